Source: an optimization exercise on an open RTL-to-GDS flow (aim: small area and a short achievable clock period). Production flows keep margins and buffers that such runs may drop. At most, simulation tests tie the RTL to the original design; equivalence was not proved. Order is by start time. A run may have started before the one above it ended, and the first run may already hold edits. Not every run is shown, and edits may drop behaviour that the tests do not exercise. Only the layout flow was run in runs 6, 11, 12, 28 and 29; the RTL was not checked for function there. The clock cells of runs 5 to 43 come from the design's own scripts or RTL, not from TritonCTS. No driver is modelled on the clock port, so clock power and skew are understated where the tree is cut down; a real chip needs a root buffer or a tree.

==> flow/design.v <==
module XORmessage(a,m,b);
input [127:0] a;
input [127:0] m;
output[127:0] b;
assign b = a ^ m;
endmodule
module GS(a3,a2,a1,a0,sbox_type,
          b3,b2,b1,b0);
input  a3,a2,a1,a0,sbox_type;
output b3,b2,b1,b0;
nand (a0_a2,a0,a2);
xnor (t1,a1,a0_a2);
nand (t1_a3,t1,a3);
xnor (t0,a0,t1_a3);
nor  (t0_t1,t0,t1);
xnor (t2,a2,t0_t1);
xnor (t3,a3,t2);
xnor (s1,t1,t3);
nand (t0_s1,t0,s1);
xnor (s2,t2,t0_s1);
buf  (b3,t0);
buf  (b1,s1);
buf  (b2,s2);
xor  (b0,t3,sbox_type);
endmodule
module SubCells(a0,a1,a2,a3,sbox_type,
                b0,b1,b2,b3);
input [31:0] a0,a1,a2,a3;
input        sbox_type;
output[31:0] b0,b1,b2,b3;
GS u31(a3[31],a2[31],a1[31],a0[31],sbox_type,b3[31],b2[31],b1[31],b0[31]);
GS u30(a3[30],a2[30],a1[30],a0[30],sbox_type,b3[30],b2[30],b1[30],b0[30]);
GS u29(a3[29],a2[29],a1[29],a0[29],sbox_type,b3[29],b2[29],b1[29],b0[29]);
GS u28(a3[28],a2[28],a1[28],a0[28],sbox_type,b3[28],b2[28],b1[28],b0[28]);
GS u27(a3[27],a2[27],a1[27],a0[27],sbox_type,b3[27],b2[27],b1[27],b0[27]);
GS u26(a3[26],a2[26],a1[26],a0[26],sbox_type,b3[26],b2[26],b1[26],b0[26]);
GS u25(a3[25],a2[25],a1[25],a0[25],sbox_type,b3[25],b2[25],b1[25],b0[25]);
GS u24(a3[24],a2[24],a1[24],a0[24],sbox_type,b3[24],b2[24],b1[24],b0[24]);
GS u23(a3[23],a2[23],a1[23],a0[23],sbox_type,b3[23],b2[23],b1[23],b0[23]);
GS u22(a3[22],a2[22],a1[22],a0[22],sbox_type,b3[22],b2[22],b1[22],b0[22]);
GS u21(a3[21],a2[21],a1[21],a0[21],sbox_type,b3[21],b2[21],b1[21],b0[21]);
GS u20(a3[20],a2[20],a1[20],a0[20],sbox_type,b3[20],b2[20],b1[20],b0[20]);
GS u19(a3[19],a2[19],a1[19],a0[19],sbox_type,b3[19],b2[19],b1[19],b0[19]);
GS u18(a3[18],a2[18],a1[18],a0[18],sbox_type,b3[18],b2[18],b1[18],b0[18]);
GS u17(a3[17],a2[17],a1[17],a0[17],sbox_type,b3[17],b2[17],b1[17],b0[17]);
GS u16(a3[16],a2[16],a1[16],a0[16],sbox_type,b3[16],b2[16],b1[16],b0[16]);
GS u15(a3[15],a2[15],a1[15],a0[15],sbox_type,b3[15],b2[15],b1[15],b0[15]);
GS u14(a3[14],a2[14],a1[14],a0[14],sbox_type,b3[14],b2[14],b1[14],b0[14]);
GS u13(a3[13],a2[13],a1[13],a0[13],sbox_type,b3[13],b2[13],b1[13],b0[13]);
GS u12(a3[12],a2[12],a1[12],a0[12],sbox_type,b3[12],b2[12],b1[12],b0[12]);
GS u11(a3[11],a2[11],a1[11],a0[11],sbox_type,b3[11],b2[11],b1[11],b0[11]);
GS u10(a3[10],a2[10],a1[10],a0[10],sbox_type,b3[10],b2[10],b1[10],b0[10]);
GS u09(a3[ 9],a2[ 9],a1[ 9],a0[ 9],sbox_type,b3[ 9],b2[ 9],b1[ 9],b0[ 9]);
GS u08(a3[ 8],a2[ 8],a1[ 8],a0[ 8],sbox_type,b3[ 8],b2[ 8],b1[ 8],b0[ 8]);
GS u07(a3[ 7],a2[ 7],a1[ 7],a0[ 7],sbox_type,b3[ 7],b2[ 7],b1[ 7],b0[ 7]);
GS u06(a3[ 6],a2[ 6],a1[ 6],a0[ 6],sbox_type,b3[ 6],b2[ 6],b1[ 6],b0[ 6]);
GS u05(a3[ 5],a2[ 5],a1[ 5],a0[ 5],sbox_type,b3[ 5],b2[ 5],b1[ 5],b0[ 5]);
GS u04(a3[ 4],a2[ 4],a1[ 4],a0[ 4],sbox_type,b3[ 4],b2[ 4],b1[ 4],b0[ 4]);
GS u03(a3[ 3],a2[ 3],a1[ 3],a0[ 3],sbox_type,b3[ 3],b2[ 3],b1[ 3],b0[ 3]);
GS u02(a3[ 2],a2[ 2],a1[ 2],a0[ 2],sbox_type,b3[ 2],b2[ 2],b1[ 2],b0[ 2]);
GS u01(a3[ 1],a2[ 1],a1[ 1],a0[ 1],sbox_type,b3[ 1],b2[ 1],b1[ 1],b0[ 1]);
GS u00(a3[ 0],a2[ 0],a1[ 0],a0[ 0],sbox_type,b3[ 0],b2[ 0],b1[ 0],b0[ 0]);
endmodule
module PermBits(a0,a1,a2,a3,
                b0,b1,b2,b3);
input [31:0] a0,a1,a2,a3;
output[31:0] b0,b1,b2,b3;
assign b0[0] = a0[0];
assign b0[24] = a0[1];
assign b0[16] = a0[2];
assign b0[8] = a0[3];
assign b0[1] = a0[4];
assign b0[25] = a0[5];
assign b0[17] = a0[6];
assign b0[9] = a0[7];
assign b0[2] = a0[8];
assign b0[26] = a0[9];
assign b0[18] = a0[10];
assign b0[10] = a0[11];
assign b0[3] = a0[12];
assign b0[27] = a0[13];
assign b0[19] = a0[14];
assign b0[11] = a0[15];
assign b0[4] = a0[16];
assign b0[28] = a0[17];
assign b0[20] = a0[18];
assign b0[12] = a0[19];
assign b0[5] = a0[20];
assign b0[29] = a0[21];
assign b0[21] = a0[22];
assign b0[13] = a0[23];
assign b0[6] = a0[24];
assign b0[30] = a0[25];
assign b0[22] = a0[26];
assign b0[14] = a0[27];
assign b0[7] = a0[28];
assign b0[31] = a0[29];
assign b0[23] = a0[30];
assign b0[15] = a0[31];
assign b1[8] = a1[0];
assign b1[0] = a1[1];
assign b1[24] = a1[2];
assign b1[16] = a1[3];
assign b1[9] = a1[4];
assign b1[1] = a1[5];
assign b1[25] = a1[6];
assign b1[17] = a1[7];
assign b1[10] = a1[8];
assign b1[2] = a1[9];
assign b1[26] = a1[10];
assign b1[18] = a1[11];
assign b1[11] = a1[12];
assign b1[3] = a1[13];
assign b1[27] = a1[14];
assign b1[19] = a1[15];
assign b1[12] = a1[16];
assign b1[4] = a1[17];
assign b1[28] = a1[18];
assign b1[20] = a1[19];
assign b1[13] = a1[20];
assign b1[5] = a1[21];
assign b1[29] = a1[22];
assign b1[21] = a1[23];
assign b1[14] = a1[24];
assign b1[6] = a1[25];
assign b1[30] = a1[26];
assign b1[22] = a1[27];
assign b1[15] = a1[28];
assign b1[7] = a1[29];
assign b1[31] = a1[30];
assign b1[23] = a1[31];
assign b2[16] = a2[0];
assign b2[8] = a2[1];
assign b2[0] = a2[2];
assign b2[24] = a2[3];
assign b2[17] = a2[4];
assign b2[9] = a2[5];
assign b2[1] = a2[6];
assign b2[25] = a2[7];
assign b2[18] = a2[8];
assign b2[10] = a2[9];
assign b2[2] = a2[10];
assign b2[26] = a2[11];
assign b2[19] = a2[12];
assign b2[11] = a2[13];
assign b2[3] = a2[14];
assign b2[27] = a2[15];
assign b2[20] = a2[16];
assign b2[12] = a2[17];
assign b2[4] = a2[18];
assign b2[28] = a2[19];
assign b2[21] = a2[20];
assign b2[13] = a2[21];
assign b2[5] = a2[22];
assign b2[29] = a2[23];
assign b2[22] = a2[24];
assign b2[14] = a2[25];
assign b2[6] = a2[26];
assign b2[30] = a2[27];
assign b2[23] = a2[28];
assign b2[15] = a2[29];
assign b2[7] = a2[30];
assign b2[31] = a2[31];
assign b3[24] = a3[0];
assign b3[16] = a3[1];
assign b3[8] = a3[2];
assign b3[0] = a3[3];
assign b3[25] = a3[4];
assign b3[17] = a3[5];
assign b3[9] = a3[6];
assign b3[1] = a3[7];
assign b3[26] = a3[8];
assign b3[18] = a3[9];
assign b3[10] = a3[10];
assign b3[2] = a3[11];
assign b3[27] = a3[12];
assign b3[19] = a3[13];
assign b3[11] = a3[14];
assign b3[3] = a3[15];
assign b3[28] = a3[16];
assign b3[20] = a3[17];
assign b3[12] = a3[18];
assign b3[4] = a3[19];
assign b3[29] = a3[20];
assign b3[21] = a3[21];
assign b3[13] = a3[22];
assign b3[5] = a3[23];
assign b3[30] = a3[24];
assign b3[22] = a3[25];
assign b3[14] = a3[26];
assign b3[6] = a3[27];
assign b3[31] = a3[28];
assign b3[23] = a3[29];
assign b3[15] = a3[30];
assign b3[7] = a3[31];
endmodule
module AddRoundKey(a0,a1,a2,a3,
                   key0,
                   key2,
                   rc,
                   b0,b1,b2,b3);
input [31:0] a0,a1,a2,a3;
input [31:0] key0;
input [31:0] key2;
input [5:0]  rc;
output[31:0] b0,b1,b2,b3;
assign b0 = a0;
assign b1 = a1 ^ key0;
assign b2 = a2 ^ key2;
assign b3[31]   = a3[31] ^ 1'b1;
assign b3[30:6] = a3[30:6];
assign b3[5:0]  = a3[5:0] ^ rc;
endmodule
module RoundFunction(a,
                     key0,
                     key2,
                     rc,
                     sbox_type,
                     b);
input [127:0] a;
input [31:0] key0;
input [31:0] key2;
input [5:0]  rc;
input        sbox_type;
output[127:0] b;
wire [31:0] a0,a1,a2,a3;
wire [31:0] s0,s1,s2,s3;
wire [31:0] p0,p1,p2,p3;
wire [31:0] b0,b1,b2,b3;
assign a0 = {a[124],a[120],a[116],a[112],a[108],a[104],a[100],a[96],a[92],a[88],a[84],a[80],a[76],a[72],a[68],a[64],a[60],a[56],a[52],a[48],a[44],a[40],a[36],a[32],a[28],a[24],a[20],a[16],a[12],a[8],a[4],a[0] };
assign a1 = {a[125],a[121],a[117],a[113],a[109],a[105],a[101],a[97],a[93],a[89],a[85],a[81],a[77],a[73],a[69],a[65],a[61],a[57],a[53],a[49],a[45],a[41],a[37],a[33],a[29],a[25],a[21],a[17],a[13],a[9],a[5],a[1] };
assign a2 = {a[126],a[122],a[118],a[114],a[110],a[106],a[102],a[98],a[94],a[90],a[86],a[82],a[78],a[74],a[70],a[66],a[62],a[58],a[54],a[50],a[46],a[42],a[38],a[34],a[30],a[26],a[22],a[18],a[14],a[10],a[6],a[2]};
assign a3 = {a[127],a[123],a[119],a[115],a[111],a[107],a[103],a[99],a[95],a[91],a[87],a[83],a[79],a[75],a[71],a[67],a[63],a[59],a[55],a[51],a[47],a[43],a[39],a[35],a[31],a[27],a[23],a[19],a[15],a[11],a[7],a[3]};
SubCells sc0(a0,a1,a2,a3,
             sbox_type,
             s0,s1,s2,s3);
PermBits pm0(s0,s1,s2,s3,
             p0,p1,p2,p3);
AddRoundKey ak0(p0,p1,p2,p3,
                key0,
                key2,
                rc,
                b0,b1,b2,b3);
assign b={b3[31],b2[31],b1[31],b0[31],
          b3[30],b2[30],b1[30],b0[30],
          b3[29],b2[29],b1[29],b0[29], 
          b3[28],b2[28],b1[28],b0[28], 
          b3[27],b2[27],b1[27],b0[27], 
          b3[26],b2[26],b1[26],b0[26], 
          b3[25],b2[25],b1[25],b0[25],
          b3[24],b2[24],b1[24],b0[24],
          b3[23],b2[23],b1[23],b0[23],
          b3[22],b2[22],b1[22],b0[22],
          b3[21],b2[21],b1[21],b0[21],
          b3[20],b2[20],b1[20],b0[20],
          b3[19],b2[19],b1[19],b0[19], 
          b3[18],b2[18],b1[18],b0[18], 
          b3[17],b2[17],b1[17],b0[17], 
          b3[16],b2[16],b1[16],b0[16], 
          b3[15],b2[15],b1[15],b0[15],
          b3[14],b2[14],b1[14],b0[14],
          b3[13],b2[13],b1[13],b0[13],
          b3[12],b2[12],b1[12],b0[12],
          b3[11],b2[11],b1[11],b0[11],
          b3[10],b2[10],b1[10],b0[10],
          b3[9] ,b2[9] ,b1[9] ,b0[9] ,
          b3[8] ,b2[8] ,b1[8] ,b0[8] ,
          b3[7] ,b2[7] ,b1[7] ,b0[7] ,
          b3[6] ,b2[6] ,b1[6] ,b0[6] ,
          b3[5] ,b2[5] ,b1[5] ,b0[5] ,
          b3[4] ,b2[4] ,b1[4] ,b0[4] ,
          b3[3] ,b2[3] ,b1[3] ,b0[3] ,
          b3[2] ,b2[2] ,b1[2] ,b0[2] ,
          b3[1] ,b2[1] ,b1[1] ,b0[1] ,
          b3[0] ,b2[0] ,b1[0] ,b0[0] };
endmodule
module LFSR(clk,rst,LFSR_out);
input        clk,rst;
output [5:0] LFSR_out;
reg  [5:0] LFSR_out_r;
wire [5:0] LFSR_out_w;
assign LFSR_out_w[5] = LFSR_out_r[4];
assign LFSR_out_w[4] = LFSR_out_r[3];
assign LFSR_out_w[3] = LFSR_out_r[2];
assign LFSR_out_w[2] = LFSR_out_r[1];
assign LFSR_out_w[1] = LFSR_out_r[0];
assign LFSR_out_w[0] = LFSR_out_r[5] ^ LFSR_out_r[4] ^ 1'b1;
always @(posedge clk) begin
    if(rst) begin
        LFSR_out_r[5] <= 0;
        LFSR_out_r[4] <= 0;
        LFSR_out_r[3] <= 0;
        LFSR_out_r[2] <= 0;
        LFSR_out_r[1] <= 0;
        LFSR_out_r[0] <= 0;
    end
    else begin
        LFSR_out_r[5] <= LFSR_out_w[5];
        LFSR_out_r[4] <= LFSR_out_w[4];
        LFSR_out_r[3] <= LFSR_out_w[3];
        LFSR_out_r[2] <= LFSR_out_w[2];
        LFSR_out_r[1] <= LFSR_out_w[1];
        LFSR_out_r[0] <= LFSR_out_w[0];
    end
end
assign LFSR_out = LFSR_out_w;
endmodule
module KeyUpdate(a,
                 b);
input [127:0] a;
output[127:0] b;
wire [31:0] a0,a1,a2,a3;
wire [31:0] b0,b1,b2,b3;
assign a0 = a[31:0];
assign a1 = a[63:32];
assign a2 = a[95:64];
assign a3 = a[127:96];
assign b3[0] = a0[12];
assign b3[1] = a0[13];
assign b3[2] = a0[14];
assign b3[3] = a0[15];
assign b3[4] = a0[0];
assign b3[5] = a0[1];
assign b3[6] = a0[2];
assign b3[7] = a0[3];
assign b3[8] = a0[4];
assign b3[9] = a0[5];
assign b3[10] = a0[6];
assign b3[11] = a0[7];
assign b3[12] = a0[8];
assign b3[13] = a0[9];
assign b3[14] = a0[10];
assign b3[15] = a0[11];
assign b3[16] = a0[18];
assign b3[17] = a0[19];
assign b3[18] = a0[20];
assign b3[19] = a0[21];
assign b3[20] = a0[22];
assign b3[21] = a0[23];
assign b3[22] = a0[24];
assign b3[23] = a0[25];
assign b3[24] = a0[26];
assign b3[25] = a0[27];
assign b3[26] = a0[28];
assign b3[27] = a0[29];
assign b3[28] = a0[30];
assign b3[29] = a0[31];
assign b3[30] = a0[16];
assign b3[31] = a0[17];
assign b0 = a1;
assign b1 = a2;
assign b2 = a3;
assign b = {b3,b2,b1,b0};
endmodule
module PelicanMAC(clk,rst,
             load_iv,
             load_k,
             load_m,
             din,
             dout,
             done);
input             clk,rst;
input             load_iv;
output reg        load_k;
output reg        load_m;
input     [127:0] din;
output reg[127:0] dout;
output reg        done;
reg [127:0] s;
reg [127:0] k_enc;
reg         sbox_type;
reg  [127:0] xmi;
wire [127:0] xmo;
reg  [127:0] rfi;
wire [127:0] rfo;
reg         rst_lfsr;
wire [5:0]  LFSR_out;
wire [127:0] kuo;
reg [2:0] state;
reg [5:0] cntr,cntr_limit;
reg       cntr_up;
reg [2:0] blok;
reg       blok_up;
always @(posedge clk) begin 
    if(rst) begin
        state <= 3'd4;  
    end
    else begin
        case(state)
        3'd0: state <= (cntr_up) ? 1 : 0;                          
        3'd1: state <= (cntr_up) ? ((blok>3) ? 5 : 3) : 1;  
        3'd2: state <= (cntr_up) ? 3 : 2;                          
        3'd3: state <= (blok_up) ? 0 : 2;                          
        3'd4: state <= 3'd0;                                       
        default: state <= state;                                   
        endcase
    end
end
always @(*) begin
    case(state)
    3'd1   : cntr_limit=39;  
    3'd2   : cntr_limit=25;  
    default: cntr_limit=1;   
    endcase
end
always @(*) begin
    cntr_up = (cntr==cntr_limit);
end
always @(posedge clk) begin
    case(state)
    3'd0,3'd1,3'd2: cntr <= (~cntr_up) ? cntr+1 : 0;
    default       : cntr <= 0; 
    endcase
end
always @(*) begin
    blok_up = (blok==3);
end
always @(posedge clk) begin
    blok <= (rst) ? 0 : blok + (state==3'd3);
end
always @(*) begin 
    load_m = (cntr_up && ~(blok>3) && (state==3'd1 || state==3'd2));
end
always @(*) begin 
    case(state)
    3'd0   : load_k = 1;
    default: load_k = 0;
    endcase
end
always@(*) begin
    done = (state==3'd5);
end
always @(*) begin
    dout <= s;
end
always @(posedge clk) begin
    if(load_iv) begin
        s <= din;
    end
    else begin
        case(state)
        3'd3     : s <= xmo;
        3'd1,3'd2: s <= rfo;
        default  : s <= s;
        endcase
    end
end
always @(posedge clk) begin 
    case(state)
    3'd0   : k_enc <= din;
    default: k_enc <= kuo;
    endcase
end
always @(*) begin
    xmi = s;
    rfi = s;
end
always @(*) begin
    case(state)
    3'd1   : sbox_type = 0;
    default: sbox_type = 1;
    endcase
end
always @(*) begin
    case(state)
    3'd0,3'd3: rst_lfsr = 1;
    default  : rst_lfsr = 0;
    endcase  
end
XORmessage xm0(xmi,
               din,
               xmo);
RoundFunction rf0(rfi,
                  (k_enc[31:0]  & {32{~sbox_type}}),
                  (k_enc[95:64] & {32{~sbox_type}}),
                  LFSR_out,
                  sbox_type,
                  rfo);
LFSR lf0(clk,rst_lfsr,
         LFSR_out);
KeyUpdate ku0(k_enc,
              kuo);
endmodule
==> flow/run.sh <==
#!/bin/bash
# synth_recipe.tcl (not shown) runs the flow's synth.tcl, then flattens the netlist and writes it again
# the make line also repeats each setting of config.mk as NAME=value (left out here)
make -C /OpenROAD-flow-scripts/flow DESIGN_CONFIG=/design/flow/config.mk WORK_HOME=/design/flow/orfs CLKGATE_MAP_FILE= SYNTH_SCRIPT=/design/flow/synth_recipe.tcl finish
==> flow/config.mk <==
export PLATFORM = sky130hd
export DESIGN_NAME = PelicanMAC
export DESIGN_NICKNAME = PelicanMAC
export VERILOG_FILES = /design/flow/design.v
export SDC_FILE = /design/flow/constraint.sdc
export NUM_CORES = 4
export LEC_CHECK = 0
export CAP_MARGIN = 20
export CORE_MARGIN = 2
export CORE_UTILIZATION = 40
export SLEW_MARGIN = 20
==> flow/constraint.sdc <==
create_clock -name core_clock -period 3.5 [get_ports {clk}]
set_input_delay 0.7000 -clock core_clock [delete_from_list [all_inputs] [get_ports {clk}]]
set_output_delay 0.7000 -clock core_clock [all_outputs]
set_load 0.01 [all_outputs]
==> impl_results.md, run 1 <==
* Number of max-cap violations at 0
* Count of flip-flops with a built-in enable after synthesis at 128
* Detailed-placement wirelength estimate at 44900 µm
* Count of boundary I/O pins at 262
* GRT Util Overall at 26.6%
* Clock Sinks at 274
* Element type at the critical path end: primary output
* CTS H-Tree Depth at 1
* Avg Cell Area, Syn at 9.01 µm²
* Slowest-stage cell, CP: sky130_fd_sc_hd__or3b_1
* Insertion delay to the later sink of the worst-skew pair at 0.59 ns
* Global-route wire length before repair at 96100 µm
* Endpoint required time on the critical path at 2.80 ns
* Post-DRT Antenna Nets at 0
* Combined area of all synthesized cells at 18500 µm²
* Wire per inst at 24.0 µm
* Global placer's final weighted congestion at 0.833
* Port Buffer Count at 261
* Die Footprint at 47900 µm²
* Count of unresolved DRC violations after routing at 0
* TritonCTS clock tree: built
* Cell-by-cell trace of the critical path: or3b_1 -> mux2i_1 -> or2_2 -> nor3_1 -> dlymetal6s2s_1
* Final number of hold-violating endpoints at 0
* Number of gates given a new drive strength after cts at 3
* Number of instances in the synthesized netlist at 2050
* Crit Path Class: reg -> out
* Maximum frequency from static timing analysis at 329 MHz
* Pin count of the biggest net entering global routing at 206
* Effective utilization at floorplan at 40.6%
* Floorplan core area at 45500 µm²
* Worst-case headroom to the max-slew limit at 26.2%
* Root cell of the clock tree: sky130_fd_sc_hd__clkbuf_16
* Startpoint class of the critical path: flop
* Final-stage net count at 2237
* Yosys synthesis warning count at 12
* Unrepaired setup endpoints after global routing: false
* Area added between synthesis and finish at 17.4%
* Final core utilization at 47.7%
* Vert. Die Dim at 219 µm
* 1st-pass router iterations at 5
* Via count of the first global-routing pass at 14800
* Finish-stage setup viols at 0
* Arrival time of the worst setup path at 2.34 ns
* Flop and latch count out of synthesis at 274
* Width of the die at 219 µm
* Drt total wl at 65600 µm
* CTS buffer count at 31
* Number of buffers inserted by hold repair at cts at 0
* Setup TNS at 0 ns
* Clock period minus worst slack at 3.04 ns
* Critical path peak fanout at 12
* Average via count per standard cell at 5.82
* Detailed router's first-iteration violation count at 1909
* Synth unique cells at 54
* Post-CTS setup buffer count at 0
* Sequential-to-total area share from yosys stat at 36.6%
* Fraction of layout instances using a drive strength above 1 at 11.2%
* Worst hold path type: reg -> reg
* Leading register cell type out of synthesis: sky130_fd_sc_hd__dfxtp_1
* FFs w/ async S/R, synth at 0%
* Maximum clock insertion buffer count at 3
* Outcome: timing/DRC/antenna clean
* Total overflow reported by the global router at 0
* Layout fillers at 4341
* Clock Pin Slew Worst Setup and Hold Paths at 0.06 ns
* Worst-case clock skew at 0.0153 ns
* Initial antenna violation count at 10
* Slew of the pin with the lowest slew margin at 1.11 ns
* Peak per-stage delay on the critical path at 0.44 ns
* Final period utilization at 86.7%
* Core Rows at 78
* Via count at 15900
* Max-slew violations at 0
## layer usage
layer  vias to the layer above  wire (µm)  GRT usage, %
li1                       7449          -             -
met1                      7684      28100          36.1
met2                       621      29500          41.7
met3                       137       5160          4.84
met4                        12       2760          11.0
met5                         -         88             0
## sequential cells by signal, indices dropped and copies added, names as in the netlist
name	count
k_enc	128
s	128
cntr	6
lf0.LFSR_out_r	6
blok	3
state	3
## path summary, 6_finish.rpt
kind	from	to	slack (ns)	cells past startpoint
worst min register to register	k_enc[56]	k_enc[24]	0.45	1
worst max register to register	state[0]	s[43]	1.12	5
worst min-delay path	k_enc[56]	k_enc[24]	0.45	1
worst max-delay path	state[0]	load_m	0.46	5
## worst max-delay path, delay by kind of cell, from the launching register on
kind	cells	cell delay (ns)
and+or+nand+nor	3	0.94
DFF	1	0.43
buffers and inverters	1	0.21
muxes	1	0.16
## area by class of cell
cell class / count / area, µm² / share of cell area, %
Multi-Input combinational cell: 1488 / 10100 / 46.4
Sequential cell: 274 / 6770 / 31.2
Timing Repair Buffer: 281 / 2890 / 13.3
Clock buffer: 51 / 1040 / 4.81
Tap cell: 600 / 751 / 3.46
Inverter: 27 / 101 / 0.467
Clock inverter: 6 / 58.8 / 0.271
Antenna cell: 4 / 10.0 / 0.0461
## cell families after synthesis
logic type,after synthesis,share of synthesized area (%)
and+or+nand+nor,860,26.0
DFF,274,36.6
muxes,184,11.0
xor gates and xnor gates,110,5.26
buffers and inverters,288,9.10
adders and majority gates,3,0.203
AOI/OAI and AO/OA,331,11.8
## synthesized netlist by cell type, types with 4 or more instances
cell type / instances / area share (%)
sky130_fd_sc_hd__nor2b_1: 142 / 4.8
sky130_fd_sc_hd__mux2_2: 150 / 9.1
sky130_fd_sc_hd__o2111ai_1: 62 / 2.9
sky130_fd_sc_hd__and4b_1: 6 / 0.33
sky130_fd_sc_hd__xor2_1: 7 / 0.33
sky130_fd_sc_hd__buf_6: 7 / 0.43
sky130_fd_sc_hd__a21oi_1: 18 / 0.49
sky130_fd_sc_hd__buf_4: 134 / 5.4
sky130_fd_sc_hd__nand3_1: 35 / 0.95
sky130_fd_sc_hd__nand3b_1: 5 / 0.20
sky130_fd_sc_hd__or4_1: 62 / 2.5
sky130_fd_sc_hd__a221oi_1: 22 / 1.0
sky130_fd_sc_hd__nand2b_1: 4 / 0.14
sky130_fd_sc_hd__inv_1: 26 / 0.53
sky130_fd_sc_hd__mux2i_1: 34 / 1.8
sky130_fd_sc_hd__o211ai_1: 8 / 0.33
sky130_fd_sc_hd__clkbuf_1: 84 / 1.7
sky130_fd_sc_hd__o21a_1: 32 / 1.3
sky130_fd_sc_hd__nor2_1: 78 / 1.6
sky130_fd_sc_hd__nor3b_1: 133 / 5.4
sky130_fd_sc_hd__a211oi_1: 28 / 1.1
sky130_fd_sc_hd__buf_2: 32 / 0.87
sky130_fd_sc_hd__dfxtp_1: 146 / 16
sky130_fd_sc_hd__nand2_1: 222 / 4.5
sky130_fd_sc_hd__xnor2_1: 102 / 4.8
sky130_fd_sc_hd__and2_1: 33 / 1.1
sky130_fd_sc_hd__edfxtp_1: 128 / 21
sky130_fd_sc_hd__nand4_1: 64 / 2.2
sky130_fd_sc_hd__nor3_1: 61 / 1.7
sky130_fd_sc_hd__o21ai_0: 150 / 4.1
## per-stage QoR
stage | instance area (µm²) | instances | hold WS (ns) | worst slack [ns]
detailed placement | 20600 | 2670 | 0.442 | 0.477
global placement | 20600 | 2670 | 0.438 | 0.483
finish | 21700 | 2731 | 0.455 | 0.465
global route | 21700 | 2728 | 0.466 | 0.352
CTS | 21700 | 2727 | 0.457 | 0.0425
floorplan | 18500 | 2050 | 0.434 | 0.298
## placed cells by master (no fill, tap or decap), types with 34 or more instances in the layout
master	Yosys	final
sky130_fd_sc_hd__clkdlybuf4s50_1	0	259
sky130_fd_sc_hd__dfxtp_1	146	144
sky130_fd_sc_hd__edfxtp_1	128	128
sky130_fd_sc_hd__mux2_2	150	150
sky130_fd_sc_hd__mux2i_1	34	34
sky130_fd_sc_hd__nand2_1	222	222
sky130_fd_sc_hd__nand3_1	35	35
sky130_fd_sc_hd__nand4_1	64	64
sky130_fd_sc_hd__nor2_1	78	78
sky130_fd_sc_hd__nor2b_1	142	142
sky130_fd_sc_hd__nor3_1	61	60
sky130_fd_sc_hd__nor3b_1	133	133
sky130_fd_sc_hd__o2111ai_1	62	62
sky130_fd_sc_hd__o21ai_0	150	149
sky130_fd_sc_hd__or4_1	62	62
sky130_fd_sc_hd__xnor2_1	102	102
Power of run 1 is not shown: the default activity estimate is doubtful for this run.
==> run 2: changes to the inputs <==
==> flow/design.v (replaced) <==
module GS(a3,a2,a1,a0,
          b3,b2,b1,b0);
input  a3,a2,a1,a0;
output b3,b2,b1,b0;
wire t0,t1,t2,t3,s1,s2;
assign t1 = a1 ^ ~(a0 & a2) ^ 1'b1;
assign t0 = a0 ^ ~(t1 & a3) ^ 1'b1;
assign t2 = a2 ^ ~(t0 | t1) ^ 1'b1;
assign t3 = ~(a3 ^ t2);
assign s1 = ~(t1 ^ t3);
assign s2 = t2 ^ ~(t0 & s1) ^ 1'b1;
assign b3 = t0;
assign b1 = s1;
assign b2 = s2;
assign b0 = t3;
endmodule
module SubCells(a0,a1,a2,a3,
                b0,b1,b2,b3);
input [31:0] a0,a1,a2,a3;
output[31:0] b0,b1,b2,b3;
genvar i;
generate
for (i = 0; i < 32; i = i + 1) begin : sb
    GS u(a3[i],a2[i],a1[i],a0[i],b3[i],b2[i],b1[i],b0[i]);
end
endgenerate
endmodule
module PermBits(a0,a1,a2,a3,
                b0,b1,b2,b3);
input [31:0] a0,a1,a2,a3;
output[31:0] b0,b1,b2,b3;
assign b0[0] = a0[0];
assign b0[24] = a0[1];
assign b0[16] = a0[2];
assign b0[8] = a0[3];
assign b0[1] = a0[4];
assign b0[25] = a0[5];
assign b0[17] = a0[6];
assign b0[9] = a0[7];
assign b0[2] = a0[8];
assign b0[26] = a0[9];
assign b0[18] = a0[10];
assign b0[10] = a0[11];
assign b0[3] = a0[12];
assign b0[27] = a0[13];
assign b0[19] = a0[14];
assign b0[11] = a0[15];
assign b0[4] = a0[16];
assign b0[28] = a0[17];
assign b0[20] = a0[18];
assign b0[12] = a0[19];
assign b0[5] = a0[20];
assign b0[29] = a0[21];
assign b0[21] = a0[22];
assign b0[13] = a0[23];
assign b0[6] = a0[24];
assign b0[30] = a0[25];
assign b0[22] = a0[26];
assign b0[14] = a0[27];
assign b0[7] = a0[28];
assign b0[31] = a0[29];
assign b0[23] = a0[30];
assign b0[15] = a0[31];
assign b1[8] = a1[0];
assign b1[0] = a1[1];
assign b1[24] = a1[2];
assign b1[16] = a1[3];
assign b1[9] = a1[4];
assign b1[1] = a1[5];
assign b1[25] = a1[6];
assign b1[17] = a1[7];
assign b1[10] = a1[8];
assign b1[2] = a1[9];
assign b1[26] = a1[10];
assign b1[18] = a1[11];
assign b1[11] = a1[12];
assign b1[3] = a1[13];
assign b1[27] = a1[14];
assign b1[19] = a1[15];
assign b1[12] = a1[16];
assign b1[4] = a1[17];
assign b1[28] = a1[18];
assign b1[20] = a1[19];
assign b1[13] = a1[20];
assign b1[5] = a1[21];
assign b1[29] = a1[22];
assign b1[21] = a1[23];
assign b1[14] = a1[24];
assign b1[6] = a1[25];
assign b1[30] = a1[26];
assign b1[22] = a1[27];
assign b1[15] = a1[28];
assign b1[7] = a1[29];
assign b1[31] = a1[30];
assign b1[23] = a1[31];
assign b2[16] = a2[0];
assign b2[8] = a2[1];
assign b2[0] = a2[2];
assign b2[24] = a2[3];
assign b2[17] = a2[4];
assign b2[9] = a2[5];
assign b2[1] = a2[6];
assign b2[25] = a2[7];
assign b2[18] = a2[8];
assign b2[10] = a2[9];
assign b2[2] = a2[10];
assign b2[26] = a2[11];
assign b2[19] = a2[12];
assign b2[11] = a2[13];
assign b2[3] = a2[14];
assign b2[27] = a2[15];
assign b2[20] = a2[16];
assign b2[12] = a2[17];
assign b2[4] = a2[18];
assign b2[28] = a2[19];
assign b2[21] = a2[20];
assign b2[13] = a2[21];
assign b2[5] = a2[22];
assign b2[29] = a2[23];
assign b2[22] = a2[24];
assign b2[14] = a2[25];
assign b2[6] = a2[26];
assign b2[30] = a2[27];
assign b2[23] = a2[28];
assign b2[15] = a2[29];
assign b2[7] = a2[30];
assign b2[31] = a2[31];
assign b3[24] = a3[0];
assign b3[16] = a3[1];
assign b3[8] = a3[2];
assign b3[0] = a3[3];
assign b3[25] = a3[4];
assign b3[17] = a3[5];
assign b3[9] = a3[6];
assign b3[1] = a3[7];
assign b3[26] = a3[8];
assign b3[18] = a3[9];
assign b3[10] = a3[10];
assign b3[2] = a3[11];
assign b3[27] = a3[12];
assign b3[19] = a3[13];
assign b3[11] = a3[14];
assign b3[3] = a3[15];
assign b3[28] = a3[16];
assign b3[20] = a3[17];
assign b3[12] = a3[18];
assign b3[4] = a3[19];
assign b3[29] = a3[20];
assign b3[21] = a3[21];
assign b3[13] = a3[22];
assign b3[5] = a3[23];
assign b3[30] = a3[24];
assign b3[22] = a3[25];
assign b3[14] = a3[26];
assign b3[6] = a3[27];
assign b3[31] = a3[28];
assign b3[23] = a3[29];
assign b3[15] = a3[30];
assign b3[7] = a3[31];
endmodule
module RoundFunction(a,
                     b);
input [127:0] a;
output[127:0] b;
wire [31:0] a0,a1,a2,a3;
wire [31:0] s0,s1,s2,s3;
wire [31:0] p0,p1,p2,p3;
genvar i;
generate
for (i = 0; i < 32; i = i + 1) begin : sl
    assign a0[i] = a[4*i];
    assign a1[i] = a[4*i+1];
    assign a2[i] = a[4*i+2];
    assign a3[i] = a[4*i+3];
    assign b[4*i]   = p0[i];
    assign b[4*i+1] = p1[i];
    assign b[4*i+2] = p2[i];
    assign b[4*i+3] = p3[i];
end
endgenerate
SubCells sc0(a0,a1,a2,a3,
             s0,s1,s2,s3);
PermBits pm0(s0,s1,s2,s3,
             p0,p1,p2,p3);
endmodule
module KeyUpdate(a,
                 b);
input [127:0] a;
output[127:0] b;
wire [31:0] a0,a1,a2,a3;
wire [31:0] b0,b1,b2,b3;
assign a0 = a[31:0];
assign a1 = a[63:32];
assign a2 = a[95:64];
assign a3 = a[127:96];
assign b3[0] = a0[12];
assign b3[1] = a0[13];
assign b3[2] = a0[14];
assign b3[3] = a0[15];
assign b3[4] = a0[0];
assign b3[5] = a0[1];
assign b3[6] = a0[2];
assign b3[7] = a0[3];
assign b3[8] = a0[4];
assign b3[9] = a0[5];
assign b3[10] = a0[6];
assign b3[11] = a0[7];
assign b3[12] = a0[8];
assign b3[13] = a0[9];
assign b3[14] = a0[10];
assign b3[15] = a0[11];
assign b3[16] = a0[18];
assign b3[17] = a0[19];
assign b3[18] = a0[20];
assign b3[19] = a0[21];
assign b3[20] = a0[22];
assign b3[21] = a0[23];
assign b3[22] = a0[24];
assign b3[23] = a0[25];
assign b3[24] = a0[26];
assign b3[25] = a0[27];
assign b3[26] = a0[28];
assign b3[27] = a0[29];
assign b3[28] = a0[30];
assign b3[29] = a0[31];
assign b3[30] = a0[16];
assign b3[31] = a0[17];
assign b0 = a1;
assign b1 = a2;
assign b2 = a3;
assign b = {b3,b2,b1,b0};
endmodule
module PelicanMAC(clk,rst,
             load_iv,
             load_k,
             load_m,
             din,
             dout,
             done);
input             clk,rst;
input             load_iv;
output            load_k;
output            load_m;
input     [127:0] din;
output    [127:0] dout;
output            done;
reg st_i, st_k, st_e, st_p, st_x, st_d;    
reg st_r, st_h;                            
reg kc;                                    
reg [1:0] blok;                            
reg second;                                
reg last;                                  
reg lm;                                    
reg [5:0] q;                               
wire last_n = (st_e & (q == 6'd45)) | (st_p & (q == 6'd33));
wire b3     = (blok == 2'd3);
wire n_i = rst;
wire n_k = ~rst & (st_i | (st_k & ~kc) | (st_x & b3));
wire n_e = ~rst & ((st_k & kc) | (st_e & ~last));
wire n_x = ~rst & ((st_e & last & ~second) | (st_p & last));
wire n_p = ~rst & ((st_x & ~b3) | (st_p & ~last));
wire n_d = ~rst & (st_d | (st_e & last & second));
always @(posedge clk) begin
    st_i   <= n_i;
    st_k   <= n_k;
    st_e   <= n_e;
    st_p   <= n_p;
    st_x   <= n_x;
    st_d   <= n_d;
    st_r   <= n_e | n_p;
    st_h   <= n_i | n_k | n_x | n_d;
    kc     <= ~rst & st_k & ~kc;
    blok   <= rst ? 2'd0 : blok + {1'b0, st_x};
    second <= ~rst & (second | (st_x & b3));
    last   <= ~rst & last_n;
    lm     <= ~rst & ((st_e & (q == 6'd45) & ~second) | (st_p & (q == 6'd33)));
    q      <= (st_k | st_x) ? 6'd1 : {q[4:0], ~(q[5] ^ q[4])};
end
assign load_k = st_k;
assign load_m = lm;
assign done   = st_d;
reg  [127:0] s;
reg  [127:0] k;
wire [127:0] sp;
wire [127:0] kuo;
wire rl = st_r & ~load_iv;       
wire hl = st_h & ~load_iv;       
wire xl = st_x | load_iv;        
wire el = st_e & ~load_iv;       
wire pl = st_p & ~load_iv;       
RoundFunction rf0(s, sp);
KeyUpdate ku0(k, kuo);
reg [127:0] t;
integer m;
always @(*) begin
    t = 128'd0;
    for (m = 0; m < 32; m = m + 1) begin
        t[4*m]   = pl;
        t[4*m+1] = k[m]    & el;
        t[4*m+2] = k[64+m] & el;
    end
    for (m = 0; m < 6; m = m + 1)
        t[4*m+3] = q[m] & rl;
    t[127] = rl;
end
always @(posedge clk) begin
    s <= ((sp & {128{rl}}) | (s & {128{hl}})) ^ (din & {128{xl}}) ^ t;
    k <= st_k ? din : kuo;
end
assign dout = s;
endmodule
--- a/flow/config.mk
+++ b/flow/config.mk
@@ -8,4 +8,5 @@
 export CAP_MARGIN = 20
 export CORE_MARGIN = 2
 export CORE_UTILIZATION = 40
+export SETUP_SLACK_MARGIN = 2.0
 export SLEW_MARGIN = 20
==> run 2 against run 1 <==
Die area decreased by 6.5%. First-iteration DRC count decreased by 12%. Non-clock buffer count is 243 higher. Highest routed layer is now met4. Register-to-register slack gained 0.65 ns. Count of clock-buffer cells in the layout is 6 lower. Fmax increased by 65%. Clock skew is 0.0041 ns higher. Area after synthesis decreased by 6.6%. Final cell count is 1.7% higher.
==> impl_results.md, run 2 <==
* Outcome: timing/DRC/antenna clean (unchanged)
* Synth unique cells at 48 (was 54)
* Most common library cell in the layout ignoring fill and taps: sky130_fd_sc_hd__nand2_1 (was sky130_fd_sc_hd__clkdlybuf4s50_1)
* Detailed router's first-iteration violation count at 1674 (was 1909)
* Count of flip-flops with a built-in enable after synthesis at 0 (was 128)
* Tightest hold margin at 0.451 ns (was 0.455 ns)
* Startpoint class of the critical path: flop (unchanged)
* Width of the die at 212 µm (was 219 µm)
* Combined area of all synthesized cells at 17200 µm² (was 18500 µm²)
* Total overflow reported by the global router at 0 (unchanged)
* Via count of the first global-routing pass at 15100 (was 14800)
* Drt total wl at 74100 µm (was 65600 µm)
* Effective utilization at floorplan at 40.3% (was 40.6%)
* GRT Util Overall at 31.0% (was 26.6%)
* Layout fillers at 3591 (was 4341)
* Worst-case headroom to the max-slew limit at 67.2% (was 26.2%)
* Post-DRT Antenna Nets at 0 (unchanged)
* Leading cell types in the layout, fill and taps excluded: sky130_fd_sc_hd__nand2_1, sky130_fd_sc_hd__buf_4, sky130_fd_sc_hd__buf_6 (was sky130_fd_sc_hd__clkdlybuf4s50_1, sky130_fd_sc_hd__nand2_1, sky130_fd_sc_hd__mux2_2)
* Final number of hold-violating endpoints at 0 (unchanged)
* Avg Cell Area, Syn at 8.81 µm² (was 9.01 µm²)
* FF-to-FF setup slack at 1.77 ns (was 1.12 ns)
* Library cell with the highest instance count after synthesis: sky130_fd_sc_hd__dfxtp_1 (was sky130_fd_sc_hd__nand2_1)
* Clock Pin Slew Worst Setup and Hold Paths at 0.06 ns (about the same)
* Initial antenna violation count at 0 (was 10)
* Die Footprint at 44800 µm² (was 47900 µm²)
* Pin count of the biggest net entering global routing at 72 (was 206)
* Core Rows at 76 (was 78)
* Final period utilization at 52.5% (was 86.7%)
* Number of instances in the synthesized netlist at 1957 (was 2050)
* CTS buffer count at 31 (unchanged)
* Area taken by flip-flops and latches at 6020 µm² (was 6770 µm²)
* Finish-stage setup viols at 0 (unchanged)
* Global-route wire length before repair at 101000 µm (was 96100 µm)
* Critical path peak fanout at 2 (was 12)
* Clock Sinks at 276 (was 274)
* Yosys synthesis warning count at 1 (was 12)
* Dominant cell type by count on the critical path: sky130_fd_sc_hd__buf_6
* Port Buffer Count at 261 (unchanged)
* Post-synth top area cell: sky130_fd_sc_hd__dfxtp_1 (was sky130_fd_sc_hd__edfxtp_1)
* Count of unresolved DRC violations after routing at 0 (unchanged)
* Area of combinational cells with multiple inputs at 11500 µm² (was 10100 µm²)
* Fraction of layout instances using a drive strength above 1 at 45.3% (was 11.2%)
* Slew of the pin with the lowest slew margin at 0.492 ns (was 1.11 ns)
* Pre-CTS setup slack at 1.01 ns (was 0.477 ns)
* Worst hold path type: reg -> reg (unchanged)
* Final-stage net count at 2340 (was 2237)
* Cell-by-cell trace of the critical path: buf_6 -> buf_6 (was or3b_1 -> mux2i_1 -> or2_2 -> nor3_1 -> dlymetal6s2s_1)
* Buf/Inv on CP at 2 (was 1)
* Clock period minus worst slack at 1.84 ns (was 3.04 ns)
* Crit path setup slack, layout at 1.66 ns (was 0.465 ns)
* CP delay by family, top: flip-flops (was simple AND/OR/NAND/NOR gates)
* 1st-pass router iterations at 5 (unchanged)
* Floorplan core area at 42800 µm² (was 45500 µm²)
* Unrepaired setup endpoints after global routing: true (was false)
* Antenna cell count at 0 (was 4)
* Synth top area cells: sky130_fd_sc_hd__dfxtp_1, sky130_fd_sc_hd__mux2_2, sky130_fd_sc_hd__xnor2_1, sky130_fd_sc_hd__buf_4, sky130_fd_sc_hd__nand2_1 (was sky130_fd_sc_hd__edfxtp_1, sky130_fd_sc_hd__dfxtp_1, sky130_fd_sc_hd__mux2_2, sky130_fd_sc_hd__buf_4, sky130_fd_sc_hd__nor3b_1)
* Maximum clock insertion buffer count at 3 (unchanged)
* Maximum frequency from static timing analysis at 544 MHz (was 329 MHz)
* Slowest-stage cell, CP: sky130_fd_sc_hd__dfxtp_1 (was sky130_fd_sc_hd__or3b_1)
* Flop and latch count out of synthesis at 276 (was 274)
* Peak per-stage delay on the critical path at 0.31 ns (was 0.44 ns)
* Endpoint required time on the critical path at 2.80 ns (about the same)
* Worst-case clock skew at 0.0194 ns (was 0.0153 ns)
* Count of boundary I/O pins at 262 (unchanged)
* Element type at the critical path end: primary output (unchanged)
* CTS H-Tree Depth at 1 (unchanged)
* Setup TNS at 0 ns (unchanged)
* TritonCTS clock tree: built (unchanged)
* Max-slew violations at 0 (unchanged)
* Fraction of post-synthesis cell area in the top cell type by area at 32.0% (was 20.8%)
* Arrival time of the worst setup path at 1.14 ns (was 2.34 ns)
* Average via count per standard cell at 5.96 (was 5.82)
* Wire per inst at 26.7 µm (was 24.0 µm)
* Number of max-cap violations at 0 (unchanged)
* Insertion delay to the later sink of the worst-skew pair at 0.59 ns (about the same)
* Number of buffers inserted by hold repair at cts at 0 (unchanged)
* Final core utilization at 58.6% (was 47.7%)
* Largest registers in the final layout: k (128), s (128), q (6) (was k_enc (128), s (128))
* Vert. Die Dim at 212 µm (was 219 µm)
* Leading register cell type out of synthesis: sky130_fd_sc_hd__dfxtp_1 (unchanged)
* Sequential-to-total area share from yosys stat at 32.0% (was 36.6%)
* Commonest cells in the synthesized netlist: sky130_fd_sc_hd__dfxtp_1, sky130_fd_sc_hd__nand2_1, sky130_fd_sc_hd__xnor2_1 (was sky130_fd_sc_hd__nand2_1, sky130_fd_sc_hd__mux2_2, sky130_fd_sc_hd__o21ai_0)
* Via count at 16500 (was 15900)
* FFs w/ async S/R, synth at 0% (unchanged)
* Detailed-placement wirelength estimate at 46700 µm (was 44900 µm)
* Root cell of the clock tree: sky130_fd_sc_hd__clkbuf_16 (unchanged)
* Crit Path Class: reg -> out (unchanged)
* Global placer's final weighted congestion at 0.900 (was 0.833)
* Area added between synthesis and finish at 45.4% (was 17.4%)
## run 2: kinds of logic after synthesis
group	share of synthesized area [%]
buffers and inverters	10.6
AND/OR/NAND/NOR	18.2
flip-flops	32.0
adder cells (fa/ha/maj)	0.145
AO/OA/AOI/OAI	20.0
XOR/XNOR	10.5
multiplexers	8.49
## run 2: timing repair
action	CTS	global route
setup buffers	176	40
cloned	22	8
resized for setup	1092	127
hold endpoints to repair	0	0
setup endpoints to repair	276	318
pin swaps	73	75
## run 2: cell type report
class | count | share of cell area (%)
timing repair buffer | 524 | 23.1
clock buffer | 45 | 3.70
tap | 546 | 2.72
sequential | 276 | 24.0
inverter | 3 | 0.0449
multi-input combinational | 1371 | 45.9
clock inverter | 12 | 0.554
## run 2: worst reg2reg max path, stage by stage (launching register included)
cell and delay, ns:
sky130_fd_sc_hd__dfxtp_2 0.32, sky130_fd_sc_hd__buf_8 0.12, sky130_fd_sc_hd__nor2b_4 0.14, sky130_fd_sc_hd__buf_6 0.15, sky130_fd_sc_hd__buf_6 0.13, sky130_fd_sc_hd__buf_16 0.14
sky130_fd_sc_hd__buf_8 0.13, sky130_fd_sc_hd__buf_6 0.11, sky130_fd_sc_hd__a22oi_2 0.17, sky130_fd_sc_hd__xor2_1 0.23
## run 2: layer usage
metal,track usage [%],share of wire (%),vias to the layer above
met1,40.6,40,8106
met5,0,0,-
met2,49.2,45,943
met3,7.64,10,168
met4,11.5,4.2,0
li1,-,-,7323
## run 2: through the flow
step	instances	cell area [µm²]
finish	2777	25100
global route	2777	25100
CTS	2729	24000
detailed placement	2474	19600
global placement	2474	19600
floorplan	1957	18200
## run 2: final timing paths
check	to	startpoint	cells past startpoint
max	dout[106]	s[106]	2
min	k[26]	k[58]	1
max reg2reg	s[20]	st_r	9
min reg2reg	k[26]	k[58]	1
Power of run 2 is not shown: the default activity estimate is doubtful for this run.
==> run 3: changes to the inputs <==
--- a/flow/config.mk
+++ b/flow/config.mk
@@ -8,5 +8,4 @@
 export CAP_MARGIN = 20
 export CORE_MARGIN = 2
 export CORE_UTILIZATION = 40
-export SETUP_SLACK_MARGIN = 2.0
 export SLEW_MARGIN = 20
==> run 3 against run 2 <==
Register-to-register slack got worse by 0.77 ns. Sequential cell count unchanged. Final area fell by 20%. Sequential share of layout area is 3.5 points higher. Clock skew is 0.0018 ns higher. Worst hold slack got worse by 0.0012 ns. Area after synthesis unchanged. Non-clock buffer count down 233. Global-route usage down 4.3 points. First-iteration DRC count fell by 5.3%. Count of clock-buffer cells in the layout up 6. Critical endpoint is now dout[110]. Largest cell class unchanged. Highest routed layer unchanged.
==> impl_results.md, run 3 <==
* Setup TNS at 0 ns (unchanged)
* Finish-stage setup viols at 0 (unchanged)
* Count of flip-flops with a built-in enable after synthesis at 0 (unchanged)
* Number of stages on the worst setup path at 1 (was 2)
* Max-slew violations at 0 (unchanged)
* Unrepaired setup endpoints after global routing: false (was true)
* Library cell with the highest instance count after synthesis: sky130_fd_sc_hd__dfxtp_1 (unchanged)
* Post-CTS setup buffer count at 0 (was 176)
* Clock period minus worst slack at 2.58 ns (was 1.84 ns)
* Root cell of the clock tree: sky130_fd_sc_hd__clkbuf_16 (unchanged)
* Leading register cell type out of synthesis: sky130_fd_sc_hd__dfxtp_1 (unchanged)
* Combined area of all synthesized cells at 17200 µm² (unchanged)
* Initial antenna violation count at 0 (unchanged)
* GRT Util Overall at 26.7% (was 31.0%)
* XOR/XNOR share of the synthesized area at 10.5% (unchanged)
* Count of boundary I/O pins at 262 (unchanged)
* Maximum clock insertion buffer count at 3 (unchanged)
* Via count of the first global-routing pass at 13300 (was 15100)
* Antenna cell count at 0 (unchanged)
* Fraction of post-synthesis cell area in the top cell type by area at 32.0% (unchanged)
* Peak per-stage delay on the critical path at 0.68 ns (was 0.31 ns)
* Slowest-stage cell, CP: sky130_fd_sc_hd__clkdlybuf4s50_1 (was sky130_fd_sc_hd__dfxtp_1)
* Clock Pin Slew Worst Setup and Hold Paths at 0.06 ns (about the same)
* Leading cell types in the layout, fill and taps excluded: sky130_fd_sc_hd__dfxtp_1, sky130_fd_sc_hd__clkdlybuf4s50_1, sky130_fd_sc_hd__nand2_1 (was sky130_fd_sc_hd__nand2_1, sky130_fd_sc_hd__buf_4, sky130_fd_sc_hd__buf_6)
* Largest registers in the final layout: k (128), s (128), q (6) (unchanged)
* Synth Area in Simple Gates at 18.2% (unchanged)
* CTS H-Tree Depth at 2 (was 1)
* CTS buffer count at 35 (was 31)
* 1st-pass router iterations at 6 (was 5)
* TritonCTS clock tree: built (unchanged)
* Element type at the critical path end: primary output (unchanged)
* Synth top area cells: sky130_fd_sc_hd__dfxtp_1, sky130_fd_sc_hd__mux2_2, sky130_fd_sc_hd__xnor2_1, sky130_fd_sc_hd__buf_4, sky130_fd_sc_hd__nand2_1 (unchanged)
* Total overflow reported by the global router at 0 (unchanged)
* Final period utilization at 73.7% (was 52.5%)
* Core Rows at 76 (unchanged)
* Detailed-placement wirelength estimate at 47300 µm (was 46700 µm)
* CP delay by family, top: buffers and inverters (was flip-flops)
* Share of synthesized cell area in full adder, half adder and majority cells at 0.145% (unchanged)
* Area added between synthesis and finish at 16.7% (was 45.4%)
* Number of max-cap violations at 0 (unchanged)
* Mux cell area share after synthesis at 8.49% (unchanged)
* Worst-case clock skew at 0.0211 ns (was 0.0194 ns)
* Crit Path Class: reg -> out (unchanged)
* Number of cell instances on the worst register-to-register path at 3 (was 9)
* Worst-case headroom to the max-slew limit at 38.9% (was 67.2%)
* Floorplan core area at 42800 µm² (unchanged)
* Commonest cells in the synthesized netlist: sky130_fd_sc_hd__dfxtp_1, sky130_fd_sc_hd__nand2_1, sky130_fd_sc_hd__xnor2_1 (unchanged)
* Number of buffers inserted by hold repair at cts at 0 (unchanged)
* Sequential-to-total area share from yosys stat at 32.0% (unchanged)
* Die Footprint at 44800 µm² (unchanged)
* Synth Area in Compound Gates at 20.0% (unchanged)
* Synth unique cells at 48 (unchanged)
* Main combinational cell family by area after synthesis: compound AO/OA/AOI/OAI gates (unchanged)
* Width of the die at 212 µm (unchanged)
* Layout fillers at 4087 (was 3591)
* Post-DRT Antenna Nets at 0 (unchanged)
* Arrival time of the worst setup path at 1.88 ns (was 1.14 ns)
* Vert. Die Dim at 212 µm (unchanged)
* Clock Sinks at 276 (unchanged)
* Outcome: timing/DRC/antenna clean (unchanged)
* Insertion delay to the later sink of the worst-skew pair at 0.53 ns (was 0.59 ns)
* Pin count of the biggest net entering global routing at 134 (was 72)
* Effective utilization at floorplan at 40.3% (unchanged)
* Startpoint class of the critical path: flop (unchanged)
* Area taken by flip-flops and latches at 5530 µm² (was 6020 µm²)
* Most common library cell in the layout ignoring fill and taps: sky130_fd_sc_hd__dfxtp_1 (was sky130_fd_sc_hd__nand2_1)
* Via count at 14600 (was 16500)
* Final number of hold-violating endpoints at 0 (unchanged)
* Post-synth top area cell: sky130_fd_sc_hd__dfxtp_1 (unchanged)
* Avg Cell Area, Syn at 8.81 µm² (unchanged)
* FFs w/ async S/R, synth at 0% (unchanged)
* Critical path peak fanout at 10 (was 2)
* Global placer's final weighted congestion at 0.897 (was 0.900)
* Cell-by-cell trace of the critical path: clkdlybuf4s50_1 (was buf_6 -> buf_6)
* Final-stage net count at 2106 (was 2340)
* Buf/Inv on CP at 1 (was 2)
* Yosys synthesis warning count at 1 (unchanged)
* Number of instances in the synthesized netlist at 1957 (unchanged)
* Global-route wire length before repair at 88000 µm (was 101000 µm)
* Area of combinational cells with multiple inputs at 9920 µm² (was 11500 µm²)
* Slew of the pin with the lowest slew margin at 0.915 ns (was 0.492 ns)
* Wire per inst at 24.1 µm (was 26.7 µm)
* Port Buffer Count at 261 (unchanged)
* Number of gates given a new drive strength after cts at 0 (was 1092)
* Detailed router's first-iteration violation count at 1585 (was 1674)
* Fraction of layout instances using a drive strength above 1 at 15.8% (was 45.3%)
* Flop and latch count out of synthesis at 276 (unchanged)
* Drt total wl at 61400 µm (was 74100 µm)
* Worst hold path depth at 1 (unchanged)
* Endpoint required time on the critical path at 2.80 ns (about the same)
* Worst hold path type: reg -> reg (unchanged)
* Count of unresolved DRC violations after routing at 0 (unchanged)
* Average via count per standard cell at 5.75 (was 5.96)
* Maximum frequency from static timing analysis at 388 MHz (was 544 MHz)
[run 3: cell counts after synthesis]
No cell type changed its count.
[run 3: path summary, 6_finish.rpt]
kind                            slack, ns   start         to
worst max register to register       1.00    st_e      s[97]
worst min register to register       0.45  k[111]      k[79]
worst min-delay path                 0.45  k[111]      k[79]
worst max-delay path                 0.92  s[110]  dout[110]
[run 3: per-layer routing]
| layer | wire length [µm] | track usage, % | up-vias |
|---|---|---|---|
| met2 | 26800 | 40.4 | 619 |
| met1 | 27100 | 37.9 | 7081 |
| met5 | 0 | 0 | - |
| met4 | 1450 | 6.70 | 0 |
| met3 | 5990 | 6.54 | 76 |
| li1 | - | - | 6829 |
[run 3: through the flow]
stage	instance area (µm²)	setup WS, ns	hold slack, ns	std cells	utilization, %
after floorplan	17200	1.74	0.425	1957	-
after global placement	19000	0.902	0.437	2482	44.5
after detailed placement	19000	0.913	0.442	2482	44.5
after CTS	20100	0.935	0.452	2542	47.0
after global routing	20100	0.897	0.465	2542	47.0
final	20100	0.919	0.450	2542	47.0
[run 3: final cells by class]
| type | count | share of cell area, % |
|---|---|---|
| Sequential cell | 276 | 27.5 |
| Multi-Input combinational cell | 1366 | 49.3 |
| Clock inverter | 9 | 0.298 |
| Tap cell | 546 | 3.39 |
| Clock buffer | 51 | 5.10 |
| Inverter | 3 | 0.0559 |
| Timing Repair Buffer | 291 | 14.4 |
[run 3: cells by family (layout without fill, tap and decap cells)]
kind of cell,Yosys count,count (layout)
AND/OR/NAND/NOR,577,577
adder cells (fa/ha/maj),2,2
AO/OA/AOI/OAI,450,450
buffers and inverters,315,354
flip-flops,276,276
multiplexers,130,130
XOR/XNOR,207,207
Power of run 3 is not shown: the default activity estimate is doubtful for this run.
==> run 4: changes to the inputs <==
==> flow/flow/run.sh (new file) <==
#!/bin/bash
# Standard ORFS layout, with plain buf_1 cells as the port buffers (the
# resizer still upsizes them where timing or slew needs it).
set -euo pipefail
export BUFFER_PORTS_ARGS="-buffer_cell sky130_fd_sc_hd__buf_1"
bash standard.sh > standard.log 2>&1
==> flow/standard.sh (new file) <==
#!/bin/bash
# synth_recipe.tcl (not shown) runs the flow's synth.tcl, then flattens the netlist and writes it again
# the make line also repeats each setting of config.mk as NAME=value (left out here)
make -C /OpenROAD-flow-scripts/flow DESIGN_CONFIG=/design/flow/config.mk WORK_HOME=/design/flow/orfs CLKGATE_MAP_FILE= SYNTH_SCRIPT=/design/flow/synth_recipe.tcl "${@:-finish}"
--- a/flow/config.mk
+++ b/flow/config.mk
@@ -8,4 +8,7 @@
 export CAP_MARGIN = 20
 export CORE_MARGIN = 2
 export CORE_UTILIZATION = 40
+export CTS_BUF_LIST = sky130_fd_sc_hd__clkbuf_8
+export CTS_CLUSTER_SIZE = 20
+export SETUP_SLACK_MARGIN = 1.5
 export SLEW_MARGIN = 20
removed: flow/run.sh
==> run 4 against run 3 <==
Clock skew barely moved. Final cell count grew 1.2%. Final area down 5.9%. Synthesized cell count unchanged. Non-clock buffer count is 3 higher. Worst hold slack lost 0.099 ns. Register-to-register slack better by 0.57 ns. Wire length down 0.38%. Die area unchanged. Highest routed layer unchanged.
==> impl_results.md, run 4 <==
* Startpoint class of the critical path: flop (unchanged)
* Cell area after layout at 19000 µm² (was 20100 µm²)
* CTS H-Tree Depth at 2 (unchanged)
* GRT Util Overall at 26.6% (was 26.7%)
* Outcome: timing/DRC/antenna clean (unchanged)
* 1st-pass router iterations at 6 (unchanged)
* Reg-to-reg startpoint: st_e (unchanged)
* Endpoint required time on the critical path at 2.80 ns (about the same)
* Combined area of all synthesized cells at 17200 µm² (unchanged)
* Worst hold path type: in -> reg (was reg -> reg)
* Clock Sinks at 276 (unchanged)
* Maximum frequency from static timing analysis at 507 MHz (was 388 MHz)
* Via count at 14800 (was 14600)
* Arrival time of the worst setup path at 1.27 ns (was 1.88 ns)
* Clock period minus worst slack at 1.97 ns (was 2.58 ns)
* Largest registers in the final layout: k (128), s (128), q (6) (unchanged)
* Effective utilization at floorplan at 40.3% (unchanged)
* Total overflow reported by the global router at 0 (unchanged)
* Number of stages on the worst setup path at 1 (unchanged)
* Layout fillers at 4190 (was 4087)
* Yosys synthesis warning count at 1 (unchanged)
* Unrepaired setup endpoints after global routing: false (unchanged)
* Synth top area cells: sky130_fd_sc_hd__dfxtp_1, sky130_fd_sc_hd__mux2_2, sky130_fd_sc_hd__xnor2_1, sky130_fd_sc_hd__buf_4, sky130_fd_sc_hd__nand2_1 (unchanged)
* Timing endpoint of the critical path: dout[112] (was dout[110])
* Detailed router's first-iteration violation count at 1383 (was 1585)
* Library cell with the highest instance count after synthesis: sky130_fd_sc_hd__dfxtp_1 (unchanged)
* CP delay by family, top: flip-flops (was buffers and inverters)
* Initial antenna violation count at 0 (unchanged)
* Vert. Die Dim at 212 µm (unchanged)
* Final number of hold-violating endpoints at 0 (unchanged)
* TritonCTS clock tree: built (unchanged)
* Count of boundary I/O pins at 262 (unchanged)
* Commonest cells in the synthesized netlist: sky130_fd_sc_hd__dfxtp_1, sky130_fd_sc_hd__nand2_1, sky130_fd_sc_hd__xnor2_1 (unchanged)
* Via count of the first global-routing pass at 13500 (was 13300)
* Area of placed instances at 17400 µm² (was 19000 µm²)
* Width of the die at 212 µm (unchanged)
* CTS buffer count at 50 (was 35)
* Sequential-to-total area share from yosys stat at 32.0% (unchanged)
* Count of unresolved DRC violations after routing at 0 (unchanged)
* Post-synth top area cell: sky130_fd_sc_hd__dfxtp_1 (unchanged)
* Crit Path Class: reg -> out (unchanged)
* Max-slew violations at 0 (unchanged)
* Number of instances in the synthesized netlist at 1957 (unchanged)
* Slew of the pin with the lowest slew margin at 0.676 ns (was 0.915 ns)
* Worst-case clock skew at 0.0211 ns (about the same)
* Global placer's final weighted congestion at 0.899 (was 0.897)
* Leading register cell type out of synthesis: sky130_fd_sc_hd__dfxtp_1 (unchanged)
* Final core utilization at 44.3% (was 47.0%)
* Most common library cell in the layout ignoring fill and taps: sky130_fd_sc_hd__buf_1 (was sky130_fd_sc_hd__dfxtp_1)
* Floorplan core area at 42800 µm² (unchanged)
* Global-route wire length before repair at 88000 µm (about the same)
* Buf/Inv on CP at 1 (unchanged)
* Avg Cell Area, Syn at 8.81 µm² (unchanged)
* FF-to-FF setup slack at 1.57 ns (was 1.00 ns)
* Worst flop-to-flop path endpoint: s[105] (was s[97])
* Finish-stage setup viols at 0 (unchanged)
* Worst-case headroom to the max-slew limit at 54.4% (was 38.9%)
* Core Rows at 76 (unchanged)
* Clock Pin Slew Worst Setup and Hold Paths at 0.06 ns (about the same)
* Antenna cell count at 0 (unchanged)
* Element type at the critical path end: primary output (unchanged)
* Number of cell instances on the worst register-to-register path at 6 (was 3)
* Root cell of the clock tree: sky130_fd_sc_hd__clkbuf_8 (was sky130_fd_sc_hd__clkbuf_16)
* Fraction of layout instances using a drive strength above 1 at 26.2% (was 15.8%)
* Synth unique cells at 48 (unchanged)
* Pin count of the biggest net entering global routing at 103 (was 134)
* Detailed-placement wirelength estimate at 46800 µm (was 47300 µm)
* Number of max-cap violations at 0 (unchanged)
* Area added between synthesis and finish at 9.87% (was 16.7%)
* Worst setup startpoint: s[112] (was s[110])
* Critical path peak fanout at 10 (unchanged)
* Maximum clock insertion buffer count at 3 (unchanged)
* Die Footprint at 44800 µm² (unchanged)
* Tightest hold margin at 0.351 ns (was 0.450 ns)
* FFs w/ async S/R, synth at 0% (unchanged)
* Post-DRT Antenna Nets at 0 (unchanged)
* Cell-by-cell trace of the critical path: buf_2 (was clkdlybuf4s50_1)
* Average via count per standard cell at 5.74 (was 5.75)
* Final period utilization at 56.4% (was 73.7%)
* Peak per-stage delay on the critical path at 0.45 ns (was 0.68 ns)
* Insertion delay to the later sink of the worst-skew pair at 0.63 ns (was 0.53 ns)
* Port Buffer Count at 261 (unchanged)
* Count of flip-flops with a built-in enable after synthesis at 0 (unchanged)
* Drt total wl at 61200 µm (was 61400 µm)
* Flop and latch count out of synthesis at 276 (unchanged)
* Setup TNS at 0 ns (unchanged)
* Slowest-stage cell, CP: sky130_fd_sc_hd__dfxtp_2 (was sky130_fd_sc_hd__clkdlybuf4s50_1)
* Leading cell types in the layout, fill and taps excluded: sky130_fd_sc_hd__buf_1, sky130_fd_sc_hd__nand2_1, sky130_fd_sc_hd__dfxtp_1 (was sky130_fd_sc_hd__dfxtp_1, sky130_fd_sc_hd__clkdlybuf4s50_1, sky130_fd_sc_hd__nand2_1)
* Final-stage net count at 2126 (was 2106)
* Wire per inst at 23.8 µm (was 24.1 µm)
* Fraction of post-synthesis cell area in the top cell type by area at 32.0% (unchanged)
run 4: cell counts after synthesis:
No cell type changed its count.
run 4: metrics by stage:
step	setup slack (ns)	cells
final	1.53	2572
after global routing	1.50	2572
after CTS	1.50	2566
after detailed placement	0.895	2475
after global placement	0.865	2475
after floorplan	1.74	1957
run 4: worst min-delay path by stage:
stage,startpoint,to,slack [ns],cells past startpoint
floorplan,st_i,st_h,0.43,2
global placement,k[101],k[69],0.44,1
global route,din[31],k[31],0.35,2
detailed placement,k[100],k[68],0.44,1
CTS,din[63],s[63],0.30,3
finish,din[63],s[63],0.35,3
run 4: per-layer routing:
layer | wire, µm | track usage [%] | part of all wire [%] | up-vias
li1 | - | - | - | 6888
met4 | 1370 | 7.14 | 2.2 | 0
met2 | 27400 | 41.6 | 45 | 650
met1 | 26900 | 37.3 | 44 | 7156
met3 | 5470 | 5.28 | 8.9 | 77
met5 | 0 | 0 | 0 | -
run 4: cell type report:
type | count | area [µm²] | area share, %
tap | 546 | 683 | 3.60
inverter | 3 | 11.3 | 0.0594
timing repair buffer | 294 | 1460 | 7.71
multi-input combinational | 1368 | 9960 | 52.6
sequential | 276 | 5820 | 30.7
clock inverter | 18 | 87.6 | 0.462
clock buffer | 67 | 922 | 4.87
run 4: cells by family after synthesis:
logic type                 count (synthesis)  synth area share (%)
xor gates and xnor gates                 207                  10.5
muxes                                    130                  8.49
and+or+nand+nor                          577                  18.2
AOI/OAI and AO/OA                        450                  20.0
adders and majority gates                  2                 0.145
DFF                                      276                  32.0
buffers and inverters                    315                  10.6
run 4: timing repair:
item / 4_1_cts / 5_1_grt
setup endpoints to repair: 227 / 64
hold buffers: 0 / 0
buffers inserted: 5 / 5
cloned: 1 / 1
resized for setup: 203 / 43
hold endpoints to repair: 0 / 0
Power of run 4 is not shown: the default activity estimate is doubtful for this run.
==> run 5: changes to the inputs <==
==> flow/flow/run.sh (replaced) <==
#!/bin/bash
# ORFS layout through standard.sh, with
#  - plain buf_1 cells as port buffers (the resizer upsizes where needed),
#  - a hand-built two-level clock tree (flow/cts_hook.tcl) in place of
#    TritonCTS, for a low clock insertion delay.
set -euo pipefail
here=$(cd "$(dirname "$0")" && pwd)
export BUFFER_PORTS_ARGS="-buffer_cell sky130_fd_sc_hd__buf_1"
export PRE_CTS_TCL="$here/cts_hook.tcl"
export MCTS_RLEV=2 MCTS_LLEV=2
export MCTS_ROOT=sky130_fd_sc_hd__clkbuf_16 MCTS_LEAF=sky130_fd_sc_hd__clkbuf_16
bash standard.sh > standard.log 2>&1
==> flow/flow/cts_hook.tcl (new file) <==
# PRE_CTS hook: build a shallow, balanced clock tree by hand (see mancts.tcl)
# in place of TritonCTS; the rest of ORFS's CTS step (legalisation, timing
# repair) runs as usual.
source [file join [file dirname [info script]] mancts.tcl]
man_cts $::env(MCTS_RLEV) $::env(MCTS_LLEV) $::env(MCTS_ROOT) $::env(MCTS_LEAF)
set_propagated_clock [all_clocks]
rename clock_tree_synthesis ""
proc clock_tree_synthesis {args} {
  puts "clock_tree_synthesis skipped: clock tree built by cts_hook.tcl"
}
==> flow/flow/mancts.tcl (new file) <==
# Manual clock tree: the flip-flops are split by balanced recursive bisection
# of their placed positions into 2^(rlev+llev) groups; each group gets a leaf
# buffer at its centre, and each 2^llev neighbouring leaves a root buffer
# driven by the clock port (2^rlev roots). With llev 0 the roots drive the
# flip-flops directly.
proc man_cts {rlev llev rootcell leafcell} {
  set block [ord::get_db_block]
  set db [ord::get_db]
  set clknet [$block findNet clk]
  set sinks {}
  foreach it [$clknet getITerms] {
    lappend sinks $it
  }
  # positions
  set pts {}
  foreach it $sinks {
    set inst [$it getInst]
    set bb [$inst getBBox]
    lappend pts [list [expr {([$bb xMin]+[$bb xMax])/2}] [expr {([$bb yMin]+[$bb yMax])/2}]]
  }
  # balanced recursive bisection: split along the wider spread
  proc bisect {items levels} {
    if {$levels == 0} { return [list $items] }
    set xs {}; set ys {}
    foreach it $items { lappend xs [lindex $it 0]; lappend ys [lindex $it 1] }
    set xs [lsort -integer $xs]; set ys [lsort -integer $ys]
    set ax [expr {([lindex $xs end] - [lindex $xs 0]) >= ([lindex $ys end] - [lindex $ys 0]) ? 0 : 1}]
    set s [lsort -integer -index $ax $items]
    set h [expr {[llength $s] / 2}]
    return [concat [bisect [lrange $s 0 [expr {$h-1}]] [expr {$levels-1}]] [bisect [lrange $s $h end] [expr {$levels-1}]]]
  }
  proc centre {items} {
    set sx 0; set sy 0
    foreach it $items { incr sx [lindex $it 0]; incr sy [lindex $it 1] }
    set n [llength $items]
    return [list [expr {$sx / $n}] [expr {$sy / $n}]]
  }
  set items {}
  set i 0
  foreach p $pts { lappend items [list [lindex $p 0] [lindex $p 1] $i]; incr i }
  set groups [bisect $items [expr {$rlev + $llev}]]
  set lasg [lrepeat [llength $pts] 0]
  set lcs {}
  set g 0
  foreach grp $groups {
    lappend lcs [centre $grp]
    foreach it $grp { lset lasg [lindex $it 2] $g }
    incr g
  }
  set nleaf [expr {$llev > 0 ? [llength $groups] : 0}]
  set nroot [expr {1 << $rlev}]
  set per [expr {1 << $llev}]
  set rcs {}; set rasg {}
  for {set r 0} {$r < $nroot} {incr r} {
    set sub {}
    for {set l [expr {$r*$per}]} {$l < ($r+1)*$per} {incr l} { lappend sub [lindex $lcs $l]; lappend rasg $r }
    lappend rcs [centre $sub]
  }
  set rootm [$db findMaster $rootcell]
  set leafm [$db findMaster $leafcell]
  # root buffers
  set rnets {}
  for {set r 0} {$r < $nroot} {incr r} {
    set inst [odb::dbInst_create $block $rootm "mcts_root_$r"]
    $inst setLocation [lindex $rcs $r 0] [lindex $rcs $r 1]
    $inst setPlacementStatus PLACED
    set net [odb::dbNet_create $block "mcts_rnet_$r"]
    $net setSigType CLOCK
    [$inst findITerm A] connect $clknet
    [$inst findITerm X] connect $net
    lappend rnets $net
  }
  set dnets $rnets
  if {$nleaf > 0} {
    set dnets {}
    for {set l 0} {$l < $nleaf} {incr l} {
      set inst [odb::dbInst_create $block $leafm "mcts_leaf_$l"]
      $inst setLocation [lindex $lcs $l 0] [lindex $lcs $l 1]
      $inst setPlacementStatus PLACED
      set net [odb::dbNet_create $block "mcts_lnet_$l"]
      $net setSigType CLOCK
      [$inst findITerm A] connect [lindex $rnets [lindex $rasg $l]]
      [$inst findITerm X] connect $net
      lappend dnets $net
    }
  }
  set i 0
  foreach it $sinks {
    $it disconnect
    $it connect [lindex $dnets [lindex $lasg $i]]
    incr i
  }
}
--- a/flow/config.mk
+++ b/flow/config.mk
@@ -8,7 +8,5 @@
 export CAP_MARGIN = 20
 export CORE_MARGIN = 2
 export CORE_UTILIZATION = 40
-export CTS_BUF_LIST = sky130_fd_sc_hd__clkbuf_8
-export CTS_CLUSTER_SIZE = 20
-export SETUP_SLACK_MARGIN = 1.5
+export SETUP_SLACK_MARGIN = 1.8
 export SLEW_MARGIN = 20
==> run 5 against run 4 <==
Via count rose by 1.2%. Critical path depth rose by 4. Final cell count fell by 1.6%. Worst hold slack improved by 0.097 ns. Sequential cell count did not move. Register-to-register slack improved by 0.25 ns. Die area did not move. Wire length rose by 7.0%. Utilization fell by 0.19 points. Setup slack improved by 0.26 ns. Fmax rose by 15%. Critical endpoint is now s[121]. Highest routed layer unchanged.
==> impl_results.md, run 5 <==
* Leading cell types in the layout, fill and taps excluded: sky130_fd_sc_hd__buf_1, sky130_fd_sc_hd__nand2_1, sky130_fd_sc_hd__dfxtp_1 (unchanged)
* Timing endpoint of the critical path: s[121] (was dout[112])
* Sequential-to-total area share from yosys stat at 32.0% (unchanged)
* Buf/Inv on CP at 2 (was 1)
* Most common library cell in the layout ignoring fill and taps: sky130_fd_sc_hd__buf_1 (unchanged)
* Peak per-stage delay on the critical path at 0.51 ns (was 0.45 ns)
* Insertion delay to the later sink of the worst-skew pair at 0.33 ns (was 0.63 ns)
* Maximum frequency from static timing analysis at 584 MHz (was 507 MHz)
* Initial antenna violation count at 2 (was 0)
* Library cell with the highest instance count after synthesis: sky130_fd_sc_hd__dfxtp_1 (unchanged)
* Pin count of the biggest net entering global routing at 80 (was 103)
* Clock period minus worst slack at 1.71 ns (was 1.97 ns)
* Detailed-placement wirelength estimate at 47900 µm (was 46800 µm)
* Worst flop-to-flop path endpoint: s[33] (was s[105])
* Global-route wire length before repair at 91100 µm (was 88000 µm)
* Via count of the first global-routing pass at 13300 (was 13500)
* Critical path peak fanout at 22 (was 10)
* Leading register cell type out of synthesis: sky130_fd_sc_hd__dfxtp_1 (unchanged)
* Number of buffers inserted by hold repair at cts at 0 (unchanged)
* Largest registers in the final layout: k (128), s (128), q (6) (unchanged)
* Yosys synthesis warning count at 1 (unchanged)
* Setup TNS at 0 ns (unchanged)
* Number of stages on the worst setup path at 5 (was 1)
* Unrepaired setup endpoints after global routing: true (was false)
* Number of instances in the synthesized netlist at 1957 (unchanged)
* Area added between synthesis and finish at 9.39% (was 9.87%)
* Share of synthesized cell area in full adder, half adder and majority cells at 0.145% (unchanged)
* Count of unresolved DRC violations after routing at 0 (unchanged)
* FF-to-FF setup slack at 1.82 ns (was 1.57 ns)
* Wire per inst at 25.9 µm (was 23.8 µm)
* Startpoint class of the critical path: input pin (was flop)
* Final period utilization at 48.9% (was 56.4%)
* Fraction of post-synthesis cell area in the top cell type by area at 32.0% (unchanged)
* Flop and latch count out of synthesis at 276 (unchanged)
* 1st-pass router iterations at 6 (unchanged)
* Average via count per standard cell at 5.91 (was 5.74)
* Global placer's final weighted congestion at 0.910 (was 0.899)
* Combined area of all synthesized cells at 17200 µm² (unchanged)
* Via count at 15000 (was 14800)
* Synth top area cells: sky130_fd_sc_hd__dfxtp_1, sky130_fd_sc_hd__mux2_2, sky130_fd_sc_hd__xnor2_1, sky130_fd_sc_hd__buf_4, sky130_fd_sc_hd__nand2_1 (unchanged)
* Element type at the critical path end: flop (was primary output)
* Die Footprint at 44800 µm² (unchanged)
* Core Rows at 76 (unchanged)
* Reg-to-reg startpoint: st_e (unchanged)
* Vert. Die Dim at 212 µm (unchanged)
* Post-synth top area cell: sky130_fd_sc_hd__dfxtp_1 (unchanged)
* CP delay by family, top: compound AO/OA/AOI/OAI gates (was flip-flops)
* Slowest-stage cell, CP: sky130_fd_sc_hd__a32oi_1 (was sky130_fd_sc_hd__dfxtp_2)
* Width of the die at 212 µm (unchanged)
* Clock Pin Slew Worst Setup and Hold Paths at 0.09 ns (was 0.06 ns)
* Floorplan core area at 42800 µm² (unchanged)
* Post-DRT Antenna Nets at 0 (unchanged)
* Count of flip-flops with a built-in enable after synthesis at 0 (unchanged)
* Final number of hold-violating endpoints at 0 (unchanged)
* FFs w/ async S/R, synth at 0% (unchanged)
* Commonest cells in the synthesized netlist: sky130_fd_sc_hd__dfxtp_1, sky130_fd_sc_hd__nand2_1, sky130_fd_sc_hd__xnor2_1 (unchanged)
* GRT Util Overall at 27.5% (was 26.6%)
* XOR/XNOR share of the synthesized area at 10.5% (unchanged)
* Number of cell instances on the worst register-to-register path at 5 (was 6)
* Final-stage net count at 2118 (was 2126)
* Synth Area in Simple Gates at 18.2% (unchanged)
* Endpoint required time on the critical path at 3.69 ns (was 2.80 ns)
* Effective utilization at floorplan at 40.3% (unchanged)
* Detailed router's first-iteration violation count at 1577 (was 1383)
* Outcome: timing/DRC/antenna clean (unchanged)
* Arrival time of the worst setup path at 1.91 ns (was 1.27 ns)
* Synth Area in Compound Gates at 20.0% (unchanged)
* Worst setup startpoint: load_iv (was s[112])
* Crit Path Class: in -> reg (was reg -> out)
* Avg Cell Area, Syn at 8.81 µm² (unchanged)
* Mux cell area share after synthesis at 8.49% (unchanged)
* Max-slew violations at 0 (unchanged)
* Port Buffer Count at 261 (unchanged)
* Drt total wl at 65400 µm (was 61200 µm)
* Worst-case clock skew at 0.0260 ns (was 0.0211 ns)
* Slew of the pin with the lowest slew margin at 0.680 ns (was 0.676 ns)
* Worst-case headroom to the max-slew limit at 54.6% (was 54.4%)
* Cell-by-cell trace of the critical path: clkbuf_16 -> buf_4 -> a21o_1 -> a32oi_1 -> xor2_1 (was buf_2)
* Main combinational cell family by area after synthesis: compound AO/OA/AOI/OAI gates (unchanged)
* Count of boundary I/O pins at 262 (unchanged)
* Total overflow reported by the global router at 0 (unchanged)
* Synth unique cells at 48 (unchanged)
* Worst hold path type: reg -> reg (was in -> reg)
* Finish-stage setup viols at 0 (unchanged)
* Fraction of layout instances using a drive strength above 1 at 24.1% (was 26.2%)
* Layout fillers at 4238 (was 4190)
* Number of max-cap violations at 0 (unchanged)
-- run 5: cell counts after synthesis --
No cell type changed its count.
-- run 5: worst register-to-register path: cells and delay by family (launching register included) --
| kind | cells | cell delay (ns) |
|---|---|---|
| flops | 1 | 0.47 |
| simple gates | 2 | 0.39 |
| compound gates | 1 | 0.28 |
| buf+inv | 1 | 0.27 |
| xor+xnor | 1 | 0.19 |
-- run 5: repair_timing --
action                                  in CTS  in global routing
resized for setup                          200                 60
pin swaps                                    1                  5
buffers inserted                            14                  5
cloned                                       5                  4
endpoints found under the setup margin     319                 83
-- run 5: layout make-up --
type,instances,area [µm²],share of cell area [%]
Inverter,3,11.3,0.0597
Antenna cell,2,5.00,0.0265
Buffer,20,500,2.65
Tap cell,546,683,3.62
Timing Repair Buffer,317,1750,9.28
Multi-Input combinational cell,1367,10100,53.5
Sequential cell,276,5820,30.9
-- run 5: worst min path at each step --
stage                       from     to  slack (ns)  cells after the start
final                     k[104]  k[72]        0.45                      1
after global routing       k[97]  k[65]        0.47                      1
after CTS                 k[120]  k[88]        0.45                      1
after detailed placement  k[127]  k[95]        0.44                      1
after global placement     k[37]   k[5]        0.44                      1
after floorplan             st_i   st_h        0.43                      2
-- run 5: kinds of logic (layout without fill, tap and decap cells) --
group	count (synthesis)	in the layout
simple gates	577	578
compound gates	450	450
buf+inv	315	340
flops	276	276
xor+xnor	207	207
mux	130	130
fa+ha+maj	2	2
other cells	0	2
-- run 5: layer usage --
layer | track usage, % | vias up | routed length [µm]
met3 | 5.83 | 79 | 6580
met2 | 41.9 | 726 | 28600
met4 | 6.61 | 0 | 1800
met5 | 0 | - | 0
met1 | 39.5 | 7303 | 28500
li1 | - | 6847 | -
-- run 5: stage by stage --
stage / std cells / area, µm² / hold slack (ns) / setup WS [ns] / utilization [%]
2_1_floorplan: 1957 / 17300 / 0.425 / 1.77 / -
5_1_grt: 2530 / 18900 / 0.471 / 1.78 / 44.1
6_report: 2531 / 18900 / 0.448 / 1.79 / 44.1
4_1_cts: 2520 / 18600 / 0.450 / 1.79 / 43.4
3_3_place_gp: 2481 / 17400 / 0.437 / 0.878 / 40.7
3_5_place_dp: 2481 / 17400 / 0.442 / 0.844 / 40.7
Power of run 5 is not shown: the default activity estimate is doubtful for this run.
==> run 6: changes to the inputs <==
--- a/flow/design.v
+++ b/flow/design.v
@@ -1,3 +1,15 @@
+module XORmessage(f,s,d,k,r,h,x,e,
+                  y);
+input  f,s,d,k,r,h,x,e;
+output y;
+assign y = ((f & r) | (s & h)) ^ ((d & x) | (k & e));
+endmodule
+module XORmessage0(f,s,d,r,h,x,
+                   y);
+input  f,s,d,r,h,x;
+output y;
+assign y = ((f & r) | (s & h)) ^ (d & x);
+endmodule
 module GS(a3,a2,a1,a0,
           b3,b2,b1,b0);
 input  a3,a2,a1,a0;
@@ -158,6 +170,12 @@
 assign b3[15] = a3[30];
 assign b3[7] = a3[31];
 endmodule
+module AddRoundKey(d,u,l,nl,
+                   y);
+input  d,u,l,nl;
+output y;
+assign y = (d & l) | (u & nl);
+endmodule
 module RoundFunction(a,
                      b);
 input [127:0] a;
@@ -245,7 +263,7 @@
 output    [127:0] dout;
 output            done;
 reg st_i, st_k, st_e, st_p, st_x, st_d;    
-reg st_r, st_h;                            
+reg st_r, st_h, st_nk;                     
 reg kc;                                    
 reg [1:0] blok;                            
 reg second;                                
@@ -269,6 +287,7 @@
     st_d   <= n_d;
     st_r   <= n_e | n_p;
     st_h   <= n_i | n_k | n_x | n_d;
+    st_nk  <= ~n_k;
     kc     <= ~rst & st_k & ~kc;
     blok   <= rst ? 2'd0 : blok + {1'b0, st_x};
     second <= ~rst & (second | (st_x & b3));
@@ -290,22 +309,36 @@
 wire pl = st_p & ~load_iv;       
 RoundFunction rf0(s, sp);
 KeyUpdate ku0(k, kuo);
-reg [127:0] t;
+reg [127:0] kt, ke;
 integer m;
 always @(*) begin
-    t = 128'd0;
+    kt = 128'd0;
+    ke = 128'd0;
     for (m = 0; m < 32; m = m + 1) begin
-        t[4*m]   = pl;
-        t[4*m+1] = k[m]    & el;
-        t[4*m+2] = k[64+m] & el;
+        kt[4*m]   = 1'b1;     ke[4*m]   = pl;
+        kt[4*m+1] = k[m];     ke[4*m+1] = el;
+        kt[4*m+2] = k[64+m];  ke[4*m+2] = el;
+    end
+    for (m = 0; m < 6; m = m + 1) begin
+        kt[4*m+3] = q[m];     ke[4*m+3] = rl;
     end
-    for (m = 0; m < 6; m = m + 1)
-        t[4*m+3] = q[m] & rl;
-    t[127] = rl;
+    kt[127] = 1'b1;           ke[127] = rl;
 end
+wire [127:0] sn, kn;
+genvar j;
+generate
+for (j = 0; j < 128; j = j + 1) begin : sb
+    if ((j % 4 == 3) && (j / 4 >= 6) && (j != 127)) begin : nc
+        XORmessage0 mx(sp[j], s[j], din[j], rl, hl, xl, sn[j]);
+    end else begin : wc
+        XORmessage  mx(sp[j], s[j], din[j], kt[j], rl, hl, xl, ke[j], sn[j]);
+    end
+    AddRoundKey km(din[j], kuo[j], st_k, st_nk, kn[j]);
+end
+endgenerate
 always @(posedge clk) begin
-    s <= ((sp & {128{rl}}) | (s & {128{hl}})) ^ (din & {128{xl}}) ^ t;
-    k <= st_k ? din : kuo;
+    s <= sn;
+    k <= kn;
 end
 assign dout = s;
 endmodule
--- a/flow/config.mk
+++ b/flow/config.mk
@@ -10,3 +10,5 @@
 export CORE_UTILIZATION = 40
 export SETUP_SLACK_MARGIN = 1.8
 export SLEW_MARGIN = 20
+export SYNTH_HIERARCHICAL = 1
+export SYNTH_MINIMUM_KEEP_SIZE = 0
==> run 6 against run 5 <==
Final cell count shrank 15%. Area after synthesis decreased by 6.1%. Utilization shrank 1.3 points. Register-to-register slack better by 0.09 ns. Sequential share of layout area grew 3.0 points. Die area decreased by 6.0%.
==> impl_results.md, run 6 <==
* Count of flip-flops with a built-in enable after synthesis at 0 (unchanged)
* Element type at the critical path end: primary output (was flop)
* Initial antenna violation count at 6 (was 2)
* Cell-by-cell trace of the critical path: buf_1 (was clkbuf_16 -> buf_4 -> a21o_1 -> a32oi_1 -> xor2_1)
* GRT Util Overall at 23.4% (was 27.5%)
* Combined area of all synthesized cells at 16200 µm² (was 17200 µm²)
* Crit Path Class: reg -> out (was in -> reg)
* Worst-case headroom to the max-slew limit at 55.3% (was 54.6%)
* Outcome: timing/DRC/antenna clean (unchanged)
* Final period utilization at 48.3% (was 48.9%)
* Startpoint of the tightest hold check path: k[115] (was k[104])
* Width of the die at 205 µm (was 212 µm)
* FF-to-FF setup slack at 1.91 ns (was 1.82 ns)
* Clock period minus worst slack at 1.69 ns (was 1.71 ns)
* Slew of the pin with the lowest slew margin at 0.670 ns (was 0.680 ns)
* Global placer's final weighted congestion at 0.818 (was 0.910)
* Via count at 12000 (was 15000)
* Vert. Die Dim at 205 µm (was 212 µm)
* Via count of the first global-routing pass at 11100 (was 13300)
* Number of cell instances on the worst register-to-register path at 4 (was 5)
* Avg Cell Area, Syn at 10.3 µm² (was 8.81 µm²)
* Total overflow reported by the global router at 0 (unchanged)
* Commonest cells in the synthesized netlist: sky130_fd_sc_hd__buf_4, sky130_fd_sc_hd__dfxtp_1, sky130_fd_sc_hd__a22oi_2 (was sky130_fd_sc_hd__dfxtp_1, sky130_fd_sc_hd__nand2_1, sky130_fd_sc_hd__xnor2_1)
* Die Footprint at 42100 µm² (was 44800 µm²)
* Number of buffers inserted by hold repair at cts at 0 (unchanged)
* Effective utilization at floorplan at 40.7% (was 40.3%)
* Insertion delay to the later sink of the worst-skew pair at 0.31 ns (was 0.33 ns)
* Cell area after layout at 17000 µm² (was 18900 µm²)
* Clock Pin Slew Worst Setup and Hold Paths at 0.08 ns (was 0.09 ns)
* Largest registers in the final layout: k (128), s (128), q (6) (unchanged)
* Library cell with the highest instance count after synthesis: sky130_fd_sc_hd__buf_4 (was sky130_fd_sc_hd__dfxtp_1)
* Final-stage net count at 1763 (was 2118)
* Leading cell types in the layout, fill and taps excluded: sky130_fd_sc_hd__buf_1, sky130_fd_sc_hd__a22oi_2, sky130_fd_sc_hd__dfxtp_1 (was sky130_fd_sc_hd__buf_1, sky130_fd_sc_hd__nand2_1, sky130_fd_sc_hd__dfxtp_1)
* Detailed-placement wirelength estimate at 37200 µm (was 47900 µm)
* Synth top area cells: sky130_fd_sc_hd__dfxtp_1, sky130_fd_sc_hd__a22oi_2, sky130_fd_sc_hd__buf_4, sky130_fd_sc_hd__a22o_1, sky130_fd_sc_hd__xor2_1 (was sky130_fd_sc_hd__dfxtp_1, sky130_fd_sc_hd__mux2_2, sky130_fd_sc_hd__xnor2_1, sky130_fd_sc_hd__buf_4, sky130_fd_sc_hd__nand2_1)
* Number of instances in the synthesized netlist at 1573 (was 1957)
* Post-DRT Antenna Nets at 0 (unchanged)
* Sequential-to-total area share from yosys stat at 34.3% (was 32.0%)
* Worst flop-to-flop path endpoint: s[54] (was s[33])
* Fraction of layout instances using a drive strength above 1 at 27.3% (was 24.1%)
* Core Rows at 73 (was 76)
* Worst-case clock skew at 0.0126 ns (was 0.0260 ns)
* Slowest-stage cell, CP: sky130_fd_sc_hd__dfxtp_2 (was sky130_fd_sc_hd__a32oi_1)
* Pre-CTS setup slack at 1.08 ns (was 0.844 ns)
* Main combinational cell family by area after synthesis: compound AO/OA/AOI/OAI gates (unchanged)
* Critical path peak fanout at 9 (was 22)
* Drt total wl at 51700 µm (was 65400 µm)
* Final number of hold-violating endpoints at 0 (unchanged)
* Fraction of post-synthesis cell area in the top cell type by area at 34.3% (was 32.0%)
* Share of synthesized cell area in full adder, half adder and majority cells at 0.155% (was 0.145%)
* Port Buffer Count at 261 (unchanged)
* XOR/XNOR share of the synthesized area at 12.2% (was 10.5%)
* Floorplan core area at 39800 µm² (was 42800 µm²)
* Synth Area in Simple Gates at 6.40% (was 18.2%)
* Area taken by flip-flops and latches at 5780 µm² (was 5820 µm²)
* Count of boundary I/O pins at 262 (unchanged)
* Yosys synthesis warning count at 7 (was 1)
* Pin count of the biggest net entering global routing at 75 (was 80)
* Synth Area in Compound Gates at 29.6% (was 20.0%)
* Peak per-stage delay on the critical path at 0.48 ns (was 0.51 ns)
* Unrepaired setup endpoints after global routing: true (unchanged)
* Finish-stage setup viols at 0 (unchanged)
* Worst hold path type: reg -> reg (unchanged)
* Maximum frequency from static timing analysis at 592 MHz (was 584 MHz)
* Number of max-cap violations at 0 (unchanged)
* Arrival time of the worst setup path at 0.99 ns (was 1.91 ns)
* Area of placed instances at 16100 µm² (was 17400 µm²)
* Buf/Inv on CP at 1 (was 2)
* Area added between synthesis and finish at 5.27% (was 9.39%)
* Reg-to-reg startpoint: st_x (was st_e)
* Most common library cell in the layout ignoring fill and taps: sky130_fd_sc_hd__buf_1 (unchanged)
* Post-synth top area cell: sky130_fd_sc_hd__dfxtp_1 (unchanged)
* Crit path setup slack, layout at 1.81 ns (was 1.79 ns)
* Leading register cell type out of synthesis: sky130_fd_sc_hd__dfxtp_1 (unchanged)
* Final core utilization at 42.8% (was 44.1%)
* Layout fillers at 3964 (was 4238)
* Worst hold path endpoint: k[83] (was k[72])
* 1st-pass router iterations at 5 (was 6)
* CP delay by family, top: flip-flops (was compound AO/OA/AOI/OAI gates)
* Area of combinational cells with multiple inputs at 8630 µm² (was 10100 µm²)
* Wire per inst at 24.0 µm (was 25.9 µm)
* Worst hold path depth at 1 (unchanged)
* Max-slew violations at 0 (unchanged)
* Average via count per standard cell at 5.55 (was 5.91)
* Setup TNS at 0 ns (unchanged)
* Startpoint class of the critical path: flop (was input pin)
* Synth unique cells at 30 (was 48)
* Endpoint required time on the critical path at 2.80 ns (was 3.69 ns)
* Global-route wire length before repair at 73900 µm (was 91100 µm)
* Count of unresolved DRC violations after routing at 0 (unchanged)
* Mux cell area share after synthesis at 3.96% (was 8.49%)
* Flop and latch count out of synthesis at 277 (was 276)
* Detailed router's first-iteration violation count at 823 (was 1577)
* FFs w/ async S/R, synth at 0% (unchanged)
## run 6: changes by cell type in the layout (fill, tap and decap cells not counted), sizes merged, moves of 36 or more
| cell | change |
|---|---|
| xor2 | +60 |
| mux2i | +64 |
| nand2b | -67 |
| nand2 | -113 |
| xnor2 | -42 |
| a211o | -39 |
| a32oi | -58 |
| nor2 | -36 |
| a22o | +127 |
| nand3 | -45 |
| and2 | -51 |
| a22oi | +162 |
| mux2 | -130 |
| o21ai | -81 |
## run 6: metal layers
metal	GRT usage [%]	wire length, µm	vias up
met2	38.8	24100	313
met4	4.75	1060	4
li1	-	-	5586
met5	0	27	-
met1	31.9	23100	6007
met3	4.34	3410	59
## run 6: cell type report
class	count	share of cell area, %
multi-input combinational	1038	50.6
sequential	277	33.9
timing repair buffer	292	8.63
tap	525	3.85
buffer	20	2.94
antenna	4	0.0587
inverter	1	0.0220
## run 6: how the worst max path moves through the flow
stage | start | to | slack (ns) | cells after the start
final | s[68] | dout[68] | 1.81 | 1
after global routing | load_iv | s[105] | 1.76 | 5
after CTS | st_k | load_k | 1.60 | 1
after detailed placement | load_iv | s[1] | 1.08 | 5
after global placement | load_iv | s[8] | 1.11 | 5
after floorplan | load_iv | s[0] | -0.37 | 3
## run 6: modules after synthesis (local to each module, per instance), excerpt
| module | flip-flops and latches | cells inside |
|---|---|---|
| PelicanMAC | 277 | 325 |
| KeyUpdate | 0 | 128 |
| PermBits | 0 | 128 |
| GS | 0 | 15 |
| XORmessage | 0 | 3 |
| XORmessage0 | 0 | 3 |
| AddRoundKey | 0 | 1 |
## run 6: metrics by stage
step	hold WS, ns	instances
floorplan	0.441	1605
global placement	0.422	2121
detailed placement	0.424	2121
CTS	0.442	2150
global route	0.455	2156
finish	0.438	2157
## run 6: cells by family after synthesis
logic type | Yosys count
muxes | 64
xor gates and xnor gates | 225
buffers and inverters | 290
and+or+nand+nor | 218
adders and majority gates | 2
AOI/OAI and AO/OA | 496
DFF | 277
other | 1
## run 6: timing repair
item | 4_1_cts | 5_1_grt
resized for setup | 141 | 40
endpoints found under the setup margin | 295 | 96
pin swaps | 2 | 1
buffers inserted | 9 | 3
Power of run 6 is not shown: the default activity estimate is doubtful for this run.
==> run 7: changes to the inputs <==
--- a/flow/design.v
+++ b/flow/design.v
@@ -10,6 +10,12 @@
 output y;
 assign y = ((f & r) | (s & h)) ^ (d & x);
 endmodule
+module XORmessage1(f,s,d,r,h,x,e,
+                   y);
+input  f,s,d,r,h,x,e;
+output y;
+assign y = ((f & r) | (s & h)) ^ ((d & x) | e);
+endmodule
 module GS(a3,a2,a1,a0,
           b3,b2,b1,b0);
 input  a3,a2,a1,a0;
@@ -315,20 +321,22 @@
     kt = 128'd0;
     ke = 128'd0;
     for (m = 0; m < 32; m = m + 1) begin
-        kt[4*m]   = 1'b1;     ke[4*m]   = pl;
         kt[4*m+1] = k[m];     ke[4*m+1] = el;
         kt[4*m+2] = k[64+m];  ke[4*m+2] = el;
     end
     for (m = 0; m < 6; m = m + 1) begin
         kt[4*m+3] = q[m];     ke[4*m+3] = rl;
     end
-    kt[127] = 1'b1;           ke[127] = rl;
 end
 wire [127:0] sn, kn;
 genvar j;
 generate
 for (j = 0; j < 128; j = j + 1) begin : sb
-    if ((j % 4 == 3) && (j / 4 >= 6) && (j != 127)) begin : nc
+    if (j % 4 == 0) begin : c1
+        XORmessage1 mx(sp[j], s[j], din[j], rl, hl, xl, pl, sn[j]);
+    end else if (j == 127) begin : c2
+        XORmessage1 mx(sp[j], s[j], din[j], rl, hl, xl, rl, sn[j]);
+    end else if ((j % 4 == 3) && (j / 4 >= 6)) begin : nc
         XORmessage0 mx(sp[j], s[j], din[j], rl, hl, xl, sn[j]);
     end else begin : wc
         XORmessage  mx(sp[j], s[j], din[j], kt[j], rl, hl, xl, ke[j], sn[j]);
==> flow/flow/run.sh (replaced) <==
#!/bin/bash
# ORFS layout through standard.sh, with
#  - the standard flow's synthesis script, but ABC mapping for area (flow/synth.tcl),
#  - plain buf_1 cells as port buffers (the resizer upsizes where needed),
#  - a hand-built two-level clock tree (flow/cts_hook.tcl) in place of
#    TritonCTS, for a low clock insertion delay.
set -euo pipefail
here=$(cd "$(dirname "$0")" && pwd)
export BUFFER_PORTS_ARGS="-buffer_cell sky130_fd_sc_hd__buf_1"
export PRE_CTS_TCL="$here/cts_hook.tcl"
export MCTS_RLEV=2 MCTS_LLEV=2
export MCTS_ROOT=sky130_fd_sc_hd__clkbuf_16 MCTS_LEAF=sky130_fd_sc_hd__clkbuf_16
bash standard.sh SYNTH_SCRIPT="$here/synth.tcl" > standard.log 2>&1
==> flow/flow/abc_area.script (new file) <==
strash
dch
map -a
==> flow/flow/synth.tcl (new file) <==
# The standard synthesis script (synth_recipe.tcl), except that ABC maps
# with flow/abc_area.script: area-oriented mapping without ABC's own
# buffering and sizing, which the placer's timing repair does instead.
# Registers, flattening and renaming are exactly as in synth_recipe.tcl.
set ::abc_area_script [file join [file dirname [info script]] abc_area.script]
proc synth {args} { yosys synth -nofsm -noshare {*}$args }
proc abc {args} {
  set i [lsearch -exact $args -script]
  if {$i >= 0} { lset args [expr {$i + 1}] $::abc_area_script }
  yosys abc {*}$args
}
source $::env(SCRIPTS_DIR)/synth.tcl
# left out here: clear keep_hierarchy, flatten, clean up, hide names made inside functions, write 1_2_yosys.v
--- a/flow/config.mk
+++ b/flow/config.mk
@@ -8,7 +8,7 @@
 export CAP_MARGIN = 20
 export CORE_MARGIN = 2
 export CORE_UTILIZATION = 40
-export SETUP_SLACK_MARGIN = 1.8
+export SETUP_SLACK_MARGIN = 2.0
 export SLEW_MARGIN = 20
 export SYNTH_HIERARCHICAL = 1
 export SYNTH_MINIMUM_KEEP_SIZE = 0
==> run 7 against run 6 <==
Global-route usage up 5.7 points. Sequential share of layout area down 5.9 points. Via count up 9.7%. Synthesized cell count down 5.5%. Area after synthesis down 12%. First-iteration DRC count up 39%. Worst hold slack better by 0.0045 ns. Sequential cell count unchanged. Die area down 11%. Fmax down 32%. Final cell count up 9.6%. Still clean. Critical path type is now reg -> reg. Utilization up 18 points.
==> impl_results.md, run 7 <==
* Synth top area cells: sky130_fd_sc_hd__dfxtp_1, sky130_fd_sc_hd__xor2_1, sky130_fd_sc_hd__buf_4, sky130_fd_sc_hd__a22oi_1, sky130_fd_sc_hd__a22o_2 (was sky130_fd_sc_hd__dfxtp_1, sky130_fd_sc_hd__a22oi_2, sky130_fd_sc_hd__buf_4, sky130_fd_sc_hd__a22o_1, sky130_fd_sc_hd__xor2_1)
* Worst hold path endpoint: k[93] (was k[83])
* Outcome: timing/DRC/antenna clean (unchanged)
* Via count of the first global-routing pass at 12400 (was 11100)
* CP delay by family, top: XOR/XNOR gates (was flip-flops)
* Wire per inst at 25.6 µm (was 24.0 µm)
* Largest registers in the final layout: k (128), s (128), q (6) (unchanged)
* Max-slew violations at 0 (unchanged)
* Worst hold path type: reg -> reg (unchanged)
* Post-synth top area cell: sky130_fd_sc_hd__dfxtp_1 (unchanged)
* Number of instances in the synthesized netlist at 1487 (was 1573)
* Area of placed instances at 14200 µm² (was 16100 µm²)
* Avg Cell Area, Syn at 9.61 µm² (was 10.3 µm²)
* Worst-case headroom to the max-slew limit at 53.9% (was 55.3%)
* Reg-to-reg startpoint: s[68] (was st_x)
* Detailed router's first-iteration violation count at 1141 (was 823)
* Pin count of the biggest net entering global routing at 85 (was 75)
* Count of boundary I/O pins at 262 (unchanged)
* Yosys synthesis warning count at 7 (unchanged)
* Vert. Die Dim at 193 µm (was 205 µm)
* Final number of hold-violating endpoints at 0 (unchanged)
* Final period utilization at 71.3% (was 48.3%)
* GRT Util Overall at 29.2% (was 23.4%)
* Global-route wire length before repair at 80500 µm (was 73900 µm)
* Unrepaired setup endpoints after global routing: true (unchanged)
* Fraction of layout instances using a drive strength above 1 at 59.1% (was 27.3%)
* Worst hold path depth at 1 (unchanged)
* Detailed-placement wirelength estimate at 34800 µm (was 37200 µm)
* Port Buffer Count at 261 (unchanged)
* Worst flop-to-flop path endpoint: s[50] (was s[54])
* Final core utilization at 60.6% (was 42.8%)
* FFs w/ async S/R, synth at 0% (unchanged)
* Number of max-cap violations at 0 (unchanged)
* Crit Path Class: reg -> reg (was reg -> out)
* Cell area after layout at 21400 µm² (was 17000 µm²)
* Core Rows at 69 (was 73)
* Count of unresolved DRC violations after routing at 0 (unchanged)
* Fraction of post-synthesis cell area in the top cell type by area at 38.8% (was 34.3%)
* Width of the die at 193 µm (was 205 µm)
* Cell-by-cell trace of the critical path: nand2_4 -> xnor2_4 -> nand2_2 -> xor2_2 -> nand2_1 -> xor2_2 -> xnor2_2 -> xor2_1 -> nand2_1 -> xnor2_2 -> a22oi_2 -> xor2_1 (was buf_1)
* Startpoint class of the critical path: flop (unchanged)
* Floorplan core area at 35400 µm² (was 39800 µm²)
* Initial antenna violation count at 4 (was 6)
* Global placer's final weighted congestion at 0.888 (was 0.818)
* Clock Pin Slew Worst Setup and Hold Paths at 0.08 ns (about the same)
* 1st-pass router iterations at 5 (unchanged)
* Peak per-stage delay on the critical path at 0.41 ns (was 0.48 ns)
* Effective utilization at floorplan at 40.4% (was 40.7%)
* Flop and latch count out of synthesis at 277 (unchanged)
* Slowest-stage cell, CP: sky130_fd_sc_hd__dfxtp_4 (was sky130_fd_sc_hd__dfxtp_2)
* Arrival time of the worst setup path at 2.72 ns (was 0.99 ns)
* Slew of the pin with the lowest slew margin at 0.691 ns (was 0.670 ns)
* Via count at 13100 (was 12000)
* Library cell with the highest instance count after synthesis: sky130_fd_sc_hd__dfxtp_1 (was sky130_fd_sc_hd__buf_4)
* Total overflow reported by the global router at 0 (unchanged)
* Post-DRT Antenna Nets at 0 (unchanged)
* Leading cell types in the layout, fill and taps excluded: sky130_fd_sc_hd__buf_4, sky130_fd_sc_hd__buf_6, sky130_fd_sc_hd__xor2_1 (was sky130_fd_sc_hd__buf_1, sky130_fd_sc_hd__a22oi_2, sky130_fd_sc_hd__dfxtp_1)
* Finish-stage setup viols at 0 (unchanged)
* Layout fillers at 2735 (was 3964)
* Maximum frequency from static timing analysis at 401 MHz (was 592 MHz)
* Drt total wl at 60600 µm (was 51700 µm)
* FF-to-FF setup slack at 1.01 ns (was 1.91 ns)
* Commonest cells in the synthesized netlist: sky130_fd_sc_hd__dfxtp_1, sky130_fd_sc_hd__buf_4, sky130_fd_sc_hd__xor2_1 (was sky130_fd_sc_hd__buf_4, sky130_fd_sc_hd__dfxtp_1, sky130_fd_sc_hd__a22oi_2)
* Worst-case clock skew at 0.0122 ns (was 0.0126 ns)
* Die Footprint at 37300 µm² (was 42100 µm²)
* Clock period minus worst slack at 2.49 ns (was 1.69 ns)
* Area added between synthesis and finish at 50.0% (was 5.27%)
* Final-stage net count at 2036 (was 1763)
* Synth unique cells at 18 (was 30)
* Average via count per standard cell at 5.56 (was 5.55)
* Element type at the critical path end: flop (was primary output)
* Combined area of all synthesized cells at 14300 µm² (was 16200 µm²)
* Most common library cell in the layout ignoring fill and taps: sky130_fd_sc_hd__buf_4 (was sky130_fd_sc_hd__buf_1)
* Buf/Inv on CP at 0 (was 1)
* Insertion delay to the later sink of the worst-skew pair at 0.31 ns (about the same)
* Startpoint of the tightest hold check path: k[125] (was k[115])
* Setup TNS at 0 ns (unchanged)
* Count of flip-flops with a built-in enable after synthesis at 0 (unchanged)
* Critical path peak fanout at 2 (was 9)
* Sequential-to-total area share from yosys stat at 38.8% (was 34.3%)
* Leading register cell type out of synthesis: sky130_fd_sc_hd__dfxtp_1 (unchanged)
* Endpoint required time on the critical path at 3.73 ns (was 2.80 ns)
* Number of cell instances on the worst register-to-register path at 12 (was 4)
==> run 7: routing by layer <==
| layer | GRT usage [%] | wire, µm | up-vias |
|---|---|---|---|
| met1 | 38.4 | 23600 | 6505 |
| met5 | 0 | 37 | - |
| met3 | 5.56 | 5730 | 177 |
| met2 | 48.5 | 28400 | 765 |
| li1 | - | - | 5678 |
| met4 | 8.89 | 2850 | 6 |
==> run 7: per-stage QoR <==
stage          cells  worst slack, ns  hold WS, ns
3_5_place_dp    1975            0.565        0.429
4_1_cts         2232             1.10        0.443
3_3_place_gp    1975            0.601        0.429
2_1_floorplan   1487            0.761        0.416
6_report        2363             1.01        0.442
5_1_grt         2362            0.919        0.451
==> run 7: repair_timing <==
item / in CTS / in global routing
hold buffers: 0 / 0
cloned: 8 / 2
pin swaps: 259 / 289
setup buffers: 229 / 128
setup endpoints to repair: 342 / 258
resized for setup: 753 / 253
==> run 7: worst max path at each step <==
stage	start	endpoint	slack [ns]	cells after the start
after global routing	s[68]	s[50]	0.92	12
after CTS	s[44]	s[106]	1.10	12
final	s[68]	s[50]	1.01	12
after global placement	s[44]	s[106]	0.60	12
after detailed placement	s[44]	s[106]	0.56	12
after floorplan	load_iv	s[0]	0.76	3
==> run 7: final cells by class <==
type                    instances  area (µm²)  area share, %
plain buffers                  20         500           2.33
flip-flops and latches        277        6000           28.0
diodes                          1        2.50         0.0117
repair buffers                650        5450           25.4
multi-input cells             875        8530           39.8
inverters                      79         377           1.76
well taps                     461         577           2.69
==> run 7: Yosys stat by module, one instance, submodules excluded, excerpt <==
module	area, µm²	times used	flip-flops and latches
PelicanMAC	5820	1	277
KeyUpdate	961	1	0
PermBits	961	1	0
GS	75.1	32	0
XORmessage	23.8	70	0
XORmessage1	21.3	33	0
XORmessage0	20.0	25	0
AddRoundKey	10.0	128	0
==> run 7: cell families after synthesis <==
kind of cell,count (synthesis),share of synthesized area [%]
XOR/XNOR,320,19.6
buffers and inverters,335,15.5
flip-flops,277,38.8
AO/OA/AOI/OAI,368,20.9
AND/OR/NAND/NOR,185,5.00
adder cells (fa/ha/maj),2,0.175
Power of run 7 is not shown: the default activity estimate is doubtful for this run.
==> run 8: changes to the inputs <==
--- a/flow/config.mk
+++ b/flow/config.mk
@@ -8,7 +8,7 @@
 export CAP_MARGIN = 20
 export CORE_MARGIN = 2
 export CORE_UTILIZATION = 40
-export SETUP_SLACK_MARGIN = 2.0
+export SETUP_SLACK_MARGIN = 1.8
 export SLEW_MARGIN = 20
 export SYNTH_HIERARCHICAL = 1
 export SYNTH_MINIMUM_KEEP_SIZE = 0
==> run 8 against run 7 <==
Still clean on timing, DRC and antenna. Synthesized cell count did not move. Register-to-register slack about the same. Fmax is 0.20% higher. Critical path depth stayed put. Die area unchanged. Sequential share of layout area increased by 1.4 points. Clock skew is essentially flat. Highest routed layer unchanged.
==> impl_results.md, run 8 <==
* GRT Util Overall at 28.1% (was 29.2%)
* Floorplan core area at 35400 µm² (unchanged)
* Number of instances in the synthesized netlist at 1487 (unchanged)
* Final-stage net count at 1985 (was 2036)
* Vert. Die Dim at 193 µm (unchanged)
* Post-synth top area cell: sky130_fd_sc_hd__dfxtp_1 (unchanged)
* Global placer's final weighted congestion at 0.851 (was 0.888)
* Via count of the first global-routing pass at 12200 (was 12400)
* Cell-by-cell trace of the critical path: nand2_4 -> xnor2_4 -> nand2_2 -> xor2_2 -> nand2_2 -> xor2_2 -> xnor2_2 -> xor2_1 -> nand2_2 -> xnor2_4 -> a22oi_1 -> xor2_1 (was nand2_4 -> xnor2_4 -> nand2_2 -> xor2_2 -> nand2_1 -> xor2_2 -> xnor2_2 -> xor2_1 -> nand2_1 -> xnor2_2 -> a22oi_2 -> xor2_1)
* Area added between synthesis and finish at 38.2% (was 50.0%)
* Largest registers in the final layout: k (128), s (128), q (6) (unchanged)
* 1st-pass router iterations at 5 (unchanged)
* Wire per inst at 24.7 µm (was 25.6 µm)
* Flop and latch count out of synthesis at 277 (unchanged)
* Initial antenna violation count at 10 (was 4)
* Maximum frequency from static timing analysis at 402 MHz (was 401 MHz)
* Width of the die at 193 µm (unchanged)
* FF-to-FF setup slack at 1.01 ns (about the same)
* Startpoint class of the critical path: flop (unchanged)
* Setup TNS at 0 ns (unchanged)
* Synth unique cells at 18 (unchanged)
* Effective utilization at floorplan at 40.4% (unchanged)
* Fraction of layout instances using a drive strength above 1 at 51.6% (was 59.1%)
* Most common library cell in the layout ignoring fill and taps: sky130_fd_sc_hd__buf_4 (unchanged)
* Arrival time of the worst setup path at 2.72 ns (about the same)
* Crit Path Class: reg -> reg (unchanged)
* Worst-case headroom to the max-slew limit at 45.1% (was 53.9%)
* Post-DRT Antenna Nets at 0 (unchanged)
* Library cell with the highest instance count after synthesis: sky130_fd_sc_hd__dfxtp_1 (unchanged)
* Critical path peak fanout at 2 (unchanged)
* Startpoint of the tightest hold check path: k[37] (was k[125])
* Finish-stage setup viols at 0 (unchanged)
* Core Rows at 69 (unchanged)
* Count of unresolved DRC violations after routing at 0 (unchanged)
* Grt peak-use layer: met2 (unchanged)
* Leading register cell type out of synthesis: sky130_fd_sc_hd__dfxtp_1 (unchanged)
* Reg-to-reg startpoint: s[44] (was s[68])
* Detailed-placement wirelength estimate at 34800 µm (about the same)
* Port Buffer Count at 261 (unchanged)
* Fraction of post-synthesis cell area in the top cell type by area at 38.8% (unchanged)
* Sequential-to-total area share from yosys stat at 38.8% (unchanged)
* Total overflow reported by the global router at 0 (unchanged)
* Insertion delay to the later sink of the worst-skew pair at 0.31 ns (about the same)
* Combined area of all synthesized cells at 14300 µm² (unchanged)
* Clock period minus worst slack at 2.49 ns (about the same)
* Drt total wl at 57200 µm (was 60600 µm)
* Worst hold path endpoint: k[5] (was k[93])
* Met1 Resource Use GR at 36.6% (was 38.4%)
* Die Footprint at 37300 µm² (unchanged)
* Leading cell types in the layout, fill and taps excluded: sky130_fd_sc_hd__buf_4, sky130_fd_sc_hd__buf_1, sky130_fd_sc_hd__dfxtp_1 (was sky130_fd_sc_hd__buf_4, sky130_fd_sc_hd__buf_6, sky130_fd_sc_hd__xor2_1)
* Final period utilization at 71.1% (was 71.3%)
* Pin count of the biggest net entering global routing at 71 (was 85)
* Synth top area cells: sky130_fd_sc_hd__dfxtp_1, sky130_fd_sc_hd__xor2_1, sky130_fd_sc_hd__buf_4, sky130_fd_sc_hd__a22oi_1, sky130_fd_sc_hd__a22o_2 (unchanged)
* Number of max-cap violations at 0 (unchanged)
* Detailed router's first-iteration violation count at 950 (was 1141)
* GR Util met3 at 6.39% (was 5.56%)
* Commonest cells in the synthesized netlist: sky130_fd_sc_hd__dfxtp_1, sky130_fd_sc_hd__buf_4, sky130_fd_sc_hd__xor2_1 (unchanged)
* Worst flop-to-flop path endpoint: s[106] (was s[50])
* GR Layer Usage met2 at 46.3% (was 48.5%)
* Avg Cell Area, Syn at 9.61 µm² (unchanged)
* FFs w/ async S/R, synth at 0% (unchanged)
* Peak per-stage delay on the critical path at 0.39 ns (was 0.41 ns)
* Yosys synthesis warning count at 7 (unchanged)
* Slowest-stage cell, CP: sky130_fd_sc_hd__dfxtp_4 (unchanged)
* Worst-case clock skew at 0.0119 ns (was 0.0122 ns)
* Worst hold path depth at 1 (unchanged)
* Final number of hold-violating endpoints at 0 (unchanged)
* Slew of the pin with the lowest slew margin at 0.824 ns (was 0.691 ns)
* Via count at 12500 (was 13100)
* Element type at the critical path end: flop (unchanged)
* Endpoint required time on the critical path at 3.73 ns (about the same)
* Dominant cell type by count on the critical path: sky130_fd_sc_hd__nand2_2
* Worst hold path type: reg -> reg (unchanged)
* Count of flip-flops with a built-in enable after synthesis at 0 (unchanged)
* Average via count per standard cell at 5.38 (was 5.56)
* Number of cell instances on the worst register-to-register path at 12 (unchanged)
* Global-route wire length before repair at 77800 µm (was 80500 µm)
* Outcome: timing/DRC/antenna clean (unchanged)
* Unrepaired setup endpoints after global routing: true (unchanged)
* Max-slew violations at 0 (unchanged)
* Count of boundary I/O pins at 262 (unchanged)
* Clock Pin Slew Worst Setup and Hold Paths at 0.08 ns (about the same)
## run 8: cell counts after synthesis
Identical to the previous run, type by type.
## run 8: kinds of logic after synthesis
| logic type | after synthesis | synth area share (%) |
|---|---|---|
| buffers and inverters | 335 | 15.5 |
| DFF | 277 | 38.8 |
| and+or+nand+nor | 185 | 5.00 |
| AOI/OAI and AO/OA | 368 | 20.9 |
| adders and majority gates | 2 | 0.175 |
| xor gates and xnor gates | 320 | 19.6 |
## run 8: worst max-delay path: cells and delay by family (launching register included)
kind,cells,cell delay [ns]
AOI/OAI and AO/OA,1,0.21
DFF,1,0.39
xor gates and xnor gates,7,1.41
and+or+nand+nor,4,0.39
## run 8: worst max path at each step
stage            start     end  slack, ns  depth (start not counted)
2_1_floorplan  load_iv    s[0]       0.76                          3
3_3_place_gp     s[44]  s[106]       0.55                         12
3_5_place_dp     s[30]  s[102]       0.51                         12
4_1_cts          s[44]  s[106]       1.11                         12
5_1_grt          s[44]  s[106]       0.97                         12
6_report         s[44]  s[106]       1.01                         12
## run 8: what timing repair did
| item | in CTS | in global routing |
|---|---|---|
| resized for setup | 350 | 271 |
| hold buffers | 0 | 0 |
| buffers inserted | 244 | 70 |
| cloned | 3 | 3 |
| endpoints found under the setup margin | 155 | 178 |
| pin swaps | 215 | 256 |
## run 8: per-stage QoR
stage	cell area, µm²	std cells	utilization, %	hold slack (ns)	worst slack (ns)
after floorplan	14300	1487	-	0.416	0.761
after global placement	14200	1971	40.1	0.428	0.554
after detailed placement	14200	1971	40.1	0.429	0.508
after CTS	18000	2238	50.9	0.446	1.11
after global routing	19700	2311	55.8	0.462	0.971
final	19800	2317	55.8	0.441	1.01
## run 8: cell type report
cell class	count	area, µm²
Fill cell	2992	15600
Timing Repair Buffer	597	3950
Antenna cell	6	15.0
Multi-Input combinational cell	877	8570
Buffer	20	500
Inverter	79	338
Tap cell	461	577
Sequential cell	277	5810
## run 8: per-layer routing
metal	wire length [µm]	vias up	share of wire, %
met5	87	-	0.15
met4	2460	12	4.3
met3	5160	137	9.0
met2	26700	569	47
met1	22800	6169	40
li1	-	5577	-
## run 8: modules after synthesis, one instance, submodules excluded, a selection
module,flip-flops and latches,area [µm²],times used,cells
AddRoundKey,0,10.0,128,1
GS,0,75.1,32,12
KeyUpdate,0,961,1,128
PelicanMAC,277,5820,1,335
PermBits,0,961,1,128
XORmessage,0,23.8,70,3
XORmessage0,0,20.0,25,3
XORmessage1,0,21.3,33,3
Power of run 8 is not shown: the default activity estimate is doubtful for this run.
==> run 9: changes to the inputs <==
==> flow/flow/synth.tcl (replaced) <==
# The standard synthesis script (synth_recipe.tcl), except that ABC maps
# the S-box module GS first with ORFS's speed script, then everything else
# with flow/abc_area.script: area-oriented mapping without ABC's own buffering
# and sizing, which the placer's timing repair does instead. Registers,
# flattening and renaming are exactly as in synth_recipe.tcl.
set ::abc_area_script [file join [file dirname [info script]] abc_area.script]
proc synth {args} { yosys synth -nofsm -noshare {*}$args }
proc abc {args} {
  set i [lsearch -exact $args -script]
  if {$i >= 0} {
    yosys abc {*}$args GS
    lset args [expr {$i + 1}] $::abc_area_script
  }
  yosys abc {*}$args
}
source $::env(SCRIPTS_DIR)/synth.tcl
# left out here: clear keep_hierarchy, flatten, clean up, hide names made inside functions, write 1_2_yosys.v
--- a/flow/config.mk
+++ b/flow/config.mk
@@ -8,7 +8,7 @@
 export CAP_MARGIN = 20
 export CORE_MARGIN = 2
 export CORE_UTILIZATION = 40
-export SETUP_SLACK_MARGIN = 1.8
+export SETUP_SLACK_MARGIN = 2.0
 export SLEW_MARGIN = 20
 export SYNTH_HIERARCHICAL = 1
 export SYNTH_MINIMUM_KEEP_SIZE = 0
==> run 9 against run 8 <==
Still clean on timing, DRC and antenna. Clock skew increased by 0.0044 ns. Worst hold slack better by 0.0022 ns. Final area grew 0.46%. Critical path type is now in -> reg.
==> impl_results.md, run 9 <==
* Outcome: timing/DRC/antenna clean (unchanged)
* Area taken by flip-flops and latches at 6020 µm² (was 5810 µm²)
* Port Buffer Count at 261 (unchanged)
* FF-to-FF setup slack at 1.93 ns (was 1.01 ns)
* Number of cell instances on the worst register-to-register path at 5 (was 12)
* Total instance count after detailed placement at 2076 (was 1971)
* Max-slew violations at 0 (unchanged)
* Synth top area cells: sky130_fd_sc_hd__dfxtp_1, sky130_fd_sc_hd__buf_4, sky130_fd_sc_hd__a22oi_1, sky130_fd_sc_hd__a22o_2, sky130_fd_sc_hd__xor2_1 (was sky130_fd_sc_hd__dfxtp_1, sky130_fd_sc_hd__xor2_1, sky130_fd_sc_hd__buf_4, sky130_fd_sc_hd__a22oi_1, sky130_fd_sc_hd__a22o_2)
* Startpoint of the tightest hold check path: kc (was k[37])
* Endpoint required time on the critical path at 3.74 ns (was 3.73 ns)
* Wire per inst at 27.7 µm (was 24.7 µm)
* Yosys synthesis warning count at 7 (unchanged)
* Arrival time of the worst setup path at 1.90 ns (was 2.72 ns)
* Global placer's final weighted congestion at 0.833 (was 0.851)
* Leading cell types in the layout, fill and taps excluded: sky130_fd_sc_hd__dfxtp_1, sky130_fd_sc_hd__buf_4, sky130_fd_sc_hd__buf_1 (was sky130_fd_sc_hd__buf_4, sky130_fd_sc_hd__buf_1, sky130_fd_sc_hd__dfxtp_1)
* Number of instances in the synthesized netlist at 1583 (was 1487)
* Sequential-to-total area share from yosys stat at 36.7% (was 38.8%)
* Number of max-cap violations at 0 (unchanged)
* Unrepaired setup endpoints after global routing: true (unchanged)
* Area added between synthesis and finish at 31.5% (was 38.2%)
* Slew of the pin with the lowest slew margin at 0.533 ns (was 0.824 ns)
* Number of buffers inserted by hold repair at cts at 0 (unchanged)
* Worst hold path type: reg -> reg (unchanged)
* Final-stage net count at 1922 (was 1985)
* Worst flop-to-flop path endpoint: s[106] (unchanged)
* Clock period minus worst slack at 1.66 ns (was 2.49 ns)
* Synth unique cells at 23 (was 18)
* Vert. Die Dim at 198 µm (was 193 µm)
* Final non-filler cell total at 2304 (was 2317)
* Initial antenna violation count at 8 (was 10)
* Global-route wire length before repair at 82600 µm (was 77800 µm)
* Fraction of post-synthesis cell area in the top cell type by area at 36.7% (was 38.8%)
* Flop and latch count out of synthesis at 277 (unchanged)
* Count of boundary I/O pins at 262 (unchanged)
* FFs w/ async S/R, synth at 0% (unchanged)
* Post-DRT Antenna Nets at 0 (unchanged)
* Cell area after layout at 19900 µm² (was 19800 µm²)
* Final number of hold-violating endpoints at 0 (unchanged)
* Via count of the first global-routing pass at 12300 (was 12200)
* Worst-case headroom to the max-slew limit at 64.3% (was 45.1%)
* Largest registers in the final layout: k (128), s (128), q (6) (unchanged)
* Detailed-placement wirelength estimate at 34400 µm (was 34800 µm)
* Critical path peak fanout at 8 (was 2)
* Clock Pin Slew Worst Setup and Hold Paths at 0.08 ns (about the same)
* Crit Path Class: in -> reg (was reg -> reg)
* Area of combinational cells with multiple inputs at 8130 µm² (was 8570 µm²)
* Pre-CTS setup slack at 1.11 ns (was 0.508 ns)
* Floorplan core area at 37400 µm² (was 35400 µm²)
* Layout fillers at 3353 (was 2992)
* Worst hold path endpoint: kc (was k[5])
* Library cell with the highest instance count after synthesis: sky130_fd_sc_hd__buf_4 (was sky130_fd_sc_hd__dfxtp_1)
* Post-synth top area cell: sky130_fd_sc_hd__dfxtp_1 (unchanged)
* Worst-case clock skew at 0.0163 ns (was 0.0119 ns)
* Element type at the critical path end: flop (unchanged)
* Reg-to-reg startpoint: s[47] (was s[44])
* Commonest cells in the synthesized netlist: sky130_fd_sc_hd__buf_4, sky130_fd_sc_hd__dfxtp_1, sky130_fd_sc_hd__a22oi_1 (was sky130_fd_sc_hd__dfxtp_1, sky130_fd_sc_hd__buf_4, sky130_fd_sc_hd__xor2_1)
* Leading register cell type out of synthesis: sky130_fd_sc_hd__dfxtp_1 (unchanged)
* Fraction of layout instances using a drive strength above 1 at 43.1% (was 51.6%)
* Via count at 13500 (was 12500)
* Pin count of the biggest net entering global routing at 72 (was 71)
* GRT Util Overall at 28.8% (was 28.1%)
* Insertion delay to the later sink of the worst-skew pair at 0.32 ns (was 0.31 ns)
* Setup TNS at 0 ns (unchanged)
* Drt total wl at 63800 µm (was 57200 µm)
* Worst hold path depth at 1 (unchanged)
* Crit path setup slack, layout at 1.84 ns (was 1.01 ns)
* Startpoint class of the critical path: input pin (was flop)
* Width of the die at 198 µm (was 193 µm)
* Combined area of all synthesized cells at 15100 µm² (was 14300 µm²)
* Die Footprint at 39300 µm² (was 37300 µm²)
* Maximum frequency from static timing analysis at 601 MHz (was 402 MHz)
* Final period utilization at 47.6% (was 71.1%)
* 1st-pass router iterations at 6 (was 5)
* Avg Cell Area, Syn at 9.54 µm² (was 9.61 µm²)
* Detailed router's first-iteration violation count at 1266 (was 950)
* Total overflow reported by the global router at 0 (unchanged)
* Count of flip-flops with a built-in enable after synthesis at 0 (unchanged)
* Core Rows at 71 (was 69)
* Area of placed instances at 14700 µm² (was 14200 µm²)
* Finish-stage setup viols at 0 (unchanged)
* Count of unresolved DRC violations after routing at 0 (unchanged)
* Effective utilization at floorplan at 40.4% (about the same)
* Average via count per standard cell at 5.87 (was 5.38)
==> run 9: cell families (layout without fill, tap and decap cells) <==
kind of cell	after synthesis	after routing	synth area share [%]
flip-flops	277	277	36.7
multiplexers	64	64	4.24
other	0	6	0
AO/OA/AOI/OAI	496	496	24.6
adder cells (fa/ha/maj)	2	2	0.166
XOR/XNOR	224	224	13.0
buffers and inverters	303	507	14.7
AND/OR/NAND/NOR	217	217	6.59
==> run 9: critical path, cell delays in order <==
cell and delay [ns]:
sky130_fd_sc_hd__buf_12 0.10, sky130_fd_sc_hd__or2_4 0.24, sky130_fd_sc_hd__buf_12 0.16, sky130_fd_sc_hd__buf_12 0.13, sky130_fd_sc_hd__buf_16 0.15, sky130_fd_sc_hd__a22oi_2 0.24, sky130_fd_sc_hd__xor2_1 0.16
==> run 9: per-module statistics from Yosys, one instance, submodules excluded, a selection <==
module	cells inside	area, µm²	times used	flops+latches
XORmessage	3	23.8	70	0
AddRoundKey	1	10.0	128	0
KeyUpdate	128	961	1	0
XORmessage1	3	21.3	33	0
PermBits	128	961	1	0
PelicanMAC	335	5820	1	277
GS	15	100	32	0
XORmessage0	3	20.0	25	0
==> run 9: how the worst max path moves through the flow <==
stage	cells past startpoint	endpoint	from	slack, ns
after global routing	7	s[46]	load_iv	1.82
final	7	s[46]	load_iv	1.84
after floorplan	3	s[0]	load_iv	0.76
after global placement	5	s[5]	load_iv	1.17
after CTS	7	s[98]	load_iv	1.86
after detailed placement	5	s[46]	load_iv	1.11
==> run 9: metrics by stage <==
step	hold WS [ns]	utilization, %
global route	0.453	53.1
global placement	0.428	39.4
finish	0.443	53.1
floorplan	0.416	-
detailed placement	0.430	39.4
CTS	0.446	48.6
==> run 9: area by class of cell <==
class                   instances  area share, %
plain buffers                  20           2.52
flip-flops and latches        277           30.3
inverters                      15          0.290
well taps                     511           3.22
repair buffers                472           22.6
diodes                          6         0.0756
multi-input cells            1003           41.0
==> run 9: metal layers <==
layer	vias up	share of wire [%]	routed length [µm]	track usage [%]
met3	199	9.6	6130	6.95
met1	6673	39	25100	36.3
met2	730	45	28700	46.0
met4	6	6.1	3890	13.9
li1	5924	-	-	-
met5	-	0.066	42	0
==> run 9: what timing repair did <==
action,CTS,global route
setup buffers,144,21
pin swaps,6,18
endpoints found under the setup margin,274,227
gates cloned,17,20
resized for setup,532,203
Power of run 9 is not shown: the default activity estimate is doubtful for this run.
==> run 10: changes to the inputs <==
--- a/flow/config.mk
+++ b/flow/config.mk
@@ -8,7 +8,7 @@
 export CAP_MARGIN = 20
 export CORE_MARGIN = 2
 export CORE_UTILIZATION = 40
-export SETUP_SLACK_MARGIN = 2.0
+export SETUP_SLACK_MARGIN = 1.8
 export SLEW_MARGIN = 20
 export SYNTH_HIERARCHICAL = 1
 export SYNTH_MINIMUM_KEEP_SIZE = 0
==> run 10 against run 9 <==
Still clean on timing, DRC and antenna. Final area down 21%. Fmax down 0.89%. Register-to-register slack worse by 0.08 ns. Critical path type is now reg -> out.
==> impl_results.md, run 10 <==
* Peak per-stage delay on the critical path at 0.48 ns (was 0.24 ns)
* Number of instances in the synthesized netlist at 1583 (unchanged)
* Clock period minus worst slack at 1.68 ns (was 1.66 ns)
* Element type at the critical path end: primary output (was flop)
* Setup TNS at 0 ns (unchanged)
* Area added between synthesis and finish at 3.81% (was 31.5%)
* Combined area of all synthesized cells at 15100 µm² (unchanged)
* Total instance count after detailed placement at 2082 (was 2076)
* Layout fillers at 3714 (was 3353)
* Slowest-stage cell, CP: sky130_fd_sc_hd__dfxtp_2 (was sky130_fd_sc_hd__or2_4)
* Pre-CTS setup slack at 0.946 ns (was 1.11 ns)
* Insertion delay to the later sink of the worst-skew pair at 0.31 ns (was 0.32 ns)
* Endpoint required time on the critical path at 2.80 ns (was 3.74 ns)
* Final core utilization at 41.9% (was 53.1%)
* Final-stage net count at 1738 (was 1922)
* Worst-case headroom to the max-slew limit at 45.3% (was 64.3%)
* Max-slew violations at 0 (unchanged)
* Worst hold path type: reg -> reg (unchanged)
* Synth top area cells: sky130_fd_sc_hd__dfxtp_1, sky130_fd_sc_hd__buf_4, sky130_fd_sc_hd__a22oi_1, sky130_fd_sc_hd__a22o_2, sky130_fd_sc_hd__xor2_1 (unchanged)
* Synth Area in Simple Gates at 6.59% (unchanged)
* Post-synth top area cell: sky130_fd_sc_hd__dfxtp_1 (unchanged)
* Maximum frequency from static timing analysis at 595 MHz (was 601 MHz)
* Flop and latch count out of synthesis at 277 (unchanged)
* Effective utilization at floorplan at 40.4% (unchanged)
* Crit path setup slack, layout at 1.82 ns (was 1.84 ns)
* CP delay by family, top: flip-flops (was buffers and inverters)
* GR Util met3 at 3.92% (was 6.95%)
* Finish-stage setup viols at 0 (unchanged)
* Main combinational cell family by area after synthesis: compound AO/OA/AOI/OAI gates (unchanged)
* Share of synthesized cell area in full adder, half adder and majority cells at 0.166% (unchanged)
* Number of buffers inserted by hold repair at cts at 0 (unchanged)
* Detailed-placement wirelength estimate at 35400 µm (was 34400 µm)
* Synth unique cells at 23 (unchanged)
* Final number of hold-violating endpoints at 0 (unchanged)
* Library cell with the highest instance count after synthesis: sky130_fd_sc_hd__buf_4 (unchanged)
* Via count of the first global-routing pass at 10900 (was 12300)
* Core Rows at 71 (unchanged)
* Yosys synthesis warning count at 7 (unchanged)
* Mux cell area share after synthesis at 4.24% (unchanged)
* Clock Pin Slew Worst Setup and Hold Paths at 0.08 ns (about the same)
* Unrepaired setup endpoints after global routing: true (unchanged)
* Count of flip-flops with a built-in enable after synthesis at 0 (unchanged)
* Area of combinational cells with multiple inputs at 7380 µm² (was 8130 µm²)
* Sequential-to-total area share from yosys stat at 36.7% (unchanged)
* Avg Cell Area, Syn at 9.54 µm² (unchanged)
* Arrival time of the worst setup path at 0.98 ns (was 1.90 ns)
* Wire per inst at 23.4 µm (was 27.7 µm)
* GR Layer Usage met2 at 39.0% (was 46.0%)
* Fraction of layout instances using a drive strength above 1 at 20.4% (was 43.1%)
* Total overflow reported by the global router at 0 (unchanged)
* FFs w/ async S/R, synth at 0% (unchanged)
* Die Footprint at 39300 µm² (unchanged)
* Final period utilization at 48.0% (was 47.6%)
* Most common library cell in the layout ignoring fill and taps: sky130_fd_sc_hd__buf_1
* Area taken by flip-flops and latches at 5750 µm² (was 6020 µm²)
* Detailed router's first-iteration violation count at 787 (was 1266)
* Largest registers in the final layout: k (128), s (128), q (6) (unchanged)
* Outcome: timing/DRC/antenna clean (unchanged)
* Global placer's final weighted congestion at 0.812 (was 0.833)
* Drt total wl at 49700 µm (was 63800 µm)
* Count of boundary I/O pins at 262 (unchanged)
* XOR/XNOR share of the synthesized area at 13.0% (unchanged)
* Grt peak-use layer: met2 (unchanged)
* Initial antenna violation count at 8 (unchanged)
* Average via count per standard cell at 5.60 (was 5.87)
* Critical path peak fanout at 9 (was 8)
* Vert. Die Dim at 198 µm (unchanged)
* Number of max-cap violations at 0 (unchanged)
* Met1 Resource Use GR at 33.5% (was 36.3%)
* Leading register cell type out of synthesis: sky130_fd_sc_hd__dfxtp_1 (unchanged)
* GRT Util Overall at 24.2% (was 28.8%)
* Startpoint class of the critical path: flop (was input pin)
* Port Buffer Count at 261 (unchanged)
* Commonest cells in the synthesized netlist: sky130_fd_sc_hd__buf_4, sky130_fd_sc_hd__dfxtp_1, sky130_fd_sc_hd__a22oi_1 (unchanged)
* Worst-case clock skew at 0.0138 ns (was 0.0163 ns)
* Crit Path Class: reg -> out (was in -> reg)
* Pin count of the biggest net entering global routing at 69 (was 72)
* Cell-by-cell trace of the critical path: buf_1 (was buf_12 -> or2_4 -> buf_12 -> buf_12 -> buf_16 -> a22oi_2 -> xor2_1)
* Leading cell types in the layout, fill and taps excluded: sky130_fd_sc_hd__buf_1, sky130_fd_sc_hd__a22oi_1, sky130_fd_sc_hd__dfxtp_1 (was sky130_fd_sc_hd__dfxtp_1, sky130_fd_sc_hd__buf_4, sky130_fd_sc_hd__buf_1)
* Width of the die at 198 µm (unchanged)
* Synth Area in Compound Gates at 24.6% (unchanged)
* 1st-pass router iterations at 6 (unchanged)
* Count of unresolved DRC violations after routing at 0 (unchanged)
* Post-DRT Antenna Nets at 0 (unchanged)
* Final non-filler cell total at 2121 (was 2304)
* Buf/Inv on CP at 1 (was 4)
* Slew of the pin with the lowest slew margin at 0.820 ns (was 0.533 ns)
* Global-route wire length before repair at 72000 µm (was 82600 µm)
* Fraction of post-synthesis cell area in the top cell type by area at 36.7% (unchanged)
* Via count at 11900 (was 13500)
* Floorplan core area at 37400 µm² (unchanged)
==> run 10: cell count changes in the layout (fill, tap and decap cells not counted), moves of 13 or more <==
cell | before | now
sky130_fd_sc_hd__buf_6 | 115 | 3
sky130_fd_sc_hd__dfxtp_4 | 125 | 18
sky130_fd_sc_hd__a21oi_2 | 16 | 0
sky130_fd_sc_hd__buf_16 | 22 | 0
sky130_fd_sc_hd__a21oi_1 | 71 | 101
sky130_fd_sc_hd__dfxtp_2 | 7 | 112
sky130_fd_sc_hd__buf_1 | 130 | 249
sky130_fd_sc_hd__a22oi_1 | 96 | 197
sky130_fd_sc_hd__buf_12 | 22 | 9
sky130_fd_sc_hd__a22oi_2 | 104 | 3
sky130_fd_sc_hd__clkbuf_16 | 37 | 20
sky130_fd_sc_hd__buf_4 | 145 | 14
sky130_fd_sc_hd__a21oi_4 | 14 | 0
==> run 10: path summary, 6_finish.rpt <==
path / start / slack [ns] / depth (start not counted) / endpoint
max: s[19] / 1.82 / 1 / dout[19]
min: k[113] / 0.45 / 1 / k[81]
max reg2reg: st_nk / 1.85 / 2 / k[1]
min reg2reg: k[113] / 0.45 / 1 / k[81]
==> run 10: final cells by class <==
| type | instances | share of cell area, % |
|---|---|---|
| Sequential cell | 277 | 36.7 |
| Multi-Input combinational cell | 1004 | 47.1 |
| Antenna cell | 7 | 0.112 |
| Buffer | 20 | 3.19 |
| Timing Repair Buffer | 287 | 8.45 |
| Tap cell | 511 | 4.08 |
| Inverter | 15 | 0.359 |
==> run 10: repair_timing <==
action,in CTS,in global routing
cloned,1,0
setup buffers,11,0
pin swaps,3,1
endpoints found under the hold margin,0,0
resized for setup,126,37
endpoints found under the setup margin,237,64
==> run 10: modules after synthesis (local to each module, per instance), a selection <==
module,cells,cell area [µm²],times used,flops+latches
PermBits,128,961,1,0
AddRoundKey,1,10.0,128,0
PelicanMAC,335,5820,1,277
XORmessage1,3,21.3,33,0
XORmessage0,3,20.0,25,0
XORmessage,3,23.8,70,0
KeyUpdate,128,961,1,0
GS,15,100,32,0
==> run 10: through the flow <==
step                cell area, µm²  hold WS (ns)
floorplan                    15100         0.416
global placement             14800         0.428
detailed placement           14800         0.429
CTS                          15600         0.447
global route                 15700         0.458
finish                       15700         0.445
==> run 10: layer usage <==
layer	share of wire [%]	wire length (µm)
met1	44	22000
met2	46	22900
met3	6.9	3430
met4	2.7	1330
met5	0.089	44
==> run 10: cell families (layout without fill, tap and decap cells) <==
logic type	after synthesis	count (layout)
compound gates	496	496
xor+xnor	224	224
fa+ha+maj	2	2
buf+inv	303	322
flops	277	277
mux	64	64
other cells	0	7
simple gates	217	218
Power of run 10 is not shown: the default activity estimate is doubtful for this run.
==> run 11: changes to the inputs <==
--- a/flow/design.v
+++ b/flow/design.v
@@ -269,7 +269,6 @@
 output    [127:0] dout;
 output            done;
 reg st_i, st_k, st_e, st_p, st_x, st_d;    
-reg st_r, st_h, st_nk;                     
 reg kc;                                    
 reg [1:0] blok;                            
 reg second;                                
@@ -291,9 +290,6 @@
     st_p   <= n_p;
     st_x   <= n_x;
     st_d   <= n_d;
-    st_r   <= n_e | n_p;
-    st_h   <= n_i | n_k | n_x | n_d;
-    st_nk  <= ~n_k;
     kc     <= ~rst & st_k & ~kc;
     blok   <= rst ? 2'd0 : blok + {1'b0, st_x};
     second <= ~rst & (second | (st_x & b3));
@@ -304,15 +300,35 @@
 assign load_k = st_k;
 assign load_m = lm;
 assign done   = st_d;
+reg [3:0] gk, gnk, ge, gr, gh, gx;
+reg [3:0] gk_n, ge_n, gr_n;
+integer g;
+always @(*) begin
+    for (g = 0; g < 4; g = g + 1) begin
+        gk_n[g] = ~rst & (st_i | (gk[g] & ~kc) | (st_x & b3));
+        ge_n[g] = ~rst & ((st_k & kc) | (ge[g] & ~last));
+        gr_n[g] = ~rst & ((st_k & kc) | (st_x & ~b3) | (gr[g] & ~last));
+    end
+end
+always @(posedge clk) begin
+    for (g = 0; g < 4; g = g + 1) begin
+        gk[g]  <= gk_n[g];
+        gnk[g] <= ~gk_n[g];
+        ge[g]  <= ge_n[g];
+        gr[g]  <= gr_n[g];
+        gh[g]  <= ~gr_n[g];
+        gx[g]  <= ~rst & last & gr[g] & ~(st_e & second);
+    end
+end
 reg  [127:0] s;
 reg  [127:0] k;
 wire [127:0] sp;
 wire [127:0] kuo;
-wire rl = st_r & ~load_iv;       
-wire hl = st_h & ~load_iv;       
-wire xl = st_x | load_iv;        
-wire el = st_e & ~load_iv;       
-wire pl = st_p & ~load_iv;       
+wire [3:0] rl = gr & ~{4{load_iv}};    
+wire [3:0] hl = gh & ~{4{load_iv}};    
+wire [3:0] xl = gx |  {4{load_iv}};    
+wire [3:0] el = ge & ~{4{load_iv}};    
+wire       pl = st_p & ~load_iv;       
 RoundFunction rf0(s, sp);
 KeyUpdate ku0(k, kuo);
 reg [127:0] kt, ke;
@@ -321,11 +337,11 @@
     kt = 128'd0;
     ke = 128'd0;
     for (m = 0; m < 32; m = m + 1) begin
-        kt[4*m+1] = k[m];     ke[4*m+1] = el;
-        kt[4*m+2] = k[64+m];  ke[4*m+2] = el;
+        kt[4*m+1] = k[m];     ke[4*m+1] = el[m/8];
+        kt[4*m+2] = k[64+m];  ke[4*m+2] = el[m/8];
     end
     for (m = 0; m < 6; m = m + 1) begin
-        kt[4*m+3] = q[m];     ke[4*m+3] = rl;
+        kt[4*m+3] = q[m];     ke[4*m+3] = rl[0];
     end
 end
 wire [127:0] sn, kn;
@@ -333,15 +349,15 @@
 generate
 for (j = 0; j < 128; j = j + 1) begin : sb
     if (j % 4 == 0) begin : c1
-        XORmessage1 mx(sp[j], s[j], din[j], rl, hl, xl, pl, sn[j]);
+        XORmessage1 mx(sp[j], s[j], din[j], rl[j/32], hl[j/32], xl[j/32], pl, sn[j]);
     end else if (j == 127) begin : c2
-        XORmessage1 mx(sp[j], s[j], din[j], rl, hl, xl, rl, sn[j]);
+        XORmessage1 mx(sp[j], s[j], din[j], rl[3], hl[3], xl[3], rl[3], sn[j]);
     end else if ((j % 4 == 3) && (j / 4 >= 6)) begin : nc
-        XORmessage0 mx(sp[j], s[j], din[j], rl, hl, xl, sn[j]);
+        XORmessage0 mx(sp[j], s[j], din[j], rl[j/32], hl[j/32], xl[j/32], sn[j]);
     end else begin : wc
-        XORmessage  mx(sp[j], s[j], din[j], kt[j], rl, hl, xl, ke[j], sn[j]);
+        XORmessage  mx(sp[j], s[j], din[j], kt[j], rl[j/32], hl[j/32], xl[j/32], ke[j], sn[j]);
     end
-    AddRoundKey km(din[j], kuo[j], st_k, st_nk, kn[j]);
+    AddRoundKey km(din[j], kuo[j], gk[j/32], gnk[j/32], kn[j]);
 end
 endgenerate
 always @(posedge clk) begin
--- a/flow/config.mk
+++ b/flow/config.mk
@@ -8,7 +8,7 @@
 export CAP_MARGIN = 20
 export CORE_MARGIN = 2
 export CORE_UTILIZATION = 40
-export SETUP_SLACK_MARGIN = 1.8
+export SETUP_SLACK_MARGIN = 2.0
 export SLEW_MARGIN = 20
 export SYNTH_HIERARCHICAL = 1
 export SYNTH_MINIMUM_KEEP_SIZE = 0
==> run 11 against run 10 <==
Still clean on timing, DRC and antenna. Setup slack better by 0.12 ns. Critical path depth stayed put. Final cell count is 12% higher. Utilization is 7.9 points higher. Clock skew is 0.0055 ns higher. Worst hold slack worse by 0.018 ns. Sequential share of layout area is 3.2 points lower. Synthesized cell count is 5.1% higher. Final area is 23% higher. Register-to-register slack better by 0.11 ns. Die area is 4.3% higher. Sequential cell count is 21 higher. Critical path type unchanged.
==> impl_results.md, run 11 <==
* Average via count per standard cell at 5.86 (was 5.60)
* Global placer's final weighted congestion at 0.900 (was 0.812)
* Clock Pin Slew Worst Setup and Hold Paths at 0.08 ns (about the same)
* Outcome: timing/DRC/antenna clean (unchanged)
* Effective utilization at floorplan at 40.7% (was 40.4%)
* Area added between synthesis and finish at 22.3% (was 3.81%)
* Leading cell types in the layout, fill and taps excluded: sky130_fd_sc_hd__buf_4, sky130_fd_sc_hd__a22oi_1, sky130_fd_sc_hd__dfxtp_1 (was sky130_fd_sc_hd__buf_1, sky130_fd_sc_hd__a22oi_1, sky130_fd_sc_hd__dfxtp_1)
* Worst hold path type: reg -> reg (unchanged)
* Endpoint required time on the critical path at 2.80 ns (about the same)
* Final number of hold-violating endpoints at 0 (unchanged)
* Startpoint class of the critical path: flop (unchanged)
* FFs w/ async S/R, synth at 0% (unchanged)
* Number of cell instances on the worst register-to-register path at 5 (was 2)
* Slew of the pin with the lowest slew margin at 0.656 ns (was 0.820 ns)
* Post-DRT Antenna Nets at 0 (unchanged)
* Area of combinational cells with multiple inputs at 7880 µm² (was 7380 µm²)
* Commonest cells in the synthesized netlist: sky130_fd_sc_hd__dfxtp_1, sky130_fd_sc_hd__buf_4, sky130_fd_sc_hd__a22oi_1 (was sky130_fd_sc_hd__buf_4, sky130_fd_sc_hd__dfxtp_1, sky130_fd_sc_hd__a22oi_1)
* Combined area of all synthesized cells at 15800 µm² (was 15100 µm²)
* Drt total wl at 65200 µm (was 49700 µm)
* Post-synth top area cell: sky130_fd_sc_hd__dfxtp_1 (unchanged)
* Unrepaired setup endpoints after global routing: true (unchanged)
* Crit Path Class: reg -> out (unchanged)
* Wire per inst at 27.4 µm (was 23.4 µm)
* Cell-by-cell trace of the critical path: buf_6 (was buf_1)
* Peak per-stage delay on the critical path at 0.42 ns (was 0.48 ns)
* Worst-case headroom to the max-slew limit at 56.3% (was 45.3%)
* Final-stage net count at 1995 (was 1738)
* Number of max-cap violations at 0 (unchanged)
* Element type at the critical path end: primary output (unchanged)
* Maximum frequency from static timing analysis at 640 MHz (was 595 MHz)
* Setup TNS at 0 ns (unchanged)
* Cell area after layout at 19300 µm² (was 15700 µm²)
* Fraction of layout instances using a drive strength above 1 at 36.5% (was 20.4%)
* GRT Util Overall at 29.9% (was 24.2%)
* Startpoint of the tightest hold check path: kc (was k[113])
* Worst flop-to-flop path endpoint: s[34] (was k[1])
* 1st-pass router iterations at 6 (unchanged)
* Finish-stage setup viols at 0 (unchanged)
* Clock period minus worst slack at 1.56 ns (was 1.68 ns)
* Port Buffer Count at 261 (unchanged)
* Via count at 13900 (was 11900)
* Worst-case clock skew at 0.0193 ns (was 0.0138 ns)
* Worst hold path depth at 1 (unchanged)
* Count of flip-flops with a built-in enable after synthesis at 0 (unchanged)
* Leading register cell type out of synthesis: sky130_fd_sc_hd__dfxtp_1 (unchanged)
* Count of unresolved DRC violations after routing at 0 (unchanged)
* Core Rows at 72 (was 71)
* Number of instances in the synthesized netlist at 1663 (was 1583)
* FF-to-FF setup slack at 1.96 ns (was 1.85 ns)
* Yosys synthesis warning count at 7 (unchanged)
* Detailed router's first-iteration violation count at 1834 (was 787)
* Initial antenna violation count at 1 (was 8)
* Insertion delay to the later sink of the worst-skew pair at 0.32 ns (was 0.31 ns)
* Largest registers in the final layout: k (128), s (128), q (6) (unchanged)
* Floorplan core area at 38700 µm² (was 37400 µm²)
* Total overflow reported by the global router at 0 (unchanged)
* Slowest-stage cell, CP: sky130_fd_sc_hd__dfxtp_4 (was sky130_fd_sc_hd__dfxtp_2)
* Final period utilization at 44.7% (was 48.0%)
* Arrival time of the worst setup path at 0.86 ns (was 0.98 ns)
* Detailed-placement wirelength estimate at 41400 µm (was 35400 µm)
* Width of the die at 203 µm (was 198 µm)
* Area taken by flip-flops and latches at 6460 µm² (was 5750 µm²)
* Via count of the first global-routing pass at 13100 (was 10900)
* Flop and latch count out of synthesis at 298 (was 277)
* Count of boundary I/O pins at 262 (unchanged)
* Library cell with the highest instance count after synthesis: sky130_fd_sc_hd__dfxtp_1 (was sky130_fd_sc_hd__buf_4)
* Die Footprint at 41000 µm² (was 39300 µm²)
* Buf/Inv on CP at 1 (unchanged)
* Critical path peak fanout at 2 (was 9)
* Fraction of post-synthesis cell area in the top cell type by area at 37.8% (was 36.7%)
* Sequential-to-total area share from yosys stat at 37.8% (was 36.7%)
* Reg-to-reg startpoint: s[7] (was st_nk)
* Vert. Die Dim at 203 µm (was 198 µm)
* Layout fillers at 3644 (was 3714)
* Max-slew violations at 0 (unchanged)
* Avg Cell Area, Syn at 9.48 µm² (was 9.54 µm²)
* Synth top area cells: sky130_fd_sc_hd__dfxtp_1, sky130_fd_sc_hd__buf_4, sky130_fd_sc_hd__a22oi_1, sky130_fd_sc_hd__a22o_2, sky130_fd_sc_hd__xor2_1 (unchanged)
* CP delay by family, top: flip-flops (unchanged)
* Most common library cell in the layout ignoring fill and taps: sky130_fd_sc_hd__buf_4 (was sky130_fd_sc_hd__buf_1)
* Pin count of the biggest net entering global routing at 34 (was 69)
* Area of placed instances at 15600 µm² (was 14800 µm²)
* Synth unique cells at 22 (was 23)
* Global-route wire length before repair at 91200 µm (was 72000 µm)
* Worst hold path endpoint: kc (was k[81])
run 11: area by class of cell:
cell class                      count  share of cell area, %
Inverter                           35                  0.682
Sequential cell                   298                   33.5
Timing Repair Buffer              460                   19.0
Multi-Input combinational cell   1047                   40.9
Buffer                             20                   2.60
Tap cell                          518                   3.36
Antenna cell                        1                 0.0130
run 11: cells by family after synthesis:
logic type	count (synthesis)	synth area share, %
AO/OA/AOI/OAI	511	24.0
XOR/XNOR	224	12.4
adder cells (fa/ha/maj)	2	0.159
buffers and inverters	323	14.5
flip-flops	298	37.8
multiplexers	64	4.06
AND/OR/NAND/NOR	241	6.91
run 11: worst max path at each step:
stage / startpoint / endpoint / slack, ns / depth (start not counted)
floorplan: load_iv / s[0] / 1.89 / 3
global placement: load_iv / s[46] / 0.96 / 5
detailed placement: load_iv / s[94] / 0.90 / 5
CTS: s[31] / s[36] / 1.96 / 5
global route: s[7] / dout[7] / 1.95 / 1
finish: s[7] / dout[7] / 1.94 / 1
run 11: through the flow:
stage | worst slack [ns] | instances | hold WS [ns] | utilization (%)
CTS | 1.96 | 2371 | 0.426 | 48.9
floorplan | 1.89 | 1663 | 0.403 | -
detailed placement | 0.898 | 2180 | 0.416 | 40.3
global placement | 0.962 | 2180 | 0.412 | 40.3
finish | 1.94 | 2379 | 0.427 | 49.8
global route | 1.95 | 2378 | 0.449 | 49.8
run 11: repair_timing:
item                                    in CTS  in global routing
endpoints found under the setup margin     297                217
resized for setup                          563                 57
buffers inserted                           167                  5
pin swaps                                    9                 17
gates cloned                                 4                  2
hold buffers                                 0                  0
run 11: metal layers:
layer | global-route usage [%] | routed length, µm | share of wire, %
met1 | 40.5 | 26800 | 41
met2 | 46.9 | 28700 | 44
met3 | 5.60 | 6310 | 9.7
met4 | 12.3 | 3380 | 5.2
met5 | 0 | 0 | 0
run 11: modules after synthesis, one instance, submodules excluded, a selection:
module       cell area, µm²  flops+latches
XORmessage             23.8              0
GS                      100              0
PermBits                961              0
XORmessage0            20.0              0
PelicanMAC             6490            298
AddRoundKey            10.0              0
XORmessage1            21.3              0
KeyUpdate               961              0
Power of run 11 is not shown: the default activity estimate is doubtful for this run.
==> run 12: changes to the inputs <==
--- a/flow/config.mk
+++ b/flow/config.mk
@@ -8,7 +8,7 @@
 export CAP_MARGIN = 20
 export CORE_MARGIN = 2
 export CORE_UTILIZATION = 40
-export SETUP_SLACK_MARGIN = 2.0
+export SETUP_SLACK_MARGIN = 1.8
 export SLEW_MARGIN = 20
 export SYNTH_HIERARCHICAL = 1
 export SYNTH_MINIMUM_KEEP_SIZE = 0
==> run 12 against run 11 <==
Global-route usage decreased by 2.7 points. Area after synthesis unchanged. Still clean. Wire length decreased by 10%. Via count decreased by 7.4%. Die area unchanged. Worst hold slack about the same. Highest routed layer unchanged. Critical endpoint is now k[75].
==> impl_results.md, run 12 <==
* Outcome: timing/DRC/antenna clean (unchanged)
* Floorplan core area at 38700 µm² (unchanged)
* Final-stage net count at 1829 (was 1995)
* Wire per inst at 26.4 µm (was 27.4 µm)
* Slew of the pin with the lowest slew margin at 1.07 ns (was 0.656 ns)
* 1st-pass router iterations at 6 (unchanged)
* Grt peak-use layer: met2 (unchanged)
* GR Util met3 at 4.51% (was 5.60%)
* Drt total wl at 58500 µm (was 65200 µm)
* Startpoint class of the critical path: flop (unchanged)
* Average via count per standard cell at 5.84 (was 5.86)
* Crit path setup slack, layout at 1.80 ns (was 1.94 ns)
* Synth top area cells: sky130_fd_sc_hd__dfxtp_1, sky130_fd_sc_hd__buf_4, sky130_fd_sc_hd__a22oi_1, sky130_fd_sc_hd__a22o_2, sky130_fd_sc_hd__xor2_1 (unchanged)
* Pre-CTS setup slack at 0.984 ns (was 0.898 ns)
* Vert. Die Dim at 203 µm (unchanged)
* Flop and latch count out of synthesis at 298 (unchanged)
* Pin count of the biggest net entering global routing at 34 (unchanged)
* Global-route wire length before repair at 83300 µm (was 91200 µm)
* Maximum frequency from static timing analysis at 589 MHz (was 640 MHz)
* Insertion delay to the later sink of the worst-skew pair at 0.32 ns (about the same)
* GR Layer Usage met2 at 42.7% (was 46.9%)
* Fraction of layout instances using a drive strength above 1 at 21.2% (was 36.5%)
* Fraction of post-synthesis cell area in the top cell type by area at 37.8% (unchanged)
* Sequential-to-total area share from yosys stat at 37.8% (unchanged)
* GRT Util Overall at 27.3% (was 29.9%)
* Worst hold path type: reg -> reg (unchanged)
* Setup TNS at 0 ns (unchanged)
* Endpoint required time on the critical path at 3.75 ns (was 2.80 ns)
* Crit Path Class: reg -> reg (was reg -> out)
* Area added between synthesis and finish at 4.43% (was 22.3%)
* Most common library cell in the layout ignoring fill and taps: sky130_fd_sc_hd__buf_1 (was sky130_fd_sc_hd__buf_4)
* Via count of the first global-routing pass at 11800 (was 13100)
* Effective utilization at floorplan at 40.7% (unchanged)
* Count of unresolved DRC violations after routing at 0 (unchanged)
* Commonest cells in the synthesized netlist: sky130_fd_sc_hd__dfxtp_1, sky130_fd_sc_hd__buf_4, sky130_fd_sc_hd__a22oi_1 (unchanged)
* FFs w/ async S/R, synth at 0% (unchanged)
* Critical path peak fanout at 20 (was 2)
* Worst-case headroom to the max-slew limit at 28.4% (was 56.3%)
* Layout fillers at 3874 (was 3644)
* Initial antenna violation count at 0 (was 1)
* Global placer's final weighted congestion at 0.900 (about the same)
* Worst-case clock skew at 0.0226 ns (was 0.0193 ns)
* Arrival time of the worst setup path at 1.95 ns (was 0.86 ns)
* Width of the die at 203 µm (unchanged)
* Avg Cell Area, Syn at 9.48 µm² (unchanged)
* Via count at 12900 (was 13900)
* Leading cell types in the layout, fill and taps excluded: sky130_fd_sc_hd__buf_1, sky130_fd_sc_hd__a22oi_1, sky130_fd_sc_hd__dfxtp_1 (was sky130_fd_sc_hd__buf_4, sky130_fd_sc_hd__a22oi_1, sky130_fd_sc_hd__dfxtp_1)
* Clock period minus worst slack at 1.70 ns (was 1.56 ns)
* Combined area of all synthesized cells at 15800 µm² (unchanged)
* Max-slew violations at 0 (unchanged)
* Final number of hold-violating endpoints at 0 (unchanged)
* Leading register cell type out of synthesis: sky130_fd_sc_hd__dfxtp_1 (unchanged)
* Count of boundary I/O pins at 262 (unchanged)
* Library cell with the highest instance count after synthesis: sky130_fd_sc_hd__dfxtp_1 (unchanged)
* Met1 Resource Use GR at 38.4% (was 40.5%)
* Number of instances in the synthesized netlist at 1663 (unchanged)
* Element type at the critical path end: flop (was primary output)
* Post-DRT Antenna Nets at 0 (unchanged)
* Port Buffer Count at 261 (unchanged)
* Detailed router's first-iteration violation count at 1332 (was 1834)
* Core Rows at 72 (unchanged)
* Antenna cell count at 0 (was 1)
* Number of max-cap violations at 0 (unchanged)
* Post-synth top area cell: sky130_fd_sc_hd__dfxtp_1 (unchanged)
* Finish-stage setup viols at 0 (unchanged)
* Total overflow reported by the global router at 0 (unchanged)
* Detailed-placement wirelength estimate at 41700 µm (was 41400 µm)
* Clock Pin Slew Worst Setup and Hold Paths at 0.08 ns (about the same)
* Unrepaired setup endpoints after global routing: true (unchanged)
* Final period utilization at 48.5% (was 44.7%)
* Yosys synthesis warning count at 7 (unchanged)
* Synth unique cells at 22 (unchanged)
* Count of flip-flops with a built-in enable after synthesis at 0 (unchanged)
* Largest registers in the final layout: k (128), s (128), q (6) (unchanged)
* Die Footprint at 41000 µm² (unchanged)
-- run 12: path summary, 6_finish.rpt --
kind / start / end / slack, ns / cells after the start
max: gk[2] / k[75] / 1.80 / 2
min: kc / kc / 0.43 / 1
max reg2reg: gk[2] / k[75] / 1.80 / 2
min reg2reg: kc / kc / 0.43 / 1
-- run 12: cells by family after synthesis --
family	count (synthesis)	synth area share, %
xor gates and xnor gates	224	12.4
muxes	64	4.06
DFF	298	37.8
buffers and inverters	323	14.5
and+or+nand+nor	241	6.91
adders and majority gates	2	0.159
AOI/OAI and AO/OA	511	24.0
-- run 12: worst max-delay path, cell delays in order (launching register included) --
cell and delay [ns]:
sky130_fd_sc_hd__dfxtp_1 1.03, sky130_fd_sc_hd__buf_4 0.40, sky130_fd_sc_hd__a22o_2 0.20
-- run 12: cell type report --
cell class / count / area [µm²] / area share [%]
plain buffers: 20 / 500 / 3.04
repair buffers: 296 / 1390 / 8.43
well taps: 518 / 648 / 3.94
inverters: 35 / 131 / 0.798
flip-flops and latches: 298 / 6160 / 37.4
multi-input cells: 1045 / 7630 / 46.4
-- run 12: routing by layer --
layer	up-vias	wire length, µm
met5	-	0
met2	656	26000
li1	5809	-
met3	105	4970
met4	0	2150
met1	6342	25400
-- run 12: timing repair --
item                       in CTS  in global routing
gates cloned                    3                  0
pin swaps                      10                  0
hold buffers                    0                  0
buffers inserted               10                  0
setup endpoints to repair     244                 60
resized for setup             151                 41
-- run 12: Yosys stat by module, one instance, submodules excluded, excerpt --
module | flops+latches | copies in the design | area, µm²
PermBits | 0 | 1 | 961
XORmessage1 | 0 | 33 | 21.3
XORmessage0 | 0 | 25 | 20.0
KeyUpdate | 0 | 1 | 961
PelicanMAC | 298 | 1 | 6490
XORmessage | 0 | 70 | 23.8
AddRoundKey | 0 | 128 | 10.0
GS | 0 | 32 | 100
-- run 12: metrics by stage --
stage	instances	util, %	area, µm²	hold slack (ns)
after floorplan	1663	-	15800	0.403
after global placement	2179	40.1	15500	0.411
after detailed placement	2179	40.1	15500	0.417
after CTS	2212	42.3	16400	0.427
after global routing	2212	42.5	16500	0.456
final	2212	42.5	16500	0.428
Power of run 12 is not shown: the default activity estimate is doubtful for this run.
==> run 13: changes to the inputs <==
==> flow/design.v: back to that of run 7 <==
==> flow/flow/abc_gs.script (new file) <==
&get -n
&st
&dch
&nf
&put
==> flow/flow/synth.tcl (replaced) <==
# The standard synthesis script (synth_recipe.tcl), except that ABC maps
# the S-box module GS first with flow/abc_gs.script (ABC's delay-oriented
# mapper without buffering and sizing), the key-input module AddRoundKey with
# ORFS's speed script, then everything else with flow/abc_area.script: area-oriented mapping without ABC's own buffering
# and sizing, which the placer's timing repair does instead. Registers,
# flattening and renaming are exactly as in synth_recipe.tcl.
set ::abc_area_script [file join [file dirname [info script]] abc_area.script]
set ::abc_gs_script [file join [file dirname [info script]] abc_gs.script]
proc synth {args} { yosys synth -nofsm -noshare {*}$args }
proc abc {args} {
  set i [lsearch -exact $args -script]
  if {$i >= 0} {
    set a2 $args
    lset a2 [expr {$i + 1}] $::abc_gs_script
    yosys abc {*}$a2 GS
    yosys abc {*}$args AddRoundKey
    lset args [expr {$i + 1}] $::abc_area_script
  }
  yosys abc {*}$args
}
source $::env(SCRIPTS_DIR)/synth.tcl
# left out here: clear keep_hierarchy, flatten, clean up, hide names made inside functions, write 1_2_yosys.v
==> run 13 against run 12 <==
Global-route usage hardly changed. Die area is 7.4% lower. Register-to-register slack worse by 0.21 ns. Largest cell class unchanged.
==> impl_results.md, run 13 <==
* Final-stage net count at 1914 (was 1829)
* Library cell with the highest instance count after synthesis: sky130_fd_sc_hd__dfxtp_1 (unchanged)
* Detailed router's first-iteration violation count at 928 (was 1332)
* Unrepaired setup endpoints after global routing: true (unchanged)
* Yosys synthesis warning count at 7 (unchanged)
* Detailed-placement wirelength estimate at 34900 µm (was 41700 µm)
* Floorplan core area at 35700 µm² (was 38700 µm²)
* Core Rows at 69 (was 72)
* Final number of hold-violating endpoints at 0 (unchanged)
* Element type at the critical path end: flop (unchanged)
* Flop and latch count out of synthesis at 277 (was 298)
* Total overflow reported by the global router at 0 (unchanged)
* Leading register cell type out of synthesis: sky130_fd_sc_hd__dfxtp_1 (unchanged)
* Count of unresolved DRC violations after routing at 0 (unchanged)
* Leading cell types in the layout, fill and taps excluded: sky130_fd_sc_hd__buf_1, sky130_fd_sc_hd__buf_4, sky130_fd_sc_hd__a22oi_1 (was sky130_fd_sc_hd__buf_1, sky130_fd_sc_hd__a22oi_1, sky130_fd_sc_hd__dfxtp_1)
* Fraction of post-synthesis cell area in the top cell type by area at 38.0% (was 37.8%)
* Number of stages on the worst setup path at 7 (was 2)
* Die Footprint at 38000 µm² (was 41000 µm²)
* Via count of the first global-routing pass at 11800 (about the same)
* Peak per-stage delay on the critical path at 0.47 ns (was 1.03 ns)
* Timing endpoint of the critical path: s[106] (was k[75])
* Largest registers in the final layout: k (128), s (128), q (6) (unchanged)
* Worst flop-to-flop path endpoint: s[106] (was k[75])
* Startpoint of the tightest hold check path: k[101] (was kc)
* Sequential-to-total area share from yosys stat at 38.0% (was 37.8%)
* Finish-stage setup viols at 0 (unchanged)
* Final core utilization at 53.2% (was 42.5%)
* Post-synth top area cell: sky130_fd_sc_hd__dfxtp_1 (unchanged)
* FF-to-FF setup slack at 1.59 ns (was 1.80 ns)
* Via count at 12800 (was 12900)
* Startpoint class of the critical path: flop (unchanged)
* Wire per inst at 25.3 µm (was 26.4 µm)
* Buf/Inv on CP at 1 (unchanged)
* 1st-pass router iterations at 5 (was 6)
* Number of cell instances on the worst register-to-register path at 7 (was 2)
* Initial antenna violation count at 4 (was 0)
* Number of max-cap violations at 0 (unchanged)
* Max-slew violations at 0 (unchanged)
* Area added between synthesis and finish at 30.4% (was 4.43%)
* Vert. Die Dim at 195 µm (was 203 µm)
* Avg Cell Area, Syn at 9.80 µm² (was 9.48 µm²)
* Combined area of all synthesized cells at 14600 µm² (was 15800 µm²)
* Worst-case headroom to the max-slew limit at 52.6% (was 28.4%)
* Global placer's final weighted congestion at 0.854 (was 0.900)
* Count of flip-flops with a built-in enable after synthesis at 0 (unchanged)
* Arrival time of the worst setup path at 2.10 ns (was 1.95 ns)
* Outcome: timing/DRC/antenna clean (unchanged)
* Pin count of the biggest net entering global routing at 75 (was 34)
* Synth unique cells at 21 (was 22)
* Worst setup startpoint: s[46] (was gk[2])
* Synth top area cells: sky130_fd_sc_hd__dfxtp_1, sky130_fd_sc_hd__buf_4, sky130_fd_sc_hd__a22oi_1, sky130_fd_sc_hd__xor2_1, sky130_fd_sc_hd__a22o_1 (was sky130_fd_sc_hd__dfxtp_1, sky130_fd_sc_hd__buf_4, sky130_fd_sc_hd__a22oi_1, sky130_fd_sc_hd__a22o_2, sky130_fd_sc_hd__xor2_1)
* FFs w/ async S/R, synth at 0% (unchanged)
* Slowest-stage cell, CP: sky130_fd_sc_hd__xnor3_2 (was sky130_fd_sc_hd__dfxtp_1)
* Global-route wire length before repair at 78100 µm (was 83300 µm)
* Post-DRT Antenna Nets at 0 (unchanged)
* Width of the die at 195 µm (was 203 µm)
* Worst hold path type: reg -> reg (unchanged)
* Fraction of layout instances using a drive strength above 1 at 38.1% (was 21.2%)
* Cell-by-cell trace of the critical path: inv_2 -> xnor3_2 -> xor2_4 -> a21oi_2 -> a31oi_4 -> a22oi_2 -> xor2_1 (was buf_4 -> a22o_2)
* CP delay by family, top: XOR/XNOR gates (was flip-flops)
* Number of instances in the synthesized netlist at 1487 (was 1663)
* Clock period minus worst slack at 1.91 ns (was 1.70 ns)
* Worst-case clock skew at 0.0130 ns (was 0.0226 ns)
* Endpoint required time on the critical path at 3.69 ns (was 3.75 ns)
* Insertion delay to the later sink of the worst-skew pair at 0.32 ns (about the same)
* Final period utilization at 54.6% (was 48.5%)
* Drt total wl at 56700 µm (was 58500 µm)
* Layout fillers at 3164 (was 3874)
* Critical path peak fanout at 3 (was 20)
* GRT Util Overall at 27.3% (about the same)
* Port Buffer Count at 261 (unchanged)
* Count of boundary I/O pins at 262 (unchanged)
* Crit Path Class: reg -> reg (unchanged)
* Setup TNS at 0 ns (unchanged)
* Clock Pin Slew Worst Setup and Hold Paths at 0.08 ns (about the same)
* Reg-to-reg startpoint: s[46] (was gk[2])
* Commonest cells in the synthesized netlist: sky130_fd_sc_hd__dfxtp_1, sky130_fd_sc_hd__buf_4, sky130_fd_sc_hd__a22oi_1 (unchanged)
* Slew of the pin with the lowest slew margin at 0.710 ns (was 1.07 ns)
* Effective utilization at floorplan at 40.8% (was 40.7%)
* Maximum frequency from static timing analysis at 523 MHz (was 589 MHz)
* Average via count per standard cell at 5.70 (was 5.84)
run 13: cell count changes in the layout (fill, tap and decap cells not counted), sizes merged, moves of 31 or more:
cell    before  now
buf        288  497
mux2i       64    0
a21oi      113   69
nand2       99   58
a21o         0   32
nand3b      32    0
o211ai      32    0
o21ai       32    0
xnor2       96   64
xnor3        0   32
xor2       128  160
nand3       33   64
run 13: worst min path at each step:
| stage | end | slack (ns) | depth (start not counted) |
|---|---|---|---|
| 2_1_floorplan | q[2] | 0.42 | 2 |
| 3_3_place_gp | k[68] | 0.42 | 1 |
| 3_5_place_dp | k[13] | 0.42 | 1 |
| 4_1_cts | k[69] | 0.44 | 1 |
| 5_1_grt | k[13] | 0.45 | 1 |
| 6_report | k[69] | 0.44 | 1 |
run 13: metal layers:
layer / wire (µm) / track usage, % / vias to the layer above
li1: - / - / 5711
met1: 23800 / 36.7 / 6393
met2: 26500 / 44.8 / 567
met3: 4270 / 4.72 / 102
met4: 2050 / 8.20 / 6
met5: 43 / 0 / -
run 13: worst reg2reg max path, cell delays in order (launching register included):
cell and delay (ns):
sky130_fd_sc_hd__dfxtp_4 0.37, sky130_fd_sc_hd__inv_2 0.08, sky130_fd_sc_hd__xnor3_2 0.47, sky130_fd_sc_hd__xor2_4 0.23, sky130_fd_sc_hd__a21oi_2 0.10, sky130_fd_sc_hd__a31oi_4 0.26
sky130_fd_sc_hd__a22oi_2 0.13, sky130_fd_sc_hd__xor2_1 0.16
run 13: area by class of cell:
| cell class | count | area [µm²] | area share [%] |
|---|---|---|---|
| timing repair buffer | 526 | 3360 | 17.7 |
| antenna | 1 | 2.50 | 0.0132 |
| sequential | 277 | 5920 | 31.1 |
| tap | 461 | 577 | 3.03 |
| multi-input combinational | 909 | 8430 | 44.4 |
| buffer | 20 | 500 | 2.63 |
| inverter | 47 | 216 | 1.14 |
run 13: logic make-up (layout without fill, tap and decap cells):
kind of cell,count (synthesis),count (layout),share of synthesized area (%)
AO/OA/AOI/OAI,464,464,23.5
XOR/XNOR,256,256,18.4
adder cells (fa/ha/maj),2,2,0.172
buffers and inverters,303,593,14.4
flip-flops,277,277,38.0
other,0,1,0
AND/OR/NAND/NOR,185,187,5.45
run 13: metrics by stage:
| step | hold WS [ns] | instance area [µm²] | worst slack (ns) | cells |
|---|---|---|---|---|
| 6_report | 0.441 | 19000 | 1.59 | 2241 |
| 5_1_grt | 0.450 | 19000 | 1.54 | 2241 |
| 3_3_place_gp | 0.421 | 14500 | 0.969 | 1967 |
| 3_5_place_dp | 0.424 | 14500 | 0.943 | 1967 |
| 2_1_floorplan | 0.416 | 14600 | 0.761 | 1487 |
| 4_1_cts | 0.439 | 17600 | 1.57 | 2145 |
run 13: what timing repair did:
action                                  in CTS  in global routing
endpoints found under the setup margin     157                104
pin swaps                                  155                128
hold buffers                                 0                  0
gates cloned                                 5                  1
gates resized for setup                    378                205
hold endpoints to repair                     0                  0
buffers inserted                           153                 94
run 13: per-module statistics from Yosys (local to each module, per instance), a selection:
module / cell area, µm² / cells inside / flip-flops and latches / times used
XORmessage: 23.8 / 3 / 0 / 70
XORmessage0: 20.0 / 3 / 0 / 25
GS: 88.8 / 12 / 0 / 32
KeyUpdate: 961 / 128 / 0 / 1
AddRoundKey: 8.76 / 1 / 0 / 128
PermBits: 961 / 128 / 0 / 1
PelicanMAC: 5820 / 335 / 277 / 1
XORmessage1: 21.3 / 3 / 0 / 33
Power of run 13 is not shown: the default activity estimate is doubtful for this run.
==> run 14: changes to the inputs <==
==> flow/flow/synth.tcl (replaced) <==
# The standard synthesis script (synth_recipe.tcl), except that ABC maps
# the S-box module GS and the key-input module AddRoundKey first with ORFS's
# speed script, then everything else
# with flow/abc_area.script: area-oriented mapping without ABC's own buffering
# and sizing, which the placer's timing repair does instead. Registers,
# flattening and renaming are exactly as in synth_recipe.tcl.
set ::abc_area_script [file join [file dirname [info script]] abc_area.script]
proc synth {args} { yosys synth -nofsm -noshare {*}$args }
proc abc {args} {
  set i [lsearch -exact $args -script]
  if {$i >= 0} {
    yosys abc {*}$args GS
    yosys abc {*}$args AddRoundKey
    lset args [expr {$i + 1}] $::abc_area_script
  }
  yosys abc {*}$args
}
source $::env(SCRIPTS_DIR)/synth.tcl
# left out here: clear keep_hierarchy, flatten, clean up, hide names made inside functions, write 1_2_yosys.v
--- a/flow/config.mk
+++ b/flow/config.mk
@@ -7,7 +7,7 @@
 export LEC_CHECK = 0
 export CAP_MARGIN = 20
 export CORE_MARGIN = 2
-export CORE_UTILIZATION = 40
+export CORE_UTILIZATION = 60
 export SETUP_SLACK_MARGIN = 1.8
 export SLEW_MARGIN = 20
 export SYNTH_HIERARCHICAL = 1
removed: flow/flow/abc_gs.script
==> run 14 against run 13 <==
Setup slack better by 0.16 ns. Critical path type is now reg -> out. Wire length is 18% lower. Critical path depth is 6 lower. Sequential share of layout area is 6.3 points higher. Fmax is 8.9% higher. Area after synthesis is 2.5% higher. Global-route usage is 6.3 points higher. Synthesized cell count is 6.5% higher. Register-to-register slack better by 0.29 ns. Still clean. First-iteration DRC count is 40% higher. Die area is 31% lower.
==> impl_results.md, run 14 <==
* Detailed-placement wirelength estimate at 29800 µm (was 34900 µm)
* Commonest cells in the synthesized netlist: sky130_fd_sc_hd__buf_4, sky130_fd_sc_hd__dfxtp_1, sky130_fd_sc_hd__a22oi_1 (was sky130_fd_sc_hd__dfxtp_1, sky130_fd_sc_hd__buf_4, sky130_fd_sc_hd__a22oi_1)
* Final period utilization at 50.1% (was 54.6%)
* Post-DRT Antenna Nets at 0 (unchanged)
* Final non-filler cell total at 1926 (was 2241)
* Max-slew violations at 0 (unchanged)
* Cell-by-cell trace of the critical path: buf_1 (was inv_2 -> xnor3_2 -> xor2_4 -> a21oi_2 -> a31oi_4 -> a22oi_2 -> xor2_1)
* Most common library cell in the layout ignoring fill and taps: sky130_fd_sc_hd__buf_1
* Fraction of post-synthesis cell area in the top cell type by area at 37.1% (was 38.0%)
* Count of unresolved DRC violations after routing at 0 (unchanged)
* Leading cell types in the layout, fill and taps excluded: sky130_fd_sc_hd__buf_1, sky130_fd_sc_hd__a22oi_1, sky130_fd_sc_hd__dfxtp_1 (was sky130_fd_sc_hd__buf_1, sky130_fd_sc_hd__buf_4, sky130_fd_sc_hd__a22oi_1)
* Final core utilization at 62.9% (was 53.2%)
* Vert. Die Dim at 162 µm (was 195 µm)
* Global-route wire length before repair at 67700 µm (was 78100 µm)
* Library cell with the highest instance count after synthesis: sky130_fd_sc_hd__buf_4 (was sky130_fd_sc_hd__dfxtp_1)
* Unrepaired setup endpoints after global routing: true (unchanged)
* Maximum frequency from static timing analysis at 570 MHz (was 523 MHz)
* Core Rows at 57 (was 69)
* Count of boundary I/O pins at 262 (unchanged)
* Effective utilization at floorplan at 61.2% (was 40.8%)
* Floorplan core area at 24400 µm² (was 35700 µm²)
* Fraction of layout instances using a drive strength above 1 at 11.7% (was 38.1%)
* Worst-case headroom to the max-slew limit at 52.7% (was 52.6%)
* Element type at the critical path end: primary output (was flop)
* Global placer's final weighted congestion at 0.840 (was 0.854)
* Combined area of all synthesized cells at 14900 µm² (was 14600 µm²)
* Number of instances in the synthesized netlist at 1583 (was 1487)
* Largest registers in the final layout: k (128), s (128), q (6) (unchanged)
* Area added between synthesis and finish at 2.71% (was 30.4%)
* Port Buffer Count at 261 (unchanged)
* FFs w/ async S/R, synth at 0% (unchanged)
* Arrival time of the worst setup path at 1.05 ns (was 2.10 ns)
* Synth unique cells at 23 (was 21)
* Clock Pin Slew Worst Setup and Hold Paths at 0.08 ns (about the same)
* Detailed router's first-iteration violation count at 1297 (was 928)
* Worst hold path type: reg -> reg (unchanged)
* Startpoint class of the critical path: flop (unchanged)
* Total overflow reported by the global router at 0 (unchanged)
* Average via count per standard cell at 6.21 (was 5.70)
* Critical path peak fanout at 11 (was 3)
* GRT Util Overall at 33.6% (was 27.3%)
* Avg Cell Area, Syn at 9.43 µm² (was 9.80 µm²)
* Yosys synthesis warning count at 7 (unchanged)
* Endpoint required time on the critical path at 2.80 ns (was 3.69 ns)
* Setup TNS at 0 ns (unchanged)
* 1st-pass router iterations at 5 (unchanged)
* Number of max-cap violations at 0 (unchanged)
* Total instance count after detailed placement at 1893 (was 1967)
* Drt total wl at 46300 µm (was 56700 µm)
* Buf/Inv on CP at 1 (unchanged)
* Outcome: timing/DRC/antenna clean (unchanged)
* Clock period minus worst slack at 1.75 ns (was 1.91 ns)
* Finish-stage setup viols at 0 (unchanged)
* Slew of the pin with the lowest slew margin at 0.709 ns (was 0.710 ns)
* Via count of the first global-routing pass at 10800 (was 11800)
* Slowest-stage cell, CP: sky130_fd_sc_hd__dfxtp_4 (was sky130_fd_sc_hd__xnor3_2)
* Width of the die at 162 µm (was 195 µm)
* Via count at 12000 (was 12800)
* Synth top area cells: sky130_fd_sc_hd__dfxtp_1, sky130_fd_sc_hd__buf_4, sky130_fd_sc_hd__a22oi_1, sky130_fd_sc_hd__a22o_1, sky130_fd_sc_hd__xor2_1 (was sky130_fd_sc_hd__dfxtp_1, sky130_fd_sc_hd__buf_4, sky130_fd_sc_hd__a22oi_1, sky130_fd_sc_hd__xor2_1, sky130_fd_sc_hd__a22o_1)
* Pin count of the biggest net entering global routing at 69 (was 75)
* Wire per inst at 24.1 µm (was 25.3 µm)
* Final-stage net count at 1737 (was 1914)
* Count of flip-flops with a built-in enable after synthesis at 0 (unchanged)
* Final number of hold-violating endpoints at 0 (unchanged)
* CP delay by family, top: flip-flops (was XOR/XNOR gates)
* Sequential-to-total area share from yosys stat at 37.1% (was 38.0%)
* Leading register cell type out of synthesis: sky130_fd_sc_hd__dfxtp_1 (unchanged)
* Initial antenna violation count at 0 (was 4)
* Worst-case clock skew at 0.0173 ns (was 0.0130 ns)
* Flop and latch count out of synthesis at 277 (unchanged)
* Die Footprint at 26200 µm² (was 38000 µm²)
* Peak per-stage delay on the critical path at 0.56 ns (was 0.47 ns)
* Number of buffers inserted by hold repair at cts at 0 (unchanged)
* Insertion delay to the later sink of the worst-skew pair at 0.31 ns (was 0.32 ns)
* Post-synth top area cell: sky130_fd_sc_hd__dfxtp_1 (unchanged)
* Antenna cell count at 0 (was 1)
* Crit Path Class: reg -> out (was reg -> reg)
run 14: cell families (layout without fill, tap and decap cells):
group | count (synthesis) | count (layout) | share of synthesized area, %
AO/OA/AOI/OAI | 496 | 496 | 23.8
XOR/XNOR | 224 | 224 | 13.1
adder cells (fa/ha/maj) | 2 | 2 | 0.168
buffers and inverters | 303 | 321 | 14.9
flip-flops | 277 | 277 | 37.1
multiplexers | 64 | 64 | 4.29
AND/OR/NAND/NOR | 217 | 218 | 6.66
run 14: worst register-to-register path, stage by stage, from the launching register on:
cell and delay, ns:
sky130_fd_sc_hd__dfxtp_4 0.80, sky130_fd_sc_hd__buf_4 0.52, sky130_fd_sc_hd__a22o_1 0.23
run 14: path summary, 6_finish.rpt:
kind                            startpoint  slack, ns  depth (start not counted)  endpoint
worst min register to register      k[113]       0.44                          1     k[81]
worst max register to register       st_nk       1.88                          2     k[92]
worst max-delay path                  st_k       1.75                          1    load_k
worst min-delay path                k[113]       0.44                          1     k[81]
run 14: what timing repair did:
action / 4_1_cts / 5_1_grt
pin swaps: 3 / 0
resized for setup: 90 / 61
cloned: 5 / 0
endpoints found under the setup margin: 247 / 106
buffers inserted: 6 / 2
run 14: per-stage QoR:
step           hold slack (ns)  setup slack (ns)  area (µm²)
2_1_floorplan            0.416             0.761       15000
3_3_place_gp             0.423              1.21       14400
3_5_place_dp             0.424              1.18       14400
4_1_cts                  0.438              1.66       15200
5_1_grt                  0.460              1.73       15300
6_report                 0.437              1.75       15300
run 14: modules after synthesis, one instance, submodules excluded, excerpt:
module | cells inside | area (µm²) | copies in the design
XORmessage0 | 3 | 20.0 | 25
GS | 15 | 100 | 32
PelicanMAC | 335 | 5820 | 1
XORmessage1 | 3 | 21.3 | 33
AddRoundKey | 1 | 8.76 | 128
KeyUpdate | 128 | 961 | 1
run 14: cell type report:
class	count	area [µm²]
fillers	2145	9050
plain buffers	20	500
repair buffers	286	1420
well taps	324	405
multi-input cells	1004	7220
inverters	15	60.1
flip-flops and latches	277	5740
run 14: metal layers:
metal / GRT usage, % / part of all wire [%] / up-vias
met4: 9.09 / 3.0 / 0
met2: 52.8 / 45 / 525
met5: 0 / 0 / -
li1: - / - / 5539
met3: 4.93 / 8.5 / 62
met1: 48.2 / 44 / 5834
Power of run 14 is not shown: the default activity estimate is doubtful for this run.
==> run 15: changes to the inputs <==
--- a/flow/config.mk
+++ b/flow/config.mk
@@ -7,8 +7,8 @@
 export LEC_CHECK = 0
 export CAP_MARGIN = 20
 export CORE_MARGIN = 2
-export CORE_UTILIZATION = 60
-export SETUP_SLACK_MARGIN = 1.8
+export CORE_UTILIZATION = 40
+export SETUP_SLACK_MARGIN = 1.9
 export SLEW_MARGIN = 20
 export SYNTH_HIERARCHICAL = 1
 export SYNTH_MINIMUM_KEEP_SIZE = 0
==> run 15 against run 14 <==
Sequential share of layout area down 1.9 points. Setup slack gained 0.13 ns. Wire length up 16%. Fmax rose by 8.1%. Area after synthesis stayed put. Critical path depth grew 6. Register-to-register slack better by 0.04 ns. Clock skew about the same. Via count increased by 3.3%. Final cell count grew 11%. Final area rose by 11%. Sequential cell count stayed put. Critical path type is now in -> reg. Largest cell class unchanged.
==> impl_results.md, run 15 <==
* Outcome: timing/DRC/antenna clean (unchanged)
* Detailed-placement wirelength estimate at 34800 µm (was 29800 µm)
* Avg Cell Area, Syn at 9.43 µm² (unchanged)
* Core Rows at 70 (was 57)
* Crit Path Class: in -> reg (was reg -> out)
* Endpoint required time on the critical path at 3.74 ns (was 2.80 ns)
* Finish-stage setup viols at 0 (unchanged)
* Startpoint of the tightest hold check path: k[61] (was k[113])
* Insertion delay to the later sink of the worst-skew pair at 0.31 ns (about the same)
* Critical path peak fanout at 8 (was 11)
* Maximum frequency from static timing analysis at 616 MHz (was 570 MHz)
* Commonest cells in the synthesized netlist: sky130_fd_sc_hd__buf_4, sky130_fd_sc_hd__dfxtp_1, sky130_fd_sc_hd__a22oi_1 (unchanged)
* Count of flip-flops with a built-in enable after synthesis at 0 (unchanged)
* Combined area of all synthesized cells at 14900 µm² (unchanged)
* Worst flop-to-flop path endpoint: s[105] (was k[92])
* Area added between synthesis and finish at 13.6% (was 2.71%)
* Leading register cell type out of synthesis: sky130_fd_sc_hd__dfxtp_1 (unchanged)
* Area taken by flip-flops and latches at 6030 µm² (was 5740 µm²)
* Final-stage net count at 1810 (was 1737)
* Port Buffer Count at 261 (unchanged)
* Number of instances in the synthesized netlist at 1583 (unchanged)
* Library cell with the highest instance count after synthesis: sky130_fd_sc_hd__buf_4 (unchanged)
* Top layer reached by signal wires: met4 (unchanged)
* Flop and latch count out of synthesis at 277 (unchanged)
* Worst-case headroom to the max-slew limit at 64.5% (was 52.7%)
* FF-to-FF setup slack at 1.92 ns (was 1.88 ns)
* Initial antenna violation count at 2 (was 0)
* Clock Pin Slew Worst Setup and Hold Paths at 0.08 ns (about the same)
* Clock period minus worst slack at 1.62 ns (was 1.75 ns)
* Final number of hold-violating endpoints at 0 (unchanged)
* Floorplan core area at 36700 µm² (was 24400 µm²)
* Amount of wire on met3 after detailed routing at 3940 µm (was 3950 µm)
* Metal2 WL at 24500 µm (was 20800 µm)
* Count of boundary I/O pins at 262 (unchanged)
* Leading cell types in the layout, fill and taps excluded: sky130_fd_sc_hd__a22oi_1, sky130_fd_sc_hd__buf_1, sky130_fd_sc_hd__dfxtp_1 (was sky130_fd_sc_hd__buf_1, sky130_fd_sc_hd__a22oi_1, sky130_fd_sc_hd__dfxtp_1)
* Number of max-cap violations at 0 (unchanged)
* Fraction of post-synthesis cell area in the top cell type by area at 37.1% (unchanged)
* Via count of the first global-routing pass at 11300 (was 10800)
* Yosys synthesis warning count at 7 (unchanged)
* Worst hold path depth at 1 (unchanged)
* M1 wire length at 23400 µm (was 20200 µm)
* Total overflow reported by the global router at 0 (unchanged)
* Worst hold path type: reg -> reg (unchanged)
* Drt total wl at 53800 µm (was 46300 µm)
* Global placer's final weighted congestion at 0.825 (was 0.840)
* Synth top area cells: sky130_fd_sc_hd__dfxtp_1, sky130_fd_sc_hd__buf_4, sky130_fd_sc_hd__a22oi_1, sky130_fd_sc_hd__a22o_1, sky130_fd_sc_hd__xor2_1 (unchanged)
* Wire per inst at 25.1 µm (was 24.1 µm)
* Worst hold path endpoint: k[29] (was k[81])
* Width of the die at 197 µm (was 162 µm)
* Post-synth top area cell: sky130_fd_sc_hd__dfxtp_1 (unchanged)
* Largest registers in the final layout: k (128), s (128), q (6) (unchanged)
* Element type at the critical path end: flop (was primary output)
* Slew of the pin with the lowest slew margin at 0.530 ns (was 0.709 ns)
* Sequential-to-total area share from yosys stat at 37.1% (unchanged)
* Area of combinational cells with multiple inputs at 7450 µm² (was 7220 µm²)
* Setup TNS at 0 ns (unchanged)
* Layout fillers at 3553 (was 2145)
* Final period utilization at 46.4% (was 50.1%)
* Pin count of the biggest net entering global routing at 88 (was 69)
* Reg-to-reg startpoint: st_e (was st_nk)
* Worst-case clock skew at 0.0170 ns (was 0.0173 ns)
* Max-slew violations at 0 (unchanged)
* Unrepaired setup endpoints after global routing: true (unchanged)
* 1st-pass router iterations at 5 (unchanged)
* Vert. Die Dim at 197 µm (was 162 µm)
* Startpoint class of the critical path: input pin (was flop)
* Global-route wire length before repair at 75800 µm (was 67700 µm)
* Via count at 12400 (was 12000)
* Number of buffers inserted by hold repair at cts at 0 (unchanged)
* FFs w/ async S/R, synth at 0% (unchanged)
* Effective utilization at floorplan at 40.7% (was 61.2%)
* Post-DRT Antenna Nets at 0 (unchanged)
* Average via count per standard cell at 5.76 (was 6.21)
* Arrival time of the worst setup path at 1.87 ns (was 1.05 ns)
* GRT Util Overall at 25.9% (was 33.6%)
* Detailed router's first-iteration violation count at 998 (was 1297)
* Fraction of layout instances using a drive strength above 1 at 24.7% (was 11.7%)
* Synth unique cells at 23 (unchanged)
* Die Footprint at 38900 µm² (was 26200 µm²)
* Count of unresolved DRC violations after routing at 0 (unchanged)
* Number of cell instances on the worst register-to-register path at 5 (was 2)
run 15: cell types whose count changed in the layout (fill, tap and decap cells not counted), moves of 5 or more:
cell                       change
sky130_fd_sc_hd__dfxtp_2     -114
sky130_fd_sc_hd__a22oi_2      +44
sky130_fd_sc_hd__buf_2        +59
sky130_fd_sc_hd__buf_12        +8
sky130_fd_sc_hd__a22oi_1      -44
sky130_fd_sc_hd__dfxtp_4     +115
sky130_fd_sc_hd__clkbuf_2     +34
sky130_fd_sc_hd__buf_4        +65
sky130_fd_sc_hd__buf_1       -102
sky130_fd_sc_hd__a21oi_2       +5
sky130_fd_sc_hd__a21oi_1       -5
run 15: per-stage QoR:
stage	instance area (µm²)	instances	util, %	hold WS [ns]	setup slack (ns)
after floorplan	15000	1583	-	0.416	0.761
after global placement	14600	2040	39.9	0.422	1.17
after detailed placement	14600	2040	39.9	0.423	1.13
after CTS	16300	2094	44.4	0.443	1.86
after global routing	17000	2144	46.2	0.458	1.83
final	17000	2145	46.2	0.439	1.88
run 15: cell type report:
class,instances,area share [%]
Multi-Input combinational cell,1004,43.9
Timing Repair Buffer,359,13.8
Sequential cell,277,35.5
Antenna cell,2,0.0295
Tap cell,468,3.45
Buffer,20,2.95
Inverter,15,0.339
run 15: logic make-up after synthesis:
family	after synthesis	synth area share, %
AOI/OAI and AO/OA	496	23.8
xor gates and xnor gates	224	13.1
adders and majority gates	2	0.168
buffers and inverters	303	14.9
DFF	277	37.1
muxes	64	4.29
and+or+nand+nor	217	6.66
run 15: worst max-delay path: stages:
cell and delay (ns):
sky130_fd_sc_hd__buf_12 0.10, sky130_fd_sc_hd__or2_4 0.23, sky130_fd_sc_hd__buf_8 0.15, sky130_fd_sc_hd__buf_12 0.15, sky130_fd_sc_hd__buf_16 0.16, sky130_fd_sc_hd__a22oi_2 0.20, sky130_fd_sc_hd__xor2_1 0.16
run 15: modules after synthesis, one instance, submodules excluded, a selection:
module,times used,area (µm²),flip-flops and latches
KeyUpdate,1,961,0
AddRoundKey,128,8.76,0
PelicanMAC,1,5820,277
GS,32,100,0
PermBits,1,961,0
XORmessage1,33,21.3,0
XORmessage,70,23.8,0
XORmessage0,25,20.0,0
run 15: worst max-delay path by stage:
stage             from     end  slack [ns]  depth (start not counted)
2_1_floorplan  load_iv    s[0]        0.76                          3
3_3_place_gp   load_iv  s[119]        1.17                          5
3_5_place_dp   load_iv   s[58]        1.13                          5
4_1_cts        load_iv   s[54]        1.86                          7
5_1_grt        load_iv   s[21]        1.83                          7
6_report       load_iv  s[121]        1.88                          7
run 15: layer usage:
layer / up-vias / global-route usage, %
met5: - / 0
met4: 0 / 7.99
li1: 5701 / -
met1: 6063 / 36.1
met3: 85 / 4.06
met2: 503 / 41.1
run 15: timing repair:
action / CTS / global route
cloned: 7 / 3
gates resized for setup: 349 / 90
pin swaps: 10 / 21
endpoints found under the setup margin: 257 / 205
buffers inserted: 27 / 46
Power of run 15 is not shown: the default activity estimate is doubtful for this run.
==> run 16: changes to the inputs <==
--- a/flow/config.mk
+++ b/flow/config.mk
@@ -8,7 +8,7 @@
 export CAP_MARGIN = 20
 export CORE_MARGIN = 2
 export CORE_UTILIZATION = 40
-export SETUP_SLACK_MARGIN = 1.9
+export SETUP_SLACK_MARGIN = 1.8
 export SLEW_MARGIN = 20
 export SYNTH_HIERARCHICAL = 1
 export SYNTH_MINIMUM_KEEP_SIZE = 0
==> run 16 against run 15 <==
Global-route usage down 1.1 points. Final cell count decreased by 3.3%. Clock skew is 0.0036 ns higher. Critical path type is now reg -> out. Largest cell class unchanged. Die area unchanged. Fmax shrank 3.1%.
==> impl_results.md, run 16 <==
* Count of flip-flops with a built-in enable after synthesis at 0 (unchanged)
* Synth top area cells: sky130_fd_sc_hd__dfxtp_1, sky130_fd_sc_hd__buf_4, sky130_fd_sc_hd__a22oi_1, sky130_fd_sc_hd__a22o_1, sky130_fd_sc_hd__xor2_1 (unchanged)
* Critical path peak fanout at 7 (was 8)
* Amount of wire on met3 after detailed routing at 3470 µm (was 3940 µm)
* Fraction of layout instances using a drive strength above 1 at 12.5% (was 24.7%)
* Number of max-cap violations at 0 (unchanged)
* Worst-case headroom to the max-slew limit at 50.7% (was 64.5%)
* Setup TNS at 0 ns (unchanged)
* Finish-stage setup viols at 0 (unchanged)
* Startpoint class of the critical path: flop (was input pin)
* Layout fillers at 3660 (was 3553)
* CP delay by family, top: flip-flops (was buffers and inverters)
* Largest registers in the final layout: k (128), s (128), q (6) (unchanged)
* Wire per inst at 24.4 µm (was 25.1 µm)
* FFs w/ async S/R, synth at 0% (unchanged)
* Unrepaired setup endpoints after global routing: true (unchanged)
* Flop and latch count out of synthesis at 277 (unchanged)
* Post-synth top area cell: sky130_fd_sc_hd__dfxtp_1 (unchanged)
* Drt total wl at 50600 µm (was 53800 µm)
* Number of cell instances on the worst register-to-register path at 3 (was 5)
* Max-slew violations at 0 (unchanged)
* Leading register cell type out of synthesis: sky130_fd_sc_hd__dfxtp_1 (unchanged)
* Synth unique cells at 23 (unchanged)
* Startpoint of the tightest hold check path: k[47] (was k[61])
* Final period utilization at 47.8% (was 46.4%)
* Library cell with the highest instance count after synthesis: sky130_fd_sc_hd__buf_4 (unchanged)
* M1 wire length at 22600 µm (was 23400 µm)
* Buf/Inv on CP at 1 (was 4)
* Worst hold path endpoint: k[15] (was k[29])
* Detailed-placement wirelength estimate at 34600 µm (was 34800 µm)
* Initial antenna violation count at 2 (unchanged)
* Detailed router's first-iteration violation count at 968 (was 998)
* Area added between synthesis and finish at 3.66% (was 13.6%)
* Port Buffer Count at 261 (unchanged)
* Final-stage net count at 1738 (was 1810)
* Commonest cells in the synthesized netlist: sky130_fd_sc_hd__buf_4, sky130_fd_sc_hd__dfxtp_1, sky130_fd_sc_hd__a22oi_1 (unchanged)
* Count of boundary I/O pins at 262 (unchanged)
* Width of the die at 197 µm (unchanged)
* Leading cell types in the layout, fill and taps excluded: sky130_fd_sc_hd__buf_1, sky130_fd_sc_hd__a22oi_1, sky130_fd_sc_hd__dfxtp_1 (was sky130_fd_sc_hd__a22oi_1, sky130_fd_sc_hd__buf_1, sky130_fd_sc_hd__dfxtp_1)
* Number of instances in the synthesized netlist at 1583 (unchanged)
* Worst hold path depth at 1 (unchanged)
* Clock Pin Slew Worst Setup and Hold Paths at 0.08 ns (about the same)
* Worst flop-to-flop path endpoint: k[108] (was s[105])
* Final number of hold-violating endpoints at 0 (unchanged)
* Worst hold path type: reg -> reg (unchanged)
* Element type at the critical path end: primary output (was flop)
* Maximum frequency from static timing analysis at 597 MHz (was 616 MHz)
* Post-DRT Antenna Nets at 0 (unchanged)
* FF-to-FF setup slack at 1.88 ns (was 1.92 ns)
* GRT Util Overall at 24.8% (was 25.9%)
* Arrival time of the worst setup path at 0.97 ns (was 1.87 ns)
* Pin count of the biggest net entering global routing at 78 (was 88)
* Combined area of all synthesized cells at 14900 µm² (unchanged)
* Endpoint required time on the critical path at 2.80 ns (was 3.74 ns)
* Insertion delay to the later sink of the worst-skew pair at 0.31 ns (about the same)
* Clock period minus worst slack at 1.67 ns (was 1.62 ns)
* Fraction of post-synthesis cell area in the top cell type by area at 37.1% (unchanged)
* Number of buffers inserted by hold repair at cts at 0 (unchanged)
* Crit Path Class: reg -> out (was in -> reg)
* Peak per-stage delay on the critical path at 0.43 ns (was 0.23 ns)
* Worst-case clock skew at 0.0206 ns (was 0.0170 ns)
* Sequential-to-total area share from yosys stat at 37.1% (unchanged)
* Global-route wire length before repair at 72900 µm (was 75800 µm)
* Die Footprint at 38900 µm² (unchanged)
* Count of unresolved DRC violations after routing at 0 (unchanged)
* Core Rows at 70 (unchanged)
* Total overflow reported by the global router at 0 (unchanged)
* 1st-pass router iterations at 5 (unchanged)
* Avg Cell Area, Syn at 9.43 µm² (unchanged)
* Cell area after layout at 15500 µm² (was 17000 µm²)
* Via count at 11900 (was 12400)
* Average via count per standard cell at 5.76 (about the same)
* Via count of the first global-routing pass at 11000 (was 11300)
* Metal2 WL at 23200 µm (was 24500 µm)
* Outcome: timing/DRC/antenna clean (unchanged)
* Top layer reached by signal wires: met4 (unchanged)
* Vert. Die Dim at 197 µm (unchanged)
* Slowest-stage cell, CP: sky130_fd_sc_hd__dfxtp_2 (was sky130_fd_sc_hd__or2_4)
* Number of stages on the worst setup path at 1 (was 7)
* Reg-to-reg startpoint: st_k (was st_e)
* Most common library cell in the layout ignoring fill and taps: sky130_fd_sc_hd__buf_1
* Global placer's final weighted congestion at 0.818 (was 0.825)
* Cell-by-cell trace of the critical path: buf_1 (was buf_12 -> or2_4 -> buf_8 -> buf_12 -> buf_16 -> a22oi_2 -> xor2_1)
* Effective utilization at floorplan at 40.7% (unchanged)
* Area of placed instances at 14500 µm² (was 14600 µm²)
* Yosys synthesis warning count at 7 (unchanged)
* Slew of the pin with the lowest slew margin at 0.739 ns (was 0.530 ns)
* Floorplan core area at 36700 µm² (unchanged)
-- run 16: final cells by class --
class / count / area (µm²) / share of cell area (%)
diodes: 3 / 7.51 / 0.0485
plain buffers: 20 / 500 / 3.23
inverters: 15 / 56.3 / 0.364
multi-input cells: 1004 / 7210 / 46.5
flip-flops and latches: 277 / 5750 / 37.2
well taps: 468 / 586 / 3.78
repair buffers: 287 / 1370 / 8.87
-- run 16: per-stage QoR --
step	std cells	util, %	hold slack (ns)	worst slack (ns)
after floorplan	1583	-	0.416	0.761
after global placement	2039	39.6	0.422	1.21
after detailed placement	2039	39.6	0.424	1.13
after CTS	2069	41.9	0.440	1.70
after global routing	2073	42.2	0.451	1.80
final	2074	42.2	0.439	1.83
-- run 16: repair_timing --
action	4_1_cts	5_1_grt
endpoints found under the setup margin	284	75
pin swaps	2	1
buffers inserted	7	2
cloned	3	0
resized for setup	121	46
-- run 16: per-module statistics from Yosys, one instance, submodules excluded, excerpt --
module | cells inside | cell area [µm²]
GS | 15 | 100
XORmessage | 3 | 23.8
KeyUpdate | 128 | 961
PelicanMAC | 335 | 5820
XORmessage0 | 3 | 20.0
XORmessage1 | 3 | 21.3
PermBits | 128 | 961
AddRoundKey | 1 | 8.76
-- run 16: worst max path at each step --
stage,from,end,slack (ns)
after CTS,st_k,load_k,1.70
after global placement,load_iv,s[117],1.21
final,s[98],dout[98],1.83
after global routing,s[83],dout[83],1.80
after detailed placement,load_iv,s[117],1.13
after floorplan,load_iv,s[0],0.76
-- run 16: metal layers --
layer  vias up  global-route usage (%)
li1       5541                       -
met1      5902                    34.7
met2       437                    40.1
met3        59                    3.91
met4         0                    5.93
met5         -                       0
-- run 16: logic make-up after synthesis --
logic type	Yosys count	synth area share (%)
simple gates	217	6.66
buf+inv	303	14.9
fa+ha+maj	2	0.168
compound gates	496	23.8
flops	277	37.1
xor+xnor	224	13.1
mux	64	4.29
Power of run 16 is not shown: the default activity estimate is doubtful for this run.
==> run 17: changes to the inputs <==
--- a/flow/flow/run.sh
+++ b/flow/flow/run.sh
@@ -9,5 +9,5 @@
 export BUFFER_PORTS_ARGS="-buffer_cell sky130_fd_sc_hd__buf_1"
 export PRE_CTS_TCL="$here/cts_hook.tcl"
 export MCTS_RLEV=2 MCTS_LLEV=2
-export MCTS_ROOT=sky130_fd_sc_hd__clkbuf_16 MCTS_LEAF=sky130_fd_sc_hd__clkbuf_16
+export MCTS_ROOT=sky130_fd_sc_hd__clkbuf_16 MCTS_LEAF=sky130_fd_sc_hd__clkbuf_8
 bash standard.sh SYNTH_SCRIPT="$here/synth.tcl" > standard.log 2>&1
==> run 17 against run 16 <==
Via count shrank 0.15%. Die area is the same. Register-to-register slack gained 0.02 ns. Final area shrank 0.90%. Worst hold slack gained 0.0039 ns. Critical path type is now in -> reg. Highest routed layer unchanged.
==> impl_results.md, run 17 <==
* Finish-stage setup viols at 0 (unchanged)
* Average via count per standard cell at 5.75 (was 5.76)
* Setup TNS at 0 ns (unchanged)
* Count of boundary I/O pins at 262 (unchanged)
* Fraction of layout instances using a drive strength above 1 at 12.9% (was 12.5%)
* Initial antenna violation count at 1 (was 2)
* Count of unresolved DRC violations after routing at 0 (unchanged)
* Global placer's final weighted congestion at 0.818 (unchanged)
* Worst hold path type: reg -> reg (unchanged)
* Maximum frequency from static timing analysis at 584 MHz (was 597 MHz)
* Drt total wl at 50300 µm (was 50600 µm)
* Final core utilization at 41.8% (was 42.2%)
* Vert. Die Dim at 197 µm (unchanged)
* Flop and latch count out of synthesis at 277 (unchanged)
* Startpoint class of the critical path: input pin (was flop)
* Detailed router's first-iteration violation count at 972 (was 968)
* Via count at 11900 (about the same)
* Sequential-to-total area share from yosys stat at 37.1% (unchanged)
* Combined area of all synthesized cells at 14900 µm² (unchanged)
* Unrepaired setup endpoints after global routing: true (unchanged)
* Most common library cell in the layout ignoring fill and taps: sky130_fd_sc_hd__buf_1 (unchanged)
* Total overflow reported by the global router at 0 (unchanged)
* 1st-pass router iterations at 5 (unchanged)
* Slowest-stage cell, CP: sky130_fd_sc_hd__clkbuf_16 (was sky130_fd_sc_hd__dfxtp_2)
* Fraction of post-synthesis cell area in the top cell type by area at 37.1% (unchanged)
* Pin count of the biggest net entering global routing at 78 (unchanged)
* Critical path peak fanout at 64 (was 7)
* Wire per inst at 24.3 µm (was 24.4 µm)
* Final period utilization at 48.9% (was 47.8%)
* Final number of hold-violating endpoints at 0 (unchanged)
* Via count of the first global-routing pass at 10900 (was 11000)
* Final-stage net count at 1738 (unchanged)
* Core Rows at 70 (unchanged)
* Cell-by-cell trace of the critical path: buf_2 -> nor2_4 -> clkbuf_16 -> a22oi_1 -> xor2_1 (was buf_1)
* Element type at the critical path end: flop (was primary output)
* Yosys synthesis warning count at 7 (unchanged)
* Leading register cell type out of synthesis: sky130_fd_sc_hd__dfxtp_1 (unchanged)
* Clock Pin Slew Worst Setup and Hold Paths at 0.12 ns (was 0.08 ns)
* Crit path setup slack, layout at 1.79 ns (was 1.83 ns)
* Pre-CTS setup slack at 1.13 ns (unchanged)
* Detailed-placement wirelength estimate at 34600 µm (unchanged)
* Insertion delay to the later sink of the worst-skew pair at 0.32 ns (was 0.31 ns)
* Crit Path Class: in -> reg (was reg -> out)
* Library cell with the highest instance count after synthesis: sky130_fd_sc_hd__buf_4 (unchanged)
* Global-route wire length before repair at 72300 µm (was 72900 µm)
* Synth unique cells at 23 (unchanged)
* FFs w/ async S/R, synth at 0% (unchanged)
* Number of instances in the synthesized netlist at 1583 (unchanged)
* Clock period minus worst slack at 1.71 ns (was 1.67 ns)
* Area taken by flip-flops and latches at 5810 µm² (was 5750 µm²)
* Worst-case headroom to the max-slew limit at 50.5% (was 50.7%)
* Tightest hold margin at 0.442 ns (was 0.439 ns)
* Die Footprint at 38900 µm² (unchanged)
* Synth top area cells: sky130_fd_sc_hd__dfxtp_1, sky130_fd_sc_hd__buf_4, sky130_fd_sc_hd__a22oi_1, sky130_fd_sc_hd__a22o_1, sky130_fd_sc_hd__xor2_1 (unchanged)
* Outcome: timing/DRC/antenna clean (unchanged)
* Count of flip-flops with a built-in enable after synthesis at 0 (unchanged)
* Area of combinational cells with multiple inputs at 7210 µm² (about the same)
* Area added between synthesis and finish at 2.72% (was 3.66%)
* Max-slew violations at 0 (unchanged)
* Effective utilization at floorplan at 40.7% (unchanged)
* Slew of the pin with the lowest slew margin at 0.742 ns (was 0.739 ns)
* Commonest cells in the synthesized netlist: sky130_fd_sc_hd__buf_4, sky130_fd_sc_hd__dfxtp_1, sky130_fd_sc_hd__a22oi_1 (unchanged)
* Avg Cell Area, Syn at 9.43 µm² (unchanged)
* Width of the die at 197 µm (unchanged)
* Worst-case clock skew at 0.0184 ns (was 0.0206 ns)
* Largest registers in the final layout: k (128), s (128), q (6) (unchanged)
* Endpoint required time on the critical path at 3.69 ns (was 2.80 ns)
* Peak per-stage delay on the critical path at 0.39 ns (was 0.43 ns)
* Post-DRT Antenna Nets at 0 (unchanged)
* Leading cell types in the layout, fill and taps excluded: sky130_fd_sc_hd__buf_1, sky130_fd_sc_hd__a22oi_1, sky130_fd_sc_hd__dfxtp_1 (unchanged)
* Floorplan core area at 36700 µm² (unchanged)
* Layout fillers at 3668 (was 3660)
* GRT Util Overall at 24.6% (was 24.8%)
* Arrival time of the worst setup path at 1.91 ns (was 0.97 ns)
* Number of max-cap violations at 0 (unchanged)
* Post-synth top area cell: sky130_fd_sc_hd__dfxtp_1 (unchanged)
* Port Buffer Count at 261 (unchanged)
==> run 17: cell counts after synthesis <==
Identical to the previous run, type by type.
==> run 17: layout make-up <==
type | instances | share of cell area, %
Inverter | 15 | 0.367
Antenna cell | 1 | 0.0163
Timing Repair Buffer | 287 | 8.87
Tap cell | 468 | 3.82
Multi-Input combinational cell | 1004 | 47.0
Sequential cell | 277 | 37.8
Buffer | 20 | 2.09
==> run 17: worst paths after layout <==
| path | from | endpoint | slack, ns | cells past startpoint |
|---|---|---|---|---|
| max | load_iv | s[23] | 1.79 | 5 |
| min | k[115] | k[83] | 0.44 | 1 |
| max reg2reg | st_k | k[108] | 1.90 | 3 |
| min reg2reg | k[115] | k[83] | 0.44 | 1 |
==> run 17: layer usage <==
layer	part of all wire [%]	vias to the layer above	track usage [%]	wire length, µm
met4	1.6	0	4.04	826
met1	45	5905	34.8	22700
met3	6.5	45	3.12	3280
li1	-	5528	-	-
met2	47	443	40.4	23500
met5	0	-	0	0
==> run 17: Yosys stat by module, one instance, submodules excluded, a selection <==
| module | flip-flops and latches | cell area [µm²] | copies in the design | cells inside |
|---|---|---|---|---|
| PermBits | 0 | 961 | 1 | 128 |
| PelicanMAC | 277 | 5820 | 1 | 335 |
| XORmessage | 0 | 23.8 | 70 | 3 |
| AddRoundKey | 0 | 8.76 | 128 | 1 |
| KeyUpdate | 0 | 961 | 1 | 128 |
| XORmessage1 | 0 | 21.3 | 33 | 3 |
| XORmessage0 | 0 | 20.0 | 25 | 3 |
==> run 17: logic make-up after synthesis <==
group                    after synthesis  share of synthesized area [%]
buffers and inverters                303                           14.9
adder cells (fa/ha/maj)                2                          0.168
AO/OA/AOI/OAI                        496                           23.8
flip-flops                           277                           37.1
XOR/XNOR                             224                           13.1
AND/OR/NAND/NOR                      217                           6.66
multiplexers                          64                           4.29
==> run 17: metrics by stage <==
step	area, µm²	std cells
final	15300	2072
after floorplan	15000	1583
after global placement	14500	2039
after global routing	15300	2072
after detailed placement	14500	2039
after CTS	15200	2066
==> run 17: critical path: cells and delay by family <==
family                    cells  cell delay, ns
and+or+nand+nor               1            0.27
buffers and inverters         2            0.58
AOI/OAI and AO/OA             1            0.14
xor gates and xnor gates      1            0.16
==> run 17: timing repair <==
item,in CTS,in global routing
cloned,2,1
buffers inserted,5,4
hold buffers,0,0
endpoints found under the setup margin,294,95
pin swaps,1,0
resized for setup,142,51
Power of run 17 is not shown: the default activity estimate is doubtful for this run.
==> run 18: changes to the inputs <==
==> flow/flow/run.sh (replaced) <==
#!/bin/bash
# ORFS layout through standard.sh, with
#  - the standard flow's synthesis script, but ABC mapping for area (flow/synth.tcl),
#  - plain buf_1 cells as port buffers (the resizer upsizes where needed),
#  - a hand-built two-level clock tree of inverters (two inversions keep
#    the clock's polarity; flow/cts_hook.tcl) in place of
#    TritonCTS, for a low clock insertion delay.
set -euo pipefail
here=$(cd "$(dirname "$0")" && pwd)
export BUFFER_PORTS_ARGS="-buffer_cell sky130_fd_sc_hd__buf_1"
export PRE_CTS_TCL="$here/cts_hook.tcl"
export MCTS_RLEV=2 MCTS_LLEV=2
export MCTS_ROOT=sky130_fd_sc_hd__clkinv_16 MCTS_LEAF=sky130_fd_sc_hd__clkinv_8
bash standard.sh SYNTH_SCRIPT="$here/synth.tcl" > standard.log 2>&1
--- a/flow/flow/cts_hook.tcl
+++ b/flow/flow/cts_hook.tcl
@@ -8,3 +8,9 @@
 proc clock_tree_synthesis {args} {
   puts "clock_tree_synthesis skipped: clock tree built by cts_hook.tcl"
 }
+# ORFS's CTS step next clones clock inverters next to each register load;
+# the hand-built tree is already final.
+rename repair_clock_inverters ""
+proc repair_clock_inverters {args} {
+  puts "repair_clock_inverters skipped: clock tree built by cts_hook.tcl"
+}
--- a/flow/flow/mancts.tcl
+++ b/flow/flow/mancts.tcl
@@ -2,7 +2,8 @@
 # of their placed positions into 2^(rlev+llev) groups; each group gets a leaf
 # buffer at its centre, and each 2^llev neighbouring leaves a root buffer
 # driven by the clock port (2^rlev roots). With llev 0 the roots drive the
-# flip-flops directly.
+# flip-flops directly. The cells may be buffers or, with two levels,
+# inverters (output pin Y), whose two inversions keep the polarity.
 proc man_cts {rlev llev rootcell leafcell} {
   set block [ord::get_db_block]
   set db [ord::get_db]
@@ -67,7 +68,7 @@
     set net [odb::dbNet_create $block "mcts_rnet_$r"]
     $net setSigType CLOCK
     [$inst findITerm A] connect $clknet
-    [$inst findITerm X] connect $net
+    [$inst findITerm [expr {[$inst findITerm X] ne "NULL" ? "X" : "Y"}]] connect $net
     lappend rnets $net
   }
   set dnets $rnets
@@ -80,7 +81,7 @@
       set net [odb::dbNet_create $block "mcts_lnet_$l"]
       $net setSigType CLOCK
       [$inst findITerm A] connect [lindex $rnets [lindex $rasg $l]]
-      [$inst findITerm X] connect $net
+      [$inst findITerm [expr {[$inst findITerm X] ne "NULL" ? "X" : "Y"}]] connect $net
       lappend dnets $net
     }
   }
==> run 18 against run 17 <==
Still clean. Fmax increased by 1.1%. Final area increased by 1.0%. Die area unchanged. Area after synthesis unchanged. Largest cell class unchanged.
==> impl_results.md, run 18 <==
* Max-slew violations at 0 (unchanged)
* Via count at 12000 (was 11900)
* Fraction of layout instances using a drive strength above 1 at 6.52% (was 12.9%)
* Post-synth top area cell: sky130_fd_sc_hd__dfxtp_1 (unchanged)
* Final period utilization at 48.4% (was 48.9%)
* Total overflow reported by the global router at 0 (unchanged)
* Via count of the first global-routing pass at 11000 (was 10900)
* Leading cell types in the layout, fill and taps excluded: sky130_fd_sc_hd__buf_1, sky130_fd_sc_hd__dfxtp_1, sky130_fd_sc_hd__a22oi_1 (was sky130_fd_sc_hd__buf_1, sky130_fd_sc_hd__a22oi_1, sky130_fd_sc_hd__dfxtp_1)
* GRT Util Overall at 25.1% (was 24.6%)
* Synth unique cells at 23 (unchanged)
* Die Footprint at 38900 µm² (unchanged)
* Core Rows at 70 (unchanged)
* CP delay by family, top: buffers and inverters (unchanged)
* Slowest-stage cell, CP: sky130_fd_sc_hd__buf_4 (was sky130_fd_sc_hd__clkbuf_16)
* Commonest cells in the synthesized netlist: sky130_fd_sc_hd__buf_4, sky130_fd_sc_hd__dfxtp_1, sky130_fd_sc_hd__a22oi_1 (unchanged)
* Setup TNS at 0 ns (unchanged)
* Leading register cell type out of synthesis: sky130_fd_sc_hd__dfxtp_1 (unchanged)
* Combined area of all synthesized cells at 14900 µm² (unchanged)
* Count of flip-flops with a built-in enable after synthesis at 0 (unchanged)
* Endpoint required time on the critical path at 3.55 ns (was 3.69 ns)
* Sequential-to-total area share from yosys stat at 37.1% (unchanged)
* Finish-stage setup viols at 0 (unchanged)
* Element type at the critical path end: flop (unchanged)
* Worst-case headroom to the max-slew limit at 50.0% (was 50.5%)
* Worst-case clock skew at 0.0162 ns (was 0.0184 ns)
* Floorplan core area at 36700 µm² (unchanged)
* GR Layer Usage met2 at 40.1% (was 40.4%)
* Post-DRT Antenna Nets at 0 (unchanged)
* Insertion delay to the later sink of the worst-skew pair at 0.17 ns (was 0.32 ns)
* Outcome: timing/DRC/antenna clean (unchanged)
* Startpoint class of the critical path: input pin (unchanged)
* Clock Pin Slew Worst Setup and Hold Paths at 0.07 ns (was 0.12 ns)
* Pin count of the biggest net entering global routing at 90 (was 78)
* Area added between synthesis and finish at 3.80% (was 2.72%)
* Critical path peak fanout at 29 (was 64)
* Drt total wl at 52700 µm (was 50300 µm)
* Largest registers in the final layout: k (128), s (128), q (6) (unchanged)
* Width of the die at 197 µm (unchanged)
* Avg Cell Area, Syn at 9.43 µm² (unchanged)
* Library cell with the highest instance count after synthesis: sky130_fd_sc_hd__buf_4 (unchanged)
* Number of max-cap violations at 0 (unchanged)
* Flop and latch count out of synthesis at 277 (unchanged)
* Unrepaired setup endpoints after global routing: true (unchanged)
* Global placer's final weighted congestion at 0.818 (unchanged)
* Average via count per standard cell at 5.79 (was 5.75)
* Effective utilization at floorplan at 40.7% (unchanged)
* Final-stage net count at 1746 (was 1738)
* Peak per-stage delay on the critical path at 0.37 ns (was 0.39 ns)
* Most common library cell in the layout ignoring fill and taps: sky130_fd_sc_hd__buf_1 (unchanged)
* Crit Path Class: in -> reg (unchanged)
* 1st-pass router iterations at 5 (unchanged)
* Count of unresolved DRC violations after routing at 0 (unchanged)
* Detailed router's first-iteration violation count at 1041 (was 972)
* Number of buffers inserted by hold repair at cts at 0 (unchanged)
* Port Buffer Count at 261 (unchanged)
* Buf/Inv on CP at 2 (unchanged)
* Vert. Die Dim at 197 µm (unchanged)
* Synth top area cells: sky130_fd_sc_hd__dfxtp_1, sky130_fd_sc_hd__buf_4, sky130_fd_sc_hd__a22oi_1, sky130_fd_sc_hd__a22o_1, sky130_fd_sc_hd__xor2_1 (unchanged)
* Yosys synthesis warning count at 7 (unchanged)
* Global-route wire length before repair at 73400 µm (was 72300 µm)
* FFs w/ async S/R, synth at 0% (unchanged)
* Wire per inst at 25.3 µm (was 24.3 µm)
* Cell-by-cell trace of the critical path: buf_6 -> nor2_4 -> buf_4 -> a22oi_1 -> xor2_1 (was buf_2 -> nor2_4 -> clkbuf_16 -> a22oi_1 -> xor2_1)
* Initial antenna violation count at 2 (was 1)
* Worst hold path type: reg -> reg (unchanged)
* Count of boundary I/O pins at 262 (unchanged)
* Slew of the pin with the lowest slew margin at 0.750 ns (was 0.742 ns)
* Arrival time of the worst setup path at 1.74 ns (was 1.91 ns)
* Grt peak-use layer: met2 (unchanged)
* Clock period minus worst slack at 1.69 ns (was 1.71 ns)
* Met1 Resource Use GR at 34.4% (was 34.8%)
* Maximum frequency from static timing analysis at 590 MHz (was 584 MHz)
* Final number of hold-violating endpoints at 0 (unchanged)
* GR Util met3 at 4.59% (was 3.12%)
* Number of instances in the synthesized netlist at 1583 (unchanged)
* Fraction of post-synthesis cell area in the top cell type by area at 37.1% (unchanged)
* Detailed-placement wirelength estimate at 34600 µm (unchanged)
==> run 18: cell counts after synthesis <==
Identical to the previous run, type by type.
==> run 18: per-stage QoR <==
step                      worst slack, ns  std cells  utilization [%]  hold WS [ns]  area [µm²]
final                                1.81       2082             42.2         0.437       15500
after global routing                 1.75       2081             42.2         0.450       15500
after CTS                            1.75       2071             41.5         0.438       15200
after detailed placement             1.13       2039             39.6         0.424       14500
after global placement               1.21       2039             39.6         0.422       14500
after floorplan                     0.761       1583                -         0.416       15000
==> run 18: path summary, 6_finish.rpt <==
kind / start / endpoint / slack (ns) / depth (start not counted)
max: load_iv / s[33] / 1.81 / 5
min: k[61] / k[29] / 0.44 / 1
max reg2reg: s[74] / s[113] / 1.86 / 4
min reg2reg: k[61] / k[29] / 0.44 / 1
==> run 18: layout make-up <==
class,instances,area (µm²)
fill,3638,21200
multi-input combinational,1005,7310
sequential,277,5580
timing repair buffer,294,1580
tap,468,586
inverter,35,437
antenna,3,7.51
==> run 18: per-module statistics from Yosys (local to each module, per instance), a selection <==
module	cells	copies in the design	flops+latches
AddRoundKey	1	128	0
GS	15	32	0
KeyUpdate	128	1	0
PelicanMAC	335	1	277
PermBits	128	1	0
XORmessage	3	70	0
XORmessage0	3	25	0
XORmessage1	3	33	0
==> run 18: repair_timing <==
item / 4_1_cts / 5_1_grt
pin swaps: 2 / 2
resized for setup: 26 / 37
setup endpoints to repair: 183 / 185
setup buffers: 6 / 2
gates cloned: 6 / 6
==> run 18: cells by family after synthesis <==
logic type | share of synthesized area, %
buf+inv | 14.9
flops | 37.1
xor+xnor | 13.1
simple gates | 6.66
fa+ha+maj | 0.168
mux | 4.29
compound gates | 23.8
==> run 18: layer usage <==
| metal | up-vias | share of wire, % |
|---|---|---|
| met1 | 5920 | 44 |
| met3 | 71 | 7.7 |
| li1 | 5554 | - |
| met4 | 0 | 2.9 |
| met2 | 500 | 45 |
| met5 | - | 0 |
Power of run 18 is not shown: the default activity estimate is doubtful for this run.
==> run 19: changes to the inputs <==
--- a/flow/flow/run.sh
+++ b/flow/flow/run.sh
@@ -10,5 +10,5 @@
 export BUFFER_PORTS_ARGS="-buffer_cell sky130_fd_sc_hd__buf_1"
 export PRE_CTS_TCL="$here/cts_hook.tcl"
 export MCTS_RLEV=2 MCTS_LLEV=2
-export MCTS_ROOT=sky130_fd_sc_hd__clkinv_16 MCTS_LEAF=sky130_fd_sc_hd__clkinv_8
+export MCTS_ROOT=sky130_fd_sc_hd__inv_8 MCTS_LEAF=sky130_fd_sc_hd__inv_8
 bash standard.sh SYNTH_SCRIPT="$here/synth.tcl" > standard.log 2>&1
==> run 19 against run 18 <==
Worst hold slack improved by 0.0062 ns. Global-route usage grew 0.33 points. Still clean on timing, DRC and antenna. Sequential share of layout area is essentially flat. Final cell count about the same. Final area barely moved. Synthesized cell count is the same. Via count is 0.22% higher. Wire length grew 1.2%. First-iteration DRC count is 9.7% lower. Critical path depth unchanged. Sequential cell count did not move.
==> impl_results.md, run 19 <==
* Startpoint class of the critical path: input pin (unchanged)
* Final period utilization at 48.1% (was 48.4%)
* FFs w/ async S/R, synth at 0% (unchanged)
* Maximum frequency from static timing analysis at 594 MHz (was 590 MHz)
* Via count at 12100 (was 12000)
* Sequential-to-total area share from yosys stat at 37.1% (unchanged)
* Clock Pin Slew Worst Setup and Hold Paths at 0.09 ns (was 0.07 ns)
* Synth top area cells: sky130_fd_sc_hd__dfxtp_1, sky130_fd_sc_hd__buf_4, sky130_fd_sc_hd__a22oi_1, sky130_fd_sc_hd__a22o_1, sky130_fd_sc_hd__xor2_1 (unchanged)
* Total overflow reported by the global router at 0 (unchanged)
* Amount of wire on met3 after detailed routing at 4190 µm (was 4040 µm)
* Port Buffer Count at 261 (unchanged)
* Detailed-placement wirelength estimate at 34600 µm (unchanged)
* M1 wire length at 23500 µm (was 23200 µm)
* Largest registers in the final layout: k (128), s (128), q (6) (unchanged)
* Width of the die at 197 µm (unchanged)
* Unrepaired setup endpoints after global routing: true (unchanged)
* Outcome: timing/DRC/antenna clean (unchanged)
* Core Rows at 70 (unchanged)
* Most common library cell in the layout ignoring fill and taps: sky130_fd_sc_hd__buf_1 (unchanged)
* Count of flip-flops with a built-in enable after synthesis at 0 (unchanged)
* Post-synth top area cell: sky130_fd_sc_hd__dfxtp_1 (unchanged)
* Area of placed instances at 14500 µm² (unchanged)
* Floorplan core area at 36700 µm² (unchanged)
* Critical path peak fanout at 28 (was 29)
* Worst hold path type: reg -> reg (unchanged)
* Insertion delay to the later sink of the worst-skew pair at 0.16 ns (was 0.17 ns)
* Clock period minus worst slack at 1.68 ns (was 1.69 ns)
* Endpoint required time on the critical path at 3.58 ns (was 3.55 ns)
* Arrival time of the worst setup path at 1.76 ns (was 1.74 ns)
* Number of instances in the synthesized netlist at 1583 (unchanged)
* Avg Cell Area, Syn at 9.43 µm² (unchanged)
* Worst-case clock skew at 0.0145 ns (was 0.0162 ns)
* Global-route wire length before repair at 74700 µm (was 73400 µm)
* Total instance count after detailed placement at 2039 (unchanged)
* Pin count of the biggest net entering global routing at 65 (was 90)
* Max-slew violations at 0 (unchanged)
* Leading cell types in the layout, fill and taps excluded: sky130_fd_sc_hd__buf_1, sky130_fd_sc_hd__dfxtp_1, sky130_fd_sc_hd__a22oi_1 (unchanged)
* Final non-filler cell total at 2083 (was 2082)
* Worst-case headroom to the max-slew limit at 50.2% (was 50.0%)
* Average via count per standard cell at 5.80 (was 5.79)
* Flop and latch count out of synthesis at 277 (unchanged)
* Post-DRT Antenna Nets at 0 (unchanged)
* Top layer reached by signal wires: met4 (unchanged)
* Area added between synthesis and finish at 3.69% (was 3.80%)
* Cell area after layout at 15500 µm² (about the same)
* Count of unresolved DRC violations after routing at 0 (unchanged)
* Count of boundary I/O pins at 262 (unchanged)
* Cell-by-cell trace of the critical path: buf_6 -> or2_4 -> buf_12 -> a22oi_2 -> xor2_1 (was buf_6 -> nor2_4 -> buf_4 -> a22oi_1 -> xor2_1)
* Crit Path Class: in -> reg (unchanged)
* Setup TNS at 0 ns (unchanged)
* Wire per inst at 25.6 µm (was 25.3 µm)
* Final number of hold-violating endpoints at 0 (unchanged)
* Via count of the first global-routing pass at 11100 (was 11000)
* Vert. Die Dim at 197 µm (unchanged)
* Final core utilization at 42.2% (about the same)
* GRT Util Overall at 25.4% (was 25.1%)
* Slew of the pin with the lowest slew margin at 0.747 ns (was 0.750 ns)
* Number of max-cap violations at 0 (unchanged)
* Die Footprint at 38900 µm² (unchanged)
* Effective utilization at floorplan at 40.7% (unchanged)
* Peak per-stage delay on the critical path at 0.33 ns (was 0.37 ns)
* Slowest-stage cell, CP: sky130_fd_sc_hd__or2_4 (was sky130_fd_sc_hd__buf_4)
* Yosys synthesis warning count at 7 (unchanged)
* Final-stage net count at 1748 (was 1746)
* Element type at the critical path end: flop (unchanged)
* Metal2 WL at 24600 µm (was 23900 µm)
* Initial antenna violation count at 0 (was 2)
* Commonest cells in the synthesized netlist: sky130_fd_sc_hd__buf_4, sky130_fd_sc_hd__dfxtp_1, sky130_fd_sc_hd__a22oi_1 (unchanged)
* Fraction of layout instances using a drive strength above 1 at 7.63% (was 6.52%)
* Combined area of all synthesized cells at 14900 µm² (unchanged)
* Fraction of post-synthesis cell area in the top cell type by area at 37.1% (unchanged)
* Global placer's final weighted congestion at 0.818 (unchanged)
* Finish-stage setup viols at 0 (unchanged)
* Library cell with the highest instance count after synthesis: sky130_fd_sc_hd__buf_4 (unchanged)
* 1st-pass router iterations at 5 (unchanged)
* Drt total wl at 53400 µm (was 52700 µm)
* Leading register cell type out of synthesis: sky130_fd_sc_hd__dfxtp_1 (unchanged)
* Detailed router's first-iteration violation count at 940 (was 1041)
* Synth unique cells at 23 (unchanged)
-- run 19: changes by cell type in the layout (fill, tap and decap cells not counted) --
| cell | change |
|---|---|
| sky130_fd_sc_hd__clkinv_16 | -4 |
| sky130_fd_sc_hd__diode_2 | -1 |
| sky130_fd_sc_hd__buf_12 | +2 |
| sky130_fd_sc_hd__a21oi_1 | -1 |
| sky130_fd_sc_hd__buf_16 | +1 |
| sky130_fd_sc_hd__buf_6 | -3 |
| sky130_fd_sc_hd__a21oi_2 | +1 |
| sky130_fd_sc_hd__clkinv_8 | -16 |
| sky130_fd_sc_hd__a22oi_2 | +15 |
| sky130_fd_sc_hd__buf_8 | +2 |
| sky130_fd_sc_hd__inv_8 | +20 |
| sky130_fd_sc_hd__a22oi_1 | -15 |
-- run 19: final timing paths --
path / cells past startpoint / slack (ns) / endpoint / startpoint
setup reg to reg: 4 / 1.84 / s[113] / s[72]
hold / removal: 1 / 0.44 / k[89] / k[121]
setup / recovery: 5 / 1.82 / s[65] / load_iv
hold reg to reg: 1 / 0.44 / k[89] / k[121]
-- run 19: area by class of cell --
class / instances / area [µm²]
well taps: 468 / 586
diodes: 2 / 5.00
fillers: 3659 / 21200
inverters: 35 / 282
multi-input cells: 1005 / 7390
flip-flops and latches: 277 / 5580
repair buffers: 296 / 1650
-- run 19: cells by family after synthesis --
group                    count (synthesis)  synth area share, %
AO/OA/AOI/OAI                          496                 23.8
XOR/XNOR                               224                 13.1
adder cells (fa/ha/maj)                  2                0.168
buffers and inverters                  303                 14.9
flip-flops                             277                 37.1
multiplexers                            64                 4.29
AND/OR/NAND/NOR                        217                 6.66
-- run 19: through the flow --
stage	setup WS (ns)	hold WS, ns
CTS	1.74	0.441
floorplan	0.761	0.416
finish	1.82	0.443
detailed placement	1.13	0.424
global placement	1.21	0.422
global route	1.80	0.453
-- run 19: repair_timing --
action | in CTS | in global routing
pin swaps | 2 | 4
hold buffers | 0 | 0
setup endpoints to repair | 183 | 119
resized for setup | 26 | 56
setup buffers | 8 | 1
gates cloned | 7 | 6
-- run 19: Yosys stat by module (local to each module, per instance), a selection --
module | cells | flops+latches | cell area [µm²]
AddRoundKey | 1 | 0 | 8.76
GS | 15 | 0 | 100
KeyUpdate | 128 | 0 | 961
PelicanMAC | 335 | 277 | 5820
PermBits | 128 | 0 | 961
XORmessage | 3 | 0 | 23.8
XORmessage0 | 3 | 0 | 20.0
XORmessage1 | 3 | 0 | 21.3
-- run 19: per-layer routing --
layer | track usage, % | up-vias
li1 | - | 5569
met1 | 35.8 | 5929
met2 | 41.9 | 516
met3 | 3.45 | 57
met4 | 4.46 | 0
met5 | 0 | -
-- run 19: worst max-delay path: cells and delay by family --
family | cells | cell delay, ns
and+or+nand+nor | 1 | 0.33
AOI/OAI and AO/OA | 1 | 0.19
xor gates and xnor gates | 1 | 0.19
buffers and inverters | 2 | 0.34
Power of run 19 is not shown: the default activity estimate is doubtful for this run.
==> run 20: changes to the inputs <==
==> flow/flow/run.sh (replaced) <==
#!/bin/bash
# ORFS layout through standard.sh, with
#  - the standard flow's synthesis script, but ABC mapping for area (flow/synth.tcl),
#  - plain buf_1 cells as port buffers (the resizer upsizes where needed),
#  - a hand-built two-level clock tree (flow/cts_hook.tcl) in place of
#    TritonCTS, for a low clock insertion delay.
set -euo pipefail
here=$(cd "$(dirname "$0")" && pwd)
export BUFFER_PORTS_ARGS="-buffer_cell sky130_fd_sc_hd__buf_1"
export PRE_CTS_TCL="$here/cts_hook.tcl"
export MCTS_RLEV=2 MCTS_LLEV=2
export MCTS_ROOT=sky130_fd_sc_hd__clkbuf_16 MCTS_LEAF=sky130_fd_sc_hd__clkbuf_16
bash standard.sh SYNTH_SCRIPT="$here/synth.tcl" > standard.log 2>&1
--- a/flow/flow/cts_hook.tcl
+++ b/flow/flow/cts_hook.tcl
@@ -8,9 +8,3 @@
 proc clock_tree_synthesis {args} {
   puts "clock_tree_synthesis skipped: clock tree built by cts_hook.tcl"
 }
-# ORFS's CTS step next clones clock inverters next to each register load;
-# the hand-built tree is already final.
-rename repair_clock_inverters ""
-proc repair_clock_inverters {args} {
-  puts "repair_clock_inverters skipped: clock tree built by cts_hook.tcl"
-}
--- a/flow/flow/mancts.tcl
+++ b/flow/flow/mancts.tcl
@@ -2,8 +2,7 @@
 # of their placed positions into 2^(rlev+llev) groups; each group gets a leaf
 # buffer at its centre, and each 2^llev neighbouring leaves a root buffer
 # driven by the clock port (2^rlev roots). With llev 0 the roots drive the
-# flip-flops directly. The cells may be buffers or, with two levels,
-# inverters (output pin Y), whose two inversions keep the polarity.
+# flip-flops directly.
 proc man_cts {rlev llev rootcell leafcell} {
   set block [ord::get_db_block]
   set db [ord::get_db]
@@ -68,7 +67,7 @@
     set net [odb::dbNet_create $block "mcts_rnet_$r"]
     $net setSigType CLOCK
     [$inst findITerm A] connect $clknet
-    [$inst findITerm [expr {[$inst findITerm X] ne "NULL" ? "X" : "Y"}]] connect $net
+    [$inst findITerm X] connect $net
     lappend rnets $net
   }
   set dnets $rnets
@@ -81,7 +80,7 @@
       set net [odb::dbNet_create $block "mcts_lnet_$l"]
       $net setSigType CLOCK
       [$inst findITerm A] connect [lindex $rnets [lindex $rasg $l]]
-      [$inst findITerm [expr {[$inst findITerm X] ne "NULL" ? "X" : "Y"}]] connect $net
+      [$inst findITerm X] connect $net
       lappend dnets $net
     }
   }
--- a/flow/config.mk
+++ b/flow/config.mk
@@ -7,7 +7,7 @@
 export LEC_CHECK = 0
 export CAP_MARGIN = 20
 export CORE_MARGIN = 2
-export CORE_UTILIZATION = 40
+export CORE_UTILIZATION = 50
 export SETUP_SLACK_MARGIN = 1.8
 export SLEW_MARGIN = 20
 export SYNTH_HIERARCHICAL = 1
==> run 20 against run 19 <==
Sequential share of layout area is 1.4 points higher. Critical path depth down 4. Worst hold slack got worse by 0.0033 ns.
==> impl_results.md, run 20 <==
* GRT Util Overall at 28.3% (was 25.4%)
* Max-slew violations at 0 (unchanged)
* FFs w/ async S/R, synth at 0% (unchanged)
* Insertion delay to the later sink of the worst-skew pair at 0.31 ns (was 0.16 ns)
* Die Footprint at 31300 µm² (was 38900 µm²)
* Library cell with the highest instance count after synthesis: sky130_fd_sc_hd__buf_4 (unchanged)
* Element type at the critical path end: primary output (was flop)
* Synth unique cells at 23 (unchanged)
* Critical path peak fanout at 9 (was 28)
* Leading register cell type out of synthesis: sky130_fd_sc_hd__dfxtp_1 (unchanged)
* Top layer reached by signal wires: met4 (unchanged)
* Metal2 WL at 21000 µm (was 24600 µm)
* Cell-by-cell trace of the critical path: buf_1 (was buf_6 -> or2_4 -> buf_12 -> a22oi_2 -> xor2_1)
* Avg Cell Area, Syn at 9.43 µm² (unchanged)
* 1st-pass router iterations at 5 (unchanged)
* Antenna cell count at 0 (was 2)
* Peak per-stage delay on the critical path at 0.49 ns (was 0.33 ns)
* Layout fillers at 2828 (was 3659)
* Count of flip-flops with a built-in enable after synthesis at 0 (unchanged)
* Slew of the pin with the lowest slew margin at 0.517 ns (was 0.747 ns)
* Final-stage net count at 1735 (was 1748)
* Flop and latch count out of synthesis at 277 (unchanged)
* CP delay by family, top: flip-flops (was buffers and inverters)
* Worst-case headroom to the max-slew limit at 65.5% (was 50.2%)
* Number of max-cap violations at 0 (unchanged)
* Arrival time of the worst setup path at 0.98 ns (was 1.76 ns)
* Final number of hold-violating endpoints at 0 (unchanged)
* Count of unresolved DRC violations after routing at 0 (unchanged)
* Largest registers in the final layout: k (128), s (128), q (6) (unchanged)
* Clock Pin Slew Worst Setup and Hold Paths at 0.08 ns (was 0.09 ns)
* Most common library cell in the layout ignoring fill and taps: sky130_fd_sc_hd__buf_1 (unchanged)
* Sequential-to-total area share from yosys stat at 37.1% (unchanged)
* Buf/Inv on CP at 1 (was 2)
* Maximum frequency from static timing analysis at 594 MHz (about the same)
* Unrepaired setup endpoints after global routing: true (unchanged)
* Area of combinational cells with multiple inputs at 7220 µm² (was 7390 µm²)
* Post-synth top area cell: sky130_fd_sc_hd__dfxtp_1 (unchanged)
* Fraction of layout instances using a drive strength above 1 at 11.9% (was 7.63%)
* Clock period minus worst slack at 1.68 ns (about the same)
* Leading cell types in the layout, fill and taps excluded: sky130_fd_sc_hd__buf_1, sky130_fd_sc_hd__a22oi_1, sky130_fd_sc_hd__dfxtp_1 (was sky130_fd_sc_hd__buf_1, sky130_fd_sc_hd__dfxtp_1, sky130_fd_sc_hd__a22oi_1)
* Width of the die at 177 µm (was 197 µm)
* Worst-case clock skew at 0.00919 ns (was 0.0145 ns)
* Via count of the first global-routing pass at 10600 (was 11100)
* Vert. Die Dim at 177 µm (was 197 µm)
* Drt total wl at 46500 µm (was 53400 µm)
* Finish-stage setup viols at 0 (unchanged)
* Synth top area cells: sky130_fd_sc_hd__dfxtp_1, sky130_fd_sc_hd__buf_4, sky130_fd_sc_hd__a22oi_1, sky130_fd_sc_hd__a22o_1, sky130_fd_sc_hd__xor2_1 (unchanged)
* Area taken by flip-flops and latches at 5750 µm² (was 5580 µm²)
* Worst hold path type: reg -> reg (unchanged)
* Post-DRT Antenna Nets at 0 (unchanged)
* Core Rows at 63 (was 70)
* Setup TNS at 0 ns (unchanged)
* Final period utilization at 48.1% (about the same)
* Global placer's final weighted congestion at 0.827 (was 0.818)
* Detailed-placement wirelength estimate at 31500 µm (was 34600 µm)
* Global-route wire length before repair at 67500 µm (was 74700 µm)
* Endpoint required time on the critical path at 2.80 ns (was 3.58 ns)
* Number of instances in the synthesized netlist at 1583 (unchanged)
* Outcome: timing/DRC/antenna clean (unchanged)
* Combined area of all synthesized cells at 14900 µm² (unchanged)
* Slowest-stage cell, CP: sky130_fd_sc_hd__dfxtp_2 (was sky130_fd_sc_hd__or2_4)
* Amount of wire on met3 after detailed routing at 3330 µm (was 4190 µm)
* Commonest cells in the synthesized netlist: sky130_fd_sc_hd__buf_4, sky130_fd_sc_hd__dfxtp_1, sky130_fd_sc_hd__a22oi_1 (unchanged)
* Tightest hold margin at 0.439 ns (was 0.443 ns)
* Count of boundary I/O pins at 262 (unchanged)
* Wire per inst at 23.4 µm (was 25.6 µm)
* Average via count per standard cell at 5.91 (was 5.80)
* Port Buffer Count at 261 (unchanged)
* Detailed router's first-iteration violation count at 996 (was 940)
* Startpoint class of the critical path: flop (was input pin)
* Initial antenna violation count at 0 (unchanged)
* Total overflow reported by the global router at 0 (unchanged)
* Area added between synthesis and finish at 2.94% (was 3.69%)
* Floorplan core area at 29600 µm² (was 36700 µm²)
* Pin count of the biggest net entering global routing at 104 (was 65)
* Fraction of post-synthesis cell area in the top cell type by area at 37.1% (unchanged)
* Yosys synthesis warning count at 7 (unchanged)
* Number of buffers inserted by hold repair at cts at 0 (unchanged)
* M1 wire length at 20700 µm (was 23500 µm)
* Crit Path Class: reg -> out (was in -> reg)
* Via count at 11800 (was 12100)
* Effective utilization at floorplan at 50.5% (was 40.7%)
[run 20: cell count changes in the layout (fill, tap and decap cells not counted), sizes merged]
cell	delta
buf	-12
clkbuf	+20
clkinv	-1
clkinvlp	+1
diode	-2
inv	-20
nor2	+1
or2	-2
[run 20: final cells by class]
| type | count | share of cell area, % |
|---|---|---|
| buffer | 20 | 3.26 |
| inverter | 15 | 0.391 |
| multi-input combinational | 1004 | 46.9 |
| tap | 390 | 3.17 |
| sequential | 277 | 37.4 |
| timing repair buffer | 284 | 8.87 |
[run 20: logic make-up after synthesis]
| family | synth area share [%] |
|---|---|
| mux | 4.29 |
| buf+inv | 14.9 |
| fa+ha+maj | 0.168 |
| compound gates | 23.8 |
| simple gates | 6.66 |
| flops | 37.1 |
| xor+xnor | 13.1 |
[run 20: per-module statistics from Yosys, one instance, submodules excluded, excerpt]
module	copies in the design	flip-flops and latches	area, µm²
PelicanMAC	1	277	5820
XORmessage	70	0	23.8
XORmessage0	25	0	20.0
XORmessage1	33	0	21.3
AddRoundKey	128	0	8.76
GS	32	0	100
PermBits	1	0	961
KeyUpdate	1	0	961
[run 20: layer usage]
layer,GRT usage (%),vias up
met5,0,-
met4,8.37,0
met3,3.84,69
met2,44.5,453
met1,40.5,5696
li1,-,5541
[run 20: path summary, 6_finish.rpt]
check / start / to / slack, ns / cells after the start
hold reg to reg: k[121] / k[89] / 0.44 / 1
setup / recovery: s[31] / dout[31] / 1.82 / 1
setup reg to reg: st_k / q[0] / 1.92 / 5
hold / removal: k[121] / k[89] / 0.44 / 1
[run 20: per-stage QoR]
step | area (µm²) | cells | util, % | setup WS (ns)
after floorplan | 15000 | 1583 | - | 0.761
after detailed placement | 14500 | 1957 | 48.9 | 1.20
final | 15400 | 1990 | 52.0 | 1.82
after global placement | 14500 | 1957 | 48.9 | 1.25
after CTS | 15300 | 1988 | 51.6 | 1.80
after global routing | 15400 | 1990 | 52.0 | 1.77
[run 20: repair_timing]
action                                  CTS  global route
pin swaps                                 2             0
endpoints found under the setup margin  219           136
cloned                                    2             0
endpoints found under the hold margin     0             0
resized for setup                       104            55
setup buffers                             9             2
Power of run 20 is not shown: the default activity estimate is doubtful for this run.
==> run 21: changes to the inputs <==
--- a/flow/config.mk
+++ b/flow/config.mk
@@ -7,8 +7,8 @@
 export LEC_CHECK = 0
 export CAP_MARGIN = 20
 export CORE_MARGIN = 2
-export CORE_UTILIZATION = 50
-export SETUP_SLACK_MARGIN = 1.8
+export CORE_UTILIZATION = 40
+export SETUP_SLACK_MARGIN = 1.85
 export SLEW_MARGIN = 20
 export SYNTH_HIERARCHICAL = 1
 export SYNTH_MINIMUM_KEEP_SIZE = 0
==> run 21 against run 20 <==
Sequential share of layout area down 0.58 points. Worst hold slack worse by 0.0055 ns. Still clean. Die area up 24%. Via count up 2.0%. Clock skew up 0.0065 ns. Fmax up 3.2%. Critical path type unchanged. Utilization down 8.4 points. Wire length up 12%.
==> impl_results.md, run 21 <==
* Outcome: timing/DRC/antenna clean (unchanged)
* Library cell with the highest instance count after synthesis: sky130_fd_sc_hd__buf_4 (unchanged)
* Final-stage net count at 1747 (was 1735)
* FFs w/ async S/R, synth at 0% (unchanged)
* Width of the die at 197 µm (was 177 µm)
* Synth top area cells: sky130_fd_sc_hd__dfxtp_1, sky130_fd_sc_hd__buf_4, sky130_fd_sc_hd__a22oi_1, sky130_fd_sc_hd__a22o_1, sky130_fd_sc_hd__xor2_1 (unchanged)
* Largest registers in the final layout: k (128), s (128), q (6) (unchanged)
* Max-slew violations at 0 (unchanged)
* Drt total wl at 51900 µm (was 46500 µm)
* Effective utilization at floorplan at 40.7% (was 50.5%)
* Detailed-placement wirelength estimate at 34300 µm (was 31500 µm)
* Setup TNS at 0 ns (unchanged)
* Number of max-cap violations at 0 (unchanged)
* Layout fillers at 3590 (was 2828)
* Vert. Die Dim at 197 µm (was 177 µm)
* Insertion delay to the later sink of the worst-skew pair at 0.31 ns (about the same)
* CP delay by family, top: flip-flops (unchanged)
* Critical path peak fanout at 7 (was 9)
* Fraction of post-synthesis cell area in the top cell type by area at 37.1% (unchanged)
* Pre-CTS setup slack at 1.13 ns (was 1.20 ns)
* Number of instances in the synthesized netlist at 1583 (unchanged)
* Post-DRT Antenna Nets at 0 (unchanged)
* Wire per inst at 24.9 µm (was 23.4 µm)
* Worst-case headroom to the max-slew limit at 48.6% (was 65.5%)
* Crit Path Class: reg -> out (unchanged)
* Peak per-stage delay on the critical path at 0.42 ns (was 0.49 ns)
* Crit path setup slack, layout at 1.87 ns (was 1.82 ns)
* Maximum frequency from static timing analysis at 613 MHz (was 594 MHz)
* Arrival time of the worst setup path at 0.93 ns (was 0.98 ns)
* Slew of the pin with the lowest slew margin at 0.771 ns (was 0.517 ns)
* Most common library cell in the layout ignoring fill and taps: sky130_fd_sc_hd__buf_1 (unchanged)
* Sequential-to-total area share from yosys stat at 37.1% (unchanged)
* Post-synth top area cell: sky130_fd_sc_hd__dfxtp_1 (unchanged)
* GRT Util Overall at 25.3% (was 28.3%)
* Endpoint required time on the critical path at 2.80 ns (about the same)
* Slowest-stage cell, CP: sky130_fd_sc_hd__dfxtp_2 (unchanged)
* Die Footprint at 38900 µm² (was 31300 µm²)
* Avg Cell Area, Syn at 9.43 µm² (unchanged)
* Worst hold path type: reg -> reg (unchanged)
* Buf/Inv on CP at 1 (unchanged)
* Leading cell types in the layout, fill and taps excluded: sky130_fd_sc_hd__buf_1, sky130_fd_sc_hd__a22oi_1, sky130_fd_sc_hd__dfxtp_1 (unchanged)
* Element type at the critical path end: primary output (unchanged)
* Detailed router's first-iteration violation count at 932 (was 996)
* Via count at 12000 (was 11800)
* Area of combinational cells with multiple inputs at 7370 µm² (was 7220 µm²)
* Global-route wire length before repair at 74200 µm (was 67500 µm)
* Initial antenna violation count at 4 (was 0)
* Finish-stage setup viols at 0 (unchanged)
* Total overflow reported by the global router at 0 (unchanged)
* Pin count of the biggest net entering global routing at 70 (was 104)
* Startpoint class of the critical path: flop (unchanged)
* Average via count per standard cell at 5.76 (was 5.91)
* Yosys synthesis warning count at 7 (unchanged)
* Commonest cells in the synthesized netlist: sky130_fd_sc_hd__buf_4, sky130_fd_sc_hd__dfxtp_1, sky130_fd_sc_hd__a22oi_1 (unchanged)
* Clock Pin Slew Worst Setup and Hold Paths at 0.08 ns (about the same)
* Count of unresolved DRC violations after routing at 0 (unchanged)
* Via count of the first global-routing pass at 11100 (was 10600)
* Worst-case clock skew at 0.0157 ns (was 0.00919 ns)
* Number of buffers inserted by hold repair at cts at 0 (unchanged)
* Area taken by flip-flops and latches at 5890 µm² (was 5750 µm²)
* Leading register cell type out of synthesis: sky130_fd_sc_hd__dfxtp_1 (unchanged)
* Tightest hold margin at 0.434 ns (was 0.439 ns)
* Fraction of layout instances using a drive strength above 1 at 16.4% (was 11.9%)
* Area added between synthesis and finish at 7.23% (was 2.94%)
* Cell-by-cell trace of the critical path: buf_1 (unchanged)
* Port Buffer Count at 261 (unchanged)
* Synth unique cells at 23 (unchanged)
* Global placer's final weighted congestion at 0.814 (was 0.827)
* 1st-pass router iterations at 5 (unchanged)
* Floorplan core area at 36700 µm² (was 29600 µm²)
* Clock period minus worst slack at 1.63 ns (was 1.68 ns)
* Combined area of all synthesized cells at 14900 µm² (unchanged)
* Unrepaired setup endpoints after global routing: false (was true)
* Final number of hold-violating endpoints at 0 (unchanged)
* Count of boundary I/O pins at 262 (unchanged)
* Flop and latch count out of synthesis at 277 (unchanged)
* Final period utilization at 46.6% (was 48.1%)
* Core Rows at 70 (was 63)
* Count of flip-flops with a built-in enable after synthesis at 0 (unchanged)
-- run 21: metrics by stage --
stage | std cells | util [%] | cell area, µm²
after floorplan | 1583 | - | 15000
after CTS | 2074 | 42.9 | 15700
final | 2083 | 43.6 | 16000
after global routing | 2082 | 43.6 | 16000
after detailed placement | 2035 | 39.6 | 14500
after global placement | 2035 | 39.6 | 14500
-- run 21: cell families (layout without fill, tap and decap cells) --
kind of cell             after synthesis  in the layout  synth area share [%]
AO/OA/AOI/OAI                        496            496                  23.8
XOR/XNOR                             224            224                  13.1
multiplexers                          64             64                  4.29
flip-flops                           277            277                  37.1
adder cells (fa/ha/maj)                2              2                 0.168
other                                  0              3                     0
AND/OR/NAND/NOR                      217            218                  6.66
buffers and inverters                303            331                  14.9
-- run 21: final cells by class --
| type | count | area share, % |
|---|---|---|
| diodes | 3 | 0.0469 |
| plain buffers | 20 | 3.12 |
| inverters | 15 | 0.352 |
| multi-input cells | 1004 | 46.0 |
| flip-flops and latches | 277 | 36.8 |
| well taps | 468 | 3.66 |
| repair buffers | 296 | 9.98 |
-- run 21: path summary, 6_finish.rpt --
path                from  endpoint  slack, ns  cells past startpoint
setup / recovery   s[94]  dout[94]       1.87                      1
hold / removal    k[117]     k[85]       0.43                      1
setup reg to reg   st_nk      k[9]       1.93                      2
hold reg to reg   k[117]     k[85]       0.43                      1
-- run 21: routing by layer --
layer | up-vias | wire length [µm] | GRT usage (%) | part of all wire (%)
met2 | 460 | 23900 | 41.3 | 46
met4 | 2 | 1300 | 5.93 | 2.5
met5 | - | 16 | 0 | 0.031
met1 | 5896 | 22800 | 34.9 | 44
met3 | 62 | 3910 | 4.34 | 7.5
li1 | 5570 | - | - | -
-- run 21: per-module statistics from Yosys (local to each module, per instance), a selection --
module | times used | flops+latches
PelicanMAC | 1 | 277
KeyUpdate | 1 | 0
GS | 32 | 0
XORmessage | 70 | 0
XORmessage0 | 25 | 0
AddRoundKey | 128 | 0
-- run 21: repair_timing --
item	4_1_cts	5_1_grt
setup buffers	14	4
setup endpoints to repair	296	109
hold endpoints to repair	0	0
pin swaps	7	1
gates resized for setup	203	76
cloned	5	2
Power of run 21 is not shown: the default activity estimate is doubtful for this run.
==> run 22: changes to the inputs <==
--- a/flow/config.mk
+++ b/flow/config.mk
@@ -8,7 +8,7 @@
 export CAP_MARGIN = 20
 export CORE_MARGIN = 2
 export CORE_UTILIZATION = 40
-export SETUP_SLACK_MARGIN = 1.85
+export SETUP_SLACK_MARGIN = 1.75
 export SLEW_MARGIN = 20
 export SYNTH_HIERARCHICAL = 1
 export SYNTH_MINIMUM_KEEP_SIZE = 0
==> run 22 against run 21 <==
Still clean. Global-route usage down 1.1 points. Die area unchanged. Wire length down 2.7%. Final area down 4.4%. Utilization down 1.9 points. Via count down 0.98%. Area after synthesis unchanged. Synthesized cell count unchanged. Worst hold slack better by 0.0065 ns. Largest cell class unchanged. Highest routed layer is now met4.
==> impl_results.md, run 22 <==
* Number of max-cap violations at 0 (unchanged)
* Synth top area cells: sky130_fd_sc_hd__dfxtp_1, sky130_fd_sc_hd__buf_4, sky130_fd_sc_hd__a22oi_1, sky130_fd_sc_hd__a22o_1, sky130_fd_sc_hd__xor2_1 (unchanged)
* Startpoint class of the critical path: flop (unchanged)
* Cell-by-cell trace of the critical path: buf_1 (unchanged)
* Outcome: timing/DRC/antenna clean (unchanged)
* Slowest-stage cell, CP: sky130_fd_sc_hd__dfxtp_4 (was sky130_fd_sc_hd__dfxtp_2)
* Pin count of the biggest net entering global routing at 90 (was 70)
* Endpoint required time on the critical path at 2.80 ns (about the same)
* Final number of hold-violating endpoints at 0 (unchanged)
* Worst hold path type: reg -> reg (unchanged)
* Critical path peak fanout at 15 (was 7)
* FFs w/ async S/R, synth at 0% (unchanged)
* Clock period minus worst slack at 1.80 ns (was 1.63 ns)
* Leading register cell type out of synthesis: sky130_fd_sc_hd__dfxtp_1 (unchanged)
* Worst hold path endpoint: k[29] (was k[85])
* Most common library cell in the layout ignoring fill and taps: sky130_fd_sc_hd__buf_1 (unchanged)
* Vert. Die Dim at 197 µm (unchanged)
* Pre-CTS setup slack at 1.13 ns (about the same)
* Post-DRT Antenna Nets at 0 (unchanged)
* Reg-to-reg startpoint: st_h (was st_nk)
* Width of the die at 197 µm (unchanged)
* Flop and latch count out of synthesis at 277 (unchanged)
* Library cell with the highest instance count after synthesis: sky130_fd_sc_hd__buf_4 (unchanged)
* Tightest hold margin at 0.440 ns (was 0.434 ns)
* Floorplan core area at 36700 µm² (unchanged)
* Initial antenna violation count at 1 (was 4)
* Port Buffer Count at 261 (unchanged)
* Detailed-placement wirelength estimate at 34600 µm (was 34300 µm)
* Finish-stage setup viols at 0 (unchanged)
* Number of buffers inserted by hold repair at cts at 0 (unchanged)
* Global-route wire length before repair at 71400 µm (was 74200 µm)
* GRT Util Overall at 24.2% (was 25.3%)
* Total overflow reported by the global router at 0 (unchanged)
* Sequential-to-total area share from yosys stat at 37.1% (unchanged)
* Count of unresolved DRC violations after routing at 0 (unchanged)
* Crit Path Class: reg -> out (unchanged)
* Final period utilization at 51.3% (was 46.6%)
* Count of boundary I/O pins at 262 (unchanged)
* CP delay by family, top: flip-flops (unchanged)
* Max-slew violations at 0 (unchanged)
* Leading cell types in the layout, fill and taps excluded: sky130_fd_sc_hd__buf_1, sky130_fd_sc_hd__a22oi_1, sky130_fd_sc_hd__dfxtp_1 (unchanged)
* Via count at 11900 (was 12000)
* FF-to-FF setup slack at 1.93 ns (about the same)
* Worst hold path depth at 1 (unchanged)
* Commonest cells in the synthesized netlist: sky130_fd_sc_hd__buf_4, sky130_fd_sc_hd__dfxtp_1, sky130_fd_sc_hd__a22oi_1 (unchanged)
* Combined area of all synthesized cells at 14900 µm² (unchanged)
* Core Rows at 70 (unchanged)
* Post-synth top area cell: sky130_fd_sc_hd__dfxtp_1 (unchanged)
* Number of cell instances on the worst register-to-register path at 5 (was 2)
* Final-stage net count at 1734 (was 1747)
* Synth unique cells at 23 (unchanged)
* Peak per-stage delay on the critical path at 0.58 ns (was 0.42 ns)
* Area added between synthesis and finish at 2.54% (was 7.23%)
* Worst flop-to-flop path endpoint: s[95] (was k[9])
* Element type at the critical path end: primary output (unchanged)
* Fraction of post-synthesis cell area in the top cell type by area at 37.1% (unchanged)
* Average via count per standard cell at 5.74 (was 5.76)
* Global placer's final weighted congestion at 0.818 (was 0.814)
* Detailed router's first-iteration violation count at 1012 (was 932)
* Die Footprint at 38900 µm² (unchanged)
* Arrival time of the worst setup path at 1.10 ns (was 0.93 ns)
* Worst-case headroom to the max-slew limit at 48.5% (was 48.6%)
* Largest registers in the final layout: k (128), s (128), q (6) (unchanged)
* 1st-pass router iterations at 5 (unchanged)
* Clock Pin Slew Worst Setup and Hold Paths at 0.08 ns (about the same)
* Setup TNS at 0 ns (unchanged)
* Fraction of layout instances using a drive strength above 1 at 9.88% (was 16.4%)
* Wire per inst at 24.4 µm (was 24.9 µm)
* Count of flip-flops with a built-in enable after synthesis at 0 (unchanged)
* Drt total wl at 50600 µm (was 51900 µm)
* Via count of the first global-routing pass at 10900 (was 11100)
* Worst-case clock skew at 0.0212 ns (was 0.0157 ns)
* Unrepaired setup endpoints after global routing: true (was false)
* Buf/Inv on CP at 1 (unchanged)
* Crit path setup slack, layout at 1.70 ns (was 1.87 ns)
* Slew of the pin with the lowest slew margin at 0.772 ns (was 0.771 ns)
* Maximum frequency from static timing analysis at 557 MHz (was 613 MHz)
* Insertion delay to the later sink of the worst-skew pair at 0.31 ns (about the same)
* Startpoint of the tightest hold check path: k[61] (was k[117])
* Effective utilization at floorplan at 40.7% (unchanged)
* Avg Cell Area, Syn at 9.43 µm² (unchanged)
* Yosys synthesis warning count at 7 (unchanged)
* Number of instances in the synthesized netlist at 1583 (unchanged)
run 22: cell counts after synthesis:
No cell type changed its count.
run 22: kinds of logic (layout without fill, tap and decap cells):
logic type	Yosys count	in the layout	share of synthesized area [%]
and+or+nand+nor	217	218	6.66
muxes	64	64	4.29
buffers and inverters	303	318	14.9
xor gates and xnor gates	224	224	13.1
AOI/OAI and AO/OA	496	496	23.8
DFF	277	277	37.1
other	0	1	0
adders and majority gates	2	2	0.168
run 22: repair_timing:
item                                   CTS  global route
pin swaps                                1             0
gates cloned                             2             1
gates resized for setup                 52            58
setup buffers                            3             2
setup endpoints to repair              188           102
endpoints found under the hold margin    0             0
run 22: per-stage QoR:
stage,utilization (%),instance area (µm²),instances
6_report,41.7,15300,2068
5_1_grt,41.7,15300,2068
4_1_cts,41.4,15200,2064
3_5_place_dp,39.6,14500,2039
3_3_place_gp,39.6,14500,2039
2_1_floorplan,-,15000,1583
run 22: final cells by class:
type                       count  area (µm²)
antenna                        1        2.50
buffer                        20         500
fill                        3666       21400
inverter                      15        56.3
multi-input combinational   1004        7210
sequential                   277        5680
tap                          468         586
timing repair buffer         283        1280
run 22: Yosys stat by module (local to each module, per instance), a selection:
module       cell area (µm²)  cells inside
PelicanMAC              5820           335
KeyUpdate                961           128
PermBits                 961           128
GS                       100            15
XORmessage              23.8             3
XORmessage1             21.3             3
XORmessage0             20.0             3
AddRoundKey             8.76             1
run 22: worst max-delay path by stage:
stage          depth (start not counted)  endpoint  slack [ns]  startpoint
4_1_cts                                1    load_k        1.58        st_k
3_5_place_dp                           5    s[117]        1.13     load_iv
6_report                               1    load_k        1.70        st_k
2_1_floorplan                          3      s[0]        0.76     load_iv
5_1_grt                                1    load_k        1.69        st_k
3_3_place_gp                           5    s[117]        1.21     load_iv
run 22: per-layer routing:
metal  part of all wire, %  track usage [%]  wire length, µm  up-vias
met2                    46             39.6            23300      456
met4                   2.4             4.93             1210        0
met5                     0                0                0        -
met1                    44             33.9            22300     5825
li1                      -                -                -     5534
met3                   7.4             3.52             3750       57
Power of run 22 is not shown: the default activity estimate is doubtful for this run.
==> run 23: changes to the inputs <==
--- a/flow/config.mk
+++ b/flow/config.mk
@@ -8,7 +8,7 @@
 export CAP_MARGIN = 20
 export CORE_MARGIN = 2
 export CORE_UTILIZATION = 40
-export SETUP_SLACK_MARGIN = 1.75
+export SETUP_SLACK_MARGIN = 1.82
 export SLEW_MARGIN = 20
 export SYNTH_HIERARCHICAL = 1
 export SYNTH_MINIMUM_KEEP_SIZE = 0
==> run 23 against run 22 <==
Sequential cell count unchanged. Die area unchanged. Final cell count increased by 0.58%. Utilization increased by 1.5 points.
==> impl_results.md, run 23 <==
* Number of buffers inserted by hold repair at cts at 0 (unchanged)
* Crit Path Class: reg -> out (unchanged)
* Average via count per standard cell at 5.74 (about the same)
* Drt total wl at 51400 µm (was 50600 µm)
* Post-synth top area cell: sky130_fd_sc_hd__dfxtp_1 (unchanged)
* Yosys synthesis warning count at 7 (unchanged)
* Via count at 11900 (about the same)
* Insertion delay to the later sink of the worst-skew pair at 0.31 ns (about the same)
* Number of max-cap violations at 0 (unchanged)
* Detailed-placement wirelength estimate at 34300 µm (was 34600 µm)
* Area added between synthesis and finish at 6.13% (was 2.54%)
* Buf/Inv on CP at 1 (unchanged)
* Count of flip-flops with a built-in enable after synthesis at 0 (unchanged)
* Wire per inst at 24.7 µm (was 24.4 µm)
* Number of instances in the synthesized netlist at 1583 (unchanged)
* Sequential-to-total area share from yosys stat at 37.1% (unchanged)
* Fraction of post-synthesis cell area in the top cell type by area at 37.1% (unchanged)
* Finish-stage setup viols at 0 (unchanged)
* Leading cell types in the layout, fill and taps excluded: sky130_fd_sc_hd__buf_1, sky130_fd_sc_hd__a22oi_1, sky130_fd_sc_hd__dfxtp_1 (unchanged)
* Final period utilization at 47.3% (was 51.3%)
* Outcome: timing/DRC/antenna clean (unchanged)
* Worst hold path type: reg -> reg (unchanged)
* Floorplan core area at 36700 µm² (unchanged)
* Cell-by-cell trace of the critical path: buf_2 (was buf_1)
* Unrepaired setup endpoints after global routing: false (was true)
* 1st-pass router iterations at 5 (unchanged)
* Initial antenna violation count at 4 (was 1)
* Pin count of the biggest net entering global routing at 70 (was 90)
* Peak per-stage delay on the critical path at 0.45 ns (was 0.58 ns)
* GRT Util Overall at 25.2% (was 24.2%)
* Clock Pin Slew Worst Setup and Hold Paths at 0.08 ns (about the same)
* Via count of the first global-routing pass at 11000 (was 10900)
* Leading register cell type out of synthesis: sky130_fd_sc_hd__dfxtp_1 (unchanged)
* Width of the die at 197 µm (unchanged)
* Endpoint required time on the critical path at 2.80 ns (about the same)
* Most common library cell in the layout ignoring fill and taps: sky130_fd_sc_hd__buf_1 (unchanged)
* Final-stage net count at 1743 (was 1734)
* Count of boundary I/O pins at 262 (unchanged)
* Layout fillers at 3612 (was 3666)
* Clock period minus worst slack at 1.65 ns (was 1.80 ns)
* Global-route wire length before repair at 74200 µm (was 71400 µm)
* Worst-case clock skew at 0.0166 ns (was 0.0212 ns)
* Detailed router's first-iteration violation count at 978 (was 1012)
* Fraction of layout instances using a drive strength above 1 at 15.1% (was 9.88%)
* Setup TNS at 0 ns (unchanged)
* Die Footprint at 38900 µm² (unchanged)
* Combined area of all synthesized cells at 14900 µm² (unchanged)
* Vert. Die Dim at 197 µm (unchanged)
* CP delay by family, top: flip-flops (unchanged)
* Post-DRT Antenna Nets at 0 (unchanged)
* Slowest-stage cell, CP: sky130_fd_sc_hd__dfxtp_2 (was sky130_fd_sc_hd__dfxtp_4)
* Max-slew violations at 0 (unchanged)
* Global placer's final weighted congestion at 0.814 (was 0.818)
* Total overflow reported by the global router at 0 (unchanged)
* Effective utilization at floorplan at 40.7% (unchanged)
* Arrival time of the worst setup path at 0.95 ns (was 1.10 ns)
* Critical path peak fanout at 9 (was 15)
* Core Rows at 70 (unchanged)
* Maximum frequency from static timing analysis at 605 MHz (was 557 MHz)
* Commonest cells in the synthesized netlist: sky130_fd_sc_hd__buf_4, sky130_fd_sc_hd__dfxtp_1, sky130_fd_sc_hd__a22oi_1 (unchanged)
* Flop and latch count out of synthesis at 277 (unchanged)
* Startpoint class of the critical path: flop (unchanged)
* Final number of hold-violating endpoints at 0 (unchanged)
* Synth unique cells at 23 (unchanged)
* Library cell with the highest instance count after synthesis: sky130_fd_sc_hd__buf_4 (unchanged)
* Port Buffer Count at 261 (unchanged)
* Largest registers in the final layout: k (128), s (128), q (6) (unchanged)
* Avg Cell Area, Syn at 9.43 µm² (unchanged)
* Worst-case headroom to the max-slew limit at 48.0% (was 48.5%)
* FFs w/ async S/R, synth at 0% (unchanged)
* Element type at the critical path end: primary output (unchanged)
* Synth top area cells: sky130_fd_sc_hd__dfxtp_1, sky130_fd_sc_hd__buf_4, sky130_fd_sc_hd__a22oi_1, sky130_fd_sc_hd__a22o_1, sky130_fd_sc_hd__xor2_1 (unchanged)
* Slew of the pin with the lowest slew margin at 0.780 ns (was 0.772 ns)
* Count of unresolved DRC violations after routing at 0 (unchanged)
[run 23: cell count changes in the layout (fill, tap and decap cells not counted), sizes merged]
| cell | previous run | this run |
|---|---|---|
| diode | 1 | 4 |
| clkbuf | 24 | 33 |
| bufbuf | 0 | 3 |
| buf | 279 | 276 |
[run 23: final timing paths]
| kind | slack [ns] | from | to | cells past startpoint |
|---|---|---|---|---|
| max reg2reg | 1.88 | st_x | s[16] | 4 |
| max | 1.85 | s[5] | dout[5] | 1 |
| min | 0.43 | k[117] | k[85] | 1 |
| min reg2reg | 0.43 | k[117] | k[85] | 1 |
[run 23: kinds of logic after synthesis]
logic type / count (synthesis) / synth area share [%]
AO/OA/AOI/OAI: 496 / 23.8
XOR/XNOR: 224 / 13.1
adder cells (fa/ha/maj): 2 / 0.168
buffers and inverters: 303 / 14.9
flip-flops: 277 / 37.1
multiplexers: 64 / 4.29
AND/OR/NAND/NOR: 217 / 6.66
[run 23: area by class of cell]
class | count | area [µm²] | area share (%)
antenna | 4 | 10.0 | 0.0631
buffer | 20 | 500 | 3.16
inverter | 15 | 56.3 | 0.355
multi-input combinational | 1004 | 7350 | 46.4
sequential | 277 | 5790 | 36.5
tap | 468 | 586 | 3.69
timing repair buffer | 292 | 1560 | 9.84
[run 23: layer usage]
layer	vias up	share of wire [%]	track usage [%]
li1	5561	-	-
met1	5891	45	35.3
met2	440	46	41.2
met5	-	0.031	0
met3	50	6.9	4.11
met4	2	1.7	4.20
[run 23: Yosys stat by module (local to each module, per instance), excerpt]
module | cell area (µm²) | copies in the design
PelicanMAC | 5820 | 1
KeyUpdate | 961 | 1
PermBits | 961 | 1
GS | 100 | 32
XORmessage | 23.8 | 70
XORmessage1 | 21.3 | 33
XORmessage0 | 20.0 | 25
AddRoundKey | 8.76 | 128
[run 23: timing repair]
action,CTS,global route
setup buffers,11,3
cloned,5,2
pin swaps,3,3
endpoints found under the setup margin,286,88
resized for setup,171,45
[run 23: per-stage QoR]
stage          cell area (µm²)  cells  hold WS (ns)  setup slack, ns  util, %
2_1_floorplan            15000   1583         0.416            0.761        -
3_3_place_gp             14500   2035         0.422             1.18     39.6
3_5_place_dp             14500   2035         0.424             1.13     39.6
4_1_cts                  15700   2071         0.438             1.72     42.7
5_1_grt                  15800   2079         0.451             1.82     43.2
6_report                 15900   2080         0.434             1.85     43.2
Power of run 23 is not shown: the default activity estimate is doubtful for this run.
==> run 24: changes to the inputs <==
--- a/flow/config.mk
+++ b/flow/config.mk
@@ -7,8 +7,8 @@
 export LEC_CHECK = 0
 export CAP_MARGIN = 20
 export CORE_MARGIN = 2
-export CORE_UTILIZATION = 40
-export SETUP_SLACK_MARGIN = 1.82
+export CORE_UTILIZATION = 45
+export SETUP_SLACK_MARGIN = 1.8
 export SLEW_MARGIN = 20
 export SYNTH_HIERARCHICAL = 1
 export SYNTH_MINIMUM_KEEP_SIZE = 0
==> run 24 against run 23 <==
Die area decreased by 11%. First-iteration DRC count increased by 12%. Synthesized cell count unchanged. Worst hold slack improved by 0.0057 ns. Critical path depth increased by 5. Clock skew decreased by 0.0063 ns. Final cell count decreased by 1.7%. Area after synthesis unchanged. Critical endpoint is now s[61]. Highest routed layer is now met4.
==> impl_results.md, run 24 <==
* Clock period minus worst slack at 1.71 ns (was 1.65 ns)
* Count of flip-flops with a built-in enable after synthesis at 0 (unchanged)
* Effective utilization at floorplan at 45.8% (was 40.7%)
* Via count of the first global-routing pass at 10700 (was 11000)
* Total overflow reported by the global router at 0 (unchanged)
* Global-route wire length before repair at 69200 µm (was 74200 µm)
* Max-slew violations at 0 (unchanged)
* Global placer's final weighted congestion at 0.831 (was 0.814)
* Vert. Die Dim at 186 µm (was 197 µm)
* Detailed-placement wirelength estimate at 32300 µm (was 34300 µm)
* Area added between synthesis and finish at 3.89% (was 6.13%)
* Port Buffer Count at 261 (unchanged)
* Buf/Inv on CP at 3 (was 1)
* Startpoint class of the critical path: input pin (was flop)
* Most common library cell in the layout ignoring fill and taps: sky130_fd_sc_hd__buf_1 (unchanged)
* Avg Cell Area, Syn at 9.43 µm² (unchanged)
* Average via count per standard cell at 5.85 (was 5.74)
* Cell-by-cell trace of the critical path: buf_4 -> or2_4 -> buf_12 -> buf_12 -> a22oi_1 -> xor2_1 (was buf_2)
* Post-synth top area cell: sky130_fd_sc_hd__dfxtp_1 (unchanged)
* Slew of the pin with the lowest slew margin at 0.660 ns (was 0.780 ns)
* Core Rows at 66 (was 70)
* Total instance count after detailed placement at 2009 (was 2035)
* Width of the die at 186 µm (was 197 µm)
* Synth Area in Compound Gates at 23.8% (unchanged)
* Finish-stage setup viols at 0 (unchanged)
* Count of boundary I/O pins at 262 (unchanged)
* Synth unique cells at 23 (unchanged)
* Leading cell types in the layout, fill and taps excluded: sky130_fd_sc_hd__buf_1, sky130_fd_sc_hd__a22oi_1, sky130_fd_sc_hd__dfxtp_1 (unchanged)
* Clock Pin Slew Worst Setup and Hold Paths at 0.08 ns (about the same)
* Slowest-stage cell, CP: sky130_fd_sc_hd__or2_4 (was sky130_fd_sc_hd__dfxtp_2)
* 1st-pass router iterations at 6 (was 5)
* Main combinational cell family by area after synthesis: compound AO/OA/AOI/OAI gates (unchanged)
* Tightest hold margin at 0.439 ns (was 0.434 ns)
* Wire per inst at 23.6 µm (was 24.7 µm)
* Insertion delay to the later sink of the worst-skew pair at 0.31 ns (about the same)
* Synth top area cells: sky130_fd_sc_hd__dfxtp_1, sky130_fd_sc_hd__buf_4, sky130_fd_sc_hd__a22oi_1, sky130_fd_sc_hd__a22o_1, sky130_fd_sc_hd__xor2_1 (unchanged)
* Library cell with the highest instance count after synthesis: sky130_fd_sc_hd__buf_4 (unchanged)
* Share of synthesized cell area in full adder, half adder and majority cells at 0.168% (unchanged)
* Element type at the critical path end: flop (was primary output)
* Via count at 12000 (was 11900)
* Layout fillers at 3211 (was 3612)
* Detailed router's first-iteration violation count at 1095 (was 978)
* Final non-filler cell total at 2045 (was 2080)
* Drt total wl at 48400 µm (was 51400 µm)
* Combined area of all synthesized cells at 14900 µm² (unchanged)
* CP delay by family, top: buffers and inverters (was flip-flops)
* Maximum frequency from static timing analysis at 584 MHz (was 605 MHz)
* Worst-case headroom to the max-slew limit at 56.0% (was 48.0%)
* Peak per-stage delay on the critical path at 0.33 ns (was 0.45 ns)
* Leading register cell type out of synthesis: sky130_fd_sc_hd__dfxtp_1 (unchanged)
* Final period utilization at 48.9% (was 47.3%)
* Arrival time of the worst setup path at 1.95 ns (was 0.95 ns)
* Synth Area in Simple Gates at 6.66% (unchanged)
* Fraction of post-synthesis cell area in the top cell type by area at 37.1% (unchanged)
* Endpoint required time on the critical path at 3.74 ns (was 2.80 ns)
* Worst-case clock skew at 0.0103 ns (was 0.0166 ns)
* Sequential-to-total area share from yosys stat at 37.1% (unchanged)
* Setup TNS at 0 ns (unchanged)
* Dominant cell type by count on the critical path: sky130_fd_sc_hd__buf_12
* Yosys synthesis warning count at 7 (unchanged)
* Final core utilization at 47.6% (was 43.2%)
* Fraction of layout instances using a drive strength above 1 at 12.4% (was 15.1%)
* Number of buffers inserted by hold repair at cts at 0 (unchanged)
* FFs w/ async S/R, synth at 0% (unchanged)
* Flop and latch count out of synthesis at 277 (unchanged)
* Die Footprint at 34700 µm² (was 38900 µm²)
* Mux cell area share after synthesis at 4.29% (unchanged)
* Final number of hold-violating endpoints at 0 (unchanged)
* GRT Util Overall at 26.6% (was 25.2%)
* XOR/XNOR share of the synthesized area at 13.1% (unchanged)
* Pin count of the biggest net entering global routing at 129 (was 70)
* Antenna cell count at 0 (was 4)
* Final-stage net count at 1738 (was 1743)
* Largest registers in the final layout: k (128), s (128), q (6) (unchanged)
* Commonest cells in the synthesized netlist: sky130_fd_sc_hd__buf_4, sky130_fd_sc_hd__dfxtp_1, sky130_fd_sc_hd__a22oi_1 (unchanged)
* Critical path peak fanout at 36 (was 9)
* Unrepaired setup endpoints after global routing: true (was false)
* Initial antenna violation count at 0 (was 4)
* Floorplan core area at 32600 µm² (was 36700 µm²)
* Count of unresolved DRC violations after routing at 0 (unchanged)
* Number of max-cap violations at 0 (unchanged)
* Worst hold path type: reg -> reg (unchanged)
* Outcome: timing/DRC/antenna clean (unchanged)
* Crit Path Class: in -> reg (was reg -> out)
* Number of instances in the synthesized netlist at 1583 (unchanged)
* Post-DRT Antenna Nets at 0 (unchanged)
-- run 24: cell counts after synthesis --
Identical to the previous run, type by type.
-- run 24: layout make-up --
cell class | count | area [µm²] | area share, %
Sequential cell | 277 | 5740 | 37.0
Multi-Input combinational cell | 1005 | 7230 | 46.6
Inverter | 15 | 56.3 | 0.363
Timing Repair Buffer | 286 | 1440 | 9.26
Tap cell | 442 | 553 | 3.56
Buffer | 20 | 500 | 3.23
-- run 24: per-stage QoR --
step / instance area [µm²] / worst slack, ns
finish: 15500 / 1.79
global route: 15500 / 1.76
CTS: 15400 / 1.80
detailed placement: 14500 / 0.973
global placement: 14500 / 1.03
floorplan: 15000 / 0.761
-- run 24: final timing paths --
| kind | slack (ns) | from | cells after the start | to |
|---|---|---|---|---|
| max | 1.79 | load_iv | 6 | s[61] |
| min | 0.44 | k[121] | 1 | k[89] |
| max reg2reg | 1.94 | st_r | 4 | s[126] |
| min reg2reg | 0.44 | k[121] | 1 | k[89] |
-- run 24: repair_timing --
action,in CTS,in global routing
buffers inserted,11,0
setup endpoints to repair,222,66
pin swaps,3,0
resized for setup,107,52
cloned,5,0
-- run 24: per-module statistics from Yosys (local to each module, per instance), excerpt --
| module | flip-flops and latches | area, µm² |
|---|---|---|
| AddRoundKey | 0 | 8.76 |
| GS | 0 | 100 |
| PelicanMAC | 277 | 5820 |
| PermBits | 0 | 961 |
| XORmessage | 0 | 23.8 |
| XORmessage0 | 0 | 20.0 |
-- run 24: logic make-up after synthesis --
family	after synthesis
AO/OA/AOI/OAI	496
AND/OR/NAND/NOR	217
buffers and inverters	303
XOR/XNOR	224
multiplexers	64
flip-flops	277
adder cells (fa/ha/maj)	2
-- run 24: layer usage --
| metal | part of all wire (%) | vias up | wire length, µm | global-route usage [%] |
|---|---|---|---|---|
| met5 | 0 | - | 0 | 0 |
| li1 | - | 5547 | - | - |
| met4 | 2.7 | 0 | 1320 | 6.36 |
| met1 | 43 | 5820 | 20900 | 37.4 |
| met2 | 46 | 523 | 22100 | 43.1 |
| met3 | 8.2 | 70 | 3970 | 3.86 |
Power of run 24 is not shown: the default activity estimate is doubtful for this run.
==> run 25: changes to the inputs <==
--- a/flow/config.mk
+++ b/flow/config.mk
@@ -7,7 +7,7 @@
 export LEC_CHECK = 0
 export CAP_MARGIN = 20
 export CORE_MARGIN = 2
-export CORE_UTILIZATION = 45
+export CORE_UTILIZATION = 35
 export SETUP_SLACK_MARGIN = 1.8
 export SLEW_MARGIN = 20
 export SYNTH_HIERARCHICAL = 1
==> run 25 against run 24 <==
Fmax is 2.9% lower. Die area is 28% higher. Sequential share of layout area is 0.18 points lower. Global-route usage is 4.4 points lower. Clock skew is 0.0084 ns higher. Via count is 0.25% lower. Final cell count is 5.1% higher. Area after synthesis stayed put. Setup slack worse by 0.051 ns. Register-to-register slack worse by 0.03 ns. Sequential cell count stayed put. Wire length is 6.6% higher.
==> impl_results.md, run 25 <==
* Via count at 11900 (was 12000)
* Critical path peak fanout at 94 (was 36)
* M1 wire length at 23100 µm (was 20900 µm)
* Post-synth top area cell: sky130_fd_sc_hd__dfxtp_1 (unchanged)
* Slowest-stage cell, CP: sky130_fd_sc_hd__clkbuf_16 (was sky130_fd_sc_hd__or2_4)
* Endpoint required time on the critical path at 3.69 ns (was 3.74 ns)
* CP delay by family, top: buffers and inverters (unchanged)
* Final period utilization at 50.4% (was 48.9%)
* Buf/Inv on CP at 2 (was 3)
* Port Buffer Count at 261 (unchanged)
* Number of max-cap violations at 0 (unchanged)
* Global-route wire length before repair at 74600 µm (was 69200 µm)
* Finish-stage setup viols at 0 (unchanged)
* Clock period minus worst slack at 1.76 ns (was 1.71 ns)
* Worst hold path depth at 1 (unchanged)
* Synth top area cells: sky130_fd_sc_hd__dfxtp_1, sky130_fd_sc_hd__buf_4, sky130_fd_sc_hd__a22oi_1, sky130_fd_sc_hd__a22o_1, sky130_fd_sc_hd__xor2_1 (unchanged)
* Arrival time of the worst setup path at 1.96 ns (was 1.95 ns)
* Cell-by-cell trace of the critical path: buf_2 -> nor2_4 -> clkbuf_16 -> a22oi_1 -> xor2_1 (was buf_4 -> or2_4 -> buf_12 -> buf_12 -> a22oi_1 -> xor2_1)
* Synth unique cells at 23 (unchanged)
* Count of boundary I/O pins at 262 (unchanged)
* Area of placed instances at 14700 µm² (was 14500 µm²)
* Worst hold path type: reg -> reg (unchanged)
* Detailed-placement wirelength estimate at 37200 µm (was 32300 µm)
* Die Footprint at 44300 µm² (was 34700 µm²)
* Total overflow reported by the global router at 0 (unchanged)
* Tightest hold margin at 0.443 ns (was 0.439 ns)
* Slew of the pin with the lowest slew margin at 0.702 ns (was 0.660 ns)
* Final-stage net count at 1744 (was 1738)
* Final number of hold-violating endpoints at 0 (unchanged)
* Avg Cell Area, Syn at 9.43 µm² (unchanged)
* FFs w/ async S/R, synth at 0% (unchanged)
* Fraction of layout instances using a drive strength above 1 at 13.5% (was 12.4%)
* Outcome: timing/DRC/antenna clean (unchanged)
* Max-slew violations at 0 (unchanged)
* Largest registers in the final layout: k (128), s (128), q (6) (unchanged)
* Global placer's final weighted congestion at 0.819 (was 0.831)
* Number of instances in the synthesized netlist at 1583 (unchanged)
* 1st-pass router iterations at 5 (was 6)
* Via count of the first global-routing pass at 11200 (was 10700)
* Top layer reached by signal wires: met5 (was met4)
* Metal2 WL at 23500 µm (was 22100 µm)
* Final non-filler cell total at 2150 (was 2045)
* Area added between synthesis and finish at 4.62% (was 3.89%)
* Leading register cell type out of synthesis: sky130_fd_sc_hd__dfxtp_1 (unchanged)
* Sequential-to-total area share from yosys stat at 37.1% (unchanged)
* Width of the die at 211 µm (was 186 µm)
* Crit Path Class: in -> reg (unchanged)
* Clock Pin Slew Worst Setup and Hold Paths at 0.08 ns (about the same)
* Library cell with the highest instance count after synthesis: sky130_fd_sc_hd__buf_4 (unchanged)
* Initial antenna violation count at 3 (was 0)
* Core Rows at 75 (was 66)
* Combined area of all synthesized cells at 14900 µm² (unchanged)
* Unrepaired setup endpoints after global routing: true (unchanged)
* Vert. Die Dim at 211 µm (was 186 µm)
* Insertion delay to the later sink of the worst-skew pair at 0.32 ns (was 0.31 ns)
* Commonest cells in the synthesized netlist: sky130_fd_sc_hd__buf_4, sky130_fd_sc_hd__dfxtp_1, sky130_fd_sc_hd__a22oi_1 (unchanged)
* Count of unresolved DRC violations after routing at 0 (unchanged)
* Startpoint class of the critical path: input pin (unchanged)
* Worst-case clock skew at 0.0187 ns (was 0.0103 ns)
* Fraction of post-synthesis cell area in the top cell type by area at 37.1% (unchanged)
* Effective utilization at floorplan at 35.5% (was 45.8%)
* Pin count of the biggest net entering global routing at 95 (was 129)
* Total instance count after detailed placement at 2113 (was 2009)
* Flop and latch count out of synthesis at 277 (unchanged)
* Amount of wire on met3 after detailed routing at 3510 µm (was 3970 µm)
* Floorplan core area at 42000 µm² (was 32600 µm²)
* Peak per-stage delay on the critical path at 0.39 ns (was 0.33 ns)
* Yosys synthesis warning count at 7 (unchanged)
* Element type at the critical path end: flop (unchanged)
* Leading cell types in the layout, fill and taps excluded: sky130_fd_sc_hd__buf_1, sky130_fd_sc_hd__a22oi_1, sky130_fd_sc_hd__dfxtp_1 (unchanged)
* Number of cell instances on the worst register-to-register path at 5 (was 4)
* Setup TNS at 0 ns (unchanged)
* Average via count per standard cell at 5.55 (was 5.85)
* Most common library cell in the layout ignoring fill and taps: sky130_fd_sc_hd__buf_1 (unchanged)
* Cell area after layout at 15600 µm² (was 15500 µm²)
* GRT Util Overall at 22.2% (was 26.6%)
* Detailed router's first-iteration violation count at 908 (was 1095)
* Drt total wl at 51500 µm (was 48400 µm)
* Post-DRT Antenna Nets at 0 (unchanged)
* Maximum frequency from static timing analysis at 567 MHz (was 584 MHz)
* Number of stages on the worst setup path at 5 (was 6)
* Wire per inst at 24.0 µm (was 23.6 µm)
* Count of flip-flops with a built-in enable after synthesis at 0 (unchanged)
* Worst-case headroom to the max-slew limit at 53.2% (was 56.0%)
## run 25: worst reg2reg max path, cell delays in order (launching register included)
cell and delay (ns):
sky130_fd_sc_hd__dfxtp_1 0.40, sky130_fd_sc_hd__clkinv_1 0.15, sky130_fd_sc_hd__nor2_4 0.29, sky130_fd_sc_hd__buf_4 0.32
sky130_fd_sc_hd__a22oi_1 0.14, sky130_fd_sc_hd__xor2_1 0.18
## run 25: stage by stage
step                util, %  setup WS (ns)
floorplan                 -          0.761
CTS                    36.8           1.68
global placement       34.9           1.14
finish                 37.2           1.74
global route           37.2           1.71
detailed placement     34.9           1.09
## run 25: layer usage
metal	track usage [%]	vias up
li1	-	5561
met1	30.8	5860
met2	35.7	433
met3	3.37	74
met4	6.31	2
met5	0	-
## run 25: path summary, 6_finish.rpt
| check | slack, ns | end | start |
|---|---|---|---|
| hold / removal | 0.44 | k[16] | k[48] |
| setup / recovery | 1.74 | s[89] | load_iv |
| hold reg to reg | 0.44 | k[16] | k[48] |
| setup reg to reg | 1.91 | s[10] | st_e |
## run 25: layout make-up
| type | instances | area (µm²) |
|---|---|---|
| fill | 4295 | 26400 |
| multi-input combinational | 1004 | 7230 |
| sequential | 277 | 5760 |
| timing repair buffer | 293 | 1400 |
| tap | 539 | 674 |
| buffer | 20 | 500 |
| inverter | 15 | 56.3 |
| antenna | 2 | 5.00 |
## run 25: kinds of logic (layout without fill, tap and decap cells)
kind of cell	after synthesis	in the layout	share of synthesized area, %
AO/OA/AOI/OAI	496	496	23.8
buffers and inverters	303	328	14.9
flip-flops	277	277	37.1
XOR/XNOR	224	224	13.1
AND/OR/NAND/NOR	217	218	6.66
multiplexers	64	64	4.29
adder cells (fa/ha/maj)	2	2	0.168
other	0	2	0
## run 25: Yosys stat by module, one instance, submodules excluded, excerpt
module | times used | flops+latches | area [µm²]
XORmessage1 | 33 | 0 | 21.3
PelicanMAC | 1 | 277 | 5820
AddRoundKey | 128 | 0 | 8.76
XORmessage0 | 25 | 0 | 20.0
KeyUpdate | 1 | 0 | 961
PermBits | 1 | 0 | 961
GS | 32 | 0 | 100
XORmessage | 70 | 0 | 23.8
## run 25: timing repair
item                                    4_1_cts  5_1_grt
setup buffers                                 9        5
pin swaps                                     2        0
hold buffers                                  0        0
endpoints found under the setup margin      287      149
cloned                                        1        0
resized for setup                           134       47
Power of run 25 is not shown: the default activity estimate is doubtful for this run.
==> run 26: changes to the inputs <==
--- a/flow/config.mk
+++ b/flow/config.mk
@@ -7,7 +7,8 @@
 export LEC_CHECK = 0
 export CAP_MARGIN = 20
 export CORE_MARGIN = 2
-export CORE_UTILIZATION = 35
+export CORE_UTILIZATION = 40
+export PLACE_DENSITY = 0.5
 export SETUP_SLACK_MARGIN = 1.8
 export SLEW_MARGIN = 20
 export SYNTH_HIERARCHICAL = 1
==> run 26 against run 25 <==
Still clean. Register-to-register slack about the same. Worst hold slack got worse by 0.00098 ns. Sequential share of layout area fell by 0.70 points. Clock skew shrank 0.0067 ns. Critical endpoint is now s[105]. Highest routed layer is now met4.
==> impl_results.md, run 26 <==
* Outcome: timing/DRC/antenna clean (unchanged)
* Width of the die at 197 µm (was 211 µm)
* Reg-to-reg startpoint: st_e (unchanged)
* Final core utilization at 43.4% (was 37.2%)
* Average via count per standard cell at 5.64 (was 5.55)
* Clock period minus worst slack at 1.76 ns (about the same)
* Setup TNS at 0 ns (unchanged)
* Final number of hold-violating endpoints at 0 (unchanged)
* Fraction of post-synthesis cell area in the top cell type by area at 37.1% (unchanged)
* Total overflow reported by the global router at 0 (unchanged)
* Avg Cell Area, Syn at 9.43 µm² (unchanged)
* Initial antenna violation count at 1 (was 3)
* Mux cell area share after synthesis at 4.29% (unchanged)
* Count of unresolved DRC violations after routing at 0 (unchanged)
* Flop and latch count out of synthesis at 277 (unchanged)
* Clock Pin Slew Worst Setup and Hold Paths at 0.08 ns (about the same)
* Endpoint required time on the critical path at 3.71 ns (was 3.69 ns)
* Synth top area cells: sky130_fd_sc_hd__dfxtp_1, sky130_fd_sc_hd__buf_4, sky130_fd_sc_hd__a22oi_1, sky130_fd_sc_hd__a22o_1, sky130_fd_sc_hd__xor2_1 (unchanged)
* Leading cell types in the layout, fill and taps excluded: sky130_fd_sc_hd__buf_1, sky130_fd_sc_hd__a22oi_1, sky130_fd_sc_hd__dfxtp_1 (unchanged)
* Main combinational cell family by area after synthesis: compound AO/OA/AOI/OAI gates (unchanged)
* Combined area of all synthesized cells at 14900 µm² (unchanged)
* Leading register cell type out of synthesis: sky130_fd_sc_hd__dfxtp_1 (unchanged)
* Vert. Die Dim at 197 µm (was 211 µm)
* Slew of the pin with the lowest slew margin at 0.663 ns (was 0.702 ns)
* Startpoint of the tightest hold check path: k[96] (was k[48])
* Sequential-to-total area share from yosys stat at 37.1% (unchanged)
* Die Footprint at 38900 µm² (was 44300 µm²)
* Detailed-placement wirelength estimate at 34500 µm (was 37200 µm)
* Finish-stage setup viols at 0 (unchanged)
* Wire per inst at 24.7 µm (was 24.0 µm)
* Arrival time of the worst setup path at 1.97 ns (was 1.96 ns)
* Worst hold path type: reg -> reg (unchanged)
* Unrepaired setup endpoints after global routing: true (unchanged)
* Number of max-cap violations at 0 (unchanged)
* Core Rows at 70 (was 75)
* Commonest cells in the synthesized netlist: sky130_fd_sc_hd__buf_4, sky130_fd_sc_hd__dfxtp_1, sky130_fd_sc_hd__a22oi_1 (unchanged)
* Yosys synthesis warning count at 7 (unchanged)
* GRT Util Overall at 25.3% (was 22.2%)
* FF-to-FF setup slack at 1.90 ns (was 1.91 ns)
* Synth Area in Compound Gates at 23.8% (unchanged)
* Largest registers in the final layout: k (128), s (128), q (6) (unchanged)
* FFs w/ async S/R, synth at 0% (unchanged)
* Synth Area in Simple Gates at 6.66% (unchanged)
* XOR/XNOR share of the synthesized area at 13.1% (unchanged)
* Number of instances in the synthesized netlist at 1583 (unchanged)
* Crit Path Class: in -> reg (unchanged)
* 1st-pass router iterations at 5 (unchanged)
* Synth unique cells at 23 (unchanged)
* Area added between synthesis and finish at 6.67% (was 4.62%)
* Via count of the first global-routing pass at 10700 (was 11200)
* Cell area after layout at 15900 µm² (was 15600 µm²)
* Effective utilization at floorplan at 40.7% (was 35.5%)
* Worst-case clock skew at 0.0120 ns (was 0.0187 ns)
* Final period utilization at 50.2% (was 50.4%)
* Max-slew violations at 0 (unchanged)
* Number of cell instances on the worst register-to-register path at 5 (unchanged)
* Share of synthesized cell area in full adder, half adder and majority cells at 0.168% (unchanged)
* Worst flop-to-flop path endpoint: s[13] (was s[10])
* Port Buffer Count at 261 (unchanged)
* Critical path peak fanout at 24 (was 94)
* Floorplan core area at 36700 µm² (was 42000 µm²)
* Fraction of layout instances using a drive strength above 1 at 16.2% (was 13.5%)
* Library cell with the highest instance count after synthesis: sky130_fd_sc_hd__buf_4 (unchanged)
* Worst hold path depth at 1 (unchanged)
* Final-stage net count at 1749 (was 1744)
* Via count at 11800 (was 11900)
* Global-route wire length before repair at 73700 µm (was 74600 µm)
* Detailed router's first-iteration violation count at 916 (was 908)
* Drt total wl at 51500 µm (about the same)
* Worst-case headroom to the max-slew limit at 55.8% (was 53.2%)
* Post-DRT Antenna Nets at 0 (unchanged)
* Global placer's final weighted congestion at 0.801 (was 0.819)
* Worst hold path endpoint: k[64] (was k[16])
* Post-synth top area cell: sky130_fd_sc_hd__dfxtp_1 (unchanged)
* Element type at the critical path end: flop (unchanged)
* Count of boundary I/O pins at 262 (unchanged)
* Count of flip-flops with a built-in enable after synthesis at 0 (unchanged)
* Most common library cell in the layout ignoring fill and taps: sky130_fd_sc_hd__buf_1 (unchanged)
* Startpoint class of the critical path: input pin (unchanged)
* Area of placed instances at 14600 µm² (was 14700 µm²)
* Insertion delay to the later sink of the worst-skew pair at 0.31 ns (was 0.32 ns)
* Maximum frequency from static timing analysis at 570 MHz (was 567 MHz)
* Pin count of the biggest net entering global routing at 65 (was 95)
-- run 26: per-module statistics from Yosys (local to each module, per instance), a selection --
module | flip-flops and latches | cells inside | times used
XORmessage0 | 0 | 3 | 25
AddRoundKey | 0 | 1 | 128
PelicanMAC | 277 | 335 | 1
PermBits | 0 | 128 | 1
XORmessage | 0 | 3 | 70
XORmessage1 | 0 | 3 | 33
KeyUpdate | 0 | 128 | 1
GS | 0 | 15 | 32
-- run 26: area by class of cell --
| class | instances | area, µm² |
|---|---|---|
| antenna | 1 | 2.50 |
| buffer | 20 | 500 |
| inverter | 15 | 56.3 |
| timing repair buffer | 297 | 1560 |
| sequential | 277 | 5760 |
| tap | 468 | 586 |
| fill | 3656 | 20800 |
| multi-input combinational | 1005 | 7470 |
-- run 26: per-layer routing --
metal | track usage, % | up-vias | part of all wire [%] | routed length (µm)
met2 | 40.2 | 352 | 46 | 23600
met5 | 0 | - | 0 | 0
li1 | - | 5569 | - | -
met4 | 5.54 | 0 | 2.4 | 1210
met1 | 37.1 | 5780 | 47 | 24100
met3 | 2.54 | 53 | 5.1 | 2610
-- run 26: worst max-delay path by stage --
stage,endpoint,slack (ns),cells after the start,start
global placement,s[54],1.10,5,load_iv
global route,s[105],1.76,6,load_iv
finish,s[105],1.74,6,load_iv
floorplan,s[0],0.76,3,load_iv
detailed placement,s[22],1.08,5,load_iv
CTS,s[17],1.79,6,load_iv
-- run 26: cell families (layout without fill, tap and decap cells) --
logic type                 Yosys count  count (layout)
xor gates and xnor gates           224             224
muxes                               64              64
AOI/OAI and AO/OA                  496             496
other                                0               1
adders and majority gates            2               2
DFF                                277             277
buffers and inverters              303             332
and+or+nand+nor                    217             219
-- run 26: worst max-delay path, cell delays in order --
cell and delay (ns):
sky130_fd_sc_hd__buf_4 0.17, sky130_fd_sc_hd__or2_4 0.32, sky130_fd_sc_hd__buf_4 0.17, sky130_fd_sc_hd__buf_16 0.17, sky130_fd_sc_hd__a22oi_2 0.19, sky130_fd_sc_hd__xor2_1 0.21
-- run 26: repair_timing --
| item | CTS | global route |
|---|---|---|
| buffers inserted | 13 | 4 |
| gates resized for setup | 120 | 97 |
| setup endpoints to repair | 235 | 101 |
| gates cloned | 7 | 0 |
| hold buffers | 0 | 0 |
| pin swaps | 3 | 2 |
-- run 26: stage by stage --
stage          setup slack [ns]  cells  hold slack, ns
5_1_grt                    1.76   2083           0.452
3_3_place_gp               1.10   2038           0.422
2_1_floorplan             0.761   1583           0.416
3_5_place_dp               1.08   2038           0.423
6_report                   1.74   2083           0.442
4_1_cts                    1.79   2078           0.441
Power of run 26 is not shown: the default activity estimate is doubtful for this run.
==> run 27: changes to the inputs <==
--- a/flow/config.mk
+++ b/flow/config.mk
@@ -8,7 +8,7 @@
 export CAP_MARGIN = 20
 export CORE_MARGIN = 2
 export CORE_UTILIZATION = 40
-export PLACE_DENSITY = 0.5
+export PLACE_DENSITY = 0.7
 export SETUP_SLACK_MARGIN = 1.8
 export SLEW_MARGIN = 20
 export SYNTH_HIERARCHICAL = 1
==> run 27 against run 26 <==
Still clean on timing, DRC and antenna. Register-to-register slack worse by 0.06 ns. Final cell count down 0.29%. Synthesized cell count did not move. Final area shrank 1.8%. Setup slack improved by 0.065 ns. Fmax rose by 3.9%. Wire length increased by 1.4%. Die area unchanged. Sequential cell count did not move.
==> impl_results.md, run 27 <==
* Outcome: timing/DRC/antenna clean (unchanged)
* Detailed-placement wirelength estimate at 34600 µm (was 34500 µm)
* Startpoint of the tightest hold check path: k[108] (was k[96])
* Area added between synthesis and finish at 4.75% (was 6.67%)
* Fraction of layout instances using a drive strength above 1 at 12.9% (was 16.2%)
* Maximum frequency from static timing analysis at 592 MHz (was 570 MHz)
* Library cell with the highest instance count after synthesis: sky130_fd_sc_hd__buf_4 (unchanged)
* Via count of the first global-routing pass at 11200 (was 10700)
* Commonest cells in the synthesized netlist: sky130_fd_sc_hd__buf_4, sky130_fd_sc_hd__dfxtp_1, sky130_fd_sc_hd__a22oi_1 (unchanged)
* Worst hold path endpoint: k[76] (was k[64])
* Critical path peak fanout at 16 (was 24)
* Count of flip-flops with a built-in enable after synthesis at 0 (unchanged)
* Die Footprint at 38900 µm² (unchanged)
* Leading cell types in the layout, fill and taps excluded: sky130_fd_sc_hd__buf_1, sky130_fd_sc_hd__a22oi_1, sky130_fd_sc_hd__dfxtp_1 (unchanged)
* Drt total wl at 52200 µm (was 51500 µm)
* Final number of hold-violating endpoints at 0 (unchanged)
* Number of max-cap violations at 0 (unchanged)
* Element type at the critical path end: flop (unchanged)
* Core Rows at 70 (unchanged)
* Worst-case clock skew at 0.0168 ns (was 0.0120 ns)
* Worst hold path depth at 1 (unchanged)
* Leading register cell type out of synthesis: sky130_fd_sc_hd__dfxtp_1 (unchanged)
* Global-route wire length before repair at 73400 µm (was 73700 µm)
* Met1 Resource Use GR at 33.5% (was 37.1%)
* Endpoint required time on the critical path at 3.72 ns (was 3.71 ns)
* Area of combinational cells with multiple inputs at 7250 µm² (was 7470 µm²)
* Fraction of post-synthesis cell area in the top cell type by area at 37.1% (unchanged)
* Total instance count after detailed placement at 2035 (was 2038)
* Buf/Inv on CP at 3 (unchanged)
* Combined area of all synthesized cells at 14900 µm² (unchanged)
* Count of boundary I/O pins at 262 (unchanged)
* GRT Util Overall at 25.1% (was 25.3%)
* Slowest-stage cell, CP: sky130_fd_sc_hd__or2_4 (unchanged)
* Synth top area cells: sky130_fd_sc_hd__dfxtp_1, sky130_fd_sc_hd__buf_4, sky130_fd_sc_hd__a22oi_1, sky130_fd_sc_hd__a22o_1, sky130_fd_sc_hd__xor2_1 (unchanged)
* Worst hold path type: reg -> reg (unchanged)
* Layout fillers at 3605 (was 3656)
* Post-DRT Antenna Nets at 0 (unchanged)
* GR Layer Usage met2 at 40.2% (about the same)
* Number of cell instances on the worst register-to-register path at 2 (was 5)
* Largest registers in the final layout: k (128), s (128), q (6) (unchanged)
* Max-slew violations at 0 (unchanged)
* Final-stage net count at 1739 (was 1749)
* Grt peak-use layer: met2 (unchanged)
* GR Util met3 at 5.98% (was 2.54%)
* FFs w/ async S/R, synth at 0% (unchanged)
* Pin count of the biggest net entering global routing at 68 (was 65)
* Port Buffer Count at 261 (unchanged)
* Avg Cell Area, Syn at 9.43 µm² (unchanged)
* Reg-to-reg startpoint: st_nk (was st_e)
* Finish-stage setup viols at 0 (unchanged)
* Yosys synthesis warning count at 7 (unchanged)
* Insertion delay to the later sink of the worst-skew pair at 0.31 ns (about the same)
* Setup TNS at 0 ns (unchanged)
* Vert. Die Dim at 197 µm (unchanged)
* Initial antenna violation count at 6 (was 1)
* Count of unresolved DRC violations after routing at 0 (unchanged)
* Floorplan core area at 36700 µm² (unchanged)
* Total overflow reported by the global router at 0 (unchanged)
* Clock Pin Slew Worst Setup and Hold Paths at 0.07 ns (was 0.08 ns)
* Worst flop-to-flop path endpoint: k[108] (was s[13])
* Most common library cell in the layout ignoring fill and taps: sky130_fd_sc_hd__buf_1 (unchanged)
* Worst setup startpoint: load_iv (unchanged)
* 1st-pass router iterations at 6 (was 5)
* Flop and latch count out of synthesis at 277 (unchanged)
* Startpoint class of the critical path: input pin (unchanged)
* Post-synth top area cell: sky130_fd_sc_hd__dfxtp_1 (unchanged)
* Crit Path Class: in -> reg (unchanged)
* Via count at 12100 (was 11800)
* CP delay by family, top: buffers and inverters (unchanged)
* Final period utilization at 48.3% (was 50.2%)
* Sequential-to-total area share from yosys stat at 37.1% (unchanged)
* Area taken by flip-flops and latches at 5750 µm² (was 5760 µm²)
* Slew of the pin with the lowest slew margin at 0.857 ns (was 0.663 ns)
* Average via count per standard cell at 5.84 (was 5.64)
* Number of instances in the synthesized netlist at 1583 (unchanged)
* Worst-case headroom to the max-slew limit at 42.9% (was 55.8%)
* Detailed router's first-iteration violation count at 1208 (was 916)
* Cell-by-cell trace of the critical path: buf_6 -> or2_4 -> buf_12 -> clkbuf_16 -> a22oi_1 -> xor2_1 (was buf_4 -> or2_4 -> buf_4 -> buf_16 -> a22oi_2 -> xor2_1)
* Clock period minus worst slack at 1.69 ns (was 1.76 ns)
* Peak per-stage delay on the critical path at 0.31 ns (was 0.32 ns)
* Effective utilization at floorplan at 40.7% (unchanged)
* Final non-filler cell total at 2077 (was 2083)
* Cell area after layout at 15600 µm² (was 15900 µm²)
* Global placer's final weighted congestion at 0.815 (was 0.801)
* FF-to-FF setup slack at 1.84 ns (was 1.90 ns)
* Synth unique cells at 23 (unchanged)
* Wire per inst at 25.1 µm (was 24.7 µm)
* Arrival time of the worst setup path at 1.91 ns (was 1.97 ns)
* Area of placed instances at 14500 µm² (was 14600 µm²)
* Unrepaired setup endpoints after global routing: true (unchanged)
* Width of the die at 197 µm (unchanged)
[run 27: layer usage]
| layer | routed length, µm | up-vias | part of all wire, % |
|---|---|---|---|
| met5 | 28 | - | 0.054 |
| met1 | 21900 | 5935 | 42 |
| met4 | 1620 | 4 | 3.1 |
| met3 | 4810 | 84 | 9.2 |
| li1 | - | 5557 | - |
| met2 | 23800 | 540 | 46 |
[run 27: cell type report]
cell class                 count  area share, %
sequential                   277           36.7
timing repair buffer         287           9.53
antenna                        5         0.0800
tap                          468           3.74
buffer                        20           3.20
multi-input combinational   1005           46.4
inverter                      15          0.360
[run 27: kinds of logic (layout without fill, tap and decap cells)]
| kind of cell | count (synthesis) | in the layout | synth area share (%) |
|---|---|---|---|
| fa+ha+maj | 2 | 2 | 0.168 |
| mux | 64 | 64 | 4.29 |
| buf+inv | 303 | 322 | 14.9 |
| other cells | 0 | 5 | 0 |
| flops | 277 | 277 | 37.1 |
| xor+xnor | 224 | 224 | 13.1 |
| simple gates | 217 | 219 | 6.66 |
| compound gates | 496 | 496 | 23.8 |
[run 27: worst register-to-register path: cells and delay by family, from the launching register on]
family | cells | cell delay (ns)
flops | 1 | 0.90
compound gates | 1 | 0.29
buf+inv | 1 | 0.38
[run 27: repair_timing]
item / 4_1_cts / 5_1_grt
cloned: 6 / 2
hold buffers: 0 / 0
pin swaps: 3 / 3
setup endpoints to repair: 233 / 132
resized for setup: 123 / 51
buffers inserted: 9 / 0
[run 27: metrics by stage]
stage	hold WS, ns	util (%)	worst slack (ns)
after floorplan	0.416	-	0.761
after global placement	0.422	39.6	0.984
after detailed placement	0.426	39.6	0.941
after CTS	0.437	42.2	1.79
after global routing	0.455	42.6	1.80
final	0.438	42.6	1.81
[run 27: per-module statistics from Yosys, one instance, submodules excluded, a selection]
module       cells  area (µm²)  copies in the design
AddRoundKey      1        8.76                   128
PermBits       128         961                     1
XORmessage0      3        20.0                    25
KeyUpdate      128         961                     1
PelicanMAC     335        5820                     1
XORmessage1      3        21.3                    33
[run 27: worst max path at each step]
| stage | end | slack [ns] | cells after the start |
|---|---|---|---|
| 5_1_grt | s[76] | 1.80 | 5 |
| 3_3_place_gp | s[11] | 0.98 | 5 |
| 6_report | s[65] | 1.81 | 6 |
| 2_1_floorplan | s[0] | 0.76 | 3 |
| 4_1_cts | s[105] | 1.79 | 6 |
| 3_5_place_dp | s[15] | 0.94 | 5 |
Power of run 27 is not shown: the default activity estimate is doubtful for this run.
==> run 28: changes to the inputs <==
--- a/flow/design.v
+++ b/flow/design.v
@@ -20,17 +20,12 @@
           b3,b2,b1,b0);
 input  a3,a2,a1,a0;
 output b3,b2,b1,b0;
-wire t0,t1,t2,t3,s1,s2;
-assign t1 = a1 ^ ~(a0 & a2) ^ 1'b1;
-assign t0 = a0 ^ ~(t1 & a3) ^ 1'b1;
-assign t2 = a2 ^ ~(t0 | t1) ^ 1'b1;
-assign t3 = ~(a3 ^ t2);
-assign s1 = ~(t1 ^ t3);
-assign s2 = t2 ^ ~(t0 & s1) ^ 1'b1;
-assign b3 = t0;
-assign b1 = s1;
-assign b2 = s2;
-assign b0 = t3;
+wire x23 = a2 ^ a3;
+wire x12 = a1 ^ a2;
+assign b0 = ~(a0 | a1) ^ x23;
+assign b1 = (a0 & ~x12) ^ x23;
+assign b2 = a3 ? (a0 ^ (a2 & ~a1)) : x12;
+assign b3 = a0 ^ (a3 & (a1 ^ (a0 & a2)));
 endmodule
 module SubCells(a0,a1,a2,a3,
                 b0,b1,b2,b3);
--- a/flow/config.mk
+++ b/flow/config.mk
@@ -8,7 +8,6 @@
 export CAP_MARGIN = 20
 export CORE_MARGIN = 2
 export CORE_UTILIZATION = 40
-export PLACE_DENSITY = 0.7
 export SETUP_SLACK_MARGIN = 1.8
 export SLEW_MARGIN = 20
 export SYNTH_HIERARCHICAL = 1
==> run 28 against run 27 <==
Still clean. Register-to-register slack is essentially flat. Global-route usage shrank 0.85 points. Area after synthesis is the same. Clock skew shrank 0.0040 ns. Final area grew 0.67%. Utilization grew 0.29 points. Critical path type is now reg -> out. Largest cell class unchanged.
==> impl_results.md, run 28 <==
* Outcome: timing/DRC/antenna clean (unchanged)
* Mux cell area share after synthesis at 4.29% (unchanged)
* Final period utilization at 47.8% (was 48.3%)
* Fraction of layout instances using a drive strength above 1 at 13.9% (was 12.9%)
* Worst-case headroom to the max-slew limit at 54.4% (was 42.9%)
* Width of the die at 197 µm (unchanged)
* Area added between synthesis and finish at 5.45% (was 4.75%)
* Total instance count after detailed placement at 1977 (was 2035)
* Cell-by-cell trace of the critical path: buf_2 (was buf_6 -> or2_4 -> buf_12 -> clkbuf_16 -> a22oi_1 -> xor2_1)
* Critical path peak fanout at 5 (was 16)
* Worst setup startpoint: s[5] (was load_iv)
* Clock period minus worst slack at 1.67 ns (was 1.69 ns)
* Most common library cell in the layout ignoring fill and taps: sky130_fd_sc_hd__buf_1 (unchanged)
* Sequential-to-total area share from yosys stat at 37.1% (unchanged)
* Core Rows at 70 (unchanged)
* Synth top area cells: sky130_fd_sc_hd__dfxtp_1, sky130_fd_sc_hd__buf_4, sky130_fd_sc_hd__a22oi_1, sky130_fd_sc_hd__xor2_1, sky130_fd_sc_hd__a22o_1 (was sky130_fd_sc_hd__dfxtp_1, sky130_fd_sc_hd__buf_4, sky130_fd_sc_hd__a22oi_1, sky130_fd_sc_hd__a22o_1, sky130_fd_sc_hd__xor2_1)
* Leading register cell type out of synthesis: sky130_fd_sc_hd__dfxtp_1 (unchanged)
* Final core utilization at 42.9% (was 42.6%)
* Element type at the critical path end: primary output (was flop)
* Library cell with the highest instance count after synthesis: sky130_fd_sc_hd__dfxtp_1 (was sky130_fd_sc_hd__buf_4)
* Wire per inst at 24.5 µm (was 25.1 µm)
* Drt total wl at 49500 µm (was 52200 µm)
* Worst hold path type: reg -> reg (unchanged)
* Area of combinational cells with multiple inputs at 7360 µm² (was 7250 µm²)
* Final-stage net count at 1712 (was 1739)
* Die Footprint at 38900 µm² (unchanged)
* Final number of hold-violating endpoints at 0 (unchanged)
* Buf/Inv on CP at 1 (was 3)
* Initial antenna violation count at 3 (was 6)
* 1st-pass router iterations at 6 (unchanged)
* Count of boundary I/O pins at 262 (unchanged)
* Maximum frequency from static timing analysis at 597 MHz (was 592 MHz)
* Global placer's final weighted congestion at 0.827 (was 0.815)
* Post-DRT Antenna Nets at 0 (unchanged)
* Layout fillers at 3602 (was 3605)
* Clock Pin Slew Worst Setup and Hold Paths at 0.08 ns (was 0.07 ns)
* Count of flip-flops with a built-in enable after synthesis at 0 (unchanged)
* Port Buffer Count at 261 (unchanged)
* Largest registers in the final layout: k (128), s (128), q (6) (unchanged)
* Final non-filler cell total at 2018 (was 2077)
* Startpoint class of the critical path: flop (was input pin)
* Combined area of all synthesized cells at 14900 µm² (unchanged)
* Detailed-placement wirelength estimate at 35400 µm (was 34600 µm)
* Max-slew violations at 0 (unchanged)
* Slowest-stage cell, CP: sky130_fd_sc_hd__dfxtp_1 (was sky130_fd_sc_hd__or2_4)
* Main combinational cell family by area after synthesis: compound AO/OA/AOI/OAI gates (unchanged)
* Yosys synthesis warning count at 7 (unchanged)
* Detailed router's first-iteration violation count at 926 (was 1208)
* Worst-case clock skew at 0.0128 ns (was 0.0168 ns)
* Peak per-stage delay on the critical path at 0.46 ns (was 0.31 ns)
* Share of synthesized cell area in full adder, half adder and majority cells at 2.85% (was 0.168%)
* Pin count of the biggest net entering global routing at 70 (was 68)
* Number of instances in the synthesized netlist at 1487 (was 1583)
* Crit Path Class: reg -> out (was in -> reg)
* Reg-to-reg startpoint: s[45] (was st_nk)
* Flop and latch count out of synthesis at 277 (unchanged)
* Fraction of post-synthesis cell area in the top cell type by area at 37.1% (unchanged)
* Slew of the pin with the lowest slew margin at 0.684 ns (was 0.857 ns)
* Number of max-cap violations at 0 (unchanged)
* Count of unresolved DRC violations after routing at 0 (unchanged)
* CP delay by family, top: flip-flops (was buffers and inverters)
* Leading cell types in the layout, fill and taps excluded: sky130_fd_sc_hd__buf_1, sky130_fd_sc_hd__a22oi_1, sky130_fd_sc_hd__dfxtp_1 (unchanged)
* Insertion delay to the later sink of the worst-skew pair at 0.31 ns (about the same)
* XOR/XNOR share of the synthesized area at 16.6% (was 13.1%)
* Via count of the first global-routing pass at 10700 (was 11200)
* Floorplan core area at 36700 µm² (unchanged)
* Avg Cell Area, Syn at 10.0 µm² (was 9.43 µm²)
* Total overflow reported by the global router at 0 (unchanged)
* Synth Area in Simple Gates at 3.18% (was 6.66%)
* Area taken by flip-flops and latches at 5680 µm² (was 5750 µm²)
* Setup TNS at 0 ns (unchanged)
* Startpoint of the tightest hold check path: k[37] (was k[108])
* FFs w/ async S/R, synth at 0% (unchanged)
* Arrival time of the worst setup path at 0.97 ns (was 1.91 ns)
* GRT Util Overall at 24.3% (was 25.1%)
* Vert. Die Dim at 197 µm (unchanged)
* Finish-stage setup viols at 0 (unchanged)
* Average via count per standard cell at 5.57 (was 5.84)
* Post-synth top area cell: sky130_fd_sc_hd__dfxtp_1 (unchanged)
* Synth Area in Compound Gates at 21.9% (was 23.8%)
* Global-route wire length before repair at 70800 µm (was 73400 µm)
* Effective utilization at floorplan at 40.7% (unchanged)
* Unrepaired setup endpoints after global routing: true (unchanged)
* Commonest cells in the synthesized netlist: sky130_fd_sc_hd__dfxtp_1, sky130_fd_sc_hd__buf_4, sky130_fd_sc_hd__a22oi_1 (was sky130_fd_sc_hd__buf_4, sky130_fd_sc_hd__dfxtp_1, sky130_fd_sc_hd__a22oi_1)
* Synth unique cells at 23 (unchanged)
* Via count at 11200 (was 12100)
* Endpoint required time on the critical path at 2.80 ns (was 3.72 ns)
==> run 28: cell families after synthesis <==
| logic type | count (synthesis) |
|---|---|
| AOI/OAI and AO/OA | 432 |
| xor gates and xnor gates | 256 |
| adders and majority gates | 34 |
| buffers and inverters | 303 |
| DFF | 277 |
| muxes | 64 |
| and+or+nand+nor | 121 |
==> run 28: routing by layer <==
metal  vias up  wire length (µm)  global-route usage, %
met5         -                 0                      0
met4         0              1560                   7.02
met3        58              3440                   4.05
met2       374             22400                   38.7
met1      5557             22100                   33.7
li1       5250                 -                      -
==> run 28: per-stage QoR <==
stage                     hold slack (ns)  cell area, µm²  worst slack, ns
after floorplan                     0.416           15000            0.761
after detailed placement            0.425           14800             1.08
after CTS                           0.438           15600             1.80
after global placement              0.422           14800             1.11
final                               0.435           15800             1.83
after global routing                0.444           15700             1.77
==> run 28: timing repair <==
action	in CTS	in global routing
endpoints found under the setup margin	265	61
cloned	2	0
pin swaps	3	1
resized for setup	85	42
setup buffers	13	1
hold buffers	0	0
==> run 28: path summary, 6_finish.rpt <==
path / slack, ns / cells after the start / endpoint
max: 1.83 / 1 / dout[5]
min reg2reg: 0.44 / 1 / k[5]
min: 0.44 / 1 / k[5]
max reg2reg: 1.83 / 6 / s[106]
==> run 28: Yosys stat by module, one instance, submodules excluded, excerpt <==
module / cells inside / times used
XORmessage: 3 / 70
XORmessage1: 3 / 33
PelicanMAC: 335 / 1
XORmessage0: 3 / 25
PermBits: 128 / 1
AddRoundKey: 1 / 128
GS: 12 / 32
KeyUpdate: 128 / 1
==> run 28: final cells by class <==
class | count | area share [%]
diodes | 5 | 0.0794
plain buffers | 20 | 3.18
inverters | 47 | 1.12
repair buffers | 293 | 9.08
well taps | 468 | 3.72
multi-input cells | 908 | 46.8
flip-flops and latches | 277 | 36.1
Power of run 28 is not shown: the default activity estimate is doubtful for this run.
==> run 29: changes to the inputs <==
==> flow/design.v: back to that of run 11 <==
==> run 29 against run 28 <==
Global-route usage increased by 2.9 points. Fmax is 0.85% lower. Still clean. Wire length grew 18%. Final area increased by 3.9%. Synthesized cell count is 12% higher. Critical path type unchanged. Critical endpoint is now dout[96].
==> impl_results.md, run 29 <==
* Detailed-placement wirelength estimate at 41200 µm (was 35400 µm)
* Max-slew violations at 0 (unchanged)
* Count of unresolved DRC violations after routing at 0 (unchanged)
* Port Buffer Count at 261 (unchanged)
* Total overflow reported by the global router at 0 (unchanged)
* Number of cell instances on the worst register-to-register path at 2 (was 6)
* Final-stage net count at 1835 (was 1712)
* Final period utilization at 48.3% (was 47.8%)
* Peak per-stage delay on the critical path at 0.46 ns (about the same)
* Insertion delay to the later sink of the worst-skew pair at 0.32 ns (was 0.31 ns)
* Unrepaired setup endpoints after global routing: false (was true)
* Number of instances in the synthesized netlist at 1663 (was 1487)
* Most common library cell in the layout ignoring fill and taps: sky130_fd_sc_hd__buf_1 (unchanged)
* Average via count per standard cell at 5.81 (was 5.57)
* Synth top area cells: sky130_fd_sc_hd__dfxtp_1, sky130_fd_sc_hd__buf_4, sky130_fd_sc_hd__a22oi_1, sky130_fd_sc_hd__a22o_1, sky130_fd_sc_hd__xor2_1 (was sky130_fd_sc_hd__dfxtp_1, sky130_fd_sc_hd__buf_4, sky130_fd_sc_hd__a22oi_1, sky130_fd_sc_hd__xor2_1, sky130_fd_sc_hd__a22o_1)
* Worst hold path depth at 1 (unchanged)
* Width of the die at 202 µm (was 197 µm)
* Largest registers in the final layout: k (128), s (128), q (6) (unchanged)
* 1st-pass router iterations at 6 (unchanged)
* Die Footprint at 40600 µm² (was 38900 µm²)
* CP delay by family, top: flip-flops (unchanged)
* Element type at the critical path end: primary output (unchanged)
* Number of max-cap violations at 0 (unchanged)
* Via count at 12900 (was 11200)
* Number of stages on the worst setup path at 1 (unchanged)
* Worst hold path type: reg -> reg (unchanged)
* Pin count of the biggest net entering global routing at 39 (was 70)
* Endpoint required time on the critical path at 2.80 ns (about the same)
* GRT Util Overall at 27.2% (was 24.3%)
* Yosys synthesis warning count at 7 (unchanged)
* Clock Pin Slew Worst Setup and Hold Paths at 0.09 ns (was 0.08 ns)
* Outcome: timing/DRC/antenna clean (unchanged)
* Leading register cell type out of synthesis: sky130_fd_sc_hd__dfxtp_1 (unchanged)
* Commonest cells in the synthesized netlist: sky130_fd_sc_hd__dfxtp_1, sky130_fd_sc_hd__buf_4, sky130_fd_sc_hd__a22oi_1 (unchanged)
* Effective utilization at floorplan at 40.5% (was 40.7%)
* Sequential-to-total area share from yosys stat at 38.2% (was 37.1%)
* Combined area of all synthesized cells at 15600 µm² (was 14900 µm²)
* Maximum frequency from static timing analysis at 592 MHz (was 597 MHz)
* Via count of the first global-routing pass at 11900 (was 10700)
* Wire per inst at 26.3 µm (was 24.5 µm)
* Initial antenna violation count at 1 (was 3)
* Leading cell types in the layout, fill and taps excluded: sky130_fd_sc_hd__buf_1, sky130_fd_sc_hd__a22oi_1, sky130_fd_sc_hd__dfxtp_1 (unchanged)
* Global-route wire length before repair at 83100 µm (was 70800 µm)
* Layout fillers at 3921 (was 3602)
* Final core utilization at 42.4% (was 42.9%)
* Area added between synthesis and finish at 4.86% (was 5.45%)
* Count of boundary I/O pins at 262 (unchanged)
* Final number of hold-violating endpoints at 0 (unchanged)
* Buf/Inv on CP at 1 (unchanged)
* Finish-stage setup viols at 0 (unchanged)
* Count of flip-flops with a built-in enable after synthesis at 0 (unchanged)
* Library cell with the highest instance count after synthesis: sky130_fd_sc_hd__dfxtp_1 (unchanged)
* Worst-case headroom to the max-slew limit at 47.5% (was 54.4%)
* Slew of the pin with the lowest slew margin at 0.786 ns (was 0.684 ns)
* Clock period minus worst slack at 1.69 ns (was 1.67 ns)
* Drt total wl at 58400 µm (was 49500 µm)
* Post-DRT Antenna Nets at 0 (unchanged)
* Worst-case clock skew at 0.0171 ns (was 0.0128 ns)
* Setup TNS at 0 ns (unchanged)
* Avg Cell Area, Syn at 9.38 µm² (was 10.0 µm²)
* Synth unique cells at 22 (was 23)
* Core Rows at 72 (was 70)
* Detailed router's first-iteration violation count at 1219 (was 926)
* Fraction of layout instances using a drive strength above 1 at 13.8% (was 13.9%)
* Cell-by-cell trace of the critical path: buf_2 (unchanged)
* Floorplan core area at 38600 µm² (was 36700 µm²)
* FFs w/ async S/R, synth at 0% (unchanged)
* Slowest-stage cell, CP: sky130_fd_sc_hd__dfxtp_2 (was sky130_fd_sc_hd__dfxtp_1)
* Fraction of post-synthesis cell area in the top cell type by area at 38.2% (was 37.1%)
* Startpoint class of the critical path: flop (unchanged)
* Global placer's final weighted congestion at 0.872 (was 0.827)
* Flop and latch count out of synthesis at 298 (was 277)
* Crit Path Class: reg -> out (unchanged)
* Arrival time of the worst setup path at 0.99 ns (was 0.97 ns)
* Vert. Die Dim at 202 µm (was 197 µm)
* Post-synth top area cell: sky130_fd_sc_hd__dfxtp_1 (unchanged)
* Critical path peak fanout at 9 (was 5)
-- run 29: layer usage --
metal	global-route usage (%)	up-vias	wire, µm
met5	0	-	12
met4	7.67	2	1900
met3	5.04	97	5410
met2	44.2	683	26600
met1	36.9	6311	24600
li1	-	5810	-
-- run 29: area by class of cell --
type                            count  area [µm²]  area share, %
Multi-Input combinational cell   1044        7450           45.5
Sequential cell                   298        6160           37.7
Timing Repair Buffer              303        1470           8.97
Tap cell                          518         648           3.96
Buffer                             20         500           3.06
Inverter                           35         131          0.803
Antenna cell                        1        2.50         0.0153
-- run 29: final timing paths --
kind | slack (ns) | from | endpoint
setup reg to reg | 1.92 | gnk[3] | k[127]
hold / removal | 0.42 | kc | kc
setup / recovery | 1.81 | s[96] | dout[96]
hold reg to reg | 0.42 | kc | kc
-- run 29: Yosys stat by module (local to each module, per instance), a selection --
module,area [µm²],copies in the design,flip-flops and latches
GS,100,32,0
XORmessage1,21.3,33,0
XORmessage0,20.0,25,0
AddRoundKey,8.76,128,0
PermBits,961,1,0
XORmessage,23.8,70,0
KeyUpdate,961,1,0
PelicanMAC,6490,1,298
-- run 29: cell families after synthesis --
kind of cell | share of synthesized area (%)
DFF | 38.2
and+or+nand+nor | 6.98
adders and majority gates | 0.160
xor gates and xnor gates | 12.6
AOI/OAI and AO/OA | 23.2
muxes | 4.11
buffers and inverters | 14.7
-- run 29: stage by stage --
| stage | hold slack [ns] | std cells | setup slack (ns) | area [µm²] |
|---|---|---|---|---|
| floorplan | 0.403 | 1663 | 1.87 | 15700 |
| global placement | 0.411 | 2181 | 0.997 | 15400 |
| detailed placement | 0.416 | 2181 | 0.900 | 15400 |
| CTS | 0.427 | 2218 | 1.80 | 16300 |
| global route | 0.454 | 2218 | 1.80 | 16400 |
| finish | 0.424 | 2219 | 1.81 | 16400 |
-- run 29: timing repair --
action	in CTS	in global routing
pin swaps	9	0
cloned	2	0
buffers inserted	15	0
resized for setup	134	43
setup endpoints to repair	236	74
hold buffers	0	0
Power of run 29 is not shown: the default activity estimate is doubtful for this run.
==> run 30: changes to the inputs <==
==> flow/design.v: back to that of run 7 <==
==> flow/flow/run.sh (replaced) <==
#!/bin/bash
# ORFS layout through standard.sh, with
#  - the standard flow's synthesis script, but ABC mapping for area (flow/synth.tcl),
#  - plain buf_1 cells as port buffers (the resizer upsizes where needed),
#  - a hand-built two-level clock tree of inverters (two inversions keep
#    the clock's polarity; flow/cts_hook.tcl) in place of
#    TritonCTS, for a low clock insertion delay.
set -euo pipefail
here=$(cd "$(dirname "$0")" && pwd)
export BUFFER_PORTS_ARGS="-buffer_cell sky130_fd_sc_hd__buf_1"
export PRE_CTS_TCL="$here/cts_hook.tcl"
export MCTS_RLEV=2 MCTS_LLEV=2
export MCTS_ROOT=sky130_fd_sc_hd__inv_2 MCTS_LEAF=sky130_fd_sc_hd__inv_8
bash standard.sh SYNTH_SCRIPT="$here/synth.tcl" > standard.log 2>&1
--- a/flow/flow/cts_hook.tcl
+++ b/flow/flow/cts_hook.tcl
@@ -8,3 +8,9 @@
 proc clock_tree_synthesis {args} {
   puts "clock_tree_synthesis skipped: clock tree built by cts_hook.tcl"
 }
+# ORFS's CTS step next clones clock inverters next to each register load;
+# the hand-built tree is already final.
+rename repair_clock_inverters ""
+proc repair_clock_inverters {args} {
+  puts "repair_clock_inverters skipped: clock tree built by cts_hook.tcl"
+}
--- a/flow/flow/mancts.tcl
+++ b/flow/flow/mancts.tcl
@@ -2,7 +2,8 @@
 # of their placed positions into 2^(rlev+llev) groups; each group gets a leaf
 # buffer at its centre, and each 2^llev neighbouring leaves a root buffer
 # driven by the clock port (2^rlev roots). With llev 0 the roots drive the
-# flip-flops directly.
+# flip-flops directly. The cells may be buffers or, with two levels,
+# inverters (output pin Y), whose two inversions keep the polarity.
 proc man_cts {rlev llev rootcell leafcell} {
   set block [ord::get_db_block]
   set db [ord::get_db]
@@ -67,7 +68,7 @@
     set net [odb::dbNet_create $block "mcts_rnet_$r"]
     $net setSigType CLOCK
     [$inst findITerm A] connect $clknet
-    [$inst findITerm X] connect $net
+    [$inst findITerm [expr {[$inst findITerm X] ne "NULL" ? "X" : "Y"}]] connect $net
     lappend rnets $net
   }
   set dnets $rnets
@@ -80,7 +81,7 @@
       set net [odb::dbNet_create $block "mcts_lnet_$l"]
       $net setSigType CLOCK
       [$inst findITerm A] connect [lindex $rnets [lindex $rasg $l]]
-      [$inst findITerm X] connect $net
+      [$inst findITerm [expr {[$inst findITerm X] ne "NULL" ? "X" : "Y"}]] connect $net
       lappend dnets $net
     }
   }
==> run 30 against run 29 <==
Highest routed layer is now met4. Fmax is 1.9% lower. Final area down 6.8%. Area after synthesis decreased by 4.3%. Worst hold slack improved by 0.019 ns. Clock skew rose by 0.0086 ns. Via count decreased by 8.0%. Wire length down 13%. Register-to-register slack is essentially flat. Critical endpoint is now s[11]. Critical path type is now in -> reg. First-iteration DRC count decreased by 22%. Still clean on timing, DRC and antenna.
==> impl_results.md, run 30 <==
* Outcome: timing/DRC/antenna clean (unchanged)
* Final number of hold-violating endpoints at 0 (unchanged)
* Critical path peak fanout at 32 (was 9)
* Global placer's final weighted congestion at 0.818 (was 0.872)
* Most common library cell in the layout ignoring fill and taps: sky130_fd_sc_hd__buf_1 (unchanged)
* Worst-case clock skew at 0.0256 ns (was 0.0171 ns)
* GRT Util Overall at 24.7% (was 27.2%)
* Post-DRT Antenna Nets at 0 (unchanged)
* Number of instances in the synthesized netlist at 1583 (was 1663)
* Port Buffer Count at 261 (unchanged)
* Detailed router's first-iteration violation count at 954 (was 1219)
* Number of buffers inserted by hold repair at cts at 0 (unchanged)
* Synth top area cells: sky130_fd_sc_hd__dfxtp_1, sky130_fd_sc_hd__buf_4, sky130_fd_sc_hd__a22oi_1, sky130_fd_sc_hd__a22o_1, sky130_fd_sc_hd__xor2_1 (unchanged)
* Element type at the critical path end: flop (was primary output)
* Fraction of layout instances using a drive strength above 1 at 13.2% (was 13.8%)
* Maximum frequency from static timing analysis at 581 MHz (was 592 MHz)
* Floorplan core area at 36700 µm² (was 38600 µm²)
* Drt total wl at 51100 µm (was 58400 µm)
* Arrival time of the worst setup path at 1.92 ns (was 0.99 ns)
* GR Util met3 at 3.79% (was 5.04%)
* Unrepaired setup endpoints after global routing: true (was false)
* Average via count per standard cell at 5.72 (was 5.81)
* Largest registers in the final layout: k (128), s (128), q (6) (unchanged)
* Core Rows at 70 (was 72)
* Pin count of the biggest net entering global routing at 78 (was 39)
* Max-slew violations at 0 (unchanged)
* Reg-to-reg startpoint: st_h (was gnk[3])
* Worst-case headroom to the max-slew limit at 50.3% (was 47.5%)
* Count of flip-flops with a built-in enable after synthesis at 0 (unchanged)
* Insertion delay to the later sink of the worst-skew pair at 0.33 ns (was 0.32 ns)
* Met1 Resource Use GR at 34.5% (was 36.9%)
* Detailed-placement wirelength estimate at 34600 µm (was 41200 µm)
* Via count of the first global-routing pass at 10900 (was 11900)
* Worst setup startpoint: load_iv (was s[96])
* Final period utilization at 49.2% (was 48.3%)
* Global-route wire length before repair at 72500 µm (was 83100 µm)
* Slew of the pin with the lowest slew margin at 0.745 ns (was 0.786 ns)
* Clock Pin Slew Worst Setup and Hold Paths at 0.11 ns (was 0.09 ns)
* Library cell with the highest instance count after synthesis: sky130_fd_sc_hd__buf_4 (was sky130_fd_sc_hd__dfxtp_1)
* Area added between synthesis and finish at 2.07% (was 4.86%)
* FFs w/ async S/R, synth at 0% (unchanged)
* Initial antenna violation count at 3 (was 1)
* Wire per inst at 24.6 µm (was 26.3 µm)
* Commonest cells in the synthesized netlist: sky130_fd_sc_hd__buf_4, sky130_fd_sc_hd__dfxtp_1, sky130_fd_sc_hd__a22oi_1 (was sky130_fd_sc_hd__dfxtp_1, sky130_fd_sc_hd__buf_4, sky130_fd_sc_hd__a22oi_1)
* Fraction of post-synthesis cell area in the top cell type by area at 37.1% (was 38.2%)
* Count of unresolved DRC violations after routing at 0 (unchanged)
* Leading register cell type out of synthesis: sky130_fd_sc_hd__dfxtp_1 (unchanged)
* Die Footprint at 38900 µm² (was 40600 µm²)
* Endpoint required time on the critical path at 3.70 ns (was 2.80 ns)
* Combined area of all synthesized cells at 14900 µm² (was 15600 µm²)
* Total overflow reported by the global router at 0 (unchanged)
* Effective utilization at floorplan at 40.7% (was 40.5%)
* Synth unique cells at 23 (was 22)
* Count of boundary I/O pins at 262 (unchanged)
* Finish-stage setup viols at 0 (unchanged)
* Sequential-to-total area share from yosys stat at 37.1% (was 38.2%)
* Vert. Die Dim at 197 µm (was 202 µm)
* Crit Path Class: in -> reg (was reg -> out)
* Flop and latch count out of synthesis at 277 (was 298)
* Width of the die at 197 µm (was 202 µm)
* Worst hold path type: reg -> reg (unchanged)
* Grt peak-use layer: met2 (unchanged)
* Startpoint of the tightest hold check path: k[61] (was kc)
* GR Layer Usage met2 at 39.2% (was 44.2%)
* Avg Cell Area, Syn at 9.43 µm² (was 9.38 µm²)
* Clock period minus worst slack at 1.72 ns (was 1.69 ns)
* Via count at 11900 (was 12900)
* Number of max-cap violations at 0 (unchanged)
* Post-synth top area cell: sky130_fd_sc_hd__dfxtp_1 (unchanged)
* Final-stage net count at 1740 (was 1835)
* Yosys synthesis warning count at 7 (unchanged)
* Setup TNS at 0 ns (unchanged)
* 1st-pass router iterations at 5 (was 6)
* Leading cell types in the layout, fill and taps excluded: sky130_fd_sc_hd__buf_1, sky130_fd_sc_hd__a22oi_1, sky130_fd_sc_hd__dfxtp_1 (unchanged)
* Startpoint class of the critical path: input pin (was flop)
[run 30: cell count changes after synthesis, moves of 3 or more]
cell / before / now
sky130_fd_sc_hd__a21oi_1: 113 / 101
sky130_fd_sc_hd__a31oi_1: 5 / 1
sky130_fd_sc_hd__clkinv_1: 35 / 15
sky130_fd_sc_hd__dfxtp_1: 298 / 277
sky130_fd_sc_hd__nand2_1: 99 / 90
sky130_fd_sc_hd__nor2_1: 65 / 54
sky130_fd_sc_hd__or2_2: 5 / 2
[run 30: worst paths after layout]
kind	endpoint	slack [ns]	cells after the start
worst max register to register	s[11]	1.93	5
worst min register to register	k[29]	0.44	1
worst max-delay path	s[11]	1.78	5
worst min-delay path	k[29]	0.44	1
[run 30: cells by family (layout without fill, tap and decap cells)]
group           Yosys count  in the layout  share of synthesized area [%]
simple gates            217            218                           6.66
fa+ha+maj                 2              2                          0.168
compound gates          496            496                           23.8
flops                   277            277                           37.1
mux                      64             64                           4.29
xor+xnor                224            224                           13.1
buf+inv                 303            324                           14.9
other cells               0              3                              0
[run 30: metal layers]
metal	routed length, µm	part of all wire (%)
met1	22900	45
met2	23200	45
met3	3420	6.7
met4	1560	3.1
met5	0	0
[run 30: layout make-up]
| type | instances | area, µm² |
|---|---|---|
| Antenna cell | 3 | 7.51 |
| Timing Repair Buffer | 289 | 1370 |
| Multi-Input combinational cell | 1004 | 7210 |
| Sequential cell | 277 | 5820 |
| Fill cell | 3700 | 21500 |
| Inverter | 35 | 251 |
| Tap cell | 468 | 586 |
[run 30: critical path, stage by stage]
cell and delay, ns:
sky130_fd_sc_hd__buf_2 0.18, sky130_fd_sc_hd__nor2_4 0.31, sky130_fd_sc_hd__buf_6 0.39, sky130_fd_sc_hd__a22oi_1 0.14, sky130_fd_sc_hd__xor2_1 0.17
[run 30: per-stage QoR]
step           cells  util [%]  setup slack, ns  instance area, µm²  hold WS (ns)
2_1_floorplan   1583         -            0.761               15000         0.416
3_3_place_gp    2039      39.6             1.21               14500         0.422
3_5_place_dp    2039      39.6             1.13               14500         0.424
4_1_cts         2069      41.1             1.80               15100         0.444
5_1_grt         2076      41.5             1.77               15200         0.458
6_report        2076      41.5             1.78               15200         0.443
[run 30: Yosys stat by module, one instance, submodules excluded, excerpt]
module / cell area (µm²) / times used / cells / flip-flops and latches
XORmessage0: 20.0 / 25 / 3 / 0
XORmessage1: 21.3 / 33 / 3 / 0
AddRoundKey: 8.76 / 128 / 1 / 0
GS: 100 / 32 / 15 / 0
XORmessage: 23.8 / 70 / 3 / 0
KeyUpdate: 961 / 1 / 128 / 0
PermBits: 961 / 1 / 128 / 0
[run 30: timing repair]
| item | in CTS | in global routing |
|---|---|---|
| endpoints found under the setup margin | 300 | 91 |
| gates resized for setup | 154 | 51 |
| buffers inserted | 8 | 2 |
| endpoints found under the hold margin | 0 | 0 |
| cloned | 2 | 2 |
| pin swaps | 1 | 2 |
Power of run 30 is not shown: the default activity estimate is doubtful for this run.
==> run 31: changes to the inputs <==
--- a/flow/flow/run.sh
+++ b/flow/flow/run.sh
@@ -10,5 +10,5 @@
 export BUFFER_PORTS_ARGS="-buffer_cell sky130_fd_sc_hd__buf_1"
 export PRE_CTS_TCL="$here/cts_hook.tcl"
 export MCTS_RLEV=2 MCTS_LLEV=2
-export MCTS_ROOT=sky130_fd_sc_hd__inv_2 MCTS_LEAF=sky130_fd_sc_hd__inv_8
+export MCTS_ROOT=sky130_fd_sc_hd__inv_4 MCTS_LEAF=sky130_fd_sc_hd__inv_8
 bash standard.sh SYNTH_SCRIPT="$here/synth.tcl" > standard.log 2>&1
--- a/flow/config.mk
+++ b/flow/config.mk
@@ -8,7 +8,7 @@
 export CAP_MARGIN = 20
 export CORE_MARGIN = 2
 export CORE_UTILIZATION = 40
-export SETUP_SLACK_MARGIN = 1.8
+export SETUP_SLACK_MARGIN = 1.85
 export SLEW_MARGIN = 20
 export SYNTH_HIERARCHICAL = 1
 export SYNTH_MINIMUM_KEEP_SIZE = 0
==> run 31 against run 30 <==
Still clean on timing, DRC and antenna. Setup slack got worse by 0.040 ns. Via count rose by 6.5%. Final cell count rose by 2.3%. Sequential share of layout area fell by 4.3 points. Utilization rose by 4.4 points. Register-to-register slack got worse by 0.06 ns. Worst hold slack got worse by 0.011 ns. Wire length rose by 12%. Synthesized cell count did not move. Clock skew rose by 0.00078 ns. Critical path depth rose by 3. Sequential cell count did not move.
==> impl_results.md, run 31 <==
* Fraction of layout instances using a drive strength above 1 at 20.5% (was 13.2%)
* Library cell with the highest instance count after synthesis: sky130_fd_sc_hd__buf_4 (unchanged)
* Final-stage net count at 1788 (was 1740)
* Worst-case clock skew at 0.0264 ns (was 0.0256 ns)
* Avg Cell Area, Syn at 9.43 µm² (unchanged)
* Synth Area in Compound Gates at 23.8% (unchanged)
* Dominant cell type by count on the critical path: sky130_fd_sc_hd__buf_12
* Worst hold path type: reg -> reg (unchanged)
* Worst-case headroom to the max-slew limit at 47.1% (was 50.3%)
* Largest registers in the final layout: k (128), s (128), q (6) (unchanged)
* Via count at 12600 (was 11900)
* Main combinational cell family by area after synthesis: compound AO/OA/AOI/OAI gates (unchanged)
* Area of combinational cells with multiple inputs at 7750 µm² (was 7210 µm²)
* Arrival time of the worst setup path at 1.85 ns (was 1.92 ns)
* M1 wire length at 24300 µm (was 22900 µm)
* Pre-CTS setup slack at 1.13 ns (about the same)
* Clock period minus worst slack at 1.76 ns (was 1.72 ns)
* Detailed-placement wirelength estimate at 34300 µm (was 34600 µm)
* Die Footprint at 38900 µm² (unchanged)
* Amount of wire on met3 after detailed routing at 5120 µm (was 3420 µm)
* 1st-pass router iterations at 5 (unchanged)
* Number of buffers inserted by hold repair at cts at 0 (unchanged)
* Wire per inst at 27.1 µm (was 24.6 µm)
* Crit Path Class: in -> reg (unchanged)
* Clock Pin Slew Worst Setup and Hold Paths at 0.10 ns (was 0.11 ns)
* Effective utilization at floorplan at 40.7% (unchanged)
* Drt total wl at 57400 µm (was 51100 µm)
* Startpoint class of the critical path: input pin (unchanged)
* Setup TNS at 0 ns (unchanged)
* Endpoint required time on the critical path at 3.59 ns (was 3.70 ns)
* Floorplan core area at 36700 µm² (unchanged)
* Number of instances in the synthesized netlist at 1583 (unchanged)
* FFs w/ async S/R, synth at 0% (unchanged)
* Crit path setup slack, layout at 1.74 ns (was 1.78 ns)
* Pin count of the biggest net entering global routing at 70 (was 78)
* Leading cell types in the layout, fill and taps excluded: sky130_fd_sc_hd__buf_1, sky130_fd_sc_hd__dfxtp_1, sky130_fd_sc_hd__xor2_1, sky130_fd_sc_hd__a22o_1, sky130_fd_sc_hd__dfxtp_2 (was sky130_fd_sc_hd__buf_1, sky130_fd_sc_hd__a22oi_1, sky130_fd_sc_hd__dfxtp_1)
* Initial antenna violation count at 3 (unchanged)
* Detailed router's first-iteration violation count at 1249 (was 954)
* Final period utilization at 50.3% (was 49.2%)
* Most common library cell in the layout ignoring fill and taps: sky130_fd_sc_hd__buf_1 (unchanged)
* Finish-stage setup viols at 0 (unchanged)
* Share of synthesized cell area in full adder, half adder and majority cells at 0.168% (unchanged)
* Core Rows at 70 (unchanged)
* Mux cell area share after synthesis at 4.29% (unchanged)
* Synth Area in Simple Gates at 6.66% (unchanged)
* Final number of hold-violating endpoints at 0 (unchanged)
* Element type at the critical path end: flop (unchanged)
* Slew of the pin with the lowest slew margin at 0.794 ns (was 0.745 ns)
* Global-route wire length before repair at 77700 µm (was 72500 µm)
* Port Buffer Count at 261 (unchanged)
* Number of max-cap violations at 0 (unchanged)
* Combined area of all synthesized cells at 14900 µm² (unchanged)
* Fraction of post-synthesis cell area in the top cell type by area at 37.1% (unchanged)
* Vert. Die Dim at 197 µm (unchanged)
* Post-synth top area cell: sky130_fd_sc_hd__dfxtp_1 (unchanged)
* Leading register cell type out of synthesis: sky130_fd_sc_hd__dfxtp_1 (unchanged)
* Peak per-stage delay on the critical path at 0.18 ns (was 0.39 ns)
* Layout fillers at 3529 (was 3700)
* Cell area after layout at 16900 µm² (was 15200 µm²)
* Synth top area cells: sky130_fd_sc_hd__dfxtp_1, sky130_fd_sc_hd__buf_4, sky130_fd_sc_hd__a22oi_1, sky130_fd_sc_hd__a22o_1, sky130_fd_sc_hd__xor2_1 (unchanged)
* Metal2 WL at 26500 µm (was 23200 µm)
* Total overflow reported by the global router at 0 (unchanged)
* Post-DRT Antenna Nets at 0 (unchanged)
* Sequential-to-total area share from yosys stat at 37.1% (unchanged)
* Commonest cells in the synthesized netlist: sky130_fd_sc_hd__buf_4, sky130_fd_sc_hd__dfxtp_1, sky130_fd_sc_hd__a22oi_1 (unchanged)
* Max-slew violations at 0 (unchanged)
* Area of placed instances at 14500 µm² (about the same)
* Average via count per standard cell at 5.96 (was 5.72)
* Count of flip-flops with a built-in enable after synthesis at 0 (unchanged)
* Top layer reached by signal wires: met5 (was met4)
* Yosys synthesis warning count at 7 (unchanged)
* Area taken by flip-flops and latches at 5710 µm² (was 5820 µm²)
* Slowest-stage cell, CP: sky130_fd_sc_hd__xor2_1 (was sky130_fd_sc_hd__buf_6)
* Area added between synthesis and finish at 13.0% (was 2.07%)
* Unrepaired setup endpoints after global routing: true (unchanged)
* Synth unique cells at 23 (unchanged)
* Cell-by-cell trace of the critical path: buf_12 -> buf_4 -> nor2_4 -> buf_12 -> buf_12 -> clkbuf_16 -> a22oi_1 -> xor2_1 (was buf_2 -> nor2_4 -> buf_6 -> a22oi_1 -> xor2_1)
* Count of boundary I/O pins at 262 (unchanged)
* Outcome: timing/DRC/antenna clean (unchanged)
* Flop and latch count out of synthesis at 277 (unchanged)
* Global placer's final weighted congestion at 0.814 (was 0.818)
* Via count of the first global-routing pass at 11200 (was 10900)
* Count of unresolved DRC violations after routing at 0 (unchanged)
* Insertion delay to the later sink of the worst-skew pair at 0.23 ns (was 0.33 ns)
* GRT Util Overall at 26.7% (was 24.7%)
* Width of the die at 197 µm (unchanged)
* Maximum frequency from static timing analysis at 568 MHz (was 581 MHz)
* Critical path peak fanout at 7 (was 32)
* XOR/XNOR share of the synthesized area at 13.1% (unchanged)
## run 31: cell counts after synthesis
No cell type changed its count.
## run 31: per-stage QoR
step / hold slack, ns / std cells / utilization, %
final: 0.433 / 2123 / 46.0
after global routing: 0.453 / 2123 / 46.0
after CTS: 0.441 / 2096 / 43.5
after detailed placement: 0.424 / 2035 / 39.6
after global placement: 0.422 / 2035 / 39.6
after floorplan: 0.416 / 1583 / -
## run 31: repair_timing
| item | 4_1_cts | 5_1_grt |
|---|---|---|
| endpoints found under the setup margin | 239 | 181 |
| pin swaps | 15 | 15 |
| gates cloned | 16 | 21 |
| endpoints found under the hold margin | 0 | 0 |
| setup buffers | 25 | 4 |
| gates resized for setup | 159 | 127 |
## run 31: Yosys stat by module, one instance, submodules excluded, excerpt
module	copies in the design	area (µm²)	cells
XORmessage	70	23.8	3
PelicanMAC	1	5820	335
PermBits	1	961	128
XORmessage0	25	20.0	3
AddRoundKey	128	8.76	1
GS	32	100	15
## run 31: layout make-up
cell class | instances | area share, %
multi-input combinational | 1004 | 45.9
sequential | 277 | 33.9
timing repair buffer | 337 | 15.1
tap | 468 | 3.47
inverter | 35 | 1.55
antenna | 2 | 0.0297
## run 31: critical path: cells and delay by family
kind / cells / cell delay (ns)
compound gates: 1 / 0.11
xor+xnor: 1 / 0.18
buf+inv: 5 / 0.70
simple gates: 1 / 0.15
## run 31: kinds of logic (layout without fill, tap and decap cells)
group | Yosys count | after routing
AND/OR/NAND/NOR | 217 | 218
buffers and inverters | 303 | 372
flip-flops | 277 | 277
other | 0 | 2
AO/OA/AOI/OAI | 496 | 496
XOR/XNOR | 224 | 224
adder cells (fa/ha/maj) | 2 | 2
multiplexers | 64 | 64
## run 31: final timing paths
check | start | end | slack, ns | depth (start not counted)
setup reg to reg | st_x | s[42] | 1.87 | 6
hold reg to reg | k[117] | k[85] | 0.43 | 1
setup / recovery | load_iv | s[98] | 1.74 | 8
hold / removal | k[117] | k[85] | 0.43 | 1
## run 31: routing by layer
layer	vias up	GRT usage, %
met5	-	0
met4	2	4.43
met3	84	4.49
met2	596	43.9
met1	6284	37.2
li1	5677	-
Power of run 31 is not shown: the default activity estimate is doubtful for this run.
==> run 32: changes to the inputs <==
--- a/flow/flow/run.sh
+++ b/flow/flow/run.sh
@@ -9,6 +9,6 @@
 here=$(cd "$(dirname "$0")" && pwd)
 export BUFFER_PORTS_ARGS="-buffer_cell sky130_fd_sc_hd__buf_1"
 export PRE_CTS_TCL="$here/cts_hook.tcl"
-export MCTS_RLEV=2 MCTS_LLEV=2
-export MCTS_ROOT=sky130_fd_sc_hd__inv_4 MCTS_LEAF=sky130_fd_sc_hd__inv_8
+export MCTS_RLEV=2 MCTS_LLEV=3
+export MCTS_ROOT=sky130_fd_sc_hd__inv_4 MCTS_LEAF=sky130_fd_sc_hd__inv_4
 bash standard.sh SYNTH_SCRIPT="$here/synth.tcl" > standard.log 2>&1
--- a/flow/config.mk
+++ b/flow/config.mk
@@ -8,7 +8,7 @@
 export CAP_MARGIN = 20
 export CORE_MARGIN = 2
 export CORE_UTILIZATION = 40
-export SETUP_SLACK_MARGIN = 1.85
+export SETUP_SLACK_MARGIN = 1.8
 export SLEW_MARGIN = 20
 export SYNTH_HIERARCHICAL = 1
 export SYNTH_MINIMUM_KEEP_SIZE = 0
==> run 32 against run 31 <==
Largest cell class unchanged. Critical path depth shrank 2. First-iteration DRC count is 22% lower. Worst hold slack gained 0.00091 ns. Final area fell by 9.6%. Via count is 5.6% lower. Fmax up 2.9%. Utilization shrank 4.4 points. Critical path type unchanged.
==> impl_results.md, run 32 <==
* Vert. Die Dim at 197 µm (unchanged)
* Detailed router's first-iteration violation count at 977 (was 1249)
* Number of instances in the synthesized netlist at 1583 (unchanged)
* Insertion delay to the later sink of the worst-skew pair at 0.24 ns (was 0.23 ns)
* Grt peak-use layer: met2 (unchanged)
* Outcome: timing/DRC/antenna clean (unchanged)
* Slew of the pin with the lowest slew margin at 0.753 ns (was 0.794 ns)
* Final period utilization at 48.9% (was 50.3%)
* Wire per inst at 24.7 µm (was 27.1 µm)
* Drt total wl at 51600 µm (was 57400 µm)
* Core Rows at 70 (unchanged)
* Dominant cell type by count on the critical path: sky130_fd_sc_hd__buf_4 (was sky130_fd_sc_hd__buf_12)
* Clock Pin Slew Worst Setup and Hold Paths at 0.09 ns (was 0.10 ns)
* Number of buffers inserted by hold repair at cts at 0 (unchanged)
* Area of placed instances at 14500 µm² (about the same)
* Synth top area cells: sky130_fd_sc_hd__dfxtp_1, sky130_fd_sc_hd__buf_4, sky130_fd_sc_hd__a22oi_1, sky130_fd_sc_hd__a22o_1, sky130_fd_sc_hd__xor2_1 (unchanged)
* Finish-stage setup viols at 0 (unchanged)
* Initial antenna violation count at 2 (was 3)
* Maximum frequency from static timing analysis at 584 MHz (was 568 MHz)
* Count of boundary I/O pins at 262 (unchanged)
* Die Footprint at 38900 µm² (unchanged)
* Floorplan core area at 36700 µm² (unchanged)
* Port Buffer Count at 261 (unchanged)
* Largest registers in the final layout: k (128), s (128), q (6) (unchanged)
* Startpoint class of the critical path: input pin (unchanged)
* Commonest cells in the synthesized netlist: sky130_fd_sc_hd__buf_4, sky130_fd_sc_hd__dfxtp_1, sky130_fd_sc_hd__a22oi_1 (unchanged)
* Unrepaired setup endpoints after global routing: true (unchanged)
* Post-DRT Antenna Nets at 0 (unchanged)
* Synth unique cells at 23 (unchanged)
* Final number of hold-violating endpoints at 0 (unchanged)
* Slowest-stage cell, CP: sky130_fd_sc_hd__buf_6 (was sky130_fd_sc_hd__xor2_1)
* Cell-by-cell trace of the critical path: buf_4 -> nor2_4 -> buf_4 -> buf_6 -> a22oi_1 -> xor2_1 (was buf_12 -> buf_4 -> nor2_4 -> buf_12 -> buf_12 -> clkbuf_16 -> a22oi_1 -> xor2_1)
* Count of unresolved DRC violations after routing at 0 (unchanged)
* Via count at 11900 (was 12600)
* Worst hold path type: reg -> reg (unchanged)
* FFs w/ async S/R, synth at 0% (unchanged)
* Sequential-to-total area share from yosys stat at 37.1% (unchanged)
* Most common library cell in the layout ignoring fill and taps: sky130_fd_sc_hd__buf_1 (unchanged)
* Count of flip-flops with a built-in enable after synthesis at 0 (unchanged)
* Worst-case headroom to the max-slew limit at 49.8% (was 47.1%)
* Leading register cell type out of synthesis: sky130_fd_sc_hd__dfxtp_1 (unchanged)
* Effective utilization at floorplan at 40.7% (unchanged)
* Pin count of the biggest net entering global routing at 78 (was 70)
* Area added between synthesis and finish at 2.10% (was 13.0%)
* Met1 Resource Use GR at 35.2% (was 37.2%)
* Worst-case clock skew at 0.0294 ns (was 0.0264 ns)
* Post-synth top area cell: sky130_fd_sc_hd__dfxtp_1 (unchanged)
* Setup TNS at 0 ns (unchanged)
* Clock period minus worst slack at 1.71 ns (was 1.76 ns)
* Leading cell types in the layout, fill and taps excluded: sky130_fd_sc_hd__buf_1, sky130_fd_sc_hd__dfxtp_1, sky130_fd_sc_hd__a22oi_1 (was sky130_fd_sc_hd__buf_1, sky130_fd_sc_hd__dfxtp_1, sky130_fd_sc_hd__xor2_1, sky130_fd_sc_hd__a22o_1, sky130_fd_sc_hd__dfxtp_2)
* GRT Util Overall at 25.1% (was 26.7%)
* Flop and latch count out of synthesis at 277 (unchanged)
* Global placer's final weighted congestion at 0.818 (was 0.814)
* GR Layer Usage met2 at 39.5% (was 43.9%)
* Peak per-stage delay on the critical path at 0.29 ns (was 0.18 ns)
* 1st-pass router iterations at 5 (unchanged)
* Number of max-cap violations at 0 (unchanged)
* Layout fillers at 3712 (was 3529)
* Final-stage net count at 1757 (was 1788)
* Arrival time of the worst setup path at 1.82 ns (was 1.85 ns)
* Crit Path Class: in -> reg (unchanged)
* GR Util met3 at 4.30% (was 4.49%)
* Detailed-placement wirelength estimate at 34600 µm (was 34300 µm)
* Width of the die at 197 µm (unchanged)
* Element type at the critical path end: flop (unchanged)
* Global-route wire length before repair at 73500 µm (was 77700 µm)
* Via count of the first global-routing pass at 11100 (was 11200)
* Endpoint required time on the critical path at 3.61 ns (was 3.59 ns)
* Combined area of all synthesized cells at 14900 µm² (unchanged)
* Avg Cell Area, Syn at 9.43 µm² (unchanged)
* Critical path peak fanout at 16 (was 7)
* Yosys synthesis warning count at 7 (unchanged)
* Average via count per standard cell at 5.70 (was 5.96)
* Fraction of layout instances using a drive strength above 1 at 10.9% (was 20.5%)
* Max-slew violations at 0 (unchanged)
* Cell area after layout at 15200 µm² (was 16900 µm²)
* Library cell with the highest instance count after synthesis: sky130_fd_sc_hd__buf_4 (unchanged)
* Total overflow reported by the global router at 0 (unchanged)
* Final core utilization at 41.6% (was 46.0%)
* Fraction of post-synthesis cell area in the top cell type by area at 37.1% (unchanged)
## run 32: cell counts after synthesis
Identical to the previous run, type by type.
## run 32: worst paths after layout
kind            from     end  slack [ns]  cells past startpoint
min            k[96]   k[64]        0.43                      1
max          load_iv    s[6]        1.79                      6
max reg2reg   s[106]  s[121]        1.95                      4
min reg2reg    k[96]   k[64]        0.43                      1
## run 32: worst max-delay path, delay by kind of cell
family | cells | cell delay [ns]
xor gates and xnor gates | 1 | 0.17
and+or+nand+nor | 1 | 0.13
AOI/OAI and AO/OA | 1 | 0.13
buffers and inverters | 3 | 0.68
## run 32: per-stage QoR
stage                     std cells  worst slack (ns)  hold slack, ns
final                          2092              1.79           0.433
after global routing           2092              1.78           0.439
after CTS                      2088              1.80           0.428
after detailed placement       2039              1.13           0.424
after global placement         2039              1.21           0.422
after floorplan                1583             0.761           0.416
## run 32: area by class of cell
type | instances | area (µm²) | share of cell area (%)
flip-flops and latches | 277 | 5660 | 37.1
inverters | 51 | 282 | 1.85
diodes | 2 | 5.00 | 0.0328
well taps | 468 | 586 | 3.84
repair buffers | 290 | 1440 | 9.46
multi-input cells | 1004 | 7280 | 47.7
## run 32: logic make-up after synthesis
group | after synthesis | synth area share [%]
adders and majority gates | 2 | 0.168
buffers and inverters | 303 | 14.9
xor gates and xnor gates | 224 | 13.1
DFF | 277 | 37.1
muxes | 64 | 4.29
and+or+nand+nor | 217 | 6.66
AOI/OAI and AO/OA | 496 | 23.8
## run 32: layer usage
layer / up-vias / wire length [µm]
met5: - / 0
met4: 0 / 1540
met3: 75 / 4060
met2: 458 / 23300
met1: 5814 / 22600
li1: 5583 / -
## run 32: what timing repair did
item | 4_1_cts | 5_1_grt
pin swaps | 2 | 1
setup endpoints to repair | 213 | 121
gates cloned | 4 | 2
setup buffers | 9 | 0
resized for setup | 43 | 68
## run 32: Yosys stat by module, one instance, submodules excluded, excerpt
module	cells	flops+latches	area, µm²	copies in the design
KeyUpdate	128	0	961	1
AddRoundKey	1	0	8.76	128
PelicanMAC	335	277	5820	1
PermBits	128	0	961	1
GS	15	0	100	32
XORmessage	3	0	23.8	70
XORmessage1	3	0	21.3	33
XORmessage0	3	0	20.0	25
Power of run 32 is not shown: the default activity estimate is doubtful for this run.
==> run 33: changes to the inputs <==
--- a/flow/flow/run.sh
+++ b/flow/flow/run.sh
@@ -9,6 +9,6 @@
 here=$(cd "$(dirname "$0")" && pwd)
 export BUFFER_PORTS_ARGS="-buffer_cell sky130_fd_sc_hd__buf_1"
 export PRE_CTS_TCL="$here/cts_hook.tcl"
-export MCTS_RLEV=2 MCTS_LLEV=3
-export MCTS_ROOT=sky130_fd_sc_hd__inv_4 MCTS_LEAF=sky130_fd_sc_hd__inv_4
+export MCTS_RLEV=2 MCTS_LLEV=2
+export MCTS_ROOT=sky130_fd_sc_hd__inv_4 MCTS_LEAF=sky130_fd_sc_hd__inv_8
 bash standard.sh SYNTH_SCRIPT="$here/synth.tcl" > standard.log 2>&1
--- a/flow/config.mk
+++ b/flow/config.mk
@@ -8,7 +8,7 @@
 export CAP_MARGIN = 20
 export CORE_MARGIN = 2
 export CORE_UTILIZATION = 40
-export SETUP_SLACK_MARGIN = 1.8
+export SETUP_SLACK_MARGIN = 1.78
 export SLEW_MARGIN = 20
 export SYNTH_HIERARCHICAL = 1
 export SYNTH_MINIMUM_KEEP_SIZE = 0
==> run 33 against run 32 <==
Sequential share of layout area down 0.22 points. Worst hold slack better by 0.0046 ns. Utilization is 0.13 points lower. Sequential cell count unchanged. Critical path type unchanged.
==> impl_results.md, run 33 <==
* Port Buffer Count at 261 (unchanged)
* Global placer's final weighted congestion at 0.818 (unchanged)
* Number of max-cap violations at 0 (unchanged)
* Core Rows at 70 (unchanged)
* Finish-stage setup viols at 0 (unchanged)
* Initial antenna violation count at 0 (was 2)
* Leading register cell type out of synthesis: sky130_fd_sc_hd__dfxtp_1 (unchanged)
* Element type at the critical path end: flop (unchanged)
* Main combinational cell family by area after synthesis: compound AO/OA/AOI/OAI gates (unchanged)
* Crit path setup slack, layout at 1.79 ns (about the same)
* Share of synthesized cell area in full adder, half adder and majority cells at 0.168% (unchanged)
* Mux cell area share after synthesis at 4.29% (unchanged)
* Avg Cell Area, Syn at 9.43 µm² (unchanged)
* Library cell with the highest instance count after synthesis: sky130_fd_sc_hd__buf_4 (unchanged)
* Clock Pin Slew Worst Setup and Hold Paths at 0.10 ns (was 0.09 ns)
* XOR/XNOR share of the synthesized area at 13.1% (unchanged)
* Synth Area in Simple Gates at 6.66% (unchanged)
* Slew of the pin with the lowest slew margin at 0.750 ns (was 0.753 ns)
* Max-slew violations at 0 (unchanged)
* Fraction of layout instances using a drive strength above 1 at 7.03% (was 10.9%)
* Drt total wl at 51700 µm (was 51600 µm)
* Most common library cell in the layout ignoring fill and taps: sky130_fd_sc_hd__buf_1 (unchanged)
* Wire per inst at 24.9 µm (was 24.7 µm)
* Number of instances in the synthesized netlist at 1583 (unchanged)
* Arrival time of the worst setup path at 1.85 ns (was 1.82 ns)
* Vert. Die Dim at 197 µm (unchanged)
* Count of unresolved DRC violations after routing at 0 (unchanged)
* Unrepaired setup endpoints after global routing: true (unchanged)
* Worst hold path type: reg -> reg (unchanged)
* Yosys synthesis warning count at 7 (unchanged)
* Pin count of the biggest net entering global routing at 90 (was 78)
* Floorplan core area at 36700 µm² (unchanged)
* Synth Area in Compound Gates at 23.8% (unchanged)
* Setup TNS at 0 ns (unchanged)
* Combined area of all synthesized cells at 14900 µm² (unchanged)
* Crit Path Class: in -> reg (unchanged)
* Final number of hold-violating endpoints at 0 (unchanged)
* Detailed-placement wirelength estimate at 34600 µm (unchanged)
* Largest registers in the final layout: k (128), s (128), q (6) (unchanged)
* Count of boundary I/O pins at 262 (unchanged)
* Final non-filler cell total at 2077 (was 2092)
* Total instance count after detailed placement at 2039 (unchanged)
* Leading cell types in the layout, fill and taps excluded: sky130_fd_sc_hd__buf_1, sky130_fd_sc_hd__dfxtp_1, sky130_fd_sc_hd__a22oi_1 (unchanged)
* Die Footprint at 38900 µm² (unchanged)
* FFs w/ async S/R, synth at 0% (unchanged)
* Effective utilization at floorplan at 40.7% (unchanged)
* Insertion delay to the later sink of the worst-skew pair at 0.22 ns (was 0.24 ns)
* Via count of the first global-routing pass at 11000 (was 11100)
* Startpoint class of the critical path: input pin (unchanged)
* Outcome: timing/DRC/antenna clean (unchanged)
* Area added between synthesis and finish at 1.79% (was 2.10%)
* Synth top area cells: sky130_fd_sc_hd__dfxtp_1, sky130_fd_sc_hd__buf_4, sky130_fd_sc_hd__a22oi_1, sky130_fd_sc_hd__a22o_1, sky130_fd_sc_hd__xor2_1 (unchanged)
* 1st-pass router iterations at 7 (was 5)
* Endpoint required time on the critical path at 3.64 ns (was 3.61 ns)
* Width of the die at 197 µm (unchanged)
* Total overflow reported by the global router at 0 (unchanged)
* Global-route wire length before repair at 73600 µm (was 73500 µm)
* Worst-case headroom to the max-slew limit at 50.0% (was 49.8%)
* Cell area after layout at 15200 µm² (about the same)
* Critical path peak fanout at 28 (was 16)
* Fraction of post-synthesis cell area in the top cell type by area at 37.1% (unchanged)
* Count of flip-flops with a built-in enable after synthesis at 0 (unchanged)
* Pre-CTS setup slack at 1.13 ns (unchanged)
* Maximum frequency from static timing analysis at 586 MHz (was 584 MHz)
* Synth unique cells at 23 (unchanged)
* Average via count per standard cell at 5.76 (was 5.70)
* Post-synth top area cell: sky130_fd_sc_hd__dfxtp_1 (unchanged)
* Final period utilization at 48.7% (was 48.9%)
* Commonest cells in the synthesized netlist: sky130_fd_sc_hd__buf_4, sky130_fd_sc_hd__dfxtp_1, sky130_fd_sc_hd__a22oi_1 (unchanged)
* Flop and latch count out of synthesis at 277 (unchanged)
* GRT Util Overall at 25.0% (was 25.1%)
* Final-stage net count at 1743 (was 1757)
* Worst-case clock skew at 0.0185 ns (was 0.0294 ns)
* Sequential-to-total area share from yosys stat at 37.1% (unchanged)
* Detailed router's first-iteration violation count at 980 (was 977)
* Clock period minus worst slack at 1.71 ns (about the same)
* Post-DRT Antenna Nets at 0 (unchanged)
* Via count at 12000 (was 11900)
* Area of placed instances at 14500 µm² (unchanged)
run 33: area by class of cell:
| cell class | instances | area, µm² |
|---|---|---|
| multi-input cells | 1004 | 7230 |
| inverters | 35 | 262 |
| fillers | 3682 | 21500 |
| repair buffers | 292 | 1520 |
| flip-flops and latches | 277 | 5610 |
| well taps | 468 | 586 |
| diodes | 1 | 2.50 |
run 33: per-module statistics from Yosys (local to each module, per instance), excerpt:
module / copies in the design / cells inside / flip-flops and latches
XORmessage: 70 / 3 / 0
XORmessage0: 25 / 3 / 0
GS: 32 / 15 / 0
AddRoundKey: 128 / 1 / 0
KeyUpdate: 1 / 128 / 0
PermBits: 1 / 128 / 0
run 33: logic make-up (layout without fill, tap and decap cells):
family	count (synthesis)	count (layout)
buffers and inverters	303	327
flip-flops	277	277
XOR/XNOR	224	224
AO/OA/AOI/OAI	496	496
multiplexers	64	64
AND/OR/NAND/NOR	217	218
adder cells (fa/ha/maj)	2	2
other	0	1
run 33: metrics by stage:
| stage | utilization [%] | hold slack (ns) |
|---|---|---|
| after floorplan | - | 0.416 |
| after global placement | 39.6 | 0.422 |
| after detailed placement | 39.6 | 0.424 |
| after CTS | 41.0 | 0.442 |
| after global routing | 41.4 | 0.454 |
| final | 41.4 | 0.438 |
run 33: timing repair:
| action | in CTS | in global routing |
|---|---|---|
| cloned | 6 | 1 |
| endpoints found under the setup margin | 193 | 134 |
| endpoints found under the hold margin | 0 | 0 |
| setup buffers | 7 | 3 |
| pin swaps | 2 | 1 |
| resized for setup | 26 | 38 |
| hold buffers | 0 | 0 |
run 33: final timing paths:
| path | from | endpoint | slack, ns | depth (start not counted) |
|---|---|---|---|---|
| setup / recovery | load_iv | s[66] | 1.79 | 5 |
| setup reg to reg | s[74] | s[113] | 1.90 | 4 |
| hold / removal | k[61] | k[29] | 0.44 | 1 |
| hold reg to reg | k[61] | k[29] | 0.44 | 1 |
run 33: per-layer routing:
layer | share of wire [%] | up-vias | wire [µm] | global-route usage (%)
met5 | 0 | - | 0 | 0
met4 | 2.0 | 0 | 1060 | 5.10
met3 | 7.0 | 63 | 3610 | 3.40
met2 | 46 | 489 | 23800 | 40.9
met1 | 45 | 5855 | 23200 | 35.2
li1 | - | 5557 | - | -
run 33: worst max-delay path, stage by stage:
cell,delay (ns)
sky130_fd_sc_hd__buf_4,0.16
sky130_fd_sc_hd__or2_4,0.35
sky130_fd_sc_hd__buf_12,0.21
sky130_fd_sc_hd__a22oi_1,0.24
sky130_fd_sc_hd__xor2_1,0.17
Power of run 33 is not shown: the default activity estimate is doubtful for this run.
==> run 34: changes to the inputs <==
--- a/flow/config.mk
+++ b/flow/config.mk
@@ -7,8 +7,8 @@
 export LEC_CHECK = 0
 export CAP_MARGIN = 20
 export CORE_MARGIN = 2
-export CORE_UTILIZATION = 40
-export SETUP_SLACK_MARGIN = 1.78
+export CORE_UTILIZATION = 42
+export SETUP_SLACK_MARGIN = 1.8
 export SLEW_MARGIN = 20
 export SYNTH_HIERARCHICAL = 1
 export SYNTH_MINIMUM_KEEP_SIZE = 0
==> run 34 against run 33 <==
Critical endpoint is now s[19]. Clock skew shrank 0.0040 ns. Via count grew 1.7%. Utilization grew 2.4 points. Wire length grew 3.9%. Worst hold slack gained 0.0034 ns. Synthesized cell count is the same. Still clean on timing, DRC and antenna. Sequential cell count is the same. First-iteration DRC count grew 22%. Sequential share of layout area shrank 0.47 points. Final cell count shrank 0.14%.
==> impl_results.md, run 34 <==
* Outcome: timing/DRC/antenna clean (unchanged)
* Clock Pin Slew Worst Setup and Hold Paths at 0.10 ns (about the same)
* Cell area after layout at 15500 µm² (was 15200 µm²)
* Final-stage net count at 1748 (was 1743)
* Global placer's final weighted congestion at 0.828 (was 0.818)
* Effective utilization at floorplan at 42.3% (was 40.7%)
* Worst-case headroom to the max-slew limit at 48.7% (was 50.0%)
* Critical path peak fanout at 8 (was 28)
* Fraction of post-synthesis cell area in the top cell type by area at 37.1% (unchanged)
* Finish-stage setup viols at 0 (unchanged)
* Library cell with the highest instance count after synthesis: sky130_fd_sc_hd__buf_4 (unchanged)
* Detailed-placement wirelength estimate at 33200 µm (was 34600 µm)
* FF-to-FF setup slack at 1.91 ns (was 1.90 ns)
* Unrepaired setup endpoints after global routing: false (was true)
* Synth unique cells at 23 (unchanged)
* Flop and latch count out of synthesis at 277 (unchanged)
* Sequential-to-total area share from yosys stat at 37.1% (unchanged)
* Layout fillers at 3521 (was 3682)
* Area added between synthesis and finish at 3.65% (was 1.79%)
* Worst hold path type: reg -> reg (unchanged)
* Total overflow reported by the global router at 0 (unchanged)
* Average via count per standard cell at 5.87 (was 5.76)
* Via count at 12200 (was 12000)
* Startpoint class of the critical path: input pin (unchanged)
* Clock period minus worst slack at 1.67 ns (was 1.71 ns)
* Synth top area cells: sky130_fd_sc_hd__dfxtp_1, sky130_fd_sc_hd__buf_4, sky130_fd_sc_hd__a22oi_1, sky130_fd_sc_hd__a22o_1, sky130_fd_sc_hd__xor2_1 (unchanged)
* Maximum frequency from static timing analysis at 597 MHz (was 586 MHz)
* Count of boundary I/O pins at 262 (unchanged)
* FFs w/ async S/R, synth at 0% (unchanged)
* Post-DRT Antenna Nets at 0 (unchanged)
* Pin count of the biggest net entering global routing at 92 (was 90)
* Vert. Die Dim at 193 µm (was 197 µm)
* Worst hold path endpoint: k[13] (was k[29])
* Crit path setup slack, layout at 1.83 ns (was 1.79 ns)
* Leading register cell type out of synthesis: sky130_fd_sc_hd__dfxtp_1 (unchanged)
* Final number of hold-violating endpoints at 0 (unchanged)
* Commonest cells in the synthesized netlist: sky130_fd_sc_hd__buf_4, sky130_fd_sc_hd__dfxtp_1, sky130_fd_sc_hd__a22oi_1 (unchanged)
* Setup TNS at 0 ns (unchanged)
* Largest registers in the final layout: k (128), s (128), q (6) (unchanged)
* Wire per inst at 25.9 µm (was 24.9 µm)
* Worst hold path depth at 1 (unchanged)
* Width of the die at 193 µm (was 197 µm)
* Fraction of layout instances using a drive strength above 1 at 9.42% (was 7.03%)
* Detailed router's first-iteration violation count at 1198 (was 980)
* Pre-CTS setup slack at 1.10 ns (was 1.13 ns)
* Arrival time of the worst setup path at 1.82 ns (was 1.85 ns)
* Crit Path Class: in -> reg (unchanged)
* Combined area of all synthesized cells at 14900 µm² (unchanged)
* Initial antenna violation count at 0 (unchanged)
* 1st-pass router iterations at 5 (was 7)
* Global-route wire length before repair at 72800 µm (was 73600 µm)
* Number of cell instances on the worst register-to-register path at 2 (was 4)
* Slew of the pin with the lowest slew margin at 0.769 ns (was 0.750 ns)
* Die Footprint at 37100 µm² (was 38900 µm²)
* Core Rows at 69 (was 70)
* Number of instances in the synthesized netlist at 1583 (unchanged)
* Insertion delay to the later sink of the worst-skew pair at 0.22 ns (about the same)
* Count of flip-flops with a built-in enable after synthesis at 0 (unchanged)
* Port Buffer Count at 261 (unchanged)
* Yosys synthesis warning count at 7 (unchanged)
* Reg-to-reg startpoint: st_nk (was s[74])
* Worst-case clock skew at 0.0146 ns (was 0.0185 ns)
* Count of unresolved DRC violations after routing at 0 (unchanged)
* Worst flop-to-flop path endpoint: k[9] (was s[113])
* Avg Cell Area, Syn at 9.43 µm² (unchanged)
* Leading cell types in the layout, fill and taps excluded: sky130_fd_sc_hd__buf_1, sky130_fd_sc_hd__dfxtp_1, sky130_fd_sc_hd__a22oi_1 (unchanged)
* Number of max-cap violations at 0 (unchanged)
* Max-slew violations at 0 (unchanged)
* Antenna cell count at 0 (was 1)
* Floorplan core area at 35300 µm² (was 36700 µm²)
* Endpoint required time on the critical path at 3.64 ns (about the same)
* Area of combinational cells with multiple inputs at 7300 µm² (was 7230 µm²)
* Drt total wl at 53700 µm (was 51700 µm)
* Element type at the critical path end: flop (unchanged)
* Via count of the first global-routing pass at 10900 (was 11000)
* Post-synth top area cell: sky130_fd_sc_hd__dfxtp_1 (unchanged)
* Startpoint of the tightest hold check path: k[45] (was k[61])
* Area taken by flip-flops and latches at 5640 µm² (was 5610 µm²)
* Area of placed instances at 14500 µm² (about the same)
* Final period utilization at 47.9% (was 48.7%)
* Number of buffers inserted by hold repair at cts at 0 (unchanged)
* GRT Util Overall at 26.5% (was 25.0%)
* Most common library cell in the layout ignoring fill and taps: sky130_fd_sc_hd__buf_1 (unchanged)
run 34: cell counts after synthesis:
Identical to the previous run, type by type.
run 34: worst max path at each step:
stage             from  endpoint  slack, ns  cells past startpoint
6_report       load_iv     s[19]       1.83                      5
5_1_grt           s[4]   dout[4]       1.80                      1
4_1_cts        load_iv     s[69]       1.77                      5
3_5_place_dp   load_iv     s[23]       1.10                      5
3_3_place_gp   load_iv      s[7]       1.11                      5
2_1_floorplan  load_iv      s[0]       0.76                      3
run 34: kinds of logic (layout without fill, tap and decap cells):
kind of cell	count (synthesis)	in the layout	synth area share [%]
simple gates	217	220	6.66
mux	64	64	4.29
fa+ha+maj	2	2	0.168
flops	277	277	37.1
buf+inv	303	330	14.9
xor+xnor	224	224	13.1
compound gates	496	496	23.8
run 34: modules after synthesis (local to each module, per instance), a selection:
module | flops+latches | area, µm²
KeyUpdate | 0 | 961
XORmessage0 | 0 | 20.0
XORmessage | 0 | 23.8
AddRoundKey | 0 | 8.76
PermBits | 0 | 961
PelicanMAC | 277 | 5820
GS | 0 | 100
XORmessage1 | 0 | 21.3
run 34: metrics by stage:
step | instances | utilization [%] | hold slack, ns
3_5_place_dp | 2025 | 41.1 | 0.423
2_1_floorplan | 1583 | - | 0.416
3_3_place_gp | 2025 | 41.1 | 0.423
4_1_cts | 2063 | 42.9 | 0.445
6_report | 2074 | 43.8 | 0.441
5_1_grt | 2074 | 43.8 | 0.461
run 34: metal layers:
| metal | part of all wire [%] | track usage [%] | up-vias |
|---|---|---|---|
| li1 | - | - | 5568 |
| met1 | 43 | 36.7 | 5920 |
| met2 | 45 | 42.5 | 586 |
| met3 | 8.5 | 4.26 | 99 |
| met4 | 3.3 | 8.04 | 0 |
| met5 | 0 | 0 | - |
run 34: worst max-delay path: stages:
cell and delay, ns:
sky130_fd_sc_hd__buf_6 0.14, sky130_fd_sc_hd__or2_4 0.37, sky130_fd_sc_hd__clkbuf_16 0.22, sky130_fd_sc_hd__a22oi_1 0.20, sky130_fd_sc_hd__xor2_1 0.17
run 34: area by class of cell:
class	count	share of cell area (%)
tap	461	3.73
sequential	277	36.4
timing repair buffer	295	11.0
inverter	35	1.69
multi-input combinational	1006	47.1
run 34: timing repair:
| action | 4_1_cts | 5_1_grt |
|---|---|---|
| resized for setup | 44 | 58 |
| setup endpoints to repair | 157 | 132 |
| endpoints found under the hold margin | 0 | 0 |
| buffers inserted | 9 | 0 |
| cloned | 9 | 11 |
| pin swaps | 3 | 0 |
Power of run 34 is not shown: the default activity estimate is doubtful for this run.
==> run 35: changes to the inputs <==
--- a/flow/config.mk
+++ b/flow/config.mk
@@ -7,8 +7,9 @@
 export LEC_CHECK = 0
 export CAP_MARGIN = 20
 export CORE_MARGIN = 2
-export CORE_UTILIZATION = 42
+export CORE_UTILIZATION = 40
 export SETUP_SLACK_MARGIN = 1.8
 export SLEW_MARGIN = 20
 export SYNTH_HIERARCHICAL = 1
 export SYNTH_MINIMUM_KEEP_SIZE = 0
+export TNS_END_PERCENT = 20
==> run 35 against run 34 <==
Via count is 3.0% lower. Area after synthesis unchanged. Largest cell class unchanged. Synthesized cell count is the same. Final area shrank 3.1%. Die area is 4.9% higher. Final cell count down 0.29%.
==> impl_results.md, run 35 <==
* Startpoint class of the critical path: input pin (unchanged)
* Flop and latch count out of synthesis at 277 (unchanged)
* Final period utilization at 50.2% (was 47.9%)
* Pin count of the biggest net entering global routing at 78 (was 92)
* Wire per inst at 24.3 µm (was 25.9 µm)
* Area of combinational cells with multiple inputs at 7210 µm² (was 7300 µm²)
* Number of instances in the synthesized netlist at 1583 (unchanged)
* GR Util met3 at 3.53% (was 4.26%)
* Area added between synthesis and finish at 0.444% (was 3.65%)
* Floorplan core area at 36700 µm² (was 35300 µm²)
* Grt peak-use layer: met2 (unchanged)
* Leading cell types in the layout, fill and taps excluded: sky130_fd_sc_hd__buf_1, sky130_fd_sc_hd__dfxtp_1, sky130_fd_sc_hd__a22oi_1 (unchanged)
* Worst hold path type: reg -> reg (unchanged)
* Count of flip-flops with a built-in enable after synthesis at 0 (unchanged)
* Final number of hold-violating endpoints at 0 (unchanged)
* Via count of the first global-routing pass at 11000 (was 10900)
* Clock Pin Slew Worst Setup and Hold Paths at 0.09 ns (was 0.10 ns)
* Endpoint required time on the critical path at 3.60 ns (was 3.64 ns)
* Number of max-cap violations at 0 (unchanged)
* Combined area of all synthesized cells at 14900 µm² (unchanged)
* Slew of the pin with the lowest slew margin at 0.681 ns (was 0.769 ns)
* Worst-case clock skew at 0.0146 ns (about the same)
* Synth unique cells at 23 (unchanged)
* Library cell with the highest instance count after synthesis: sky130_fd_sc_hd__buf_4 (unchanged)
* Crit Path Class: in -> reg (unchanged)
* Post-synth top area cell: sky130_fd_sc_hd__dfxtp_1 (unchanged)
* Clock period minus worst slack at 1.76 ns (was 1.67 ns)
* Unrepaired setup endpoints after global routing: true (was false)
* Area taken by flip-flops and latches at 5580 µm² (was 5640 µm²)
* Total overflow reported by the global router at 0 (unchanged)
* Setup TNS at 0 ns (unchanged)
* Cell-by-cell trace of the critical path: buf_4 -> or2_4 -> buf_4 -> a22oi_1 -> xor2_1 (was buf_6 -> or2_4 -> clkbuf_16 -> a22oi_1 -> xor2_1)
* Sequential-to-total area share from yosys stat at 37.1% (unchanged)
* Vert. Die Dim at 197 µm (was 193 µm)
* FF-to-FF setup slack at 1.86 ns (was 1.91 ns)
* GRT Util Overall at 24.8% (was 26.5%)
* Leading register cell type out of synthesis: sky130_fd_sc_hd__dfxtp_1 (unchanged)
* Most common library cell in the layout ignoring fill and taps: sky130_fd_sc_hd__buf_1 (unchanged)
* Insertion delay to the later sink of the worst-skew pair at 0.22 ns (about the same)
* Number of cell instances on the worst register-to-register path at 2 (unchanged)
* Largest registers in the final layout: k (128), s (128), q (6) (unchanged)
* Startpoint of the tightest hold check path: k[125] (was k[45])
* Commonest cells in the synthesized netlist: sky130_fd_sc_hd__buf_4, sky130_fd_sc_hd__dfxtp_1, sky130_fd_sc_hd__a22oi_1 (unchanged)
* Global-route wire length before repair at 73000 µm (was 72800 µm)
* Initial antenna violation count at 1 (was 0)
* Average via count per standard cell at 5.71 (was 5.87)
* GR Layer Usage met2 at 40.1% (was 42.5%)
* Core Rows at 70 (was 69)
* Count of boundary I/O pins at 262 (unchanged)
* Effective utilization at floorplan at 40.7% (was 42.3%)
* Count of unresolved DRC violations after routing at 0 (unchanged)
* Die Footprint at 38900 µm² (was 37100 µm²)
* Arrival time of the worst setup path at 1.86 ns (was 1.82 ns)
* Drt total wl at 50300 µm (was 53700 µm)
* 1st-pass router iterations at 5 (unchanged)
* Worst hold path depth at 1 (unchanged)
* Width of the die at 197 µm (was 193 µm)
* Dominant cell type by count on the critical path: sky130_fd_sc_hd__buf_4
* Reg-to-reg startpoint: st_nk (unchanged)
* Slowest-stage cell, CP: sky130_fd_sc_hd__buf_4 (was sky130_fd_sc_hd__or2_4)
* Post-DRT Antenna Nets at 0 (unchanged)
* Critical path peak fanout at 22 (was 8)
* Worst hold path endpoint: k[93] (was k[13])
* Max-slew violations at 0 (unchanged)
* Outcome: timing/DRC/antenna clean (unchanged)
* Synth top area cells: sky130_fd_sc_hd__dfxtp_1, sky130_fd_sc_hd__buf_4, sky130_fd_sc_hd__a22oi_1, sky130_fd_sc_hd__a22o_1, sky130_fd_sc_hd__xor2_1 (unchanged)
* Maximum frequency from static timing analysis at 569 MHz (was 597 MHz)
* Detailed-placement wirelength estimate at 34300 µm (was 33200 µm)
* Layout fillers at 3712 (was 3521)
* Port Buffer Count at 261 (unchanged)
* Fraction of post-synthesis cell area in the top cell type by area at 37.1% (unchanged)
* Worst-case headroom to the max-slew limit at 54.6% (was 48.7%)
* Finish-stage setup viols at 0 (unchanged)
* Peak per-stage delay on the critical path at 0.33 ns (was 0.37 ns)
* Yosys synthesis warning count at 7 (unchanged)
* Element type at the critical path end: flop (unchanged)
* Worst flop-to-flop path endpoint: k[84] (was k[9])
* Fraction of layout instances using a drive strength above 1 at 4.57% (was 9.42%)
* Detailed router's first-iteration violation count at 917 (was 1198)
* Via count at 11800 (was 12200)
* Avg Cell Area, Syn at 9.43 µm² (unchanged)
* Final-stage net count at 1734 (was 1748)
* Global placer's final weighted congestion at 0.846 (was 0.828)
* FFs w/ async S/R, synth at 0% (unchanged)
* Met1 Resource Use GR at 35.2% (was 36.7%)
[run 35: cell types whose count changed in the layout (fill, tap and decap cells not counted), sizes merged]
cell / delta
buf: -3
bufbuf: -1
clkbuf: -8
diode: +1
or2: -2
[run 35: layout make-up]
cell class | count | area share (%)
multi-input combinational | 1004 | 48.1
sequential | 277 | 37.2
timing repair buffer | 283 | 9.10
tap | 468 | 3.90
inverter | 35 | 1.74
antenna | 1 | 0.0167
[run 35: Yosys stat by module (local to each module, per instance), excerpt]
module / copies in the design / flops+latches
GS: 32 / 0
KeyUpdate: 1 / 0
PermBits: 1 / 0
PelicanMAC: 1 / 277
XORmessage1: 33 / 0
XORmessage: 70 / 0
XORmessage0: 25 / 0
[run 35: cells by family (layout without fill, tap and decap cells)]
family / after synthesis / after routing / synth area share (%)
XOR/XNOR: 224 / 224 / 13.1
AND/OR/NAND/NOR: 217 / 218 / 6.66
buffers and inverters: 303 / 318 / 14.9
AO/OA/AOI/OAI: 496 / 496 / 23.8
adder cells (fa/ha/maj): 2 / 2 / 0.168
multiplexers: 64 / 64 / 4.29
other: 0 / 1 / 0
flip-flops: 277 / 277 / 37.1
[run 35: worst max path at each step]
stage,startpoint,to,slack [ns]
2_1_floorplan,load_iv,s[0],0.76
3_3_place_gp,load_iv,s[106],1.16
3_5_place_dp,load_iv,s[11],1.11
4_1_cts,s[7],dout[7],1.70
5_1_grt,load_iv,s[25],1.73
6_report,load_iv,s[54],1.74
[run 35: per-layer routing]
layer | vias to the layer above | share of wire, % | wire [µm]
li1 | 5532 | - | -
met1 | 5773 | 45 | 22600
met2 | 445 | 46 | 23000
met3 | 60 | 7.2 | 3610
met4 | 2 | 2.3 | 1140
met5 | - | 0.026 | 13
[run 35: worst max-delay path: cells and delay by family]
kind,cells,cell delay [ns]
simple gates,1,0.29
compound gates,1,0.15
xor+xnor,1,0.19
buf+inv,2,0.50
[run 35: per-stage QoR]
step / instance area [µm²] / hold WS, ns / instances / setup WS [ns] / utilization (%)
6_report: 15000 / 0.447 / 2068 / 1.74 / 40.9
5_1_grt: 15000 / 0.465 / 2067 / 1.73 / 40.9
4_1_cts: 14900 / 0.446 / 2064 / 1.70 / 40.7
3_5_place_dp: 14500 / 0.425 / 2034 / 1.11 / 39.6
3_3_place_gp: 14500 / 0.422 / 2034 / 1.16 / 39.6
2_1_floorplan: 15000 / 0.416 / 1583 / 0.761 / -
[run 35: repair_timing]
action,4_1_cts,5_1_grt
resized for setup,7,21
cloned,4,1
setup buffers,6,2
pin swaps,2,1
hold buffers,0,0
endpoints found under the setup margin,158,170
Power of run 35 is not shown: the default activity estimate is doubtful for this run.
==> run 36: changes to the inputs <==
--- a/flow/config.mk
+++ b/flow/config.mk
@@ -8,8 +8,8 @@
 export CAP_MARGIN = 20
 export CORE_MARGIN = 2
 export CORE_UTILIZATION = 40
+export GPL_ROUTABILITY_DRIVEN = 0
 export SETUP_SLACK_MARGIN = 1.8
 export SLEW_MARGIN = 20
 export SYNTH_HIERARCHICAL = 1
 export SYNTH_MINIMUM_KEEP_SIZE = 0
-export TNS_END_PERCENT = 20
==> run 36 against run 35 <==
Sequential cell count is the same. Die area unchanged. Critical path depth unchanged. Synthesized cell count unchanged. Final area rose by 2.0%. Largest cell class unchanged. Highest routed layer is now met4.
==> impl_results.md, run 36 <==
* Insertion delay to the later sink of the worst-skew pair at 0.22 ns (about the same)
* Count of flip-flops with a built-in enable after synthesis at 0 (unchanged)
* Via count at 11900 (was 11800)
* Combined area of all synthesized cells at 14900 µm² (unchanged)
* Wire per inst at 24.9 µm (was 24.3 µm)
* Max-slew violations at 0 (unchanged)
* Fraction of layout instances using a drive strength above 1 at 9.14% (was 4.57%)
* Final number of hold-violating endpoints at 0 (unchanged)
* Floorplan core area at 36700 µm² (unchanged)
* Port Buffer Count at 261 (unchanged)
* Synth unique cells at 23 (unchanged)
* Post-DRT Antenna Nets at 0 (unchanged)
* Core Rows at 70 (unchanged)
* Area added between synthesis and finish at 2.44% (was 0.444%)
* Worst-case clock skew at 0.0184 ns (was 0.0146 ns)
* Initial antenna violation count at 1 (unchanged)
* FFs w/ async S/R, synth at 0% (unchanged)
* Worst-case headroom to the max-slew limit at 49.1% (was 54.6%)
* Post-synth top area cell: sky130_fd_sc_hd__dfxtp_1 (unchanged)
* 1st-pass router iterations at 5 (unchanged)
* Final-stage net count at 1743 (was 1734)
* Worst hold path type: reg -> reg (unchanged)
* Flop and latch count out of synthesis at 277 (unchanged)
* Setup TNS at 0 ns (unchanged)
* Startpoint class of the critical path: input pin (unchanged)
* Layout fillers at 3671 (was 3712)
* Cell-by-cell trace of the critical path: buf_4 -> nor2_4 -> clkbuf_16 -> a22oi_1 -> xor2_1 (was buf_4 -> or2_4 -> buf_4 -> a22oi_1 -> xor2_1)
* Element type at the critical path end: flop (unchanged)
* Clock Pin Slew Worst Setup and Hold Paths at 0.09 ns (about the same)
* Number of max-cap violations at 0 (unchanged)
* Most common library cell in the layout ignoring fill and taps: sky130_fd_sc_hd__buf_1 (unchanged)
* Average via count per standard cell at 5.73 (was 5.71)
* GRT Util Overall at 25.2% (was 24.8%)
* Arrival time of the worst setup path at 1.80 ns (was 1.86 ns)
* Sequential-to-total area share from yosys stat at 37.1% (unchanged)
* Commonest cells in the synthesized netlist: sky130_fd_sc_hd__buf_4, sky130_fd_sc_hd__dfxtp_1, sky130_fd_sc_hd__a22oi_1 (unchanged)
* Fraction of post-synthesis cell area in the top cell type by area at 37.1% (unchanged)
* Yosys synthesis warning count at 7 (unchanged)
* Leading register cell type out of synthesis: sky130_fd_sc_hd__dfxtp_1 (unchanged)
* Synth top area cells: sky130_fd_sc_hd__dfxtp_1, sky130_fd_sc_hd__buf_4, sky130_fd_sc_hd__a22oi_1, sky130_fd_sc_hd__a22o_1, sky130_fd_sc_hd__xor2_1 (unchanged)
* Global-route wire length before repair at 73600 µm (was 73000 µm)
* Endpoint required time on the critical path at 3.60 ns (about the same)
* Maximum frequency from static timing analysis at 586 MHz (was 569 MHz)
* Total overflow reported by the global router at 0 (unchanged)
* Number of instances in the synthesized netlist at 1583 (unchanged)
* Peak per-stage delay on the critical path at 0.36 ns (was 0.33 ns)
* Drt total wl at 51700 µm (was 50300 µm)
* Clock period minus worst slack at 1.71 ns (was 1.76 ns)
* Number of buffers inserted by hold repair at cts at 0 (unchanged)
* Final period utilization at 48.7% (was 50.2%)
* Largest registers in the final layout: k (128), s (128), q (6) (unchanged)
* Slew of the pin with the lowest slew margin at 0.764 ns (was 0.681 ns)
* Unrepaired setup endpoints after global routing: true (unchanged)
* Crit Path Class: in -> reg (unchanged)
* Pin count of the biggest net entering global routing at 78 (unchanged)
* Detailed-placement wirelength estimate at 34600 µm (was 34300 µm)
* Width of the die at 197 µm (unchanged)
* Library cell with the highest instance count after synthesis: sky130_fd_sc_hd__buf_4 (unchanged)
* Slowest-stage cell, CP: sky130_fd_sc_hd__clkbuf_16 (was sky130_fd_sc_hd__buf_4)
* Effective utilization at floorplan at 40.7% (unchanged)
* Finish-stage setup viols at 0 (unchanged)
* Via count of the first global-routing pass at 11000 (about the same)
* Count of boundary I/O pins at 262 (unchanged)
* Count of unresolved DRC violations after routing at 0 (unchanged)
* Critical path peak fanout at 77 (was 22)
* Avg Cell Area, Syn at 9.43 µm² (unchanged)
* Vert. Die Dim at 197 µm (unchanged)
* Leading cell types in the layout, fill and taps excluded: sky130_fd_sc_hd__buf_1, sky130_fd_sc_hd__dfxtp_1, sky130_fd_sc_hd__a22oi_1 (unchanged)
* Detailed router's first-iteration violation count at 919 (was 917)
* Outcome: timing/DRC/antenna clean (unchanged)
* Die Footprint at 38900 µm² (unchanged)
==> run 36: through the flow <==
step	hold slack, ns	cells	instance area (µm²)	setup WS, ns	utilization, %
2_1_floorplan	0.416	1583	15000	0.761	-
3_3_place_gp	0.422	2039	14500	1.21	39.6
3_5_place_dp	0.424	2039	14500	1.13	39.6
4_1_cts	0.442	2073	15100	1.79	41.0
5_1_grt	0.454	2077	15300	1.77	41.7
6_report	0.441	2079	15300	1.79	41.7
==> run 36: final cells by class <==
| type | instances | area, µm² | area share (%) |
|---|---|---|---|
| Antenna cell | 3 | 7.51 | 0.0491 |
| Inverter | 35 | 262 | 1.71 |
| Multi-Input combinational cell | 1004 | 7300 | 47.7 |
| Sequential cell | 277 | 5640 | 36.8 |
| Tap cell | 468 | 586 | 3.83 |
| Timing Repair Buffer | 292 | 1510 | 9.86 |
==> run 36: worst paths after layout <==
| kind | cells after the start | slack (ns) | startpoint | endpoint |
|---|---|---|---|---|
| setup / recovery | 5 | 1.79 | load_iv | s[104] |
| hold / removal | 1 | 0.44 | k[61] | k[29] |
| setup reg to reg | 4 | 1.91 | s[74] | s[113] |
| hold reg to reg | 1 | 0.44 | k[61] | k[29] |
==> run 36: modules after synthesis (local to each module, per instance), excerpt <==
| module | copies in the design | cells inside |
|---|---|---|
| PelicanMAC | 1 | 335 |
| KeyUpdate | 1 | 128 |
| PermBits | 1 | 128 |
| GS | 32 | 15 |
| XORmessage | 70 | 3 |
| XORmessage1 | 33 | 3 |
| XORmessage0 | 25 | 3 |
| AddRoundKey | 128 | 1 |
==> run 36: cell families after synthesis <==
family / synth area share, %
AOI/OAI and AO/OA: 23.8
muxes: 4.29
buffers and inverters: 14.9
xor gates and xnor gates: 13.1
DFF: 37.1
adders and majority gates: 0.168
and+or+nand+nor: 6.66
==> run 36: routing by layer <==
| layer | routed length, µm | up-vias | GRT usage, % | part of all wire (%) |
|---|---|---|---|---|
| li1 | - | 5556 | - | - |
| met1 | 22900 | 5854 | 34.9 | 44 |
| met2 | 23400 | 432 | 40.4 | 45 |
| met3 | 3830 | 77 | 4.15 | 7.4 |
| met4 | 1630 | 0 | 6.93 | 3.1 |
| met5 | 0 | - | 0 | 0 |
==> run 36: what timing repair did <==
| item | 4_1_cts | 5_1_grt |
|---|---|---|
| pin swaps | 1 | 1 |
| resized for setup | 38 | 65 |
| buffers inserted | 9 | 0 |
| gates cloned | 5 | 3 |
| setup endpoints to repair | 209 | 141 |
==> run 36: critical path, delay by kind of cell <==
kind,cells,cell delay (ns)
AO/OA/AOI/OAI,1,0.17
XOR/XNOR,1,0.17
buffers and inverters,2,0.52
AND/OR/NAND/NOR,1,0.16
Power of run 36 is not shown: the default activity estimate is doubtful for this run.
==> run 37: changes to the inputs <==
--- a/flow/config.mk
+++ b/flow/config.mk
@@ -8,8 +8,8 @@
 export CAP_MARGIN = 20
 export CORE_MARGIN = 2
 export CORE_UTILIZATION = 40
-export GPL_ROUTABILITY_DRIVEN = 0
-export SETUP_SLACK_MARGIN = 1.8
+export SETUP_SLACK_MARGIN = 1.9
 export SLEW_MARGIN = 20
 export SYNTH_HIERARCHICAL = 1
 export SYNTH_MINIMUM_KEEP_SIZE = 0
+export TNS_END_PERCENT = 5
==> run 37 against run 36 <==
Highest routed layer is now met5. Setup slack worse by 0.032 ns. Critical path depth is 1 lower. Register-to-register slack worse by 0.15 ns. Via count is 1.7% higher. Final area is 2.0% higher. Critical path type is now reg -> reg. Largest cell class unchanged.
==> impl_results.md, run 37 <==
* XOR/XNOR share of the synthesized area at 13.1% (unchanged)
* Worst-case clock skew at 0.0142 ns (was 0.0184 ns)
* Total overflow reported by the global router at 0 (unchanged)
* Main combinational cell family by area after synthesis: compound AO/OA/AOI/OAI gates (unchanged)
* Avg Cell Area, Syn at 9.43 µm² (unchanged)
* Slowest-stage cell, CP: sky130_fd_sc_hd__dfxtp_1 (was sky130_fd_sc_hd__clkbuf_16)
* Count of boundary I/O pins at 262 (unchanged)
* GR Util met3 at 2.90% (was 4.15%)
* Final period utilization at 49.6% (was 48.7%)
* Sequential-to-total area share from yosys stat at 37.1% (unchanged)
* Width of the die at 197 µm (unchanged)
* Global placer's final weighted congestion at 0.820
* Worst hold path depth at 1 (unchanged)
* Maximum frequency from static timing analysis at 576 MHz (was 586 MHz)
* Reg-to-reg startpoint: st_x (was s[74])
* Via count of the first global-routing pass at 10900 (was 11000)
* Endpoint required time on the critical path at 3.60 ns (about the same)
* Synth top area cells: sky130_fd_sc_hd__dfxtp_1, sky130_fd_sc_hd__buf_4, sky130_fd_sc_hd__a22oi_1, sky130_fd_sc_hd__a22o_1, sky130_fd_sc_hd__xor2_1 (unchanged)
* Number of instances in the synthesized netlist at 1583 (unchanged)
* Number of cell instances on the worst register-to-register path at 4 (unchanged)
* Initial antenna violation count at 3 (was 1)
* Max-slew violations at 0 (unchanged)
* Synth Area in Simple Gates at 6.66% (unchanged)
* Pre-CTS setup slack at 1.00 ns (was 1.13 ns)
* Final-stage net count at 1756 (was 1743)
* Most common library cell in the layout ignoring fill and taps: sky130_fd_sc_hd__buf_1 (unchanged)
* Peak per-stage delay on the critical path at 0.62 ns (was 0.36 ns)
* Fraction of layout instances using a drive strength above 1 at 8.51% (was 9.14%)
* Flop and latch count out of synthesis at 277 (unchanged)
* Outcome: timing/DRC/antenna clean (unchanged)
* Combined area of all synthesized cells at 14900 µm² (unchanged)
* Synth Area in Compound Gates at 23.8% (unchanged)
* Arrival time of the worst setup path at 1.84 ns (was 1.80 ns)
* Slew of the pin with the lowest slew margin at 0.615 ns (was 0.764 ns)
* Leading cell types in the layout, fill and taps excluded: sky130_fd_sc_hd__buf_1, sky130_fd_sc_hd__dfxtp_1, sky130_fd_sc_hd__a22oi_1 (unchanged)
* Global-route wire length before repair at 73500 µm (was 73600 µm)
* Finish-stage setup viols at 0 (unchanged)
* Drt total wl at 53700 µm (was 51700 µm)
* Crit Path Class: reg -> reg (was in -> reg)
* GRT Util Overall at 25.0% (was 25.2%)
* Layout fillers at 3656 (was 3671)
* Library cell with the highest instance count after synthesis: sky130_fd_sc_hd__buf_4 (unchanged)
* Synth unique cells at 23 (unchanged)
* 1st-pass router iterations at 5 (unchanged)
* Startpoint of the tightest hold check path: k[47] (was k[61])
* Effective utilization at floorplan at 40.7% (unchanged)
* Post-synth top area cell: sky130_fd_sc_hd__dfxtp_1 (unchanged)
* GR Layer Usage met2 at 41.0% (was 40.4%)
* FFs w/ async S/R, synth at 0% (unchanged)
* Yosys synthesis warning count at 7 (unchanged)
* FF-to-FF setup slack at 1.76 ns (was 1.91 ns)
* Pin count of the biggest net entering global routing at 83 (was 78)
* Share of synthesized cell area in full adder, half adder and majority cells at 0.168% (unchanged)
* Count of unresolved DRC violations after routing at 0 (unchanged)
* Area of combinational cells with multiple inputs at 7350 µm² (was 7300 µm²)
* Critical path peak fanout at 16 (was 77)
* Largest registers in the final layout: k (128), s (128), q (6) (unchanged)
* Detailed-placement wirelength estimate at 34200 µm (was 34600 µm)
* Final non-filler cell total at 2090 (was 2079)
* Grt peak-use layer: met2 (unchanged)
* Number of max-cap violations at 0 (unchanged)
* Worst flop-to-flop path endpoint: s[117] (was s[113])
* Crit path setup slack, layout at 1.76 ns (was 1.79 ns)
* Area taken by flip-flops and latches at 5610 µm² (was 5640 µm²)
* Commonest cells in the synthesized netlist: sky130_fd_sc_hd__buf_4, sky130_fd_sc_hd__dfxtp_1, sky130_fd_sc_hd__a22oi_1 (unchanged)
* Worst-case headroom to the max-slew limit at 59.0% (was 49.1%)
* Cell-by-cell trace of the critical path: or2_4 -> buf_4 -> a22oi_1 -> xor2_1 (was buf_4 -> nor2_4 -> clkbuf_16 -> a22oi_1 -> xor2_1)
* Detailed router's first-iteration violation count at 1127 (was 919)
* Average via count per standard cell at 5.80 (was 5.73)
* Die Footprint at 38900 µm² (unchanged)
* Number of buffers inserted by hold repair at cts at 0 (unchanged)
* Unrepaired setup endpoints after global routing: true (unchanged)
* Floorplan core area at 36700 µm² (unchanged)
* Clock period minus worst slack at 1.74 ns (was 1.71 ns)
* Wire per inst at 25.7 µm (was 24.9 µm)
* Via count at 12100 (was 11900)
* Post-DRT Antenna Nets at 0 (unchanged)
* Worst hold path endpoint: k[15] (was k[29])
* Clock Pin Slew Worst Setup and Hold Paths at 0.10 ns (was 0.09 ns)
* Total instance count after detailed placement at 2035 (was 2039)
* Vert. Die Dim at 197 µm (unchanged)
* Fraction of post-synthesis cell area in the top cell type by area at 37.1% (unchanged)
* Count of flip-flops with a built-in enable after synthesis at 0 (unchanged)
* Startpoint class of the critical path: flop (was input pin)
* Mux cell area share after synthesis at 4.29% (unchanged)
* Element type at the critical path end: flop (unchanged)
* Insertion delay to the later sink of the worst-skew pair at 0.22 ns (about the same)
* Area added between synthesis and finish at 4.49% (was 2.44%)
* Worst hold path type: reg -> reg (unchanged)
* Core Rows at 70 (unchanged)
* Final number of hold-violating endpoints at 0 (unchanged)
* Leading register cell type out of synthesis: sky130_fd_sc_hd__dfxtp_1 (unchanged)
* Port Buffer Count at 261 (unchanged)
* Setup TNS at 0 ns (unchanged)
* Met1 Resource Use GR at 36.1% (was 34.9%)
[run 37: timing repair]
item                                    in CTS  in global routing
hold endpoints to repair                     0                  0
gates cloned                                 8                 12
buffers inserted                             7                  7
endpoints found under the setup margin     249                257
gates resized for setup                     23                 62
pin swaps                                    4                  7
[run 37: cell families (layout without fill, tap and decap cells)]
group,count (synthesis),after routing
other,0,1
and+or+nand+nor,217,220
buffers and inverters,303,338
adders and majority gates,2,2
muxes,64,64
DFF,277,277
xor gates and xnor gates,224,224
AOI/OAI and AO/OA,496,496
[run 37: layout make-up]
class | count | share of cell area (%)
Inverter | 35 | 1.68
Antenna cell | 1 | 0.0160
Sequential cell | 277 | 35.9
Timing Repair Buffer | 303 | 11.5
Multi-Input combinational cell | 1006 | 47.1
Tap cell | 468 | 3.75
[run 37: per-layer routing]
metal / part of all wire, % / wire length, µm
met1: 44 / 23600
met2: 46 / 24600
met3: 8.2 / 4400
met4: 1.9 / 1000
met5: 0.047 / 25
[run 37: stage by stage]
| step | cell area (µm²) | hold WS [ns] | util [%] |
|---|---|---|---|
| 2_1_floorplan | 15000 | 0.416 | - |
| 6_report | 15600 | 0.441 | 42.5 |
| 3_5_place_dp | 14600 | 0.423 | 39.7 |
| 3_3_place_gp | 14600 | 0.423 | 39.7 |
| 5_1_grt | 15600 | 0.458 | 42.5 |
| 4_1_cts | 15100 | 0.439 | 41.2 |
[run 37: worst max-delay path, delay by kind of cell (launching register included)]
family	cells	cell delay, ns
AND/OR/NAND/NOR	1	0.34
XOR/XNOR	1	0.19
flip-flops	1	0.62
buffers and inverters	1	0.31
AO/OA/AOI/OAI	1	0.16
[run 37: worst max path at each step]
| stage | slack (ns) | start | depth (start not counted) | endpoint |
|---|---|---|---|---|
| 6_report | 1.76 | st_x | 4 | s[117] |
| 5_1_grt | 1.76 | st_x | 4 | s[93] |
| 4_1_cts | 1.75 | s[71] | 1 | dout[71] |
| 3_5_place_dp | 1.00 | load_iv | 5 | s[46] |
| 3_3_place_gp | 1.06 | load_iv | 5 | s[101] |
| 2_1_floorplan | 0.76 | load_iv | 3 | s[0] |
[run 37: modules after synthesis, one instance, submodules excluded, a selection]
module | times used | cells
AddRoundKey | 128 | 1
GS | 32 | 15
KeyUpdate | 1 | 128
PelicanMAC | 1 | 335
PermBits | 1 | 128
XORmessage | 70 | 3
XORmessage0 | 25 | 3
XORmessage1 | 33 | 3
Power of run 37 is not shown: the default activity estimate is doubtful for this run.
==> run 38: changes to the inputs <==
--- a/flow/config.mk
+++ b/flow/config.mk
@@ -12,4 +12,4 @@
 export SLEW_MARGIN = 20
 export SYNTH_HIERARCHICAL = 1
 export SYNTH_MINIMUM_KEEP_SIZE = 0
-export TNS_END_PERCENT = 5
+export TNS_END_PERCENT = 20
==> run 38 against run 37 <==
Utilization increased by 3.3 points. Final area increased by 7.8%. Still clean. Global-route usage increased by 2.1 points. Critical endpoint is now s[72].
==> impl_results.md, run 38 <==
* Outcome: timing/DRC/antenna clean (unchanged)
* Combined area of all synthesized cells at 14900 µm² (unchanged)
* Finish-stage setup viols at 0 (unchanged)
* Via count of the first global-routing pass at 11600 (was 10900)
* Worst-case clock skew at 0.0132 ns (was 0.0142 ns)
* Yosys synthesis warning count at 7 (unchanged)
* Global-route wire length before repair at 78700 µm (was 73500 µm)
* Synth top area cells: sky130_fd_sc_hd__dfxtp_1, sky130_fd_sc_hd__buf_4, sky130_fd_sc_hd__a22oi_1, sky130_fd_sc_hd__a22o_1, sky130_fd_sc_hd__xor2_1 (unchanged)
* Most common library cell in the layout ignoring fill and taps: sky130_fd_sc_hd__buf_1 (unchanged)
* Maximum frequency from static timing analysis at 579 MHz (was 576 MHz)
* Avg Cell Area, Syn at 9.43 µm² (unchanged)
* Number of max-cap violations at 0 (unchanged)
* Sequential-to-total area share from yosys stat at 37.1% (unchanged)
* Average via count per standard cell at 5.90 (was 5.80)
* Crit Path Class: in -> reg (was reg -> reg)
* Via count at 12600 (was 12100)
* Final period utilization at 49.3% (was 49.6%)
* Leading register cell type out of synthesis: sky130_fd_sc_hd__dfxtp_1 (unchanged)
* Layout fillers at 3547 (was 3656)
* Port Buffer Count at 261 (unchanged)
* Vert. Die Dim at 197 µm (unchanged)
* Startpoint of the tightest hold check path: k[125] (was k[47])
* Number of instances in the synthesized netlist at 1583 (unchanged)
* Arrival time of the worst setup path at 1.84 ns (about the same)
* Count of flip-flops with a built-in enable after synthesis at 0 (unchanged)
* Leading cell types in the layout, fill and taps excluded: sky130_fd_sc_hd__buf_1, sky130_fd_sc_hd__dfxtp_1, sky130_fd_sc_hd__a22oi_1 (unchanged)
* Element type at the critical path end: flop (unchanged)
* Total overflow reported by the global router at 0 (unchanged)
* Detailed-placement wirelength estimate at 34300 µm (was 34200 µm)
* Worst flop-to-flop path endpoint: k[84] (was s[117])
* 1st-pass router iterations at 6 (was 5)
* GRT Util Overall at 27.1% (was 25.0%)
* Die Footprint at 38900 µm² (unchanged)
* Area added between synthesis and finish at 12.6% (was 4.49%)
* Insertion delay to the later sink of the worst-skew pair at 0.22 ns (about the same)
* Commonest cells in the synthesized netlist: sky130_fd_sc_hd__buf_4, sky130_fd_sc_hd__dfxtp_1, sky130_fd_sc_hd__a22oi_1 (unchanged)
* Drt total wl at 57600 µm (was 53700 µm)
* Post-DRT Antenna Nets at 0 (unchanged)
* Max-slew violations at 0 (unchanged)
* FFs w/ async S/R, synth at 0% (unchanged)
* Reg-to-reg startpoint: st_nk (was st_x)
* Unrepaired setup endpoints after global routing: true (unchanged)
* Post-synth top area cell: sky130_fd_sc_hd__dfxtp_1 (unchanged)
* Count of boundary I/O pins at 262 (unchanged)
* Effective utilization at floorplan at 40.7% (unchanged)
* Floorplan core area at 36700 µm² (unchanged)
* Worst hold path type: reg -> reg (unchanged)
* Width of the die at 197 µm (unchanged)
* Detailed router's first-iteration violation count at 1104 (was 1127)
* Global placer's final weighted congestion at 0.846 (was 0.820)
* Number of cell instances on the worst register-to-register path at 2 (was 4)
* Final-stage net count at 1794 (was 1756)
* Worst hold path endpoint: k[93] (was k[15])
* Fraction of post-synthesis cell area in the top cell type by area at 37.1% (unchanged)
* Flop and latch count out of synthesis at 277 (unchanged)
* Fraction of layout instances using a drive strength above 1 at 13.5% (was 8.51%)
* Initial antenna violation count at 4 (was 3)
* Worst-case headroom to the max-slew limit at 54.3% (was 59.0%)
* Largest registers in the final layout: k (128), s (128), q (6) (unchanged)
* Critical path peak fanout at 8 (was 16)
* Count of unresolved DRC violations after routing at 0 (unchanged)
* Library cell with the highest instance count after synthesis: sky130_fd_sc_hd__buf_4 (unchanged)
* Setup TNS at 0 ns (unchanged)
* FF-to-FF setup slack at 1.83 ns (was 1.76 ns)
* Final number of hold-violating endpoints at 0 (unchanged)
* Number of buffers inserted by hold repair at cts at 0 (unchanged)
* Slew of the pin with the lowest slew margin at 0.686 ns (was 0.615 ns)
* Clock period minus worst slack at 1.73 ns (was 1.74 ns)
* Clock Pin Slew Worst Setup and Hold Paths at 0.09 ns (was 0.10 ns)
* Core Rows at 70 (unchanged)
* Pin count of the biggest net entering global routing at 78 (was 83)
* Wire per inst at 27.1 µm (was 25.7 µm)
* Worst hold path depth at 1 (unchanged)
* Final core utilization at 45.8% (was 42.5%)
* Startpoint class of the critical path: input pin (was flop)
* Synth unique cells at 23 (unchanged)
* Endpoint required time on the critical path at 3.61 ns (was 3.60 ns)
==> run 38: Yosys stat by module, one instance, submodules excluded, a selection <==
module | flops+latches | times used
PermBits | 0 | 1
XORmessage0 | 0 | 25
XORmessage1 | 0 | 33
KeyUpdate | 0 | 1
PelicanMAC | 277 | 1
XORmessage | 0 | 70
==> run 38: repair_timing <==
action                                  in CTS  in global routing
cloned                                      25                 15
endpoints found under the setup margin     264                259
setup buffers                               28                  5
hold endpoints to repair                     0                  0
pin swaps                                   15                 11
resized for setup                           91                110
==> run 38: area by class of cell <==
cell class                 count  area (µm²)  area share [%]
sequential                   277        5650            33.6
inverter                      35         262            1.55
antenna                        1        2.50          0.0149
multi-input combinational   1004        7580            45.1
timing repair buffer         343        2750            16.3
tap                          468         586            3.48
==> run 38: kinds of logic (layout without fill, tap and decap cells) <==
family	count (synthesis)	after routing	synth area share [%]
other cells	0	1	0
compound gates	496	496	23.8
buf+inv	303	378	14.9
flops	277	277	37.1
xor+xnor	224	224	13.1
simple gates	217	218	6.66
fa+ha+maj	2	2	0.168
mux	64	64	4.29
==> run 38: worst max-delay path: stages <==
cell                      delay [ns]
sky130_fd_sc_hd__buf_12         0.11
sky130_fd_sc_hd__buf_12         0.12
sky130_fd_sc_hd__nor2_4         0.09
sky130_fd_sc_hd__buf_12         0.15
sky130_fd_sc_hd__buf_12         0.14
sky130_fd_sc_hd__buf_6          0.12
sky130_fd_sc_hd__buf_16         0.13
sky130_fd_sc_hd__a22oi_1        0.09
sky130_fd_sc_hd__xor2_1         0.18
==> run 38: how the worst max path moves through the flow <==
stage                          end  depth (start not counted)    start  slack (ns)
after global routing         s[20]                          9  load_iv        1.75
after detailed placement     s[11]                          5  load_iv        1.11
after CTS                 dout[11]                          1    s[11]        1.75
after floorplan               s[0]                          3  load_iv        0.76
final                        s[72]                          9  load_iv        1.77
after global placement      s[106]                          5  load_iv        1.16
==> run 38: routing by layer <==
metal / routed length, µm / GRT usage, %
met1: 24800 / 38.0
met2: 26600 / 44.3
met3: 4800 / 3.93
met4: 1410 / 5.68
met5: 42 / 0
==> run 38: per-stage QoR <==
| step | cell area, µm² | setup WS, ns | hold slack, ns | instances |
|---|---|---|---|---|
| floorplan | 15000 | 0.761 | 0.416 | 1583 |
| global placement | 14500 | 1.16 | 0.422 | 2034 |
| detailed placement | 14500 | 1.11 | 0.425 | 2034 |
| CTS | 16100 | 1.75 | 0.446 | 2107 |
| global route | 16800 | 1.75 | 0.465 | 2128 |
| finish | 16800 | 1.77 | 0.447 | 2128 |
Power of run 38 is not shown: the default activity estimate is doubtful for this run.
==> run 39: changes to the inputs <==
--- a/flow/config.mk
+++ b/flow/config.mk
@@ -8,8 +8,7 @@
 export CAP_MARGIN = 20
 export CORE_MARGIN = 2
 export CORE_UTILIZATION = 40
-export SETUP_SLACK_MARGIN = 1.9
+export SETUP_SLACK_MARGIN = 1.8
 export SLEW_MARGIN = 20
 export SYNTH_HIERARCHICAL = 1
 export SYNTH_MINIMUM_KEEP_SIZE = 0
-export TNS_END_PERCENT = 20
==> run 39 against run 38 <==
Still clean. Die area is the same. Register-to-register slack improved by 0.10 ns. Critical path depth down 3. Final area fell by 9.0%.
==> impl_results.md, run 39 <==
* Worst hold path type: reg -> reg (unchanged)
* Most common library cell in the layout ignoring fill and taps: sky130_fd_sc_hd__buf_1 (unchanged)
* Effective utilization at floorplan at 40.7% (unchanged)
* Number of cell instances on the worst register-to-register path at 5 (was 2)
* Via count at 11900 (was 12600)
* Port Buffer Count at 261 (unchanged)
* Clock period minus worst slack at 1.68 ns (was 1.73 ns)
* Worst-case clock skew at 0.0233 ns (was 0.0132 ns)
* Crit Path Class: in -> reg (unchanged)
* GRT Util Overall at 25.6% (was 27.1%)
* Count of flip-flops with a built-in enable after synthesis at 0 (unchanged)
* Initial antenna violation count at 0 (was 4)
* Vert. Die Dim at 197 µm (unchanged)
* Slowest-stage cell, CP: sky130_fd_sc_hd__or2_4 (was sky130_fd_sc_hd__xor2_1)
* Synth Area in Simple Gates at 6.66% (unchanged)
* Global-route wire length before repair at 74900 µm (was 78700 µm)
* Final number of hold-violating endpoints at 0 (unchanged)
* Total instance count after detailed placement at 2039 (was 2034)
* Count of boundary I/O pins at 262 (unchanged)
* Max-slew violations at 0 (unchanged)
* Worst flop-to-flop path endpoint: s[46] (was k[84])
* Finish-stage setup viols at 0 (unchanged)
* Final-stage net count at 1746 (was 1794)
* Post-DRT Antenna Nets at 0 (unchanged)
* Combined area of all synthesized cells at 14900 µm² (unchanged)
* Leading cell types in the layout, fill and taps excluded: sky130_fd_sc_hd__buf_1, sky130_fd_sc_hd__dfxtp_1, sky130_fd_sc_hd__a22oi_1 (unchanged)
* Endpoint required time on the critical path at 3.64 ns (was 3.61 ns)
* Detailed router's first-iteration violation count at 937 (was 1104)
* Flop and latch count out of synthesis at 277 (unchanged)
* Area of placed instances at 14500 µm² (about the same)
* Total overflow reported by the global router at 0 (unchanged)
* Maximum frequency from static timing analysis at 594 MHz (was 579 MHz)
* Layout fillers at 3670 (was 3547)
* Drt total wl at 51800 µm (was 57600 µm)
* Library cell with the highest instance count after synthesis: sky130_fd_sc_hd__buf_4 (unchanged)
* Core Rows at 70 (unchanged)
* Main combinational cell family by area after synthesis: compound AO/OA/AOI/OAI gates (unchanged)
* Antenna cell count at 0 (was 1)
* Detailed-placement wirelength estimate at 34600 µm (was 34300 µm)
* Outcome: timing/DRC/antenna clean (unchanged)
* Global placer's final weighted congestion at 0.818 (was 0.846)
* Synth Area in Compound Gates at 23.8% (unchanged)
* Synth top area cells: sky130_fd_sc_hd__dfxtp_1, sky130_fd_sc_hd__buf_4, sky130_fd_sc_hd__a22oi_1, sky130_fd_sc_hd__a22o_1, sky130_fd_sc_hd__xor2_1 (unchanged)
* Average via count per standard cell at 5.74 (was 5.90)
* Startpoint of the tightest hold check path: k[47] (was k[125])
* Cell area after layout at 15300 µm² (was 16800 µm²)
* Worst hold path depth at 1 (unchanged)
* Clock Pin Slew Worst Setup and Hold Paths at 0.10 ns (was 0.09 ns)
* Slew of the pin with the lowest slew margin at 0.746 ns (was 0.686 ns)
* Wire per inst at 24.9 µm (was 27.1 µm)
* Avg Cell Area, Syn at 9.43 µm² (unchanged)
* Width of the die at 197 µm (unchanged)
* Die Footprint at 38900 µm² (unchanged)
* Post-synth top area cell: sky130_fd_sc_hd__dfxtp_1 (unchanged)
* Leading register cell type out of synthesis: sky130_fd_sc_hd__dfxtp_1 (unchanged)
* Share of synthesized cell area in full adder, half adder and majority cells at 0.168% (unchanged)
* Insertion delay to the later sink of the worst-skew pair at 0.23 ns (was 0.22 ns)
* 1st-pass router iterations at 5 (was 6)
* Via count of the first global-routing pass at 11100 (was 11600)
* Final non-filler cell total at 2079 (was 2128)
* Number of instances in the synthesized netlist at 1583 (unchanged)
* Element type at the critical path end: flop (unchanged)
* FFs w/ async S/R, synth at 0% (unchanged)
* Commonest cells in the synthesized netlist: sky130_fd_sc_hd__buf_4, sky130_fd_sc_hd__dfxtp_1, sky130_fd_sc_hd__a22oi_1 (unchanged)
* Yosys synthesis warning count at 7 (unchanged)
* Final period utilization at 48.1% (was 49.3%)
* Sequential-to-total area share from yosys stat at 37.1% (unchanged)
* Fraction of layout instances using a drive strength above 1 at 8.75% (was 13.5%)
* Mux cell area share after synthesis at 4.29% (unchanged)
* Area added between synthesis and finish at 2.55% (was 12.6%)
* Buf/Inv on CP at 3 (was 6)
* Fraction of post-synthesis cell area in the top cell type by area at 37.1% (unchanged)
* Setup TNS at 0 ns (unchanged)
* Cell-by-cell trace of the critical path: buf_12 -> or2_4 -> buf_6 -> buf_8 -> a22oi_2 -> xor2_1 (was buf_12 -> buf_12 -> nor2_4 -> buf_12 -> buf_12 -> buf_6 -> buf_16 -> a22oi_1 -> xor2_1)
* Startpoint class of the critical path: input pin (unchanged)
* XOR/XNOR share of the synthesized area at 13.1% (unchanged)
* Arrival time of the worst setup path at 1.82 ns (was 1.84 ns)
* FF-to-FF setup slack at 1.93 ns (was 1.83 ns)
* Worst-case headroom to the max-slew limit at 50.2% (was 54.3%)
* Peak per-stage delay on the critical path at 0.33 ns (was 0.18 ns)
* CP delay by family, top: buffers and inverters (unchanged)
* Count of unresolved DRC violations after routing at 0 (unchanged)
* Reg-to-reg startpoint: st_e (was st_nk)
* Floorplan core area at 36700 µm² (unchanged)
* Pin count of the biggest net entering global routing at 65 (was 78)
* Number of max-cap violations at 0 (unchanged)
* Critical path peak fanout at 7 (was 8)
* Synth unique cells at 23 (unchanged)
* Unrepaired setup endpoints after global routing: false (was true)
* Worst hold path endpoint: k[15] (was k[93])
* Largest registers in the final layout: k (128), s (128), q (6) (unchanged)
[run 39: through the flow]
stage	util (%)	hold slack, ns	setup slack, ns
2_1_floorplan	-	0.416	0.761
3_3_place_gp	39.6	0.422	1.21
3_5_place_dp	39.6	0.424	1.13
4_1_cts	41.5	0.442	1.80
5_1_grt	41.7	0.454	1.80
6_report	41.7	0.441	1.82
[run 39: worst max path at each step]
| stage | start | cells after the start | to |
|---|---|---|---|
| 3_3_place_gp | load_iv | 5 | s[117] |
| 2_1_floorplan | load_iv | 3 | s[0] |
| 3_5_place_dp | load_iv | 5 | s[117] |
| 5_1_grt | s[10] | 1 | dout[10] |
| 4_1_cts | load_iv | 6 | s[61] |
| 6_report | load_iv | 6 | s[19] |
[run 39: logic make-up (layout without fill, tap and decap cells)]
group,after synthesis,after routing
compound gates,496,496
xor+xnor,224,224
fa+ha+maj,2,2
buf+inv,303,330
flops,277,277
mux,64,64
simple gates,217,218
[run 39: what timing repair did]
action | CTS | global route
setup endpoints to repair | 205 | 62
gates cloned | 7 | 0
gates resized for setup | 48 | 51
buffers inserted | 13 | 0
pin swaps | 3 | 2
hold buffers | 0 | 0
[run 39: metal layers]
| layer | vias up | share of wire (%) | track usage [%] |
|---|---|---|---|
| li1 | 5559 | - | - |
| met1 | 5875 | 45 | 36.2 |
| met2 | 441 | 46 | 41.6 |
| met3 | 68 | 7.2 | 3.41 |
| met4 | 0 | 2.4 | 5.43 |
| met5 | - | 0 | 0 |
[run 39: per-module statistics from Yosys, one instance, submodules excluded, a selection]
module       cell area (µm²)  times used  cells  flops+latches
XORmessage1             21.3          33      3              0
PermBits                 961           1    128              0
AddRoundKey             8.76         128      1              0
GS                       100          32     15              0
PelicanMAC              5820           1    335            277
XORmessage              23.8          70      3              0
KeyUpdate                961           1    128              0
XORmessage0             20.0          25      3              0
[run 39: layout make-up]
type | count | area, µm² | share of cell area (%)
Multi-Input combinational cell | 1004 | 7250 | 47.3
Sequential cell | 277 | 5640 | 36.8
Timing Repair Buffer | 295 | 1590 | 10.4
Tap cell | 468 | 586 | 3.82
Inverter | 35 | 262 | 1.71
Power of run 39 is not shown: the default activity estimate is doubtful for this run.
==> run 40: changes to the inputs <==
--- a/flow/flow/run.sh
+++ b/flow/flow/run.sh
@@ -10,5 +10,5 @@
 export BUFFER_PORTS_ARGS="-buffer_cell sky130_fd_sc_hd__buf_1"
 export PRE_CTS_TCL="$here/cts_hook.tcl"
 export MCTS_RLEV=2 MCTS_LLEV=2
-export MCTS_ROOT=sky130_fd_sc_hd__inv_4 MCTS_LEAF=sky130_fd_sc_hd__inv_8
+export MCTS_ROOT=sky130_fd_sc_hd__inv_6 MCTS_LEAF=sky130_fd_sc_hd__inv_8
 bash standard.sh SYNTH_SCRIPT="$here/synth.tcl" > standard.log 2>&1
==> run 40 against run 39 <==
Via count is 1.1% higher. Worst hold slack better by 0.0018 ns. Final area is 0.16% higher. Highest routed layer unchanged. Setup slack worse by 0.010 ns. Critical endpoint is now s[17]. Final cell count is 0.24% higher. Global-route usage is 0.72 points lower. Register-to-register slack worse by 0.03 ns.
==> impl_results.md, run 40 <==
* Yosys synthesis warning count at 7 (unchanged)
* Commonest cells in the synthesized netlist: sky130_fd_sc_hd__buf_4, sky130_fd_sc_hd__dfxtp_1, sky130_fd_sc_hd__a22oi_1 (unchanged)
* Count of boundary I/O pins at 262 (unchanged)
* Via count at 12100 (was 11900)
* Finish-stage setup viols at 0 (unchanged)
* Fraction of post-synthesis cell area in the top cell type by area at 37.1% (unchanged)
* Insertion delay to the later sink of the worst-skew pair at 0.18 ns (was 0.23 ns)
* Final-stage net count at 1750 (was 1746)
* Post-synth top area cell: sky130_fd_sc_hd__dfxtp_1 (unchanged)
* Worst-case clock skew at 0.0191 ns (was 0.0233 ns)
* Detailed router's first-iteration violation count at 1084 (was 937)
* Largest registers in the final layout: k (128), s (128), q (6) (unchanged)
* Leading register cell type out of synthesis: sky130_fd_sc_hd__dfxtp_1 (unchanged)
* Crit Path Class: in -> reg (unchanged)
* Slew of the pin with the lowest slew margin at 0.742 ns (was 0.746 ns)
* Endpoint required time on the critical path at 3.56 ns (was 3.64 ns)
* Fraction of layout instances using a drive strength above 1 at 7.06% (was 8.75%)
* Avg Cell Area, Syn at 9.43 µm² (unchanged)
* Synth unique cells at 23 (unchanged)
* Unrepaired setup endpoints after global routing: true (was false)
* Worst hold path type: reg -> reg (unchanged)
* Final period utilization at 48.4% (was 48.1%)
* Average via count per standard cell at 5.80 (was 5.74)
* Pin count of the biggest net entering global routing at 78 (was 65)
* Floorplan core area at 36700 µm² (unchanged)
* Effective utilization at floorplan at 40.7% (unchanged)
* Count of flip-flops with a built-in enable after synthesis at 0 (unchanged)
* GRT Util Overall at 24.9% (was 25.6%)
* Max-slew violations at 0 (unchanged)
* Worst hold path endpoint: k[29] (was k[15])
* Initial antenna violation count at 1 (was 0)
* Vert. Die Dim at 197 µm (unchanged)
* FFs w/ async S/R, synth at 0% (unchanged)
* Total overflow reported by the global router at 0 (unchanged)
* Reg-to-reg startpoint: s[72] (was st_e)
* Final number of hold-violating endpoints at 0 (unchanged)
* Cell-by-cell trace of the critical path: buf_6 -> nor2_4 -> buf_4 -> clkbuf_16 -> a22oi_1 -> xor2_1 (was buf_12 -> or2_4 -> buf_6 -> buf_8 -> a22oi_2 -> xor2_1)
* Port Buffer Count at 261 (unchanged)
* Layout fillers at 3676 (was 3670)
* Width of the die at 197 µm (unchanged)
* Most common library cell in the layout ignoring fill and taps: sky130_fd_sc_hd__buf_1 (unchanged)
* Leading cell types in the layout, fill and taps excluded: sky130_fd_sc_hd__buf_1, sky130_fd_sc_hd__dfxtp_1, sky130_fd_sc_hd__a22oi_1 (unchanged)
* Critical path peak fanout at 19 (was 7)
* Number of cell instances on the worst register-to-register path at 4 (was 5)
* Area added between synthesis and finish at 2.71% (was 2.55%)
* Clock Pin Slew Worst Setup and Hold Paths at 0.10 ns (about the same)
* Combined area of all synthesized cells at 14900 µm² (unchanged)
* Number of instances in the synthesized netlist at 1583 (unchanged)
* Slowest-stage cell, CP: sky130_fd_sc_hd__clkbuf_16 (was sky130_fd_sc_hd__or2_4)
* Peak per-stage delay on the critical path at 0.23 ns (was 0.33 ns)
* FF-to-FF setup slack at 1.90 ns (was 1.93 ns)
* Worst-case headroom to the max-slew limit at 50.5% (was 50.2%)
* Sequential-to-total area share from yosys stat at 37.1% (unchanged)
* Maximum frequency from static timing analysis at 590 MHz (was 594 MHz)
* Count of unresolved DRC violations after routing at 0 (unchanged)
* Core Rows at 70 (unchanged)
* Drt total wl at 52800 µm (was 51800 µm)
* Startpoint class of the critical path: input pin (unchanged)
* Worst hold path depth at 1 (unchanged)
* Clock period minus worst slack at 1.69 ns (was 1.68 ns)
* Synth top area cells: sky130_fd_sc_hd__dfxtp_1, sky130_fd_sc_hd__buf_4, sky130_fd_sc_hd__a22oi_1, sky130_fd_sc_hd__a22o_1, sky130_fd_sc_hd__xor2_1 (unchanged)
* Startpoint of the tightest hold check path: k[61] (was k[47])
* Setup TNS at 0 ns (unchanged)
* Die Footprint at 38900 µm² (unchanged)
* Flop and latch count out of synthesis at 277 (unchanged)
* Detailed-placement wirelength estimate at 34600 µm (unchanged)
* Via count of the first global-routing pass at 11000 (was 11100)
* Wire per inst at 25.3 µm (was 24.9 µm)
* Arrival time of the worst setup path at 1.75 ns (was 1.82 ns)
* Outcome: timing/DRC/antenna clean (unchanged)
* Worst flop-to-flop path endpoint: s[113] (was s[46])
* Global placer's final weighted congestion at 0.818 (unchanged)
* 1st-pass router iterations at 5 (unchanged)
* Number of max-cap violations at 0 (unchanged)
* Library cell with the highest instance count after synthesis: sky130_fd_sc_hd__buf_4 (unchanged)
* Global-route wire length before repair at 73000 µm (was 74900 µm)
* Post-DRT Antenna Nets at 0 (unchanged)
* Element type at the critical path end: flop (unchanged)
-- run 40: changes by cell type in the layout (fill, tap and decap cells not counted), sizes merged --
| cell | previous run | this run |
|---|---|---|
| buf | 292 | 290 |
| bufbuf | 1 | 0 |
| clkbuf | 2 | 8 |
| diode | 0 | 1 |
| or2 | 3 | 4 |
-- run 40: worst max-delay path: cells and delay by family --
family | cells | cell delay (ns)
xor+xnor | 1 | 0.16
buf+inv | 3 | 0.58
simple gates | 1 | 0.19
compound gates | 1 | 0.11
-- run 40: worst max-delay path by stage --
stage	from	endpoint	slack, ns
3_5_place_dp	load_iv	s[117]	1.13
4_1_cts	load_iv	s[74]	1.77
3_3_place_gp	load_iv	s[117]	1.21
6_report	load_iv	s[17]	1.81
2_1_floorplan	load_iv	s[0]	0.76
5_1_grt	load_iv	s[19]	1.80
-- run 40: per-module statistics from Yosys, one instance, submodules excluded, a selection --
module / area (µm²) / copies in the design / flip-flops and latches
GS: 100 / 32 / 0
XORmessage: 23.8 / 70 / 0
XORmessage0: 20.0 / 25 / 0
XORmessage1: 21.3 / 33 / 0
PelicanMAC: 5820 / 1 / 277
AddRoundKey: 8.76 / 128 / 0
KeyUpdate: 961 / 1 / 0
PermBits: 961 / 1 / 0
-- run 40: area by class of cell --
type | count | area, µm² | area share [%]
repair buffers | 298 | 1620 | 10.5
flip-flops and latches | 277 | 5590 | 36.5
diodes | 1 | 2.50 | 0.0163
well taps | 468 | 586 | 3.82
multi-input cells | 1005 | 7270 | 47.4
inverters | 35 | 272 | 1.77
-- run 40: kinds of logic after synthesis --
family	Yosys count	synth area share, %
muxes	64	4.29
and+or+nand+nor	217	6.66
DFF	277	37.1
adders and majority gates	2	0.168
buffers and inverters	303	14.9
xor gates and xnor gates	224	13.1
AOI/OAI and AO/OA	496	23.8
-- run 40: metal layers --
metal / vias up / GRT usage [%] / share of wire (%)
li1: 5568 / - / -
met1: 5969 / 34.7 / 44
met2: 469 / 39.7 / 46
met3: 71 / 4.18 / 7.6
met4: 0 / 6.68 / 2.6
met5: - / 0 / 0
-- run 40: what timing repair did --
action                     4_1_cts  5_1_grt
gates cloned                     3        8
pin swaps                        2        2
hold buffers                     0        0
setup buffers                    7        6
setup endpoints to repair      189      150
resized for setup               24       42
-- run 40: stage by stage --
stage	setup WS [ns]	utilization (%)	area [µm²]	hold slack, ns	cells
after floorplan	0.761	-	15000	0.416	1583
after global placement	1.21	39.6	14500	0.422	2039
after detailed placement	1.13	39.6	14500	0.424	2039
after CTS	1.77	40.9	15000	0.441	2069
after global routing	1.80	41.8	15300	0.453	2084
final	1.81	41.8	15300	0.443	2084
Power of run 40 is not shown: the default activity estimate is doubtful for this run.
==> run 41: changes to the inputs <==
--- a/flow/flow/run.sh
+++ b/flow/flow/run.sh
@@ -10,5 +10,5 @@
 export BUFFER_PORTS_ARGS="-buffer_cell sky130_fd_sc_hd__buf_1"
 export PRE_CTS_TCL="$here/cts_hook.tcl"
 export MCTS_RLEV=2 MCTS_LLEV=2
-export MCTS_ROOT=sky130_fd_sc_hd__inv_6 MCTS_LEAF=sky130_fd_sc_hd__inv_8
+export MCTS_ROOT=sky130_fd_sc_hd__inv_4 MCTS_LEAF=sky130_fd_sc_hd__inv_8
 bash standard.sh SYNTH_SCRIPT="$here/synth.tcl" > standard.log 2>&1
--- a/flow/config.mk
+++ b/flow/config.mk
@@ -7,7 +7,7 @@
 export LEC_CHECK = 0
 export CAP_MARGIN = 20
 export CORE_MARGIN = 2
-export CORE_UTILIZATION = 40
+export CORE_UTILIZATION = 38
 export SETUP_SLACK_MARGIN = 1.8
 export SLEW_MARGIN = 20
 export SYNTH_HIERARCHICAL = 1
==> run 41 against run 40 <==
Setup slack worse by 0.027 ns. Synthesized cell count is the same. Utilization shrank 1.6 points. Area after synthesis did not move. Critical path depth decreased by 1. Fmax fell by 1.6%. Die area rose by 5.2%. Wire length fell by 2.8%. Via count decreased by 1.4%. First-iteration DRC count fell by 20%. Sequential cell count unchanged. Largest cell class unchanged.
==> impl_results.md, run 41 <==
* Vert. Die Dim at 202 µm (was 197 µm)
* Endpoint required time on the critical path at 3.64 ns (was 3.56 ns)
* Top layer reached by signal wires: met5 (was met4)
* Maximum frequency from static timing analysis at 581 MHz (was 590 MHz)
* Number of instances in the synthesized netlist at 1583 (unchanged)
* Combined area of all synthesized cells at 14900 µm² (unchanged)
* Floorplan core area at 38700 µm² (was 36700 µm²)
* Number of buffers inserted by hold repair at cts at 0 (unchanged)
* Area of combinational cells with multiple inputs at 7530 µm² (was 7270 µm²)
* Final non-filler cell total at 2125 (was 2084)
* Number of max-cap violations at 0 (unchanged)
* Yosys synthesis warning count at 7 (unchanged)
* Count of unresolved DRC violations after routing at 0 (unchanged)
* Core Rows at 72 (was 70)
* Element type at the critical path end: flop (unchanged)
* Setup TNS at 0 ns (unchanged)
* Arrival time of the worst setup path at 1.86 ns (was 1.75 ns)
* Slowest-stage cell, CP: sky130_fd_sc_hd__bufbuf_16 (was sky130_fd_sc_hd__clkbuf_16)
* 1st-pass router iterations at 5 (unchanged)
* Fraction of layout instances using a drive strength above 1 at 12.8% (was 7.06%)
* Largest registers in the final layout: k (128), s (128), q (6) (unchanged)
* Worst-case headroom to the max-slew limit at 62.1% (was 50.5%)
* Area taken by flip-flops and latches at 5650 µm² (was 5590 µm²)
* Fraction of post-synthesis cell area in the top cell type by area at 37.1% (unchanged)
* Final-stage net count at 1741 (was 1750)
* Layout fillers at 3957 (was 3676)
* Total instance count after detailed placement at 2089 (was 2039)
* Cell-by-cell trace of the critical path: buf_6 -> or2_4 -> bufbuf_16 -> a21oi_1 -> xor2_1 (was buf_6 -> nor2_4 -> buf_4 -> clkbuf_16 -> a22oi_1 -> xor2_1)
* Metal2 WL at 24100 µm (about the same)
* Worst hold path type: reg -> reg (unchanged)
* Final core utilization at 40.2% (was 41.8%)
* Commonest cells in the synthesized netlist: sky130_fd_sc_hd__buf_4, sky130_fd_sc_hd__dfxtp_1, sky130_fd_sc_hd__a22oi_1 (unchanged)
* Clock period minus worst slack at 1.72 ns (was 1.69 ns)
* Outcome: timing/DRC/antenna clean (unchanged)
* Amount of wire on met3 after detailed routing at 3170 µm (was 4000 µm)
* Max-slew violations at 0 (unchanged)
* Pin count of the biggest net entering global routing at 81 (was 78)
* Width of the die at 202 µm (was 197 µm)
* Clock Pin Slew Worst Setup and Hold Paths at 0.10 ns (about the same)
* Synth top area cells: sky130_fd_sc_hd__dfxtp_1, sky130_fd_sc_hd__buf_4, sky130_fd_sc_hd__a22oi_1, sky130_fd_sc_hd__a22o_1, sky130_fd_sc_hd__xor2_1 (unchanged)
* Wire per inst at 24.2 µm (was 25.3 µm)
* Global-route wire length before repair at 73700 µm (was 73000 µm)
* Leading cell types in the layout, fill and taps excluded: sky130_fd_sc_hd__buf_1, sky130_fd_sc_hd__dfxtp_1, sky130_fd_sc_hd__a22oi_1 (unchanged)
* Area added between synthesis and finish at 4.25% (was 2.71%)
* Count of flip-flops with a built-in enable after synthesis at 0 (unchanged)
* Effective utilization at floorplan at 38.6% (was 40.7%)
* Crit Path Class: in -> reg (unchanged)
* Finish-stage setup viols at 0 (unchanged)
* Unrepaired setup endpoints after global routing: true (unchanged)
* Via count at 11900 (was 12100)
* Drt total wl at 51300 µm (was 52800 µm)
* Buf/Inv on CP at 2 (was 3)
* Die Footprint at 40900 µm² (was 38900 µm²)
* Total overflow reported by the global router at 0 (unchanged)
* Critical path peak fanout at 34 (was 19)
* Leading register cell type out of synthesis: sky130_fd_sc_hd__dfxtp_1 (unchanged)
* Final number of hold-violating endpoints at 0 (unchanged)
* M1 wire length at 23100 µm (was 23300 µm)
* GRT Util Overall at 23.4% (was 24.9%)
* Synth unique cells at 23 (unchanged)
* CP delay by family, top: buffers and inverters (unchanged)
* Post-DRT Antenna Nets at 0 (unchanged)
* Library cell with the highest instance count after synthesis: sky130_fd_sc_hd__buf_4 (unchanged)
* Peak per-stage delay on the critical path at 0.34 ns (was 0.23 ns)
* Insertion delay to the later sink of the worst-skew pair at 0.22 ns (was 0.18 ns)
* FFs w/ async S/R, synth at 0% (unchanged)
* Average via count per standard cell at 5.60 (was 5.80)
* Via count of the first global-routing pass at 11000 (about the same)
* Most common library cell in the layout ignoring fill and taps: sky130_fd_sc_hd__buf_1 (unchanged)
* Initial antenna violation count at 4 (was 1)
* Sequential-to-total area share from yosys stat at 37.1% (unchanged)
* Worst-case clock skew at 0.0161 ns (was 0.0191 ns)
* Count of boundary I/O pins at 262 (unchanged)
* Global placer's final weighted congestion at 0.821 (was 0.818)
* Slew of the pin with the lowest slew margin at 0.568 ns (was 0.742 ns)
* Port Buffer Count at 261 (unchanged)
* Detailed router's first-iteration violation count at 870 (was 1084)
* Final period utilization at 49.2% (was 48.4%)
* Detailed-placement wirelength estimate at 35800 µm (was 34600 µm)
* Post-synth top area cell: sky130_fd_sc_hd__dfxtp_1 (unchanged)
* Avg Cell Area, Syn at 9.43 µm² (unchanged)
* Startpoint class of the critical path: input pin (unchanged)
* Flop and latch count out of synthesis at 277 (unchanged)
## run 41: cell families after synthesis
family,count (synthesis),share of synthesized area [%]
mux,64,4.29
simple gates,217,6.66
flops,277,37.1
fa+ha+maj,2,0.168
compound gates,496,23.8
xor+xnor,224,13.1
buf+inv,303,14.9
## run 41: path summary, 6_finish.rpt
check,startpoint,endpoint,slack [ns],cells after the start
max,load_iv,s[96],1.78,5
min,k[47],k[15],0.44,1
max reg2reg,st_x,s[96],1.81,4
min reg2reg,k[47],k[15],0.44,1
## run 41: worst register-to-register path, stage by stage, from the launching register on
cell	delay, ns
sky130_fd_sc_hd__dfxtp_1	0.59
sky130_fd_sc_hd__or2_4	0.27
sky130_fd_sc_hd__bufbuf_16	0.39
sky130_fd_sc_hd__a21oi_1	0.15
sky130_fd_sc_hd__xor2_1	0.19
## run 41: per-stage QoR
step / hold slack (ns) / instance area [µm²] / setup slack, ns
2_1_floorplan: 0.416 / 15000 / 0.761
4_1_cts: 0.442 / 15200 / 1.74
6_report: 0.437 / 15600 / 1.78
5_1_grt: 0.457 / 15600 / 1.75
3_5_place_dp: 0.425 / 14700 / 0.998
3_3_place_gp: 0.423 / 14700 / 1.03
## run 41: what timing repair did
| action | in CTS | in global routing |
|---|---|---|
| cloned | 3 | 2 |
| endpoints found under the setup margin | 157 | 114 |
| gates resized for setup | 49 | 111 |
| setup buffers | 9 | 1 |
| pin swaps | 6 | 5 |
## run 41: cell type report
| class | instances | area share, % |
|---|---|---|
| antenna | 1 | 0.0161 |
| inverter | 35 | 1.68 |
| multi-input combinational | 1004 | 48.4 |
| sequential | 277 | 36.3 |
| tap | 518 | 4.16 |
| timing repair buffer | 290 | 9.49 |
## run 41: metal layers
layer	vias up	track usage, %
met5	-	0
met4	6	3.65
met3	57	3.14
met2	385	38.9
met1	5902	32.9
li1	5553	-
## run 41: per-module statistics from Yosys, one instance, submodules excluded, a selection
module | copies in the design | flops+latches | area (µm²)
PelicanMAC | 1 | 277 | 5820
KeyUpdate | 1 | 0 | 961
PermBits | 1 | 0 | 961
GS | 32 | 0 | 100
XORmessage | 70 | 0 | 23.8
XORmessage1 | 33 | 0 | 21.3
XORmessage0 | 25 | 0 | 20.0
AddRoundKey | 128 | 0 | 8.76
Power of run 41 is not shown: the default activity estimate is doubtful for this run.
==> run 42: changes to the inputs <==
--- a/flow/flow/run.sh
+++ b/flow/flow/run.sh
@@ -7,7 +7,7 @@
 #    TritonCTS, for a low clock insertion delay.
 set -euo pipefail
 here=$(cd "$(dirname "$0")" && pwd)
-export BUFFER_PORTS_ARGS="-buffer_cell sky130_fd_sc_hd__buf_1"
+export BUFFER_PORTS_ARGS="-buffer_cell sky130_fd_sc_hd__buf_2"
 export PRE_CTS_TCL="$here/cts_hook.tcl"
 export MCTS_RLEV=2 MCTS_LLEV=2
 export MCTS_ROOT=sky130_fd_sc_hd__inv_4 MCTS_LEAF=sky130_fd_sc_hd__inv_8
--- a/flow/config.mk
+++ b/flow/config.mk
@@ -7,7 +7,7 @@
 export LEC_CHECK = 0
 export CAP_MARGIN = 20
 export CORE_MARGIN = 2
-export CORE_UTILIZATION = 38
+export CORE_UTILIZATION = 40
 export SETUP_SLACK_MARGIN = 1.8
 export SLEW_MARGIN = 20
 export SYNTH_HIERARCHICAL = 1
==> run 42 against run 41 <==
Fmax down 1.3%. Die area down 4.9%. Global-route usage up 1.9 points. Wire length up 2.1%. Worst hold slack better by 0.0050 ns. Synthesized cell count unchanged. Sequential cell count unchanged. Highest routed layer unchanged. Register-to-register slack better by 0.08 ns. Clock skew down 0.0055 ns. Final cell count down 2.1%. Sequential share of layout area down 0.24 points. First-iteration DRC count up 30%. Critical path type unchanged.
==> impl_results.md, run 42 <==
* Outcome: timing/DRC/antenna clean (unchanged)
* Worst hold path type: reg -> reg (unchanged)
* Drt total wl at 52400 µm (was 51300 µm)
* Startpoint of the tightest hold check path: k[50] (was k[47])
* Die Footprint at 38900 µm² (was 40900 µm²)
* Worst-case clock skew at 0.0106 ns (was 0.0161 ns)
* Layout fillers at 3616 (was 3957)
* Global-route wire length before repair at 74200 µm (was 73700 µm)
* Detailed-placement wirelength estimate at 34200 µm (was 35800 µm)
* Synth top area cells: sky130_fd_sc_hd__dfxtp_1, sky130_fd_sc_hd__buf_4, sky130_fd_sc_hd__a22oi_1, sky130_fd_sc_hd__a22o_1, sky130_fd_sc_hd__xor2_1 (unchanged)
* Final period utilization at 49.8% (was 49.2%)
* Area added between synthesis and finish at 4.44% (was 4.25%)
* Count of boundary I/O pins at 262 (unchanged)
* Post-DRT Antenna Nets at 0 (unchanged)
* Slowest-stage cell, CP: sky130_fd_sc_hd__or2_4 (was sky130_fd_sc_hd__bufbuf_16)
* Worst-case headroom to the max-slew limit at 53.2% (was 62.1%)
* Effective utilization at floorplan at 40.7% (was 38.6%)
* Wire per inst at 25.2 µm (was 24.2 µm)
* Detailed router's first-iteration violation count at 1135 (was 870)
* Average via count per standard cell at 5.81 (was 5.60)
* Avg Cell Area, Syn at 9.43 µm² (unchanged)
* Count of unresolved DRC violations after routing at 0 (unchanged)
* Element type at the critical path end: flop (unchanged)
* Pin count of the biggest net entering global routing at 78 (was 81)
* Max-slew violations at 0 (unchanged)
* Final-stage net count at 1741 (unchanged)
* Maximum frequency from static timing analysis at 573 MHz (was 581 MHz)
* Slew of the pin with the lowest slew margin at 0.701 ns (was 0.568 ns)
* Port Buffer Count at 261 (unchanged)
* Crit Path Class: in -> reg (unchanged)
* Vert. Die Dim at 197 µm (was 202 µm)
* Floorplan core area at 36700 µm² (was 38700 µm²)
* Insertion delay to the later sink of the worst-skew pair at 0.22 ns (about the same)
* Finish-stage setup viols at 0 (unchanged)
* Buf/Inv on CP at 2 (unchanged)
* Core Rows at 70 (was 72)
* Number of cell instances on the worst register-to-register path at 4 (unchanged)
* Global placer's final weighted congestion at 0.820 (was 0.821)
* Initial antenna violation count at 6 (was 4)
* Leading register cell type out of synthesis: sky130_fd_sc_hd__dfxtp_1 (unchanged)
* Worst flop-to-flop path endpoint: s[102] (was s[96])
* Yosys synthesis warning count at 7 (unchanged)
* Fraction of post-synthesis cell area in the top cell type by area at 37.1% (unchanged)
* Via count of the first global-routing pass at 11100 (was 11000)
* Combined area of all synthesized cells at 14900 µm² (unchanged)
* Library cell with the highest instance count after synthesis: sky130_fd_sc_hd__buf_4 (unchanged)
* Arrival time of the worst setup path at 1.90 ns (was 1.86 ns)
* Number of max-cap violations at 0 (unchanged)
* Worst hold path endpoint: k[18] (was k[15])
* Final number of hold-violating endpoints at 0 (unchanged)
* GRT Util Overall at 25.3% (was 23.4%)
* Largest registers in the final layout: k (128), s (128), q (6) (unchanged)
* FFs w/ async S/R, synth at 0% (unchanged)
* 1st-pass router iterations at 5 (unchanged)
* Reg-to-reg startpoint: st_x (unchanged)
* Endpoint required time on the critical path at 3.65 ns (was 3.64 ns)
* Number of instances in the synthesized netlist at 1583 (unchanged)
* Via count at 12100 (was 11900)
* GR Util met3 at 4.25% (was 3.14%)
* Total overflow reported by the global router at 0 (unchanged)
* Fraction of layout instances using a drive strength above 1 at 24.5% (was 12.8%)
* CP delay by family, top: buffers and inverters (unchanged)
* Most common library cell in the layout ignoring fill and taps: sky130_fd_sc_hd__buf_2 (was sky130_fd_sc_hd__buf_1)
* Post-synth top area cell: sky130_fd_sc_hd__dfxtp_1 (unchanged)
* Clock Pin Slew Worst Setup and Hold Paths at 0.10 ns (about the same)
* Grt peak-use layer: met2 (unchanged)
* Startpoint class of the critical path: input pin (unchanged)
* Peak per-stage delay on the critical path at 0.35 ns (was 0.34 ns)
* Width of the die at 197 µm (was 202 µm)
* FF-to-FF setup slack at 1.89 ns (was 1.81 ns)
* Commonest cells in the synthesized netlist: sky130_fd_sc_hd__buf_4, sky130_fd_sc_hd__dfxtp_1, sky130_fd_sc_hd__a22oi_1 (unchanged)
* Worst hold path depth at 1 (unchanged)
* Number of buffers inserted by hold repair at cts at 0 (unchanged)
* Count of flip-flops with a built-in enable after synthesis at 0 (unchanged)
* Critical path peak fanout at 8 (was 34)
* Synth unique cells at 23 (unchanged)
* Setup TNS at 0 ns (unchanged)
* Unrepaired setup endpoints after global routing: true (unchanged)
* Leading cell types in the layout, fill and taps excluded: sky130_fd_sc_hd__buf_2, sky130_fd_sc_hd__dfxtp_1, sky130_fd_sc_hd__a22oi_1 (was sky130_fd_sc_hd__buf_1, sky130_fd_sc_hd__dfxtp_1, sky130_fd_sc_hd__a22oi_1)
* Dominant cell type by count on the critical path: sky130_fd_sc_hd__buf_4
* Met1 Resource Use GR at 35.3% (was 32.9%)
* Clock period minus worst slack at 1.74 ns (was 1.72 ns)
* Flop and latch count out of synthesis at 277 (unchanged)
* Cell-by-cell trace of the critical path: buf_4 -> or2_4 -> buf_4 -> a22oi_2 -> xor2_1 (was buf_6 -> or2_4 -> bufbuf_16 -> a21oi_1 -> xor2_1)
* Sequential-to-total area share from yosys stat at 37.1% (unchanged)
* Final core utilization at 42.5% (was 40.2%)
* GR Layer Usage met2 at 40.8% (was 38.9%)
==> run 42: modules after synthesis, one instance, submodules excluded, a selection <==
module	times used	flops+latches	cell area, µm²	cells inside
GS	32	0	100	15
XORmessage	70	0	23.8	3
KeyUpdate	1	0	961	128
XORmessage1	33	0	21.3	3
PermBits	1	0	961	128
AddRoundKey	128	0	8.76	1
XORmessage0	25	0	20.0	3
PelicanMAC	1	277	5820	335
==> run 42: kinds of logic after synthesis <==
group | count (synthesis) | synth area share, %
mux | 64 | 4.29
xor+xnor | 224 | 13.1
flops | 277 | 37.1
compound gates | 496 | 23.8
buf+inv | 303 | 14.9
fa+ha+maj | 2 | 0.168
simple gates | 217 | 6.66
==> run 42: stage by stage <==
step	std cells	setup slack, ns	cell area [µm²]	hold WS [ns]
after floorplan	1583	0.761	15000	0.416
after global placement	2035	1.23	14800	0.424
after detailed placement	2035	1.22	14800	0.425
after CTS	2070	1.71	15400	0.444
after global routing	2077	1.76	15600	0.464
final	2081	1.76	15600	0.442
==> run 42: worst max path at each step <==
| stage | from | endpoint | slack [ns] | cells after the start |
|---|---|---|---|---|
| floorplan | load_iv | s[0] | 0.76 | 3 |
| global placement | load_iv | s[122] | 1.23 | 5 |
| detailed placement | load_iv | s[22] | 1.22 | 5 |
| CTS | load_iv | s[81] | 1.71 | 5 |
| global route | load_iv | s[6] | 1.76 | 5 |
| finish | load_iv | s[46] | 1.76 | 5 |
==> run 42: timing repair <==
item,4_1_cts,5_1_grt
pin swaps,1,2
gates cloned,5,3
endpoints found under the setup margin,151,156
setup buffers,10,1
resized for setup,33,54
==> run 42: area by class of cell <==
type | count | area, µm² | area share [%]
multi-input cells | 1004 | 7300 | 46.8
flip-flops and latches | 277 | 5620 | 36.0
repair buffers | 290 | 1820 | 11.6
well taps | 468 | 586 | 3.75
diodes | 7 | 17.5 | 0.112
inverters | 35 | 262 | 1.68
==> run 42: metal layers <==
| metal | part of all wire, % | up-vias | wire length, µm |
|---|---|---|---|
| met2 | 45 | 518 | 23800 |
| met4 | 2.4 | 4 | 1240 |
| met1 | 44 | 5962 | 23100 |
| met3 | 8.1 | 63 | 4250 |
| met5 | 0.048 | - | 25 |
| li1 | - | 5552 | - |
Power of run 42 is not shown: the default activity estimate is doubtful for this run.
==> run 43: changes to the inputs <==
--- a/flow/config.mk
+++ b/flow/config.mk
@@ -8,7 +8,7 @@
 export CAP_MARGIN = 20
 export CORE_MARGIN = 2
 export CORE_UTILIZATION = 40
-export SETUP_SLACK_MARGIN = 1.8
+export SETUP_SLACK_MARGIN = 1.85
 export SLEW_MARGIN = 20
 export SYNTH_HIERARCHICAL = 1
 export SYNTH_MINIMUM_KEEP_SIZE = 0
==> run 43 against run 42 <==
Final area grew 14%. Via count grew 6.4%. Wire length grew 18%. Utilization increased by 5.9 points. Area after synthesis stayed put.
==> impl_results.md, run 43 <==
* Critical path peak fanout at 8 (unchanged)
* Vert. Die Dim at 197 µm (unchanged)
* GRT Util Overall at 28.2% (was 25.3%)
* Via count at 12900 (was 12100)
* Leading register cell type out of synthesis: sky130_fd_sc_hd__dfxtp_1 (unchanged)
* Worst hold path depth at 1 (unchanged)
* Worst setup startpoint: load_iv (unchanged)
* Global placer's final weighted congestion at 0.809 (was 0.820)
* Endpoint required time on the critical path at 3.63 ns (was 3.65 ns)
* Via count of the first global-routing pass at 11400 (was 11100)
* Final number of hold-violating endpoints at 0 (unchanged)
* Startpoint of the tightest hold check path: k[61] (was k[50])
* Insertion delay to the later sink of the worst-skew pair at 0.22 ns (about the same)
* Fraction of layout instances using a drive strength above 1 at 40.1% (was 24.5%)
* Arrival time of the worst setup path at 1.92 ns (was 1.90 ns)
* Max-slew violations at 0 (unchanged)
* Port Buffer Count at 261 (unchanged)
* Total overflow reported by the global router at 0 (unchanged)
* Worst-case headroom to the max-slew limit at 56.4% (was 53.2%)
* Worst-case clock skew at 0.0192 ns (was 0.0106 ns)
* Final-stage net count at 1792 (was 1741)
* FFs w/ async S/R, synth at 0% (unchanged)
* Slew of the pin with the lowest slew margin at 0.654 ns (was 0.701 ns)
* Maximum frequency from static timing analysis at 558 MHz (was 573 MHz)
* Die Footprint at 38900 µm² (unchanged)
* Wire per inst at 29.1 µm (was 25.2 µm)
* Number of cell instances on the worst register-to-register path at 6 (was 4)
* Clock period minus worst slack at 1.79 ns (was 1.74 ns)
* Number of instances in the synthesized netlist at 1583 (unchanged)
* Reg-to-reg startpoint: st_x (unchanged)
* Count of flip-flops with a built-in enable after synthesis at 0 (unchanged)
* Count of unresolved DRC violations after routing at 0 (unchanged)
* Global-route wire length before repair at 80300 µm (was 74200 µm)
* Core Rows at 70 (unchanged)
* 1st-pass router iterations at 5 (unchanged)
* Initial antenna violation count at 5 (was 6)
* Library cell with the highest instance count after synthesis: sky130_fd_sc_hd__buf_4 (unchanged)
* Sequential-to-total area share from yosys stat at 37.1% (unchanged)
* Crit Path Class: in -> reg (unchanged)
* Largest registers in the final layout: k (128), s (128), q (6) (unchanged)
* Drt total wl at 62100 µm (was 52400 µm)
* Worst hold path type: reg -> reg (unchanged)
* Most common library cell in the layout ignoring fill and taps: sky130_fd_sc_hd__buf_2 (unchanged)
* Floorplan core area at 36700 µm² (unchanged)
* Synth unique cells at 23 (unchanged)
* Post-DRT Antenna Nets at 0 (unchanged)
* Clock Pin Slew Worst Setup and Hold Paths at 0.10 ns (about the same)
* Leading cell types in the layout, fill and taps excluded: sky130_fd_sc_hd__buf_2, sky130_fd_sc_hd__dfxtp_1, sky130_fd_sc_hd__a22oi_2 (was sky130_fd_sc_hd__buf_2, sky130_fd_sc_hd__dfxtp_1, sky130_fd_sc_hd__a22oi_1)
* Outcome: timing/DRC/antenna clean (unchanged)
* Setup TNS at 0 ns (unchanged)
* FF-to-FF setup slack at 1.90 ns (was 1.89 ns)
* Area added between synthesis and finish at 18.9% (was 4.44%)
* Commonest cells in the synthesized netlist: sky130_fd_sc_hd__buf_4, sky130_fd_sc_hd__dfxtp_1, sky130_fd_sc_hd__a22oi_1 (unchanged)
* Startpoint class of the critical path: input pin (unchanged)
* Average via count per standard cell at 6.04 (was 5.81)
* Synth top area cells: sky130_fd_sc_hd__dfxtp_1, sky130_fd_sc_hd__buf_4, sky130_fd_sc_hd__a22oi_1, sky130_fd_sc_hd__a22o_1, sky130_fd_sc_hd__xor2_1 (unchanged)
* Detailed-placement wirelength estimate at 34400 µm (was 34200 µm)
* Unrepaired setup endpoints after global routing: true (unchanged)
* Pin count of the biggest net entering global routing at 83 (was 78)
* Element type at the critical path end: flop (unchanged)
* Yosys synthesis warning count at 7 (unchanged)
* Post-synth top area cell: sky130_fd_sc_hd__dfxtp_1 (unchanged)
* Width of the die at 197 µm (unchanged)
* Worst flop-to-flop path endpoint: s[61] (was s[102])
* Effective utilization at floorplan at 40.7% (unchanged)
* Fraction of post-synthesis cell area in the top cell type by area at 37.1% (unchanged)
* Finish-stage setup viols at 0 (unchanged)
* Worst hold path endpoint: k[29] (was k[18])
* Avg Cell Area, Syn at 9.43 µm² (unchanged)
* Final period utilization at 51.2% (was 49.8%)
* Count of boundary I/O pins at 262 (unchanged)
* Flop and latch count out of synthesis at 277 (unchanged)
* Detailed router's first-iteration violation count at 1287 (was 1135)
* Combined area of all synthesized cells at 14900 µm² (unchanged)
* Number of max-cap violations at 0 (unchanged)
## run 43: changes by cell type in the layout (fill, tap and decap cells not counted), moves of 6 or more
cell | previous run | this run
sky130_fd_sc_hd__a21oi_1 | 96 | 85
sky130_fd_sc_hd__a21oi_4 | 1 | 7
sky130_fd_sc_hd__a22oi_1 | 187 | 42
sky130_fd_sc_hd__a22oi_2 | 13 | 158
sky130_fd_sc_hd__buf_12 | 4 | 16
sky130_fd_sc_hd__buf_16 | 8 | 29
sky130_fd_sc_hd__clkbuf_16 | 3 | 20
sky130_fd_sc_hd__dfxtp_1 | 220 | 162
sky130_fd_sc_hd__dfxtp_2 | 55 | 112
sky130_fd_sc_hd__nand2_1 | 90 | 84
sky130_fd_sc_hd__nand2_2 | 0 | 6
## run 43: per-module statistics from Yosys (local to each module, per instance), a selection
module       cells  times used  flops+latches
AddRoundKey      1         128              0
GS              15          32              0
KeyUpdate      128           1              0
PermBits       128           1              0
XORmessage       3          70              0
XORmessage0      3          25              0
XORmessage1      3          33              0
## run 43: logic make-up after synthesis
group,Yosys count,share of synthesized area [%]
XOR/XNOR,224,13.1
adder cells (fa/ha/maj),2,0.168
AO/OA/AOI/OAI,496,23.8
multiplexers,64,4.29
AND/OR/NAND/NOR,217,6.66
buffers and inverters,303,14.9
flip-flops,277,37.1
## run 43: final cells by class
type	count	area, µm²
antenna	5	12.5
fill	3445	18900
inverter	35	262
multi-input combinational	1003	8120
sequential	277	5700
tap	468	586
timing repair buffer	342	3090
## run 43: critical path: stages
cell and delay [ns]:
sky130_fd_sc_hd__buf_12 0.11, sky130_fd_sc_hd__or2_4 0.30, sky130_fd_sc_hd__buf_12 0.17, sky130_fd_sc_hd__buf_12 0.12, sky130_fd_sc_hd__buf_16 0.14, sky130_fd_sc_hd__a22oi_2 0.19, sky130_fd_sc_hd__xor2_1 0.17
## run 43: metal layers
metal  part of all wire (%)  vias to the layer above  track usage, %  routed length (µm)
li1                       -                     5682               -                   -
met1                     40                     6328            37.9               25100
met2                     45                      703            44.7               27700
met3                     10                      159            6.03                6240
met4                    4.9                        2            9.83                3060
met5                  0.021                        -               0                  13
## run 43: per-stage QoR
step           worst slack, ns  hold WS (ns)  cells  utilization [%]  instance area [µm²]
2_1_floorplan            0.761         0.416   1583                -                15000
3_3_place_gp              1.22         0.422   2034             40.4                14800
3_5_place_dp              1.21         0.425   2034             40.4                14800
4_1_cts                   1.72         0.444   2094             44.5                16300
5_1_grt                   1.68         0.456   2129             48.4                17800
6_report                  1.71         0.442   2130             48.4                17800
## run 43: how the worst max path moves through the flow
stage	endpoint	cells past startpoint	slack [ns]
3_3_place_gp	s[110]	5	1.22
2_1_floorplan	s[0]	3	0.76
3_5_place_dp	s[74]	5	1.21
6_report	s[61]	7	1.71
5_1_grt	s[110]	7	1.68
4_1_cts	load_k	1	1.72
## run 43: repair_timing
item,CTS,global route
setup endpoints to repair,238,175
gates resized for setup,150,201
hold buffers,0,0
cloned,24,22
setup buffers,16,9
pin swaps,13,29
Power of run 43 is not shown: the default activity estimate is doubtful for this run.

-- static timing again, ports no longer ideal --
How much do the figures lean on ideal ports? The routed layouts below were timed once more, with nothing changed but the port constraints. Step 1 (the two cells are an assumption about what drives the block):
set clk [get_ports {clk}]
set_driving_cell -lib_cell sky130_fd_sc_hd__clkbuf_16 $clk
set_driving_cell -lib_cell sky130_fd_sc_hd__buf_2 [delete_from_list [all_inputs] $clk]
Step 2, shift: input delay + t, output delay - t, t = (earliest + latest rising clock arrival at the registers) / 2. This alone moves slack from input paths to output paths. Three values: ideal ports, drivers, drivers and shift; two values: the first two.
| run | t, ns | setup slack, ns | worst register clock-pin slew, ns | cell pins on the clock port's net |
|---|---|---|---|---|
| run 1 | 0.634 | 0.465 / 0.411 / 0.977 | 0.07 / 0.07 | 1 |
| run 2 | 0.644 | 1.662 / 1.602 / 1.216 | 0.07 / 0.07 | 1 |
| run 3 | 0.574 | 0.919 / 0.862 / 0.826 | 0.06 / 0.06 | 1 |
| run 4 | 0.667 | 1.526 / 1.475 / 0.988 | 0.06 / 0.06 | 1 |
| run 5 | 0.429 | 1.788 / 1.694 / 1.316 | 0.09 / 0.09 | 4 |
| run 6 | 0.414 | 1.810 / 1.702 / 1.466 | 0.08 / 0.08 | 4 |
| run 7 | 0.419 | 1.006 / 1.006 / 1.006 | 0.08 / 0.08 | 4 |
| run 8 | 0.417 | 1.011 / 1.011 / 1.011 | 0.08 / 0.08 | 4 |
| run 9 | 0.424 | 1.835 / 1.749 / 1.462 | 0.08 / 0.08 | 4 |
| run 10 | 0.416 | 1.820 / 1.710 / 1.483 | 0.08 / 0.08 | 4 |
| run 11 | 0.433 | 1.936 / 1.817 / 1.582 | 0.09 / 0.09 | 4 |
| run 12 | 0.417 | 1.802 / 1.710 / 1.487 | 0.09 / 0.09 | 4 |
| run 13 | 0.423 | 1.589 / 1.589 / 1.492 | 0.08 / 0.08 | 4 |
| run 14 | 0.404 | 1.746 / 1.644 / 1.499 | 0.08 / 0.08 | 4 |
| run 15 | 0.420 | 1.877 / 1.790 / 1.518 | 0.08 / 0.08 | 4 |
| run 16 | 0.411 | 1.826 / 1.717 / 1.521 | 0.08 / 0.08 | 4 |
| run 17 | 0.418 | 1.787 / 1.722 / 1.454 | 0.12 / 0.12 | 4 |
| run 18 | 0.396 | 1.806 / 1.588 / 1.607 | 0.08 / 0.08 | 4 |
| run 19 | 0.310 | 1.816 / 1.676 / 1.627 | 0.10 / 0.10 | 4 |
| run 20 | 0.416 | 1.817 / 1.705 / 1.499 | 0.08 / 0.08 | 4 |
| run 21 | 0.412 | 1.869 / 1.759 / 1.538 | 0.08 / 0.08 | 4 |
| run 22 | 0.412 | 1.704 / 1.596 / 1.391 | 0.08 / 0.08 | 4 |
| run 23 | 0.415 | 1.846 / 1.735 / 1.524 | 0.08 / 0.08 | 4 |
| run 24 | 0.413 | 1.788 / 1.701 / 1.460 | 0.08 / 0.08 | 4 |
| run 25 | 0.416 | 1.736 / 1.707 / 1.400 | 0.08 / 0.08 | 4 |
| run 26 | 0.419 | 1.745 / 1.716 / 1.413 | 0.08 / 0.08 | 4 |
| run 27 | 0.410 | 1.810 / 1.717 / 1.464 | 0.09 / 0.09 | 4 |
| run 28 | 0.416 | 1.826 / 1.715 / 1.501 | 0.09 / 0.09 | 4 |
| run 29 | 0.426 | 1.811 / 1.697 / 1.496 | 0.09 / 0.09 | 4 |
| run 30 | 0.412 | 1.779 / 1.742 / 1.438 | 0.11 / 0.11 | 4 |
| run 31 | 0.337 | 1.739 / 1.690 / 1.471 | 0.10 / 0.10 | 4 |
| run 32 | 0.341 | 1.789 / 1.693 / 1.536 | 0.10 / 0.10 | 4 |
| run 33 | 0.328 | 1.795 / 1.686 / 1.552 | 0.11 / 0.11 | 4 |
| run 34 | 0.332 | 1.825 / 1.713 / 1.574 | 0.10 / 0.10 | 4 |
| run 35 | 0.330 | 1.742 / 1.642 / 1.504 | 0.10 / 0.10 | 4 |
| run 36 | 0.330 | 1.795 / 1.697 / 1.552 | 0.10 / 0.10 | 4 |
| run 37 | 0.330 | 1.763 / 1.677 / 1.558 | 0.10 / 0.10 | 4 |
| run 38 | 0.335 | 1.773 / 1.661 / 1.504 | 0.10 / 0.10 | 4 |
| run 39 | 0.331 | 1.816 / 1.712 / 1.548 | 0.11 / 0.11 | 4 |
| run 40 | 0.310 | 1.806 / 1.677 / 1.596 | 0.10 / 0.10 | 4 |
| run 41 | 0.331 | 1.779 / 1.720 / 1.529 | 0.10 / 0.10 | 4 |
| run 42 | 0.330 | 1.756 / 1.714 / 1.510 | 0.10 / 0.10 | 4 |
| run 43 | 0.331 | 1.709 / 1.718 / 1.453 | 0.11 / 0.11 | 4 |
After both steps setup and hold are still met in every run listed. For run 4, which loses most, drivers alone change the setup slack by -0.051 ns; drivers and shift together by -0.538 ns.
